This is an optimization exercise on Yosys and OpenROAD, whose aim is small area and a short achievable clock period, not a production implementation.
Where RTL was checked, it was by simulation tests only, not by an equivalence proof against the original.
Runs are listed by start time; runs that overlapped did not see each other's results, and the first one shown may already differ from the original design.
The series may have gaps, and a smaller design here may also do less where the tests do not look.
For runs 2 to 6, 12 to 14, 19, 23 to 25 and 30, only the layout was checked, not whether the RTL still works.
Power is estimated from default activity; no workload was simulated.

<file path="design/flow/design.v">
`default_nettype wire
`timescale 1 ns / 1 ps
parameter STEP    = 10;
parameter DWIDTH  = 16;
parameter LWIDTH  = 16;
parameter WAVSIZE = 16;
parameter CORE    = 4;
parameter CORELOG = 2;
parameter NETSIZE = 10;
module mac
  ( input                       clk
  , input                       xrst
  , input                       out_en
  , input                       accum_we
  , input                       reset
  , input  signed [DWIDTH-1:0]  x
  , input  signed [DWIDTH-1:0]  w
  , output signed [DWIDTH-1:0]  y
  );
  wire signed [2*DWIDTH-1:0] pro;
  wire signed [DWIDTH-1:0]   pro_short;
  reg signed [DWIDTH-1:0] x$;
  reg signed [DWIDTH-1:0] w$;
  reg signed [DWIDTH-1:0] y$;
  reg signed [DWIDTH-1:0] accum$;
  reg signed [2*DWIDTH-1:0] pro$;
  reg signed [DWIDTH-1:0] pro_short$;
  assign pro = x$ * w$;
  assign pro_short = round(pro$);
  assign y = y$;
  always @(posedge clk)
    if (!xrst)
      x$ <= 0;
    else
      x$ <= x;
  always @(posedge clk)
    if (!xrst)
      w$ <= 0;
    else
      w$ <= w;
  always @(posedge clk)
    if (!xrst)
      y$ <= 0;
    else if (out_en)
      y$ <= accum$;
  always @(posedge clk)
    if (!xrst)
      accum$ <= 0;
    else if (reset)
      accum$ <= 0;
    else if (accum_we)
      accum$ <= accum$ + pro_short$;
  always @(posedge clk)
    if (!xrst)
      pro$ <= 0;
    else
      pro$ <= pro;
  always @(posedge clk)
    if (!xrst)
      pro_short$ <= 0;
    else
      pro_short$ <= pro_short;
  function signed [DWIDTH-1:0] round;
    input signed [2*DWIDTH-1:0] data;
    if (data[2*DWIDTH-DWIDTH/2-2] == 1 && data[DWIDTH/2-1:0] == 0)
      round = $signed({
                data[2*DWIDTH-DWIDTH/2-2],
                data[2*DWIDTH-DWIDTH/2-2:DWIDTH/2] - 1'b1
              });
    else
      round = $signed({
                data[2*DWIDTH-DWIDTH/2-2],
                data[2*DWIDTH-DWIDTH/2-2:DWIDTH/2]
              });
  endfunction
endmodule
</file>
<file path="design/flow/config.mk">
export PLATFORM = sky130hd
export DESIGN_NAME = mac
export DESIGN_NICKNAME = mac
export VERILOG_FILES = /design/flow/design.v
export SDC_FILE = /design/flow/constraint.sdc
export NUM_CORES = 4
export LEC_CHECK = 0
export CAP_MARGIN = 20
export CORE_MARGIN = 2
export CORE_UTILIZATION = 40
export SLEW_MARGIN = 20
</file>
<file path="design/flow/constraint.sdc">
create_clock -name core_clock -period 6.0 [get_ports {clk}]
set_input_delay 1.2000 -clock core_clock [delete_from_list [all_inputs] [get_ports {clk}]]
set_output_delay 1.2000 -clock core_clock [all_outputs]
set_load 0.01 [all_outputs]
</file>
<file path="design/flow/run.sh">
#!/bin/bash
# synth_recipe.tcl (not shown) runs the flow's synth.tcl, then flattens the netlist and writes it again
# the make line also repeats each setting of config.mk as NAME=value (left out here)
make -C /OpenROAD-flow-scripts/flow DESIGN_CONFIG=/design/flow/config.mk WORK_HOME=/design/flow/orfs CLKGATE_MAP_FILE= SYNTH_SCRIPT=/design/flow/synth_recipe.tcl finish
</file>
==> impl_metrics.json, run 1 <==
{
  "drc": 0,
  "cts_tree": "built",
  "routed_wl_mm": 22.9,
  "start_util_pct": 40.6,
  "setup_viol": 0,
  "final_cells": 1645,
  "drive_gt1_share_pct": 4.97,
  "ys_ff_latch": 103,
  "cts_buffers": 9,
  "num_antenna_cells": 0,
  "cp_top_family": "adder cells",
  "grt_setup_unrepaired": "no",
  "final.fill_count": 2705,
  "p_leak_nw": 5.92,
  "synth_area_leader_cell": "fa_1",
  "cts_buffer_depth": 2,
  "synth_cells": 1220,
  "synth_cell_types": 57,
  "crit_path_frequent_cell": "fa_1",
  "areaGrowthSynthToFinish_pct": 11.7,
  "multiInputGateArea_mm2": 0.00818,
  "dp.cells": 1629,
  "total_power_mw": 2.77,
  "critPathArrivalTime_ns": 6.00,
  "fin_nets": 1563,
  "seqCellArea_mm2": 0.00207,
  "syn_nets": 1521,
  "worstSkewPairLatency_ns": 0.37,
  "dpl.hpwl_mm": 18.7,
  "die_area_mm2": 0.0296,
  "crit_path_end_kind": "register",
  "slew_violations": 0,
  "clock-sinks": 103,
  "drt-initial-drc-count": 267,
  "synth_top_cell_area_share_pct": 31.2,
  "fp.dieW_um": 172,
  "crit_cells": 19,
  "ys_async_sr_fraction_pct": 0,
  "synth_flop_cell": "dfxtp_1",
  "ir_drop_uv": 140,
  "hold_class": "register to register",
  "hold-path-cell-count": 2,
  "critPathMaxStageDelay_ns": 0.66,
  "grt.met3_usage_pct": 2.70,
  "crit_chain": "nand2_1 > fa_1 > inv_1 > fa_1 > inv_1 > fa_1 > inv_1 > fa_1 > fa_1 > inv_1 > fa_1 > inv_1 > ha_1 > nand2_1 > or4b_4 > nand4_2 > nand4_1 > and3_1 > o21a_1",
  "num_vias": 7704,
  "fin_crit_ns": 5.75,
  "io_pins": 53,
  "synth_area_leaders": "fa_1, dfxtp_1, and2_1, ha_1, inv_1",
  "finalHoldViolCount": 0,
  "reg2reg_depth": 19,
  "crit_buf_inv": 5,
  "cp_max_fo": 10,
  "crit_slowest_cell": "dfxtp_1",
  "port_buffers": 52,
  "ctsRootBufferMaster": "clkbuf_16",
  "fp.dieH_um": 172,
  "syn_avg_cell_area_um2": 9.25,
  "coreArea_mm2": 0.0278,
  "fin_area_mm2": 0.0126,
  "slew_headroom_pct": 37.8,
  "outcome": "complete, no violations",
  "cts-htree-levels": 3,
  "holdBufCountCts": 0,
  "path_class": "register to register",
  "grtUsageTotal_pct": 16.7,
  "synth_edf_count": 0,
  "overflow": 0,
  "drtPass1Iterations": 5,
  "placed_area_mm2": 0.0123,
  "ys_seq_area_share_pct": 18.3,
  "top_usage_layer": "met2",
  "synth_area_mm2": 0.0113,
  "std_cell_rows": 61,
  "tns_ns": 0,
  "fin_skew_ns": 0.0179,
  "finalCritPeriodShare_pct": 95.8,
  "post_drt_wl_per_cell_um": 13.9,
  "clkTransAtPathRegs_ns": 0.08,
  "max_freq_ghz": 0.174,
  "met2_usage_pct": 28.6,
  "grt_max_degree": 88,
  "powerDensity_mw_per_mm2": 220,
  "final_util_pct": 45.4,
  "viasPerCell": 4.68,
  "grt_pass1_wl_mm": 38.8,
  "worstPathRequired_ns": 6.25,
  "worstMarginPinSlew_ns": 0.931,
  "drv_cap": 0,
  "gp_congestion": 0.849,
  "worstSetupStartpointType": "register",
  "grt.met1_usage_pct": 21.9,
  "antenna_found_initial": 0,
  "antenna_left": 0,
  "ys_warn_count": 1,
  "grt_pass1_vias": 7924
}
tightest hold or removal path: stages (launching register included):
cell and delay, ns:
dfxtp_1 0.34, nand2_1 0.06, o21ai_0 0.06
metal layers:
layer / vias to the layer above / routed length, um / part of all wire (%)
li1: 3780 / - / -
met1: 3751 / 10700 / 47
met2: 150 / 10800 / 47
met3: 23 / 1100 / 4.8
met4: 0 / 311 / 1.4
met5: - / 0 / 0
cells by family (layout without fill, tap and decap cells):
kind of cell | count (synthesis) | count (layout) | synth area share, %
muxes | 28 | 28 | 2.50
adders and majority gates | 264 | 264 | 41.0
AOI/OAI and AO/OA | 80 | 80 | 4.64
xor gates and xnor gates | 58 | 58 | 4.50
buffers and inverters | 276 | 323 | 9.22
and+or+nand+nor | 411 | 411 | 19.9
DFF | 103 | 103 | 18.3
worst paths after layout:
check	startpoint	to	slack (ns)
setup reg to reg	w$[8]$_SDFF_PN0_	pro$[22]$_SDFF_PN0_	0.25
hold / removal	accum$[13]$_SDFFE_PP0P_	accum$[13]$_SDFFE_PP0P_	0.50
hold reg to reg	accum$[13]$_SDFFE_PP0P_	accum$[13]$_SDFFE_PP0P_	0.50
setup / recovery	w$[8]$_SDFF_PN0_	pro$[22]$_SDFF_PN0_	0.25
layout make-up:
| cell class | count | area share [%] |
|---|---|---|
| clock buffers | 9 | 1.79 |
| flip-flops and latches | 103 | 16.5 |
| multi-input cells | 841 | 64.9 |
| repair buffers | 72 | 5.28 |
| inverters | 235 | 7.00 |
| well taps | 378 | 3.75 |
| clock inverters | 7 | 0.804 |
what timing repair did:
item | 4_1_cts | 5_1_grt
resized for setup | 0 | 10
endpoints found under the setup margin | 0 | 4
buffers inserted | 0 | 0
cells in the mapped netlist, types with 2 or more instances:
master	n
xnor2_1	44
nor3_1	11
nor3b_1	3
o211ai_1	2
clkbuf_1	39
a21oi_1	24
nand2_1	115
xor2_1	14
nand4_1	3
and2_1	179
ha_1	88
dfxtp_1	103
or3_1	4
nand3_1	8
o21a_1	6
a21boi_1	3
nor2b_1	17
and3b_1	2
o31a_1	2
nor4_1	2
a211oi_1	5
nand3b_1	2
and3_1	6
o21ai_1	2
a21o_1	6
inv_1	235
a31o_2	2
fa_1	176
mux2i_1	27
nor4_2	2
or4_4	2
nor2_1	39
a31oi_1	4
nand2b_1	7
o21ai_0	14
flip-flops by register name (all words and copies together) (netlist names):
register / cells
accum$: 16
pro$: 23
pro_short$: 16
w$: 16
x$: 16
y$: 16
through the flow:
stage / setup slack, ns / hold slack (ns)
final: 0.253 / 0.502
after global routing: 0.00263 / 0.525
after CTS: 0.112 / 0.502
after detailed placement: 0.163 / 0.490
after global placement: 0.271 / 0.471
after floorplan: 0.522 / 0.453
placed cells by master (no fill, tap or decap), types with 3 or more instances in the layout:
master and instances:
xnor2_1 44, nor3b_1 3, nand2_1 115, nor3_1 11, a21oi_1 24, inv_1 235, ha_1 88, nor2_1 39
clkdlybuf4s50_1 51, nand4_1 3, buf_4 20, a211oi_1 5, or3_1 4, o21a_1 6, nand3_1 8, o21ai_0 14
nand2b_1 7, dfxtp_1 93, a31oi_1 4, xor2_1 14, dfxtp_2 10, a21boi_1 3, and2_1 179, fa_1 176
and3_1 6, clkbuf_16 9, mux2i_1 27, a21o_1 6, nor2b_1 17
power breakdown:
part | internal [mW] | switching (mW) | leakage [nW]
Combinational | 0.587 | 0.660 | 4.92
Sequential | 0.776 | 0.101 | 0.849
Clock | 0.338 | 0.306 | 0.155
==> run 2, diff against run 1 <==
==> design/flow/design.v (replaced) <==
`default_nettype wire
`timescale 1 ns / 1 ps
parameter STEP    = 10;
parameter DWIDTH  = 16;
parameter LWIDTH  = 16;
parameter WAVSIZE = 16;
parameter CORE    = 4;
parameter CORELOG = 2;
parameter NETSIZE = 10;
module mac
  ( input                       clk
  , input                       xrst
  , input                       out_en
  , input                       accum_we
  , input                       reset
  , input  signed [DWIDTH-1:0]  x
  , input  signed [DWIDTH-1:0]  w
  , output signed [DWIDTH-1:0]  y
  );
  reg v0, v1, v2;
  always @(posedge clk) begin
    v0 <= xrst;
    v1 <= xrst & v0;
    v2 <= xrst & v1;
  end
  reg [15:0] xr;
  always @(posedge clk) xr <= x;
  reg [15:0] wr;
  always @(posedge clk) wr <= w;
  wire [16:0] we = {wr, 1'b0};
  wire [7:0] neg, one, two;
  genvar g;
  generate for (g = 0; g < 8; g = g + 1) begin : benc
    assign neg[g] = we[2*g+2];
    assign one[g] = we[2*g+1] ^ we[2*g];
    assign two[g] = (we[2*g+2] & ~we[2*g+1] & ~we[2*g]) | (~we[2*g+2] & we[2*g+1] & we[2*g]);
  end endgenerate
  wire [17:0] xe = {xr[15], xr, 1'b0};
  wire neg0 = neg[0];
  wire [16:0] pp0 = ({17{one[0]}} & xe[17:1] | {17{two[0]}} & xe[16:0]) ^ {17{neg[0]}};
  wire npp0 = ~pp0[16];
  wire neg1 = neg[1];
  wire [16:0] pp1 = ({17{one[1]}} & xe[17:1] | {17{two[1]}} & xe[16:0]) ^ {17{neg[1]}};
  wire npp1 = ~pp1[16];
  wire neg2 = neg[2];
  wire [16:0] pp2 = ({17{one[2]}} & xe[17:1] | {17{two[2]}} & xe[16:0]) ^ {17{neg[2]}};
  wire npp2 = ~pp2[16];
  wire neg3 = neg[3];
  wire [16:0] pp3 = ({17{one[3]}} & xe[17:1] | {17{two[3]}} & xe[16:0]) ^ {17{neg[3]}};
  wire npp3 = ~pp3[16];
  wire neg4 = neg[4];
  wire [16:0] pp4 = ({17{one[4]}} & xe[17:1] | {17{two[4]}} & xe[16:0]) ^ {17{neg[4]}};
  wire npp4 = ~pp4[16];
  wire neg5 = neg[5];
  wire [16:0] pp5 = ({17{one[5]}} & xe[17:1] | {17{two[5]}} & xe[16:0]) ^ {17{neg[5]}};
  wire npp5 = ~pp5[16];
  wire neg6 = neg[6];
  wire [16:0] pp6 = ({17{one[6]}} & xe[17:1] | {17{two[6]}} & xe[16:0]) ^ {17{neg[6]}};
  wire npp6 = ~pp6[16];
  wire neg7 = neg[7];
  wire [16:0] pp7 = ({17{one[7]}} & xe[17:1] | {17{two[7]}} & xe[16:0]) ^ {17{neg[7]}};
  wire npp7 = ~pp7[16];
  wire s1;
  wire c2;
  wire s3;
  wire c4;
  wire s5;
  wire c6;
  wire s7;
  wire c8;
  wire s9;
  wire c10;
  wire s11;
  wire c12;
  wire s13;
  wire c14;
  wire s15;
  wire c16;
  wire s17;
  wire c18;
  wire s19;
  wire c20;
  wire s21;
  wire c22;
  wire s23;
  wire c24;
  wire s25;
  wire c26;
  wire s27;
  wire c28;
  wire s29;
  wire c30;
  wire s31;
  wire c32;
  wire s33;
  wire c34;
  wire s35;
  wire c36;
  wire s37;
  wire c38;
  wire s39;
  wire c40;
  wire s41;
  wire c42;
  wire s43;
  wire c44;
  wire s45;
  wire c46;
  wire s47;
  wire c48;
  wire s49;
  wire c50;
  wire s51;
  wire c52;
  wire s53;
  wire c54;
  wire s55;
  wire c56;
  wire s57;
  wire c58;
  wire s59;
  wire c60;
  wire s61;
  wire c62;
  wire s63;
  wire c64;
  wire s65;
  wire c66;
  wire s67;
  wire c68;
  wire s69;
  wire c70;
  wire s71;
  wire c72;
  wire s73;
  wire c74;
  wire s75;
  wire c76;
  wire s77;
  wire c78;
  wire s79;
  wire c80;
  wire s81;
  wire c82;
  wire s83;
  wire c84;
  wire s85;
  wire c86;
  wire s87;
  wire c88;
  wire s89;
  wire c90;
  wire s91;
  wire c92;
  wire s93;
  wire c94;
  wire s95;
  wire c96;
  wire s97;
  wire c98;
  wire s99;
  wire c100;
  wire s101;
  wire c102;
  wire s103;
  wire c104;
  wire s105;
  wire c106;
  wire s107;
  wire c108;
  wire s109;
  wire c110;
  wire s111;
  wire c112;
  wire s113;
  wire c114;
  wire s115;
  wire c116;
  wire s117;
  wire c118;
  wire s119;
  wire c120;
  wire s121;
  wire c122;
  wire s123;
  wire c124;
  wire s125;
  wire c126;
  wire s127;
  wire c128;
  wire s129;
  wire c130;
  wire s131;
  wire c132;
  wire s133;
  wire c134;
  wire s135;
  wire c136;
  wire s137;
  wire c138;
  wire s139;
  wire c140;
  wire s141;
  wire c142;
  wire s143;
  wire c144;
  wire s145;
  wire c146;
  wire s147;
  wire c148;
  wire s149;
  wire c150;
  wire s151;
  wire c152;
  wire s153;
  wire c154;
  wire s155;
  wire c156;
  wire s157;
  wire c158;
  wire s159;
  wire c160;
  wire s161;
  wire c162;
  wire s163;
  wire c164;
  wire s165;
  wire c166;
  wire s167;
  wire c168;
  wire s169;
  wire c170;
  wire s171;
  wire c172;
  wire s173;
  wire c174;
  wire s175;
  wire c176;
  wire s177;
  wire c178;
  wire s179;
  wire c180;
  wire s181;
  wire c182;
  wire s183;
  wire c184;
  wire s185;
  wire c186;
  wire s187;
  wire c188;
  wire s189;
  wire c190;
  wire s191;
  wire c192;
  wire s193;
  wire c194;
  wire s195;
  wire c196;
  assign {c2, s1} = pp0[6] + pp1[4];
  assign {c4, s3} = pp0[7] + pp1[5];
  assign {c6, s5} = pp0[4] + pp1[2];
  assign {c8, s7} = pp0[5] + pp1[3];
  assign {c10, s9} = pp2[2] + pp3[0] + neg3;
  assign {c12, s11} = pp2[3] + pp3[1] + s3;
  assign {c14, s13} = pp0[2] + pp1[0];
  assign {c16, s15} = pp0[3] + pp1[1];
  assign {c18, s17} = pp2[0] + neg2 + s5;
  assign {c20, s19} = pp2[1] + s7 + c6;
  assign {c22, s21} = s1 + s9 + c8;
  assign {c24, s23} = c2 + s11 + c10;
  wire [7:0] lo_a = {s23, s21, s19, s17, s15, neg1, pp0[1], pp0[0]};
  wire [7:0] lo_b = {c22, c20, c18, c16, c14, s13, 1'b0, neg0};
  wire [8:0] lo_sum = lo_a + lo_b;
  assign {c26, s25} = pp0[8] + pp1[6] + pp2[4];
  assign {c28, s27} = pp3[2] + pp4[0];
  assign {c30, s29} = pp0[9] + pp1[7];
  assign {c32, s31} = pp0[10] + pp1[8] + pp2[6];
  assign {c34, s33} = pp0[11] + pp1[9];
  assign {c36, s35} = pp0[12] + pp1[10] + pp2[8];
  assign {c38, s37} = pp3[6] + pp4[4];
  assign {c40, s39} = pp0[13] + pp1[11] + pp2[9];
  assign {c42, s41} = pp3[7] + pp4[5];
  assign {c44, s43} = pp0[14] + pp1[12] + pp2[10];
  assign {c46, s45} = pp3[8] + pp4[6] + pp5[4];
  assign {c48, s47} = pp6[2] + pp7[0];
  assign {c50, s49} = pp0[15] + pp1[13] + pp2[11];
  assign {c52, s51} = pp3[9] + pp4[7] + pp5[5];
  assign {c54, s53} = pp6[3] + pp7[1];
  assign {c56, s55} = npp0 + pp1[14] + pp2[12];
  assign {c58, s57} = pp3[10] + pp4[8] + pp5[6];
  assign {c60, s59} = pp6[4] + pp7[2] + 1'b1;
  assign {c62, s61} = pp1[15] + pp2[13] + pp3[11];
  assign {c64, s63} = pp4[9] + pp5[7] + pp6[5];
  assign {c66, s65} = pp7[3] + 1'b1;
  assign {c68, s67} = npp1 + pp2[14] + pp3[12];
  assign {c70, s69} = pp4[10] + pp5[8] + pp6[6];
  assign {c72, s71} = pp2[15] + pp3[13] + pp4[11];
  assign {c74, s73} = pp5[9] + pp6[7];
  assign {c76, s75} = npp2 + pp3[14] + pp4[12];
  assign {c78, s77} = pp3[15] + pp4[13];
  assign {c80, s79} = neg4 + c4 + c12;
  assign {c82, s81} = pp2[5] + pp3[3] + pp4[1];
  assign {c84, s83} = s29 + c26;
  assign {c86, s85} = pp3[4] + pp4[2] + pp5[0];
  assign {c88, s87} = neg5 + s31 + c30;
  assign {c90, s89} = pp2[7] + pp3[5] + pp4[3];
  assign {c92, s91} = pp5[1] + s33 + c32;
  assign {c94, s93} = pp5[2] + pp6[0] + neg6;
  assign {c96, s95} = s35 + s37 + c34;
  assign {c98, s97} = pp5[3] + pp6[1] + s39;
  assign {c100, s99} = s41 + c36 + c38;
  assign {c102, s101} = neg7 + s43 + s45;
  assign {c104, s103} = s47 + c40 + c42;
  assign {c106, s105} = s49 + s51 + s53;
  assign {c108, s107} = c44 + c46 + c48;
  assign {c110, s109} = s55 + s57 + s59;
  assign {c112, s111} = c50 + c52 + c54;
  assign {c114, s113} = s61 + s63 + s65;
  assign {c116, s115} = c56 + c58 + c60;
  assign {c118, s117} = pp7[4] + s67 + s69;
  assign {c120, s119} = c62 + c64 + c66;
  assign {c122, s121} = pp7[5] + 1'b1 + s71;
  assign {c124, s123} = s73 + c68 + c70;
  assign {c126, s125} = pp5[10] + pp6[8] + pp7[6];
  assign {c128, s127} = s75 + c72 + c74;
  assign {c130, s129} = pp5[11] + pp6[9] + pp7[7];
  assign {c132, s131} = 1'b1 + s77 + c76;
  assign {c134, s133} = npp3 + pp4[14] + pp5[12];
  assign {c136, s135} = pp6[10] + pp7[8] + c78;
  assign {c138, s137} = c24 + s25;
  assign {c140, s139} = c28 + s81 + s83;
  assign {c142, s141} = s85 + s87 + c82;
  assign {c144, s143} = s89 + s91 + c86;
  assign {c146, s145} = s93 + s95 + c90;
  assign {c148, s147} = s97 + s99 + c94;
  assign {c150, s149} = s101 + s103 + c98;
  assign {c152, s151} = s105 + s107 + c102;
  assign {c154, s153} = s109 + s111 + c106;
  assign {c156, s155} = s113 + s115 + c110;
  assign {c158, s157} = s117 + s119 + c114;
  assign {c160, s159} = s121 + s123 + c118;
  assign {c162, s161} = s125 + s127 + c122;
  assign {c164, s163} = s129 + s131 + c126;
  assign {c166, s165} = s133 + s135 + c130;
  assign {c168, s167} = s27 + s79;
  assign {c170, s169} = c80 + s139 + c138;
  assign {c172, s171} = c84 + s141 + c140;
  assign {c174, s173} = c88 + s143 + c142;
  assign {c176, s175} = c92 + s145 + c144;
  assign {c178, s177} = c96 + s147 + c146;
  assign {c180, s179} = c100 + s149 + c148;
  assign {c182, s181} = c104 + s151 + c150;
  assign {c184, s183} = c108 + s153 + c152;
  assign {c186, s185} = c112 + s155 + c154;
  assign {c188, s187} = c116 + s157 + c156;
  assign {c190, s189} = c120 + s159 + c158;
  assign {c192, s191} = c124 + s161 + c160;
  assign {c194, s193} = c128 + s163 + c162;
  assign {c196, s195} = c132 + s165 + c164;
  reg lo_c, lo_z;
  reg ra0;
  reg rb0;
  reg ra1;
  reg rb1;
  reg ra2;
  reg rb2;
  reg ra3;
  reg rb3;
  reg ra4;
  reg rb4;
  reg ra5;
  reg rb5;
  reg ra6;
  reg rb6;
  reg ra7;
  reg rb7;
  reg ra8;
  reg rb8;
  reg ra9;
  reg rb9;
  reg ra10;
  reg rb10;
  reg ra11;
  reg rb11;
  reg ra12;
  reg rb12;
  reg ra13;
  reg rb13;
  reg ra14;
  reg rb14;
  always @(posedge clk) begin
    lo_c <= lo_sum[8];
    lo_z <= lo_sum[7:0] == 0;
    ra0 <= s137;
    rb0 <= s167;
    ra1 <= s169;
    rb1 <= c168;
    ra2 <= s171;
    rb2 <= c170;
    ra3 <= s173;
    rb3 <= c172;
    ra4 <= s175;
    rb4 <= c174;
    ra5 <= s177;
    rb5 <= c176;
    ra6 <= s179;
    rb6 <= c178;
    ra7 <= s181;
    rb7 <= c180;
    ra8 <= s183;
    rb8 <= c182;
    ra9 <= s185;
    rb9 <= c184;
    ra10 <= s187;
    rb10 <= c186;
    ra11 <= s189;
    rb11 <= c188;
    ra12 <= s191;
    rb12 <= c190;
    ra13 <= s193;
    rb13 <= c192;
    ra14 <= s195;
    rb14 <= c194;
  end
  wire [14:0] ha = {ra14, ra13, ra12, ra11, ra10, ra9, ra8, ra7, ra6, ra5, ra4, ra3, ra2, ra1, ra0};
  wire [14:0] hb = {rb14, rb13, rb12, rb11, rb10, rb9, rb8, rb7, rb6, rb5, rb4, rb3, rb2, rb1, rb0};
  wire [14:0] ph = ha + hb + lo_c;
  wire dec = ph[14] & lo_z;
  wire [15:0] rnd = {ph[14], ph - dec};
  reg [15:0] rr;
  always @(posedge clk) rr <= rnd;
  reg [15:0] acc, yr;
  always @(posedge clk)
    if (!xrst | reset)
      acc <= 0;
    else if (accum_we & v2)
      acc <= acc + rr;
  always @(posedge clk)
    if (!xrst)
      yr <= 0;
    else if (out_en)
      yr <= acc;
  assign y = yr;
endmodule
--- a/design/flow/config.mk
+++ b/design/flow/config.mk
@@ -5,7 +5,9 @@
 export SDC_FILE = /design/flow/constraint.sdc
 export NUM_CORES = 4
 export LEC_CHECK = 0
+export ABC_CLOCK_PERIOD_IN_PS = 2500
 export CAP_MARGIN = 20
 export CORE_MARGIN = 2
 export CORE_UTILIZATION = 40
+export SETUP_SLACK_MARGIN = 3.3
 export SLEW_MARGIN = 20
==> impl_metrics.json, run 2 <==
{
  "outcome": "complete, no violations",
  "worstPathRequired_ns": 6.37,
  "final_common_cell": "a21oi_1",
  "fp.dieH_um": 168,
  "critPathMaxStageDelay_ns": 0.52,
  "reg2reg_depth": 11,
  "cts_tree": "built",
  "powerDensity_mw_per_mm2": 349,
  "layout_common_cells": "a21oi_1, nand2_1, buf_4",
  "synth_cells": 1368,
  "grt_pass1_wl_mm": 53.1,
  "total_power_mw": 5.14,
  "ctsRootBufferMaster": "clkbuf_16",
  "p_leak_nw": 5.86,
  "clkTransAtPathRegs_ns": 0.06,
  "slew_headroom_pct": 40.5,
  "worstSkewPairLatency_ns": 0.44,
  "dpl.hpwl_mm": 20.7,
  "drtPass1Iterations": 6,
  "hold_class": "register to register",
  "worstMarginPinSlew_ns": 0.889,
  "die_area_mm2": 0.0282,
  "drc": 0,
  "finalCritPeriodShare_pct": 55.7,
  "finalHoldViolCount": 0,
  "synth_area_leaders": "dfxtp_1, fa_1, ha_1, a21oi_1, nand2_1",
  "viasPerCell": 5.85,
  "antenna_left": 0,
  "antenna_found_initial": 0,
  "critPathArrivalTime_ns": 3.72,
  "crit_slowest_cell": "fa_1",
  "synth_area_mm2": 0.0107,
  "seqCellArea_mm2": 0.00240,
  "drt-initial-drc-count": 1101,
  "grtUsageTotal_pct": 23.9,
  "slew_violations": 0,
  "fin_crit_ns": 3.34,
  "num_vias": 10697,
  "drive_gt1_share_pct": 29.1,
  "fin_nets": 1649,
  "synth_top_cell_area_share_pct": 21.4,
  "grt_setup_unrepaired": "yes",
  "fp.dieW_um": 168,
  "synth_area_leader_cell": "dfxtp_1",
  "areaGrowthSynthToFinish_pct": 37.0,
  "std_cell_rows": 59,
  "synth_commonest_cells": "a21oi_1, nand2_1, dfxtp_1, clkbuf_1, inv_1",
  "yosysMostFrequentCell": "a21oi_1",
  "final.fill_count": 2239,
  "worstSetupStartpointType": "register",
  "ys_ff_latch": 115,
  "clock-sinks": 115,
  "tns_ns": 0,
  "syn_nets": 1537,
  "start_util_pct": 41.0,
  "synth_cell_types": 63,
  "ir_drop_uv": 249,
  "routed_wl_mm": 34.4,
  "max_freq_ghz": 0.299,
  "num_antenna_cells": 0,
  "setup_viol": 0,
  "cts_buffer_depth": 2,
  "synth_edf_count": 0,
  "hold-path-cell-count": 1,
  "gp_congestion": 0.928,
  "grt_max_degree": 36,
  "syn_avg_cell_area_um2": 7.85,
  "path_class": "register to register",
  "multiInputGateArea_mm2": 0.00850,
  "post_drt_wl_per_cell_um": 18.8,
  "crit_chain": "buf_12 > nand3_1 > a21oi_2 > nor2_1 > a221oi_4 > fa_1 > fa_1 > inv_1 > fa_1 > inv_1 > fa_2",
  "cp_max_fo": 15,
  "crit_path_end_kind": "register",
  "cts_buffers": 17,
  "synth_flop_cell": "dfxtp_1",
  "coreArea_mm2": 0.0262,
  "fin_skew_ns": 0.0141,
  "io_pins": 53,
  "ys_async_sr_fraction_pct": 0,
  "port_buffers": 52,
  "dp.cells": 1649,
  "drv_cap": 0,
  "ys_seq_area_share_pct": 21.4,
  "crit_path_frequent_cell": "fa_1",
  "overflow": 0,
  "grt_pass1_vias": 9848,
  "cts-htree-levels": 4,
  "final_cells": 1828,
  "ys_warn_count": 1
}
-- run 2: cell count changes in the layout (fill, tap and decap cells not counted), sizes merged, moves of 79 or more --
cell	previous run	this run
and2	179	17
buf	21	156
inv	237	107
a21oi	24	147
fa	176	72
o21ai	16	95
-- run 2: area by class of cell --
class	count	share of cell area [%]
clock inverters	14	0.825
well taps	335	2.85
multi-input cells	1022	57.8
inverters	107	3.00
clock buffers	18	2.99
flip-flops and latches	115	16.3
repair buffers	217	16.2
-- run 2: timing repair --
item	CTS	global route
pin swaps	51	33
resized for setup	251	79
gates cloned	11	0
endpoints found under the setup margin	47	49
setup buffers	94	42
hold buffers	0	0
-- run 2: logic make-up (layout without fill, tap and decap cells) --
family	count (synthesis)	after routing	synth area share [%]
buffers and inverters	232	356	8.11
multiplexers	22	22	2.07
XOR/XNOR	81	81	6.81
AND/OR/NAND/NOR	325	326	13.8
AO/OA/AOI/OAI	442	442	25.6
flip-flops	115	115	21.4
adder cells (fa/ha/maj)	151	151	22.2
-- run 2: worst paths after layout --
check | from | endpoint | slack [ns]
setup / recovery | xr[11]$_DFF_P_ | ra6$_DFF_P_ | 2.66
hold / removal | v0$_DFF_P_ | v1$_DFF_P_ | 0.42
setup reg to reg | xr[11]$_DFF_P_ | ra6$_DFF_P_ | 2.66
hold reg to reg | v0$_DFF_P_ | v1$_DFF_P_ | 0.42
-- run 2: critical path, delay by kind of cell (launching register included) --
family                     cells  cell delay [ns]
AOI/OAI and AO/OA              2             0.41
adders and majority gates      4             1.98
buffers and inverters          3             0.27
DFF                            1             0.41
and+or+nand+nor                2             0.20
-- run 2: routing by layer --
layer | global-route usage, % | share of wire (%) | vias to the layer above
met2 | 39.8 | 46 | 600
met4 | 11.2 | 5.6 | 0
met5 | 0 | 0 | -
li1 | - | - | 4994
met1 | 29.2 | 39 | 4937
met3 | 5.76 | 10 | 166
-- run 2: where the power goes --
group / leakage [nW] / switching (mW) / internal, mW
clock network: 0.265 / 0.431 / 0.550
logic: 4.63 / 1.65 / 1.42
registers: 0.966 / 0.106 / 0.985
total: 5.86 / 2.18 / 2.96
-- run 2: per-stage QoR --
step / hold WS [ns] / utilization [%] / area, um^2 / worst slack, ns
CTS: 0.429 / 53.7 / 14100 / 2.72
detailed placement: 0.421 / 44.0 / 11500 / 1.79
finish: 0.424 / 56.1 / 14700 / 2.66
global route: 0.435 / 56.1 / 14700 / 2.52
floorplan: 0.406 / - / 11200 / 2.64
global placement: 0.408 / 44.0 / 11500 / 1.82
==> run 3, diff against run 2 <==
==> design/flow/config.mk (replaced) <==
export PLATFORM = sky130hd
export DESIGN_NAME = mac
export DESIGN_NICKNAME = mac
export VERILOG_FILES = /design/flow/design.v
export SDC_FILE = /design/flow/constraint.sdc
export NUM_CORES = 4
export LEC_CHECK = 0
export CAP_MARGIN = 20
export CORE_MARGIN = 2
export CORE_UTILIZATION = 40
export SLEW_MARGIN = 20
==> impl_metrics.json, run 3 <==
{
  "outcome": "complete, no violations",
  "finalHoldViolCount": 0,
  "timing.final.ws_setup_ns": 1.70,
  "ys_async_sr_fraction_pct": 0,
  "final_common_cell": "a21oi_1",
  "dp.cells": 1652,
  "finalCritPeriodShare_pct": 71.7,
  "crit_buf_inv": 4,
  "hold_class": "register to register",
  "max_freq_ghz": 0.233,
  "start_util_pct": 41.0,
  "slew_headroom_pct": 36.4,
  "synth_top_cell_area_share_pct": 21.4,
  "cp_max_fo": 30,
  "powerDensity_mw_per_mm2": 387,
  "syn_nets": 1537,
  "post_drt_wl_per_cell_um": 17.6,
  "drc": 0,
  "viasPerCell": 5.73,
  "ir_drop_uv": 174,
  "synth_area_leaders": "dfxtp_1, fa_1, ha_1, a21oi_1, nand2_1",
  "routed_wl_mm": 29.6,
  "crit_path_end_kind": "register",
  "grt_max_degree": 46,
  "holdBufCountCts": 0,
  "num_vias": 9647,
  "slew_violations": 0,
  "fp.dieH_um": 168,
  "yosysMostFrequentCell": "a21oi_1",
  "cts_tree": "built",
  "grt_setup_unrepaired": "no",
  "p_leak_nw": 4.81,
  "cts_setup_buffers": 0,
  "num_antenna_cells": 0,
  "overflow": 0,
  "fin_area_mm2": 0.0120,
  "setup_viol": 0,
  "fin_crit_ns": 4.30,
  "synth_cell_types": 63,
  "cts_buffers": 17,
  "worstSkewPairLatency_ns": 0.43,
  "cts_resized": 0,
  "critPathArrivalTime_ns": 4.62,
  "synth_area_leader_cell": "dfxtp_1",
  "areaGrowthSynthToFinish_pct": 11.7,
  "cts_buffer_depth": 2,
  "clkTransAtPathRegs_ns": 0.06,
  "ctsRootBufferMaster": "clkbuf_16",
  "grtUsageTotal_pct": 21.4,
  "ys_ff_latch": 115,
  "grt_pass1_vias": 8899,
  "path_class": "register to register",
  "ys_warn_count": 1,
  "synth_edf_count": 0,
  "gp_congestion": 0.907,
  "worstPathRequired_ns": 6.32,
  "placed_area_mm2": 0.0114,
  "fin_skew_ns": 0.0144,
  "crit_path_frequent_cell": "inv_1",
  "tns_ns": 0,
  "synth_cells": 1368,
  "drv_cap": 0,
  "ys_seq_area_share_pct": 21.4,
  "worstMarginPinSlew_ns": 0.954,
  "std_cell_rows": 59,
  "synth_flop_cell": "dfxtp_1",
  "worstSetupStartpointType": "register",
  "antenna_found_initial": 0,
  "clock-sinks": 115,
  "die_area_mm2": 0.0282,
  "drtPass1Iterations": 6,
  "drt-initial-drc-count": 990,
  "layout_common_cells": "a21oi_1, nand2_1, dfxtp_1",
  "final_cells": 1684,
  "fp.dieW_um": 168,
  "place_ws_ns": 1.76,
  "coreArea_mm2": 0.0262,
  "critPathMaxStageDelay_ns": 0.65,
  "crit_slowest_cell": "dfxtp_1",
  "drive_gt1_share_pct": 5.11,
  "io_pins": 53,
  "dpl.hpwl_mm": 21.2,
  "synth_area_mm2": 0.0107,
  "synth_commonest_cells": "a21oi_1, nand2_1, dfxtp_1, clkbuf_1, inv_1",
  "cp_top_family": "adder cells",
  "cts-htree-levels": 4,
  "syn_avg_cell_area_um2": 7.85,
  "crit_chain": "buf_4 > and2_1 > a21oi_1 > o22ai_1 > a21oi_1 > ha_1 > inv_1 > fa_1 > fa_1 > inv_1 > ha_1 > inv_1 > a21boi_0 > mux2i_1 > nor4_1",
  "antenna_left": 0,
  "fin_nets": 1505,
  "port_buffers": 52,
  "grt_pass1_wl_mm": 48.0,
  "total_power_mw": 4.64
}
==> run 3: logic make-up after synthesis <==
logic type / Yosys count / synth area share, %
flip-flops: 115 / 21.4
AO/OA/AOI/OAI: 442 / 25.6
XOR/XNOR: 81 / 6.81
multiplexers: 22 / 2.07
adder cells (fa/ha/maj): 151 / 22.2
AND/OR/NAND/NOR: 325 / 13.8
buffers and inverters: 232 / 8.11
==> run 3: path summary, 6_finish.rpt <==
check	from	to	slack, ns	cells past startpoint
worst max-delay path	wr[3]$_DFF_P_	lo_z$_DFF_P_	1.70	15
worst min-delay path	v0$_DFF_P_	v1$_DFF_P_	0.42	1
worst max register to register	wr[3]$_DFF_P_	lo_z$_DFF_P_	1.70	15
worst min register to register	v0$_DFF_P_	v1$_DFF_P_	0.42	1
==> run 3: area by class of cell <==
type / instances / area, um^2
Multi-Input combinational cell: 1021 / 7560
Timing Repair Buffer: 74 / 686
Fill cell: 2581 / 14200
Sequential cell: 115 / 2300
Clock inverter: 15 / 194
Inverter: 107 / 402
Tap cell: 335 / 419
Clock buffer: 17 / 425
==> run 3: metrics by stage <==
step | utilization [%] | hold slack (ns)
6_report | 45.8 | 0.424
3_5_place_dp | 43.4 | 0.413
3_3_place_gp | 43.4 | 0.410
2_1_floorplan | - | 0.406
4_1_cts | 45.8 | 0.428
5_1_grt | 45.8 | 0.433
==> run 3: worst register-to-register path, stage by stage (launching register included) <==
cell and delay [ns]:
dfxtp_1 0.65, buf_4 0.39, and2_1 0.46, a21oi_1 0.13, o22ai_1 0.14, a21oi_1 0.07, ha_1 0.33, inv_1 0.05
fa_1 0.51, fa_1 0.51, inv_1 0.04, ha_1 0.34, inv_1 0.05, a21boi_0 0.16, mux2i_1 0.09, nor4_1 0.29
==> run 3: power by group <==
part | switching [mW] | internal, mW
Sequential | 0.114 | 0.987
Combinational | 1.38 | 1.08
Clock | 0.418 | 0.665
Total | 1.91 | 2.73
==> run 3: per-layer routing <==
layer	track usage (%)	share of wire, %	up-vias
met5	0	0	-
met4	8.09	3.2	0
met3	3.57	7.7	60
met2	34.7	46	415
met1	28.8	43	4482
li1	-	-	4690
==> run 4, diff against run 3 <==
--- a/design/flow/design.v
+++ b/design/flow/design.v
@@ -25,16 +25,15 @@
   end
   reg [15:0] xr;
   always @(posedge clk) xr <= x;
-  reg [15:0] wr;
-  always @(posedge clk) wr <= w;
-  wire [16:0] we = {wr, 1'b0};
-  wire [7:0] neg, one, two;
-  genvar g;
-  generate for (g = 0; g < 8; g = g + 1) begin : benc
-    assign neg[g] = we[2*g+2];
-    assign one[g] = we[2*g+1] ^ we[2*g];
-    assign two[g] = (we[2*g+2] & ~we[2*g+1] & ~we[2*g]) | (~we[2*g+2] & we[2*g+1] & we[2*g]);
-  end endgenerate
+  reg [7:0] neg, one, two;
+  integer i;
+  wire [16:0] we = {w, 1'b0};
+  always @(posedge clk)
+    for (i = 0; i < 8; i = i + 1) begin
+      neg[i] <= we[2*i+2];
+      one[i] <= we[2*i+1] ^ we[2*i];
+      two[i] <= (we[2*i+2] & ~we[2*i+1] & ~we[2*i]) | (~we[2*i+2] & we[2*i+1] & we[2*i]);
+    end
   wire [17:0] xe = {xr[15], xr, 1'b0};
   wire neg0 = neg[0];
   wire [16:0] pp0 = ({17{one[0]}} & xe[17:1] | {17{two[0]}} & xe[16:0]) ^ {17{neg[0]}};
@@ -424,9 +423,16 @@
   end
   wire [14:0] ha = {ra14, ra13, ra12, ra11, ra10, ra9, ra8, ra7, ra6, ra5, ra4, ra3, ra2, ra1, ra0};
   wire [14:0] hb = {rb14, rb13, rb12, rb11, rb10, rb9, rb8, rb7, rb6, rb5, rb4, rb3, rb2, rb1, rb0};
-  wire [14:0] ph = ha + hb + lo_c;
+  wire [15:0] phs = {ha, 1'b1} + {hb, lo_c};
+  wire [14:0] ph = phs[15:1];
   wire dec = ph[14] & lo_z;
-  wire [15:0] rnd = {ph[14], ph - dec};
+  wire [14:0] nz;
+  assign nz[0] = 1'b0;
+  genvar q;
+  generate for (q = 1; q < 15; q = q + 1) begin : rz
+    assign nz[q] = |ph[q-1:0];
+  end endgenerate
+  wire [15:0] rnd = {ph[14], ph ^ ({15{dec}} & ~nz)};
   reg [15:0] rr;
   always @(posedge clk) rr <= rnd;
   reg [15:0] acc, yr;
--- a/design/flow/config.mk
+++ b/design/flow/config.mk
@@ -8,4 +8,5 @@
 export CAP_MARGIN = 20
 export CORE_MARGIN = 2
 export CORE_UTILIZATION = 40
+export SETUP_SLACK_MARGIN = 2.8
 export SLEW_MARGIN = 20
==> impl_metrics.json, run 4 <==
{
  "outcome": "complete, no violations",
  "grt_max_degree": 21,
  "syn_avg_cell_area_um2": 9.59,
  "num_vias": 6625,
  "ctsRootBufferMaster": "clkbuf_16",
  "max_freq_ghz": 0.321,
  "synth_commonest_cells": "dfxtp_1, a22oi_1, xnor2_1, inv_1, xor2_1",
  "finalCritPeriodShare_pct": 51.9,
  "slew_violations": 0,
  "syn_nets": 1118,
  "ys_warn_count": 1,
  "cp_max_fo": 12,
  "p_sw_mw": 1.99,
  "clock-sinks": 123,
  "worstSkewPairLatency_ns": 0.42,
  "worstSetupStartpointType": "register",
  "fin_crit_ns": 3.12,
  "ys_ff_latch": 123,
  "clkTransAtPathRegs_ns": 0.06,
  "worstMarginPinSlew_ns": 0.935,
  "start_util_pct": 40.5,
  "fin_nets": 1155,
  "grtUsageTotal_pct": 17.2,
  "powerDensity_mw_per_mm2": 452,
  "cts_tree": "built",
  "rr_endpoint": "ra9$_DFF_P_",
  "cts-htree-levels": 4,
  "wl_met3_um": 918,
  "std_cell_rows": 55,
  "internal_power_mw": 2.87,
  "ys_async_sr_fraction_pct": 0,
  "timing.critical_path.from": "one[1]$_DFF_P_",
  "coreArea_mm2": 0.0225,
  "p_sw_share_pct": 40.9,
  "finalHoldViolCount": 0,
  "grt_setup_unrepaired": "yes",
  "fin_skew_ns": 0.0108,
  "areaGrowthSynthToFinish_pct": 18.0,
  "reg2reg_depth": 10,
  "layout_common_cells": "a22oi_1, xnor2_1, inv_1",
  "r2r_slack_ns": 2.88,
  "detailroute.wirelength.met2_mm": 9.37,
  "synth_flop_cell": "dfxtp_1",
  "routed_wl_mm": 19.5,
  "p_leak_nw": 4.51,
  "synth_cells": 951,
  "yosysMostFrequentCell": "dfxtp_1",
  "cts_buffer_depth": 2,
  "synth_edf_count": 0,
  "synth_top_cell_area_share_pct": 27.0,
  "critPathCapture": "ra9$_DFF_P_",
  "final_common_cell": "a22oi_1",
  "fp.dieW_um": 155,
  "seqPwrFrac_pct": 24.6,
  "drt-initial-drc-count": 444,
  "drive_gt1_share_pct": 13.0,
  "post_drt_wl_per_cell_um": 15.1,
  "critPathArrivalTime_ns": 3.41,
  "crit_path_end_kind": "register",
  "synth_area_leader_cell": "dfxtp_1",
  "wl_met1_mm": 8.62,
  "port_buffers": 52,
  "path_class": "register to register",
  "drc": 0,
  "dpl.hpwl_mm": 14.2,
  "drv_cap": 0,
  "fp.dieH_um": 155,
  "worstPathRequired_ns": 6.29,
  "antenna_left": 0,
  "grt_pass1_vias": 6729,
  "gp_congestion": 0.851,
  "overflow": 0,
  "synth_cell_types": 52,
  "setup_viol": 0,
  "hold_slack_ns": 0.424,
  "die_area_mm2": 0.0240,
  "drtPass1Iterations": 5,
  "ir_drop_uv": 188,
  "p_comb_share_pct": 54.0,
  "cts_buffers": 17,
  "synth_area_mm2": 0.00912,
  "antenna_found_initial": 0,
  "hold_class": "register to register",
  "clockPowerShare_pct": 21.5,
  "r2r-start": "one[1]$_DFF_P_",
  "num_antenna_cells": 0,
  "routed.top_layer": "met4",
  "slew_headroom_pct": 37.5,
  "io_pins": 53,
  "tns_ns": 0,
  "synth_area_leaders": "dfxtp_1, fa_1, xnor2_1, a22oi_1, ha_1",
  "viasPerCell": 5.15,
  "grt_pass1_wl_mm": 33.1,
  "ys_seq_area_share_pct": 27.0
}
[run 4: cell count changes after synthesis, moves of 17 or more]
cell      before  now
clkbuf_1     112   58
a21oi_1      147   28
nand2_1      125   41
xor2_1        30   76
a22oi_1       49  105
o21ai_1       48    3
o21ai_0       47   24
o22ai_1       40    0
a211oi_1      21    3
nor2_1        98   20
a221oi_1      17    0
xnor2_1       49   95
maj3_1        19    0
[run 4: power by group through the flow]
stage               Sequential [mW]  Combinational, mW  Clock, mW
floorplan                      1.13               2.13          0
global placement               1.22               2.53          0
detailed placement             1.22               2.59          0
CTS                            1.21               2.62       1.08
global route                   1.22               3.09       1.10
finish                         1.20               2.63       1.04
[run 4: layer usage]
| metal | GRT usage, % | vias up |
|---|---|---|
| li1 | - | 3272 |
| met1 | 21.3 | 3142 |
| met2 | 29.4 | 177 |
| met3 | 3.23 | 34 |
| met4 | 7.32 | 0 |
| met5 | 0 | - |
[run 4: what timing repair did]
item,in CTS,in global routing
endpoints found under the setup margin,23,15
pin swaps,0,15
hold buffers,0,0
buffers inserted,4,25
gates resized for setup,40,34
[run 4: final cells by class]
cell class	instances	area (um^2)
multi-input cells	671	6160
repair buffers	81	736
clock inverters	15	179
clock buffers	17	425
fillers	2087	11700
well taps	285	357
flip-flops and latches	123	2550
inverters	94	355
[run 4: how the worst min path moves through the flow]
| stage | from | end | slack [ns] | depth (start not counted) |
|---|---|---|---|---|
| 3_5_place_dp | v0$_DFF_P_ | v1$_DFF_P_ | 0.41 | 1 |
| 3_3_place_gp | v0$_DFF_P_ | v1$_DFF_P_ | 0.41 | 1 |
| 4_1_cts | v0$_DFF_P_ | v1$_DFF_P_ | 0.42 | 1 |
| 5_1_grt | v0$_DFF_P_ | v1$_DFF_P_ | 0.45 | 1 |
| 6_report | v0$_DFF_P_ | v1$_DFF_P_ | 0.42 | 1 |
| 2_1_floorplan | v0$_DFF_P_ | v1$_DFF_P_ | 0.41 | 1 |
[run 4: worst max-delay path, cell delays in order, from the launching register on]
cell and delay (ns):
dfxtp_4 0.37, buf_4 0.19, a22oi_2 0.10, xor2_1 0.20
fa_1 0.54, inv_1 0.07, fa_1 0.53, inv_1 0.05
fa_1 0.49, inv_1 0.05, fa_1 0.42
[run 4: cells by family after synthesis]
| family | Yosys count | synth area share [%] |
|---|---|---|
| AO/OA/AOI/OAI | 210 | 16.1 |
| XOR/XNOR | 171 | 16.4 |
| buffers and inverters | 157 | 6.46 |
| AND/OR/NAND/NOR | 141 | 8.22 |
| adder cells (fa/ha/maj) | 130 | 23.7 |
| flip-flops | 123 | 27.0 |
| multiplexers | 19 | 2.10 |
[run 4: metrics by stage]
step / setup slack [ns] / instances / area [um^2] / util, % / total power [mW]
CTS: 2.77 / 1261 / 10500 / 46.5 / 4.90
finish: 2.88 / 1286 / 10800 / 47.8 / 4.87
global route: 2.73 / 1286 / 10800 / 47.8 / 5.42
floorplan: 2.76 / 951 / 9160 / - / 3.26
global placement: 2.49 / 1225 / 9760 / 43.4 / 3.76
detailed placement: 2.37 / 1225 / 9760 / 43.4 / 3.82
==> run 5, diff against run 4 <==
--- a/design/flow/config.mk
+++ b/design/flow/config.mk
@@ -8,5 +8,4 @@
 export CAP_MARGIN = 20
 export CORE_MARGIN = 2
 export CORE_UTILIZATION = 40
-export SETUP_SLACK_MARGIN = 2.8
 export SLEW_MARGIN = 20
==> impl_metrics.json, run 5 <==
{
  "total_power_mw": 4.80,
  "start_util_pct": 40.5,
  "routed_wl_mm": 18.8,
  "gp_congestion": 0.879,
  "syn_nets": 1118,
  "drt-initial-drc-count": 490,
  "powerDensity_mw_per_mm2": 463,
  "ys_async_sr_fraction_pct": 0,
  "path_class": "register to register",
  "antenna_found_initial": 0,
  "worstMarginPinSlew_ns": 1.00,
  "finalHoldViolCount": 0,
  "cts_buffers": 17,
  "antenna_left": 0,
  "tns_ns": 0,
  "max_freq_ghz": 0.271,
  "dpl.hpwl_mm": 14.2,
  "fin_nets": 1126,
  "grt_setup_unrepaired": "no",
  "synth_area_leaders": "dfxtp_1, fa_1, xnor2_1, a22oi_1, ha_1",
  "layout_common_cells": "dfxtp_1, a22oi_1, xnor2_1",
  "outcome": "complete, no violations",
  "cp_max_fo": 18,
  "viasPerCell": 5.16,
  "ys_ff_latch": 123,
  "overflow": 0,
  "drive_gt1_share_pct": 4.94,
  "synth_flop_cell": "dfxtp_1",
  "drc": 0,
  "grt_pass1_wl_mm": 32.6,
  "worstSetupStartpointType": "register",
  "crit_path_end_kind": "register",
  "fin_area_mm2": 0.0104,
  "synth_area_mm2": 0.00912,
  "critPathArrivalTime_ns": 4.05,
  "final_common_cell": "dfxtp_1",
  "cts_setup_buffers": 0,
  "grtUsageTotal_pct": 16.9,
  "grt_max_degree": 21,
  "crit_cells": 13,
  "cp_top_family": "adder cells",
  "hold-path-cell-count": 1,
  "slew_violations": 0,
  "worstSkewPairLatency_ns": 0.43,
  "fp.dieH_um": 155,
  "fin_crit_ns": 3.69,
  "clock-sinks": 123,
  "clkTransAtPathRegs_ns": 0.06,
  "place_ws_ns": 2.39,
  "cts_resized": 0,
  "yosysMostFrequentCell": "dfxtp_1",
  "synth_area_leader_cell": "dfxtp_1",
  "hp-start": "v0$_DFF_P_",
  "synth_cells": 951,
  "hold_class": "register to register",
  "synth_commonest_cells": "dfxtp_1, a22oi_1, xnor2_1, inv_1, xor2_1",
  "drtPass1Iterations": 6,
  "coreArea_mm2": 0.0225,
  "fin_skew_ns": 0.00930,
  "drv_cap": 0,
  "ctsRootBufferMaster": "clkbuf_16",
  "finalCritPeriodShare_pct": 61.4,
  "cts_tree": "built",
  "timing.final.ws_setup_ns": 2.31,
  "final_util_pct": 46.0,
  "synth_edf_count": 0,
  "crit_buf_inv": 3,
  "crit_slowest_cell": "dfxtp_1",
  "timing.critical_path.from": "neg[1]$_DFF_P_",
  "worstPathRequired_ns": 6.36,
  "grt_pass1_vias": 6691,
  "r2r-start": "neg[1]$_DFF_P_",
  "holdBufCountCts": 0,
  "setup_viol": 0,
  "post_drt_wl_per_cell_um": 14.9,
  "crit_path_frequent_cell": "inv_1",
  "std_cell_rows": 55,
  "critPathMaxStageDelay_ns": 0.97,
  "crit_chain": "xnor2_1 > ha_1 > inv_1 > fa_1 > fa_1 > inv_1 > ha_1 > inv_1 > a211oi_1 > o311ai_0 > nor3_1 > o21ai_0 > nor2_1",
  "num_antenna_cells": 0,
  "placed_area_mm2": 0.00976,
  "synth_cell_types": 52,
  "port_buffers": 52,
  "ys_warn_count": 1,
  "fp.dieW_um": 155,
  "die_area_mm2": 0.0240,
  "ys_seq_area_share_pct": 27.0,
  "ir_drop_uv": 196,
  "syn_avg_cell_area_um2": 9.59,
  "areaGrowthSynthToFinish_pct": 13.6,
  "io_pins": 53,
  "cts-htree-levels": 4,
  "cts_buffer_depth": 2,
  "synth_top_cell_area_share_pct": 27.0,
  "slew_headroom_pct": 33.1,
  "p_leak_nw": 4.34,
  "reg2reg_depth": 13,
  "num_vias": 6491
}
[run 5: cell types whose count changed in the layout (fill, tap and decap cells not counted), sizes merged]
cell,delta
buf,-29
clkinvlp,+2
inv,+1
clkinv,-2
bufinv,-1
[run 5: path summary, 6_finish.rpt]
| kind | end | slack (ns) |
|---|---|---|
| setup / recovery | lo_z$_DFF_P_ | 2.31 |
| hold / removal | v1$_DFF_P_ | 0.43 |
| setup reg to reg | lo_z$_DFF_P_ | 2.31 |
| hold reg to reg | v1$_DFF_P_ | 0.43 |
[run 5: area by class of cell]
cell class,count,area [um^2]
Inverter,94,353
Sequential cell,123,2460
Fill cell,2170,12100
Clock buffer,17,425
Multi-Input combinational cell,671,6070
Tap cell,285,357
Clock inverter,15,176
Timing Repair Buffer,52,520
[run 5: cells by family after synthesis]
family	Yosys count	synth area share, %
buf+inv	157	6.46
mux	19	2.10
compound gates	210	16.1
xor+xnor	171	16.4
fa+ha+maj	130	23.7
flops	123	27.0
simple gates	141	8.22
[run 5: metrics by stage]
stage                     hold slack [ns]  cells
after floorplan                     0.406    951
after global placement              0.410   1225
after detailed placement            0.415   1225
after CTS                           0.430   1257
after global routing                0.448   1257
final                               0.425   1257
[run 5: layer usage]
layer	track usage (%)	vias up	routed length (um)
met2	29.3	156	9150
met5	0	-	0
met3	2.92	27	719
li1	-	3208	-
met4	5.73	0	346
met1	21.2	3100	8570
[run 5: power by group]
part | leakage, nW | switching, mW | internal (mW)
Clock | 0.286 | 0.444 | 0.595
Sequential | 1.02 | 0.147 | 1.06
Combinational | 3.03 | 1.40 | 1.15
==> run 6, diff against run 5 <==
--- a/design/flow/design.v
+++ b/design/flow/design.v
@@ -270,6 +270,7 @@
   wire [7:0] lo_a = {s23, s21, s19, s17, s15, neg1, pp0[1], pp0[0]};
   wire [7:0] lo_b = {c22, c20, c18, c16, c14, s13, 1'b0, neg0};
   wire [8:0] lo_sum = lo_a + lo_b;
+  wire lo_zero = &(~((lo_a ^ lo_b) ^ {lo_a[6:0] | lo_b[6:0], 1'b0}));
   assign {c26, s25} = pp0[8] + pp1[6] + pp2[4];
   assign {c28, s27} = pp3[2] + pp4[0];
   assign {c30, s29} = pp0[9] + pp1[7];
@@ -389,7 +390,7 @@
   reg rb14;
   always @(posedge clk) begin
     lo_c <= lo_sum[8];
-    lo_z <= lo_sum[7:0] == 0;
+    lo_z <= lo_zero;
     ra0 <= s137;
     rb0 <= s167;
     ra1 <= s169;
@@ -426,21 +427,22 @@
   wire [15:0] phs = {ha, 1'b1} + {hb, lo_c};
   wire [14:0] ph = phs[15:1];
   wire dec = ph[14] & lo_z;
-  wire [14:0] nz;
-  assign nz[0] = 1'b0;
-  genvar q;
-  generate for (q = 1; q < 15; q = q + 1) begin : rz
-    assign nz[q] = |ph[q-1:0];
-  end endgenerate
-  wire [15:0] rnd = {ph[14], ph ^ ({15{dec}} & ~nz)};
-  reg [15:0] rr;
-  always @(posedge clk) rr <= rnd;
+  reg [14:0] phr;
+  reg decr;
+  always @(posedge clk) begin
+    phr <= ph;
+    decr <= dec;
+  end
+  wire [15:0] q16 = {phr[14], phr};
+  wire [15:0] ts = ~(acc ^ q16);
+  wire [15:0] tc = {acc[14:0] | q16[14:0], ~decr};
+  wire [15:0] sum = ts + tc;
   reg [15:0] acc, yr;
   always @(posedge clk)
     if (!xrst | reset)
       acc <= 0;
     else if (accum_we & v2)
-      acc <= acc + rr;
+      acc <= sum;
   always @(posedge clk)
     if (!xrst)
       yr <= 0;
--- a/design/flow/config.mk
+++ b/design/flow/config.mk
@@ -8,4 +8,5 @@
 export CAP_MARGIN = 20
 export CORE_MARGIN = 2
 export CORE_UTILIZATION = 40
+export SETUP_SLACK_MARGIN = 3.3
 export SLEW_MARGIN = 20
==> impl_metrics.json, run 6 <==
{
  "cts_buffer_depth": 2,
  "r2r-start": "one[0]$_DFF_P_",
  "dpl.hpwl_mm": 15.1,
  "fp.dieH_um": 158,
  "start_util_pct": 40.6,
  "synth_edf_count": 0,
  "synth_top_cell_area_share_pct": 25.9,
  "outcome": "complete, no violations",
  "viasPerCell": 5.11,
  "finalCritPeriodShare_pct": 50.0,
  "ir_drop_uv": 215,
  "crit_path_frequent_cell": "fa_1",
  "drt-initial-drc-count": 423,
  "synth_top_family_by_area": "adder cells",
  "finalHoldViolCount": 0,
  "synth_area_leaders": "dfxtp_1, fa_1, ha_1, xnor2_1, a22oi_1",
  "grt_setup_unrepaired": "yes",
  "num_vias": 7263,
  "synthXorXnorAreaFrac_pct": 14.5,
  "fin_nets": 1276,
  "powerDensity_mw_per_mm2": 458,
  "ys_warn_count": 1,
  "drc": 0,
  "fp.dieW_um": 158,
  "port_buffers": 52,
  "reg2reg_depth": 8,
  "p_leak_nw": 5.05,
  "cts_tree": "built",
  "hold_slack_ns": 0.433,
  "grt_pass1_vias": 7275,
  "io_pins": 53,
  "yosysMostFrequentCell": "inv_1",
  "syn_nets": 1206,
  "cts_buffers": 17,
  "crit_buf_inv": 2,
  "grtUsageTotal_pct": 18.2,
  "std_cell_rows": 56,
  "top_regs": "acc x16, xr x16, yr x16",
  "coreArea_mm2": 0.0234,
  "critPathArrivalTime_ns": 3.30,
  "synthSimpleGateAreaFrac_pct": 7.38,
  "synthMuxAreaShare_pct": 2.12,
  "clkTransAtPathRegs_ns": 0.06,
  "worstSkewPairLatency_ns": 0.43,
  "grt_max_degree": 22,
  "fin_skew_ns": 0.0126,
  "synth_compound_area_share_pct": 15.9,
  "num_antenna_cells": 0,
  "cp_max_fo": 7,
  "tns_ns": 0,
  "worstPathRequired_ns": 6.30,
  "post_drt_wl_per_cell_um": 15.3,
  "path_class": "register to register",
  "layout_common_cells": "inv_1, dfxtp_1, xnor2_1",
  "syn_avg_cell_area_um2": 9.31,
  "crit_slowest_cell": "fa_1",
  "max_freq_ghz": 0.334,
  "timing.critical_path.from": "one[0]$_DFF_P_",
  "drive_gt1_share_pct": 19.9,
  "slew_violations": 0,
  "ys_ff_latch": 123,
  "crit_chain": "buf_4 > a22oi_1 > xnor2_1 > fa_1 > fa_2 > fa_1 > inv_1 > fa_1",
  "worstMarginPinSlew_ns": 0.922,
  "gp_congestion": 0.861,
  "ctsRootBufferMaster": "clkbuf_16",
  "synth_commonest_cells": "inv_1, dfxtp_1, a22oi_1, xnor2_1, ha_1",
  "synth_cell_types": 55,
  "slew_headroom_pct": 38.4,
  "areaGrowthSynthToFinish_pct": 24.4,
  "critPathMaxStageDelay_ns": 0.61,
  "antenna_found_initial": 0,
  "cp_top_family": "adder cells",
  "synth_area_leader_cell": "dfxtp_1",
  "drtPass1Iterations": 5,
  "grt_pass1_wl_mm": 36.0,
  "drv_cap": 0,
  "overflow": 0,
  "crit_cells": 8,
  "synthAdderAreaFrac_pct": 25.3,
  "ys_async_sr_fraction_pct": 0,
  "r2r_slack_ns": 3.00,
  "crit_path_end_kind": "register",
  "die_area_mm2": 0.0250,
  "clock-sinks": 123,
  "antenna_left": 0,
  "ys_seq_area_share_pct": 25.9,
  "setup_viol": 0,
  "synth_flop_cell": "dfxtp_1",
  "final_util_pct": 50.4,
  "critPathCapture": "ra5$_DFF_P_",
  "synth_area_mm2": 0.00949,
  "worstSetupStartpointType": "register",
  "hold_class": "register to register",
  "timing.final.ws_setup_ns": 3.00,
  "rr_endpoint": "ra5$_DFF_P_",
  "fin_crit_ns": 3.00,
  "routed_wl_mm": 21.7,
  "place_ws_ns": 2.32,
  "holdBufCountCts": 0,
  "final_common_cell": "inv_1",
  "cts-htree-levels": 4,
  "synth_cells": 1020
}
[run 6: cell types whose count changed in the layout (fill, tap and decap cells not counted), sizes merged, moves of 6 or more]
| cell | before | now |
|---|---|---|
| inv | 103 | 162 |
| nor2 | 20 | 28 |
| buf | 0 | 61 |
| xor2 | 76 | 66 |
| nand2 | 41 | 35 |
| a211oi | 4 | 10 |
| nor3 | 15 | 6 |
| ha | 59 | 78 |
[run 6: logic make-up after synthesis]
| family | after synthesis |
|---|---|
| flip-flops | 123 |
| buffers and inverters | 220 |
| adder cells (fa/ha/maj) | 149 |
| AO/OA/AOI/OAI | 217 |
| XOR/XNOR | 157 |
| multiplexers | 20 |
| AND/OR/NAND/NOR | 134 |
[run 6: worst min path at each step]
| stage | slack (ns) | startpoint | endpoint | cells past startpoint |
|---|---|---|---|---|
| final | 0.43 | v1$_DFF_P_ | v2$_DFF_P_ | 1 |
| after global routing | 0.44 | v1$_DFF_P_ | v2$_DFF_P_ | 1 |
| after CTS | 0.44 | v1$_DFF_P_ | v2$_DFF_P_ | 1 |
| after detailed placement | 0.42 | v0$_DFF_P_ | v1$_DFF_P_ | 1 |
| after global placement | 0.41 | v0$_DFF_P_ | v1$_DFF_P_ | 1 |
| after floorplan | 0.41 | lo_z$_DFF_P_ | decr$_DFF_P_ | 1 |
[run 6: power breakdown]
group | switching, mW | leakage, nW | internal [mW] | total [mW]
Sequential | 0.130 | 1.04 | 1.06 | 1.18
Clock | 0.417 | 0.286 | 0.631 | 1.05
Combinational | 1.73 | 3.73 | 1.44 | 3.17
Total | 2.28 | 5.05 | 3.13 | 5.41
[run 6: through the flow]
stage               total power [mW]  instance area, um^2  std cells
floorplan                       3.60                 9790       1020
CTS                             5.40                11500       1408
finish                          5.41                11800       1422
global placement                4.18                10200       1328
global route                    5.99                11800       1422
detailed placement              4.23                10200       1328
[run 6: what timing repair did]
| action | CTS | global route |
|---|---|---|
| pin swaps | 37 | 31 |
| setup endpoints to repair | 34 | 34 |
| gates resized for setup | 109 | 37 |
| setup buffers | 48 | 14 |
| hold endpoints to repair | 0 | 0 |
[run 6: area by class of cell]
type | instances | area (um^2)
Clock buffer | 18 | 439
Inverter | 157 | 592
Timing Repair Buffer | 114 | 1050
Sequential cell | 123 | 2590
Multi-Input combinational cell | 677 | 6580
Tap cell | 319 | 399
Fill cell | 2183 | 11600
Clock inverter | 14 | 160
[run 6: per-layer routing]
layer  part of all wire [%]  track usage (%)
met1                     44             22.9
met5                      0                0
met2                     48             31.3
met4                    2.4             6.05
met3                    5.0             3.64
==> run 7, diff against run 6 <==
--- a/design/flow/design.v
+++ b/design/flow/design.v
@@ -342,88 +342,118 @@
   assign {c162, s161} = s125 + s127 + c122;
   assign {c164, s163} = s129 + s131 + c126;
   assign {c166, s165} = s133 + s135 + c130;
-  assign {c168, s167} = s27 + s79;
-  assign {c170, s169} = c80 + s139 + c138;
-  assign {c172, s171} = c84 + s141 + c140;
-  assign {c174, s173} = c88 + s143 + c142;
-  assign {c176, s175} = c92 + s145 + c144;
-  assign {c178, s177} = c96 + s147 + c146;
-  assign {c180, s179} = c100 + s149 + c148;
-  assign {c182, s181} = c104 + s151 + c150;
-  assign {c184, s183} = c108 + s153 + c152;
-  assign {c186, s185} = c112 + s155 + c154;
-  assign {c188, s187} = c116 + s157 + c156;
-  assign {c190, s189} = c120 + s159 + c158;
-  assign {c192, s191} = c124 + s161 + c160;
-  assign {c194, s193} = c128 + s163 + c162;
-  assign {c196, s195} = c132 + s165 + c164;
   reg lo_c, lo_z;
-  reg ra0;
-  reg rb0;
-  reg ra1;
-  reg rb1;
-  reg ra2;
-  reg rb2;
-  reg ra3;
-  reg rb3;
-  reg ra4;
-  reg rb4;
-  reg ra5;
-  reg rb5;
-  reg ra6;
-  reg rb6;
-  reg ra7;
-  reg rb7;
-  reg ra8;
-  reg rb8;
-  reg ra9;
-  reg rb9;
-  reg ra10;
-  reg rb10;
-  reg ra11;
-  reg rb11;
-  reg ra12;
-  reg rb12;
-  reg ra13;
-  reg rb13;
-  reg ra14;
-  reg rb14;
+  reg t8_0;
+  reg t8_1;
+  reg t8_2;
+  reg t9_0;
+  reg t9_1;
+  reg t9_2;
+  reg t10_0;
+  reg t10_1;
+  reg t10_2;
+  reg t11_0;
+  reg t11_1;
+  reg t11_2;
+  reg t12_0;
+  reg t12_1;
+  reg t12_2;
+  reg t13_0;
+  reg t13_1;
+  reg t13_2;
+  reg t14_0;
+  reg t14_1;
+  reg t14_2;
+  reg t15_0;
+  reg t15_1;
+  reg t15_2;
+  reg t16_0;
+  reg t16_1;
+  reg t16_2;
+  reg t17_0;
+  reg t17_1;
+  reg t17_2;
+  reg t18_0;
+  reg t18_1;
+  reg t18_2;
+  reg t19_0;
+  reg t19_1;
+  reg t19_2;
+  reg t20_0;
+  reg t20_1;
+  reg t20_2;
+  reg t21_0;
+  reg t21_1;
+  reg t21_2;
+  reg t22_0;
+  reg t22_1;
+  reg t22_2;
   always @(posedge clk) begin
     lo_c <= lo_sum[8];
     lo_z <= lo_zero;
-    ra0 <= s137;
-    rb0 <= s167;
-    ra1 <= s169;
-    rb1 <= c168;
-    ra2 <= s171;
-    rb2 <= c170;
-    ra3 <= s173;
-    rb3 <= c172;
-    ra4 <= s175;
-    rb4 <= c174;
-    ra5 <= s177;
-    rb5 <= c176;
-    ra6 <= s179;
-    rb6 <= c178;
-    ra7 <= s181;
-    rb7 <= c180;
-    ra8 <= s183;
-    rb8 <= c182;
-    ra9 <= s185;
-    rb9 <= c184;
-    ra10 <= s187;
-    rb10 <= c186;
-    ra11 <= s189;
-    rb11 <= c188;
-    ra12 <= s191;
-    rb12 <= c190;
-    ra13 <= s193;
-    rb13 <= c192;
-    ra14 <= s195;
-    rb14 <= c194;
+    t8_0 <= s27;
+    t8_1 <= s79;
+    t8_2 <= s137;
+    t9_0 <= c80;
+    t9_1 <= s139;
+    t9_2 <= c138;
+    t10_0 <= c84;
+    t10_1 <= s141;
+    t10_2 <= c140;
+    t11_0 <= c88;
+    t11_1 <= s143;
+    t11_2 <= c142;
+    t12_0 <= c92;
+    t12_1 <= s145;
+    t12_2 <= c144;
+    t13_0 <= c96;
+    t13_1 <= s147;
+    t13_2 <= c146;
+    t14_0 <= c100;
+    t14_1 <= s149;
+    t14_2 <= c148;
+    t15_0 <= c104;
+    t15_1 <= s151;
+    t15_2 <= c150;
+    t16_0 <= c108;
+    t16_1 <= s153;
+    t16_2 <= c152;
+    t17_0 <= c112;
+    t17_1 <= s155;
+    t17_2 <= c154;
+    t18_0 <= c116;
+    t18_1 <= s157;
+    t18_2 <= c156;
+    t19_0 <= c120;
+    t19_1 <= s159;
+    t19_2 <= c158;
+    t20_0 <= c124;
+    t20_1 <= s161;
+    t20_2 <= c160;
+    t21_0 <= c128;
+    t21_1 <= s163;
+    t21_2 <= c162;
+    t22_0 <= c132;
+    t22_1 <= s165;
+    t22_2 <= c164;
   end
-  wire [14:0] ha = {ra14, ra13, ra12, ra11, ra10, ra9, ra8, ra7, ra6, ra5, ra4, ra3, ra2, ra1, ra0};
-  wire [14:0] hb = {rb14, rb13, rb12, rb11, rb10, rb9, rb8, rb7, rb6, rb5, rb4, rb3, rb2, rb1, rb0};
+  assign {c168, s167} = t8_0 + t8_1;
+  assign {c170, s169} = t9_0 + t9_1 + t9_2;
+  assign {c172, s171} = t10_0 + t10_1 + t10_2;
+  assign {c174, s173} = t11_0 + t11_1 + t11_2;
+  assign {c176, s175} = t12_0 + t12_1 + t12_2;
+  assign {c178, s177} = t13_0 + t13_1 + t13_2;
+  assign {c180, s179} = t14_0 + t14_1 + t14_2;
+  assign {c182, s181} = t15_0 + t15_1 + t15_2;
+  assign {c184, s183} = t16_0 + t16_1 + t16_2;
+  assign {c186, s185} = t17_0 + t17_1 + t17_2;
+  assign {c188, s187} = t18_0 + t18_1 + t18_2;
+  assign {c190, s189} = t19_0 + t19_1 + t19_2;
+  assign {c192, s191} = t20_0 + t20_1 + t20_2;
+  assign {c194, s193} = t21_0 + t21_1 + t21_2;
+  assign {c196, s195} = t22_0 + t22_1 + t22_2;
+  wire [14:0] ha = {s195, s193, s191, s189, s187, s185, s183, s181, s179, s177, s175, s173, s171, s169, t8_2};
+  wire [14:0] hb = {c194, c192, c190, c188, c186, c184, c182, c180, c178, c176, c174, c172, c170, c168, s167};
   wire [15:0] phs = {ha, 1'b1} + {hb, lo_c};
   wire [14:0] ph = phs[15:1];
   wire dec = ph[14] & lo_z;
==> impl_metrics.json, run 7 <==
{
  "outcome": "complete, no violations",
  "io_pins": 53,
  "setup_viol": 0,
  "gp_congestion": 0.854,
  "cp_max_fo": 4,
  "powerDensity_mw_per_mm2": 531,
  "grt_pass1_vias": 7136,
  "tns_ns": 0,
  "worstPathRequired_ns": 6.30,
  "overflow": 0,
  "slew_headroom_pct": 39.6,
  "synth_commonest_cells": "inv_1, dfxtp_1, xnor2_1, a22oi_1, ha_1",
  "ir_drop_uv": 262,
  "layout_common_cells": "inv_1, xnor2_1, dfxtp_1",
  "ys_async_sr_fraction_pct": 0,
  "p_leak_nw": 4.80,
  "fp.dieH_um": 160,
  "cts_buffer_depth": 2,
  "start_util_pct": 40.5,
  "seqPwrFrac_pct": 22.1,
  "grt_pass1_wl_mm": 35.2,
  "crit_buf_inv": 2,
  "slew_violations": 0,
  "cts_tree": "built",
  "drt-initial-drc-count": 476,
  "ys_ff_latch": 138,
  "synth_area_mm2": 0.00976,
  "antenna_found_initial": 0,
  "placed_area_mm2": 0.0105,
  "finalHoldViolCount": 0,
  "hold_class": "register to register",
  "crit_path_end_kind": "register",
  "final_common_cell": "inv_1",
  "grtUsageTotal_pct": 16.7,
  "max_freq_ghz": 0.351,
  "place_ws_ns": 2.68,
  "p_comb_share_pct": 60.0,
  "synth_area_leaders": "dfxtp_1, fa_1, ha_1, xnor2_1, a22oi_1",
  "finalCritPeriodShare_pct": 47.5,
  "num_antenna_cells": 0,
  "synth_cell_types": 59,
  "critPathMaxStageDelay_ns": 0.50,
  "drc": 0,
  "fp.dieW_um": 160,
  "fin_area_mm2": 0.0115,
  "drive_gt1_share_pct": 13.1,
  "fin_nets": 1239,
  "total_power_mw": 6.12,
  "cts-htree-levels": 4,
  "timing.final.ws_setup_ns": 3.15,
  "die_area_mm2": 0.0257,
  "clkTransAtPathRegs_ns": 0.07,
  "internal_power_mw": 3.54,
  "ctsRootBufferMaster": "clkbuf_16",
  "fin_crit_ns": 2.85,
  "final.fill_count": 2325,
  "drtPass1Iterations": 6,
  "top_regs": "acc x16, xr x16, yr x16",
  "synth_area_leader_cell": "dfxtp_1",
  "worstSetupStartpointType": "register",
  "coreArea_mm2": 0.0241,
  "ys_warn_count": 1,
  "yosysMostFrequentCell": "inv_1",
  "syn_nets": 1205,
  "path_class": "register to register",
  "routed_wl_mm": 20.5,
  "worstSkewPairLatency_ns": 0.42,
  "synth_top_cell_area_share_pct": 28.3,
  "port_buffers": 52,
  "grt_setup_unrepaired": "yes",
  "p_sw_mw": 2.58,
  "crit_chain": "a22oi_2 > xnor2_1 > ha_1 > inv_1 > fa_1 > inv_1 > fa_1 > ha_4 > a211o_1 > a211oi_2 > nor3_1",
  "cts_buffers": 17,
  "areaGrowthSynthToFinish_pct": 18.1,
  "cp_top_family": "adder cells",
  "synth_flop_cell": "dfxtp_1",
  "clock-sinks": 138,
  "post_drt_wl_per_cell_um": 14.7,
  "grt_max_degree": 22,
  "dp.cells": 1330,
  "p_sw_share_pct": 42.1,
  "critPathArrivalTime_ns": 3.15,
  "synth_cells": 1019,
  "ys_seq_area_share_pct": 28.3,
  "viasPerCell": 5.10,
  "dpl.hpwl_mm": 15.1,
  "drv_cap": 0,
  "antenna_left": 0,
  "crit_slowest_cell": "fa_1",
  "num_vias": 7084,
  "clockPowerShare_pct": 17.9,
  "std_cell_rows": 57,
  "synth_edf_count": 0,
  "worstMarginPinSlew_ns": 0.904,
  "final_cells": 1390,
  "holdBufCountCts": 0,
  "fin_skew_ns": 0.0154,
  "syn_avg_cell_area_um2": 9.57
}
==> run 7: cell types whose count changed after synthesis, sizes merged, moves of 4 or more <==
cell,before,now
xor2,66,46
xnor2,91,107
dfxtp,123,138
nor2,28,15
inv,157,146
clkbuf,51,61
buf,12,6
a21oi,32,27
nand3,3,8
o31ai,0,5
and4,0,4
==> run 7: kinds of logic (layout without fill, tap and decap cells) <==
logic type	Yosys count	after routing	share of synthesized area (%)
xor+xnor	153	153	13.7
mux	22	22	2.28
buf+inv	214	261	8.26
flops	138	138	28.3
simple gates	129	129	7.26
compound gates	214	214	15.6
fa+ha+maj	149	149	24.6
==> run 7: cell type report <==
class	count	area [um^2]	area share (%)
multi-input cells	667	6370	55.2
flip-flops and latches	138	2850	24.7
repair buffers	82	748	6.49
inverters	147	552	4.79
clock buffers	18	439	3.81
well taps	324	405	3.52
clock inverters	14	171	1.49
==> run 7: final timing paths <==
path / to / from / cells past startpoint / slack (ns)
worst max-delay path: lo_c$_DFF_P_ / one[0]$_DFF_P_ / 11 / 3.15
worst min-delay path: v1$_DFF_P_ / v0$_DFF_P_ / 1 / 0.44
worst max register to register: lo_c$_DFF_P_ / one[0]$_DFF_P_ / 11 / 3.15
worst min register to register: v1$_DFF_P_ / v0$_DFF_P_ / 1 / 0.44
==> run 7: stage by stage <==
stage,utilization (%),hold WS [ns]
2_1_floorplan,-,0.406
3_3_place_gp,43.4,0.427
3_5_place_dp,43.4,0.430
4_1_cts,47.0,0.448
5_1_grt,47.8,0.472
6_report,47.8,0.440
==> run 7: metal layers <==
layer  part of all wire, %  up-vias  global-route usage [%]
met2                    48      200                    28.6
li1                      -     3484                       -
met4                   2.4        0                    6.35
met3                   4.6       34                    2.57
met5                     0        -                       0
met1                    45     3366                    21.4
==> run 7: power by group through the flow <==
stage	clock [mW]	sequential, mW	combinational (mW)
after floorplan	0	1.30	2.72
after global placement	0	1.38	3.34
after detailed placement	0	1.38	3.36
after CTS	1.12	1.35	3.50
after global routing	1.17	1.38	4.21
final	1.10	1.35	3.67
==> run 7: timing repair <==
item,4_1_cts,5_1_grt
resized for setup,50,37
endpoints found under the hold margin,0,0
setup buffers,19,9
pin swaps,4,14
setup endpoints to repair,36,25
==> run 8, diff against run 7 <==
--- a/design/flow/config.mk
+++ b/design/flow/config.mk
@@ -7,6 +7,8 @@
 export LEC_CHECK = 0
 export CAP_MARGIN = 20
 export CORE_MARGIN = 2
-export CORE_UTILIZATION = 40
+export CORE_UTILIZATION = 60
+export CTS_BUF_LIST = sky130_fd_sc_hd__clkbuf_8
+export CTS_CLUSTER_SIZE = 30
 export SETUP_SLACK_MARGIN = 3.3
 export SLEW_MARGIN = 20
==> impl_metrics.json, run 8 <==
{
  "synth_area_leaders": "dfxtp_1, fa_1, ha_1, xnor2_1, a22oi_1",
  "drv_cap": 0,
  "synth_area_leader_cell": "dfxtp_1",
  "crit_chain": "buf_6 > a22oi_1 > xnor2_1 > ha_1 > inv_1 > fa_1 > inv_1 > ha_1 > xor2_1 > nand4_1 > a2111oi_4",
  "final_cells": 1266,
  "cp_max_fo": 16,
  "cts_buffers": 17,
  "layout_common_cells": "inv_1, xnor2_1, dfxtp_1",
  "ys_ff_latch": 138,
  "synth_top_family_by_area": "adder cells",
  "hold_class": "register to register",
  "slew_violations": 0,
  "num_vias": 7034,
  "synth_compound_area_share_pct": 15.6,
  "dp.cells": 1220,
  "r2r-start": "one[0]$_DFF_P_",
  "rr_endpoint": "lo_z$_DFF_P_",
  "final_util_pct": 70.2,
  "grt_max_degree": 22,
  "synth_area_mm2": 0.00976,
  "drt-initial-drc-count": 436,
  "fin_area_mm2": 0.0112,
  "synthSimpleGateAreaFrac_pct": 7.26,
  "synth_commonest_cells": "inv_1, dfxtp_1, xnor2_1, a22oi_1, ha_1",
  "antenna_left": 0,
  "fp.dieH_um": 132,
  "tns_ns": 0,
  "synth_flop_cell": "dfxtp_1",
  "synth_top_cell_area_share_pct": 28.3,
  "critPathMaxStageDelay_ns": 0.50,
  "fin_crit_ns": 2.76,
  "antenna_found_initial": 0,
  "worstMarginPinSlew_ns": 0.926,
  "final_common_cell": "inv_1",
  "synthXorXnorAreaFrac_pct": 13.7,
  "dpl.hpwl_mm": 14.9,
  "cts_buffer_depth": 2,
  "synth_cells": 1019,
  "drc": 0,
  "clock-sinks": 138,
  "synth_edf_count": 0,
  "crit_path_end_kind": "register",
  "timing.critical_path.from": "one[0]$_DFF_P_",
  "reg2reg_depth": 11,
  "cts_tree": "built",
  "powerDensity_mw_per_mm2": 520,
  "grt_pass1_wl_mm": 33.8,
  "std_cell_rows": 46,
  "clkTransAtPathRegs_ns": 0.08,
  "max_freq_ghz": 0.363,
  "crit_slowest_cell": "fa_1",
  "io_pins": 53,
  "worstSetupStartpointType": "register",
  "top_regs": "acc x16, xr x16, yr x16",
  "coreArea_mm2": 0.0159,
  "ys_warn_count": 1,
  "routed_wl_mm": 20.5,
  "finalCritPeriodShare_pct": 46.0,
  "r2r_slack_ns": 3.24,
  "path_class": "register to register",
  "hp-start": "v1$_DFF_P_",
  "num_antenna_cells": 0,
  "grt_setup_unrepaired": "yes",
  "worstPathRequired_ns": 6.35,
  "synth_cell_types": 59,
  "drtPass1Iterations": 6,
  "start_util_pct": 61.4,
  "fin_skew_ns": 0.0116,
  "p_leak_nw": 4.64,
  "grt_pass1_vias": 6989,
  "ctsRootBufferMaster": "clkbuf_8",
  "ys_async_sr_fraction_pct": 0,
  "die_area_mm2": 0.0173,
  "drive_gt1_share_pct": 12.5,
  "grtUsageTotal_pct": 24.3,
  "gp_congestion": 0.853,
  "syn_avg_cell_area_um2": 9.57,
  "cp_top_family": "adder cells",
  "crit_buf_inv": 3,
  "setup_viol": 0,
  "fin_nets": 1223,
  "port_buffers": 52,
  "placed_area_mm2": 0.0103,
  "ir_drop_uv": 228,
  "outcome": "complete, no violations",
  "worstSkewPairLatency_ns": 0.45,
  "hold-path-cell-count": 1,
  "final.fill_count": 1299,
  "areaGrowthSynthToFinish_pct": 14.4,
  "whs_endpoint": "v2$_DFF_P_",
  "slew_headroom_pct": 38.0,
  "holdBufCountCts": 0,
  "finalHoldViolCount": 0,
  "synthMuxAreaShare_pct": 2.28,
  "yosysMostFrequentCell": "inv_1",
  "cts-htree-levels": 4,
  "hold_slack_ns": 0.445,
  "overflow": 0,
  "viasPerCell": 5.56,
  "ys_seq_area_share_pct": 28.3,
  "syn_nets": 1205,
  "fp.dieW_um": 132,
  "post_drt_wl_per_cell_um": 16.2,
  "critPathArrivalTime_ns": 3.11,
  "synthAdderAreaFrac_pct": 24.6
}
-- run 8: cell counts after synthesis --
Identical to the previous run, type by type.
-- run 8: worst reg2reg max path, cell delays in order (launching register included) --
cell and delay, ns:
dfxtp_4 0.36, buf_6 0.15, a22oi_1 0.22, xnor2_1 0.09, ha_1 0.28, inv_1 0.04, fa_1 0.50, inv_1 0.05
ha_1 0.30, xor2_1 0.16, nand4_1 0.16, a2111oi_4 0.34
-- run 8: timing repair --
action                                 CTS  global route
buffers inserted                        12             2
endpoints found under the hold margin    0             0
setup endpoints to repair               34            28
pin swaps                               11            18
cloned                                   0             0
gates resized for setup                 56            47
-- run 8: cell families (layout without fill, tap and decap cells) --
group,after synthesis,after routing
adder cells (fa/ha/maj),149,149
AND/OR/NAND/NOR,129,129
multiplexers,22,22
XOR/XNOR,153,153
AO/OA/AOI/OAI,214,214
buffers and inverters,214,245
flip-flops,138,138
-- run 8: final cells by class --
class / count / area [um^2] / area share [%]
multi-input combinational: 667 / 6390 / 57.3
sequential: 138 / 2860 / 25.6
timing repair buffer: 66 / 643 / 5.76
inverter: 147 / 556 / 4.98
tap: 216 / 270 / 2.42
clock buffer: 18 / 248 / 2.22
clock inverter: 14 / 191 / 1.72
-- run 8: worst max-delay path by stage --
| stage | cells past startpoint | end | slack (ns) |
|---|---|---|---|
| 2_1_floorplan | 13 | lo_c$_DFF_P_ | 3.14 |
| 3_3_place_gp | 5 | acc[14]$_SDFFE_PP0P_ | 2.71 |
| 3_5_place_dp | 5 | acc[14]$_SDFFE_PP0P_ | 2.60 |
| 4_1_cts | 10 | lo_z$_DFF_P_ | 3.15 |
| 5_1_grt | 11 | lo_z$_DFF_P_ | 3.11 |
| 6_report | 11 | lo_z$_DFF_P_ | 3.24 |
-- run 8: report_power, final --
group	total, mW	internal (mW)	switching [mW]
sequential	1.36	1.19	0.168
clock	0.844	0.465	0.379
combinational	3.60	1.66	1.94
total	5.80	3.32	2.49
-- run 8: per-layer routing --
layer / routed length [um] / global-route usage, % / part of all wire, % / vias up
met5: 0 / 0 / 0 / -
met3: 990 / 4.40 / 4.8 / 37
met1: 8570 / 29.4 / 42 / 3337
met4: 686 / 10.9 / 3.4 / 0
li1: - / - / - / 3440
met2: 10200 / 42.2 / 50 / 220
-- run 8: stage by stage --
| stage | setup WS, ns | power, mW |
|---|---|---|
| 2_1_floorplan | 3.14 | 4.02 |
| 3_3_place_gp | 2.71 | 4.65 |
| 3_5_place_dp | 2.60 | 4.72 |
| 4_1_cts | 3.15 | 5.71 |
| 5_1_grt | 3.11 | 6.37 |
| 6_report | 3.24 | 5.80 |
==> run 9, diff against run 8 <==
==> design/flow/design.v (replaced) <==
`default_nettype wire
`timescale 1 ns / 1 ps
parameter STEP    = 10;
parameter DWIDTH  = 16;
parameter LWIDTH  = 16;
parameter WAVSIZE = 16;
parameter CORE    = 4;
parameter CORELOG = 2;
parameter NETSIZE = 10;
module mac
  ( input                       clk
  , input                       xrst
  , input                       out_en
  , input                       accum_we
  , input                       reset
  , input  signed [DWIDTH-1:0]  x
  , input  signed [DWIDTH-1:0]  w
  , output signed [DWIDTH-1:0]  y
  );
  reg v0, v1, v2;
  always @(posedge clk) begin
    v0 <= xrst;
    v1 <= xrst & v0;
    v2 <= xrst & v1;
  end
  reg [15:0] xr;
  always @(posedge clk) xr <= x;
  reg [7:0] neg, one, two;
  integer i;
  wire [16:0] we = {w, 1'b0};
  always @(posedge clk)
    for (i = 0; i < 8; i = i + 1) begin
      neg[i] <= we[2*i+2];
      one[i] <= we[2*i+1] ^ we[2*i];
      two[i] <= (we[2*i+2] & ~we[2*i+1] & ~we[2*i]) | (~we[2*i+2] & we[2*i+1] & we[2*i]);
    end
  wire [17:0] xe = {xr[15], xr, 1'b0};
  wire neg0 = neg[0];
  wire [16:0] pp0 = ({17{one[0]}} & xe[17:1] | {17{two[0]}} & xe[16:0]) ^ {17{neg[0]}};
  wire npp0 = ~pp0[16];
  wire neg1 = neg[1];
  wire [16:0] pp1 = ({17{one[1]}} & xe[17:1] | {17{two[1]}} & xe[16:0]) ^ {17{neg[1]}};
  wire npp1 = ~pp1[16];
  wire neg2 = neg[2];
  wire [16:0] pp2 = ({17{one[2]}} & xe[17:1] | {17{two[2]}} & xe[16:0]) ^ {17{neg[2]}};
  wire npp2 = ~pp2[16];
  wire neg3 = neg[3];
  wire [16:0] pp3 = ({17{one[3]}} & xe[17:1] | {17{two[3]}} & xe[16:0]) ^ {17{neg[3]}};
  wire npp3 = ~pp3[16];
  wire neg4 = neg[4];
  wire [16:0] pp4 = ({17{one[4]}} & xe[17:1] | {17{two[4]}} & xe[16:0]) ^ {17{neg[4]}};
  wire npp4 = ~pp4[16];
  wire neg5 = neg[5];
  wire [16:0] pp5 = ({17{one[5]}} & xe[17:1] | {17{two[5]}} & xe[16:0]) ^ {17{neg[5]}};
  wire npp5 = ~pp5[16];
  wire neg6 = neg[6];
  wire [16:0] pp6 = ({17{one[6]}} & xe[17:1] | {17{two[6]}} & xe[16:0]) ^ {17{neg[6]}};
  wire npp6 = ~pp6[16];
  wire neg7 = neg[7];
  wire [16:0] pp7 = ({17{one[7]}} & xe[17:1] | {17{two[7]}} & xe[16:0]) ^ {17{neg[7]}};
  wire npp7 = ~pp7[16];
  wire s1;
  wire c2;
  wire s3;
  wire c4;
  wire s5;
  wire c6;
  wire s7;
  wire c8;
  wire s9;
  wire c10;
  wire s11;
  wire c12;
  wire s13;
  wire c14;
  wire s15;
  wire c16;
  wire s17;
  wire c18;
  wire s19;
  wire c20;
  wire s21;
  wire c22;
  wire s23;
  wire c24;
  wire s25;
  wire c26;
  wire s27;
  wire c28;
  wire s29;
  wire c30;
  wire s31;
  wire c32;
  wire s33;
  wire c34;
  wire s35;
  wire c36;
  wire s37;
  wire c38;
  wire s39;
  wire c40;
  wire s41;
  wire c42;
  wire s43;
  wire c44;
  wire s45;
  wire c46;
  wire s47;
  wire c48;
  wire s49;
  wire c50;
  wire s51;
  wire c52;
  wire s53;
  wire c54;
  wire s55;
  wire c56;
  wire s57;
  wire c58;
  wire s59;
  wire c60;
  wire s61;
  wire c62;
  wire s63;
  wire c64;
  wire s65;
  wire c66;
  wire s67;
  wire c68;
  wire s69;
  wire c70;
  wire s71;
  wire c72;
  wire s73;
  wire c74;
  wire s75;
  wire c76;
  wire s77;
  wire c78;
  wire s79;
  wire c80;
  wire s81;
  wire c82;
  wire s83;
  wire c84;
  wire s85;
  wire c86;
  wire s87;
  wire c88;
  wire s89;
  wire c90;
  wire s91;
  wire c92;
  wire s93;
  wire c94;
  wire s95;
  wire c96;
  wire s97;
  wire c98;
  wire s99;
  wire c100;
  wire s101;
  wire c102;
  wire s103;
  wire c104;
  wire s105;
  wire c106;
  wire s107;
  wire c108;
  wire s109;
  wire c110;
  wire s111;
  wire c112;
  wire s113;
  wire c114;
  wire s115;
  wire c116;
  wire s117;
  wire c118;
  wire s119;
  wire c120;
  wire s121;
  wire c122;
  wire s123;
  wire c124;
  wire s125;
  wire c126;
  wire s127;
  wire c128;
  wire s129;
  wire c130;
  wire s131;
  wire c132;
  wire s133;
  wire c134;
  wire s135;
  wire c136;
  wire s137;
  wire c138;
  wire s139;
  wire c140;
  wire s141;
  wire c142;
  wire s143;
  wire c144;
  wire s145;
  wire c146;
  wire s147;
  wire c148;
  wire s149;
  wire c150;
  wire s151;
  wire c152;
  wire s153;
  wire c154;
  wire s155;
  wire c156;
  wire s157;
  wire c158;
  wire s159;
  wire c160;
  wire s161;
  wire c162;
  wire s163;
  wire c164;
  wire s165;
  wire c166;
  wire s167;
  wire c168;
  wire s169;
  wire c170;
  wire s171;
  wire c172;
  wire s173;
  wire c174;
  wire s175;
  wire c176;
  wire s177;
  wire c178;
  wire s179;
  wire c180;
  wire s181;
  wire c182;
  wire s183;
  wire c184;
  wire s185;
  wire c186;
  wire s187;
  wire c188;
  wire s189;
  wire c190;
  wire s191;
  wire c192;
  wire s193;
  wire c194;
  assign {c2, s1} = pp0[4] + pp1[2];
  assign {c4, s3} = pp0[5] + pp1[3];
  assign {c6, s5} = pp0[2] + pp1[0];
  assign {c8, s7} = pp0[3] + pp1[1];
  assign {c10, s9} = pp2[0] + neg2 + s1;
  assign {c12, s11} = pp2[1] + s3 + c2;
  wire [5:0] lo_a = {s11, s9, s7, neg1, pp0[1], pp0[0]};
  wire [5:0] lo_b = {c10, c8, c6, s5, 1'b0, neg0};
  wire [6:0] lo_sum = lo_a + lo_b;
  wire lo_zero = &(~((lo_a ^ lo_b) ^ {lo_a[4:0] | lo_b[4:0], 1'b0}));
  assign {c14, s13} = pp0[6] + pp1[4];
  assign {c16, s15} = pp0[10] + pp1[8];
  assign {c18, s17} = pp0[11] + pp1[9];
  assign {c20, s19} = pp0[12] + pp1[10] + pp2[8];
  assign {c22, s21} = pp3[6] + pp4[4];
  assign {c24, s23} = pp0[13] + pp1[11] + pp2[9];
  assign {c26, s25} = pp3[7] + pp4[5];
  assign {c28, s27} = pp0[14] + pp1[12] + pp2[10];
  assign {c30, s29} = pp3[8] + pp4[6] + pp5[4];
  assign {c32, s31} = pp6[2] + pp7[0];
  assign {c34, s33} = pp0[15] + pp1[13] + pp2[11];
  assign {c36, s35} = pp3[9] + pp4[7] + pp5[5];
  assign {c38, s37} = pp6[3] + pp7[1];
  assign {c40, s39} = npp0 + pp1[14] + pp2[12];
  assign {c42, s41} = pp3[10] + pp4[8] + pp5[6];
  assign {c44, s43} = pp6[4] + pp7[2] + 1'b1;
  assign {c46, s45} = pp1[15] + pp2[13] + pp3[11];
  assign {c48, s47} = pp4[9] + pp5[7] + pp6[5];
  assign {c50, s49} = pp7[3] + 1'b1;
  assign {c52, s51} = npp1 + pp2[14] + pp3[12];
  assign {c54, s53} = pp4[10] + pp5[8] + pp6[6];
  assign {c56, s55} = pp2[15] + pp3[13] + pp4[11];
  assign {c58, s57} = pp5[9] + pp6[7];
  assign {c60, s59} = npp2 + pp3[14] + pp4[12];
  assign {c62, s61} = pp3[15] + pp4[13];
  assign {c64, s63} = pp2[2] + pp3[0] + neg3;
  assign {c66, s65} = pp0[7] + pp1[5] + pp2[3];
  assign {c68, s67} = pp0[8] + pp1[6] + pp2[4];
  assign {c70, s69} = pp3[2] + pp4[0];
  assign {c72, s71} = pp0[9] + pp1[7] + pp2[5];
  assign {c74, s73} = pp3[3] + pp4[1];
  assign {c76, s75} = pp2[6] + pp3[4] + pp4[2];
  assign {c78, s77} = pp5[0] + neg5 + s15;
  assign {c80, s79} = pp2[7] + pp3[5] + pp4[3];
  assign {c82, s81} = pp5[1] + s17 + c16;
  assign {c84, s83} = pp5[2] + pp6[0] + neg6;
  assign {c86, s85} = s19 + s21 + c18;
  assign {c88, s87} = pp5[3] + pp6[1] + s23;
  assign {c90, s89} = s25 + c20 + c22;
  assign {c92, s91} = neg7 + s27 + s29;
  assign {c94, s93} = s31 + c24 + c26;
  assign {c96, s95} = s33 + s35 + s37;
  assign {c98, s97} = c28 + c30 + c32;
  assign {c100, s99} = s39 + s41 + s43;
  assign {c102, s101} = c34 + c36 + c38;
  assign {c104, s103} = s45 + s47 + s49;
  assign {c106, s105} = c40 + c42 + c44;
  assign {c108, s107} = pp7[4] + s51 + s53;
  assign {c110, s109} = c46 + c48 + c50;
  assign {c112, s111} = pp7[5] + 1'b1 + s55;
  assign {c114, s113} = s57 + c52 + c54;
  assign {c116, s115} = pp5[10] + pp6[8] + pp7[6];
  assign {c118, s117} = s59 + c56 + c58;
  assign {c120, s119} = pp5[11] + pp6[9] + pp7[7];
  assign {c122, s121} = 1'b1 + s61 + c60;
  assign {c124, s123} = npp3 + pp4[14] + pp5[12];
  assign {c126, s125} = pp6[10] + pp7[8] + c62;
  assign {c128, s127} = c4 + c12;
  assign {c130, s129} = pp3[1] + c14 + s65;
  assign {c132, s131} = neg4 + s67 + s69;
  assign {c134, s133} = s71 + s73 + c68;
  assign {c136, s135} = s75 + s77 + c72;
  assign {c138, s137} = s79 + s81 + c76;
  assign {c140, s139} = s83 + s85 + c80;
  assign {c142, s141} = s87 + s89 + c84;
  assign {c144, s143} = s91 + s93 + c88;
  assign {c146, s145} = s95 + s97 + c92;
  assign {c148, s147} = s99 + s101 + c96;
  assign {c150, s149} = s103 + s105 + c100;
  assign {c152, s151} = s107 + s109 + c104;
  assign {c154, s153} = s111 + s113 + c108;
  assign {c156, s155} = s115 + s117 + c112;
  assign {c158, s157} = s119 + s121 + c116;
  assign {c160, s159} = s123 + s125 + c120;
  reg lo_c, lo_z;
  reg t6_0;
  reg t6_1;
  reg t6_2;
  reg t7_0;
  reg t7_1;
  reg t7_2;
  reg t8_0;
  reg t8_1;
  reg t8_2;
  reg t9_0;
  reg t9_1;
  reg t9_2;
  reg t10_0;
  reg t10_1;
  reg t10_2;
  reg t11_0;
  reg t11_1;
  reg t11_2;
  reg t12_0;
  reg t12_1;
  reg t12_2;
  reg t13_0;
  reg t13_1;
  reg t13_2;
  reg t14_0;
  reg t14_1;
  reg t14_2;
  reg t15_0;
  reg t15_1;
  reg t15_2;
  reg t16_0;
  reg t16_1;
  reg t16_2;
  reg t17_0;
  reg t17_1;
  reg t17_2;
  reg t18_0;
  reg t18_1;
  reg t18_2;
  reg t19_0;
  reg t19_1;
  reg t19_2;
  reg t20_0;
  reg t20_1;
  reg t20_2;
  reg t21_0;
  reg t21_1;
  reg t21_2;
  reg t22_0;
  reg t22_1;
  reg t22_2;
  always @(posedge clk) begin
    lo_c <= lo_sum[6];
    lo_z <= lo_zero;
    t6_0 <= s13;
    t6_1 <= s63;
    t6_2 <= s127;
    t7_0 <= c64;
    t7_1 <= s129;
    t7_2 <= c128;
    t8_0 <= c66;
    t8_1 <= s131;
    t8_2 <= c130;
    t9_0 <= c70;
    t9_1 <= s133;
    t9_2 <= c132;
    t10_0 <= c74;
    t10_1 <= s135;
    t10_2 <= c134;
    t11_0 <= c78;
    t11_1 <= s137;
    t11_2 <= c136;
    t12_0 <= c82;
    t12_1 <= s139;
    t12_2 <= c138;
    t13_0 <= c86;
    t13_1 <= s141;
    t13_2 <= c140;
    t14_0 <= c90;
    t14_1 <= s143;
    t14_2 <= c142;
    t15_0 <= c94;
    t15_1 <= s145;
    t15_2 <= c144;
    t16_0 <= c98;
    t16_1 <= s147;
    t16_2 <= c146;
    t17_0 <= c102;
    t17_1 <= s149;
    t17_2 <= c148;
    t18_0 <= c106;
    t18_1 <= s151;
    t18_2 <= c150;
    t19_0 <= c110;
    t19_1 <= s153;
    t19_2 <= c152;
    t20_0 <= c114;
    t20_1 <= s155;
    t20_2 <= c154;
    t21_0 <= c118;
    t21_1 <= s157;
    t21_2 <= c156;
    t22_0 <= c122;
    t22_1 <= s159;
    t22_2 <= c158;
  end
  assign {c162, s161} = t6_0 + t6_1;
  assign {c164, s163} = t7_0 + t7_1 + t7_2;
  assign {c166, s165} = t8_0 + t8_1 + t8_2;
  assign {c168, s167} = t9_0 + t9_1 + t9_2;
  assign {c170, s169} = t10_0 + t10_1 + t10_2;
  assign {c172, s171} = t11_0 + t11_1 + t11_2;
  assign {c174, s173} = t12_0 + t12_1 + t12_2;
  assign {c176, s175} = t13_0 + t13_1 + t13_2;
  assign {c178, s177} = t14_0 + t14_1 + t14_2;
  assign {c180, s179} = t15_0 + t15_1 + t15_2;
  assign {c182, s181} = t16_0 + t16_1 + t16_2;
  assign {c184, s183} = t17_0 + t17_1 + t17_2;
  assign {c186, s185} = t18_0 + t18_1 + t18_2;
  assign {c188, s187} = t19_0 + t19_1 + t19_2;
  assign {c190, s189} = t20_0 + t20_1 + t20_2;
  assign {c192, s191} = t21_0 + t21_1 + t21_2;
  assign {c194, s193} = t22_0 + t22_1 + t22_2;
  wire [16:0] ha = {s193, s191, s189, s187, s185, s183, s181, s179, s177, s175, s173, s171, s169, s167, s165, s163, t6_2};
  wire [16:0] hb = {c192, c190, c188, c186, c184, c182, c180, c178, c176, c174, c172, c170, c168, c166, c164, c162, s161};
  wire [17:0] phs = {ha, 1'b1} + {hb, lo_c};
  wire [16:0] ph = phs[17:1];
  wire [14:0] p15 = ph[16:2];
  wire dec = p15[14] & lo_z & ~|ph[1:0];
  reg [14:0] phr;
  reg decr;
  always @(posedge clk) begin
    phr <= p15;
    decr <= dec;
  end
  wire [15:0] q16 = {phr[14], phr};
  wire [15:0] ts = ~(acc ^ q16);
  wire [15:0] tc = {acc[14:0] | q16[14:0], ~decr};
  wire [15:0] sum = ts + tc;
  reg [15:0] acc, yr;
  always @(posedge clk)
    if (!xrst | reset)
      acc <= 0;
    else if (accum_we & v2)
      acc <= sum;
  always @(posedge clk)
    if (!xrst)
      yr <= 0;
    else if (out_en)
      yr <= acc;
  assign y = yr;
endmodule
--- a/design/flow/config.mk
+++ b/design/flow/config.mk
@@ -10,5 +10,5 @@
 export CORE_UTILIZATION = 60
 export CTS_BUF_LIST = sky130_fd_sc_hd__clkbuf_8
 export CTS_CLUSTER_SIZE = 30
-export SETUP_SLACK_MARGIN = 3.3
+export SETUP_SLACK_MARGIN = 3.6
 export SLEW_MARGIN = 20
==> impl_metrics.json, run 9 <==
{
  "outcome": "complete, no violations",
  "p_leak_nw": 5.15,
  "holdBufCountCts": 0,
  "ys_ff_latch": 144,
  "start_util_pct": 61.7,
  "powerDensity_mw_per_mm2": 550,
  "internal_power_mw": 3.87,
  "clkTransAtPathRegs_ns": 0.08,
  "worstSetupStartpointType": "register",
  "crit_slowest_cell": "fa_1",
  "max_freq_ghz": 0.393,
  "r2r_slack_ns": 3.46,
  "top_regs": "acc x16, xr x16, yr x16",
  "areaGrowthSynthToFinish_pct": 23.9,
  "layout_common_cells": "inv_1, xnor2_1, dfxtp_1",
  "hp-start": "v1$_DFF_P_",
  "io_pins": 53,
  "drv_cap": 0,
  "num_antenna_cells": 0,
  "clockPowerShare_pct": 13.2,
  "critPathMaxStageDelay_ns": 0.62,
  "r2r-start": "two[2]$_DFF_P_",
  "path_class": "register to register",
  "ys_async_sr_fraction_pct": 0,
  "synth_edf_count": 0,
  "crit_path_frequent_cell": "fa_1",
  "num_vias": 7460,
  "crit_buf_inv": 1,
  "fin_crit_ns": 2.54,
  "cts_buffer_depth": 2,
  "slew_violations": 0,
  "final_cells": 1327,
  "total_power_mw": 6.71,
  "seqPwrFrac_pct": 21.0,
  "grt_pass1_vias": 7510,
  "slew_headroom_pct": 37.2,
  "rr_endpoint": "t15_1$_DFF_P_",
  "overflow": 0,
  "std_cell_rows": 46,
  "synth_top_cell_area_share_pct": 29.3,
  "drive_gt1_share_pct": 24.9,
  "post_drt_wl_per_cell_um": 17.3,
  "dp.cells": 1223,
  "setup_viol": 0,
  "crit_path_end_kind": "register",
  "p_comb_share_pct": 65.9,
  "grt_setup_unrepaired": "yes",
  "syn_avg_cell_area_um2": 9.69,
  "grt_pass1_wl_mm": 36.7,
  "cts_buffers": 17,
  "clock-sinks": 144,
  "p_sw_mw": 2.84,
  "drtPass1Iterations": 5,
  "port_buffers": 52,
  "cts-htree-levels": 4,
  "antenna_found_initial": 0,
  "fp.dieW_um": 132,
  "cts_tree": "built",
  "hold_class": "register to register",
  "synth_area_leaders": "dfxtp_1, fa_1, ha_1, xnor2_1, a22oi_1",
  "gp_congestion": 0.896,
  "die_area_mm2": 0.0174,
  "synth_area_mm2": 0.00984,
  "dpl.hpwl_mm": 14.8,
  "fin_skew_ns": 0.0200,
  "cp_top_family": "adder cells",
  "synth_commonest_cells": "dfxtp_1, inv_1, xnor2_1, a22oi_1, ha_1",
  "fp.dieH_um": 132,
  "grtUsageTotal_pct": 26.5,
  "final.fill_count": 1121,
  "drt-initial-drc-count": 453,
  "antenna_left": 0,
  "synth_flop_cell": "dfxtp_1",
  "cp_max_fo": 6,
  "reg2reg_depth": 6,
  "grt_max_degree": 21,
  "coreArea_mm2": 0.0159,
  "finalHoldViolCount": 0,
  "whs_endpoint": "v2$_DFF_P_",
  "worstMarginPinSlew_ns": 0.940,
  "viasPerCell": 5.62,
  "drc": 0,
  "ctsRootBufferMaster": "clkbuf_8",
  "synth_area_leader_cell": "dfxtp_1",
  "worstPathRequired_ns": 6.42,
  "ys_warn_count": 1,
  "syn_nets": 1197,
  "ir_drop_uv": 231,
  "routed_wl_mm": 23.0,
  "critPathArrivalTime_ns": 2.97,
  "tns_ns": 0,
  "hold-path-cell-count": 1,
  "finalCritPeriodShare_pct": 42.4,
  "crit_chain": "buf_6 > a22oi_2 > xnor2_2 > fa_1 > fa_1 > fa_2",
  "yosysMostFrequentCell": "dfxtp_1",
  "worstSkewPairLatency_ns": 0.49,
  "final_common_cell": "inv_1",
  "ys_seq_area_share_pct": 29.3,
  "p_sw_share_pct": 42.3,
  "synth_cell_types": 62,
  "synth_cells": 1015,
  "fin_nets": 1281
}
## run 9: cell types whose count changed in the layout (fill, tap and decap cells not counted), moves of 8 or more
cell	delta
nor2_1	+10
a22oi_1	-19
o21ai_0	-8
a22oi_2	+20
buf_4	+53
ha_1	-17
clkdlybuf4s50_1	-17
inv_1	-19
ha_4	+13
dlygate4sd2_1	+16
dfxtp_4	+12
## run 9: layout make-up
class	count	area (um^2)	area share [%]
Tap cell	216	270	2.22
Clock inverter	11	179	1.47
Sequential cell	144	3020	24.8
Multi-Input combinational cell	675	6780	55.7
Inverter	133	507	4.16
Timing Repair Buffer	128	1150	9.43
Clock buffer	20	275	2.26
## run 9: logic make-up (layout without fill, tap and decap cells)
| kind of cell | after synthesis | in the layout | share of synthesized area [%] |
|---|---|---|---|
| muxes | 24 | 24 | 2.51 |
| xor gates and xnor gates | 153 | 153 | 13.6 |
| AOI/OAI and AO/OA | 217 | 217 | 15.9 |
| DFF | 144 | 144 | 29.3 |
| buffers and inverters | 196 | 292 | 7.71 |
| and+or+nand+nor | 136 | 136 | 7.20 |
| adders and majority gates | 145 | 145 | 23.8 |
## run 9: per-stage QoR
stage	utilization [%]	area, um^2	hold slack (ns)	setup slack (ns)
floorplan	-	10100	0.406	3.51
global placement	65.8	10500	0.414	2.69
detailed placement	65.8	10500	0.424	2.62
CTS	73.6	11700	0.443	3.48
global route	76.4	12200	0.459	3.42
finish	76.4	12200	0.444	3.46
## run 9: how the worst max path moves through the flow
stage | start | end | slack [ns] | cells after the start
after floorplan | one[1]$_DFF_P_ | t13_1$_DFF_P_ | 3.51 | 10
after global placement | xrst | acc[13]$_SDFFE_PP0P_ | 2.69 | 6
after detailed placement | xrst | acc[13]$_SDFFE_PP0P_ | 2.62 | 6
after CTS | t7_2$_DFF_P_ | decr$_DFF_P_ | 3.48 | 10
after global routing | xr[14]$_DFF_P_ | t17_1$_DFF_P_ | 3.42 | 7
final | two[2]$_DFF_P_ | t15_1$_DFF_P_ | 3.46 | 6
## run 9: what timing repair did
item,CTS,global route
cloned,1,0
setup endpoints to repair,62,34
pin swaps,54,65
setup buffers,47,25
gates resized for setup,166,63
## run 9: layer usage
| layer | track usage [%] | vias up | wire length [um] |
|---|---|---|---|
| met2 | 48.3 | 267 | 11900 |
| met3 | 6.11 | 74 | 1240 |
| met5 | 0 | - | 0 |
| li1 | - | 3555 | - |
| met4 | 11.3 | 0 | 855 |
| met1 | 29.5 | 3564 | 8970 |
## run 9: power groups by stage
stage / combinational, mW / sequential, mW / clock, mW
after global placement: 3.46 / 1.44 / 0
after floorplan: 2.91 / 1.35 / 0
after detailed placement: 3.55 / 1.44 / 0
after global routing: 4.89 / 1.44 / 0.939
after CTS: 3.98 / 1.41 / 0.891
final: 4.42 / 1.41 / 0.883
==> run 10, diff against run 9 <==
--- a/design/flow/config.mk
+++ b/design/flow/config.mk
@@ -10,5 +10,5 @@
 export CORE_UTILIZATION = 60
 export CTS_BUF_LIST = sky130_fd_sc_hd__clkbuf_8
 export CTS_CLUSTER_SIZE = 30
-export SETUP_SLACK_MARGIN = 3.6
+export SETUP_SLACK_MARGIN = 3.3
 export SLEW_MARGIN = 20
==> impl_metrics.json, run 10 <==
{
  "outcome": "complete, no violations",
  "drt-initial-drc-count": 400,
  "fp.dieW_um": 132,
  "powerDensity_mw_per_mm2": 532,
  "slew_violations": 0,
  "synth_cells": 1015,
  "placed_area_mm2": 0.0104,
  "ir_drop_uv": 266,
  "final_common_cell": "inv_1",
  "fin_area_mm2": 0.0110,
  "fin_skew_ns": 0.0141,
  "drv_cap": 0,
  "grt_pass1_vias": 7022,
  "drive_gt1_share_pct": 10.1,
  "cts_buffer_depth": 2,
  "ys_warn_count": 1,
  "synth_top_cell_area_share_pct": 29.3,
  "worstSkewPairLatency_ns": 0.46,
  "post_drt_wl_per_cell_um": 15.7,
  "top_regs": "acc x16, xr x16, yr x16",
  "grt_max_degree": 21,
  "finalHoldViolCount": 0,
  "die_area_mm2": 0.0174,
  "grt_setup_unrepaired": "no",
  "num_antenna_cells": 0,
  "path_class": "register to register",
  "p_leak_nw": 4.65,
  "coreArea_mm2": 0.0159,
  "layout_common_cells": "inv_1, dfxtp_1, xnor2_1",
  "multiInputGateArea_mm2": 0.00626,
  "holdBufCountCts": 0,
  "areaGrowthSynthToFinish_pct": 11.5,
  "clock-sinks": 144,
  "routed_wl_mm": 19.8,
  "clkTransAtPathRegs_ns": 0.09,
  "ys_async_sr_fraction_pct": 0,
  "grtUsageTotal_pct": 23.8,
  "overflow": 0,
  "final_cells": 1259,
  "antenna_found_initial": 0,
  "cts-htree-levels": 4,
  "syn_nets": 1197,
  "fin_nets": 1214,
  "synth_area_leaders": "dfxtp_1, fa_1, ha_1, xnor2_1, a22oi_1",
  "ys_ff_latch": 144,
  "drc": 0,
  "cp_max_fo": 11,
  "dp.cells": 1221,
  "crit_path_end_kind": "register",
  "synth_flop_cell": "dfxtp_1",
  "ctsRootBufferMaster": "clkbuf_8",
  "cts_tree": "built",
  "syn_avg_cell_area_um2": 9.69,
  "grt_pass1_wl_mm": 33.5,
  "tns_ns": 0,
  "setup_viol": 0,
  "start_util_pct": 61.7,
  "slew_headroom_pct": 34.8,
  "antenna_left": 0,
  "synth_edf_count": 0,
  "critPathArrivalTime_ns": 2.95,
  "synth_area_leader_cell": "dfxtp_1",
  "finalCritPeriodShare_pct": 43.6,
  "final.fill_count": 1313,
  "hold_slack_ns": 0.440,
  "synth_cell_types": 62,
  "fp.dieH_um": 132,
  "worstPathRequired_ns": 6.33,
  "final_util_pct": 68.8,
  "hold_class": "register to register",
  "yosysMostFrequentCell": "dfxtp_1",
  "io_pins": 53,
  "worstMarginPinSlew_ns": 0.975,
  "seqCellArea_mm2": 0.00296,
  "port_buffers": 52,
  "viasPerCell": 5.52,
  "ys_seq_area_share_pct": 29.3,
  "cts_buffers": 17,
  "std_cell_rows": 46,
  "synth_area_mm2": 0.00984,
  "drtPass1Iterations": 6,
  "fin_crit_ns": 2.61,
  "num_vias": 6948,
  "dpl.hpwl_mm": 14.8,
  "max_freq_ghz": 0.382,
  "worstSetupStartpointType": "register",
  "synth_commonest_cells": "dfxtp_1, inv_1, xnor2_1, a22oi_1, ha_1",
  "gp_congestion": 0.883
}
[run 10: final timing paths]
path,startpoint,end,slack [ns],cells past startpoint
min,v0$_DFF_P_,v1$_DFF_P_,0.44,1
max reg2reg,one[6]$_DFF_P_,t18_1$_DFF_P_,3.39,6
max,one[6]$_DFF_P_,t18_1$_DFF_P_,3.39,6
min reg2reg,v0$_DFF_P_,v1$_DFF_P_,0.44,1
[run 10: what timing repair did]
action | 4_1_cts | 5_1_grt
endpoints found under the setup margin | 25 | 26
pin swaps | 0 | 3
buffers inserted | 0 | 8
gates resized for setup | 30 | 31
[run 10: layout make-up]
cell class                      instances  area share, %
Multi-Input combinational cell        675           57.1
Sequential cell                       144           27.0
Timing Repair Buffer                   61           5.38
Inverter                              133           4.56
Tap cell                              216           2.46
Clock buffer                           18           2.26
Clock inverter                         12           1.30
[run 10: per-layer routing]
metal  up-vias  global-route usage [%]  share of wire [%]
li1       3407                       -                  -
met1      3308                    28.3                 43
met2       193                    42.8                 50
met3        40                    5.07                4.9
met4         0                    8.03                2.2
met5         -                       0                  0
[run 10: worst max-delay path, stage by stage (launching register included)]
cell and delay, ns:
dfxtp_1 0.58, a22oi_1 0.17, xor2_1 0.19, fa_1 0.53
inv_1 0.05, fa_1 0.54, fa_1 0.42
[run 10: kinds of logic after synthesis]
logic type / share of synthesized area, %
AND/OR/NAND/NOR: 7.20
flip-flops: 29.3
XOR/XNOR: 13.6
AO/OA/AOI/OAI: 15.9
buffers and inverters: 7.71
adder cells (fa/ha/maj): 23.8
multiplexers: 2.51
[run 10: power by group]
| part | internal (mW) | switching, mW | total (mW) |
|---|---|---|---|
| Combinational | 1.66 | 1.97 | 3.63 |
| Clock | 0.413 | 0.364 | 0.778 |
| Sequential | 1.24 | 0.182 | 1.42 |
| Total | 3.32 | 2.51 | 5.83 |
[run 10: stage by stage]
| stage | power (mW) | setup slack, ns |
|---|---|---|
| 5_1_grt | 6.44 | 3.31 |
| 4_1_cts | 5.77 | 3.30 |
| 2_1_floorplan | 4.20 | 3.31 |
| 6_report | 5.83 | 3.39 |
| 3_3_place_gp | 4.86 | 2.69 |
| 3_5_place_dp | 4.93 | 2.63 |
==> run 11, diff against run 10 <==
==> design/flow/flow/run.sh (new file) <==
#!/bin/bash
# The standard layout (standard.sh: the standard flow's synthesis and ORFS flow, unchanged), except that
# the port buffers are plain buffers (buf_2) instead of the delay buffer buffer_ports picks
# by default. Every tool's output goes to standard.log in the work folder; ORFS also keeps
# its per-step logs under orfs/logs.
set -euo pipefail
bash standard.sh BUFFER_PORTS_ARGS="-buffer_cell sky130_fd_sc_hd__buf_2" finish > standard.log 2>&1
==> design/flow/standard.sh (new file) <==
#!/bin/bash
# synth_recipe.tcl (not shown) runs the flow's synth.tcl, then flattens the netlist and writes it again
# the make line also repeats each setting of config.mk as NAME=value (left out here)
make -C /OpenROAD-flow-scripts/flow DESIGN_CONFIG=/design/flow/config.mk WORK_HOME=/design/flow/orfs CLKGATE_MAP_FILE= SYNTH_SCRIPT=/design/flow/synth_recipe.tcl "${@:-finish}"
removed: design/flow/run.sh
==> impl_metrics.json, run 11 <==
{
  "outcome": "complete, no violations",
  "start_util_pct": 61.7,
  "finalHoldViolCount": 0,
  "antenna_left": 0,
  "drv_cap": 0,
  "fin_skew_ns": 0.0140,
  "holdBufCountCts": 0,
  "drive_gt1_share_pct": 14.3,
  "ctsRootBufferMaster": "clkbuf_8",
  "cp_max_fo": 16,
  "placed_area_mm2": 0.0101,
  "rr_endpoint": "t13_1$_DFF_P_",
  "coreArea_mm2": 0.0159,
  "die_area_mm2": 0.0174,
  "grt_max_degree": 21,
  "total_power_mw": 5.81,
  "setup_viol": 0,
  "viasPerCell": 5.59,
  "std_cell_rows": 46,
  "clock-sinks": 144,
  "met2_usage_pct": 41.6,
  "synth_area_mm2": 0.00984,
  "dp.cells": 1221,
  "fin_nets": 1210,
  "ys_warn_count": 1,
  "synth_area_leader_cell": "dfxtp_1",
  "antenna_found_initial": 0,
  "drc": 0,
  "grt_pass1_vias": 7042,
  "grt.met1_usage_pct": 31.3,
  "hold_class": "register to register",
  "synth_commonest_cells": "dfxtp_1, inv_1, xnor2_1, a22oi_1, ha_1",
  "io_pins": 53,
  "crit_slowest_cell": "dfxtp_2",
  "ys_seq_area_share_pct": 29.3,
  "fin_area_mm2": 0.0107,
  "cts_buffer_depth": 2,
  "grtUsageTotal_pct": 24.5,
  "drtPass1Iterations": 5,
  "final_common_cell": "inv_1",
  "fp.dieH_um": 132,
  "areaGrowthSynthToFinish_pct": 8.44,
  "layout_common_cells": "inv_1, dfxtp_1, xnor2_1",
  "worstSkewPairLatency_ns": 0.45,
  "crit_chain": "a22oi_1 > xor2_1 > fa_1 > inv_1 > fa_1 > inv_1 > fa_1 > inv_1",
  "final_cells": 1257,
  "p_leak_nw": 4.67,
  "cts_tree": "built",
  "synth_flop_cell": "dfxtp_1",
  "crit_buf_inv": 3,
  "dpl.hpwl_mm": 14.8,
  "gp_congestion": 0.887,
  "ys_async_sr_fraction_pct": 0,
  "num_vias": 7023,
  "grt_setup_unrepaired": "yes",
  "routed_wl_mm": 20.2,
  "num_antenna_cells": 0,
  "top_usage_layer": "met2",
  "critPathMaxStageDelay_ns": 0.56,
  "yosysMostFrequentCell": "dfxtp_1",
  "ys_ff_latch": 144,
  "hp-start": "v0$_DFF_P_",
  "port_buffers": 52,
  "clkTransAtPathRegs_ns": 0.08,
  "cts-htree-levels": 4,
  "tns_ns": 0,
  "timing.critical_path.from": "two[2]$_DFF_P_",
  "syn_avg_cell_area_um2": 9.69,
  "cts_buffers": 17,
  "top_regs": "acc x16, xr x16, yr x16",
  "drt-initial-drc-count": 424,
  "fp.dieW_um": 132,
  "synth_edf_count": 0,
  "syn_nets": 1197,
  "synth_cells": 1015,
  "crit_path_end_kind": "register",
  "worstMarginPinSlew_ns": 0.836,
  "reg2reg_depth": 8,
  "critPathArrivalTime_ns": 2.98,
  "r2r-start": "two[2]$_DFF_P_",
  "synth_area_leaders": "dfxtp_1, fa_1, ha_1, xnor2_1, a22oi_1",
  "max_freq_ghz": 0.381,
  "synth_cell_types": 62,
  "overflow": 0,
  "slew_violations": 0,
  "crit_cells": 8,
  "finalCritPeriodShare_pct": 43.7,
  "fin_crit_ns": 2.62,
  "worstPathRequired_ns": 6.36,
  "grt_pass1_wl_mm": 34.2,
  "ir_drop_uv": 248,
  "powerDensity_mw_per_mm2": 545,
  "worstSetupStartpointType": "register",
  "synth_top_cell_area_share_pct": 29.3,
  "cp_top_family": "adder cells",
  "slew_headroom_pct": 43.9,
  "critPathCapture": "t13_1$_DFF_P_",
  "path_class": "register to register",
  "grt.met3_usage_pct": 4.42,
  "post_drt_wl_per_cell_um": 16.1,
  "r2r_slack_ns": 3.38
}
-- run 11: area by class of cell --
type	instances	area, um^2
Multi-Input combinational cell	675	6230
Fill cell	1336	5270
Sequential cell	144	2960
Inverter	133	500
Timing Repair Buffer	57	298
Tap cell	216	270
Clock buffer	19	262
Clock inverter	13	149
-- run 11: layer usage --
| layer | vias up | wire length (um) | part of all wire (%) |
|---|---|---|---|
| li1 | 3413 | - | - |
| met1 | 3335 | 8940 | 44 |
| met2 | 237 | 9700 | 48 |
| met3 | 38 | 1130 | 5.6 |
| met4 | 0 | 472 | 2.3 |
| met5 | - | 0 | 0 |
-- run 11: logic make-up (layout without fill, tap and decap cells) --
kind of cell | Yosys count | in the layout | synth area share (%)
buf+inv | 196 | 222 | 7.71
compound gates | 217 | 217 | 15.9
mux | 24 | 24 | 2.51
simple gates | 136 | 136 | 7.20
fa+ha+maj | 145 | 145 | 23.8
xor+xnor | 153 | 153 | 13.6
flops | 144 | 144 | 29.3
-- run 11: timing repair --
action,CTS,global route
cloned,0,0
buffers inserted,0,4
setup endpoints to repair,21,18
pin swaps,0,6
gates resized for setup,31,25
-- run 11: how the worst min path moves through the flow --
| stage | to | slack, ns | depth (start not counted) |
|---|---|---|---|
| 2_1_floorplan | v1$_DFF_P_ | 0.41 | 1 |
| 3_3_place_gp | v1$_DFF_P_ | 0.41 | 1 |
| 3_5_place_dp | v1$_DFF_P_ | 0.41 | 1 |
| 4_1_cts | v1$_DFF_P_ | 0.43 | 1 |
| 5_1_grt | v2$_DFF_P_ | 0.46 | 1 |
| 6_report | v1$_DFF_P_ | 0.43 | 1 |
-- run 11: where the power goes --
group          internal (mW)  switching, mW  leakage, nW
sequential              1.24          0.188         1.21
clock                  0.428          0.369        0.226
combinational           1.64           1.95         3.24
total                   3.31           2.51         4.67
-- run 11: per-stage QoR --
stage          worst slack, ns  hold slack [ns]  util (%)
4_1_cts                   3.30            0.434      66.4
6_report                  3.38            0.431      66.9
5_1_grt                   3.29            0.462      66.9
2_1_floorplan             3.31            0.406         -
3_3_place_gp              2.76            0.409      63.5
3_5_place_dp              2.70            0.414      63.5
==> run 12, diff against run 11 <==
--- a/design/flow/design.v
+++ b/design/flow/design.v
@@ -474,19 +474,30 @@
     decr <= dec;
   end
   wire [15:0] q16 = {phr[14], phr};
+  wire [15:0] acc = {acch, accl};
   wire [15:0] ts = ~(acc ^ q16);
   wire [15:0] tc = {acc[14:0] | q16[14:0], ~decr};
-  wire [15:0] sum = ts + tc;
-  reg [15:0] acc, yr;
+  reg [7:0] acch;
+  reg [7:0] accl;
+  reg acck;
+  reg [15:0] yr;
+  wire [8:0] suml = ts[7:0] + tc[7:0];
+  wire [8:0] sumhc = {ts[15:8], 1'b1} + {tc[15:8], acck};
+  wire [7:0] sumh = sumhc[8:1];
   always @(posedge clk)
-    if (!xrst | reset)
-      acc <= 0;
-    else if (accum_we & v2)
-      acc <= sum;
+    if (!xrst | reset) begin
+      acch <= 0;
+      accl <= 0;
+      acck <= 0;
+    end else if (accum_we & v2) begin
+      acch <= sumh;
+      accl <= suml[7:0];
+      acck <= suml[8];
+    end
   always @(posedge clk)
     if (!xrst)
       yr <= 0;
     else if (out_en)
-      yr <= acc;
+      yr <= {acch + acck, accl};
   assign y = yr;
 endmodule
==> design/flow/flow/run.sh (replaced) <==
#!/bin/bash
# The standard layout (standard.sh: the standard flow's synthesis and ORFS flow) with these make settings:
# the port buffers are plain buffers (buf_2) instead of the delay buffer that buffer_ports
# picks by default. All output goes to standard.log in the work folder; ORFS also keeps its
# per-step logs under orfs/logs.
set -euo pipefail
bash standard.sh BUFFER_PORTS_ARGS="-buffer_cell sky130_fd_sc_hd__buf_2"  finish > standard.log 2>&1
==> impl_metrics.json, run 12 <==
{
  "ys_ff_latch": 145,
  "antenna_found_initial": 0,
  "finalCritPeriodShare_pct": 44.2,
  "drtPass1Iterations": 8,
  "syn_avg_cell_area_um2": 9.77,
  "routed_wl_mm": 19.9,
  "clock-sinks": 145,
  "synth_top_cell_area_share_pct": 29.8,
  "grtUsageTotal_pct": 23.9,
  "whs_endpoint": "v1$_DFF_P_",
  "max_freq_ghz": 0.377,
  "cts_tree": "built",
  "synth_area_leaders": "dfxtp_1, fa_1, xnor2_1, ha_1, a22oi_1",
  "ctsRootBufferMaster": "clkbuf_8",
  "critPathMaxStageDelay_ns": 0.63,
  "tns_ns": 0,
  "syn_nets": 1182,
  "drt-initial-drc-count": 425,
  "worstPathRequired_ns": 6.33,
  "hold_class": "register to register",
  "outcome": "complete, no violations",
  "cts_buffers": 17,
  "synth_cell_types": 50,
  "grt_setup_unrepaired": "yes",
  "overflow": 0,
  "crit_path_end_kind": "register",
  "dpl.hpwl_mm": 14.9,
  "crit_slowest_cell": "dfxtp_1",
  "synth_flop_cell": "dfxtp_1",
  "ys_async_sr_fraction_pct": 0,
  "setup_viol": 0,
  "crit_chain": "a22oi_1 > xor2_1 > fa_1 > fa_1 > inv_1 > fa_1",
  "fin_nets": 1205,
  "ys_warn_count": 1,
  "rr_endpoint": "t18_1$_DFF_P_",
  "critPathArrivalTime_ns": 2.98,
  "p_leak_nw": 4.65,
  "slew_headroom_pct": 51.2,
  "powerDensity_mw_per_mm2": 518,
  "die_area_mm2": 0.0173,
  "fin_skew_ns": 0.0157,
  "clkTransAtPathRegs_ns": 0.08,
  "ys_seq_area_share_pct": 29.8,
  "synth_area_leader_cell": "dfxtp_1",
  "crit_path_frequent_cell": "fa_1",
  "yosysMostFrequentCell": "dfxtp_1",
  "fin_crit_ns": 2.65,
  "cp_max_fo": 11,
  "r2r-start": "one[6]$_DFF_P_",
  "worstSetupStartpointType": "register",
  "fp.dieH_um": 131,
  "place_ws_ns": 2.68,
  "coreArea_mm2": 0.0159,
  "layout_common_cells": "inv_1, xnor2_1, dfxtp_1",
  "grt_pass1_vias": 6964,
  "hold-path-cell-count": 1,
  "start_util_pct": 61.3,
  "grt_max_degree": 23,
  "antenna_left": 0,
  "reg2reg_depth": 6,
  "std_cell_rows": 46,
  "finalHoldViolCount": 0,
  "cts_buffer_depth": 2,
  "worstMarginPinSlew_ns": 0.732,
  "hp-start": "v0$_DFF_P_",
  "areaGrowthSynthToFinish_pct": 9.37,
  "ir_drop_uv": 237,
  "holdBufCountCts": 0,
  "synth_edf_count": 0,
  "worstSkewPairLatency_ns": 0.46,
  "cts-htree-levels": 4,
  "timing.final.ws_setup_ns": 3.35,
  "synth_cells": 997,
  "r2r_slack_ns": 3.35,
  "drive_gt1_share_pct": 14.4,
  "final_common_cell": "inv_1",
  "post_drt_wl_per_cell_um": 16.0,
  "path_class": "register to register",
  "num_vias": 6917,
  "port_buffers": 52,
  "slew_violations": 0,
  "drc": 0,
  "num_antenna_cells": 0,
  "drv_cap": 0,
  "fp.dieW_um": 131,
  "top_regs": "xr x16, yr x16, phr x15",
  "viasPerCell": 5.56,
  "grt_pass1_wl_mm": 33.3,
  "synth_area_mm2": 0.00974,
  "gp_congestion": 0.906,
  "io_pins": 53,
  "synth_commonest_cells": "dfxtp_1, inv_1, xnor2_1, a22oi_1, ha_1"
}
==> run 12: cell types whose count changed in the layout (fill, tap and decap cells not counted), sizes merged, moves of 5 or more <==
cell    change
xnor2      +10
a211oi      -6
nand3       +5
nor3        -7
nor2       -10
inv        -10
mux2i       -8
o21bai      +5
buf        +13
o211a       +6
==> run 12: routing by layer <==
layer,up-vias,global-route usage (%),share of wire [%]
li1,3342,-,-
met1,3328,29.7,42
met2,217,41.3,51
met3,30,4.63,5.3
met4,0,8.64,2.3
met5,-,0,0
==> run 12: kinds of logic after synthesis <==
logic type,after synthesis,synth area share [%]
muxes,15,1.63
adders and majority gates,148,24.5
AOI/OAI and AO/OA,211,15.5
DFF,145,29.8
buffers and inverters,193,7.50
xor gates and xnor gates,166,14.9
and+or+nand+nor,119,6.23
==> run 12: worst max-delay path by stage <==
stage,startpoint,end,slack [ns]
2_1_floorplan,neg[3]$_DFF_P_,t14_1$_DFF_P_,3.28
6_report,one[6]$_DFF_P_,t18_1$_DFF_P_,3.35
3_3_place_gp,neg[1]$_DFF_P_,t13_1$_DFF_P_,2.75
5_1_grt,xr[1]$_DFF_P_,lo_z$_DFF_P_,3.26
3_5_place_dp,neg[1]$_DFF_P_,t13_1$_DFF_P_,2.68
4_1_cts,neg[1]$_DFF_P_,t13_1$_DFF_P_,3.27
==> run 12: area by class of cell <==
| type | count | area, um^2 |
|---|---|---|
| clock buffers | 21 | 289 |
| multi-input cells | 659 | 6170 |
| inverters | 127 | 484 |
| flip-flops and latches | 145 | 2990 |
| clock inverters | 7 | 63.8 |
| well taps | 216 | 270 |
| repair buffers | 70 | 395 |
| fillers | 1298 | 5230 |
==> run 12: critical path, delay by kind of cell (launching register included) <==
family / cells / cell delay [ns]
compound gates: 1 / 0.19
xor+xnor: 1 / 0.19
fa+ha+maj: 3 / 1.47
buf+inv: 1 / 0.05
flops: 1 / 0.63
==> run 12: repair_timing <==
| item | 4_1_cts | 5_1_grt |
|---|---|---|
| gates resized for setup | 32 | 29 |
| setup endpoints to repair | 20 | 16 |
| setup buffers | 0 | 18 |
| pin swaps | 0 | 5 |
| gates cloned | 0 | 0 |
==> run 12: metrics by stage <==
| stage | util, % | power, mW | hold slack, ns | area (um^2) | cells |
|---|---|---|---|---|---|
| after floorplan | - | 4.01 | 0.406 | 9760 | 997 |
| after global placement | 63.1 | 4.54 | 0.418 | 10000 | 1199 |
| after detailed placement | 63.1 | 4.68 | 0.416 | 10000 | 1199 |
| after CTS | 65.7 | 5.43 | 0.434 | 10400 | 1227 |
| after global routing | 67.1 | 6.09 | 0.468 | 10700 | 1245 |
| final | 67.1 | 5.52 | 0.430 | 10700 | 1245 |
==> run 12: power by group <==
part           leakage [nW]  internal [mW]  switching (mW)  total (mW)
Clock                 0.188          0.358           0.348       0.706
Sequential             1.22           1.25           0.183        1.43
Combinational          3.24           1.60            1.78        3.38
Total                  4.65           3.21            2.32        5.52
==> run 13, diff against run 12 <==
--- a/design/flow/config.mk
+++ b/design/flow/config.mk
@@ -5,6 +5,7 @@
 export SDC_FILE = /design/flow/constraint.sdc
 export NUM_CORES = 4
 export LEC_CHECK = 0
+export ABC_AREA = 1
 export CAP_MARGIN = 20
 export CORE_MARGIN = 2
 export CORE_UTILIZATION = 60
==> impl_metrics.json, run 13 <==
{
  "outcome": "complete, no violations",
  "synth_cells": 1175,
  "ys_warn_count": 1,
  "viasPerCell": 5.53,
  "layout_common_cells": "inv_1, nand2_1, xor2_1",
  "ys_seq_area_share_pct": 28.9,
  "hold_class": "register to register",
  "start_util_pct": 61.0,
  "synth_area_leader_cell": "dfxtp_1",
  "antenna_left": 0,
  "final.fill_count": 1236,
  "slew_headroom_pct": 56.8,
  "ys_ff_latch": 145,
  "final_common_cell": "inv_1",
  "cts_tree": "built",
  "synth_flop_cell": "dfxtp_1",
  "path_class": "register to register",
  "num_antenna_cells": 0,
  "ir_drop_uv": 211,
  "cts_buffer_depth": 2,
  "top_usage_layer": "met2",
  "cts_buffers": 17,
  "syn_avg_cell_area_um2": 8.55,
  "synth_commonest_cells": "inv_1, dfxtp_1, nand2_1, xor2_1, o22ai_1",
  "critPathMaxStageDelay_ns": 0.51,
  "worstSetupStartpointType": "register",
  "grt.met3_usage_pct": 4.03,
  "overflow": 0,
  "ys_async_sr_fraction_pct": 0,
  "grt_max_degree": 28,
  "worstPathRequired_ns": 6.38,
  "synth_edf_count": 0,
  "std_cell_rows": 47,
  "fin_skew_ns": 0.0157,
  "dpl.hpwl_mm": 16.6,
  "syn_nets": 1360,
  "num_vias": 8378,
  "grt.met1_usage_pct": 31.5,
  "crit_path_end_kind": "register",
  "gp_congestion": 0.910,
  "ctsRootBufferMaster": "clkbuf_8",
  "finalCritPeriodShare_pct": 45.6,
  "top_regs": "xr x16, yr x16, phr x15",
  "reg2reg_depth": 11,
  "fin_crit_ns": 2.74,
  "grt_pass1_vias": 7784,
  "dp.cells": 1406,
  "timing.critical_path.from": "xr[5]$_DFF_P_",
  "drc": 0,
  "r2r-start": "xr[5]$_DFF_P_",
  "drtPass1Iterations": 7,
  "grtUsageTotal_pct": 26.6,
  "synth_cell_types": 44,
  "fin_nets": 1467,
  "fin_area_mm2": 0.0118,
  "areaGrowthSynthToFinish_pct": 17.3,
  "crit_slowest_cell": "fa_1",
  "placed_area_mm2": 0.0104,
  "coreArea_mm2": 0.0165,
  "drive_gt1_share_pct": 21.0,
  "p_leak_nw": 5.76,
  "max_freq_ghz": 0.365,
  "crit_buf_inv": 2,
  "fp.dieW_um": 133,
  "synth_area_mm2": 0.0100,
  "die_area_mm2": 0.0178,
  "crit_cells": 11,
  "total_power_mw": 5.67,
  "powerDensity_mw_per_mm2": 481,
  "port_buffers": 52,
  "cp_top_family": "adder cells",
  "cp_max_fo": 5,
  "routed_wl_mm": 24.6,
  "clkTransAtPathRegs_ns": 0.09,
  "fp.dieH_um": 133,
  "crit_chain": "clkinvlp_4 > buf_4 > o22ai_2 > xor2_1 > ha_1 > fa_1 > ha_4 > nand2_1 > nor2_1 > nand3_1 > o211ai_1",
  "worstMarginPinSlew_ns": 0.646,
  "synth_area_leaders": "dfxtp_1, fa_1, xor2_1, ha_1, inv_1",
  "holdBufCountCts": 0,
  "clock-sinks": 145,
  "met2_usage_pct": 47.2,
  "yosysMostFrequentCell": "inv_1",
  "critPathArrivalTime_ns": 3.11,
  "antenna_found_initial": 0,
  "drv_cap": 0,
  "critPathCapture": "lo_c$_DFF_P_",
  "io_pins": 53,
  "synth_top_cell_area_share_pct": 28.9,
  "grt_pass1_wl_mm": 37.4,
  "drt-initial-drc-count": 893,
  "grt_setup_unrepaired": "yes",
  "cts-htree-levels": 4,
  "post_drt_wl_per_cell_um": 16.2,
  "setup_viol": 0,
  "hold_slack_ns": 0.417,
  "rr_endpoint": "lo_c$_DFF_P_",
  "worstSkewPairLatency_ns": 0.47,
  "tns_ns": 0,
  "finalHoldViolCount": 0,
  "final_cells": 1515,
  "r2r_slack_ns": 3.26,
  "slew_violations": 0
}
run 13: cell types whose count changed after synthesis, sizes merged, moves of 18 or more:
cell,previous run,this run
nand3,10,43
clkbuf,52,13
a22oi,104,0
a21oi,35,53
nand2,41,140
xor2,50,135
inv,125,222
nor2,17,48
xnor2,116,9
o22ai,0,100
run 13: power by group:
part | switching [mW] | total, mW | leakage, nW | internal, mW
logic | 2.04 | 3.43 | 4.32 | 1.39
clock network | 0.398 | 0.874 | 0.226 | 0.476
registers | 0.131 | 1.37 | 1.22 | 1.24
run 13: what timing repair did:
action,CTS,global route
buffers inserted,32,39
gates cloned,1,5
gates resized for setup,37,71
endpoints found under the setup margin,20,19
pin swaps,0,29
run 13: metal layers:
layer  vias up  routed length (um)
li1       3965                   -
met1      3839                9410
met2       443               11900
met3       131                1920
met4         0                1340
met5         -                   0
run 13: cells by family (layout without fill, tap and decap cells):
logic type,count (synthesis),in the layout,synth area share [%]
multiplexers,8,8,0.896
flip-flops,145,145,28.9
XOR/XNOR,144,144,12.6
buffers and inverters,271,391,10.7
adder cells (fa/ha/maj),148,148,23.7
AND/OR/NAND/NOR,250,250,10.8
AO/OA/AOI/OAI,209,209,12.4
run 13: cell type report:
cell class / count / area [um^2] / area share, %
tap: 220 / 275 / 2.33
timing repair buffer: 123 / 855 / 7.25
clock inverter: 13 / 183 / 1.55
sequential: 145 / 2960 / 25.1
inverter: 230 / 973 / 8.26
multi-input combinational: 759 / 6240 / 52.9
clock buffer: 19 / 262 / 2.22
timing repair inverter: 6 / 40.0 / 0.340
run 13: how the worst min path moves through the flow:
stage          startpoint  slack, ns          to  depth (start not counted)
2_1_floorplan  v0$_DFF_P_       0.39  v1$_DFF_P_                          2
3_3_place_gp   v0$_DFF_P_       0.40  v1$_DFF_P_                          2
3_5_place_dp   v0$_DFF_P_       0.41  v1$_DFF_P_                          2
4_1_cts        v0$_DFF_P_       0.42  v1$_DFF_P_                          2
5_1_grt        v0$_DFF_P_       0.45  v1$_DFF_P_                          2
6_report       v0$_DFF_P_       0.42  v1$_DFF_P_                          2
run 13: metrics by stage:
step	util [%]	setup slack (ns)
after global placement	63.0	2.64
after detailed placement	63.0	2.58
after global routing	71.6	3.17
final	71.6	3.26
after floorplan	-	3.32
after CTS	67.8	3.27
run 13: worst register-to-register path, delay by kind of cell, from the launching register on:
family	cells	cell delay [ns]
xor+xnor	1	0.20
buf+inv	2	0.41
fa+ha+maj	3	1.08
flops	1	0.40
simple gates	3	0.27
compound gates	2	0.27
==> run 14, diff against run 13 <==
--- a/design/flow/design.v
+++ b/design/flow/design.v
@@ -466,38 +466,42 @@
   wire [17:0] phs = {ha, 1'b1} + {hb, lo_c};
   wire [16:0] ph = phs[17:1];
   wire [14:0] p15 = ph[16:2];
-  wire dec = p15[14] & lo_z & ~|ph[1:0];
+  wire zz = lo_z & ~|ph[1:0];
+  wire dec = p15[14] & zz;
   reg [14:0] phr;
-  reg decr;
+  reg zr;
   always @(posedge clk) begin
     phr <= p15;
-    decr <= dec;
+    zr <= zz;
   end
+  wire decr = phr[14] & zr;
   wire [15:0] q16 = {phr[14], phr};
   wire [15:0] acc = {acch, accl};
   wire [15:0] ts = ~(acc ^ q16);
   wire [15:0] tc = {acc[14:0] | q16[14:0], ~decr};
-  reg [7:0] acch;
-  reg [7:0] accl;
-  reg acck;
+  reg [11:0] acch;
+  reg [3:0] accl;
+  reg [2:0] acck;
   reg [15:0] yr;
-  wire [8:0] suml = ts[7:0] + tc[7:0];
-  wire [8:0] sumhc = {ts[15:8], 1'b1} + {tc[15:8], acck};
-  wire [7:0] sumh = sumhc[8:1];
+  wire [4:0] sum0 = ts[3:0] + tc[3:0];
+  wire [5:0] sumc1 = {ts[7:4], 1'b1} + {tc[7:4], acck[0]};
+  wire [5:0] sumc2 = {ts[11:8], 1'b1} + {tc[11:8], acck[1]};
+  wire [5:0] sumc3 = {ts[15:12], 1'b1} + {tc[15:12], acck[2]};
   always @(posedge clk)
     if (!xrst | reset) begin
       acch <= 0;
       accl <= 0;
       acck <= 0;
     end else if (accum_we & v2) begin
-      acch <= sumh;
-      accl <= suml[7:0];
-      acck <= suml[8];
+      accl <= sum0[3:0];
+      acch <= {sumc3[4:1], sumc2[4:1], sumc1[4:1]};
+      acck <= {sumc2[5], sumc1[5], sum0[4]};
     end
+  wire [15:0] accy = {acch, accl} + {3'd0, acck[2], 3'd0, acck[1], 3'd0, acck[0], 4'd0};
   always @(posedge clk)
     if (!xrst)
       yr <= 0;
     else if (out_en)
-      yr <= {acch + acck, accl};
+      yr <= accy;
   assign y = yr;
 endmodule
--- a/design/flow/config.mk
+++ b/design/flow/config.mk
@@ -5,7 +5,6 @@
 export SDC_FILE = /design/flow/constraint.sdc
 export NUM_CORES = 4
 export LEC_CHECK = 0
-export ABC_AREA = 1
 export CAP_MARGIN = 20
 export CORE_MARGIN = 2
 export CORE_UTILIZATION = 60
==> impl_metrics.json, run 14 <==
{
  "ys_warn_count": 1,
  "io_pins": 53,
  "synth_commonest_cells": "dfxtp_1, inv_1, xnor2_1, a22oi_1, ha_1",
  "die_area_mm2": 0.0176,
  "dpl.hpwl_mm": 15.4,
  "gp_congestion": 0.884,
  "fin_crit_ns": 2.68,
  "cts_tree": "built",
  "tns_ns": 0,
  "powerDensity_mw_per_mm2": 548,
  "reg2reg_depth": 8,
  "setup_viol": 0,
  "post_drt_wl_per_cell_um": 16.4,
  "ctsRootBufferMaster": "clkbuf_8",
  "layout_common_cells": "inv_1, xnor2_1, dfxtp_1",
  "synth_edf_count": 0,
  "synth_area_mm2": 0.00992,
  "worstSetupStartpointType": "register",
  "seqCellArea_mm2": 0.00301,
  "cts_buffers": 17,
  "clkTransAtPathRegs_ns": 0.08,
  "grt_pass1_wl_mm": 34.9,
  "start_util_pct": 60.7,
  "synth_top_cell_area_share_pct": 29.7,
  "grt_max_degree": 26,
  "max_freq_ghz": 0.374,
  "cts-htree-levels": 4,
  "hold-path-cell-count": 1,
  "path_class": "register to register",
  "grt_setup_unrepaired": "yes",
  "ys_async_sr_fraction_pct": 0,
  "slew_violations": 0,
  "ys_ff_latch": 147,
  "hp-start": "v1$_DFF_P_",
  "worstPathRequired_ns": 6.35,
  "coreArea_mm2": 0.0163,
  "p_leak_nw": 4.75,
  "ir_drop_uv": 398,
  "grtUsageTotal_pct": 24.8,
  "fin_nets": 1216,
  "detailroute.wirelength.met2_mm": 10.7,
  "syn_avg_cell_area_um2": 9.76,
  "r2r_slack_ns": 3.32,
  "hold_class": "register to register",
  "fp.dieW_um": 133,
  "finalCritPeriodShare_pct": 44.6,
  "viasPerCell": 5.54,
  "critPathArrivalTime_ns": 3.03,
  "slew_headroom_pct": 48.8,
  "drc": 0,
  "rr_endpoint": "t13_1$_DFF_P_",
  "fp.dieH_um": 133,
  "syn_nets": 1206,
  "drive_gt1_share_pct": 14.2,
  "synth_cell_types": 53,
  "grt_pass1_vias": 7251,
  "routed.top_layer": "met4",
  "drv_cap": 0,
  "synth_cells": 1017,
  "whs_endpoint": "v2$_DFF_P_",
  "antenna_found_initial": 0,
  "antenna_left": 0,
  "overflow": 0,
  "holdBufCountCts": 0,
  "outcome": "complete, no violations",
  "cts_buffer_depth": 2,
  "synth_flop_cell": "dfxtp_1",
  "crit_path_end_kind": "register",
  "worstSkewPairLatency_ns": 0.45,
  "wl_met3_um": 940,
  "ys_seq_area_share_pct": 29.7,
  "synth_area_leader_cell": "dfxtp_1",
  "routed_wl_mm": 20.7,
  "num_vias": 6985,
  "multiInputGateArea_mm2": 0.00632,
  "areaGrowthSynthToFinish_pct": 9.49,
  "final_common_cell": "inv_1",
  "final.fill_count": 1361,
  "wl_met1_mm": 8.53,
  "fin_skew_ns": 0.00918,
  "r2r-start": "xr[8]$_DFF_P_",
  "std_cell_rows": 47,
  "synth_area_leaders": "dfxtp_1, fa_1, xnor2_1, ha_1, a22oi_1",
  "worstMarginPinSlew_ns": 0.768,
  "yosysMostFrequentCell": "dfxtp_1",
  "finalHoldViolCount": 0,
  "top_regs": "xr x16, yr x16, phr x15",
  "num_antenna_cells": 0,
  "clock-sinks": 147,
  "place_ws_ns": 2.68,
  "drtPass1Iterations": 6,
  "timing.final.ws_setup_ns": 3.32,
  "cp_max_fo": 15,
  "port_buffers": 52,
  "drt-initial-drc-count": 396
}
-- run 14: cell count changes after synthesis, moves of 12 or more --
cell / change
nand3_1: -35
nor2_1: -29
xnor2_1: +108
o22ai_1: -99
inv_1: -88
clkbuf_1: +40
xor2_1: -81
o21ai_0: -17
nand2_1: -88
a21oi_1: -12
a22oi_1: +104
-- run 14: logic make-up (layout without fill, tap and decap cells) --
kind of cell,Yosys count,in the layout,synth area share [%]
fa+ha+maj,152,152,24.7
simple gates,122,122,6.06
mux,12,12,1.25
flops,147,147,29.7
buf+inv,195,218,7.55
compound gates,219,219,15.8
xor+xnor,170,170,15.0
-- run 14: cell type report --
class	count	area share, %
Sequential cell	147	27.7
Clock inverter	13	1.88
Multi-Input combinational cell	675	58.2
Clock buffer	19	2.41
Timing Repair Buffer	60	2.95
Inverter	126	4.40
Tap cell	220	2.53
-- run 14: worst max-delay path by stage --
stage	slack (ns)	to	start
after floorplan	3.30	t13_1$_DFF_P_	one[2]$_DFF_P_
after global placement	2.75	t13_1$_DFF_P_	neg[0]$_DFF_P_
after detailed placement	2.68	t13_1$_DFF_P_	neg[0]$_DFF_P_
after CTS	3.21	t13_1$_DFF_P_	neg[1]$_DFF_P_
after global routing	3.26	phr[13]$_DFF_P_	t7_0$_DFF_P_
final	3.32	t13_1$_DFF_P_	xr[8]$_DFF_P_
-- run 14: layer usage --
layer	vias up	track usage [%]
met3	38	4.41
met2	199	43.6
met4	0	10.6
met5	-	0
met1	3352	29.8
li1	3396	-
-- run 14: critical path: stages (launching register included) --
cell and delay (ns):
dfxtp_2 0.55, a22oi_1 0.17, xor2_1 0.19, fa_1 0.51, inv_1 0.05, fa_1 0.50, inv_1 0.06, fa_1 0.50
inv_1 0.04
-- run 14: where the power goes --
part / total (mW) / switching [mW] / internal (mW)
logic: 3.61 / 1.96 / 1.65
clock network: 0.894 / 0.378 / 0.517
registers: 1.45 / 0.185 / 1.27
-- run 14: stage by stage --
step | hold slack (ns) | total power [mW] | std cells | util, % | instance area (um^2)
after floorplan | 0.406 | 4.10 | 1017 | - | 9930
after CTS | 0.442 | 5.76 | 1254 | 65.5 | 10700
after detailed placement | 0.421 | 4.84 | 1222 | 62.4 | 10200
after global placement | 0.415 | 4.65 | 1222 | 62.4 | 10200
after global routing | 0.456 | 6.52 | 1260 | 66.5 | 10900
final | 0.437 | 5.96 | 1260 | 66.5 | 10900
-- run 14: repair_timing --
item | CTS | global route
endpoints found under the setup margin | 21 | 18
buffers inserted | 0 | 6
gates cloned | 0 | 0
gates resized for setup | 29 | 27
pin swaps | 0 | 4
==> run 15, diff against run 14 <==
--- a/design/flow/design.v
+++ b/design/flow/design.v
@@ -253,90 +253,90 @@
   wire c192;
   wire s193;
   wire c194;
-  assign {c2, s1} = pp0[4] + pp1[2];
-  assign {c4, s3} = pp0[5] + pp1[3];
-  assign {c6, s5} = pp0[2] + pp1[0];
-  assign {c8, s7} = pp0[3] + pp1[1];
-  assign {c10, s9} = pp2[0] + neg2 + s1;
-  assign {c12, s11} = pp2[1] + s3 + c2;
+  assign s1 = pp0[4] ^ pp1[2];  assign c2 = pp0[4] & pp1[2];
+  assign s3 = pp0[5] ^ pp1[3];  assign c4 = pp0[5] & pp1[3];
+  assign s5 = pp0[2] ^ pp1[0];  assign c6 = pp0[2] & pp1[0];
+  assign s7 = pp0[3] ^ pp1[1];  assign c8 = pp0[3] & pp1[1];
+  assign s9 = pp2[0] ^ neg2 ^ s1;  assign c10 = pp2[0] ^ neg2 ? s1 : pp2[0];
+  assign s11 = pp2[1] ^ s3 ^ c2;  assign c12 = pp2[1] ^ s3 ? c2 : pp2[1];
   wire [5:0] lo_a = {s11, s9, s7, neg1, pp0[1], pp0[0]};
   wire [5:0] lo_b = {c10, c8, c6, s5, 1'b0, neg0};
   wire [6:0] lo_sum = lo_a + lo_b;
   wire lo_zero = &(~((lo_a ^ lo_b) ^ {lo_a[4:0] | lo_b[4:0], 1'b0}));
-  assign {c14, s13} = pp0[6] + pp1[4];
-  assign {c16, s15} = pp0[10] + pp1[8];
-  assign {c18, s17} = pp0[11] + pp1[9];
-  assign {c20, s19} = pp0[12] + pp1[10] + pp2[8];
-  assign {c22, s21} = pp3[6] + pp4[4];
-  assign {c24, s23} = pp0[13] + pp1[11] + pp2[9];
-  assign {c26, s25} = pp3[7] + pp4[5];
-  assign {c28, s27} = pp0[14] + pp1[12] + pp2[10];
-  assign {c30, s29} = pp3[8] + pp4[6] + pp5[4];
-  assign {c32, s31} = pp6[2] + pp7[0];
-  assign {c34, s33} = pp0[15] + pp1[13] + pp2[11];
-  assign {c36, s35} = pp3[9] + pp4[7] + pp5[5];
-  assign {c38, s37} = pp6[3] + pp7[1];
-  assign {c40, s39} = npp0 + pp1[14] + pp2[12];
-  assign {c42, s41} = pp3[10] + pp4[8] + pp5[6];
-  assign {c44, s43} = pp6[4] + pp7[2] + 1'b1;
-  assign {c46, s45} = pp1[15] + pp2[13] + pp3[11];
-  assign {c48, s47} = pp4[9] + pp5[7] + pp6[5];
-  assign {c50, s49} = pp7[3] + 1'b1;
-  assign {c52, s51} = npp1 + pp2[14] + pp3[12];
-  assign {c54, s53} = pp4[10] + pp5[8] + pp6[6];
-  assign {c56, s55} = pp2[15] + pp3[13] + pp4[11];
-  assign {c58, s57} = pp5[9] + pp6[7];
-  assign {c60, s59} = npp2 + pp3[14] + pp4[12];
-  assign {c62, s61} = pp3[15] + pp4[13];
-  assign {c64, s63} = pp2[2] + pp3[0] + neg3;
-  assign {c66, s65} = pp0[7] + pp1[5] + pp2[3];
-  assign {c68, s67} = pp0[8] + pp1[6] + pp2[4];
-  assign {c70, s69} = pp3[2] + pp4[0];
-  assign {c72, s71} = pp0[9] + pp1[7] + pp2[5];
-  assign {c74, s73} = pp3[3] + pp4[1];
-  assign {c76, s75} = pp2[6] + pp3[4] + pp4[2];
-  assign {c78, s77} = pp5[0] + neg5 + s15;
-  assign {c80, s79} = pp2[7] + pp3[5] + pp4[3];
-  assign {c82, s81} = pp5[1] + s17 + c16;
-  assign {c84, s83} = pp5[2] + pp6[0] + neg6;
-  assign {c86, s85} = s19 + s21 + c18;
-  assign {c88, s87} = pp5[3] + pp6[1] + s23;
-  assign {c90, s89} = s25 + c20 + c22;
-  assign {c92, s91} = neg7 + s27 + s29;
-  assign {c94, s93} = s31 + c24 + c26;
-  assign {c96, s95} = s33 + s35 + s37;
-  assign {c98, s97} = c28 + c30 + c32;
-  assign {c100, s99} = s39 + s41 + s43;
-  assign {c102, s101} = c34 + c36 + c38;
-  assign {c104, s103} = s45 + s47 + s49;
-  assign {c106, s105} = c40 + c42 + c44;
-  assign {c108, s107} = pp7[4] + s51 + s53;
-  assign {c110, s109} = c46 + c48 + c50;
-  assign {c112, s111} = pp7[5] + 1'b1 + s55;
-  assign {c114, s113} = s57 + c52 + c54;
-  assign {c116, s115} = pp5[10] + pp6[8] + pp7[6];
-  assign {c118, s117} = s59 + c56 + c58;
-  assign {c120, s119} = pp5[11] + pp6[9] + pp7[7];
-  assign {c122, s121} = 1'b1 + s61 + c60;
-  assign {c124, s123} = npp3 + pp4[14] + pp5[12];
-  assign {c126, s125} = pp6[10] + pp7[8] + c62;
-  assign {c128, s127} = c4 + c12;
-  assign {c130, s129} = pp3[1] + c14 + s65;
-  assign {c132, s131} = neg4 + s67 + s69;
-  assign {c134, s133} = s71 + s73 + c68;
-  assign {c136, s135} = s75 + s77 + c72;
-  assign {c138, s137} = s79 + s81 + c76;
-  assign {c140, s139} = s83 + s85 + c80;
-  assign {c142, s141} = s87 + s89 + c84;
-  assign {c144, s143} = s91 + s93 + c88;
-  assign {c146, s145} = s95 + s97 + c92;
-  assign {c148, s147} = s99 + s101 + c96;
-  assign {c150, s149} = s103 + s105 + c100;
-  assign {c152, s151} = s107 + s109 + c104;
-  assign {c154, s153} = s111 + s113 + c108;
-  assign {c156, s155} = s115 + s117 + c112;
-  assign {c158, s157} = s119 + s121 + c116;
-  assign {c160, s159} = s123 + s125 + c120;
+  assign s13 = pp0[6] ^ pp1[4];  assign c14 = pp0[6] & pp1[4];
+  assign s15 = pp0[10] ^ pp1[8];  assign c16 = pp0[10] & pp1[8];
+  assign s17 = pp0[11] ^ pp1[9];  assign c18 = pp0[11] & pp1[9];
+  assign s19 = pp0[12] ^ pp1[10] ^ pp2[8];  assign c20 = pp0[12] ^ pp1[10] ? pp2[8] : pp0[12];
+  assign s21 = pp3[6] ^ pp4[4];  assign c22 = pp3[6] & pp4[4];
+  assign s23 = pp0[13] ^ pp1[11] ^ pp2[9];  assign c24 = pp0[13] ^ pp1[11] ? pp2[9] : pp0[13];
+  assign s25 = pp3[7] ^ pp4[5];  assign c26 = pp3[7] & pp4[5];
+  assign s27 = pp0[14] ^ pp1[12] ^ pp2[10];  assign c28 = pp0[14] ^ pp1[12] ? pp2[10] : pp0[14];
+  assign s29 = pp3[8] ^ pp4[6] ^ pp5[4];  assign c30 = pp3[8] ^ pp4[6] ? pp5[4] : pp3[8];
+  assign s31 = pp6[2] ^ pp7[0];  assign c32 = pp6[2] & pp7[0];
+  assign s33 = pp0[15] ^ pp1[13] ^ pp2[11];  assign c34 = pp0[15] ^ pp1[13] ? pp2[11] : pp0[15];
+  assign s35 = pp3[9] ^ pp4[7] ^ pp5[5];  assign c36 = pp3[9] ^ pp4[7] ? pp5[5] : pp3[9];
+  assign s37 = pp6[3] ^ pp7[1];  assign c38 = pp6[3] & pp7[1];
+  assign s39 = npp0 ^ pp1[14] ^ pp2[12];  assign c40 = npp0 ^ pp1[14] ? pp2[12] : npp0;
+  assign s41 = pp3[10] ^ pp4[8] ^ pp5[6];  assign c42 = pp3[10] ^ pp4[8] ? pp5[6] : pp3[10];
+  assign s43 = pp6[4] ^ pp7[2] ^ 1'b1;  assign c44 = pp6[4] ^ pp7[2] ? 1'b1 : pp6[4];
+  assign s45 = pp1[15] ^ pp2[13] ^ pp3[11];  assign c46 = pp1[15] ^ pp2[13] ? pp3[11] : pp1[15];
+  assign s47 = pp4[9] ^ pp5[7] ^ pp6[5];  assign c48 = pp4[9] ^ pp5[7] ? pp6[5] : pp4[9];
+  assign s49 = pp7[3] ^ 1'b1;  assign c50 = pp7[3] & 1'b1;
+  assign s51 = npp1 ^ pp2[14] ^ pp3[12];  assign c52 = npp1 ^ pp2[14] ? pp3[12] : npp1;
+  assign s53 = pp4[10] ^ pp5[8] ^ pp6[6];  assign c54 = pp4[10] ^ pp5[8] ? pp6[6] : pp4[10];
+  assign s55 = pp2[15] ^ pp3[13] ^ pp4[11];  assign c56 = pp2[15] ^ pp3[13] ? pp4[11] : pp2[15];
+  assign s57 = pp5[9] ^ pp6[7];  assign c58 = pp5[9] & pp6[7];
+  assign s59 = npp2 ^ pp3[14] ^ pp4[12];  assign c60 = npp2 ^ pp3[14] ? pp4[12] : npp2;
+  assign s61 = pp3[15] ^ pp4[13];  assign c62 = pp3[15] & pp4[13];
+  assign s63 = pp2[2] ^ pp3[0] ^ neg3;  assign c64 = pp2[2] ^ pp3[0] ? neg3 : pp2[2];
+  assign s65 = pp0[7] ^ pp1[5] ^ pp2[3];  assign c66 = pp0[7] ^ pp1[5] ? pp2[3] : pp0[7];
+  assign s67 = pp0[8] ^ pp1[6] ^ pp2[4];  assign c68 = pp0[8] ^ pp1[6] ? pp2[4] : pp0[8];
+  assign s69 = pp3[2] ^ pp4[0];  assign c70 = pp3[2] & pp4[0];
+  assign s71 = pp0[9] ^ pp1[7] ^ pp2[5];  assign c72 = pp0[9] ^ pp1[7] ? pp2[5] : pp0[9];
+  assign s73 = pp3[3] ^ pp4[1];  assign c74 = pp3[3] & pp4[1];
+  assign s75 = pp2[6] ^ pp3[4] ^ pp4[2];  assign c76 = pp2[6] ^ pp3[4] ? pp4[2] : pp2[6];
+  assign s77 = pp5[0] ^ neg5 ^ s15;  assign c78 = pp5[0] ^ neg5 ? s15 : pp5[0];
+  assign s79 = pp2[7] ^ pp3[5] ^ pp4[3];  assign c80 = pp2[7] ^ pp3[5] ? pp4[3] : pp2[7];
+  assign s81 = pp5[1] ^ s17 ^ c16;  assign c82 = pp5[1] ^ s17 ? c16 : pp5[1];
+  assign s83 = pp5[2] ^ pp6[0] ^ neg6;  assign c84 = pp5[2] ^ pp6[0] ? neg6 : pp5[2];
+  assign s85 = s19 ^ s21 ^ c18;  assign c86 = s19 ^ s21 ? c18 : s19;
+  assign s87 = pp5[3] ^ pp6[1] ^ s23;  assign c88 = pp5[3] ^ pp6[1] ? s23 : pp5[3];
+  assign s89 = s25 ^ c20 ^ c22;  assign c90 = s25 ^ c20 ? c22 : s25;
+  assign s91 = neg7 ^ s27 ^ s29;  assign c92 = neg7 ^ s27 ? s29 : neg7;
+  assign s93 = s31 ^ c24 ^ c26;  assign c94 = s31 ^ c24 ? c26 : s31;
+  assign s95 = s33 ^ s35 ^ s37;  assign c96 = s33 ^ s35 ? s37 : s33;
+  assign s97 = c28 ^ c30 ^ c32;  assign c98 = c28 ^ c30 ? c32 : c28;
+  assign s99 = s39 ^ s41 ^ s43;  assign c100 = s39 ^ s41 ? s43 : s39;
+  assign s101 = c34 ^ c36 ^ c38;  assign c102 = c34 ^ c36 ? c38 : c34;
+  assign s103 = s45 ^ s47 ^ s49;  assign c104 = s45 ^ s47 ? s49 : s45;
+  assign s105 = c40 ^ c42 ^ c44;  assign c106 = c40 ^ c42 ? c44 : c40;
+  assign s107 = pp7[4] ^ s51 ^ s53;  assign c108 = pp7[4] ^ s51 ? s53 : pp7[4];
+  assign s109 = c46 ^ c48 ^ c50;  assign c110 = c46 ^ c48 ? c50 : c46;
+  assign s111 = pp7[5] ^ 1'b1 ^ s55;  assign c112 = pp7[5] ^ 1'b1 ? s55 : pp7[5];
+  assign s113 = s57 ^ c52 ^ c54;  assign c114 = s57 ^ c52 ? c54 : s57;
+  assign s115 = pp5[10] ^ pp6[8] ^ pp7[6];  assign c116 = pp5[10] ^ pp6[8] ? pp7[6] : pp5[10];
+  assign s117 = s59 ^ c56 ^ c58;  assign c118 = s59 ^ c56 ? c58 : s59;
+  assign s119 = pp5[11] ^ pp6[9] ^ pp7[7];  assign c120 = pp5[11] ^ pp6[9] ? pp7[7] : pp5[11];
+  assign s121 = 1'b1 ^ s61 ^ c60;  assign c122 = 1'b1 ^ s61 ? c60 : 1'b1;
+  assign s123 = npp3 ^ pp4[14] ^ pp5[12];  assign c124 = npp3 ^ pp4[14] ? pp5[12] : npp3;
+  assign s125 = pp6[10] ^ pp7[8] ^ c62;  assign c126 = pp6[10] ^ pp7[8] ? c62 : pp6[10];
+  assign s127 = c4 ^ c12;  assign c128 = c4 & c12;
+  assign s129 = pp3[1] ^ c14 ^ s65;  assign c130 = pp3[1] ^ c14 ? s65 : pp3[1];
+  assign s131 = neg4 ^ s67 ^ s69;  assign c132 = neg4 ^ s67 ? s69 : neg4;
+  assign s133 = s71 ^ s73 ^ c68;  assign c134 = s71 ^ s73 ? c68 : s71;
+  assign s135 = s75 ^ s77 ^ c72;  assign c136 = s75 ^ s77 ? c72 : s75;
+  assign s137 = s79 ^ s81 ^ c76;  assign c138 = s79 ^ s81 ? c76 : s79;
+  assign s139 = s83 ^ s85 ^ c80;  assign c140 = s83 ^ s85 ? c80 : s83;
+  assign s141 = s87 ^ s89 ^ c84;  assign c142 = s87 ^ s89 ? c84 : s87;
+  assign s143 = s91 ^ s93 ^ c88;  assign c144 = s91 ^ s93 ? c88 : s91;
+  assign s145 = s95 ^ s97 ^ c92;  assign c146 = s95 ^ s97 ? c92 : s95;
+  assign s147 = s99 ^ s101 ^ c96;  assign c148 = s99 ^ s101 ? c96 : s99;
+  assign s149 = s103 ^ s105 ^ c100;  assign c150 = s103 ^ s105 ? c100 : s103;
+  assign s151 = s107 ^ s109 ^ c104;  assign c152 = s107 ^ s109 ? c104 : s107;
+  assign s153 = s111 ^ s113 ^ c108;  assign c154 = s111 ^ s113 ? c108 : s111;
+  assign s155 = s115 ^ s117 ^ c112;  assign c156 = s115 ^ s117 ? c112 : s115;
+  assign s157 = s119 ^ s121 ^ c116;  assign c158 = s119 ^ s121 ? c116 : s119;
+  assign s159 = s123 ^ s125 ^ c120;  assign c160 = s123 ^ s125 ? c120 : s123;
   reg lo_c, lo_z;
   reg t6_0;
   reg t6_1;
@@ -444,23 +444,23 @@
     t22_1 <= s159;
     t22_2 <= c158;
   end
-  assign {c162, s161} = t6_0 + t6_1;
-  assign {c164, s163} = t7_0 + t7_1 + t7_2;
-  assign {c166, s165} = t8_0 + t8_1 + t8_2;
-  assign {c168, s167} = t9_0 + t9_1 + t9_2;
-  assign {c170, s169} = t10_0 + t10_1 + t10_2;
-  assign {c172, s171} = t11_0 + t11_1 + t11_2;
-  assign {c174, s173} = t12_0 + t12_1 + t12_2;
-  assign {c176, s175} = t13_0 + t13_1 + t13_2;
-  assign {c178, s177} = t14_0 + t14_1 + t14_2;
-  assign {c180, s179} = t15_0 + t15_1 + t15_2;
-  assign {c182, s181} = t16_0 + t16_1 + t16_2;
-  assign {c184, s183} = t17_0 + t17_1 + t17_2;
-  assign {c186, s185} = t18_0 + t18_1 + t18_2;
-  assign {c188, s187} = t19_0 + t19_1 + t19_2;
-  assign {c190, s189} = t20_0 + t20_1 + t20_2;
-  assign {c192, s191} = t21_0 + t21_1 + t21_2;
-  assign {c194, s193} = t22_0 + t22_1 + t22_2;
+  assign s161 = t6_0 ^ t6_1;  assign c162 = t6_0 & t6_1;
+  assign s163 = t7_0 ^ t7_1 ^ t7_2;  assign c164 = t7_0 ^ t7_1 ? t7_2 : t7_0;
+  assign s165 = t8_0 ^ t8_1 ^ t8_2;  assign c166 = t8_0 ^ t8_1 ? t8_2 : t8_0;
+  assign s167 = t9_0 ^ t9_1 ^ t9_2;  assign c168 = t9_0 ^ t9_1 ? t9_2 : t9_0;
+  assign s169 = t10_0 ^ t10_1 ^ t10_2;  assign c170 = t10_0 ^ t10_1 ? t10_2 : t10_0;
+  assign s171 = t11_0 ^ t11_1 ^ t11_2;  assign c172 = t11_0 ^ t11_1 ? t11_2 : t11_0;
+  assign s173 = t12_0 ^ t12_1 ^ t12_2;  assign c174 = t12_0 ^ t12_1 ? t12_2 : t12_0;
+  assign s175 = t13_0 ^ t13_1 ^ t13_2;  assign c176 = t13_0 ^ t13_1 ? t13_2 : t13_0;
+  assign s177 = t14_0 ^ t14_1 ^ t14_2;  assign c178 = t14_0 ^ t14_1 ? t14_2 : t14_0;
+  assign s179 = t15_0 ^ t15_1 ^ t15_2;  assign c180 = t15_0 ^ t15_1 ? t15_2 : t15_0;
+  assign s181 = t16_0 ^ t16_1 ^ t16_2;  assign c182 = t16_0 ^ t16_1 ? t16_2 : t16_0;
+  assign s183 = t17_0 ^ t17_1 ^ t17_2;  assign c184 = t17_0 ^ t17_1 ? t17_2 : t17_0;
+  assign s185 = t18_0 ^ t18_1 ^ t18_2;  assign c186 = t18_0 ^ t18_1 ? t18_2 : t18_0;
+  assign s187 = t19_0 ^ t19_1 ^ t19_2;  assign c188 = t19_0 ^ t19_1 ? t19_2 : t19_0;
+  assign s189 = t20_0 ^ t20_1 ^ t20_2;  assign c190 = t20_0 ^ t20_1 ? t20_2 : t20_0;
+  assign s191 = t21_0 ^ t21_1 ^ t21_2;  assign c192 = t21_0 ^ t21_1 ? t21_2 : t21_0;
+  assign s193 = t22_0 ^ t22_1 ^ t22_2;  assign c194 = t22_0 ^ t22_1 ? t22_2 : t22_0;
   wire [16:0] ha = {s193, s191, s189, s187, s185, s183, s181, s179, s177, s175, s173, s171, s169, s167, s165, s163, t6_2};
   wire [16:0] hb = {c192, c190, c188, c186, c184, c182, c180, c178, c176, c174, c172, c170, c168, c166, c164, c162, s161};
   wire [17:0] phs = {ha, 1'b1} + {hb, lo_c};
==> impl_metrics.json, run 15 <==
{
  "outcome": "complete, no violations",
  "yosysMostFrequentCell": "xnor2_1",
  "slew_violations": 0,
  "drive_gt1_share_pct": 10.8,
  "overflow": 0,
  "layout_common_cells": "xnor2_1, dfxtp_1, a22oi_1",
  "antenna_found_initial": 0,
  "drt-initial-drc-count": 438,
  "gp_congestion": 0.823,
  "finalHoldViolCount": 0,
  "cts_buffers": 17,
  "cts_resized": 0,
  "ir_drop_uv": 223,
  "worstSetupStartpointType": "register",
  "place_ws_ns": 3.40,
  "synth_area_leaders": "dfxtp_1, xnor2_1, ha_1, a22oi_1, maj3_1",
  "fp.dieH_um": 135,
  "hold_class": "register to register",
  "ys_ff_latch": 147,
  "p_leak_nw": 4.40,
  "cts_buffer_depth": 2,
  "seqCellArea_mm2": 0.00295,
  "worstMarginPinSlew_ns": 1.04,
  "grt_max_degree": 25,
  "crit_path_end_kind": "register",
  "max_freq_ghz": 0.393,
  "ys_async_sr_fraction_pct": 0,
  "cp_max_fo": 16,
  "holdBufCountCts": 0,
  "synth_top_cell_area_share_pct": 28.8,
  "synth_area_mm2": 0.0102,
  "coreArea_mm2": 0.0166,
  "powerDensity_mw_per_mm2": 514,
  "slew_headroom_pct": 30.4,
  "routed_wl_mm": 19.5,
  "ys_seq_area_share_pct": 28.8,
  "synth_cell_types": 41,
  "viasPerCell": 5.42,
  "final.fill_count": 1409,
  "synth_area_leader_cell": "dfxtp_1",
  "path_class": "register to register",
  "worstSkewPairLatency_ns": 0.47,
  "fin_nets": 1217,
  "ctsRootBufferMaster": "clkbuf_8",
  "synth_commonest_cells": "xnor2_1, dfxtp_1, a22oi_1, ha_1, inv_1",
  "setup_viol": 0,
  "total_power_mw": 5.57,
  "tns_ns": 0,
  "die_area_mm2": 0.0181,
  "finalCritPeriodShare_pct": 42.4,
  "drc": 0,
  "grt_pass1_vias": 6948,
  "grtUsageTotal_pct": 22.9,
  "final_common_cell": "xnor2_1",
  "multiInputGateArea_mm2": 0.00665,
  "grt_setup_unrepaired": "yes",
  "port_buffers": 52,
  "cts-htree-levels": 4,
  "top_regs": "xr x16, yr x16, phr x15",
  "critPathArrivalTime_ns": 2.95,
  "fin_crit_ns": 2.55,
  "syn_avg_cell_area_um2": 9.34,
  "grt_pass1_wl_mm": 33.3,
  "areaGrowthSynthToFinish_pct": 6.01,
  "timing.final.ws_setup_ns": 3.45,
  "clock-sinks": 147,
  "std_cell_rows": 47,
  "drv_cap": 0,
  "clkTransAtPathRegs_ns": 0.10,
  "antenna_left": 0,
  "start_util_pct": 61.4,
  "drtPass1Iterations": 5,
  "cts_tree": "built",
  "post_drt_wl_per_cell_um": 14.7,
  "hold_slack_ns": 0.447,
  "fin_skew_ns": 0.0163,
  "syn_nets": 1215,
  "ys_warn_count": 1,
  "io_pins": 53,
  "synth_edf_count": 0,
  "cts_setup_buffers": 0,
  "dpl.hpwl_mm": 14.5,
  "fp.dieW_um": 135,
  "synth_cells": 1095,
  "worstPathRequired_ns": 6.40,
  "num_vias": 7214,
  "num_antenna_cells": 0,
  "synth_flop_cell": "dfxtp_1"
}
==> run 15: changes by cell type after synthesis, sizes merged, moves of 31 or more <==
cell / previous run / this run
fa: 73 / 5
xnor2: 117 / 258
inv: 124 / 75
clkbuf: 53 / 22
maj3: 0 / 61
buf: 16 / 47
==> run 15: per-stage QoR <==
step	cell area [um^2]	instances	util (%)
6_report	10800	1330	65.1
3_3_place_gp	10400	1298	62.4
4_1_cts	10800	1330	65.0
5_1_grt	10800	1330	65.1
3_5_place_dp	10400	1298	62.4
2_1_floorplan	10200	1095	-
==> run 15: worst max-delay path, cell delays in order (launching register included) <==
cell	delay (ns)
dfxtp_1	0.78
a22oi_1	0.23
xnor2_1	0.18
ha_1	0.34
xnor2_1	0.20
xnor2_1	0.15
ha_1	0.27
xor2_1	0.13
nand4_1	0.10
nor2_1	0.10
==> run 15: metal layers <==
layer  part of all wire [%]  vias to the layer above  GRT usage (%)
met4                    2.0                        0           8.25
met5                      0                        -              0
met2                     48                      182           39.2
met3                    4.0                       35           4.09
li1                       -                     3696              -
met1                     46                     3301           29.0
==> run 15: cell type report <==
class,instances,area share (%)
multi-input cells,804,61.3
inverters,75,2.60
clock buffers,17,2.16
flip-flops and latches,147,27.2
repair buffers,52,2.40
clock inverters,15,1.78
well taps,220,2.54
==> run 15: final timing paths <==
check,slack [ns],endpoint,start,cells past startpoint
max reg2reg,3.45,lo_z$_DFF_P_,xr[4]$_DFF_P_,9
min,0.45,v1$_DFF_P_,v0$_DFF_P_,1
min reg2reg,0.45,v1$_DFF_P_,v0$_DFF_P_,1
max,3.45,lo_z$_DFF_P_,xr[4]$_DFF_P_,9
==> run 15: where the power goes <==
group	switching (mW)	leakage, nW	internal, mW
registers	0.219	1.23	1.27
logic	1.58	2.96	1.66
clock network	0.413	0.213	0.423
==> run 15: logic make-up (layout without fill, tap and decap cells) <==
group / count (synthesis) / count (layout) / share of synthesized area, %
compound gates: 217 / 217 / 14.8
xor+xnor: 309 / 309 / 26.5
fa+ha+maj: 144 / 144 / 16.6
buf+inv: 144 / 159 / 6.36
flops: 147 / 147 / 28.8
mux: 12 / 12 / 1.22
simple gates: 122 / 122 / 5.68
==> run 16, diff against run 15 <==
--- a/design/flow/config.mk
+++ b/design/flow/config.mk
@@ -10,5 +10,5 @@
 export CORE_UTILIZATION = 60
 export CTS_BUF_LIST = sky130_fd_sc_hd__clkbuf_8
 export CTS_CLUSTER_SIZE = 30
-export SETUP_SLACK_MARGIN = 3.3
+export SETUP_SLACK_MARGIN = 3.4
 export SLEW_MARGIN = 20
==> impl_metrics.json, run 16 <==
{
  "outcome": "complete, no violations",
  "hold-path-cell-count": 1,
  "yosysMostFrequentCell": "xnor2_1",
  "ctsRootBufferMaster": "clkbuf_8",
  "post_drt_wl_per_cell_um": 14.7,
  "synth_cells": 1095,
  "max_freq_ghz": 0.407,
  "drive_gt1_share_pct": 12.1,
  "io_pins": 53,
  "fp.dieH_um": 135,
  "drtPass1Iterations": 5,
  "critPathMaxStageDelay_ns": 0.37,
  "grtUsageTotal_pct": 22.9,
  "cts_buffer_depth": 2,
  "final_common_cell": "xnor2_1",
  "routed_wl_mm": 19.5,
  "wl_met1_mm": 9.09,
  "cts_setup_buffers": 0,
  "routed.top_layer": "met4",
  "synthAdderAreaFrac_pct": 16.6,
  "syn_avg_cell_area_um2": 9.34,
  "antenna_left": 0,
  "cts_buffers": 17,
  "clock-sinks": 147,
  "seqCellArea_mm2": 0.00297,
  "crit_chain": "maj3_1 > ha_1 > a21o_1 > a21o_1 > a21oi_1 > o21ai_0 > a31oi_2 > o21ai_0 > a21oi_1 > xnor2_1",
  "synth_area_leader_cell": "dfxtp_1",
  "finalCritPeriodShare_pct": 41.0,
  "gp_congestion": 0.823,
  "synth_flop_cell": "dfxtp_1",
  "viasPerCell": 5.45,
  "p_leak_nw": 4.40,
  "drc": 0,
  "num_vias": 7243,
  "synth_commonest_cells": "xnor2_1, dfxtp_1, a22oi_1, ha_1, inv_1",
  "cp_max_fo": 5,
  "slew_violations": 0,
  "powerDensity_mw_per_mm2": 514,
  "coreArea_mm2": 0.0166,
  "clockPowerShare_pct": 15.0,
  "hold_class": "register to register",
  "rr_endpoint": "phr[14]$_DFF_P_",
  "synth_edf_count": 0,
  "wl_met3_um": 788,
  "synthXorXnorAreaFrac_pct": 26.5,
  "whs_endpoint": "v1$_DFF_P_",
  "internal_power_mw": 3.36,
  "crit_path_end_kind": "register",
  "total_power_mw": 5.59,
  "synthMuxAreaShare_pct": 1.22,
  "synth_compound_area_share_pct": 14.8,
  "timing.final.ws_setup_ns": 3.54,
  "top_regs": "xr x16, yr x16, phr x15",
  "multiInputGateArea_mm2": 0.00665,
  "tns_ns": 0,
  "syn_nets": 1215,
  "clkTransAtPathRegs_ns": 0.10,
  "dpl.hpwl_mm": 14.5,
  "crit_slowest_cell": "ha_1",
  "areaGrowthSynthToFinish_pct": 6.23,
  "layout_common_cells": "xnor2_1, dfxtp_1, a22oi_1",
  "overflow": 0,
  "p_comb_share_pct": 58.4,
  "drv_cap": 0,
  "ir_drop_uv": 223,
  "detailroute.wirelength.met2_mm": 9.25,
  "std_cell_rows": 47,
  "worstSetupStartpointType": "register",
  "finalHoldViolCount": 0,
  "fin_skew_ns": 0.0165,
  "p_sw_mw": 2.23,
  "critPathArrivalTime_ns": 2.87,
  "reg2reg_depth": 10,
  "grt_max_degree": 25,
  "antenna_found_initial": 0,
  "ys_seq_area_share_pct": 28.8,
  "holdBufCountCts": 0,
  "synth_cell_types": 41,
  "place_ws_ns": 3.40,
  "ys_warn_count": 1,
  "num_antenna_cells": 0,
  "worstMarginPinSlew_ns": 0.892,
  "setup_viol": 0,
  "worstSkewPairLatency_ns": 0.47,
  "synth_top_family_by_area": "XOR/XNOR gates",
  "die_area_mm2": 0.0181,
  "r2r_slack_ns": 3.54,
  "start_util_pct": 61.4,
  "p_sw_share_pct": 39.8,
  "worstPathRequired_ns": 6.41,
  "grt_setup_unrepaired": "no",
  "synthSimpleGateAreaFrac_pct": 5.68,
  "fin_crit_ns": 2.46,
  "r2r-start": "t12_1$_DFF_P_",
  "fp.dieW_um": 135,
  "cts-htree-levels": 4,
  "grt_pass1_wl_mm": 33.3,
  "seqPwrFrac_pct": 26.6,
  "grt_pass1_vias": 6950,
  "final.fill_count": 1400,
  "synth_top_cell_area_share_pct": 28.8,
  "fin_nets": 1217,
  "slew_headroom_pct": 40.5,
  "ys_ff_latch": 147,
  "cts_tree": "built",
  "path_class": "register to register",
  "synth_area_mm2": 0.0102,
  "synth_area_leaders": "dfxtp_1, xnor2_1, ha_1, a22oi_1, maj3_1",
  "drt-initial-drc-count": 448,
  "ys_async_sr_fraction_pct": 0,
  "hp-start": "v0$_DFF_P_",
  "port_buffers": 52
}
-- run 16: cell counts after synthesis --
Identical to the previous run, type by type.
-- run 16: layout make-up --
class                   count  area share (%)
inverters                  75            2.59
clock inverters            15            1.77
clock buffers              17            2.15
flip-flops and latches    147            27.3
multi-input cells         804            61.2
repair buffers             52            2.40
well taps                 220            2.53
-- run 16: cells by family (layout without fill, tap and decap cells) --
kind of cell	count (synthesis)	in the layout
AO/OA/AOI/OAI	217	217
XOR/XNOR	309	309
multiplexers	12	12
AND/OR/NAND/NOR	122	122
buffers and inverters	144	159
flip-flops	147	147
adder cells (fa/ha/maj)	144	144
-- run 16: worst max-delay path: cells and delay by family, from the launching register on --
| kind | cells | cell delay, ns |
|---|---|---|
| AOI/OAI and AO/OA | 7 | 1.23 |
| xor gates and xnor gates | 1 | 0.13 |
| adders and majority gates | 2 | 0.73 |
| DFF | 1 | 0.33 |
-- run 16: worst max-delay path by stage --
stage	start	endpoint	slack (ns)	cells after the start
floorplan	out_en	yr[11]$_SDFFE_PN0P_	3.59	5
global placement	t6_0$_DFF_P_	phr[14]$_DFF_P_	3.45	10
detailed placement	t6_0$_DFF_P_	phr[14]$_DFF_P_	3.40	10
CTS	xr[5]$_DFF_P_	lo_z$_DFF_P_	3.40	9
global route	neg[5]$_DFF_P_	t18_1$_DFF_P_	3.40	6
finish	t12_1$_DFF_P_	phr[14]$_DFF_P_	3.54	10
-- run 16: per-stage QoR --
| stage | hold WS, ns | utilization, % | cell area [um^2] | cells |
|---|---|---|---|---|
| 6_report | 0.447 | 65.3 | 10900 | 1330 |
| 5_1_grt | 0.465 | 65.3 | 10900 | 1330 |
| 4_1_cts | 0.454 | 65.0 | 10800 | 1330 |
| 3_5_place_dp | 0.431 | 62.4 | 10400 | 1298 |
| 3_3_place_gp | 0.410 | 62.4 | 10400 | 1298 |
| 2_1_floorplan | 0.406 | - | 10200 | 1095 |
-- run 16: power groups by stage --
stage / sequential, mW / clock [mW] / combinational, mW
CTS: 1.48 / 0.861 / 3.26
floorplan: 1.39 / 0 / 2.85
global route: 1.51 / 0.906 / 3.69
detailed placement: 1.51 / 0 / 3.22
global placement: 1.50 / 0 / 3.17
finish: 1.49 / 0.839 / 3.26
-- run 16: per-layer routing --
| layer | vias to the layer above | global-route usage (%) |
|---|---|---|
| met1 | 3306 | 29.1 |
| met3 | 38 | 4.09 |
| li1 | 3698 | - |
| met2 | 201 | 39.3 |
| met5 | - | 0 |
| met4 | 0 | 8.13 |
-- run 16: repair_timing --
action / CTS / global route
gates resized for setup: 1 / 24
pin swaps: 0 / 1
setup endpoints to repair: 2 / 18
endpoints found under the hold margin: 0 / 0
==> run 17, diff against run 16 <==
--- a/design/flow/flow/run.sh
+++ b/design/flow/flow/run.sh
@@ -4,4 +4,4 @@
 # picks by default. All output goes to standard.log in the work folder; ORFS also keeps its
 # per-step logs under orfs/logs.
 set -euo pipefail
-bash standard.sh BUFFER_PORTS_ARGS="-buffer_cell sky130_fd_sc_hd__buf_2"  finish > standard.log 2>&1
+bash standard.sh BUFFER_PORTS_ARGS="-buffer_cell sky130_fd_sc_hd__buf_2" ADDER_MAP_FILE= finish > standard.log 2>&1
--- a/design/flow/config.mk
+++ b/design/flow/config.mk
@@ -10,5 +10,5 @@
 export CORE_UTILIZATION = 60
 export CTS_BUF_LIST = sky130_fd_sc_hd__clkbuf_8
 export CTS_CLUSTER_SIZE = 30
-export SETUP_SLACK_MARGIN = 3.4
+export SETUP_SLACK_MARGIN = 3.5
 export SLEW_MARGIN = 20
==> impl_metrics.json, run 17 <==
{
  "hold-path-cell-count": 1,
  "dpl.hpwl_mm": 16.1,
  "drtPass1Iterations": 5,
  "p_sw_mw": 2.55,
  "timing.final.ws_setup_ns": 3.48,
  "ir_drop_uv": 214,
  "multiInputGateArea_mm2": 0.00728,
  "port_buffers": 52,
  "synth_cell_types": 64,
  "syn_nets": 1251,
  "synth_cells": 1214,
  "worstSkewPairLatency_ns": 0.45,
  "p_comb_share_pct": 60.4,
  "std_cell_rows": 48,
  "slew_headroom_pct": 44.4,
  "synth_flop_cell": "dfxtp_1",
  "finalHoldViolCount": 0,
  "ys_seq_area_share_pct": 27.7,
  "fin_nets": 1244,
  "crit_slowest_cell": "a222oi_1",
  "synth_area_mm2": 0.0106,
  "ys_ff_latch": 147,
  "drive_gt1_share_pct": 11.6,
  "fin_crit_ns": 2.52,
  "top_usage_layer": "met2",
  "hp-start": "v1$_DFF_P_",
  "coreArea_mm2": 0.0173,
  "clock-sinks": 147,
  "fp.dieW_um": 137,
  "post_drt_wl_per_cell_um": 15.3,
  "grt_setup_unrepaired": "yes",
  "p_leak_nw": 4.19,
  "routed_wl_mm": 22.0,
  "worstMarginPinSlew_ns": 0.832,
  "p_sw_share_pct": 42.2,
  "critPathMaxStageDelay_ns": 0.39,
  "critPathArrivalTime_ns": 2.84,
  "crit_path_end_kind": "register",
  "grt.met1_usage_pct": 30.2,
  "ys_async_sr_fraction_pct": 0,
  "yosysMostFrequentCell": "xnor2_1",
  "grt_pass1_wl_mm": 35.2,
  "drv_cap": 0,
  "antenna_left": 0,
  "gp_congestion": 0.859,
  "num_antenna_cells": 0,
  "viasPerCell": 5.74,
  "overflow": 0,
  "synth_edf_count": 0,
  "crit_path_frequent_cell": "maj3_2",
  "crit_cells": 8,
  "cp_max_fo": 6,
  "hold_class": "register to register",
  "finalCritPeriodShare_pct": 42.0,
  "slew_violations": 0,
  "worstSetupStartpointType": "register",
  "worstPathRequired_ns": 6.33,
  "cts_buffer_depth": 2,
  "antenna_found_initial": 0,
  "drt-initial-drc-count": 482,
  "holdBufCountCts": 0,
  "path_class": "register to register",
  "clkTransAtPathRegs_ns": 0.08,
  "num_vias": 8288,
  "cts-htree-levels": 4,
  "cts_tree": "built",
  "drc": 0,
  "crit_chain": "maj3_2 > maj3_2 > a222oi_1 > or3_1 > nand3_4 > buf_4 > maj3_1 > xnor2_1",
  "met2_usage_pct": 39.9,
  "crit_buf_inv": 1,
  "seqCellArea_mm2": 0.00299,
  "final_common_cell": "xnor2_1",
  "ctsRootBufferMaster": "clkbuf_8",
  "grt.met3_usage_pct": 4.41,
  "reg2reg_depth": 8,
  "start_util_pct": 61.3,
  "setup_viol": 0,
  "layout_common_cells": "xnor2_1, dfxtp_1, a22oi_1",
  "clockPowerShare_pct": 13.1,
  "areaGrowthSynthToFinish_pct": 6.72,
  "place_ws_ns": 3.35,
  "synth_area_leader_cell": "dfxtp_1",
  "synth_commonest_cells": "xnor2_1, dfxtp_1, a22oi_1, xor2_1, nand2_1",
  "grt_pass1_vias": 7355,
  "fin_skew_ns": 0.0128,
  "max_freq_ghz": 0.397,
  "grt_max_degree": 33,
  "outcome": "complete, no violations",
  "top_regs": "xr x16, yr x16, phr x15",
  "cp_top_family": "adder cells",
  "tns_ns": 0,
  "final.fill_count": 1517,
  "syn_avg_cell_area_um2": 8.74,
  "r2r-start": "t8_1$_DFF_P_",
  "synth_top_cell_area_share_pct": 27.7,
  "grtUsageTotal_pct": 23.4,
  "ys_warn_count": 1,
  "synth_area_leaders": "dfxtp_1, xnor2_1, a22oi_1, xor2_1, maj3_1",
  "io_pins": 53,
  "fp.dieH_um": 137,
  "die_area_mm2": 0.0188,
  "internal_power_mw": 3.48,
  "timing.critical_path.from": "t8_1$_DFF_P_",
  "powerDensity_mw_per_mm2": 532,
  "cts_buffers": 17,
  "seqPwrFrac_pct": 26.5
}
[run 17: changes by cell type after synthesis, sizes merged, moves of 14 or more]
| cell | delta |
|---|---|
| xnor2 | -14 |
| o21ai | +40 |
| inv | -56 |
| clkbuf | +16 |
| or3 | +18 |
| ha | -78 |
| nor2 | +41 |
| and2 | +15 |
| xor2 | +31 |
[run 17: cell families (layout without fill, tap and decap cells)]
family | Yosys count | after routing | share of synthesized area (%)
fa+ha+maj | 63 | 63 | 5.99
mux | 10 | 10 | 0.967
flops | 147 | 147 | 27.7
simple gates | 234 | 234 | 10.9
xor+xnor | 341 | 341 | 30.2
compound gates | 317 | 317 | 20.0
buf+inv | 102 | 107 | 4.15
[run 17: timing repair]
action / CTS / global route
setup endpoints to repair: 7 / 25
pin swaps: 0 / 6
buffers inserted: 0 / 4
resized for setup: 8 / 36
hold endpoints to repair: 0 / 0
[run 17: cell type report]
type	count	share of cell area (%)
sequential	147	26.4
clock inverter	14	1.47
tap	225	2.49
multi-input combinational	965	64.3
inverter	19	0.630
timing repair buffer	57	2.63
clock buffer	17	2.07
[run 17: worst paths after layout]
| path | endpoint | slack (ns) |
|---|---|---|
| setup / recovery | phr[6]$_DFF_P_ | 3.48 |
| hold / removal | v2$_DFF_P_ | 0.44 |
| setup reg to reg | phr[6]$_DFF_P_ | 3.48 |
| hold reg to reg | v2$_DFF_P_ | 0.44 |
[run 17: through the flow]
step	cells	hold WS [ns]	power, mW	cell area, um^2	utilization [%]
after global routing	1444	0.478	6.52	11300	65.5
after floorplan	1214	0.394	4.53	10600	-
after global placement	1409	0.416	5.02	10800	62.4
after detailed placement	1409	0.425	5.09	10800	62.4
after CTS	1440	0.446	5.90	11200	64.7
final	1444	0.443	6.03	11300	65.5
[run 17: metal layers]
layer | part of all wire (%) | vias to the layer above
li1 | - | 4233
met1 | 47 | 3838
met2 | 48 | 194
met3 | 4.0 | 23
met4 | 1.0 | 0
met5 | 0 | -
[run 17: power by group through the flow]
stage                     clock network (mW)  logic, mW  registers, mW
final                                  0.789       3.64           1.59
after global routing                   0.841       4.04           1.64
after CTS                              0.809       3.50           1.59
after detailed placement                   0       3.48           1.61
after global placement                     0       3.42           1.60
after floorplan                            0       3.06           1.47
==> run 18, diff against run 17 <==
--- a/design/flow/flow/run.sh
+++ b/design/flow/flow/run.sh
@@ -4,4 +4,4 @@
 # picks by default. All output goes to standard.log in the work folder; ORFS also keeps its
 # per-step logs under orfs/logs.
 set -euo pipefail
-bash standard.sh BUFFER_PORTS_ARGS="-buffer_cell sky130_fd_sc_hd__buf_2" ADDER_MAP_FILE= finish > standard.log 2>&1
+bash standard.sh BUFFER_PORTS_ARGS="-buffer_cell sky130_fd_sc_hd__buf_2"  finish > standard.log 2>&1
==> impl_metrics.json, run 18 <==
{
  "place_ws_ns": 3.40,
  "dpl.hpwl_mm": 14.5,
  "start_util_pct": 61.4,
  "drive_gt1_share_pct": 13.1,
  "setup_viol": 0,
  "reg2reg_depth": 10,
  "synth_flop_cell": "dfxtp_1",
  "die_area_mm2": 0.0181,
  "gp_congestion": 0.823,
  "crit_buf_inv": 0,
  "final_util_pct": 65.6,
  "clkTransAtPathRegs_ns": 0.09,
  "seqPwrFrac_pct": 26.3,
  "top_regs": "xr x16, yr x16, phr x15",
  "io_pins": 53,
  "crit_chain": "maj3_1 > ha_4 > a21o_1 > a21o_1 > a21oi_1 > o21ai_0 > a31oi_2 > o21ai_0 > a21oi_1 > xnor2_1",
  "layout_common_cells": "xnor2_1, dfxtp_1, a22oi_1",
  "powerDensity_mw_per_mm2": 519,
  "ys_ff_latch": 147,
  "timing.final.ws_setup_ns": 3.62,
  "ir_drop_uv": 224,
  "syn_nets": 1215,
  "fin_crit_ns": 2.38,
  "internal_power_mw": 3.41,
  "post_drt_wl_per_cell_um": 14.7,
  "port_buffers": 52,
  "grt_max_degree": 25,
  "cp_top_family": "compound AO/OA/AOI/OAI gates",
  "grt_pass1_wl_mm": 33.4,
  "r2r_slack_ns": 3.62,
  "max_freq_ghz": 0.421,
  "slew_violations": 0,
  "viasPerCell": 5.47,
  "synth_commonest_cells": "xnor2_1, dfxtp_1, a22oi_1, ha_1, inv_1",
  "antenna_left": 0,
  "path_class": "register to register",
  "worstSetupStartpointType": "register",
  "areaGrowthSynthToFinish_pct": 6.77,
  "num_antenna_cells": 0,
  "wl_met1_mm": 9.01,
  "outcome": "complete, no violations",
  "rr_endpoint": "phr[14]$_DFF_P_",
  "tns_ns": 0,
  "cp_max_fo": 5,
  "overflow": 0,
  "cts-htree-levels": 4,
  "synth_area_mm2": 0.0102,
  "grt_pass1_vias": 6971,
  "ys_seq_area_share_pct": 28.8,
  "grt_setup_unrepaired": "no",
  "clockPowerShare_pct": 14.8,
  "synth_area_leaders": "dfxtp_1, xnor2_1, ha_1, a22oi_1, maj3_1",
  "syn_avg_cell_area_um2": 9.34,
  "ctsRootBufferMaster": "clkbuf_8",
  "drtPass1Iterations": 5,
  "ys_warn_count": 1,
  "p_sw_mw": 2.25,
  "num_vias": 7275,
  "synth_area_leader_cell": "dfxtp_1",
  "final_common_cell": "xnor2_1",
  "fp.dieH_um": 135,
  "hold-path-cell-count": 1,
  "cts_buffers": 17,
  "detailroute.wirelength.met2_mm": 9.33,
  "hp-start": "v0$_DFF_P_",
  "coreArea_mm2": 0.0166,
  "routed.top_layer": "met4",
  "synth_cell_types": 41,
  "critPathArrivalTime_ns": 2.77,
  "routed_wl_mm": 19.6,
  "ys_async_sr_fraction_pct": 0,
  "yosysMostFrequentCell": "xnor2_1",
  "fin_nets": 1218,
  "synth_edf_count": 0,
  "crit_path_end_kind": "register",
  "wl_met3_um": 859,
  "slew_headroom_pct": 47.3,
  "whs_endpoint": "v1$_DFF_P_",
  "cts_tree": "built",
  "critPathMaxStageDelay_ns": 0.40,
  "std_cell_rows": 47,
  "worstPathRequired_ns": 6.40,
  "crit_slowest_cell": "maj3_1",
  "fp.dieW_um": 135,
  "clock-sinks": 147,
  "synth_top_cell_area_share_pct": 28.8,
  "finalHoldViolCount": 0,
  "grtUsageTotal_pct": 23.0,
  "hold_class": "register to register",
  "cts_buffer_depth": 2,
  "p_sw_share_pct": 39.8,
  "drc": 0,
  "fin_skew_ns": 0.0142,
  "finalCritPeriodShare_pct": 39.6,
  "p_comb_share_pct": 59.0,
  "antenna_found_initial": 0,
  "r2r-start": "t12_1$_DFF_P_",
  "drt-initial-drc-count": 433,
  "worstSkewPairLatency_ns": 0.46,
  "drv_cap": 0,
  "p_leak_nw": 4.42,
  "worstMarginPinSlew_ns": 0.788,
  "synth_cells": 1095
}
-- run 18: changes by cell type after synthesis, moves of 16 or more --
cell	delta
ha_1	+78
inv_1	+56
nor2_1	-41
o21ai_0	-35
xor2_1	-31
or3_1	-18
buf_2	-16
-- run 18: how the worst max path moves through the flow --
stage | start | to | cells past startpoint
after CTS | xr[3]$_DFF_P_ | lo_z$_DFF_P_ | 9
after floorplan | out_en | yr[11]$_SDFFE_PN0P_ | 5
final | t12_1$_DFF_P_ | phr[14]$_DFF_P_ | 10
after detailed placement | t6_0$_DFF_P_ | phr[14]$_DFF_P_ | 10
after global placement | t6_0$_DFF_P_ | phr[14]$_DFF_P_ | 10
after global routing | t7_2$_DFF_P_ | phr[11]$_DFF_P_ | 11
-- run 18: per-layer routing --
metal  vias to the layer above  GRT usage, %
met3                        36          3.87
met1                      3328          29.1
met4                         0          8.42
met2                       210          39.5
li1                       3701             -
met5                         -             0
-- run 18: final cells by class --
class                      count  area, um^2
fill                        1402        5720
multi-input combinational    804        6690
inverter                      75         282
tap                          220         275
sequential                   147        2980
timing repair buffer          53         268
clock inverter                15         193
clock buffer                  17         234
-- run 18: power by group through the flow --
stage	clock (mW)	sequential, mW	combinational [mW]
floorplan	0	1.39	2.85
CTS	0.861	1.48	3.28
finish	0.836	1.49	3.34
detailed placement	0	1.51	3.22
global placement	0	1.50	3.17
global route	0.905	1.52	3.77
-- run 18: logic make-up (layout without fill, tap and decap cells) --
family / count (synthesis) / in the layout / share of synthesized area, %
fa+ha+maj: 144 / 144 / 16.6
flops: 147 / 147 / 28.8
simple gates: 122 / 122 / 5.68
compound gates: 217 / 217 / 14.8
mux: 12 / 12 / 1.22
buf+inv: 144 / 160 / 6.36
xor+xnor: 309 / 309 / 26.5
-- run 18: what timing repair did --
item | CTS | global route
resized for setup | 12 | 28
pin swaps | 0 | 4
endpoints found under the setup margin | 15 | 25
hold buffers | 0 | 0
setup buffers | 0 | 1
cloned | 0 | 0
-- run 18: metrics by stage --
step	power [mW]	hold slack [ns]	area [um^2]	cells
2_1_floorplan	4.24	0.406	10200	1095
3_3_place_gp	4.67	0.410	10400	1298
3_5_place_dp	4.72	0.431	10400	1298
4_1_cts	5.62	0.454	10800	1330
5_1_grt	6.19	0.465	10900	1331
6_report	5.66	0.446	10900	1331
-- run 18: worst register-to-register path, delay by kind of cell (launching register included) --
kind | cells | cell delay (ns)
compound gates | 7 | 1.19
fa+ha+maj | 2 | 0.68
xor+xnor | 1 | 0.13
flops | 1 | 0.33
==> run 19, diff against run 18 <==
--- a/design/flow/design.v
+++ b/design/flow/design.v
@@ -474,8 +474,8 @@
     phr <= p15;
     zr <= zz;
   end
-  wire decr = phr[14] & zr;
-  wire [15:0] q16 = {phr[14], phr};
+  wire decr = phr[14] & zr & v2;
+  wire [15:0] q16 = {16{v2}} & {phr[14], phr};
   wire [15:0] acc = {acch, accl};
   wire [15:0] ts = ~(acc ^ q16);
   wire [15:0] tc = {acc[14:0] | q16[14:0], ~decr};
@@ -492,7 +492,7 @@
       acch <= 0;
       accl <= 0;
       acck <= 0;
-    end else if (accum_we & v2) begin
+    end else if (accum_we) begin
       accl <= sum0[3:0];
       acch <= {sumc3[4:1], sumc2[4:1], sumc1[4:1]};
       acck <= {sumc2[5], sumc1[5], sum0[4]};
==> impl_metrics.json, run 19 <==
{
  "post_drt_wl_per_cell_um": 15.1,
  "cp_max_fo": 3,
  "syn_nets": 1200,
  "drt-initial-drc-count": 381,
  "final_common_cell": "xnor2_1",
  "slew_violations": 0,
  "ys_seq_area_share_pct": 28.7,
  "fp.dieW_um": 135,
  "path_class": "register to register",
  "synth_area_leader_cell": "dfxtp_1",
  "p_leak_nw": 4.45,
  "synth_area_leaders": "dfxtp_1, xnor2_1, ha_1, a22oi_1, maj3_1",
  "cp_top_family": "compound AO/OA/AOI/OAI gates",
  "grt_setup_unrepaired": "yes",
  "synth_flop_cell": "dfxtp_1",
  "fin_nets": 1209,
  "std_cell_rows": 47,
  "crit_chain": "ha_4 > ha_4 > a21o_1 > a21oi_2 > o21bai_1 > a221o_1 > a221oi_4 > o21ai_1 > a21oi_1 > xnor2_1",
  "critPathMaxStageDelay_ns": 0.39,
  "worstMarginPinSlew_ns": 0.712,
  "drtPass1Iterations": 6,
  "slew_headroom_pct": 52.5,
  "layout_common_cells": "xnor2_1, dfxtp_1, a22oi_1",
  "areaGrowthSynthToFinish_pct": 7.66,
  "drc": 0,
  "top_regs": "xr x16, yr x16, phr x15",
  "drv_cap": 0,
  "cts-htree-levels": 4,
  "dpl.hpwl_mm": 14.8,
  "overflow": 0,
  "synth_area_mm2": 0.0103,
  "critPathArrivalTime_ns": 2.84,
  "io_pins": 53,
  "finalCritPeriodShare_pct": 40.9,
  "synth_edf_count": 0,
  "synth_top_cell_area_share_pct": 28.7,
  "synth_commonest_cells": "xnor2_1, dfxtp_1, a22oi_1, ha_1, inv_1",
  "finalHoldViolCount": 0,
  "powerDensity_mw_per_mm2": 509,
  "ys_async_sr_fraction_pct": 0,
  "grtUsageTotal_pct": 23.1,
  "cts_buffers": 17,
  "syn_avg_cell_area_um2": 9.50,
  "crit_buf_inv": 0,
  "coreArea_mm2": 0.0166,
  "gp_congestion": 0.864,
  "cts_buffer_depth": 2,
  "antenna_found_initial": 0,
  "crit_path_frequent_cell": "ha_4",
  "crit_slowest_cell": "a221o_1",
  "fin_skew_ns": 0.0120,
  "yosysMostFrequentCell": "xnor2_1",
  "worstSkewPairLatency_ns": 0.45,
  "start_util_pct": 61.6,
  "die_area_mm2": 0.0182,
  "grt_pass1_wl_mm": 33.5,
  "routed_wl_mm": 19.9,
  "ys_warn_count": 1,
  "synth_cell_types": 44,
  "grt_pass1_vias": 7016,
  "port_buffers": 52,
  "clock-sinks": 147,
  "worstSetupStartpointType": "register",
  "antenna_left": 0,
  "crit_path_end_kind": "register",
  "grt_max_degree": 27,
  "drive_gt1_share_pct": 14.8,
  "holdBufCountCts": 0,
  "viasPerCell": 5.47,
  "outcome": "complete, no violations",
  "ir_drop_uv": 237,
  "worstPathRequired_ns": 6.39,
  "placed_area_mm2": 0.0104,
  "synth_cells": 1080,
  "fp.dieH_um": 135,
  "cts_tree": "built",
  "fin_area_mm2": 0.0110,
  "total_power_mw": 5.62,
  "tns_ns": 0,
  "setup_viol": 0,
  "fin_crit_ns": 2.45,
  "ys_ff_latch": 147,
  "max_freq_ghz": 0.408,
  "num_antenna_cells": 0,
  "num_vias": 7209,
  "hold_class": "register to register",
  "clkTransAtPathRegs_ns": 0.09,
  "ctsRootBufferMaster": "clkbuf_8"
}
-- run 19: cell count changes after synthesis, sizes merged, moves of 3 or more --
cell | before | now
o21ai | 28 | 23
xnor2 | 258 | 262
and3 | 2 | 5
mux2i | 8 | 19
nand2 | 53 | 45
nand3b | 8 | 11
nor2 | 19 | 25
inv | 75 | 62
xor2 | 51 | 48
buf | 47 | 44
clkbuf | 22 | 27
a21oi | 41 | 27
-- run 19: per-layer routing --
layer | global-route usage (%) | vias up | wire length [um]
li1 | - | 3682 | -
met1 | 28.2 | 3323 | 9030
met2 | 40.6 | 184 | 9600
met3 | 5.26 | 20 | 969
met4 | 6.61 | 0 | 272
met5 | 0 | - | 0
-- run 19: repair_timing --
action,CTS,global route
endpoints found under the setup margin,16,28
pin swaps,13,18
gates resized for setup,20,27
setup buffers,6,3
-- run 19: per-stage QoR --
step	setup slack, ns	utilization (%)	hold WS, ns	cells
2_1_floorplan	3.54	-	0.406	1080
3_3_place_gp	3.31	62.6	0.411	1281
3_5_place_dp	3.29	62.6	0.415	1281
4_1_cts	3.51	65.7	0.426	1315
5_1_grt	3.45	66.3	0.442	1318
6_report	3.55	66.3	0.420	1318
-- run 19: area by class of cell --
cell class                 instances  area [um^2]
clock buffer                      19          262
clock inverter                     9          133
fill                            1374         5600
inverter                          62          233
multi-input combinational        800         6830
sequential                       147         2980
tap                              220          275
timing repair buffer              61          328
-- run 19: worst paths after layout --
| path | cells after the start | startpoint | to | slack (ns) |
|---|---|---|---|---|
| max | 10 | t6_1$_DFF_P_ | phr[12]$_DFF_P_ | 3.55 |
| min reg2reg | 1 | v0$_DFF_P_ | v1$_DFF_P_ | 0.42 |
| min | 1 | v0$_DFF_P_ | v1$_DFF_P_ | 0.42 |
| max reg2reg | 10 | t6_1$_DFF_P_ | phr[12]$_DFF_P_ | 3.55 |
-- run 19: cell families (layout without fill, tap and decap cells) --
logic type	after synthesis	after routing	synth area share [%]
AOI/OAI and AO/OA	202	202	14.2
muxes	23	23	2.29
DFF	147	147	28.7
adders and majority gates	144	144	16.6
buffers and inverters	133	151	5.92
xor gates and xnor gates	310	310	26.5
and+or+nand+nor	121	121	5.76
-- run 19: power breakdown --
group / total, mW / internal (mW) / switching (mW)
registers: 1.52 / 1.28 / 0.236
clock network: 0.794 / 0.424 / 0.370
logic: 3.30 / 1.76 / 1.55
total: 5.62 / 3.46 / 2.16
==> run 20, diff against run 19 <==
--- a/design/flow/design.v
+++ b/design/flow/design.v
@@ -474,8 +474,8 @@
     phr <= p15;
     zr <= zz;
   end
-  wire decr = phr[14] & zr & v2;
-  wire [15:0] q16 = {16{v2}} & {phr[14], phr};
+  wire decr = phr[14] & zr;
+  wire [15:0] q16 = {phr[14], phr};
   wire [15:0] acc = {acch, accl};
   wire [15:0] ts = ~(acc ^ q16);
   wire [15:0] tc = {acc[14:0] | q16[14:0], ~decr};
@@ -492,7 +492,7 @@
       acch <= 0;
       accl <= 0;
       acck <= 0;
-    end else if (accum_we) begin
+    end else if (accum_we & v2) begin
       accl <= sum0[3:0];
       acch <= {sumc3[4:1], sumc2[4:1], sumc1[4:1]};
       acck <= {sumc2[5], sumc1[5], sum0[4]};
--- a/design/flow/config.mk
+++ b/design/flow/config.mk
@@ -7,8 +7,8 @@
 export LEC_CHECK = 0
 export CAP_MARGIN = 20
 export CORE_MARGIN = 2
-export CORE_UTILIZATION = 60
+export CORE_UTILIZATION = 70
 export CTS_BUF_LIST = sky130_fd_sc_hd__clkbuf_8
 export CTS_CLUSTER_SIZE = 30
-export SETUP_SLACK_MARGIN = 3.5
+export SETUP_SLACK_MARGIN = 3.7
 export SLEW_MARGIN = 20
==> impl_metrics.json, run 20 <==
{
  "slew_headroom_pct": 50.9,
  "r2r_slack_ns": 3.73,
  "cts_tree": "built",
  "clock-sinks": 147,
  "synth_area_leader_cell": "dfxtp_1",
  "drc": 0,
  "areaGrowthSynthToFinish_pct": 8.97,
  "ctsRootBufferMaster": "clkbuf_8",
  "num_antenna_cells": 0,
  "crit_path_end_kind": "register",
  "clkTransAtPathRegs_ns": 0.08,
  "ys_seq_area_share_pct": 28.8,
  "placed_area_mm2": 0.0103,
  "timing.final.ws_setup_ns": 3.73,
  "p_leak_nw": 4.55,
  "fin_nets": 1240,
  "hold_class": "register to register",
  "cts_buffer_depth": 2,
  "viasPerCell": 5.59,
  "num_vias": 7362,
  "finalCritPeriodShare_pct": 37.8,
  "grtUsageTotal_pct": 25.5,
  "total_power_mw": 5.95,
  "port_buffers": 52,
  "fin_area_mm2": 0.0111,
  "grt_max_degree": 25,
  "ys_async_sr_fraction_pct": 0,
  "grt_pass1_wl_mm": 32.9,
  "gp_congestion": 0.839,
  "drive_gt1_share_pct": 16.8,
  "fp.dieH_um": 125,
  "layout_common_cells": "xnor2_1, dfxtp_1, a22oi_1",
  "final_util_pct": 77.3,
  "ys_ff_latch": 147,
  "synth_flop_cell": "dfxtp_1",
  "cts_buffers": 17,
  "syn_nets": 1215,
  "synth_commonest_cells": "xnor2_1, dfxtp_1, a22oi_1, ha_1, inv_1",
  "top_regs": "xr x16, yr x16, phr x15",
  "std_cell_rows": 44,
  "start_util_pct": 70.9,
  "slew_violations": 0,
  "drt-initial-drc-count": 493,
  "tns_ns": 0,
  "worstPathRequired_ns": 6.35,
  "grt_pass1_vias": 7020,
  "syn_avg_cell_area_um2": 9.34,
  "fp.dieW_um": 125,
  "rr_endpoint": "phr[12]$_DFF_P_",
  "hold_slack_ns": 0.433,
  "yosysMostFrequentCell": "xnor2_1",
  "final_cells": 1317,
  "io_pins": 53,
  "final_common_cell": "xnor2_1",
  "final.fill_count": 1025,
  "worstSkewPairLatency_ns": 0.46,
  "hold-path-cell-count": 1,
  "outcome": "complete, no violations",
  "hp-start": "v0$_DFF_P_",
  "fin_crit_ns": 2.27,
  "place_ws_ns": 3.41,
  "coreArea_mm2": 0.0144,
  "cts-htree-levels": 4,
  "antenna_found_initial": 0,
  "antenna_left": 0,
  "holdBufCountCts": 0,
  "cp_max_fo": 5,
  "post_drt_wl_per_cell_um": 15.0,
  "finalHoldViolCount": 0,
  "synth_cell_types": 41,
  "worstMarginPinSlew_ns": 0.735,
  "critPathArrivalTime_ns": 2.62,
  "dpl.hpwl_mm": 14.3,
  "worstSetupStartpointType": "register",
  "powerDensity_mw_per_mm2": 534,
  "overflow": 0,
  "setup_viol": 0,
  "whs_endpoint": "v1$_DFF_P_",
  "routed_wl_mm": 19.8,
  "synth_edf_count": 0,
  "drtPass1Iterations": 6,
  "r2r-start": "t13_1$_DFF_P_",
  "fin_skew_ns": 0.0133,
  "synth_top_cell_area_share_pct": 28.8,
  "synth_area_leaders": "dfxtp_1, xnor2_1, ha_1, a22oi_1, maj3_1",
  "drv_cap": 0,
  "ys_warn_count": 1,
  "grt_setup_unrepaired": "yes",
  "ir_drop_uv": 211,
  "path_class": "register to register",
  "max_freq_ghz": 0.441,
  "reg2reg_depth": 8,
  "die_area_mm2": 0.0156,
  "dp.cells": 1262,
  "synth_cells": 1095,
  "synth_area_mm2": 0.0102
}
[run 20: changes by cell type after synthesis, sizes merged, moves of 3 or more]
cell,change
clkbuf,-5
xor2,+3
o21ai,+5
mux2i,-11
a21oi,+14
nand2,+8
nor2,-6
xnor2,-4
and3,-3
buf,+3
inv,+13
nand3b,-3
[run 20: logic make-up after synthesis]
group / synth area share, %
DFF: 28.8
muxes: 1.22
AOI/OAI and AO/OA: 14.8
and+or+nand+nor: 5.68
xor gates and xnor gates: 26.5
buffers and inverters: 6.36
adders and majority gates: 16.6
[run 20: timing repair]
| action | in CTS | in global routing |
|---|---|---|
| gates resized for setup | 37 | 52 |
| endpoints found under the hold margin | 0 | 0 |
| setup buffers | 3 | 20 |
| setup endpoints to repair | 30 | 24 |
| pin swaps | 3 | 20 |
[run 20: layout make-up]
class	instances	area [um^2]	area share (%)
multi-input combinational	804	6790	60.9
clock buffer	21	289	2.59
clock inverter	11	87.6	0.786
sequential	147	3030	27.2
inverter	75	282	2.53
timing repair buffer	75	433	3.89
tap	184	230	2.07
[run 20: how the worst max path moves through the flow]
| stage | slack, ns | endpoint | start | cells after the start |
|---|---|---|---|---|
| 3_5_place_dp | 3.41 | phr[14]$_DFF_P_ | t6_0$_DFF_P_ | 10 |
| 6_report | 3.73 | phr[12]$_DFF_P_ | t13_1$_DFF_P_ | 8 |
| 3_3_place_gp | 3.46 | phr[14]$_DFF_P_ | t6_0$_DFF_P_ | 10 |
| 5_1_grt | 3.55 | phr[11]$_DFF_P_ | t7_1$_DFF_P_ | 11 |
| 4_1_cts | 3.70 | phr[14]$_DFF_P_ | t13_1$_DFF_P_ | 11 |
| 2_1_floorplan | 3.71 | yr[11]$_SDFFE_PN0P_ | out_en | 5 |
[run 20: worst max-delay path, cell delays in order (launching register included)]
cell	delay, ns
dfxtp_2	0.34
maj3_1	0.36
ha_1	0.41
nand3_1	0.16
nor2_1	0.31
a31oi_4	0.16
o21bai_1	0.23
a21oi_2	0.09
xnor2_1	0.12
[run 20: routing by layer]
metal,vias to the layer above,wire [um],global-route usage (%)
met5,-,0,0
met4,0,355,9.35
met3,36,994,5.15
met2,210,9710,44.1
met1,3370,8690,31.5
li1,3746,-,-
[run 20: power breakdown]
group / internal (mW) / switching [mW] / total, mW / leakage [nW]
registers: 1.27 / 0.222 / 1.49 / 1.23
clock network: 0.366 / 0.371 / 0.737 / 0.203
logic: 1.92 / 1.80 / 3.72 / 3.11
==> run 21, diff against run 20 <==
--- a/design/flow/config.mk
+++ b/design/flow/config.mk
@@ -7,8 +7,8 @@
 export LEC_CHECK = 0
 export CAP_MARGIN = 20
 export CORE_MARGIN = 2
-export CORE_UTILIZATION = 70
+export CORE_UTILIZATION = 80
 export CTS_BUF_LIST = sky130_fd_sc_hd__clkbuf_8
 export CTS_CLUSTER_SIZE = 30
-export SETUP_SLACK_MARGIN = 3.7
+export SETUP_SLACK_MARGIN = 3.8
 export SLEW_MARGIN = 20
==> impl_metrics.json, run 21 <==
{
  "outcome": "complete, no violations",
  "synthXorXnorAreaFrac_pct": 26.5,
  "place_ws_ns": 3.43,
  "yosysMostFrequentCell": "xnor2_1",
  "ys_async_sr_fraction_pct": 0,
  "synth_edf_count": 0,
  "synth_compound_area_share_pct": 14.8,
  "antenna_found_initial": 0,
  "finalCritPeriodShare_pct": 40.0,
  "die_area_mm2": 0.0137,
  "io_pins": 53,
  "worstSetupStartpointType": "register",
  "crit_path_end_kind": "register",
  "synthAdderAreaFrac_pct": 16.6,
  "seqCellArea_mm2": 0.00307,
  "synthSimpleGateAreaFrac_pct": 5.68,
  "max_freq_ghz": 0.416,
  "drc": 0,
  "drt-initial-drc-count": 1196,
  "synth_cells": 1095,
  "fin_skew_ns": 0.0142,
  "ys_seq_area_share_pct": 28.8,
  "final_util_pct": 90.1,
  "drtPass1Iterations": 9,
  "path_class": "register to register",
  "cts_tree": "built",
  "final_common_cell": "xnor2_1",
  "rr_endpoint": "phr[12]$_DFF_P_",
  "post_drt_wl_per_cell_um": 20.4,
  "slew_violations": 0,
  "ys_warn_count": 1,
  "num_vias": 8399,
  "synth_area_mm2": 0.0102,
  "finalHoldViolCount": 0,
  "crit_cells": 9,
  "synth_top_family_by_area": "XOR/XNOR gates",
  "critPathMaxStageDelay_ns": 0.43,
  "synth_flop_cell": "dfxtp_1",
  "powerDensity_mw_per_mm2": 567,
  "routed_wl_mm": 26.7,
  "timing.final.ws_setup_ns": 3.60,
  "gp_congestion": 0.869,
  "hold-path-cell-count": 1,
  "drive_gt1_share_pct": 20.1,
  "slew_headroom_pct": 46.5,
  "num_antenna_cells": 0,
  "grt_max_degree": 25,
  "clkTransAtPathRegs_ns": 0.08,
  "tns_ns": 0,
  "crit_path_frequent_cell": "xnor2_1",
  "start_util_pct": 81.4,
  "final.fill_count": 535,
  "cts-htree-levels": 4,
  "viasPerCell": 6.42,
  "synthMuxAreaShare_pct": 1.22,
  "p_leak_nw": 4.60,
  "syn_avg_cell_area_um2": 9.34,
  "r2r_slack_ns": 3.60,
  "top_regs": "xr x16, yr x16, phr x15",
  "std_cell_rows": 41,
  "port_buffers": 52,
  "cts_buffers": 17,
  "coreArea_mm2": 0.0126,
  "syn_nets": 1215,
  "multiInputGateArea_mm2": 0.00690,
  "ys_ff_latch": 147,
  "synth_cell_types": 41,
  "timing.critical_path.from": "t11_2$_DFF_P_",
  "grt_pass1_wl_mm": 35.7,
  "cp_max_fo": 4,
  "cts_buffer_depth": 2,
  "layout_common_cells": "xnor2_1, dfxtp_1, a22oi_1",
  "fp.dieH_um": 117,
  "fp.dieW_um": 117,
  "overflow": 0,
  "synth_commonest_cells": "xnor2_1, dfxtp_1, a22oi_1, ha_1, inv_1",
  "synth_area_leader_cell": "dfxtp_1",
  "fin_crit_ns": 2.40,
  "grt_setup_unrepaired": "yes",
  "cp_top_family": "compound AO/OA/AOI/OAI gates",
  "fin_nets": 1245,
  "reg2reg_depth": 9,
  "worstSkewPairLatency_ns": 0.47,
  "holdBufCountCts": 0,
  "areaGrowthSynthToFinish_pct": 10.7,
  "drv_cap": 0,
  "grt_pass1_vias": 7715,
  "synth_top_cell_area_share_pct": 28.8,
  "grtUsageTotal_pct": 33.5,
  "crit_slowest_cell": "ha_1",
  "crit_chain": "xnor2_1 > xnor2_1 > ha_1 > nand3_1 > o21ai_4 > a31oi_4 > o21bai_1 > a21oi_1 > xnor2_1",
  "dpl.hpwl_mm": 14.5,
  "r2r-start": "t11_2$_DFF_P_",
  "ctsRootBufferMaster": "clkbuf_8",
  "ir_drop_uv": 300,
  "worstPathRequired_ns": 6.36,
  "clock-sinks": 147,
  "hold_class": "register to register",
  "setup_viol": 0,
  "critPathCapture": "phr[12]$_DFF_P_",
  "critPathArrivalTime_ns": 2.76,
  "synth_area_leaders": "dfxtp_1, xnor2_1, ha_1, a22oi_1, maj3_1",
  "crit_buf_inv": 0,
  "worstMarginPinSlew_ns": 0.802,
  "antenna_left": 0
}
## run 21: cell types whose count changed in the layout (fill, tap and decap cells not counted), moves of 3 or more
cell	previous run	this run
xnor2_1	252	246
a22oi_2	7	11
dfxtp_1	108	102
dfxtp_4	17	30
inv_1	79	74
a21oi_2	6	9
buf_4	23	27
dfxtp_2	22	15
xnor2_2	6	12
a22oi_1	97	93
## run 21: worst min path at each step
stage,startpoint,end
CTS,v0$_DFF_P_,v1$_DFF_P_
global placement,v0$_DFF_P_,v1$_DFF_P_
floorplan,v0$_DFF_P_,v1$_DFF_P_
global route,v0$_DFF_P_,v1$_DFF_P_
detailed placement,v0$_DFF_P_,v1$_DFF_P_
finish,v0$_DFF_P_,v1$_DFF_P_
## run 21: layer usage
metal	global-route usage (%)	share of wire (%)	vias up	wire length (um)
li1	-	-	3755	-
met1	37.8	36	3858	9580
met2	59.4	48	590	12900
met3	7.42	9.1	196	2420
met4	16.9	6.8	0	1810
met5	0	0	-	0
## run 21: through the flow
step	hold slack [ns]	instances	total power, mW	instance area [um^2]
3_3_place_gp	0.411	1250	4.65	10400
5_1_grt	0.458	1309	6.78	11300
3_5_place_dp	0.416	1250	4.80	10400
6_report	0.439	1309	6.41	11300
4_1_cts	0.435	1287	5.86	10900
2_1_floorplan	0.406	1095	4.28	10300
## run 21: worst register-to-register path, cell delays in order, from the launching register on
cell      delay (ns)
dfxtp_1         0.34
xnor2_1         0.34
xnor2_1         0.21
ha_1            0.43
nand3_1         0.16
o21ai_4         0.28
a31oi_4         0.15
o21bai_1        0.16
a21oi_1         0.10
xnor2_1         0.13
## run 21: layout make-up
cell class	count	area share [%]
Clock inverter	12	0.951
Tap cell	172	1.90
Timing Repair Buffer	80	4.27
Multi-Input combinational cell	804	60.9
Inverter	75	2.49
Clock buffer	19	2.31
Sequential cell	147	27.2
## run 21: cell families after synthesis
logic type | after synthesis
AOI/OAI and AO/OA | 217
xor gates and xnor gates | 309
DFF | 147
adders and majority gates | 144
and+or+nand+nor | 122
buffers and inverters | 144
muxes | 12
## run 21: timing repair
action,CTS,global route
pin swaps,19,20
buffers inserted,6,22
resized for setup,70,59
setup endpoints to repair,36,33
## run 21: where the power goes
group          switching, mW  internal [mW]  leakage [nW]  total (mW)
Clock                  0.392          0.347         0.184       0.739
Combinational           2.13           2.02          3.18        4.15
Sequential             0.257           1.27          1.24        1.52
Total                   2.78           3.63          4.60        6.41
==> run 22, diff against run 21 <==
--- a/design/flow/config.mk
+++ b/design/flow/config.mk
@@ -7,8 +7,8 @@
 export LEC_CHECK = 0
 export CAP_MARGIN = 20
 export CORE_MARGIN = 2
-export CORE_UTILIZATION = 80
+export CORE_UTILIZATION = 70
 export CTS_BUF_LIST = sky130_fd_sc_hd__clkbuf_8
 export CTS_CLUSTER_SIZE = 30
-export SETUP_SLACK_MARGIN = 3.8
+export SETUP_SLACK_MARGIN = 3.6
 export SLEW_MARGIN = 20
==> impl_metrics.json, run 22 <==
{
  "synth_cell_types": 41,
  "antenna_found_initial": 0,
  "drv_cap": 0,
  "slew_violations": 0,
  "post_drt_wl_per_cell_um": 14.5,
  "clock-sinks": 147,
  "layout_common_cells": "xnor2_1, dfxtp_1, a22oi_1",
  "grt_pass1_wl_mm": 32.6,
  "routed_wl_mm": 18.8,
  "fin_skew_ns": 0.0104,
  "cts_buffers": 17,
  "ctsRootBufferMaster": "clkbuf_8",
  "ys_warn_count": 1,
  "cts_tree": "built",
  "critPathArrivalTime_ns": 2.69,
  "final.fill_count": 1076,
  "hold_slack_ns": 0.442,
  "multiInputGateArea_mm2": 0.00671,
  "setup_viol": 0,
  "grt_setup_unrepaired": "yes",
  "synth_edf_count": 0,
  "fin_nets": 1221,
  "max_freq_ghz": 0.436,
  "cts_buffer_depth": 2,
  "dpl.hpwl_mm": 14.0,
  "antenna_left": 0,
  "fp.dieW_um": 125,
  "start_util_pct": 70.9,
  "p_comb_share_pct": 60.9,
  "seqCellArea_mm2": 0.00299,
  "overflow": 0,
  "seqPwrFrac_pct": 26.0,
  "crit_path_frequent_cell": "xnor2_1",
  "num_vias": 7236,
  "ys_seq_area_share_pct": 28.8,
  "ys_ff_latch": 147,
  "p_sw_mw": 2.29,
  "drt-initial-drc-count": 463,
  "viasPerCell": 5.57,
  "num_antenna_cells": 0,
  "hp-start": "v0$_DFF_P_",
  "slew_headroom_pct": 48.6,
  "ys_async_sr_fraction_pct": 0,
  "gp_congestion": 0.874,
  "tns_ns": 0,
  "finalCritPeriodShare_pct": 38.3,
  "die_area_mm2": 0.0156,
  "crit_slowest_cell": "dfxtp_2",
  "outcome": "complete, no violations",
  "fin_crit_ns": 2.30,
  "rr_endpoint": "phr[11]$_DFF_P_",
  "worstSetupStartpointType": "register",
  "io_pins": 53,
  "clockPowerShare_pct": 13.0,
  "hold_class": "register to register",
  "syn_nets": 1215,
  "r2r-start": "t7_1$_DFF_P_",
  "hold-path-cell-count": 1,
  "cp_max_fo": 3,
  "grt_pass1_vias": 7041,
  "synth_top_cell_area_share_pct": 28.8,
  "p_leak_nw": 4.41,
  "std_cell_rows": 44,
  "fp.dieH_um": 125,
  "holdBufCountCts": 0,
  "whs_endpoint": "v1$_DFF_P_",
  "synth_commonest_cells": "xnor2_1, dfxtp_1, a22oi_1, ha_1, inv_1",
  "clkTransAtPathRegs_ns": 0.08,
  "port_buffers": 52,
  "p_sw_share_pct": 40.2,
  "synth_flop_cell": "dfxtp_1",
  "powerDensity_mw_per_mm2": 523,
  "r2r_slack_ns": 3.70,
  "reg2reg_depth": 11,
  "cts-htree-levels": 4,
  "path_class": "register to register",
  "areaGrowthSynthToFinish_pct": 6.50,
  "internal_power_mw": 3.41,
  "synth_area_leaders": "dfxtp_1, xnor2_1, ha_1, a22oi_1, maj3_1",
  "worstSkewPairLatency_ns": 0.46,
  "top_regs": "xr x16, yr x16, phr x15",
  "critPathMaxStageDelay_ns": 0.34,
  "drive_gt1_share_pct": 13.8,
  "syn_avg_cell_area_um2": 9.34,
  "crit_chain": "xnor2_2 > xnor2_1 > ha_1 > nor2b_1 > o21ai_1 > nand2b_1 > a31oi_4 > o21ai_4 > a211o_1 > a21oi_2 > xnor2_1",
  "grt_max_degree": 25,
  "synth_area_mm2": 0.0102,
  "grtUsageTotal_pct": 25.3,
  "finalHoldViolCount": 0,
  "worstMarginPinSlew_ns": 0.769,
  "synth_area_leader_cell": "dfxtp_1",
  "drc": 0,
  "coreArea_mm2": 0.0144,
  "yosysMostFrequentCell": "xnor2_1",
  "ir_drop_uv": 205,
  "synth_cells": 1095,
  "crit_path_end_kind": "register",
  "worstPathRequired_ns": 6.39,
  "final_common_cell": "xnor2_1",
  "drtPass1Iterations": 6
}
==> run 22: changes by cell type in the layout (fill, tap and decap cells not counted), moves of 6 or more <==
| cell | change |
|---|---|
| a21oi_1 | +6 |
| dfxtp_1 | +14 |
| a21oi_2 | -6 |
| xnor2_1 | +10 |
| dfxtp_2 | +11 |
| dfxtp_4 | -25 |
| xnor2_2 | -10 |
| buf_4 | -23 |
==> run 22: worst max-delay path by stage <==
stage	startpoint	end	slack [ns]
2_1_floorplan	xr[2]$_DFF_P_	lo_c$_DFF_P_	3.65
3_3_place_gp	t6_0$_DFF_P_	phr[14]$_DFF_P_	3.48
3_5_place_dp	t6_0$_DFF_P_	phr[14]$_DFF_P_	3.43
4_1_cts	two[1]$_DFF_P_	lo_z$_DFF_P_	3.59
5_1_grt	t7_1$_DFF_P_	phr[11]$_DFF_P_	3.58
6_report	t7_1$_DFF_P_	phr[11]$_DFF_P_	3.70
==> run 22: timing repair <==
item | CTS | global route
endpoints found under the setup margin | 16 | 23
pin swaps | 1 | 8
resized for setup | 20 | 34
buffers inserted | 1 | 2
==> run 22: stage by stage <==
step	setup slack, ns	instances	total power [mW]	area (um^2)	utilization [%]
floorplan	3.65	1095	4.24	10200	-
global placement	3.48	1263	4.64	10400	71.8
detailed placement	3.43	1263	4.72	10400	71.8
CTS	3.59	1296	5.57	10800	74.8
global route	3.58	1298	6.22	10900	75.5
finish	3.70	1298	5.70	10900	75.5
==> run 22: kinds of logic (layout without fill, tap and decap cells) <==
kind of cell	Yosys count	in the layout	synth area share, %
AOI/OAI and AO/OA	217	217	14.8
buffers and inverters	144	163	6.36
muxes	12	12	1.22
DFF	147	147	28.8
and+or+nand+nor	122	122	5.68
xor gates and xnor gates	309	309	26.5
adders and majority gates	144	144	16.6
==> run 22: critical path, delay by kind of cell (launching register included) <==
kind	cells	cell delay, ns
DFF	1	0.34
adders and majority gates	1	0.34
xor gates and xnor gates	3	0.38
and+or+nand+nor	2	0.28
AOI/OAI and AO/OA	5	0.90
==> run 22: power by group through the flow <==
| stage | logic, mW | registers, mW | clock network [mW] |
|---|---|---|---|
| 2_1_floorplan | 2.85 | 1.39 | 0 |
| 3_3_place_gp | 3.15 | 1.49 | 0 |
| 3_5_place_dp | 3.21 | 1.50 | 0 |
| 4_1_cts | 3.33 | 1.48 | 0.759 |
| 5_1_grt | 3.90 | 1.52 | 0.802 |
| 6_report | 3.47 | 1.48 | 0.741 |
==> run 22: cell type report <==
cell class,count,area share [%]
Clock buffer,20,2.53
Clock inverter,12,0.977
Sequential cell,147,27.5
Timing Repair Buffer,56,2.67
Tap cell,184,2.11
Multi-Input combinational cell,804,61.6
Inverter,75,2.59
==> run 22: layer usage <==
metal / vias up / GRT usage (%) / wire (um)
met1: 3277 / 31.4 / 8320
met5: - / 0 / 0
li1: 3710 / - / -
met4: 0 / 11.4 / 378
met3: 39 / 4.77 / 1120
met2: 210 / 42.7 / 9010
==> run 23, diff against run 22 <==
--- a/design/flow/design.v
+++ b/design/flow/design.v
@@ -444,23 +444,23 @@
     t22_1 <= s159;
     t22_2 <= c158;
   end
-  assign s161 = t6_0 ^ t6_1;  assign c162 = t6_0 & t6_1;
-  assign s163 = t7_0 ^ t7_1 ^ t7_2;  assign c164 = t7_0 ^ t7_1 ? t7_2 : t7_0;
-  assign s165 = t8_0 ^ t8_1 ^ t8_2;  assign c166 = t8_0 ^ t8_1 ? t8_2 : t8_0;
-  assign s167 = t9_0 ^ t9_1 ^ t9_2;  assign c168 = t9_0 ^ t9_1 ? t9_2 : t9_0;
-  assign s169 = t10_0 ^ t10_1 ^ t10_2;  assign c170 = t10_0 ^ t10_1 ? t10_2 : t10_0;
-  assign s171 = t11_0 ^ t11_1 ^ t11_2;  assign c172 = t11_0 ^ t11_1 ? t11_2 : t11_0;
-  assign s173 = t12_0 ^ t12_1 ^ t12_2;  assign c174 = t12_0 ^ t12_1 ? t12_2 : t12_0;
-  assign s175 = t13_0 ^ t13_1 ^ t13_2;  assign c176 = t13_0 ^ t13_1 ? t13_2 : t13_0;
-  assign s177 = t14_0 ^ t14_1 ^ t14_2;  assign c178 = t14_0 ^ t14_1 ? t14_2 : t14_0;
-  assign s179 = t15_0 ^ t15_1 ^ t15_2;  assign c180 = t15_0 ^ t15_1 ? t15_2 : t15_0;
-  assign s181 = t16_0 ^ t16_1 ^ t16_2;  assign c182 = t16_0 ^ t16_1 ? t16_2 : t16_0;
-  assign s183 = t17_0 ^ t17_1 ^ t17_2;  assign c184 = t17_0 ^ t17_1 ? t17_2 : t17_0;
-  assign s185 = t18_0 ^ t18_1 ^ t18_2;  assign c186 = t18_0 ^ t18_1 ? t18_2 : t18_0;
-  assign s187 = t19_0 ^ t19_1 ^ t19_2;  assign c188 = t19_0 ^ t19_1 ? t19_2 : t19_0;
-  assign s189 = t20_0 ^ t20_1 ^ t20_2;  assign c190 = t20_0 ^ t20_1 ? t20_2 : t20_0;
-  assign s191 = t21_0 ^ t21_1 ^ t21_2;  assign c192 = t21_0 ^ t21_1 ? t21_2 : t21_0;
-  assign s193 = t22_0 ^ t22_1 ^ t22_2;  assign c194 = t22_0 ^ t22_1 ? t22_2 : t22_0;
+  assign {c162, s161} = t6_0 + t6_1;
+  assign {c164, s163} = t7_0 + t7_1 + t7_2;
+  assign {c166, s165} = t8_0 + t8_1 + t8_2;
+  assign {c168, s167} = t9_0 + t9_1 + t9_2;
+  assign {c170, s169} = t10_0 + t10_1 + t10_2;
+  assign {c172, s171} = t11_0 + t11_1 + t11_2;
+  assign {c174, s173} = t12_0 + t12_1 + t12_2;
+  assign {c176, s175} = t13_0 + t13_1 + t13_2;
+  assign {c178, s177} = t14_0 + t14_1 + t14_2;
+  assign {c180, s179} = t15_0 + t15_1 + t15_2;
+  assign {c182, s181} = t16_0 + t16_1 + t16_2;
+  assign {c184, s183} = t17_0 + t17_1 + t17_2;
+  assign {c186, s185} = t18_0 + t18_1 + t18_2;
+  assign {c188, s187} = t19_0 + t19_1 + t19_2;
+  assign {c190, s189} = t20_0 + t20_1 + t20_2;
+  assign {c192, s191} = t21_0 + t21_1 + t21_2;
+  assign {c194, s193} = t22_0 + t22_1 + t22_2;
   wire [16:0] ha = {s193, s191, s189, s187, s185, s183, s181, s179, s177, s175, s173, s171, s169, s167, s165, s163, t6_2};
   wire [16:0] hb = {c192, c190, c188, c186, c184, c182, c180, c178, c176, c174, c172, c170, c168, c166, c164, c162, s161};
   wire [17:0] phs = {ha, 1'b1} + {hb, lo_c};
==> impl_metrics.json, run 23 <==
{
  "hold_class": "register to register",
  "fp.dieH_um": 126,
  "synth_top_cell_area_share_pct": 28.3,
  "grt_pass1_vias": 7231,
  "dpl.hpwl_mm": 14.6,
  "antenna_found_initial": 1,
  "die_area_mm2": 0.0159,
  "worstSetupStartpointType": "register",
  "cts_buffer_depth": 2,
  "start_util_pct": 71.6,
  "yosysMostFrequentCell": "xnor2_1",
  "synth_cell_types": 48,
  "final.fill_count": 1072,
  "drc": 0,
  "setup_viol": 0,
  "ys_ff_latch": 147,
  "path_class": "register to register",
  "ir_drop_uv": 213,
  "outcome": "complete, no violations",
  "grtUsageTotal_pct": 25.9,
  "cp_max_fo": 4,
  "crit_path_end_kind": "register",
  "grt_max_degree": 25,
  "cts_tree": "built",
  "grt_setup_unrepaired": "yes",
  "powerDensity_mw_per_mm2": 529,
  "cts-htree-levels": 4,
  "multiInputGateArea_mm2": 0.00686,
  "port_buffers": 52,
  "coreArea_mm2": 0.0145,
  "syn_nets": 1227,
  "clkTransAtPathRegs_ns": 0.08,
  "worstSkewPairLatency_ns": 0.46,
  "layout_common_cells": "xnor2_1, dfxtp_1, a22oi_1",
  "finalHoldViolCount": 0,
  "slew_headroom_pct": 47.7,
  "p_comb_share_pct": 62.1,
  "seqPwrFrac_pct": 24.8,
  "internal_power_mw": 3.46,
  "post_drt_wl_per_cell_um": 15.2,
  "num_vias": 7326,
  "fin_area_mm2": 0.0111,
  "worstPathRequired_ns": 6.40,
  "ys_async_sr_fraction_pct": 0,
  "io_pins": 53,
  "seqCellArea_mm2": 0.00301,
  "drtPass1Iterations": 6,
  "fin_nets": 1233,
  "drive_gt1_share_pct": 17.6,
  "final_common_cell": "xnor2_1",
  "ys_warn_count": 1,
  "ys_seq_area_share_pct": 28.3,
  "synth_area_leader_cell": "dfxtp_1",
  "placed_area_mm2": 0.0106,
  "synth_area_mm2": 0.0104,
  "fin_crit_ns": 2.57,
  "synth_commonest_cells": "xnor2_1, dfxtp_1, a22oi_1, inv_1, ha_1",
  "std_cell_rows": 44,
  "grt_pass1_wl_mm": 33.7,
  "slew_violations": 0,
  "top_regs": "xr x16, yr x16, phr x15",
  "critPathArrivalTime_ns": 2.97,
  "gp_congestion": 0.888,
  "cts_buffers": 17,
  "max_freq_ghz": 0.389,
  "areaGrowthSynthToFinish_pct": 6.70,
  "p_sw_mw": 2.41,
  "reg2reg_depth": 12,
  "final_util_pct": 76.4,
  "ctsRootBufferMaster": "clkbuf_8",
  "fin_skew_ns": 0.0171,
  "hold-path-cell-count": 1,
  "antenna_left": 0,
  "worstMarginPinSlew_ns": 0.782,
  "synth_area_leaders": "dfxtp_1, xnor2_1, ha_1, a22oi_1, xor2_1",
  "finalCritPeriodShare_pct": 42.8,
  "clockPowerShare_pct": 13.1,
  "tns_ns": 0,
  "viasPerCell": 5.66,
  "p_leak_nw": 4.56,
  "drv_cap": 0,
  "drt-initial-drc-count": 443,
  "num_antenna_cells": 0,
  "syn_avg_cell_area_um2": 9.53,
  "clock-sinks": 147,
  "overflow": 0,
  "synth_flop_cell": "dfxtp_1",
  "synth_edf_count": 0,
  "synth_cells": 1092,
  "fp.dieW_um": 126,
  "routed_wl_mm": 19.7,
  "p_sw_share_pct": 41.1
}
## run 23: changes by cell type after synthesis, moves of 4 or more
cell / before / now
a21o_1: 20 / 14
a22oi_1: 97 / 88
a22oi_2: 7 / 16
fa_1: 5 / 20
inv_1: 75 / 85
maj3_1: 49 / 28
maj3_2: 12 / 18
nor2_1: 19 / 23
o21ai_0: 26 / 21
xnor2_1: 257 / 215
xnor2_2: 1 / 13
## run 23: layout make-up
type | count | share of cell area, %
clock buffer | 17 | 2.11
inverter | 85 | 2.87
clock inverter | 15 | 1.39
timing repair buffer | 57 | 2.68
multi-input combinational | 790 | 61.8
sequential | 147 | 27.1
tap | 184 | 2.07
## run 23: repair_timing
action,4_1_cts,5_1_grt
setup endpoints to repair,23,27
resized for setup,28,30
pin swaps,2,5
hold buffers,0,0
setup buffers,1,3
## run 23: path summary, 6_finish.rpt
kind | startpoint | slack, ns | end
max | t7_0$_DFF_P_ | 3.43 | phr[11]$_DFF_P_
min | v0$_DFF_P_ | 0.43 | v1$_DFF_P_
max reg2reg | t7_0$_DFF_P_ | 3.43 | phr[11]$_DFF_P_
min reg2reg | v0$_DFF_P_ | 0.43 | v1$_DFF_P_
## run 23: power groups by stage
stage / registers, mW / clock network [mW] / logic, mW
floorplan: 1.38 / 0 / 2.94
global placement: 1.47 / 0 / 3.30
detailed placement: 1.48 / 0 / 3.40
CTS: 1.46 / 0.788 / 3.48
global route: 1.49 / 0.828 / 4.10
finish: 1.46 / 0.771 / 3.65
## run 23: logic make-up (layout without fill, tap and decap cells)
logic type      Yosys count  after routing  synth area share (%)
flops                   147            147                  28.3
compound gates          212            212                  14.8
xor+xnor                277            277                  24.2
buf+inv                 155            174                  6.70
simple gates            144            144                  6.84
mux                      13             13                  1.30
fa+ha+maj               144            144                  17.9
## run 23: through the flow
step | power [mW] | instances | hold WS (ns) | setup WS, ns
floorplan | 4.32 | 1092 | 0.406 | 3.57
global placement | 4.77 | 1259 | 0.410 | 3.42
detailed placement | 4.88 | 1259 | 0.417 | 3.38
CTS | 5.72 | 1292 | 0.438 | 3.45
global route | 6.41 | 1295 | 0.443 | 3.31
finish | 5.87 | 1295 | 0.434 | 3.43
## run 23: worst max-delay path, cell delays in order, from the launching register on
cell and delay (ns):
dfxtp_2 0.33, inv_2 0.04, fa_1 0.54, inv_2 0.05, ha_4 0.22, nor2b_4 0.12
o21a_1 0.18, o21ai_2 0.19, a21oi_2 0.10, o21ai_2 0.15, a22oi_2 0.12, or4_1 0.41
nand4_1 0.09
## run 23: layer usage
| metal | GRT usage, % | share of wire, % |
|---|---|---|
| met5 | 0 | 0 |
| met2 | 44.8 | 49 |
| met1 | 31.8 | 44 |
| met4 | 11.2 | 2.2 |
| met3 | 4.21 | 4.3 |
==> run 24, diff against run 23 <==
--- a/design/flow/design.v
+++ b/design/flow/design.v
@@ -444,23 +444,23 @@
     t22_1 <= s159;
     t22_2 <= c158;
   end
-  assign {c162, s161} = t6_0 + t6_1;
-  assign {c164, s163} = t7_0 + t7_1 + t7_2;
-  assign {c166, s165} = t8_0 + t8_1 + t8_2;
-  assign {c168, s167} = t9_0 + t9_1 + t9_2;
-  assign {c170, s169} = t10_0 + t10_1 + t10_2;
-  assign {c172, s171} = t11_0 + t11_1 + t11_2;
-  assign {c174, s173} = t12_0 + t12_1 + t12_2;
-  assign {c176, s175} = t13_0 + t13_1 + t13_2;
-  assign {c178, s177} = t14_0 + t14_1 + t14_2;
-  assign {c180, s179} = t15_0 + t15_1 + t15_2;
-  assign {c182, s181} = t16_0 + t16_1 + t16_2;
-  assign {c184, s183} = t17_0 + t17_1 + t17_2;
-  assign {c186, s185} = t18_0 + t18_1 + t18_2;
-  assign {c188, s187} = t19_0 + t19_1 + t19_2;
-  assign {c190, s189} = t20_0 + t20_1 + t20_2;
-  assign {c192, s191} = t21_0 + t21_1 + t21_2;
-  assign {c194, s193} = t22_0 + t22_1 + t22_2;
+  assign s161 = t6_0 ^ t6_1;  assign c162 = t6_0 & t6_1;
+  assign s163 = t7_0 ^ t7_1 ^ t7_2;  assign c164 = t7_0 ^ t7_1 ? t7_2 : t7_0;
+  assign s165 = t8_0 ^ t8_1 ^ t8_2;  assign c166 = t8_0 ^ t8_1 ? t8_2 : t8_0;
+  assign s167 = t9_0 ^ t9_1 ^ t9_2;  assign c168 = t9_0 ^ t9_1 ? t9_2 : t9_0;
+  assign s169 = t10_0 ^ t10_1 ^ t10_2;  assign c170 = t10_0 ^ t10_1 ? t10_2 : t10_0;
+  assign s171 = t11_0 ^ t11_1 ^ t11_2;  assign c172 = t11_0 ^ t11_1 ? t11_2 : t11_0;
+  assign s173 = t12_0 ^ t12_1 ^ t12_2;  assign c174 = t12_0 ^ t12_1 ? t12_2 : t12_0;
+  assign s175 = t13_0 ^ t13_1 ^ t13_2;  assign c176 = t13_0 ^ t13_1 ? t13_2 : t13_0;
+  assign s177 = t14_0 ^ t14_1 ^ t14_2;  assign c178 = t14_0 ^ t14_1 ? t14_2 : t14_0;
+  assign s179 = t15_0 ^ t15_1 ^ t15_2;  assign c180 = t15_0 ^ t15_1 ? t15_2 : t15_0;
+  assign s181 = t16_0 ^ t16_1 ^ t16_2;  assign c182 = t16_0 ^ t16_1 ? t16_2 : t16_0;
+  assign s183 = t17_0 ^ t17_1 ^ t17_2;  assign c184 = t17_0 ^ t17_1 ? t17_2 : t17_0;
+  assign s185 = t18_0 ^ t18_1 ^ t18_2;  assign c186 = t18_0 ^ t18_1 ? t18_2 : t18_0;
+  assign s187 = t19_0 ^ t19_1 ^ t19_2;  assign c188 = t19_0 ^ t19_1 ? t19_2 : t19_0;
+  assign s189 = t20_0 ^ t20_1 ^ t20_2;  assign c190 = t20_0 ^ t20_1 ? t20_2 : t20_0;
+  assign s191 = t21_0 ^ t21_1 ^ t21_2;  assign c192 = t21_0 ^ t21_1 ? t21_2 : t21_0;
+  assign s193 = t22_0 ^ t22_1 ^ t22_2;  assign c194 = t22_0 ^ t22_1 ? t22_2 : t22_0;
   wire [16:0] ha = {s193, s191, s189, s187, s185, s183, s181, s179, s177, s175, s173, s171, s169, s167, s165, s163, t6_2};
   wire [16:0] hb = {c192, c190, c188, c186, c184, c182, c180, c178, c176, c174, c172, c170, c168, c166, c164, c162, s161};
   wire [17:0] phs = {ha, 1'b1} + {hb, lo_c};
@@ -479,25 +479,23 @@
   wire [15:0] acc = {acch, accl};
   wire [15:0] ts = ~(acc ^ q16);
   wire [15:0] tc = {acc[14:0] | q16[14:0], ~decr};
-  reg [11:0] acch;
-  reg [3:0] accl;
-  reg [2:0] acck;
+  reg [7:0] acch;
+  reg [7:0] accl;
+  reg [0:0] acck;
   reg [15:0] yr;
-  wire [4:0] sum0 = ts[3:0] + tc[3:0];
-  wire [5:0] sumc1 = {ts[7:4], 1'b1} + {tc[7:4], acck[0]};
-  wire [5:0] sumc2 = {ts[11:8], 1'b1} + {tc[11:8], acck[1]};
-  wire [5:0] sumc3 = {ts[15:12], 1'b1} + {tc[15:12], acck[2]};
+  wire [8:0] sum0 = ts[7:0] + tc[7:0];
+  wire [9:0] sumc1 = {ts[15:8], 1'b1} + {tc[15:8], acck[0]};
   always @(posedge clk)
     if (!xrst | reset) begin
       acch <= 0;
       accl <= 0;
       acck <= 0;
     end else if (accum_we & v2) begin
-      accl <= sum0[3:0];
-      acch <= {sumc3[4:1], sumc2[4:1], sumc1[4:1]};
-      acck <= {sumc2[5], sumc1[5], sum0[4]};
+      accl <= sum0[7:0];
+      acch <= {sumc1[8:1]};
+      acck <= {sum0[8]};
     end
-  wire [15:0] accy = {acch, accl} + {3'd0, acck[2], 3'd0, acck[1], 3'd0, acck[0], 4'd0};
+  wire [15:0] accy = {acch, accl} + {7'd0, acck[0], 8'd0};
   always @(posedge clk)
     if (!xrst)
       yr <= 0;
==> impl_metrics.json, run 24 <==
{
  "antenna_left": 0,
  "placed_area_mm2": 0.0105,
  "drt-initial-drc-count": 527,
  "clkTransAtPathRegs_ns": 0.08,
  "fp.dieH_um": 125,
  "finalHoldViolCount": 0,
  "routed_wl_mm": 20.4,
  "path_class": "register to register",
  "tns_ns": 0,
  "fin_area_mm2": 0.0113,
  "synth_edf_count": 0,
  "synth_flop_cell": "dfxtp_1",
  "viasPerCell": 5.71,
  "powerDensity_mw_per_mm2": 593,
  "p_leak_nw": 4.54,
  "antenna_found_initial": 0,
  "hold_slack_ns": 0.440,
  "worstPathRequired_ns": 6.36,
  "crit_slowest_cell": "a2111o_1",
  "drive_gt1_share_pct": 19.6,
  "ys_warn_count": 1,
  "grt_pass1_wl_mm": 34.0,
  "std_cell_rows": 44,
  "fin_crit_ns": 2.44,
  "fin_nets": 1224,
  "syn_avg_cell_area_um2": 9.45,
  "fp.dieW_um": 125,
  "synth_area_leader_cell": "dfxtp_1",
  "yosysMostFrequentCell": "xnor2_1",
  "crit_path_end_kind": "register",
  "synth_cell_types": 57,
  "dpl.hpwl_mm": 14.5,
  "num_antenna_cells": 0,
  "worstSkewPairLatency_ns": 0.46,
  "slew_violations": 0,
  "crit_path_frequent_cell": "a21o_1",
  "critPathMaxStageDelay_ns": 0.39,
  "ctsRootBufferMaster": "clkbuf_8",
  "grt_setup_unrepaired": "yes",
  "gp_congestion": 0.876,
  "clock-sinks": 145,
  "drc": 0,
  "holdBufCountCts": 0,
  "outcome": "complete, no violations",
  "cp_max_fo": 2,
  "synth_commonest_cells": "xnor2_1, dfxtp_1, a22oi_1, inv_1, ha_1",
  "final.fill_count": 1048,
  "finalCritPeriodShare_pct": 40.7,
  "max_freq_ghz": 0.410,
  "io_pins": 53,
  "setup_viol": 0,
  "cts_buffer_depth": 2,
  "grt_pass1_vias": 7207,
  "critPathArrivalTime_ns": 2.80,
  "layout_common_cells": "xnor2_1, dfxtp_1, a22oi_1",
  "total_power_mw": 6.72,
  "drtPass1Iterations": 7,
  "die_area_mm2": 0.0157,
  "post_drt_wl_per_cell_um": 15.6,
  "overflow": 0,
  "synth_area_leaders": "dfxtp_1, xnor2_1, ha_1, a22oi_1, maj3_1",
  "timing.critical_path.from": "t10_1$_DFF_P_",
  "top_regs": "xr x16, yr x16, phr x15",
  "ir_drop_uv": 277,
  "areaGrowthSynthToFinish_pct": 10.0,
  "worstSetupStartpointType": "register",
  "grtUsageTotal_pct": 26.4,
  "fin_skew_ns": 0.0121,
  "cts_tree": "built",
  "ys_seq_area_share_pct": 28.2,
  "hold_class": "register to register",
  "final_common_cell": "xnor2_1",
  "ys_async_sr_fraction_pct": 0,
  "grt_max_degree": 23,
  "worstMarginPinSlew_ns": 0.701,
  "synth_area_mm2": 0.0103,
  "slew_headroom_pct": 53.2,
  "ys_ff_latch": 145,
  "drv_cap": 0,
  "coreArea_mm2": 0.0145,
  "synth_top_cell_area_share_pct": 28.2,
  "port_buffers": 52,
  "cts-htree-levels": 4,
  "hp-start": "v0$_DFF_P_",
  "syn_nets": 1206,
  "crit_chain": "maj3_2 > ha_4 > a21o_1 > a21o_1 > a221o_1 > a31oi_4 > o21ai_4 > a2111o_1 > o311ai_1",
  "start_util_pct": 71.1,
  "synth_cells": 1090,
  "cts_buffers": 17,
  "r2r-start": "t10_1$_DFF_P_",
  "num_vias": 7457
}
run 24: worst max-delay path: cells and delay by family (launching register included):
family	cells	cell delay [ns]
flip-flops	1	0.34
AO/OA/AOI/OAI	7	1.43
adder cells (fa/ha/maj)	2	0.58
run 24: cells by family (layout without fill, tap and decap cells):
| logic type | Yosys count | in the layout | synth area share [%] |
|---|---|---|---|
| buf+inv | 150 | 181 | 6.78 |
| simple gates | 121 | 121 | 5.87 |
| fa+ha+maj | 143 | 143 | 16.3 |
| flops | 145 | 145 | 28.2 |
| compound gates | 215 | 215 | 14.9 |
| mux | 17 | 17 | 1.70 |
| xor+xnor | 299 | 299 | 26.3 |
run 24: what timing repair did:
| action | 4_1_cts | 5_1_grt |
|---|---|---|
| gates resized for setup | 48 | 40 |
| setup buffers | 6 | 7 |
| endpoints found under the setup margin | 25 | 22 |
| pin swaps | 15 | 22 |
run 24: final timing paths:
| path | end | slack, ns | cells after the start |
|---|---|---|---|
| hold reg to reg | v1$_DFF_P_ | 0.44 | 1 |
| setup reg to reg | phr[12]$_DFF_P_ | 3.56 | 9 |
| setup / recovery | phr[12]$_DFF_P_ | 3.56 | 9 |
| hold / removal | v1$_DFF_P_ | 0.44 | 1 |
run 24: final cells by class:
| cell class | count | area [um^2] | share of cell area (%) |
|---|---|---|---|
| Multi-Input combinational cell | 795 | 6960 | 61.4 |
| Sequential cell | 145 | 2970 | 26.2 |
| Timing Repair Buffer | 67 | 385 | 3.40 |
| Inverter | 82 | 308 | 2.72 |
| Clock buffer | 20 | 275 | 2.43 |
| Tap cell | 184 | 230 | 2.03 |
| Clock inverter | 12 | 201 | 1.78 |
run 24: power by group:
group	switching [mW]	total (mW)	internal, mW
logic	2.08	4.32	2.25
registers	0.224	1.48	1.26
clock network	0.389	0.919	0.530
total	2.69	6.72	4.03
run 24: routing by layer:
metal / global-route usage, % / part of all wire [%] / routed length [um]
met1: 31.7 / 43 / 8770
met2: 46.8 / 49 / 9980
met3: 5.73 / 5.5 / 1130
met4: 9.08 / 2.5 / 504
met5: 0 / 0 / 0
run 24: through the flow:
step / setup slack (ns) / util, % / instances
after floorplan: 3.60 / - / 1090
after global placement: 3.38 / 72.2 / 1260
after detailed placement: 3.34 / 72.2 / 1260
after CTS: 3.51 / 76.8 / 1298
after global routing: 3.45 / 78.2 / 1305
final: 3.56 / 78.2 / 1305
==> run 25, diff against run 24 <==
==> design/flow/design.v (replaced) <==
`default_nettype wire
`timescale 1 ns / 1 ps
parameter STEP    = 10;
parameter DWIDTH  = 16;
parameter LWIDTH  = 16;
parameter WAVSIZE = 16;
parameter CORE    = 4;
parameter CORELOG = 2;
parameter NETSIZE = 10;
module mac
  ( input                       clk
  , input                       xrst
  , input                       out_en
  , input                       accum_we
  , input                       reset
  , input  signed [DWIDTH-1:0]  x
  , input  signed [DWIDTH-1:0]  w
  , output signed [DWIDTH-1:0]  y
  );
  reg v0, v1, v2;
  always @(posedge clk) begin
    v0 <= xrst;
    v1 <= xrst & v0;
    v2 <= xrst & v1;
  end
  reg [15:0] xr;
  always @(posedge clk) xr <= x;
  reg [7:0] neg, one, two;
  integer i;
  wire [16:0] we = {w, 1'b0};
  always @(posedge clk)
    for (i = 0; i < 8; i = i + 1) begin
      neg[i] <= we[2*i+2];
      one[i] <= we[2*i+1] ^ we[2*i];
      two[i] <= (we[2*i+2] & ~we[2*i+1] & ~we[2*i]) | (~we[2*i+2] & we[2*i+1] & we[2*i]);
    end
  wire [17:0] xe = {xr[15], xr, 1'b0};
  wire neg0 = neg[0];
  wire [16:0] pp0 = ({17{one[0]}} & xe[17:1] | {17{two[0]}} & xe[16:0]) ^ {17{neg[0]}};
  wire npp0 = ~pp0[16];
  wire neg1 = neg[1];
  wire [16:0] pp1 = ({17{one[1]}} & xe[17:1] | {17{two[1]}} & xe[16:0]) ^ {17{neg[1]}};
  wire npp1 = ~pp1[16];
  wire neg2 = neg[2];
  wire [16:0] pp2 = ({17{one[2]}} & xe[17:1] | {17{two[2]}} & xe[16:0]) ^ {17{neg[2]}};
  wire npp2 = ~pp2[16];
  wire neg3 = neg[3];
  wire [16:0] pp3 = ({17{one[3]}} & xe[17:1] | {17{two[3]}} & xe[16:0]) ^ {17{neg[3]}};
  wire npp3 = ~pp3[16];
  wire neg4 = neg[4];
  wire [16:0] pp4 = ({17{one[4]}} & xe[17:1] | {17{two[4]}} & xe[16:0]) ^ {17{neg[4]}};
  wire npp4 = ~pp4[16];
  wire neg5 = neg[5];
  wire [16:0] pp5 = ({17{one[5]}} & xe[17:1] | {17{two[5]}} & xe[16:0]) ^ {17{neg[5]}};
  wire npp5 = ~pp5[16];
  wire neg6 = neg[6];
  wire [16:0] pp6 = ({17{one[6]}} & xe[17:1] | {17{two[6]}} & xe[16:0]) ^ {17{neg[6]}};
  wire npp6 = ~pp6[16];
  wire neg7 = neg[7];
  wire [16:0] pp7 = ({17{one[7]}} & xe[17:1] | {17{two[7]}} & xe[16:0]) ^ {17{neg[7]}};
  wire npp7 = ~pp7[16];
  wire s1;
  wire c2;
  wire s3;
  wire c4;
  wire s5;
  wire c6;
  wire s7;
  wire c8;
  wire s9;
  wire c10;
  wire s11;
  wire c12;
  wire s13;
  wire c14;
  wire s15;
  wire c16;
  wire s17;
  wire c18;
  wire s19;
  wire c20;
  wire s21;
  wire c22;
  wire s23;
  wire c24;
  wire s25;
  wire c26;
  wire s27;
  wire c28;
  wire s29;
  wire c30;
  wire s31;
  wire c32;
  wire s33;
  wire c34;
  wire s35;
  wire c36;
  wire s37;
  wire c38;
  wire s39;
  wire c40;
  wire s41;
  wire c42;
  wire s43;
  wire c44;
  wire s45;
  wire c46;
  wire s47;
  wire c48;
  wire s49;
  wire c50;
  wire s51;
  wire c52;
  wire s53;
  wire c54;
  wire s55;
  wire c56;
  wire s57;
  wire c58;
  wire s59;
  wire c60;
  wire s61;
  wire c62;
  wire s63;
  wire c64;
  wire s65;
  wire c66;
  wire s67;
  wire c68;
  wire s69;
  wire c70;
  wire s71;
  wire c72;
  wire s73;
  wire c74;
  wire s75;
  wire c76;
  wire s77;
  wire c78;
  wire s79;
  wire c80;
  wire s81;
  wire c82;
  wire s83;
  wire c84;
  wire s85;
  wire c86;
  wire s87;
  wire c88;
  wire s89;
  wire c90;
  wire s91;
  wire c92;
  wire s93;
  wire c94;
  wire s95;
  wire c96;
  wire s97;
  wire c98;
  wire s99;
  wire c100;
  wire s101;
  wire c102;
  wire s103;
  wire c104;
  wire s105;
  wire c106;
  wire s107;
  wire c108;
  wire s109;
  wire c110;
  wire s111;
  wire c112;
  wire s113;
  wire c114;
  wire s115;
  wire c116;
  wire s117;
  wire c118;
  wire s119;
  wire c120;
  wire s121;
  wire c122;
  wire s123;
  wire c124;
  wire s125;
  wire c126;
  wire s127;
  wire c128;
  wire s129;
  wire c130;
  wire s131;
  wire c132;
  wire s133;
  wire c134;
  wire s135;
  wire c136;
  wire s137;
  wire c138;
  wire s139;
  wire c140;
  wire s141;
  wire c142;
  wire s143;
  wire c144;
  wire s145;
  wire c146;
  wire s147;
  wire c148;
  wire s149;
  wire c150;
  wire s151;
  wire c152;
  wire s153;
  wire c154;
  wire s155;
  wire c156;
  wire s157;
  wire c158;
  wire s159;
  wire c160;
  wire s161;
  wire c162;
  wire s163;
  wire c164;
  wire s165;
  wire c166;
  wire s167;
  wire c168;
  wire s169;
  wire c170;
  wire s171;
  wire c172;
  wire s173;
  wire c174;
  wire s175;
  wire c176;
  wire s177;
  wire c178;
  wire s179;
  wire c180;
  wire s181;
  wire c182;
  wire s183;
  wire c184;
  wire s185;
  wire c186;
  wire s187;
  wire c188;
  wire s189;
  wire c190;
  wire s191;
  wire c192;
  wire s193;
  wire c194;
  wire s195;
  wire c196;
  assign s1 = pp0[6] ^ pp1[4];  assign c2 = pp0[6] & pp1[4];
  assign s3 = pp0[7] ^ pp1[5];  assign c4 = pp0[7] & pp1[5];
  assign s5 = pp0[4] ^ pp1[2];  assign c6 = pp0[4] & pp1[2];
  assign s7 = pp0[5] ^ pp1[3];  assign c8 = pp0[5] & pp1[3];
  assign s9 = pp2[2] ^ pp3[0] ^ neg3;  assign c10 = pp2[2] ^ pp3[0] ? neg3 : pp2[2];
  assign s11 = pp2[3] ^ pp3[1] ^ s3;  assign c12 = pp2[3] ^ pp3[1] ? s3 : pp2[3];
  assign s13 = pp0[2] ^ pp1[0];  assign c14 = pp0[2] & pp1[0];
  assign s15 = pp0[3] ^ pp1[1];  assign c16 = pp0[3] & pp1[1];
  assign s17 = pp2[0] ^ neg2 ^ s5;  assign c18 = pp2[0] ^ neg2 ? s5 : pp2[0];
  assign s19 = pp2[1] ^ s7 ^ c6;  assign c20 = pp2[1] ^ s7 ? c6 : pp2[1];
  assign s21 = s1 ^ s9 ^ c8;  assign c22 = s1 ^ s9 ? c8 : s1;
  assign s23 = c2 ^ s11 ^ c10;  assign c24 = c2 ^ s11 ? c10 : c2;
  wire [7:0] lo_a = {s23, s21, s19, s17, s15, neg1, pp0[1], pp0[0]};
  wire [7:0] lo_b = {c22, c20, c18, c16, c14, s13, 1'b0, neg0};
  wire [8:0] lo_sum = lo_a + lo_b;
  wire lo_zero = &(~((lo_a ^ lo_b) ^ {lo_a[6:0] | lo_b[6:0], 1'b0}));
  assign s25 = pp0[8] ^ pp1[6] ^ pp2[4];  assign c26 = pp0[8] ^ pp1[6] ? pp2[4] : pp0[8];
  assign s27 = pp3[2] ^ pp4[0];  assign c28 = pp3[2] & pp4[0];
  assign s29 = pp0[9] ^ pp1[7];  assign c30 = pp0[9] & pp1[7];
  assign s31 = pp0[10] ^ pp1[8] ^ pp2[6];  assign c32 = pp0[10] ^ pp1[8] ? pp2[6] : pp0[10];
  assign s33 = pp0[11] ^ pp1[9];  assign c34 = pp0[11] & pp1[9];
  assign s35 = pp0[12] ^ pp1[10] ^ pp2[8];  assign c36 = pp0[12] ^ pp1[10] ? pp2[8] : pp0[12];
  assign s37 = pp3[6] ^ pp4[4];  assign c38 = pp3[6] & pp4[4];
  assign s39 = pp0[13] ^ pp1[11] ^ pp2[9];  assign c40 = pp0[13] ^ pp1[11] ? pp2[9] : pp0[13];
  assign s41 = pp3[7] ^ pp4[5];  assign c42 = pp3[7] & pp4[5];
  assign s43 = pp0[14] ^ pp1[12] ^ pp2[10];  assign c44 = pp0[14] ^ pp1[12] ? pp2[10] : pp0[14];
  assign s45 = pp3[8] ^ pp4[6] ^ pp5[4];  assign c46 = pp3[8] ^ pp4[6] ? pp5[4] : pp3[8];
  assign s47 = pp6[2] ^ pp7[0];  assign c48 = pp6[2] & pp7[0];
  assign s49 = pp0[15] ^ pp1[13] ^ pp2[11];  assign c50 = pp0[15] ^ pp1[13] ? pp2[11] : pp0[15];
  assign s51 = pp3[9] ^ pp4[7] ^ pp5[5];  assign c52 = pp3[9] ^ pp4[7] ? pp5[5] : pp3[9];
  assign s53 = pp6[3] ^ pp7[1];  assign c54 = pp6[3] & pp7[1];
  assign s55 = npp0 ^ pp1[14] ^ pp2[12];  assign c56 = npp0 ^ pp1[14] ? pp2[12] : npp0;
  assign s57 = pp3[10] ^ pp4[8] ^ pp5[6];  assign c58 = pp3[10] ^ pp4[8] ? pp5[6] : pp3[10];
  assign s59 = pp6[4] ^ pp7[2] ^ 1'b1;  assign c60 = pp6[4] ^ pp7[2] ? 1'b1 : pp6[4];
  assign s61 = pp1[15] ^ pp2[13] ^ pp3[11];  assign c62 = pp1[15] ^ pp2[13] ? pp3[11] : pp1[15];
  assign s63 = pp4[9] ^ pp5[7] ^ pp6[5];  assign c64 = pp4[9] ^ pp5[7] ? pp6[5] : pp4[9];
  assign s65 = pp7[3] ^ 1'b1;  assign c66 = pp7[3] & 1'b1;
  assign s67 = npp1 ^ pp2[14] ^ pp3[12];  assign c68 = npp1 ^ pp2[14] ? pp3[12] : npp1;
  assign s69 = pp4[10] ^ pp5[8] ^ pp6[6];  assign c70 = pp4[10] ^ pp5[8] ? pp6[6] : pp4[10];
  assign s71 = pp2[15] ^ pp3[13] ^ pp4[11];  assign c72 = pp2[15] ^ pp3[13] ? pp4[11] : pp2[15];
  assign s73 = pp5[9] ^ pp6[7];  assign c74 = pp5[9] & pp6[7];
  assign s75 = npp2 ^ pp3[14] ^ pp4[12];  assign c76 = npp2 ^ pp3[14] ? pp4[12] : npp2;
  assign s77 = pp3[15] ^ pp4[13];  assign c78 = pp3[15] & pp4[13];
  assign s79 = neg4 ^ c4 ^ c12;  assign c80 = neg4 ^ c4 ? c12 : neg4;
  assign s81 = pp2[5] ^ pp3[3] ^ pp4[1];  assign c82 = pp2[5] ^ pp3[3] ? pp4[1] : pp2[5];
  assign s83 = s29 ^ c26;  assign c84 = s29 & c26;
  assign s85 = pp3[4] ^ pp4[2] ^ pp5[0];  assign c86 = pp3[4] ^ pp4[2] ? pp5[0] : pp3[4];
  assign s87 = neg5 ^ s31 ^ c30;  assign c88 = neg5 ^ s31 ? c30 : neg5;
  assign s89 = pp2[7] ^ pp3[5] ^ pp4[3];  assign c90 = pp2[7] ^ pp3[5] ? pp4[3] : pp2[7];
  assign s91 = pp5[1] ^ s33 ^ c32;  assign c92 = pp5[1] ^ s33 ? c32 : pp5[1];
  assign s93 = pp5[2] ^ pp6[0] ^ neg6;  assign c94 = pp5[2] ^ pp6[0] ? neg6 : pp5[2];
  assign s95 = s35 ^ s37 ^ c34;  assign c96 = s35 ^ s37 ? c34 : s35;
  assign s97 = pp5[3] ^ pp6[1] ^ s39;  assign c98 = pp5[3] ^ pp6[1] ? s39 : pp5[3];
  assign s99 = s41 ^ c36 ^ c38;  assign c100 = s41 ^ c36 ? c38 : s41;
  assign s101 = neg7 ^ s43 ^ s45;  assign c102 = neg7 ^ s43 ? s45 : neg7;
  assign s103 = s47 ^ c40 ^ c42;  assign c104 = s47 ^ c40 ? c42 : s47;
  assign s105 = s49 ^ s51 ^ s53;  assign c106 = s49 ^ s51 ? s53 : s49;
  assign s107 = c44 ^ c46 ^ c48;  assign c108 = c44 ^ c46 ? c48 : c44;
  assign s109 = s55 ^ s57 ^ s59;  assign c110 = s55 ^ s57 ? s59 : s55;
  assign s111 = c50 ^ c52 ^ c54;  assign c112 = c50 ^ c52 ? c54 : c50;
  assign s113 = s61 ^ s63 ^ s65;  assign c114 = s61 ^ s63 ? s65 : s61;
  assign s115 = c56 ^ c58 ^ c60;  assign c116 = c56 ^ c58 ? c60 : c56;
  assign s117 = pp7[4] ^ s67 ^ s69;  assign c118 = pp7[4] ^ s67 ? s69 : pp7[4];
  assign s119 = c62 ^ c64 ^ c66;  assign c120 = c62 ^ c64 ? c66 : c62;
  assign s121 = pp7[5] ^ 1'b1 ^ s71;  assign c122 = pp7[5] ^ 1'b1 ? s71 : pp7[5];
  assign s123 = s73 ^ c68 ^ c70;  assign c124 = s73 ^ c68 ? c70 : s73;
  assign s125 = pp5[10] ^ pp6[8] ^ pp7[6];  assign c126 = pp5[10] ^ pp6[8] ? pp7[6] : pp5[10];
  assign s127 = s75 ^ c72 ^ c74;  assign c128 = s75 ^ c72 ? c74 : s75;
  assign s129 = pp5[11] ^ pp6[9] ^ pp7[7];  assign c130 = pp5[11] ^ pp6[9] ? pp7[7] : pp5[11];
  assign s131 = 1'b1 ^ s77 ^ c76;  assign c132 = 1'b1 ^ s77 ? c76 : 1'b1;
  assign s133 = npp3 ^ pp4[14] ^ pp5[12];  assign c134 = npp3 ^ pp4[14] ? pp5[12] : npp3;
  assign s135 = pp6[10] ^ pp7[8] ^ c78;  assign c136 = pp6[10] ^ pp7[8] ? c78 : pp6[10];
  assign s137 = c24 ^ s25;  assign c138 = c24 & s25;
  assign s139 = c28 ^ s81 ^ s83;  assign c140 = c28 ^ s81 ? s83 : c28;
  assign s141 = s85 ^ s87 ^ c82;  assign c142 = s85 ^ s87 ? c82 : s85;
  assign s143 = s89 ^ s91 ^ c86;  assign c144 = s89 ^ s91 ? c86 : s89;
  assign s145 = s93 ^ s95 ^ c90;  assign c146 = s93 ^ s95 ? c90 : s93;
  assign s147 = s97 ^ s99 ^ c94;  assign c148 = s97 ^ s99 ? c94 : s97;
  assign s149 = s101 ^ s103 ^ c98;  assign c150 = s101 ^ s103 ? c98 : s101;
  assign s151 = s105 ^ s107 ^ c102;  assign c152 = s105 ^ s107 ? c102 : s105;
  assign s153 = s109 ^ s111 ^ c106;  assign c154 = s109 ^ s111 ? c106 : s109;
  assign s155 = s113 ^ s115 ^ c110;  assign c156 = s113 ^ s115 ? c110 : s113;
  assign s157 = s117 ^ s119 ^ c114;  assign c158 = s117 ^ s119 ? c114 : s117;
  assign s159 = s121 ^ s123 ^ c118;  assign c160 = s121 ^ s123 ? c118 : s121;
  assign s161 = s125 ^ s127 ^ c122;  assign c162 = s125 ^ s127 ? c122 : s125;
  assign s163 = s129 ^ s131 ^ c126;  assign c164 = s129 ^ s131 ? c126 : s129;
  assign s165 = s133 ^ s135 ^ c130;  assign c166 = s133 ^ s135 ? c130 : s133;
  reg lo_c, lo_z;
  reg t8_0;
  reg t8_1;
  reg t8_2;
  reg t9_0;
  reg t9_1;
  reg t9_2;
  reg t10_0;
  reg t10_1;
  reg t10_2;
  reg t11_0;
  reg t11_1;
  reg t11_2;
  reg t12_0;
  reg t12_1;
  reg t12_2;
  reg t13_0;
  reg t13_1;
  reg t13_2;
  reg t14_0;
  reg t14_1;
  reg t14_2;
  reg t15_0;
  reg t15_1;
  reg t15_2;
  reg t16_0;
  reg t16_1;
  reg t16_2;
  reg t17_0;
  reg t17_1;
  reg t17_2;
  reg t18_0;
  reg t18_1;
  reg t18_2;
  reg t19_0;
  reg t19_1;
  reg t19_2;
  reg t20_0;
  reg t20_1;
  reg t20_2;
  reg t21_0;
  reg t21_1;
  reg t21_2;
  reg t22_0;
  reg t22_1;
  reg t22_2;
  always @(posedge clk) begin
    lo_c <= lo_sum[8];
    lo_z <= lo_zero;
    t8_0 <= s27;
    t8_1 <= s79;
    t8_2 <= s137;
    t9_0 <= c80;
    t9_1 <= s139;
    t9_2 <= c138;
    t10_0 <= c84;
    t10_1 <= s141;
    t10_2 <= c140;
    t11_0 <= c88;
    t11_1 <= s143;
    t11_2 <= c142;
    t12_0 <= c92;
    t12_1 <= s145;
    t12_2 <= c144;
    t13_0 <= c96;
    t13_1 <= s147;
    t13_2 <= c146;
    t14_0 <= c100;
    t14_1 <= s149;
    t14_2 <= c148;
    t15_0 <= c104;
    t15_1 <= s151;
    t15_2 <= c150;
    t16_0 <= c108;
    t16_1 <= s153;
    t16_2 <= c152;
    t17_0 <= c112;
    t17_1 <= s155;
    t17_2 <= c154;
    t18_0 <= c116;
    t18_1 <= s157;
    t18_2 <= c156;
    t19_0 <= c120;
    t19_1 <= s159;
    t19_2 <= c158;
    t20_0 <= c124;
    t20_1 <= s161;
    t20_2 <= c160;
    t21_0 <= c128;
    t21_1 <= s163;
    t21_2 <= c162;
    t22_0 <= c132;
    t22_1 <= s165;
    t22_2 <= c164;
  end
  assign s167 = t8_0 ^ t8_1;  assign c168 = t8_0 & t8_1;
  assign s169 = t9_0 ^ t9_1 ^ t9_2;  assign c170 = t9_0 ^ t9_1 ? t9_2 : t9_0;
  assign s171 = t10_0 ^ t10_1 ^ t10_2;  assign c172 = t10_0 ^ t10_1 ? t10_2 : t10_0;
  assign s173 = t11_0 ^ t11_1 ^ t11_2;  assign c174 = t11_0 ^ t11_1 ? t11_2 : t11_0;
  assign s175 = t12_0 ^ t12_1 ^ t12_2;  assign c176 = t12_0 ^ t12_1 ? t12_2 : t12_0;
  assign s177 = t13_0 ^ t13_1 ^ t13_2;  assign c178 = t13_0 ^ t13_1 ? t13_2 : t13_0;
  assign s179 = t14_0 ^ t14_1 ^ t14_2;  assign c180 = t14_0 ^ t14_1 ? t14_2 : t14_0;
  assign s181 = t15_0 ^ t15_1 ^ t15_2;  assign c182 = t15_0 ^ t15_1 ? t15_2 : t15_0;
  assign s183 = t16_0 ^ t16_1 ^ t16_2;  assign c184 = t16_0 ^ t16_1 ? t16_2 : t16_0;
  assign s185 = t17_0 ^ t17_1 ^ t17_2;  assign c186 = t17_0 ^ t17_1 ? t17_2 : t17_0;
  assign s187 = t18_0 ^ t18_1 ^ t18_2;  assign c188 = t18_0 ^ t18_1 ? t18_2 : t18_0;
  assign s189 = t19_0 ^ t19_1 ^ t19_2;  assign c190 = t19_0 ^ t19_1 ? t19_2 : t19_0;
  assign s191 = t20_0 ^ t20_1 ^ t20_2;  assign c192 = t20_0 ^ t20_1 ? t20_2 : t20_0;
  assign s193 = t21_0 ^ t21_1 ^ t21_2;  assign c194 = t21_0 ^ t21_1 ? t21_2 : t21_0;
  assign s195 = t22_0 ^ t22_1 ^ t22_2;  assign c196 = t22_0 ^ t22_1 ? t22_2 : t22_0;
  wire [14:0] ha = {s195, s193, s191, s189, s187, s185, s183, s181, s179, s177, s175, s173, s171, s169, t8_2};
  wire [14:0] hb = {c194, c192, c190, c188, c186, c184, c182, c180, c178, c176, c174, c172, c170, c168, s167};
  wire [15:0] phs = {ha, 1'b1} + {hb, lo_c};
  wire [14:0] ph = phs[15:1];
  wire [14:0] p15 = ph;
  wire zz = lo_z;
  wire dec = p15[14] & lo_z;
  reg [14:0] phr;
  reg zr;
  always @(posedge clk) begin
    phr <= p15;
    zr <= zz;
  end
  wire decr = phr[14] & zr;
  wire [15:0] q16 = {phr[14], phr};
  wire [15:0] acc = {acch, accl};
  wire [15:0] ts = ~(acc ^ q16);
  wire [15:0] tc = {acc[14:0] | q16[14:0], ~decr};
  reg [11:0] acch;
  reg [3:0] accl;
  reg [2:0] acck;
  reg [15:0] yr;
  wire [4:0] sum0 = ts[3:0] + tc[3:0];
  wire [5:0] sumc1 = {ts[7:4], 1'b1} + {tc[7:4], acck[0]};
  wire [5:0] sumc2 = {ts[11:8], 1'b1} + {tc[11:8], acck[1]};
  wire [5:0] sumc3 = {ts[15:12], 1'b1} + {tc[15:12], acck[2]};
  always @(posedge clk)
    if (!xrst | reset) begin
      acch <= 0;
      accl <= 0;
      acck <= 0;
    end else if (accum_we & v2) begin
      accl <= sum0[3:0];
      acch <= {sumc3[4:1], sumc2[4:1], sumc1[4:1]};
      acck <= {sumc2[5], sumc1[5], sum0[4]};
    end
  wire [15:0] accy = {acch, accl} + {3'd0, acck[2], 3'd0, acck[1], 3'd0, acck[0], 4'd0};
  always @(posedge clk)
    if (!xrst)
      yr <= 0;
    else if (out_en)
      yr <= accy;
  assign y = yr;
endmodule
==> impl_metrics.json, run 25 <==
{
  "syn_avg_cell_area_um2": 9.47,
  "p_comb_share_pct": 61.8,
  "grt_pass1_wl_mm": 33.8,
  "synth_commonest_cells": "xnor2_1, dfxtp_1, a22oi_1, ha_1, inv_1",
  "seqPwrFrac_pct": 24.3,
  "die_area_mm2": 0.0157,
  "hp-start": "lo_z$_DFF_P_",
  "areaGrowthSynthToFinish_pct": 12.6,
  "slew_headroom_pct": 45.2,
  "timing.final.ws_setup_ns": 3.59,
  "max_freq_ghz": 0.415,
  "gp_congestion": 0.876,
  "fin_crit_ns": 2.41,
  "cp_top_family": "adder cells",
  "yosysMostFrequentCell": "xnor2_1",
  "syn_nets": 1214,
  "synth_flop_cell": "dfxtp_1",
  "crit_chain": "a22oi_1 > xnor2_1 > ha_1 > maj3_1 > ha_4 > xor2_1 > nand4_1 > nor4_2",
  "grtUsageTotal_pct": 26.2,
  "critPathArrivalTime_ns": 2.78,
  "coreArea_mm2": 0.0145,
  "whs_endpoint": "zr$_DFF_P_",
  "fp.dieW_um": 125,
  "final_util_pct": 80.2,
  "place_ws_ns": 3.13,
  "routed_wl_mm": 21.7,
  "grt_setup_unrepaired": "yes",
  "hold_slack_ns": 0.417,
  "tns_ns": 0,
  "io_pins": 53,
  "antenna_left": 0,
  "ctsRootBufferMaster": "clkbuf_8",
  "synth_area_leaders": "dfxtp_1, xnor2_1, ha_1, a22oi_1, xor2_1",
  "crit_buf_inv": 0,
  "fin_skew_ns": 0.0104,
  "std_cell_rows": 44,
  "finalCritPeriodShare_pct": 40.1,
  "grt_max_degree": 25,
  "layout_common_cells": "xnor2_1, dfxtp_1, a22oi_1",
  "post_drt_wl_per_cell_um": 15.9,
  "fp.dieH_um": 125,
  "antenna_found_initial": 0,
  "final.fill_count": 939,
  "final_common_cell": "xnor2_1",
  "cts-htree-levels": 4,
  "fin_nets": 1287,
  "powerDensity_mw_per_mm2": 501,
  "worstSetupStartpointType": "register",
  "p_leak_nw": 4.82,
  "dpl.hpwl_mm": 14.9,
  "ys_warn_count": 1,
  "finalHoldViolCount": 0,
  "clockPowerShare_pct": 13.9,
  "ir_drop_uv": 228,
  "r2r_slack_ns": 3.59,
  "worstPathRequired_ns": 6.37,
  "cts_buffers": 17,
  "crit_slowest_cell": "dfxtp_4",
  "p_sw_share_pct": 40.7,
  "hold-path-cell-count": 0,
  "drt-initial-drc-count": 440,
  "cts_tree": "built",
  "critPathMaxStageDelay_ns": 0.40,
  "grt_pass1_vias": 7159,
  "drive_gt1_share_pct": 22.4,
  "synth_edf_count": 0,
  "drv_cap": 0,
  "clkTransAtPathRegs_ns": 0.09,
  "drc": 0,
  "synth_top_cell_area_share_pct": 27.4,
  "top_regs": "xr x16, yr x16, phr x15",
  "r2r-start": "xr[6]$_DFF_P_",
  "synth_cells": 1089,
  "drtPass1Iterations": 5,
  "ys_async_sr_fraction_pct": 0,
  "overflow": 0,
  "viasPerCell": 5.67,
  "num_antenna_cells": 0,
  "cts_buffer_depth": 2,
  "clock-sinks": 141,
  "worstSkewPairLatency_ns": 0.46,
  "port_buffers": 52,
  "outcome": "complete, no violations",
  "slew_violations": 0,
  "reg2reg_depth": 8,
  "total_power_mw": 5.82,
  "ys_ff_latch": 141,
  "start_util_pct": 71.2,
  "synth_area_mm2": 0.0103,
  "ys_seq_area_share_pct": 27.4,
  "cp_max_fo": 11,
  "internal_power_mw": 3.45,
  "crit_path_end_kind": "register",
  "synth_area_leader_cell": "dfxtp_1",
  "worstMarginPinSlew_ns": 0.819,
  "hold_class": "register to register",
  "p_sw_mw": 2.37,
  "synth_cell_types": 48,
  "path_class": "register to register",
  "rr_endpoint": "lo_z$_DFF_P_",
  "num_vias": 7704,
  "setup_viol": 0,
  "holdBufCountCts": 0
}
==> run 25: changes by cell type after synthesis, sizes merged, moves of 6 or more <==
cell,before,now
nand2,52,46
a211oi,2,13
nor2,11,42
o211a,6,0
maj3,64,58
nor2b,14,5
o21bai,9,3
clkbuf,26,20
xor2,39,50
==> run 25: repair_timing <==
item	CTS	global route
pin swaps	2	11
gates resized for setup	51	36
setup buffers	2	64
endpoints found under the setup margin	22	12
==> run 25: area by class of cell <==
type                            count  area, um^2  area share (%)
Clock buffer                       18         248            2.13
Clock inverter                     14         175            1.51
Inverter                           77         289            2.49
Multi-Input combinational cell    804        6970            60.0
Sequential cell                   141        2920            25.2
Tap cell                          184         230            1.98
Timing Repair Buffer              121         781            6.72
==> run 25: worst register-to-register path: stages (launching register included) <==
cell and delay [ns]:
dfxtp_4 0.40, a22oi_1 0.27, xnor2_1 0.10, ha_1 0.33
maj3_1 0.40, ha_4 0.30, xor2_1 0.14, nand4_1 0.14
nor4_2 0.25
==> run 25: cells by family (layout without fill, tap and decap cells) <==
logic type / Yosys count / after routing / synth area share (%)
buffers and inverters: 144 / 230 / 6.60
XOR/XNOR: 306 / 306 / 27.2
AND/OR/NAND/NOR: 129 / 129 / 5.70
flip-flops: 141 / 141 / 27.4
adder cells (fa/ha/maj): 146 / 146 / 17.0
multiplexers: 11 / 11 / 1.09
AO/OA/AOI/OAI: 212 / 212 / 15.0
==> run 25: metrics by stage <==
step	std cells	area, um^2
final	1359	11600
after global routing	1359	11600
after CTS	1295	11000
after detailed placement	1261	10400
after global placement	1261	10400
after floorplan	1089	10300
==> run 25: power groups by stage <==
stage	clock (mW)	sequential (mW)	combinational, mW
after floorplan	0	1.35	2.90
after global placement	0	1.43	3.24
after detailed placement	0	1.44	3.32
after CTS	0.829	1.42	3.39
after global routing	0.865	1.44	4.03
final	0.811	1.41	3.60
==> run 25: worst max-delay path by stage <==
stage | start | endpoint | slack, ns | cells past startpoint
6_report | xr[6]$_DFF_P_ | lo_z$_DFF_P_ | 3.59 | 8
5_1_grt | xr[6]$_DFF_P_ | lo_z$_DFF_P_ | 3.49 | 8
4_1_cts | two[3]$_DFF_P_ | lo_z$_DFF_P_ | 3.60 | 9
3_5_place_dp | neg[1]$_DFF_P_ | t18_1$_DFF_P_ | 3.13 | 7
3_3_place_gp | xr[6]$_DFF_P_ | lo_z$_DFF_P_ | 3.23 | 9
2_1_floorplan | xr[5]$_DFF_P_ | lo_z$_DFF_P_ | 3.60 | 10
==> run 25: layer usage <==
metal / GRT usage [%] / up-vias / wire length [um]
li1: - / 3818 / -
met1: 30.7 / 3591 / 8930
met2: 46.8 / 232 / 11100
met3: 5.82 / 63 / 980
met4: 9.74 / 0 / 631
met5: 0 / - / 0
==> run 26, diff against run 25 <==
==> design/flow/design.v: back to that of run 15 <==
--- a/design/flow/config.mk
+++ b/design/flow/config.mk
@@ -10,5 +10,6 @@
 export CORE_UTILIZATION = 70
 export CTS_BUF_LIST = sky130_fd_sc_hd__clkbuf_8
 export CTS_CLUSTER_SIZE = 30
+export PLACE_DENSITY = 0.8
 export SETUP_SLACK_MARGIN = 3.6
 export SLEW_MARGIN = 20
==> impl_metrics.json, run 26 <==
{
  "fin_skew_ns": 0.0144,
  "worstSkewPairLatency_ns": 0.47,
  "synth_cell_types": 41,
  "ys_warn_count": 1,
  "grt_pass1_vias": 7378,
  "ys_seq_area_share_pct": 28.8,
  "hold_class": "register to register",
  "fin_crit_ns": 2.31,
  "tns_ns": 0,
  "syn_nets": 1215,
  "ys_ff_latch": 147,
  "worstMarginPinSlew_ns": 0.737,
  "path_class": "register to register",
  "max_freq_ghz": 0.433,
  "critPathMaxStageDelay_ns": 0.40,
  "grtUsageTotal_pct": 27.1,
  "drtPass1Iterations": 5,
  "yosysMostFrequentCell": "xnor2_1",
  "cts_tree": "built",
  "antenna_found_initial": 0,
  "clock-sinks": 147,
  "slew_headroom_pct": 50.8,
  "synth_cells": 1095,
  "std_cell_rows": 44,
  "start_util_pct": 70.9,
  "dp.cells": 1262,
  "drt-initial-drc-count": 516,
  "synth_edf_count": 0,
  "coreArea_mm2": 0.0144,
  "die_area_mm2": 0.0156,
  "worstSetupStartpointType": "register",
  "dpl.hpwl_mm": 14.4,
  "cts_buffer_depth": 2,
  "areaGrowthSynthToFinish_pct": 7.34,
  "num_vias": 7495,
  "top_regs": "xr x16, yr x16, phr x15",
  "cp_max_fo": 3,
  "routed_wl_mm": 20.6,
  "grt_max_degree": 25,
  "drive_gt1_share_pct": 14.4,
  "final.fill_count": 1071,
  "cts_buffers": 17,
  "synth_commonest_cells": "xnor2_1, dfxtp_1, a22oi_1, ha_1, inv_1",
  "synth_top_cell_area_share_pct": 28.8,
  "synthXorXnorAreaFrac_pct": 26.5,
  "synth_area_leaders": "dfxtp_1, xnor2_1, ha_1, a22oi_1, maj3_1",
  "fp.dieW_um": 125,
  "fp.dieH_um": 125,
  "finalHoldViolCount": 0,
  "slew_violations": 0,
  "num_antenna_cells": 0,
  "synthSimpleGateAreaFrac_pct": 5.68,
  "final_cells": 1296,
  "p_leak_nw": 4.45,
  "place_ws_ns": 3.41,
  "grt_setup_unrepaired": "yes",
  "post_drt_wl_per_cell_um": 15.9,
  "crit_path_end_kind": "register",
  "placed_area_mm2": 0.0103,
  "synth_area_mm2": 0.0102,
  "synth_top_family_by_area": "XOR/XNOR gates",
  "finalCritPeriodShare_pct": 38.5,
  "final_common_cell": "xnor2_1",
  "hold_slack_ns": 0.442,
  "ir_drop_uv": 316,
  "timing.final.ws_setup_ns": 3.69,
  "clkTransAtPathRegs_ns": 0.08,
  "holdBufCountCts": 0,
  "synthAdderAreaFrac_pct": 16.6,
  "synth_area_leader_cell": "dfxtp_1",
  "crit_chain": "maj3_1 > ha_4 > a21o_1 > a21o_1 > a21oi_2 > o21ai_1 > a31oi_4 > o21ai_1 > a21oi_1 > xnor2_1",
  "worstPathRequired_ns": 6.35,
  "synth_flop_cell": "dfxtp_1",
  "io_pins": 53,
  "drc": 0,
  "viasPerCell": 5.78,
  "overflow": 0,
  "fin_nets": 1220,
  "grt_pass1_wl_mm": 34.6,
  "syn_avg_cell_area_um2": 9.34,
  "synthMuxAreaShare_pct": 1.22,
  "ys_async_sr_fraction_pct": 0,
  "layout_common_cells": "xnor2_1, dfxtp_1, a22oi_1",
  "crit_slowest_cell": "maj3_1",
  "antenna_left": 0,
  "setup_viol": 0,
  "port_buffers": 52,
  "synth_compound_area_share_pct": 14.8,
  "fin_area_mm2": 0.0110,
  "outcome": "complete, no violations",
  "critPathArrivalTime_ns": 2.66,
  "ctsRootBufferMaster": "clkbuf_8",
  "cts-htree-levels": 4,
  "drv_cap": 0,
  "powerDensity_mw_per_mm2": 539,
  "gp_congestion": 0.875
}
[run 26: changes by cell type after synthesis, moves of 9 or more]
| cell | before | now |
|---|---|---|
| nor2_1 | 42 | 19 |
| xnor2_2 | 11 | 1 |
| maj3_1 | 40 | 49 |
| xnor2_1 | 243 | 257 |
[run 26: repair_timing]
action,CTS,global route
pin swaps,1,11
setup endpoints to repair,19,23
buffers inserted,0,3
gates resized for setup,25,46
[run 26: per-stage QoR]
stage                     power [mW]  util (%)
after floorplan                 4.24         -
after global placement          4.62      71.7
after detailed placement        4.76      71.7
after CTS                       5.68      75.1
after global routing            6.42      76.1
final                           5.92      76.1
[run 26: worst max-delay path, delay by kind of cell (launching register included)]
kind	cells	cell delay, ns
adders and majority gates	2	0.63
xor gates and xnor gates	1	0.08
DFF	1	0.33
AOI/OAI and AO/OA	7	1.14
[run 26: metal layers]
layer / wire length [um] / GRT usage (%)
met5: 0 / 0
met4: 577 / 11.2
met3: 1390 / 6.87
met2: 10100 / 47.3
met1: 8490 / 31.8
[run 26: where the power goes]
group          internal, mW  total, mW  switching [mW]
Clock                 0.467      0.836           0.369
Sequential             1.27       1.50           0.227
Combinational          1.81       3.59            1.78
[run 26: worst paths after layout]
kind                       from         endpoint  slack, ns  depth (start not counted)
setup / recovery  t12_1$_DFF_P_  phr[14]$_DFF_P_       3.69                         10
setup reg to reg  t12_1$_DFF_P_  phr[14]$_DFF_P_       3.69                         10
hold reg to reg      v1$_DFF_P_       v2$_DFF_P_       0.44                          1
hold / removal       v1$_DFF_P_       v2$_DFF_P_       0.44                          1
[run 26: cells by family (layout without fill, tap and decap cells)]
kind of cell | after synthesis | after routing
XOR/XNOR | 309 | 309
AO/OA/AOI/OAI | 217 | 217
flip-flops | 147 | 147
adder cells (fa/ha/maj) | 144 | 144
buffers and inverters | 144 | 161
AND/OR/NAND/NOR | 122 | 122
multiplexers | 12 | 12
[run 26: cell type report]
class	count	area, um^2	share of cell area, %
Sequential cell	147	3020	27.5
Tap cell	184	230	2.10
Clock buffer	19	262	2.38
Multi-Input combinational cell	804	6740	61.4
Inverter	75	282	2.56
Clock inverter	12	166	1.52
Timing Repair Buffer	55	283	2.58
==> run 27, diff against run 26 <==
--- a/design/flow/config.mk
+++ b/design/flow/config.mk
@@ -8,7 +8,7 @@
 export CAP_MARGIN = 20
 export CORE_MARGIN = 2
 export CORE_UTILIZATION = 70
-export CTS_BUF_LIST = sky130_fd_sc_hd__clkbuf_8
+export CTS_BUF_LIST = sky130_fd_sc_hd__clkbuf_4
 export CTS_CLUSTER_SIZE = 30
 export PLACE_DENSITY = 0.8
 export SETUP_SLACK_MARGIN = 3.6
==> impl_metrics.json, run 27 <==
{
  "finalHoldViolCount": 0,
  "final.fill_count": 1109,
  "ir_drop_uv": 240,
  "dp.cells": 1262,
  "layout_common_cells": "xnor2_1, dfxtp_1, a22oi_1",
  "synthAdderAreaFrac_pct": 16.6,
  "overflow": 0,
  "synth_edf_count": 0,
  "std_cell_rows": 44,
  "antenna_left": 0,
  "synth_area_mm2": 0.0102,
  "die_area_mm2": 0.0156,
  "p_sw_mw": 2.31,
  "final_common_cell": "xnor2_1",
  "fin_nets": 1220,
  "p_comb_share_pct": 62.1,
  "cts-htree-levels": 4,
  "grt_pass1_wl_mm": 33.9,
  "drv_cap": 0,
  "clock-sinks": 147,
  "synth_cell_types": 41,
  "final_util_pct": 75.3,
  "grt_setup_unrepaired": "yes",
  "slew_violations": 0,
  "met2_usage_pct": 45.6,
  "worstSetupStartpointType": "register",
  "grt.met3_usage_pct": 6.66,
  "areaGrowthSynthToFinish_pct": 6.18,
  "routed_wl_mm": 19.8,
  "crit_path_end_kind": "register",
  "syn_nets": 1215,
  "drt-initial-drc-count": 485,
  "ys_warn_count": 1,
  "grt.met1_usage_pct": 31.3,
  "top_regs": "xr x16, yr x16, phr x15",
  "synth_flop_cell": "dfxtp_1",
  "num_vias": 7465,
  "io_pins": 53,
  "final_cells": 1297,
  "slew_headroom_pct": 51.3,
  "cts_tree": "built",
  "synth_compound_area_share_pct": 14.8,
  "post_drt_wl_per_cell_um": 15.2,
  "synth_top_cell_area_share_pct": 28.8,
  "ys_ff_latch": 147,
  "yosysMostFrequentCell": "xnor2_1",
  "synthXorXnorAreaFrac_pct": 26.5,
  "viasPerCell": 5.76,
  "gp_congestion": 0.875,
  "reg2reg_depth": 11,
  "drtPass1Iterations": 8,
  "hold_class": "register to register",
  "grt_max_degree": 25,
  "fin_skew_ns": 0.0246,
  "antenna_found_initial": 1,
  "cp_max_fo": 3,
  "finalCritPeriodShare_pct": 38.8,
  "clkTransAtPathRegs_ns": 0.12,
  "ys_async_sr_fraction_pct": 0,
  "multiInputGateArea_mm2": 0.00674,
  "critPathArrivalTime_ns": 2.78,
  "p_leak_nw": 4.40,
  "cts_buffers": 17,
  "outcome": "complete, no violations",
  "drc": 0,
  "dpl.hpwl_mm": 14.4,
  "powerDensity_mw_per_mm2": 528,
  "holdBufCountCts": 0,
  "clockPowerShare_pct": 11.9,
  "coreArea_mm2": 0.0144,
  "top_usage_layer": "met2",
  "cts_buffer_depth": 2,
  "grtUsageTotal_pct": 26.4,
  "synth_cells": 1095,
  "max_freq_ghz": 0.430,
  "start_util_pct": 70.9,
  "synthMuxAreaShare_pct": 1.22,
  "synth_area_leader_cell": "dfxtp_1",
  "synth_top_family_by_area": "XOR/XNOR gates",
  "hold-path-cell-count": 1,
  "synthSimpleGateAreaFrac_pct": 5.68,
  "tns_ns": 0,
  "port_buffers": 52,
  "fp.dieW_um": 125,
  "path_class": "register to register",
  "setup_viol": 0,
  "p_sw_share_pct": 40.3,
  "fin_crit_ns": 2.33,
  "seqPwrFrac_pct": 26.1,
  "placed_area_mm2": 0.0103,
  "worstMarginPinSlew_ns": 0.729,
  "synth_area_leaders": "dfxtp_1, xnor2_1, ha_1, a22oi_1, maj3_1",
  "fp.dieH_um": 125,
  "drive_gt1_share_pct": 14.6,
  "synth_commonest_cells": "xnor2_1, dfxtp_1, a22oi_1, ha_1, inv_1",
  "worstSkewPairLatency_ns": 0.54,
  "grt_pass1_vias": 7253,
  "seqCellArea_mm2": 0.00301,
  "ys_seq_area_share_pct": 28.8,
  "fin_area_mm2": 0.0109,
  "total_power_mw": 5.73,
  "internal_power_mw": 3.42,
  "ctsRootBufferMaster": "clkbuf_4",
  "syn_avg_cell_area_um2": 9.34,
  "worstPathRequired_ns": 6.45
}
## run 27: layout make-up
| type | instances | area share, % |
|---|---|---|
| clock buffer | 21 | 1.45 |
| antenna | 1 | 0.0230 |
| inverter | 75 | 2.59 |
| timing repair buffer | 55 | 2.60 |
| sequential | 147 | 27.7 |
| clock inverter | 10 | 1.46 |
| multi-input combinational | 804 | 62.1 |
| tap | 184 | 2.12 |
## run 27: per-stage QoR
stage          hold WS, ns  setup WS, ns
2_1_floorplan        0.406          3.65
3_3_place_gp         0.411          3.45
3_5_place_dp         0.433          3.41
4_1_cts              0.459          3.59
5_1_grt              0.483          3.56
6_report             0.446          3.67
## run 27: path summary, 6_finish.rpt
path         slack, ns              end    startpoint
max reg2reg       3.67  phr[11]$_DFF_P_  t7_2$_DFF_P_
min               0.45       v2$_DFF_P_    v1$_DFF_P_
max               3.67  phr[11]$_DFF_P_  t7_2$_DFF_P_
min reg2reg       0.45       v2$_DFF_P_    v1$_DFF_P_
## run 27: power by group through the flow
stage	registers, mW	clock network [mW]	logic (mW)
global placement	1.49	0	3.12
finish	1.49	0.680	3.56
floorplan	1.39	0	2.85
CTS	1.49	0.699	3.33
global route	1.52	0.747	3.98
detailed placement	1.51	0	3.25
## run 27: cells by family (layout without fill, tap and decap cells)
family                     count (synthesis)  count (layout)
AOI/OAI and AO/OA                        217             217
xor gates and xnor gates                 309             309
adders and majority gates                144             144
buffers and inverters                    144             161
DFF                                      147             147
muxes                                     12              12
other                                      0               1
and+or+nand+nor                          122             122
## run 27: what timing repair did
action | in CTS | in global routing
gates resized for setup | 27 | 41
buffers inserted | 0 | 3
endpoints found under the setup margin | 19 | 22
pin swaps | 1 | 7
## run 27: critical path: stages, from the launching register on
cell and delay, ns:
dfxtp_2 0.35, xnor2_2 0.13, xnor2_1 0.12, ha_1 0.31, nor2b_1 0.14, o21ai_1 0.12
nand2b_1 0.12, a31oi_4 0.25, o21ai_4 0.10, a211o_1 0.29, a21oi_2 0.16, xnor2_1 0.15
## run 27: routing by layer
| metal | up-vias | wire (um) |
|---|---|---|
| met5 | - | 0 |
| met4 | 0 | 561 |
| met3 | 56 | 1300 |
| met2 | 274 | 9730 |
| met1 | 3438 | 8180 |
| li1 | 3697 | - |
==> run 28, diff against run 27 <==
--- a/design/flow/config.mk
+++ b/design/flow/config.mk
@@ -8,8 +8,7 @@
 export CAP_MARGIN = 20
 export CORE_MARGIN = 2
 export CORE_UTILIZATION = 70
-export CTS_BUF_LIST = sky130_fd_sc_hd__clkbuf_4
+export CTS_BUF_LIST = sky130_fd_sc_hd__clkbuf_8
 export CTS_CLUSTER_SIZE = 30
-export PLACE_DENSITY = 0.8
-export SETUP_SLACK_MARGIN = 3.6
+export SETUP_SLACK_MARGIN = 3.65
 export SLEW_MARGIN = 20
==> impl_metrics.json, run 28 <==
{
  "synth_cell_types": 41,
  "hold_class": "register to register",
  "fin_skew_ns": 0.0121,
  "drc": 0,
  "synth_area_leaders": "dfxtp_1, xnor2_1, ha_1, a22oi_1, maj3_1",
  "p_leak_nw": 4.46,
  "cts_tree": "built",
  "crit_path_end_kind": "register",
  "ys_seq_area_share_pct": 28.8,
  "drv_cap": 0,
  "clkTransAtPathRegs_ns": 0.08,
  "fp.dieW_um": 125,
  "slew_violations": 0,
  "cp_max_fo": 3,
  "synth_area_leader_cell": "dfxtp_1",
  "worstPathRequired_ns": 6.38,
  "ir_drop_uv": 246,
  "worstSetupStartpointType": "register",
  "areaGrowthSynthToFinish_pct": 7.44,
  "final_common_cell": "xnor2_1",
  "routed_wl_mm": 19.2,
  "ys_async_sr_fraction_pct": 0,
  "timing.critical_path.from": "t7_1$_DFF_P_",
  "max_freq_ghz": 0.440,
  "antenna_left": 0,
  "syn_nets": 1215,
  "synth_commonest_cells": "xnor2_1, dfxtp_1, a22oi_1, ha_1, inv_1",
  "ctsRootBufferMaster": "clkbuf_8",
  "holdBufCountCts": 0,
  "drive_gt1_share_pct": 15.4,
  "crit_chain": "xnor2_2 > xnor2_1 > ha_1 > nor2b_1 > o21ai_1 > nand2b_1 > a31oi_4 > o21ai_2 > a211o_1 > a21oi_2 > xnor2_1",
  "tns_ns": 0,
  "std_cell_rows": 44,
  "finalHoldViolCount": 0,
  "fp.dieH_um": 125,
  "r2r-start": "t7_1$_DFF_P_",
  "viasPerCell": 5.59,
  "fin_crit_ns": 2.27,
  "finalCritPeriodShare_pct": 37.9,
  "final.fill_count": 1087,
  "path_class": "register to register",
  "drt-initial-drc-count": 498,
  "crit_slowest_cell": "dfxtp_2",
  "coreArea_mm2": 0.0144,
  "syn_avg_cell_area_um2": 9.34,
  "slew_headroom_pct": 50.1,
  "layout_common_cells": "xnor2_1, dfxtp_1, a22oi_1",
  "die_area_mm2": 0.0156,
  "dpl.hpwl_mm": 14.2,
  "io_pins": 53,
  "hp-start": "v0$_DFF_P_",
  "setup_viol": 0,
  "grt_pass1_vias": 6983,
  "yosysMostFrequentCell": "xnor2_1",
  "cp_top_family": "compound AO/OA/AOI/OAI gates",
  "antenna_found_initial": 0,
  "synth_top_cell_area_share_pct": 28.8,
  "synth_edf_count": 0,
  "reg2reg_depth": 11,
  "hold_slack_ns": 0.431,
  "cts_buffer_depth": 2,
  "cts_buffers": 17,
  "synth_cells": 1095,
  "grt_max_degree": 25,
  "port_buffers": 52,
  "crit_cells": 11,
  "gp_congestion": 0.865,
  "post_drt_wl_per_cell_um": 14.8,
  "synth_area_mm2": 0.0102,
  "grt_pass1_wl_mm": 32.4,
  "clock-sinks": 147,
  "crit_buf_inv": 0,
  "critPathMaxStageDelay_ns": 0.35,
  "crit_path_frequent_cell": "xnor2_1",
  "ys_ff_latch": 147,
  "start_util_pct": 70.9,
  "num_vias": 7268,
  "grt_setup_unrepaired": "yes",
  "worstSkewPairLatency_ns": 0.45,
  "fin_nets": 1224,
  "top_regs": "xr x16, yr x16, phr x15",
  "place_ws_ns": 3.43,
  "outcome": "complete, no violations",
  "ys_warn_count": 1,
  "worstMarginPinSlew_ns": 0.747,
  "grtUsageTotal_pct": 25.1,
  "synth_flop_cell": "dfxtp_1",
  "drtPass1Iterations": 6,
  "cts-htree-levels": 4,
  "num_antenna_cells": 0,
  "powerDensity_mw_per_mm2": 528,
  "overflow": 0,
  "critPathArrivalTime_ns": 2.65,
  "hold-path-cell-count": 1,
  "timing.final.ws_setup_ns": 3.73
}
[run 28: through the flow]
stage          instances  power (mW)  instance area [um^2]  utilization [%]
2_1_floorplan       1095        4.24                 10200                -
3_3_place_gp        1263        4.64                 10400             71.8
3_5_place_dp        1263        4.72                 10400             71.8
4_1_cts             1296        5.65                 10800             75.2
5_1_grt             1301        6.32                 11000             76.2
6_report            1301        5.81                 11000             76.2
[run 28: final timing paths]
kind | end | slack, ns
worst max-delay path | phr[11]$_DFF_P_ | 3.73
worst min-delay path | v1$_DFF_P_ | 0.43
worst max register to register | phr[11]$_DFF_P_ | 3.73
worst min register to register | v1$_DFF_P_ | 0.43
[run 28: routing by layer]
layer	global-route usage, %	vias to the layer above	wire, um
met1	30.9	3345	8360
met3	5.07	30	1010
met5	0	-	0
li1	-	3701	-
met2	43.4	192	9530
met4	9.67	0	327
[run 28: cells by family (layout without fill, tap and decap cells)]
family / Yosys count / count (layout) / synth area share, %
simple gates: 122 / 122 / 5.68
fa+ha+maj: 144 / 144 / 16.6
mux: 12 / 12 / 1.22
xor+xnor: 309 / 309 / 26.5
buf+inv: 144 / 166 / 6.36
flops: 147 / 147 / 28.8
compound gates: 217 / 217 / 14.8
[run 28: cell type report]
| class | instances | area, um^2 | area share [%] |
|---|---|---|---|
| Inverter | 75 | 282 | 2.56 |
| Clock inverter | 11 | 125 | 1.14 |
| Tap cell | 184 | 230 | 2.10 |
| Sequential cell | 147 | 3020 | 27.5 |
| Multi-Input combinational cell | 804 | 6730 | 61.2 |
| Clock buffer | 21 | 289 | 2.63 |
| Timing Repair Buffer | 59 | 313 | 2.85 |
[run 28: power by group]
group	total (mW)	switching (mW)	internal, mW
combinational	3.52	1.69	1.83
clock	0.790	0.375	0.415
sequential	1.49	0.224	1.27
total	5.81	2.29	3.52
[run 28: timing repair]
action / 4_1_cts / 5_1_grt
buffers inserted: 1 / 5
gates resized for setup: 29 / 45
pin swaps: 1 / 21
endpoints found under the setup margin: 21 / 22
==> run 29, diff against run 28 <==
--- a/design/flow/config.mk
+++ b/design/flow/config.mk
@@ -10,5 +10,5 @@
 export CORE_UTILIZATION = 70
 export CTS_BUF_LIST = sky130_fd_sc_hd__clkbuf_8
 export CTS_CLUSTER_SIZE = 30
-export SETUP_SLACK_MARGIN = 3.65
+export SETUP_SLACK_MARGIN = 3.55
 export SLEW_MARGIN = 20
==> impl_metrics.json, run 29 <==
{
  "outcome": "complete, no violations",
  "r2r-start": "t12_1$_DFF_P_",
  "top_regs": "xr x16, yr x16, phr x15",
  "start_util_pct": 70.9,
  "grt_pass1_wl_mm": 32.3,
  "ys_ff_latch": 147,
  "multiInputGateArea_mm2": 0.00668,
  "clock-sinks": 147,
  "final.fill_count": 1115,
  "port_buffers": 52,
  "fin_skew_ns": 0.0149,
  "timing.final.ws_setup_ns": 3.67,
  "worstSkewPairLatency_ns": 0.46,
  "tns_ns": 0,
  "max_freq_ghz": 0.430,
  "drt-initial-drc-count": 460,
  "drv_cap": 0,
  "synth_area_leaders": "dfxtp_1, xnor2_1, ha_1, a22oi_1, maj3_1",
  "worstMarginPinSlew_ns": 0.754,
  "grtUsageTotal_pct": 25.3,
  "worstSetupStartpointType": "register",
  "synth_area_leader_cell": "dfxtp_1",
  "hold_slack_ns": 0.428,
  "ys_async_sr_fraction_pct": 0,
  "p_leak_nw": 4.41,
  "slew_headroom_pct": 49.6,
  "syn_nets": 1215,
  "synth_commonest_cells": "xnor2_1, dfxtp_1, a22oi_1, ha_1, inv_1",
  "coreArea_mm2": 0.0144,
  "drive_gt1_share_pct": 13.3,
  "finalHoldViolCount": 0,
  "cp_max_fo": 5,
  "crit_chain": "maj3_1 > ha_2 > a21o_1 > a21o_1 > a21oi_1 > o21ai_1 > a31oi_4 > o21ai_0 > a21oi_1 > xnor2_1",
  "overflow": 0,
  "num_antenna_cells": 0,
  "fp.dieH_um": 125,
  "synth_flop_cell": "dfxtp_1",
  "die_area_mm2": 0.0156,
  "final_common_cell": "xnor2_1",
  "final_util_pct": 75.3,
  "drc": 0,
  "ys_seq_area_share_pct": 28.8,
  "seqCellArea_mm2": 0.00298,
  "syn_avg_cell_area_um2": 9.34,
  "setup_viol": 0,
  "antenna_found_initial": 0,
  "finalCritPeriodShare_pct": 38.8,
  "synth_area_mm2": 0.0102,
  "place_ws_ns": 3.40,
  "dpl.hpwl_mm": 14.2,
  "cts_tree": "built",
  "antenna_left": 0,
  "areaGrowthSynthToFinish_pct": 6.14,
  "powerDensity_mw_per_mm2": 522,
  "dp.cells": 1262,
  "crit_slowest_cell": "maj3_1",
  "fp.dieW_um": 125,
  "yosysMostFrequentCell": "xnor2_1",
  "synth_top_cell_area_share_pct": 28.8,
  "drtPass1Iterations": 5,
  "grt_pass1_vias": 6998,
  "synth_cells": 1095,
  "grt_max_degree": 25,
  "ys_warn_count": 1,
  "ctsRootBufferMaster": "clkbuf_8",
  "hold_class": "register to register",
  "routed_wl_mm": 19.0,
  "std_cell_rows": 44,
  "timing.critical_path.from": "t12_1$_DFF_P_",
  "post_drt_wl_per_cell_um": 14.7,
  "critPathArrivalTime_ns": 2.71,
  "cts_buffers": 17,
  "io_pins": 53,
  "grt_setup_unrepaired": "yes",
  "synth_cell_types": 41,
  "worstPathRequired_ns": 6.39,
  "synth_edf_count": 0,
  "path_class": "register to register",
  "fin_nets": 1218,
  "slew_violations": 0,
  "hp-start": "v0$_DFF_P_",
  "crit_path_end_kind": "register",
  "clkTransAtPathRegs_ns": 0.08,
  "gp_congestion": 0.880,
  "num_vias": 7270,
  "cts_buffer_depth": 2,
  "cts-htree-levels": 4,
  "layout_common_cells": "xnor2_1, dfxtp_1, a22oi_1",
  "viasPerCell": 5.62,
  "critPathMaxStageDelay_ns": 0.36,
  "holdBufCountCts": 0,
  "final_cells": 1294,
  "fin_crit_ns": 2.33,
  "ir_drop_uv": 217
}
## run 29: cell types whose count changed in the layout (fill, tap and decap cells not counted), sizes merged
cell      delta
buf          -6
bufinv       +1
clkbuf       -2
clkinv       +4
clkinvlp     -3
inv          -1
## run 29: path summary, 6_finish.rpt
check	endpoint	slack, ns	cells past startpoint
setup reg to reg	phr[14]$_DFF_P_	3.67	10
setup / recovery	phr[14]$_DFF_P_	3.67	10
hold reg to reg	v1$_DFF_P_	0.43	1
hold / removal	v1$_DFF_P_	0.43	1
## run 29: layout make-up
cell class	count	share of cell area [%]
clock buffers	19	2.41
clock inverters	12	1.41
flip-flops and latches	147	27.5
multi-input cells	804	61.5
repair buffers	53	2.47
well taps	184	2.12
inverters	75	2.59
## run 29: through the flow
step	power [mW]	cell area [um^2]
floorplan	4.24	10200
global placement	4.64	10300
detailed placement	4.73	10300
CTS	5.61	10800
global route	6.16	10900
finish	5.66	10900
## run 29: layer usage
metal	global-route usage (%)	routed length (um)	vias to the layer above	part of all wire (%)
li1	-	-	3706	-
met1	29.7	8290	3334	44
met2	44.3	9440	203	50
met3	5.20	994	27	5.2
met4	11.6	311	0	1.6
met5	0	0	-	0
## run 29: power breakdown
part / internal [mW] / switching (mW)
sequential: 1.27 / 0.216
clock: 0.432 / 0.377
combinational: 1.72 / 1.66
## run 29: cell families (layout without fill, tap and decap cells)
family	after synthesis	count (layout)	share of synthesized area [%]
xor gates and xnor gates	309	309	26.5
AOI/OAI and AO/OA	217	217	14.8
DFF	147	147	28.8
adders and majority gates	144	144	16.6
buffers and inverters	144	159	6.36
and+or+nand+nor	122	122	5.68
muxes	12	12	1.22
## run 29: repair_timing
action,CTS,global route
setup endpoints to repair,15,22
gates resized for setup,14,28
pin swaps,1,2
cloned,0,0
buffers inserted,0,1
## run 29: critical path: cells and delay by family, from the launching register on
family                     cells  cell delay, ns
xor gates and xnor gates       1            0.13
AOI/OAI and AO/OA              7            1.12
adders and majority gates      2            0.69
DFF                            1            0.33
==> run 30, diff against run 29 <==
--- a/design/flow/design.v
+++ b/design/flow/design.v
@@ -479,25 +479,23 @@
   wire [15:0] acc = {acch, accl};
   wire [15:0] ts = ~(acc ^ q16);
   wire [15:0] tc = {acc[14:0] | q16[14:0], ~decr};
-  reg [11:0] acch;
-  reg [3:0] accl;
-  reg [2:0] acck;
+  reg [7:0] acch;
+  reg [7:0] accl;
+  reg [0:0] acck;
   reg [15:0] yr;
-  wire [4:0] sum0 = ts[3:0] + tc[3:0];
-  wire [5:0] sumc1 = {ts[7:4], 1'b1} + {tc[7:4], acck[0]};
-  wire [5:0] sumc2 = {ts[11:8], 1'b1} + {tc[11:8], acck[1]};
-  wire [5:0] sumc3 = {ts[15:12], 1'b1} + {tc[15:12], acck[2]};
+  wire [8:0] sum0 = ts[7:0] + tc[7:0];
+  wire [9:0] sumc1 = {ts[15:8], 1'b1} + {tc[15:8], acck[0]};
   always @(posedge clk)
     if (!xrst | reset) begin
       acch <= 0;
       accl <= 0;
       acck <= 0;
     end else if (accum_we & v2) begin
-      accl <= sum0[3:0];
-      acch <= {sumc3[4:1], sumc2[4:1], sumc1[4:1]};
-      acck <= {sumc2[5], sumc1[5], sum0[4]};
+      accl <= sum0[7:0];
+      acch <= {sumc1[8:1]};
+      acck <= {sum0[8]};
     end
-  wire [15:0] accy = {acch, accl} + {3'd0, acck[2], 3'd0, acck[1], 3'd0, acck[0], 4'd0};
+  wire [15:0] accy = {acch, accl} + {7'd0, acck[0], 8'd0};
   always @(posedge clk)
     if (!xrst)
       yr <= 0;
--- a/design/flow/config.mk
+++ b/design/flow/config.mk
@@ -10,5 +10,5 @@
 export CORE_UTILIZATION = 70
 export CTS_BUF_LIST = sky130_fd_sc_hd__clkbuf_8
 export CTS_CLUSTER_SIZE = 30
-export SETUP_SLACK_MARGIN = 3.55
+export SETUP_SLACK_MARGIN = 3.65
 export SLEW_MARGIN = 20
==> impl_metrics.json, run 30 <==
{
  "ys_seq_area_share_pct": 28.2,
  "ys_warn_count": 1,
  "grt_pass1_vias": 7297,
  "critPathMaxStageDelay_ns": 0.40,
  "finalHoldViolCount": 0,
  "crit_chain": "maj3_2 > ha_4 > a21o_1 > a21o_1 > a221o_1 > a31oi_4 > o21ai_4 > a2111o_1 > o311ai_2",
  "synth_area_leader_cell": "dfxtp_1",
  "grt.met1_usage_pct": 30.6,
  "antenna_found_initial": 0,
  "routed_wl_mm": 19.9,
  "powerDensity_mw_per_mm2": 596,
  "yosysMostFrequentCell": "xnor2_1",
  "cts-htree-levels": 4,
  "place_ws_ns": 3.34,
  "synth_edf_count": 0,
  "worstMarginPinSlew_ns": 0.663,
  "timing.final.ws_setup_ns": 3.53,
  "post_drt_wl_per_cell_um": 15.2,
  "critPathArrivalTime_ns": 2.83,
  "top_regs": "xr x16, yr x16, phr x15",
  "dpl.hpwl_mm": 14.5,
  "num_vias": 7380,
  "path_class": "register to register",
  "p_leak_nw": 4.55,
  "layout_common_cells": "xnor2_1, dfxtp_1, a22oi_1",
  "fin_nets": 1225,
  "cts_buffer_depth": 2,
  "clkTransAtPathRegs_ns": 0.08,
  "hold_slack_ns": 0.445,
  "viasPerCell": 5.65,
  "fp.dieW_um": 125,
  "drc": 0,
  "std_cell_rows": 44,
  "num_antenna_cells": 0,
  "synth_flop_cell": "dfxtp_1",
  "crit_path_frequent_cell": "a21o_1",
  "grtUsageTotal_pct": 26.2,
  "grt_max_degree": 23,
  "max_freq_ghz": 0.406,
  "drive_gt1_share_pct": 19.5,
  "fin_crit_ns": 2.47,
  "synth_area_leaders": "dfxtp_1, xnor2_1, ha_1, a22oi_1, maj3_1",
  "crit_path_end_kind": "register",
  "synth_top_cell_area_share_pct": 28.2,
  "final_common_cell": "xnor2_1",
  "cts_tree": "built",
  "port_buffers": 52,
  "synth_area_mm2": 0.0103,
  "cp_top_family": "compound AO/OA/AOI/OAI gates",
  "fp.dieH_um": 125,
  "io_pins": 53,
  "met2_usage_pct": 46.8,
  "ir_drop_uv": 258,
  "worstSkewPairLatency_ns": 0.45,
  "hold_class": "register to register",
  "synth_commonest_cells": "xnor2_1, dfxtp_1, a22oi_1, inv_1, ha_1",
  "grt_setup_unrepaired": "yes",
  "crit_slowest_cell": "a2111o_1",
  "slew_violations": 0,
  "top_usage_layer": "met2",
  "final_util_pct": 78.4,
  "coreArea_mm2": 0.0145,
  "multiInputGateArea_mm2": 0.00695,
  "fin_skew_ns": 0.0114,
  "worstSetupStartpointType": "register",
  "setup_viol": 0,
  "grt_pass1_wl_mm": 33.7,
  "ctsRootBufferMaster": "clkbuf_8",
  "ys_ff_latch": 145,
  "overflow": 0,
  "drt-initial-drc-count": 427,
  "ys_async_sr_fraction_pct": 0,
  "syn_avg_cell_area_um2": 9.45,
  "antenna_left": 0,
  "crit_buf_inv": 0,
  "slew_headroom_pct": 55.7,
  "syn_nets": 1206,
  "synth_cells": 1090,
  "worstPathRequired_ns": 6.36,
  "gp_congestion": 0.892,
  "synth_cell_types": 57,
  "finalCritPeriodShare_pct": 41.1,
  "placed_area_mm2": 0.0105,
  "die_area_mm2": 0.0157,
  "areaGrowthSynthToFinish_pct": 10.3,
  "start_util_pct": 71.1,
  "cts_buffers": 17,
  "drtPass1Iterations": 6,
  "tns_ns": 0,
  "seqCellArea_mm2": 0.00298,
  "clock-sinks": 145,
  "cp_max_fo": 3,
  "holdBufCountCts": 0,
  "drv_cap": 0,
  "fin_area_mm2": 0.0114,
  "final.fill_count": 1041,
  "outcome": "complete, no violations",
  "grt.met3_usage_pct": 5.43
}
[run 30: worst register-to-register path, cell delays in order, from the launching register on]
cell and delay [ns]:
dfxtp_1 0.33, maj3_2 0.33, ha_4 0.26, a21o_1 0.15, a21o_1 0.18, a221o_1 0.32, a31oi_4 0.22, o21ai_4 0.10
a2111o_1 0.40, o311ai_2 0.09
[run 30: worst paths after layout]
check,slack [ns],depth (start not counted),to,from
worst min-delay path,0.44,1,v2$_DFF_P_,v1$_DFF_P_
worst min register to register,0.44,1,v2$_DFF_P_,v1$_DFF_P_
worst max register to register,3.53,9,phr[12]$_DFF_P_,t10_1$_DFF_P_
worst max-delay path,3.53,9,phr[12]$_DFF_P_,t10_1$_DFF_P_
[run 30: cell type report]
class                           instances  area share, %
Clock inverter                         13           2.05
Inverter                               82           2.71
Multi-Input combinational cell        795           61.2
Sequential cell                       145           26.3
Timing Repair Buffer                   68           3.42
Tap cell                              184           2.03
Clock buffer                           19           2.30
[run 30: power by group]
group / internal (mW) / leakage (nW) / total [mW] / switching [mW]
clock network: 0.562 / 0.251 / 0.940 / 0.379
registers: 1.25 / 1.22 / 1.47 / 0.221
logic: 2.24 / 3.08 / 4.35 / 2.11
total: 4.06 / 4.55 / 6.76 / 2.71
[run 30: cell families after synthesis]
family	synth area share (%)
xor gates and xnor gates	26.3
DFF	28.2
buffers and inverters	6.78
adders and majority gates	16.3
AOI/OAI and AO/OA	14.9
muxes	1.70
and+or+nand+nor	5.87
[run 30: through the flow]
stage          total power, mW  cells
2_1_floorplan             4.66   1090
3_3_place_gp              5.14   1260
3_5_place_dp              5.23   1260
4_1_cts                   6.49   1299
5_1_grt                   7.29   1306
6_report                  6.76   1306
[run 30: timing repair]
item | 4_1_cts | 5_1_grt
pin swaps | 9 | 18
gates resized for setup | 53 | 42
setup buffers | 7 | 7
endpoints found under the setup margin | 28 | 25
[run 30: routing by layer]
layer,wire (um),vias to the layer above
li1,-,3737
met1,8510,3404
met2,10000,200
met3,1010,39
met4,391,0
met5,0,-
==> run 31, diff against run 30 <==
--- a/design/flow/design.v
+++ b/design/flow/design.v
@@ -479,23 +479,25 @@
   wire [15:0] acc = {acch, accl};
   wire [15:0] ts = ~(acc ^ q16);
   wire [15:0] tc = {acc[14:0] | q16[14:0], ~decr};
-  reg [7:0] acch;
-  reg [7:0] accl;
-  reg [0:0] acck;
+  reg [11:0] acch;
+  reg [3:0] accl;
+  reg [2:0] acck;
   reg [15:0] yr;
-  wire [8:0] sum0 = ts[7:0] + tc[7:0];
-  wire [9:0] sumc1 = {ts[15:8], 1'b1} + {tc[15:8], acck[0]};
+  wire [4:0] sum0 = ts[3:0] + tc[3:0];
+  wire [5:0] sumc1 = {ts[7:4], 1'b1} + {tc[7:4], acck[0]};
+  wire [5:0] sumc2 = {ts[11:8], 1'b1} + {tc[11:8], acck[1]};
+  wire [5:0] sumc3 = {ts[15:12], 1'b1} + {tc[15:12], acck[2]};
   always @(posedge clk)
     if (!xrst | reset) begin
       acch <= 0;
       accl <= 0;
       acck <= 0;
     end else if (accum_we & v2) begin
-      accl <= sum0[7:0];
-      acch <= {sumc1[8:1]};
-      acck <= {sum0[8]};
+      accl <= sum0[3:0];
+      acch <= {sumc3[4:1], sumc2[4:1], sumc1[4:1]};
+      acck <= {sumc2[5], sumc1[5], sum0[4]};
     end
-  wire [15:0] accy = {acch, accl} + {7'd0, acck[0], 8'd0};
+  wire [15:0] accy = {acch, accl} + {3'd0, acck[2], 3'd0, acck[1], 3'd0, acck[0], 4'd0};
   always @(posedge clk)
     if (!xrst)
       yr <= 0;
--- a/design/flow/config.mk
+++ b/design/flow/config.mk
@@ -10,5 +10,6 @@
 export CORE_UTILIZATION = 70
 export CTS_BUF_LIST = sky130_fd_sc_hd__clkbuf_8
 export CTS_CLUSTER_SIZE = 30
-export SETUP_SLACK_MARGIN = 3.65
+export PLACE_DENSITY = 0.7
+export SETUP_SLACK_MARGIN = 3.6
 export SLEW_MARGIN = 20
==> impl_metrics.json, run 31 <==
{
  "synth_edf_count": 0,
  "total_power_mw": 5.70,
  "drv_cap": 0,
  "fp.dieH_um": 125,
  "cts_buffers": 17,
  "io_pins": 53,
  "fin_nets": 1221,
  "setup_viol": 0,
  "port_buffers": 52,
  "met2_usage_pct": 42.7,
  "synthAdderAreaFrac_pct": 16.6,
  "synth_area_mm2": 0.0102,
  "ys_warn_count": 1,
  "finalCritPeriodShare_pct": 38.3,
  "grt.met1_usage_pct": 31.4,
  "cp_top_family": "compound AO/OA/AOI/OAI gates",
  "cts_buffer_depth": 2,
  "start_util_pct": 70.9,
  "grtUsageTotal_pct": 25.3,
  "dpl.hpwl_mm": 14.0,
  "ys_async_sr_fraction_pct": 0,
  "holdBufCountCts": 0,
  "top_regs": "xr x16, yr x16, phr x15",
  "antenna_found_initial": 0,
  "drive_gt1_share_pct": 13.8,
  "gp_congestion": 0.874,
  "overflow": 0,
  "path_class": "register to register",
  "die_area_mm2": 0.0156,
  "max_freq_ghz": 0.436,
  "areaGrowthSynthToFinish_pct": 6.50,
  "synth_compound_area_share_pct": 14.8,
  "cts_tree": "built",
  "ys_seq_area_share_pct": 28.8,
  "top_usage_layer": "met2",
  "drc": 0,
  "synthXorXnorAreaFrac_pct": 26.5,
  "outcome": "complete, no violations",
  "synth_cell_types": 41,
  "worstMarginPinSlew_ns": 0.769,
  "fin_crit_ns": 2.30,
  "routed_wl_mm": 18.8,
  "cp_max_fo": 3,
  "reg2reg_depth": 11,
  "synthSimpleGateAreaFrac_pct": 5.68,
  "synthMuxAreaShare_pct": 1.22,
  "fin_skew_ns": 0.0104,
  "clock-sinks": 147,
  "drtPass1Iterations": 6,
  "hold-path-cell-count": 1,
  "ir_drop_uv": 205,
  "grt_pass1_wl_mm": 32.6,
  "syn_nets": 1215,
  "crit_path_end_kind": "register",
  "synth_area_leader_cell": "dfxtp_1",
  "crit_cells": 11,
  "grt_pass1_vias": 7041,
  "synth_cells": 1095,
  "num_vias": 7236,
  "grt.met3_usage_pct": 4.77,
  "crit_slowest_cell": "dfxtp_2",
  "worstPathRequired_ns": 6.39,
  "ys_ff_latch": 147,
  "crit_chain": "xnor2_2 > xnor2_1 > ha_1 > nor2b_1 > o21ai_1 > nand2b_1 > a31oi_4 > o21ai_4 > a211o_1 > a21oi_2 > xnor2_1",
  "slew_headroom_pct": 48.6,
  "grt_setup_unrepaired": "yes",
  "critPathArrivalTime_ns": 2.69,
  "cts-htree-levels": 4,
  "hold_class": "register to register",
  "synth_top_cell_area_share_pct": 28.8,
  "tns_ns": 0,
  "worstSetupStartpointType": "register",
  "drt-initial-drc-count": 463,
  "num_antenna_cells": 0,
  "grt_max_degree": 25,
  "slew_violations": 0,
  "synth_flop_cell": "dfxtp_1",
  "layout_common_cells": "xnor2_1, dfxtp_1, a22oi_1",
  "finalHoldViolCount": 0,
  "crit_path_frequent_cell": "xnor2_1",
  "std_cell_rows": 44,
  "hold_slack_ns": 0.442,
  "worstSkewPairLatency_ns": 0.46,
  "coreArea_mm2": 0.0144,
  "p_leak_nw": 4.41,
  "powerDensity_mw_per_mm2": 523,
  "synth_area_leaders": "dfxtp_1, xnor2_1, ha_1, a22oi_1, maj3_1",
  "critPathMaxStageDelay_ns": 0.34,
  "clkTransAtPathRegs_ns": 0.08,
  "post_drt_wl_per_cell_um": 14.5,
  "antenna_left": 0,
  "synth_top_family_by_area": "XOR/XNOR gates",
  "crit_buf_inv": 0,
  "ctsRootBufferMaster": "clkbuf_8",
  "synth_commonest_cells": "xnor2_1, dfxtp_1, a22oi_1, ha_1, inv_1",
  "syn_avg_cell_area_um2": 9.34,
  "fp.dieW_um": 125,
  "viasPerCell": 5.57,
  "final_common_cell": "xnor2_1",
  "yosysMostFrequentCell": "xnor2_1"
}
run 31: timing repair:
item,in CTS,in global routing
gates cloned,0,0
buffers inserted,1,2
pin swaps,1,8
gates resized for setup,20,34
endpoints found under the setup margin,16,23
run 31: final timing paths:
| kind | from | slack (ns) | endpoint |
|---|---|---|---|
| worst min register to register | v0$_DFF_P_ | 0.44 | v1$_DFF_P_ |
| worst min-delay path | v0$_DFF_P_ | 0.44 | v1$_DFF_P_ |
| worst max-delay path | t7_1$_DFF_P_ | 3.70 | phr[11]$_DFF_P_ |
| worst max register to register | t7_1$_DFF_P_ | 3.70 | phr[11]$_DFF_P_ |
run 31: final cells by class:
type / instances / area [um^2]
clock buffers: 20 / 275
clock inverters: 12 / 106
fillers: 1076 / 3530
inverters: 75 / 282
multi-input cells: 804 / 6710
flip-flops and latches: 147 / 2990
well taps: 184 / 230
repair buffers: 56 / 290
run 31: through the flow:
step                      area (um^2)  setup slack, ns  utilization, %  cells
after floorplan                 10200             3.65               -   1095
final                           10900             3.70            75.5   1298
after CTS                       10800             3.59            74.8   1296
after detailed placement        10400             3.43            71.8   1263
after global routing            10900             3.58            75.5   1298
after global placement          10400             3.48            71.8   1263
run 31: kinds of logic (layout without fill, tap and decap cells):
| kind of cell | count (synthesis) | count (layout) |
|---|---|---|
| mux | 12 | 12 |
| compound gates | 217 | 217 |
| fa+ha+maj | 144 | 144 |
| xor+xnor | 309 | 309 |
| buf+inv | 144 | 163 |
| simple gates | 122 | 122 |
| flops | 147 | 147 |
run 31: power breakdown:
group	leakage [nW]	internal, mW	switching (mW)
logic	2.99	1.78	1.69
registers	1.23	1.27	0.216
clock network	0.192	0.360	0.381
run 31: per-layer routing:
layer | part of all wire (%) | vias to the layer above
li1 | - | 3710
met1 | 44 | 3277
met2 | 48 | 210
met3 | 5.9 | 39
met4 | 2.0 | 0
met5 | 0 | -
==> run 32, diff against run 31 <==
--- a/design/flow/config.mk
+++ b/design/flow/config.mk
@@ -10,6 +10,7 @@
 export CORE_UTILIZATION = 70
 export CTS_BUF_LIST = sky130_fd_sc_hd__clkbuf_8
 export CTS_CLUSTER_SIZE = 30
-export PLACE_DENSITY = 0.7
+export GPL_ROUTABILITY_DRIVEN = 0
+export GPL_TIMING_DRIVEN = 1
 export SETUP_SLACK_MARGIN = 3.6
 export SLEW_MARGIN = 20
==> impl_metrics.json, run 32 <==
{
  "fin_skew_ns": 0.0104,
  "grt.met3_usage_pct": 4.77,
  "grtUsageTotal_pct": 25.3,
  "synth_cell_types": 41,
  "syn_nets": 1215,
  "layout_common_cells": "xnor2_1, dfxtp_1, a22oi_1",
  "holdBufCountCts": 0,
  "powerDensity_mw_per_mm2": 523,
  "die_area_mm2": 0.0156,
  "post_drt_wl_per_cell_um": 14.5,
  "viasPerCell": 5.57,
  "synth_top_cell_area_share_pct": 28.8,
  "drtPass1Iterations": 6,
  "path_class": "register to register",
  "tns_ns": 0,
  "p_leak_nw": 4.41,
  "cts-htree-levels": 4,
  "syn_avg_cell_area_um2": 9.34,
  "areaGrowthSynthToFinish_pct": 6.50,
  "antenna_left": 0,
  "worstSetupStartpointType": "register",
  "drc": 0,
  "cp_max_fo": 3,
  "top_usage_layer": "met2",
  "fp.dieW_um": 125,
  "coreArea_mm2": 0.0144,
  "finalCritPeriodShare_pct": 38.3,
  "grt_setup_unrepaired": "yes",
  "critPathArrivalTime_ns": 2.69,
  "ir_drop_uv": 205,
  "port_buffers": 52,
  "rr_endpoint": "phr[11]$_DFF_P_",
  "cts_tree": "built",
  "outcome": "complete, no violations",
  "synth_flop_cell": "dfxtp_1",
  "clock-sinks": 147,
  "synth_commonest_cells": "xnor2_1, dfxtp_1, a22oi_1, ha_1, inv_1",
  "met2_usage_pct": 42.7,
  "ys_ff_latch": 147,
  "worstSkewPairLatency_ns": 0.46,
  "finalHoldViolCount": 0,
  "top_regs": "xr x16, yr x16, phr x15",
  "synth_area_mm2": 0.0102,
  "slew_headroom_pct": 48.6,
  "ys_warn_count": 1,
  "grt.met1_usage_pct": 31.4,
  "antenna_found_initial": 0,
  "hold-path-cell-count": 1,
  "ys_seq_area_share_pct": 28.8,
  "grt_max_degree": 25,
  "fin_crit_ns": 2.30,
  "fin_area_mm2": 0.0109,
  "num_vias": 7236,
  "routed_wl_mm": 18.8,
  "num_antenna_cells": 0,
  "grt_pass1_wl_mm": 32.6,
  "r2r_slack_ns": 3.70,
  "r2r-start": "t7_1$_DFF_P_",
  "synth_area_leaders": "dfxtp_1, xnor2_1, ha_1, a22oi_1, maj3_1",
  "worstMarginPinSlew_ns": 0.769,
  "setup_viol": 0,
  "max_freq_ghz": 0.436,
  "synth_edf_count": 0,
  "io_pins": 53,
  "fin_nets": 1221,
  "ys_async_sr_fraction_pct": 0,
  "synth_area_leader_cell": "dfxtp_1",
  "std_cell_rows": 44,
  "grt_pass1_vias": 7041,
  "clkTransAtPathRegs_ns": 0.08,
  "yosysMostFrequentCell": "xnor2_1",
  "final_common_cell": "xnor2_1",
  "synth_cells": 1095,
  "overflow": 0,
  "ctsRootBufferMaster": "clkbuf_8",
  "cts_buffer_depth": 2,
  "drt-initial-drc-count": 463,
  "fp.dieH_um": 125,
  "placed_area_mm2": 0.0104,
  "slew_violations": 0,
  "drv_cap": 0,
  "place_ws_ns": 3.43,
  "critPathCapture": "phr[11]$_DFF_P_",
  "drive_gt1_share_pct": 13.8,
  "worstPathRequired_ns": 6.39,
  "start_util_pct": 70.9,
  "hold_class": "register to register",
  "timing.final.ws_setup_ns": 3.70,
  "timing.critical_path.from": "t7_1$_DFF_P_",
  "reg2reg_depth": 11,
  "dpl.hpwl_mm": 14.0,
  "crit_path_end_kind": "register",
  "cts_buffers": 17
}
==> run 32: cell counts in the layout (fill, tap and decap cells not counted) <==
Identical to the previous run, type by type.
==> run 32: cells by family after synthesis <==
group / count (synthesis) / synth area share (%)
mux: 12 / 1.22
buf+inv: 144 / 6.36
simple gates: 122 / 5.68
compound gates: 217 / 14.8
flops: 147 / 28.8
xor+xnor: 309 / 26.5
fa+ha+maj: 144 / 16.6
==> run 32: cell type report <==
cell class	instances	area (um^2)
Fill cell	1076	3530
Tap cell	184	230
Timing Repair Buffer	56	290
Clock inverter	12	106
Clock buffer	20	275
Inverter	75	282
Multi-Input combinational cell	804	6710
Sequential cell	147	2990
==> run 32: worst min-delay path by stage <==
stage	slack, ns	to	start
final	0.44	v1$_DFF_P_	v0$_DFF_P_
after global routing	0.45	v1$_DFF_P_	v0$_DFF_P_
after CTS	0.44	v1$_DFF_P_	v0$_DFF_P_
after detailed placement	0.42	v2$_DFF_P_	v1$_DFF_P_
after global placement	0.41	v1$_DFF_P_	v0$_DFF_P_
after floorplan	0.41	v1$_DFF_P_	v0$_DFF_P_
==> run 32: through the flow <==
stage          util (%)  hold WS (ns)  power (mW)  cells
2_1_floorplan         -         0.406        4.24   1095
3_3_place_gp       71.8         0.408        4.64   1263
3_5_place_dp       71.8         0.420        4.72   1263
4_1_cts            74.8         0.445        5.57   1296
5_1_grt            75.5         0.451        6.22   1298
6_report           75.5         0.442        5.70   1298
==> run 32: power by group <==
group / switching [mW] / total, mW / internal, mW
sequential: 0.216 / 1.48 / 1.27
clock: 0.381 / 0.741 / 0.360
combinational: 1.69 / 3.47 / 1.78
total: 2.29 / 5.70 / 3.41
==> run 32: per-layer routing <==
metal  vias to the layer above  share of wire [%]
li1                       3710                  -
met1                      3277                 44
met2                       210                 48
met3                        39                5.9
met4                         0                2.0
met5                         -                  0
==> run 32: timing repair <==
item | CTS | global route
resized for setup | 20 | 34
endpoints found under the setup margin | 16 | 23
buffers inserted | 1 | 2
cloned | 0 | 0
pin swaps | 1 | 8
==> run 32: worst max-delay path, cell delays in order (launching register included) <==
cell and delay, ns:
dfxtp_2 0.34, xnor2_2 0.13, xnor2_1 0.13, ha_1 0.34, nor2b_1 0.15, o21ai_1 0.12
nand2b_1 0.13, a31oi_4 0.24, o21ai_4 0.09, a211o_1 0.31, a21oi_2 0.14, xnor2_1 0.12
==> run 33, diff against run 32 <==
--- a/design/flow/config.mk
+++ b/design/flow/config.mk
@@ -10,7 +10,6 @@
 export CORE_UTILIZATION = 70
 export CTS_BUF_LIST = sky130_fd_sc_hd__clkbuf_8
 export CTS_CLUSTER_SIZE = 30
-export GPL_ROUTABILITY_DRIVEN = 0
-export GPL_TIMING_DRIVEN = 1
-export SETUP_SLACK_MARGIN = 3.6
+export SETUP_SLACK_MARGIN = 3.65
 export SLEW_MARGIN = 20
+export TNS_END_PERCENT = 100
==> impl_metrics.json, run 33 <==
{
  "outcome": "complete, no violations",
  "total_power_mw": 5.81,
  "max_freq_ghz": 0.440,
  "synth_commonest_cells": "xnor2_1, dfxtp_1, a22oi_1, ha_1, inv_1",
  "routed_wl_mm": 19.2,
  "synth_flop_cell": "dfxtp_1",
  "syn_avg_cell_area_um2": 9.34,
  "post_drt_wl_per_cell_um": 14.8,
  "syn_nets": 1215,
  "synth_area_mm2": 0.0102,
  "drv_cap": 0,
  "antenna_left": 0,
  "synth_top_cell_area_share_pct": 28.8,
  "ys_warn_count": 1,
  "drc": 0,
  "ir_drop_uv": 246,
  "reg2reg_depth": 11,
  "synth_cells": 1095,
  "synth_cell_types": 41,
  "ctsRootBufferMaster": "clkbuf_8",
  "num_vias": 7268,
  "slew_violations": 0,
  "port_buffers": 52,
  "final_cells": 1301,
  "ys_ff_latch": 147,
  "worstPathRequired_ns": 6.38,
  "coreArea_mm2": 0.0144,
  "num_antenna_cells": 0,
  "hold-path-cell-count": 1,
  "worstMarginPinSlew_ns": 0.747,
  "fp.dieH_um": 125,
  "path_class": "register to register",
  "dpl.hpwl_mm": 14.2,
  "fin_skew_ns": 0.0121,
  "areaGrowthSynthToFinish_pct": 7.44,
  "dp.cells": 1263,
  "cts_buffers": 17,
  "holdBufCountCts": 0,
  "antenna_found_initial": 0,
  "final_common_cell": "xnor2_1",
  "cts_tree": "built",
  "cts-htree-levels": 4,
  "crit_path_end_kind": "register",
  "drive_gt1_share_pct": 15.4,
  "grt_max_degree": 25,
  "synth_area_leaders": "dfxtp_1, xnor2_1, ha_1, a22oi_1, maj3_1",
  "slew_headroom_pct": 50.1,
  "fin_crit_ns": 2.27,
  "tns_ns": 0,
  "synth_edf_count": 0,
  "fp.dieW_um": 125,
  "synth_area_leader_cell": "dfxtp_1",
  "start_util_pct": 70.9,
  "io_pins": 53,
  "drtPass1Iterations": 6,
  "drt-initial-drc-count": 498,
  "grtUsageTotal_pct": 25.1,
  "yosysMostFrequentCell": "xnor2_1",
  "fin_nets": 1224,
  "gp_congestion": 0.865,
  "finalHoldViolCount": 0,
  "critPathArrivalTime_ns": 2.65,
  "viasPerCell": 5.59,
  "layout_common_cells": "xnor2_1, dfxtp_1, a22oi_1",
  "finalCritPeriodShare_pct": 37.9,
  "clock-sinks": 147,
  "ys_seq_area_share_pct": 28.8,
  "top_regs": "xr x16, yr x16, phr x15",
  "overflow": 0,
  "cp_max_fo": 3,
  "p_leak_nw": 4.46,
  "cts_buffer_depth": 2,
  "die_area_mm2": 0.0156,
  "worstSetupStartpointType": "register",
  "clkTransAtPathRegs_ns": 0.08,
  "setup_viol": 0,
  "grt_pass1_vias": 6983,
  "hold_class": "register to register",
  "std_cell_rows": 44,
  "grt_setup_unrepaired": "yes",
  "powerDensity_mw_per_mm2": 528,
  "worstSkewPairLatency_ns": 0.45,
  "ys_async_sr_fraction_pct": 0,
  "grt_pass1_wl_mm": 32.4
}
## run 33: changes by cell type in the layout (fill, tap and decap cells not counted), sizes merged
| cell | before | now |
|---|---|---|
| buf | 56 | 59 |
| bufinv | 1 | 2 |
| clkbuf | 20 | 21 |
| clkinv | 1 | 2 |
| inv | 81 | 78 |
## run 33: critical path, stage by stage, from the launching register on
cell and delay (ns):
dfxtp_2 0.35, xnor2_2 0.14, xnor2_1 0.13, ha_1 0.33, nor2b_1 0.14, o21ai_1 0.11, nand2b_1 0.13, a31oi_4 0.22
o21ai_2 0.10, a211o_1 0.32, a21oi_2 0.13, xnor2_1 0.12
## run 33: cell families (layout without fill, tap and decap cells)
kind of cell               after synthesis  after routing  synth area share (%)
buffers and inverters                  144            166                  6.36
and+or+nand+nor                        122            122                  5.68
adders and majority gates              144            144                  16.6
AOI/OAI and AO/OA                      217            217                  14.8
DFF                                    147            147                  28.8
xor gates and xnor gates               309            309                  26.5
muxes                                   12             12                  1.22
## run 33: power by group
group | switching [mW] | internal, mW
registers | 0.224 | 1.27
clock network | 0.375 | 0.415
logic | 1.69 | 1.83
total | 2.29 | 3.52
## run 33: layout make-up
type | instances | area [um^2]
inverter | 75 | 282
multi-input combinational | 804 | 6730
fill | 1087 | 3440
clock buffer | 21 | 289
tap | 184 | 230
timing repair buffer | 59 | 313
clock inverter | 11 | 125
sequential | 147 | 3020
## run 33: metal layers
metal  global-route usage, %  vias to the layer above  share of wire [%]
met4                    9.67                        0                1.7
met5                       0                        -                  0
li1                        -                     3701                  -
met3                    5.07                       30                5.2
met1                    30.9                     3345                 43
met2                    43.4                      192                 50
## run 33: through the flow
step	hold slack (ns)	setup slack, ns	instance area (um^2)	util (%)
after floorplan	0.406	3.67	10200	-
after global placement	0.408	3.48	10400	71.8
after detailed placement	0.413	3.43	10400	71.8
after CTS	0.433	3.61	10800	75.2
after global routing	0.458	3.59	11000	76.2
final	0.431	3.73	11000	76.2
## run 33: path summary, 6_finish.rpt
check | slack, ns | endpoint | from
worst max register to register | 3.73 | phr[11]$_DFF_P_ | t7_1$_DFF_P_
worst max-delay path | 3.73 | phr[11]$_DFF_P_ | t7_1$_DFF_P_
worst min register to register | 0.43 | v1$_DFF_P_ | v0$_DFF_P_
worst min-delay path | 0.43 | v1$_DFF_P_ | v0$_DFF_P_
## run 33: repair_timing
action | CTS | global route
endpoints found under the setup margin | 21 | 22
buffers inserted | 1 | 5
resized for setup | 29 | 45
pin swaps | 1 | 21
==> run 34, diff against run 33 <==
--- a/design/flow/config.mk
+++ b/design/flow/config.mk
@@ -7,9 +7,8 @@
 export LEC_CHECK = 0
 export CAP_MARGIN = 20
 export CORE_MARGIN = 2
-export CORE_UTILIZATION = 70
+export CORE_UTILIZATION = 65
 export CTS_BUF_LIST = sky130_fd_sc_hd__clkbuf_8
 export CTS_CLUSTER_SIZE = 30
 export SETUP_SLACK_MARGIN = 3.65
 export SLEW_MARGIN = 20
-export TNS_END_PERCENT = 100
==> impl_metrics.json, run 34 <==
{
  "outcome": "complete, no violations",
  "fin_crit_ns": 2.27,
  "grt_setup_unrepaired": "yes",
  "tns_ns": 0,
  "detailroute.wirelength.met2_mm": 9.63,
  "ys_seq_area_share_pct": 28.8,
  "synth_top_cell_area_share_pct": 28.8,
  "clock-sinks": 147,
  "critPathArrivalTime_ns": 2.65,
  "areaGrowthSynthToFinish_pct": 7.30,
  "io_pins": 53,
  "std_cell_rows": 45,
  "drc": 0,
  "syn_nets": 1215,
  "finalCritPeriodShare_pct": 37.9,
  "cts_buffers": 17,
  "antenna_found_initial": 0,
  "coreArea_mm2": 0.0153,
  "ys_async_sr_fraction_pct": 0,
  "layout_common_cells": "xnor2_1, dfxtp_1, a22oi_1",
  "final.fill_count": 1261,
  "dpl.hpwl_mm": 14.5,
  "fp.dieH_um": 129,
  "syn_avg_cell_area_um2": 9.34,
  "post_drt_wl_per_cell_um": 14.8,
  "fin_nets": 1223,
  "routed_wl_mm": 19.7,
  "worstPathRequired_ns": 6.38,
  "max_freq_ghz": 0.440,
  "slew_violations": 0,
  "wl_met1_mm": 8.62,
  "timing.critical_path.from": "t7_1$_DFF_P_",
  "hp-start": "v0$_DFF_P_",
  "drv_cap": 0,
  "ir_drop_uv": 241,
  "drt-initial-drc-count": 521,
  "rr_endpoint": "phr[11]$_DFF_P_",
  "grt_pass1_wl_mm": 33.1,
  "synth_cells": 1095,
  "worstMarginPinSlew_ns": 0.753,
  "drtPass1Iterations": 5,
  "grt_pass1_vias": 7017,
  "multiInputGateArea_mm2": 0.00673,
  "final_common_cell": "xnor2_1",
  "hold_slack_ns": 0.441,
  "r2r-start": "t7_1$_DFF_P_",
  "fp.dieW_um": 129,
  "cts-htree-levels": 4,
  "gp_congestion": 0.834,
  "slew_headroom_pct": 49.7,
  "synth_cell_types": 41,
  "crit_path_end_kind": "register",
  "cts_tree": "built",
  "num_antenna_cells": 0,
  "synth_area_mm2": 0.0102,
  "viasPerCell": 5.48,
  "clkTransAtPathRegs_ns": 0.09,
  "hold_class": "register to register",
  "powerDensity_mw_per_mm2": 525,
  "overflow": 0,
  "top_regs": "xr x16, yr x16, phr x15",
  "port_buffers": 52,
  "antenna_left": 0,
  "synth_area_leader_cell": "dfxtp_1",
  "synth_flop_cell": "dfxtp_1",
  "reg2reg_depth": 9,
  "p_leak_nw": 4.44,
  "seqCellArea_mm2": 0.00301,
  "critPathCapture": "phr[11]$_DFF_P_",
  "drive_gt1_share_pct": 15.0,
  "synth_commonest_cells": "xnor2_1, dfxtp_1, a22oi_1, ha_1, inv_1",
  "die_area_mm2": 0.0168,
  "routed.top_layer": "met4",
  "ctsRootBufferMaster": "clkbuf_8",
  "grt_max_degree": 25,
  "synth_area_leaders": "dfxtp_1, xnor2_1, ha_1, a22oi_1, maj3_1",
  "grtUsageTotal_pct": 24.8,
  "yosysMostFrequentCell": "xnor2_1",
  "num_vias": 7278,
  "worstSkewPairLatency_ns": 0.46,
  "cp_max_fo": 3,
  "path_class": "register to register",
  "wl_met3_mm": 1.07,
  "setup_viol": 0,
  "r2r_slack_ns": 3.73,
  "ys_warn_count": 1,
  "fin_skew_ns": 0.0186,
  "finalHoldViolCount": 0,
  "ys_ff_latch": 147,
  "cts_buffer_depth": 2,
  "synth_edf_count": 0,
  "start_util_pct": 66.8,
  "worstSetupStartpointType": "register"
}
[run 34: cell counts after synthesis]
No cell type changed its count.
[run 34: cell type report]
type / instances / area share (%)
Sequential cell: 147 / 27.5
Inverter: 75 / 2.57
Clock buffer: 18 / 2.26
Clock inverter: 14 / 1.20
Tap cell: 211 / 2.41
Multi-Input combinational cell: 804 / 61.3
Timing Repair Buffer: 58 / 2.78
[run 34: kinds of logic (layout without fill, tap and decap cells)]
group                    count (synthesis)  in the layout  synth area share [%]
AO/OA/AOI/OAI                          217            217                  14.8
multiplexers                            12             12                  1.22
adder cells (fa/ha/maj)                144            144                  16.6
buffers and inverters                  144            165                  6.36
AND/OR/NAND/NOR                        122            122                  5.68
XOR/XNOR                               309            309                  26.5
flip-flops                             147            147                  28.8
[run 34: worst min path at each step]
| stage | endpoint | slack (ns) | cells after the start |
|---|---|---|---|
| global placement | v1$_DFF_P_ | 0.41 | 1 |
| finish | v1$_DFF_P_ | 0.44 | 1 |
| floorplan | v1$_DFF_P_ | 0.41 | 1 |
| CTS | v2$_DFF_P_ | 0.44 | 1 |
| detailed placement | v1$_DFF_P_ | 0.42 | 1 |
| global route | v1$_DFF_P_ | 0.46 | 1 |
[run 34: timing repair]
action / in CTS / in global routing
buffers inserted: 0 / 5
resized for setup: 32 / 37
hold endpoints to repair: 0 / 0
setup endpoints to repair: 21 / 22
hold buffers: 0 / 0
pin swaps: 3 / 11
[run 34: per-layer routing]
layer,up-vias,global-route usage [%]
met1,3325,30.3
met4,0,8.35
li1,3712,-
met5,-,0
met2,209,43.9
met3,32,4.91
[run 34: power by group]
part / total, mW / internal, mW / switching [mW] / leakage, nW
clock network: 0.741 / 0.343 / 0.398 / 0.199
logic: 3.52 / 1.82 / 1.70 / 3.01
registers: 1.49 / 1.27 / 0.224 / 1.23
[run 34: critical path, cell delays in order, from the launching register on]
cell and delay [ns]:
dfxtp_2 0.34, maj3_1 0.36, ha_1 0.36, o21ai_1 0.10
nand2b_1 0.13, a31oi_4 0.26, o21ai_4 0.09, a211o_1 0.32
a21oi_2 0.13, xnor2_1 0.12
[run 34: metrics by stage]
| stage | worst slack [ns] | instance area, um^2 | power [mW] | utilization (%) | std cells |
|---|---|---|---|---|---|
| floorplan | 3.67 | 10200 | 4.24 | - | 1095 |
| global placement | 3.47 | 10400 | 4.66 | 67.8 | 1290 |
| detailed placement | 3.43 | 10400 | 4.74 | 67.8 | 1290 |
| CTS | 3.65 | 10800 | 5.60 | 70.8 | 1322 |
| global route | 3.61 | 11000 | 6.31 | 71.7 | 1327 |
| finish | 3.73 | 11000 | 5.76 | 71.7 | 1327 |

-- what the ideal ports hide --
Ports are ideal in the flow. The routed layouts listed here were re-timed in OpenROAD.
Step 1 assumes that a clkbuf_16 drives the clock port and a buf_2 every other input.
Step 2 adds t to the input delays and takes it off the output delays; t is the mean of the earliest and latest rising clock arrival at the registers after step 1. Input paths then give back, and output paths get back, about the clock's delay inside the block.
a / b / c = ideal / step 1 / step 2; a / b = the first two.
run	t, ns	setup slack, ns	worst hold slack (ns)	clock arrival spread, ns	cell pins on the clock port's net
run 1	0.408	0.253 / 0.253 / 0.253	0.502 / 0.502 / 0.502	0.019 / 0.019	1
run 2	0.478	2.656 / 2.656 / 2.656	0.424 / 0.424 / 0.424	0.014 / 0.014	1
run 3	0.469	1.699 / 1.699 / 1.699	0.424 / 0.424 / 0.424	0.014 / 0.015	1
run 4	0.466	2.884 / 2.884 / 2.799	0.424 / 0.424 / 0.424	0.013 / 0.013	1
run 5	0.465	2.314 / 2.314 / 2.314	0.425 / 0.425 / 0.425	0.010 / 0.009	1
run 6	0.465	3.002 / 3.002 / 3.002	0.433 / 0.433 / 0.433	0.013 / 0.013	1
run 7	0.453	3.152 / 3.152 / 3.112	0.440 / 0.440 / 0.440	0.015 / 0.016	1
run 8	0.487	3.242 / 3.242 / 3.056	0.445 / 0.445 / 0.445	0.012 / 0.012	1
run 9	0.516	3.456 / 3.456 / 3.226	0.444 / 0.444 / 0.444	0.020 / 0.020	1
run 10	0.497	3.385 / 3.385 / 2.939	0.440 / 0.440 / 0.440	0.014 / 0.014	1
run 11	0.483	3.379 / 3.379 / 3.213	0.431 / 0.431 / 0.431	0.014 / 0.014	1
run 12	0.497	3.349 / 3.349 / 3.109	0.430 / 0.430 / 0.430	0.016 / 0.016	1
run 13	0.502	3.264 / 3.264 / 3.264	0.417 / 0.417 / 0.417	0.016 / 0.017	1
run 14	0.488	3.325 / 3.325 / 3.325	0.437 / 0.437 / 0.437	0.010 / 0.011	1
run 15	0.499	3.454 / 3.454 / 3.454	0.447 / 0.447 / 0.447	0.017 / 0.017	1
run 16	0.501	3.543 / 3.543 / 3.516	0.447 / 0.447 / 0.447	0.018 / 0.018	1
run 17	0.483	3.481 / 3.481 / 3.447	0.443 / 0.443 / 0.443	0.013 / 0.013	1
run 18	0.491	3.624 / 3.624 / 3.513	0.446 / 0.446 / 0.446	0.014 / 0.014	1
run 19	0.486	3.547 / 3.547 / 3.547	0.420 / 0.420 / 0.420	0.014 / 0.014	1
run 20	0.489	3.732 / 3.732 / 3.538	0.433 / 0.433 / 0.433	0.013 / 0.013	1
run 21	0.502	3.599 / 3.599 / 3.468	0.439 / 0.439 / 0.439	0.015 / 0.014	1
run 22	0.488	3.705 / 3.705 / 3.509	0.442 / 0.442 / 0.442	0.011 / 0.010	1
run 23	0.490	3.430 / 3.430 / 3.430	0.434 / 0.434 / 0.434	0.018 / 0.018	1
run 24	0.499	3.558 / 3.558 / 3.558	0.440 / 0.440 / 0.440	0.017 / 0.017	1
run 25	0.497	3.592 / 3.592 / 3.469	0.417 / 0.417 / 0.417	0.011 / 0.011	1
run 26	0.500	3.691 / 3.691 / 3.518	0.442 / 0.442 / 0.442	0.015 / 0.014	1
run 27	0.564	3.672 / 3.672 / 3.551	0.446 / 0.446 / 0.446	0.025 / 0.025	1
run 28	0.482	3.726 / 3.726 / 3.535	0.431 / 0.431 / 0.431	0.013 / 0.013	1
run 29	0.486	3.675 / 3.675 / 3.539	0.428 / 0.428 / 0.428	0.015 / 0.016	1
run 30	0.488	3.534 / 3.534 / 3.534	0.445 / 0.445 / 0.445	0.014 / 0.014	1
run 31	0.488	3.705 / 3.705 / 3.509	0.442 / 0.442 / 0.442	0.011 / 0.010	1
run 32	0.488	3.705 / 3.705 / 3.509	0.442 / 0.442 / 0.442	0.011 / 0.010	1
run 33	0.482	3.726 / 3.726 / 3.535	0.431 / 0.431 / 0.431	0.013 / 0.013	1
run 34	0.488	3.727 / 3.727 / 3.529	0.441 / 0.441 / 0.441	0.019 / 0.019	1
After both steps every run listed still meets setup and hold. The setup slack of run 10, which loses most, moves by 0.000 ns with the drivers and by -0.446 ns with both steps.
